This design comes from an exercise in tuning for small area, a short achievable clock period and few clock cycles per item on the open sky130 flow, not from production work. In this exercise RTL edits were held to simulation tests only and were not proved equivalent to the original. The runs stand in the order in which they began. Some may have run side by side, so a run need not build on the results above it, and the first need not be the original design. The series may have gaps, and a smaller design here may also do less where the tests do not look. Power and IR drop assume default switching activity.

==> flow/run.sh <==
#!/bin/bash
# synth_recipe.tcl (not shown) runs the flow's synth.tcl, then flattens the netlist and writes it again
# the make line also repeats each setting of config.mk as NAME=value (left out here)
make -C /OpenROAD-flow-scripts/flow DESIGN_CONFIG=/design/flow/config.mk WORK_HOME=/design/flow/orfs CLKGATE_MAP_FILE= SYNTH_SCRIPT=/design/flow/synth_recipe.tcl finish
==> flow/config.mk <==
export PLATFORM = sky130hd
export DESIGN_NAME = dotoptact
export DESIGN_NICKNAME = dotoptact
export VERILOG_FILES = /design/flow/design.v
export SDC_FILE = /design/flow/constraint.sdc
export NUM_CORES = 4
export LEC_CHECK = 0
export CAP_MARGIN = 20
export CORE_MARGIN = 2
export CORE_UTILIZATION = 40
export SLEW_MARGIN = 20
==> flow/constraint.sdc <==
create_clock -name core_clock -period 15.0 [get_ports {clk}]
set_input_delay 3.0000 -clock core_clock [delete_from_list [all_inputs] [get_ports {clk}]]
set_output_delay 3.0000 -clock core_clock [all_outputs]
set_load 0.01 [all_outputs]
==> flow/design.v <==
module dotoptact(input logic clk, input logic rst_n,
           output logic slave_waitrequest,
           input logic [3:0] slave_address,
           input logic slave_read, output logic [31:0] slave_readdata,
           input logic slave_write, input logic [31:0] slave_writedata,
           input logic master_waitrequest,
           output logic [31:0] master_address,
           output logic master_read, input logic [31:0] master_readdata, input logic master_readdatavalid,
           output logic master_write, output logic [31:0] master_writedata,
           input logic master2_waitrequest,
           output logic [31:0] master2_address,
           output logic master2_read, input logic [31:0] master2_readdata, input logic master2_readdatavalid,
           output logic master2_write, output logic [31:0] master2_writedata);
    logic [31:2] r1, r2, r3, r4;
    logic [8:0] r5;
    logic r7;
    logic wr_q;
    logic ok;
    wire wxfer = slave_write & ~wr_q;
    wire start = wxfer & (slave_address == 4'd0);
    logic ibusy, ibias;
    logic [31:2] waddr;
    logic [8:0] icnt;
    wire itx = ibusy & ~master_waitrequest;
    logic v1;
    logic [31:0] w1, w2, w3, a3;
    logic ractive;
    logic [8:0] rcnt;
    logic [31:2] saddr;
    wire isb1 = v1 & ~ractive;
    wire isw1 = v1 & ractive;
    logic v2, b2, l2, v3, b3, l3, v4, b4, l4;
    logic [47:16] s4, c4;
    logic k4;
    logic [47:16] sm, cm;
    logic km;
    logic [31:0] sum, wdata;
    logic bpend;             
    logic uvalid;            
    logic opend;             
    logic [31:2] oaddr;
    logic oact;
    logic sdone, wpend;
    wire wrdo = wpend & ~isw1;
    assign slave_waitrequest = wr_q;
    assign slave_readdata = 32'd0;
    assign master_write = 1'b0;
    assign master_writedata = 32'd0;
    assign master_read = ibusy;
    assign master_address = {waddr, 2'b00};
    assign master2_read = isw1;
    assign master2_write = wrdo;
    assign master2_address = {wrdo ? oaddr : saddr, 2'b00};
    assign master2_writedata = wdata;
    wire [11:0] hd = oaddr[13:2] - r3[13:2];
    wire hazard = uvalid & (hd < {3'b000, r5});
    always_comb begin
        case (slave_address)
            4'd0: ok = ~ibusy & ~bpend & ~opend & ~hazard;
            4'd1, 4'd2: ok = ~ibias;
            4'd3, 4'd5: ok = ~bpend;
            4'd4, 4'd7: ok = ~opend;
            default: ok = 1'b1;
        endcase
        if (slave_read) ok = ~uvalid;
    end
    wire uvalid_n = start | (uvalid & ~(wrdo & ~opend));
    dot_multree mt(.a(a3), .w(w3), .s(sm), .c(cm), .k(km));
    always_ff @(posedge clk) begin
        if (wxfer) begin
            case (slave_address)
                4'd1: r1 <= slave_writedata[31:2];
                4'd2: r2 <= slave_writedata[31:2];
                4'd3: r3 <= slave_writedata[31:2];
                4'd4: r4 <= slave_writedata[31:2];
                4'd5: r5 <= slave_writedata[8:0];
                4'd7: r7 <= |slave_writedata;
                default: ;
            endcase
        end
        if (start) begin
            waddr <= r1;
            icnt <= r5;
        end else if (itx) begin
            if (ibias) begin
                waddr <= r2;
            end else begin
                waddr <= waddr + 30'd1;
                icnt <= icnt - 9'd1;
            end
        end
        w1 <= master_readdata;
        w2 <= w1;
        w3 <= w2;
        if (isb1) begin
            rcnt <= r5;
            saddr <= r3;
        end else if (isw1) begin
            rcnt <= rcnt - 9'd1;
            saddr <= saddr + 30'd1;
        end
        a3 <= b2 ? 32'h0001_0000 : master2_readdata;
        b2 <= isb1;
        l2 <= isw1 & (rcnt == 9'd1);
        b3 <= b2;
        l3 <= l2;
        s4 <= sm;
        c4 <= cm;
        k4 <= km;
        b4 <= b3;
        l4 <= l3;
        if (v4) sum <= (b4 ? 32'd0 : sum) + s4 + c4 + {31'd0, k4};
        if (sdone & ~wpend) wdata <= (oact & sum[31]) ? 32'd0 : sum;
        if (start & (~uvalid | (wrdo & ~opend))) begin
            oaddr <= r4;
            oact <= r7;
        end else if (wrdo & opend) begin
            oaddr <= r4;
            oact <= r7;
        end
        if (!rst_n) begin
            wr_q <= 1'b0;
            ibusy <= 1'b0;
            ibias <= 1'b0;
            v1 <= 1'b0;
            v2 <= 1'b0;
            v3 <= 1'b0;
            v4 <= 1'b0;
            ractive <= 1'b0;
            bpend <= 1'b0;
            uvalid <= 1'b0;
            opend <= 1'b0;
            sdone <= 1'b0;
            wpend <= 1'b0;
        end else begin
            wr_q <= ~(~uvalid_n | ((slave_write | slave_read) & wr_q & ok));
            if (start) begin
                ibusy <= 1'b1;
                ibias <= 1'b1;
            end else if (itx) begin
                ibias <= 1'b0;
                if (~ibias & (icnt == 9'd1)) ibusy <= 1'b0;
            end
            v1 <= master_readdatavalid;
            if (isb1) ractive <= 1'b1;
            else if (isw1 & (rcnt == 9'd1)) ractive <= 1'b0;
            v2 <= v1;
            v3 <= v2;
            v4 <= v3;
            if (start) bpend <= 1'b1;
            else if (isb1) bpend <= 1'b0;
            uvalid <= uvalid_n;
            if (start & uvalid & ~(wrdo & ~opend)) opend <= 1'b1;
            else if (wrdo) opend <= 1'b0;
            if (v4 & l4) sdone <= 1'b1;
            else if (~wpend) sdone <= 1'b0;
            if (sdone & ~wpend) wpend <= 1'b1;
            else if (wrdo) wpend <= 1'b0;
        end
    end
endmodule
module dot_multree(input logic [31:0] a, input logic [31:0] w,
                  output logic [47:16] s, output logic [47:16] c, output logic k);
    wire one0 = w[0] ^ 1'b0;
    wire two0 = (w[1] & ~w[0] & ~1'b0) | (~w[1] & w[0] & 1'b0);
    wire neg0 = w[1];
    wire one1 = w[2] ^ w[1];
    wire two1 = (w[3] & ~w[2] & ~w[1]) | (~w[3] & w[2] & w[1]);
    wire neg1 = w[3];
    wire one2 = w[4] ^ w[3];
    wire two2 = (w[5] & ~w[4] & ~w[3]) | (~w[5] & w[4] & w[3]);
    wire neg2 = w[5];
    wire one3 = w[6] ^ w[5];
    wire two3 = (w[7] & ~w[6] & ~w[5]) | (~w[7] & w[6] & w[5]);
    wire neg3 = w[7];
    wire one4 = w[8] ^ w[7];
    wire two4 = (w[9] & ~w[8] & ~w[7]) | (~w[9] & w[8] & w[7]);
    wire neg4 = w[9];
    wire one5 = w[10] ^ w[9];
    wire two5 = (w[11] & ~w[10] & ~w[9]) | (~w[11] & w[10] & w[9]);
    wire neg5 = w[11];
    wire one6 = w[12] ^ w[11];
    wire two6 = (w[13] & ~w[12] & ~w[11]) | (~w[13] & w[12] & w[11]);
    wire neg6 = w[13];
    wire one7 = w[14] ^ w[13];
    wire two7 = (w[15] & ~w[14] & ~w[13]) | (~w[15] & w[14] & w[13]);
    wire neg7 = w[15];
    wire one8 = w[16] ^ w[15];
    wire two8 = (w[17] & ~w[16] & ~w[15]) | (~w[17] & w[16] & w[15]);
    wire neg8 = w[17];
    wire one9 = w[18] ^ w[17];
    wire two9 = (w[19] & ~w[18] & ~w[17]) | (~w[19] & w[18] & w[17]);
    wire neg9 = w[19];
    wire one10 = w[20] ^ w[19];
    wire two10 = (w[21] & ~w[20] & ~w[19]) | (~w[21] & w[20] & w[19]);
    wire neg10 = w[21];
    wire one11 = w[22] ^ w[21];
    wire two11 = (w[23] & ~w[22] & ~w[21]) | (~w[23] & w[22] & w[21]);
    wire neg11 = w[23];
    wire one12 = w[24] ^ w[23];
    wire two12 = (w[25] & ~w[24] & ~w[23]) | (~w[25] & w[24] & w[23]);
    wire neg12 = w[25];
    wire one13 = w[26] ^ w[25];
    wire two13 = (w[27] & ~w[26] & ~w[25]) | (~w[27] & w[26] & w[25]);
    wire neg13 = w[27];
    wire one14 = w[28] ^ w[27];
    wire two14 = (w[29] & ~w[28] & ~w[27]) | (~w[29] & w[28] & w[27]);
    wire neg14 = w[29];
    wire one15 = w[30] ^ w[29];
    wire two15 = (w[31] & ~w[30] & ~w[29]) | (~w[31] & w[30] & w[29]);
    wire neg15 = w[31];
    wire t1 = (one0 & a[0]) ^ neg0;
    wire t2 = ((one0 & a[1]) | (two0 & a[0])) ^ neg0;
    wire t3 = ((one0 & a[2]) | (two0 & a[1])) ^ neg0;
    wire t4 = ((one0 & a[3]) | (two0 & a[2])) ^ neg0;
    wire t5 = ((one0 & a[4]) | (two0 & a[3])) ^ neg0;
    wire t6 = ((one0 & a[5]) | (two0 & a[4])) ^ neg0;
    wire t7 = ((one0 & a[6]) | (two0 & a[5])) ^ neg0;
    wire t8 = ((one0 & a[7]) | (two0 & a[6])) ^ neg0;
    wire t9 = ((one0 & a[8]) | (two0 & a[7])) ^ neg0;
    wire t10 = ((one0 & a[9]) | (two0 & a[8])) ^ neg0;
    wire t11 = ((one0 & a[10]) | (two0 & a[9])) ^ neg0;
    wire t12 = ((one0 & a[11]) | (two0 & a[10])) ^ neg0;
    wire t13 = ((one0 & a[12]) | (two0 & a[11])) ^ neg0;
    wire t14 = ((one0 & a[13]) | (two0 & a[12])) ^ neg0;
    wire t15 = ((one0 & a[14]) | (two0 & a[13])) ^ neg0;
    wire t16 = ((one0 & a[15]) | (two0 & a[14])) ^ neg0;
    wire t17 = ((one0 & a[16]) | (two0 & a[15])) ^ neg0;
    wire t18 = ((one0 & a[17]) | (two0 & a[16])) ^ neg0;
    wire t19 = ((one0 & a[18]) | (two0 & a[17])) ^ neg0;
    wire t20 = ((one0 & a[19]) | (two0 & a[18])) ^ neg0;
    wire t21 = ((one0 & a[20]) | (two0 & a[19])) ^ neg0;
    wire t22 = ((one0 & a[21]) | (two0 & a[20])) ^ neg0;
    wire t23 = ((one0 & a[22]) | (two0 & a[21])) ^ neg0;
    wire t24 = ((one0 & a[23]) | (two0 & a[22])) ^ neg0;
    wire t25 = ((one0 & a[24]) | (two0 & a[23])) ^ neg0;
    wire t26 = ((one0 & a[25]) | (two0 & a[24])) ^ neg0;
    wire t27 = ((one0 & a[26]) | (two0 & a[25])) ^ neg0;
    wire t28 = ((one0 & a[27]) | (two0 & a[26])) ^ neg0;
    wire t29 = ((one0 & a[28]) | (two0 & a[27])) ^ neg0;
    wire t30 = ((one0 & a[29]) | (two0 & a[28])) ^ neg0;
    wire t31 = ((one0 & a[30]) | (two0 & a[29])) ^ neg0;
    wire t32 = ((one0 & a[31]) | (two0 & a[30])) ^ neg0;
    wire t33 = ~(((one0 & a[31]) | (two0 & a[31])) ^ neg0);
    wire t34 = (one1 & a[0]) ^ neg1;
    wire t35 = ((one1 & a[1]) | (two1 & a[0])) ^ neg1;
    wire t36 = ((one1 & a[2]) | (two1 & a[1])) ^ neg1;
    wire t37 = ((one1 & a[3]) | (two1 & a[2])) ^ neg1;
    wire t38 = ((one1 & a[4]) | (two1 & a[3])) ^ neg1;
    wire t39 = ((one1 & a[5]) | (two1 & a[4])) ^ neg1;
    wire t40 = ((one1 & a[6]) | (two1 & a[5])) ^ neg1;
    wire t41 = ((one1 & a[7]) | (two1 & a[6])) ^ neg1;
    wire t42 = ((one1 & a[8]) | (two1 & a[7])) ^ neg1;
    wire t43 = ((one1 & a[9]) | (two1 & a[8])) ^ neg1;
    wire t44 = ((one1 & a[10]) | (two1 & a[9])) ^ neg1;
    wire t45 = ((one1 & a[11]) | (two1 & a[10])) ^ neg1;
    wire t46 = ((one1 & a[12]) | (two1 & a[11])) ^ neg1;
    wire t47 = ((one1 & a[13]) | (two1 & a[12])) ^ neg1;
    wire t48 = ((one1 & a[14]) | (two1 & a[13])) ^ neg1;
    wire t49 = ((one1 & a[15]) | (two1 & a[14])) ^ neg1;
    wire t50 = ((one1 & a[16]) | (two1 & a[15])) ^ neg1;
    wire t51 = ((one1 & a[17]) | (two1 & a[16])) ^ neg1;
    wire t52 = ((one1 & a[18]) | (two1 & a[17])) ^ neg1;
    wire t53 = ((one1 & a[19]) | (two1 & a[18])) ^ neg1;
    wire t54 = ((one1 & a[20]) | (two1 & a[19])) ^ neg1;
    wire t55 = ((one1 & a[21]) | (two1 & a[20])) ^ neg1;
    wire t56 = ((one1 & a[22]) | (two1 & a[21])) ^ neg1;
    wire t57 = ((one1 & a[23]) | (two1 & a[22])) ^ neg1;
    wire t58 = ((one1 & a[24]) | (two1 & a[23])) ^ neg1;
    wire t59 = ((one1 & a[25]) | (two1 & a[24])) ^ neg1;
    wire t60 = ((one1 & a[26]) | (two1 & a[25])) ^ neg1;
    wire t61 = ((one1 & a[27]) | (two1 & a[26])) ^ neg1;
    wire t62 = ((one1 & a[28]) | (two1 & a[27])) ^ neg1;
    wire t63 = ((one1 & a[29]) | (two1 & a[28])) ^ neg1;
    wire t64 = ((one1 & a[30]) | (two1 & a[29])) ^ neg1;
    wire t65 = ((one1 & a[31]) | (two1 & a[30])) ^ neg1;
    wire t66 = ~(((one1 & a[31]) | (two1 & a[31])) ^ neg1);
    wire t67 = (one2 & a[0]) ^ neg2;
    wire t68 = ((one2 & a[1]) | (two2 & a[0])) ^ neg2;
    wire t69 = ((one2 & a[2]) | (two2 & a[1])) ^ neg2;
    wire t70 = ((one2 & a[3]) | (two2 & a[2])) ^ neg2;
    wire t71 = ((one2 & a[4]) | (two2 & a[3])) ^ neg2;
    wire t72 = ((one2 & a[5]) | (two2 & a[4])) ^ neg2;
    wire t73 = ((one2 & a[6]) | (two2 & a[5])) ^ neg2;
    wire t74 = ((one2 & a[7]) | (two2 & a[6])) ^ neg2;
    wire t75 = ((one2 & a[8]) | (two2 & a[7])) ^ neg2;
    wire t76 = ((one2 & a[9]) | (two2 & a[8])) ^ neg2;
    wire t77 = ((one2 & a[10]) | (two2 & a[9])) ^ neg2;
    wire t78 = ((one2 & a[11]) | (two2 & a[10])) ^ neg2;
    wire t79 = ((one2 & a[12]) | (two2 & a[11])) ^ neg2;
    wire t80 = ((one2 & a[13]) | (two2 & a[12])) ^ neg2;
    wire t81 = ((one2 & a[14]) | (two2 & a[13])) ^ neg2;
    wire t82 = ((one2 & a[15]) | (two2 & a[14])) ^ neg2;
    wire t83 = ((one2 & a[16]) | (two2 & a[15])) ^ neg2;
    wire t84 = ((one2 & a[17]) | (two2 & a[16])) ^ neg2;
    wire t85 = ((one2 & a[18]) | (two2 & a[17])) ^ neg2;
    wire t86 = ((one2 & a[19]) | (two2 & a[18])) ^ neg2;
    wire t87 = ((one2 & a[20]) | (two2 & a[19])) ^ neg2;
    wire t88 = ((one2 & a[21]) | (two2 & a[20])) ^ neg2;
    wire t89 = ((one2 & a[22]) | (two2 & a[21])) ^ neg2;
    wire t90 = ((one2 & a[23]) | (two2 & a[22])) ^ neg2;
    wire t91 = ((one2 & a[24]) | (two2 & a[23])) ^ neg2;
    wire t92 = ((one2 & a[25]) | (two2 & a[24])) ^ neg2;
    wire t93 = ((one2 & a[26]) | (two2 & a[25])) ^ neg2;
    wire t94 = ((one2 & a[27]) | (two2 & a[26])) ^ neg2;
    wire t95 = ((one2 & a[28]) | (two2 & a[27])) ^ neg2;
    wire t96 = ((one2 & a[29]) | (two2 & a[28])) ^ neg2;
    wire t97 = ((one2 & a[30]) | (two2 & a[29])) ^ neg2;
    wire t98 = ((one2 & a[31]) | (two2 & a[30])) ^ neg2;
    wire t99 = ~(((one2 & a[31]) | (two2 & a[31])) ^ neg2);
    wire t100 = (one3 & a[0]) ^ neg3;
    wire t101 = ((one3 & a[1]) | (two3 & a[0])) ^ neg3;
    wire t102 = ((one3 & a[2]) | (two3 & a[1])) ^ neg3;
    wire t103 = ((one3 & a[3]) | (two3 & a[2])) ^ neg3;
    wire t104 = ((one3 & a[4]) | (two3 & a[3])) ^ neg3;
    wire t105 = ((one3 & a[5]) | (two3 & a[4])) ^ neg3;
    wire t106 = ((one3 & a[6]) | (two3 & a[5])) ^ neg3;
    wire t107 = ((one3 & a[7]) | (two3 & a[6])) ^ neg3;
    wire t108 = ((one3 & a[8]) | (two3 & a[7])) ^ neg3;
    wire t109 = ((one3 & a[9]) | (two3 & a[8])) ^ neg3;
    wire t110 = ((one3 & a[10]) | (two3 & a[9])) ^ neg3;
    wire t111 = ((one3 & a[11]) | (two3 & a[10])) ^ neg3;
    wire t112 = ((one3 & a[12]) | (two3 & a[11])) ^ neg3;
    wire t113 = ((one3 & a[13]) | (two3 & a[12])) ^ neg3;
    wire t114 = ((one3 & a[14]) | (two3 & a[13])) ^ neg3;
    wire t115 = ((one3 & a[15]) | (two3 & a[14])) ^ neg3;
    wire t116 = ((one3 & a[16]) | (two3 & a[15])) ^ neg3;
    wire t117 = ((one3 & a[17]) | (two3 & a[16])) ^ neg3;
    wire t118 = ((one3 & a[18]) | (two3 & a[17])) ^ neg3;
    wire t119 = ((one3 & a[19]) | (two3 & a[18])) ^ neg3;
    wire t120 = ((one3 & a[20]) | (two3 & a[19])) ^ neg3;
    wire t121 = ((one3 & a[21]) | (two3 & a[20])) ^ neg3;
    wire t122 = ((one3 & a[22]) | (two3 & a[21])) ^ neg3;
    wire t123 = ((one3 & a[23]) | (two3 & a[22])) ^ neg3;
    wire t124 = ((one3 & a[24]) | (two3 & a[23])) ^ neg3;
    wire t125 = ((one3 & a[25]) | (two3 & a[24])) ^ neg3;
    wire t126 = ((one3 & a[26]) | (two3 & a[25])) ^ neg3;
    wire t127 = ((one3 & a[27]) | (two3 & a[26])) ^ neg3;
    wire t128 = ((one3 & a[28]) | (two3 & a[27])) ^ neg3;
    wire t129 = ((one3 & a[29]) | (two3 & a[28])) ^ neg3;
    wire t130 = ((one3 & a[30]) | (two3 & a[29])) ^ neg3;
    wire t131 = ((one3 & a[31]) | (two3 & a[30])) ^ neg3;
    wire t132 = ~(((one3 & a[31]) | (two3 & a[31])) ^ neg3);
    wire t133 = (one4 & a[0]) ^ neg4;
    wire t134 = ((one4 & a[1]) | (two4 & a[0])) ^ neg4;
    wire t135 = ((one4 & a[2]) | (two4 & a[1])) ^ neg4;
    wire t136 = ((one4 & a[3]) | (two4 & a[2])) ^ neg4;
    wire t137 = ((one4 & a[4]) | (two4 & a[3])) ^ neg4;
    wire t138 = ((one4 & a[5]) | (two4 & a[4])) ^ neg4;
    wire t139 = ((one4 & a[6]) | (two4 & a[5])) ^ neg4;
    wire t140 = ((one4 & a[7]) | (two4 & a[6])) ^ neg4;
    wire t141 = ((one4 & a[8]) | (two4 & a[7])) ^ neg4;
    wire t142 = ((one4 & a[9]) | (two4 & a[8])) ^ neg4;
    wire t143 = ((one4 & a[10]) | (two4 & a[9])) ^ neg4;
    wire t144 = ((one4 & a[11]) | (two4 & a[10])) ^ neg4;
    wire t145 = ((one4 & a[12]) | (two4 & a[11])) ^ neg4;
    wire t146 = ((one4 & a[13]) | (two4 & a[12])) ^ neg4;
    wire t147 = ((one4 & a[14]) | (two4 & a[13])) ^ neg4;
    wire t148 = ((one4 & a[15]) | (two4 & a[14])) ^ neg4;
    wire t149 = ((one4 & a[16]) | (two4 & a[15])) ^ neg4;
    wire t150 = ((one4 & a[17]) | (two4 & a[16])) ^ neg4;
    wire t151 = ((one4 & a[18]) | (two4 & a[17])) ^ neg4;
    wire t152 = ((one4 & a[19]) | (two4 & a[18])) ^ neg4;
    wire t153 = ((one4 & a[20]) | (two4 & a[19])) ^ neg4;
    wire t154 = ((one4 & a[21]) | (two4 & a[20])) ^ neg4;
    wire t155 = ((one4 & a[22]) | (two4 & a[21])) ^ neg4;
    wire t156 = ((one4 & a[23]) | (two4 & a[22])) ^ neg4;
    wire t157 = ((one4 & a[24]) | (two4 & a[23])) ^ neg4;
    wire t158 = ((one4 & a[25]) | (two4 & a[24])) ^ neg4;
    wire t159 = ((one4 & a[26]) | (two4 & a[25])) ^ neg4;
    wire t160 = ((one4 & a[27]) | (two4 & a[26])) ^ neg4;
    wire t161 = ((one4 & a[28]) | (two4 & a[27])) ^ neg4;
    wire t162 = ((one4 & a[29]) | (two4 & a[28])) ^ neg4;
    wire t163 = ((one4 & a[30]) | (two4 & a[29])) ^ neg4;
    wire t164 = ((one4 & a[31]) | (two4 & a[30])) ^ neg4;
    wire t165 = ~(((one4 & a[31]) | (two4 & a[31])) ^ neg4);
    wire t166 = (one5 & a[0]) ^ neg5;
    wire t167 = ((one5 & a[1]) | (two5 & a[0])) ^ neg5;
    wire t168 = ((one5 & a[2]) | (two5 & a[1])) ^ neg5;
    wire t169 = ((one5 & a[3]) | (two5 & a[2])) ^ neg5;
    wire t170 = ((one5 & a[4]) | (two5 & a[3])) ^ neg5;
    wire t171 = ((one5 & a[5]) | (two5 & a[4])) ^ neg5;
    wire t172 = ((one5 & a[6]) | (two5 & a[5])) ^ neg5;
    wire t173 = ((one5 & a[7]) | (two5 & a[6])) ^ neg5;
    wire t174 = ((one5 & a[8]) | (two5 & a[7])) ^ neg5;
    wire t175 = ((one5 & a[9]) | (two5 & a[8])) ^ neg5;
    wire t176 = ((one5 & a[10]) | (two5 & a[9])) ^ neg5;
    wire t177 = ((one5 & a[11]) | (two5 & a[10])) ^ neg5;
    wire t178 = ((one5 & a[12]) | (two5 & a[11])) ^ neg5;
    wire t179 = ((one5 & a[13]) | (two5 & a[12])) ^ neg5;
    wire t180 = ((one5 & a[14]) | (two5 & a[13])) ^ neg5;
    wire t181 = ((one5 & a[15]) | (two5 & a[14])) ^ neg5;
    wire t182 = ((one5 & a[16]) | (two5 & a[15])) ^ neg5;
    wire t183 = ((one5 & a[17]) | (two5 & a[16])) ^ neg5;
    wire t184 = ((one5 & a[18]) | (two5 & a[17])) ^ neg5;
    wire t185 = ((one5 & a[19]) | (two5 & a[18])) ^ neg5;
    wire t186 = ((one5 & a[20]) | (two5 & a[19])) ^ neg5;
    wire t187 = ((one5 & a[21]) | (two5 & a[20])) ^ neg5;
    wire t188 = ((one5 & a[22]) | (two5 & a[21])) ^ neg5;
    wire t189 = ((one5 & a[23]) | (two5 & a[22])) ^ neg5;
    wire t190 = ((one5 & a[24]) | (two5 & a[23])) ^ neg5;
    wire t191 = ((one5 & a[25]) | (two5 & a[24])) ^ neg5;
    wire t192 = ((one5 & a[26]) | (two5 & a[25])) ^ neg5;
    wire t193 = ((one5 & a[27]) | (two5 & a[26])) ^ neg5;
    wire t194 = ((one5 & a[28]) | (two5 & a[27])) ^ neg5;
    wire t195 = ((one5 & a[29]) | (two5 & a[28])) ^ neg5;
    wire t196 = ((one5 & a[30]) | (two5 & a[29])) ^ neg5;
    wire t197 = ((one5 & a[31]) | (two5 & a[30])) ^ neg5;
    wire t198 = ~(((one5 & a[31]) | (two5 & a[31])) ^ neg5);
    wire t199 = (one6 & a[0]) ^ neg6;
    wire t200 = ((one6 & a[1]) | (two6 & a[0])) ^ neg6;
    wire t201 = ((one6 & a[2]) | (two6 & a[1])) ^ neg6;
    wire t202 = ((one6 & a[3]) | (two6 & a[2])) ^ neg6;
    wire t203 = ((one6 & a[4]) | (two6 & a[3])) ^ neg6;
    wire t204 = ((one6 & a[5]) | (two6 & a[4])) ^ neg6;
    wire t205 = ((one6 & a[6]) | (two6 & a[5])) ^ neg6;
    wire t206 = ((one6 & a[7]) | (two6 & a[6])) ^ neg6;
    wire t207 = ((one6 & a[8]) | (two6 & a[7])) ^ neg6;
    wire t208 = ((one6 & a[9]) | (two6 & a[8])) ^ neg6;
    wire t209 = ((one6 & a[10]) | (two6 & a[9])) ^ neg6;
    wire t210 = ((one6 & a[11]) | (two6 & a[10])) ^ neg6;
    wire t211 = ((one6 & a[12]) | (two6 & a[11])) ^ neg6;
    wire t212 = ((one6 & a[13]) | (two6 & a[12])) ^ neg6;
    wire t213 = ((one6 & a[14]) | (two6 & a[13])) ^ neg6;
    wire t214 = ((one6 & a[15]) | (two6 & a[14])) ^ neg6;
    wire t215 = ((one6 & a[16]) | (two6 & a[15])) ^ neg6;
    wire t216 = ((one6 & a[17]) | (two6 & a[16])) ^ neg6;
    wire t217 = ((one6 & a[18]) | (two6 & a[17])) ^ neg6;
    wire t218 = ((one6 & a[19]) | (two6 & a[18])) ^ neg6;
    wire t219 = ((one6 & a[20]) | (two6 & a[19])) ^ neg6;
    wire t220 = ((one6 & a[21]) | (two6 & a[20])) ^ neg6;
    wire t221 = ((one6 & a[22]) | (two6 & a[21])) ^ neg6;
    wire t222 = ((one6 & a[23]) | (two6 & a[22])) ^ neg6;
    wire t223 = ((one6 & a[24]) | (two6 & a[23])) ^ neg6;
    wire t224 = ((one6 & a[25]) | (two6 & a[24])) ^ neg6;
    wire t225 = ((one6 & a[26]) | (two6 & a[25])) ^ neg6;
    wire t226 = ((one6 & a[27]) | (two6 & a[26])) ^ neg6;
    wire t227 = ((one6 & a[28]) | (two6 & a[27])) ^ neg6;
    wire t228 = ((one6 & a[29]) | (two6 & a[28])) ^ neg6;
    wire t229 = ((one6 & a[30]) | (two6 & a[29])) ^ neg6;
    wire t230 = ((one6 & a[31]) | (two6 & a[30])) ^ neg6;
    wire t231 = ~(((one6 & a[31]) | (two6 & a[31])) ^ neg6);
    wire t232 = (one7 & a[0]) ^ neg7;
    wire t233 = ((one7 & a[1]) | (two7 & a[0])) ^ neg7;
    wire t234 = ((one7 & a[2]) | (two7 & a[1])) ^ neg7;
    wire t235 = ((one7 & a[3]) | (two7 & a[2])) ^ neg7;
    wire t236 = ((one7 & a[4]) | (two7 & a[3])) ^ neg7;
    wire t237 = ((one7 & a[5]) | (two7 & a[4])) ^ neg7;
    wire t238 = ((one7 & a[6]) | (two7 & a[5])) ^ neg7;
    wire t239 = ((one7 & a[7]) | (two7 & a[6])) ^ neg7;
    wire t240 = ((one7 & a[8]) | (two7 & a[7])) ^ neg7;
    wire t241 = ((one7 & a[9]) | (two7 & a[8])) ^ neg7;
    wire t242 = ((one7 & a[10]) | (two7 & a[9])) ^ neg7;
    wire t243 = ((one7 & a[11]) | (two7 & a[10])) ^ neg7;
    wire t244 = ((one7 & a[12]) | (two7 & a[11])) ^ neg7;
    wire t245 = ((one7 & a[13]) | (two7 & a[12])) ^ neg7;
    wire t246 = ((one7 & a[14]) | (two7 & a[13])) ^ neg7;
    wire t247 = ((one7 & a[15]) | (two7 & a[14])) ^ neg7;
    wire t248 = ((one7 & a[16]) | (two7 & a[15])) ^ neg7;
    wire t249 = ((one7 & a[17]) | (two7 & a[16])) ^ neg7;
    wire t250 = ((one7 & a[18]) | (two7 & a[17])) ^ neg7;
    wire t251 = ((one7 & a[19]) | (two7 & a[18])) ^ neg7;
    wire t252 = ((one7 & a[20]) | (two7 & a[19])) ^ neg7;
    wire t253 = ((one7 & a[21]) | (two7 & a[20])) ^ neg7;
    wire t254 = ((one7 & a[22]) | (two7 & a[21])) ^ neg7;
    wire t255 = ((one7 & a[23]) | (two7 & a[22])) ^ neg7;
    wire t256 = ((one7 & a[24]) | (two7 & a[23])) ^ neg7;
    wire t257 = ((one7 & a[25]) | (two7 & a[24])) ^ neg7;
    wire t258 = ((one7 & a[26]) | (two7 & a[25])) ^ neg7;
    wire t259 = ((one7 & a[27]) | (two7 & a[26])) ^ neg7;
    wire t260 = ((one7 & a[28]) | (two7 & a[27])) ^ neg7;
    wire t261 = ((one7 & a[29]) | (two7 & a[28])) ^ neg7;
    wire t262 = ((one7 & a[30]) | (two7 & a[29])) ^ neg7;
    wire t263 = ((one7 & a[31]) | (two7 & a[30])) ^ neg7;
    wire t264 = ~(((one7 & a[31]) | (two7 & a[31])) ^ neg7);
    wire t265 = (one8 & a[0]) ^ neg8;
    wire t266 = ((one8 & a[1]) | (two8 & a[0])) ^ neg8;
    wire t267 = ((one8 & a[2]) | (two8 & a[1])) ^ neg8;
    wire t268 = ((one8 & a[3]) | (two8 & a[2])) ^ neg8;
    wire t269 = ((one8 & a[4]) | (two8 & a[3])) ^ neg8;
    wire t270 = ((one8 & a[5]) | (two8 & a[4])) ^ neg8;
    wire t271 = ((one8 & a[6]) | (two8 & a[5])) ^ neg8;
    wire t272 = ((one8 & a[7]) | (two8 & a[6])) ^ neg8;
    wire t273 = ((one8 & a[8]) | (two8 & a[7])) ^ neg8;
    wire t274 = ((one8 & a[9]) | (two8 & a[8])) ^ neg8;
    wire t275 = ((one8 & a[10]) | (two8 & a[9])) ^ neg8;
    wire t276 = ((one8 & a[11]) | (two8 & a[10])) ^ neg8;
    wire t277 = ((one8 & a[12]) | (two8 & a[11])) ^ neg8;
    wire t278 = ((one8 & a[13]) | (two8 & a[12])) ^ neg8;
    wire t279 = ((one8 & a[14]) | (two8 & a[13])) ^ neg8;
    wire t280 = ((one8 & a[15]) | (two8 & a[14])) ^ neg8;
    wire t281 = ((one8 & a[16]) | (two8 & a[15])) ^ neg8;
    wire t282 = ((one8 & a[17]) | (two8 & a[16])) ^ neg8;
    wire t283 = ((one8 & a[18]) | (two8 & a[17])) ^ neg8;
    wire t284 = ((one8 & a[19]) | (two8 & a[18])) ^ neg8;
    wire t285 = ((one8 & a[20]) | (two8 & a[19])) ^ neg8;
    wire t286 = ((one8 & a[21]) | (two8 & a[20])) ^ neg8;
    wire t287 = ((one8 & a[22]) | (two8 & a[21])) ^ neg8;
    wire t288 = ((one8 & a[23]) | (two8 & a[22])) ^ neg8;
    wire t289 = ((one8 & a[24]) | (two8 & a[23])) ^ neg8;
    wire t290 = ((one8 & a[25]) | (two8 & a[24])) ^ neg8;
    wire t291 = ((one8 & a[26]) | (two8 & a[25])) ^ neg8;
    wire t292 = ((one8 & a[27]) | (two8 & a[26])) ^ neg8;
    wire t293 = ((one8 & a[28]) | (two8 & a[27])) ^ neg8;
    wire t294 = ((one8 & a[29]) | (two8 & a[28])) ^ neg8;
    wire t295 = ((one8 & a[30]) | (two8 & a[29])) ^ neg8;
    wire t296 = ((one8 & a[31]) | (two8 & a[30])) ^ neg8;
    wire t297 = (one9 & a[0]) ^ neg9;
    wire t298 = ((one9 & a[1]) | (two9 & a[0])) ^ neg9;
    wire t299 = ((one9 & a[2]) | (two9 & a[1])) ^ neg9;
    wire t300 = ((one9 & a[3]) | (two9 & a[2])) ^ neg9;
    wire t301 = ((one9 & a[4]) | (two9 & a[3])) ^ neg9;
    wire t302 = ((one9 & a[5]) | (two9 & a[4])) ^ neg9;
    wire t303 = ((one9 & a[6]) | (two9 & a[5])) ^ neg9;
    wire t304 = ((one9 & a[7]) | (two9 & a[6])) ^ neg9;
    wire t305 = ((one9 & a[8]) | (two9 & a[7])) ^ neg9;
    wire t306 = ((one9 & a[9]) | (two9 & a[8])) ^ neg9;
    wire t307 = ((one9 & a[10]) | (two9 & a[9])) ^ neg9;
    wire t308 = ((one9 & a[11]) | (two9 & a[10])) ^ neg9;
    wire t309 = ((one9 & a[12]) | (two9 & a[11])) ^ neg9;
    wire t310 = ((one9 & a[13]) | (two9 & a[12])) ^ neg9;
    wire t311 = ((one9 & a[14]) | (two9 & a[13])) ^ neg9;
    wire t312 = ((one9 & a[15]) | (two9 & a[14])) ^ neg9;
    wire t313 = ((one9 & a[16]) | (two9 & a[15])) ^ neg9;
    wire t314 = ((one9 & a[17]) | (two9 & a[16])) ^ neg9;
    wire t315 = ((one9 & a[18]) | (two9 & a[17])) ^ neg9;
    wire t316 = ((one9 & a[19]) | (two9 & a[18])) ^ neg9;
    wire t317 = ((one9 & a[20]) | (two9 & a[19])) ^ neg9;
    wire t318 = ((one9 & a[21]) | (two9 & a[20])) ^ neg9;
    wire t319 = ((one9 & a[22]) | (two9 & a[21])) ^ neg9;
    wire t320 = ((one9 & a[23]) | (two9 & a[22])) ^ neg9;
    wire t321 = ((one9 & a[24]) | (two9 & a[23])) ^ neg9;
    wire t322 = ((one9 & a[25]) | (two9 & a[24])) ^ neg9;
    wire t323 = ((one9 & a[26]) | (two9 & a[25])) ^ neg9;
    wire t324 = ((one9 & a[27]) | (two9 & a[26])) ^ neg9;
    wire t325 = ((one9 & a[28]) | (two9 & a[27])) ^ neg9;
    wire t326 = ((one9 & a[29]) | (two9 & a[28])) ^ neg9;
    wire t327 = (one10 & a[0]) ^ neg10;
    wire t328 = ((one10 & a[1]) | (two10 & a[0])) ^ neg10;
    wire t329 = ((one10 & a[2]) | (two10 & a[1])) ^ neg10;
    wire t330 = ((one10 & a[3]) | (two10 & a[2])) ^ neg10;
    wire t331 = ((one10 & a[4]) | (two10 & a[3])) ^ neg10;
    wire t332 = ((one10 & a[5]) | (two10 & a[4])) ^ neg10;
    wire t333 = ((one10 & a[6]) | (two10 & a[5])) ^ neg10;
    wire t334 = ((one10 & a[7]) | (two10 & a[6])) ^ neg10;
    wire t335 = ((one10 & a[8]) | (two10 & a[7])) ^ neg10;
    wire t336 = ((one10 & a[9]) | (two10 & a[8])) ^ neg10;
    wire t337 = ((one10 & a[10]) | (two10 & a[9])) ^ neg10;
    wire t338 = ((one10 & a[11]) | (two10 & a[10])) ^ neg10;
    wire t339 = ((one10 & a[12]) | (two10 & a[11])) ^ neg10;
    wire t340 = ((one10 & a[13]) | (two10 & a[12])) ^ neg10;
    wire t341 = ((one10 & a[14]) | (two10 & a[13])) ^ neg10;
    wire t342 = ((one10 & a[15]) | (two10 & a[14])) ^ neg10;
    wire t343 = ((one10 & a[16]) | (two10 & a[15])) ^ neg10;
    wire t344 = ((one10 & a[17]) | (two10 & a[16])) ^ neg10;
    wire t345 = ((one10 & a[18]) | (two10 & a[17])) ^ neg10;
    wire t346 = ((one10 & a[19]) | (two10 & a[18])) ^ neg10;
    wire t347 = ((one10 & a[20]) | (two10 & a[19])) ^ neg10;
    wire t348 = ((one10 & a[21]) | (two10 & a[20])) ^ neg10;
    wire t349 = ((one10 & a[22]) | (two10 & a[21])) ^ neg10;
    wire t350 = ((one10 & a[23]) | (two10 & a[22])) ^ neg10;
    wire t351 = ((one10 & a[24]) | (two10 & a[23])) ^ neg10;
    wire t352 = ((one10 & a[25]) | (two10 & a[24])) ^ neg10;
    wire t353 = ((one10 & a[26]) | (two10 & a[25])) ^ neg10;
    wire t354 = ((one10 & a[27]) | (two10 & a[26])) ^ neg10;
    wire t355 = (one11 & a[0]) ^ neg11;
    wire t356 = ((one11 & a[1]) | (two11 & a[0])) ^ neg11;
    wire t357 = ((one11 & a[2]) | (two11 & a[1])) ^ neg11;
    wire t358 = ((one11 & a[3]) | (two11 & a[2])) ^ neg11;
    wire t359 = ((one11 & a[4]) | (two11 & a[3])) ^ neg11;
    wire t360 = ((one11 & a[5]) | (two11 & a[4])) ^ neg11;
    wire t361 = ((one11 & a[6]) | (two11 & a[5])) ^ neg11;
    wire t362 = ((one11 & a[7]) | (two11 & a[6])) ^ neg11;
    wire t363 = ((one11 & a[8]) | (two11 & a[7])) ^ neg11;
    wire t364 = ((one11 & a[9]) | (two11 & a[8])) ^ neg11;
    wire t365 = ((one11 & a[10]) | (two11 & a[9])) ^ neg11;
    wire t366 = ((one11 & a[11]) | (two11 & a[10])) ^ neg11;
    wire t367 = ((one11 & a[12]) | (two11 & a[11])) ^ neg11;
    wire t368 = ((one11 & a[13]) | (two11 & a[12])) ^ neg11;
    wire t369 = ((one11 & a[14]) | (two11 & a[13])) ^ neg11;
    wire t370 = ((one11 & a[15]) | (two11 & a[14])) ^ neg11;
    wire t371 = ((one11 & a[16]) | (two11 & a[15])) ^ neg11;
    wire t372 = ((one11 & a[17]) | (two11 & a[16])) ^ neg11;
    wire t373 = ((one11 & a[18]) | (two11 & a[17])) ^ neg11;
    wire t374 = ((one11 & a[19]) | (two11 & a[18])) ^ neg11;
    wire t375 = ((one11 & a[20]) | (two11 & a[19])) ^ neg11;
    wire t376 = ((one11 & a[21]) | (two11 & a[20])) ^ neg11;
    wire t377 = ((one11 & a[22]) | (two11 & a[21])) ^ neg11;
    wire t378 = ((one11 & a[23]) | (two11 & a[22])) ^ neg11;
    wire t379 = ((one11 & a[24]) | (two11 & a[23])) ^ neg11;
    wire t380 = ((one11 & a[25]) | (two11 & a[24])) ^ neg11;
    wire t381 = (one12 & a[0]) ^ neg12;
    wire t382 = ((one12 & a[1]) | (two12 & a[0])) ^ neg12;
    wire t383 = ((one12 & a[2]) | (two12 & a[1])) ^ neg12;
    wire t384 = ((one12 & a[3]) | (two12 & a[2])) ^ neg12;
    wire t385 = ((one12 & a[4]) | (two12 & a[3])) ^ neg12;
    wire t386 = ((one12 & a[5]) | (two12 & a[4])) ^ neg12;
    wire t387 = ((one12 & a[6]) | (two12 & a[5])) ^ neg12;
    wire t388 = ((one12 & a[7]) | (two12 & a[6])) ^ neg12;
    wire t389 = ((one12 & a[8]) | (two12 & a[7])) ^ neg12;
    wire t390 = ((one12 & a[9]) | (two12 & a[8])) ^ neg12;
    wire t391 = ((one12 & a[10]) | (two12 & a[9])) ^ neg12;
    wire t392 = ((one12 & a[11]) | (two12 & a[10])) ^ neg12;
    wire t393 = ((one12 & a[12]) | (two12 & a[11])) ^ neg12;
    wire t394 = ((one12 & a[13]) | (two12 & a[12])) ^ neg12;
    wire t395 = ((one12 & a[14]) | (two12 & a[13])) ^ neg12;
    wire t396 = ((one12 & a[15]) | (two12 & a[14])) ^ neg12;
    wire t397 = ((one12 & a[16]) | (two12 & a[15])) ^ neg12;
    wire t398 = ((one12 & a[17]) | (two12 & a[16])) ^ neg12;
    wire t399 = ((one12 & a[18]) | (two12 & a[17])) ^ neg12;
    wire t400 = ((one12 & a[19]) | (two12 & a[18])) ^ neg12;
    wire t401 = ((one12 & a[20]) | (two12 & a[19])) ^ neg12;
    wire t402 = ((one12 & a[21]) | (two12 & a[20])) ^ neg12;
    wire t403 = ((one12 & a[22]) | (two12 & a[21])) ^ neg12;
    wire t404 = ((one12 & a[23]) | (two12 & a[22])) ^ neg12;
    wire t405 = (one13 & a[0]) ^ neg13;
    wire t406 = ((one13 & a[1]) | (two13 & a[0])) ^ neg13;
    wire t407 = ((one13 & a[2]) | (two13 & a[1])) ^ neg13;
    wire t408 = ((one13 & a[3]) | (two13 & a[2])) ^ neg13;
    wire t409 = ((one13 & a[4]) | (two13 & a[3])) ^ neg13;
    wire t410 = ((one13 & a[5]) | (two13 & a[4])) ^ neg13;
    wire t411 = ((one13 & a[6]) | (two13 & a[5])) ^ neg13;
    wire t412 = ((one13 & a[7]) | (two13 & a[6])) ^ neg13;
    wire t413 = ((one13 & a[8]) | (two13 & a[7])) ^ neg13;
    wire t414 = ((one13 & a[9]) | (two13 & a[8])) ^ neg13;
    wire t415 = ((one13 & a[10]) | (two13 & a[9])) ^ neg13;
    wire t416 = ((one13 & a[11]) | (two13 & a[10])) ^ neg13;
    wire t417 = ((one13 & a[12]) | (two13 & a[11])) ^ neg13;
    wire t418 = ((one13 & a[13]) | (two13 & a[12])) ^ neg13;
    wire t419 = ((one13 & a[14]) | (two13 & a[13])) ^ neg13;
    wire t420 = ((one13 & a[15]) | (two13 & a[14])) ^ neg13;
    wire t421 = ((one13 & a[16]) | (two13 & a[15])) ^ neg13;
    wire t422 = ((one13 & a[17]) | (two13 & a[16])) ^ neg13;
    wire t423 = ((one13 & a[18]) | (two13 & a[17])) ^ neg13;
    wire t424 = ((one13 & a[19]) | (two13 & a[18])) ^ neg13;
    wire t425 = ((one13 & a[20]) | (two13 & a[19])) ^ neg13;
    wire t426 = ((one13 & a[21]) | (two13 & a[20])) ^ neg13;
    wire t427 = (one14 & a[0]) ^ neg14;
    wire t428 = ((one14 & a[1]) | (two14 & a[0])) ^ neg14;
    wire t429 = ((one14 & a[2]) | (two14 & a[1])) ^ neg14;
    wire t430 = ((one14 & a[3]) | (two14 & a[2])) ^ neg14;
    wire t431 = ((one14 & a[4]) | (two14 & a[3])) ^ neg14;
    wire t432 = ((one14 & a[5]) | (two14 & a[4])) ^ neg14;
    wire t433 = ((one14 & a[6]) | (two14 & a[5])) ^ neg14;
    wire t434 = ((one14 & a[7]) | (two14 & a[6])) ^ neg14;
    wire t435 = ((one14 & a[8]) | (two14 & a[7])) ^ neg14;
    wire t436 = ((one14 & a[9]) | (two14 & a[8])) ^ neg14;
    wire t437 = ((one14 & a[10]) | (two14 & a[9])) ^ neg14;
    wire t438 = ((one14 & a[11]) | (two14 & a[10])) ^ neg14;
    wire t439 = ((one14 & a[12]) | (two14 & a[11])) ^ neg14;
    wire t440 = ((one14 & a[13]) | (two14 & a[12])) ^ neg14;
    wire t441 = ((one14 & a[14]) | (two14 & a[13])) ^ neg14;
    wire t442 = ((one14 & a[15]) | (two14 & a[14])) ^ neg14;
    wire t443 = ((one14 & a[16]) | (two14 & a[15])) ^ neg14;
    wire t444 = ((one14 & a[17]) | (two14 & a[16])) ^ neg14;
    wire t445 = ((one14 & a[18]) | (two14 & a[17])) ^ neg14;
    wire t446 = ((one14 & a[19]) | (two14 & a[18])) ^ neg14;
    wire t447 = (one15 & a[0]) ^ neg15;
    wire t448 = ((one15 & a[1]) | (two15 & a[0])) ^ neg15;
    wire t449 = ((one15 & a[2]) | (two15 & a[1])) ^ neg15;
    wire t450 = ((one15 & a[3]) | (two15 & a[2])) ^ neg15;
    wire t451 = ((one15 & a[4]) | (two15 & a[3])) ^ neg15;
    wire t452 = ((one15 & a[5]) | (two15 & a[4])) ^ neg15;
    wire t453 = ((one15 & a[6]) | (two15 & a[5])) ^ neg15;
    wire t454 = ((one15 & a[7]) | (two15 & a[6])) ^ neg15;
    wire t455 = ((one15 & a[8]) | (two15 & a[7])) ^ neg15;
    wire t456 = ((one15 & a[9]) | (two15 & a[8])) ^ neg15;
    wire t457 = ((one15 & a[10]) | (two15 & a[9])) ^ neg15;
    wire t458 = ((one15 & a[11]) | (two15 & a[10])) ^ neg15;
    wire t459 = ((one15 & a[12]) | (two15 & a[11])) ^ neg15;
    wire t460 = ((one15 & a[13]) | (two15 & a[12])) ^ neg15;
    wire t461 = ((one15 & a[14]) | (two15 & a[13])) ^ neg15;
    wire t462 = ((one15 & a[15]) | (two15 & a[14])) ^ neg15;
    wire t463 = ((one15 & a[16]) | (two15 & a[15])) ^ neg15;
    wire t464 = ((one15 & a[17]) | (two15 & a[16])) ^ neg15;
    wire t465 = t25 ^ t56;
    wire t466 = t25 & t56;
    wire t467 = t26 ^ t57;
    wire t468 = t26 & t57;
    wire t469 = t27 ^ t58 ^ t89;
    wire t470 = (t27 & t58) | (t27 & t89) | (t58 & t89);
    wire t471 = t120 ^ t151;
    wire t472 = t120 & t151;
    wire t473 = t28 ^ t59 ^ t90;
    wire t474 = (t28 & t59) | (t28 & t90) | (t59 & t90);
    wire t475 = t121 ^ t152;
    wire t476 = t121 & t152;
    wire t477 = t29 ^ t60 ^ t91;
    wire t478 = (t29 & t60) | (t29 & t91) | (t60 & t91);
    wire t479 = t122 ^ t153 ^ t184;
    wire t480 = (t122 & t153) | (t122 & t184) | (t153 & t184);
    wire t481 = t215 ^ t246;
    wire t482 = t215 & t246;
    wire t483 = t30 ^ t61 ^ t92;
    wire t484 = (t30 & t61) | (t30 & t92) | (t61 & t92);
    wire t485 = t123 ^ t154 ^ t185;
    wire t486 = (t123 & t154) | (t123 & t185) | (t154 & t185);
    wire t487 = t216 ^ t247;
    wire t488 = t216 & t247;
    wire t489 = t31 ^ t62 ^ t93;
    wire t490 = (t31 & t62) | (t31 & t93) | (t62 & t93);
    wire t491 = t124 ^ t155 ^ t186;
    wire t492 = (t124 & t155) | (t124 & t186) | (t155 & t186);
    wire t493 = t217 ^ t248 ^ t279;
    wire t494 = (t217 & t248) | (t217 & t279) | (t248 & t279);
    wire t495 = t309 ^ t337;
    wire t496 = t309 & t337;
    wire t497 = t32 ^ t63 ^ t94;
    wire t498 = (t32 & t63) | (t32 & t94) | (t63 & t94);
    wire t499 = t125 ^ t156 ^ t187;
    wire t500 = (t125 & t156) | (t125 & t187) | (t156 & t187);
    wire t501 = t218 ^ t249 ^ t280;
    wire t502 = (t218 & t249) | (t218 & t280) | (t249 & t280);
    wire t503 = t310 ^ t338;
    wire t504 = t310 & t338;
    wire t505 = t33 ^ t64 ^ t95;
    wire t506 = (t33 & t64) | (t33 & t95) | (t64 & t95);
    wire t507 = t126 ^ t157 ^ t188;
    wire t508 = (t126 & t157) | (t126 & t188) | (t157 & t188);
    wire t509 = t219 ^ t250 ^ t281;
    wire t510 = (t219 & t250) | (t219 & t281) | (t250 & t281);
    wire t511 = t311 ^ t339 ^ t365;
    wire t512 = (t311 & t339) | (t311 & t365) | (t339 & t365);
    wire t513 = t65 ^ t96 ^ t127;
    wire t514 = (t65 & t96) | (t65 & t127) | (t96 & t127);
    wire t515 = t158 ^ t189 ^ t220;
    wire t516 = (t158 & t189) | (t158 & t220) | (t189 & t220);
    wire t517 = t251 ^ t282 ^ t312;
    wire t518 = (t251 & t282) | (t251 & t312) | (t282 & t312);
    wire t519 = t340 ^ t366;
    wire t520 = t340 & t366;
    wire t521 = t66 ^ t97 ^ t128;
    wire t522 = (t66 & t97) | (t66 & t128) | (t97 & t128);
    wire t523 = t159 ^ t190 ^ t221;
    wire t524 = (t159 & t190) | (t159 & t221) | (t190 & t221);
    wire t525 = t252 ^ t283 ^ t313;
    wire t526 = (t252 & t283) | (t252 & t313) | (t283 & t313);
    wire t527 = t98 ^ t129 ^ t160;
    wire t528 = (t98 & t129) | (t98 & t160) | (t129 & t160);
    wire t529 = t191 ^ t222 ^ t253;
    wire t530 = (t191 & t222) | (t191 & t253) | (t222 & t253);
    wire t531 = t284 ^ t314;
    wire t532 = t284 & t314;
    wire t533 = t99 ^ t130 ^ t161;
    wire t534 = (t99 & t130) | (t99 & t161) | (t130 & t161);
    wire t535 = t192 ^ t223 ^ t254;
    wire t536 = (t192 & t223) | (t192 & t254) | (t223 & t254);
    wire t537 = t131 ^ t162 ^ t193;
    wire t538 = (t131 & t162) | (t131 & t193) | (t162 & t193);
    wire t539 = t224 ^ t255;
    wire t540 = t224 & t255;
    wire t541 = t132 ^ t163 ^ t194;
    wire t542 = (t132 & t163) | (t132 & t194) | (t163 & t194);
    wire t543 = t164 ^ t195;
    wire t544 = t164 & t195;
    wire t545 = t17 ^ t48;
    wire t546 = t17 & t48;
    wire t547 = t18 ^ t49;
    wire t548 = t18 & t49;
    wire t549 = t19 ^ t50 ^ t81;
    wire t550 = (t19 & t50) | (t19 & t81) | (t50 & t81);
    wire t551 = t112 ^ t143;
    wire t552 = t112 & t143;
    wire t553 = t20 ^ t51 ^ t82;
    wire t554 = (t20 & t51) | (t20 & t82) | (t51 & t82);
    wire t555 = t113 ^ t144;
    wire t556 = t113 & t144;
    wire t557 = t21 ^ t52 ^ t83;
    wire t558 = (t21 & t52) | (t21 & t83) | (t52 & t83);
    wire t559 = t114 ^ t145 ^ t176;
    wire t560 = (t114 & t145) | (t114 & t176) | (t145 & t176);
    wire t561 = t207 ^ t238;
    wire t562 = t207 & t238;
    wire t563 = t22 ^ t53 ^ t84;
    wire t564 = (t22 & t53) | (t22 & t84) | (t53 & t84);
    wire t565 = t115 ^ t146 ^ t177;
    wire t566 = (t115 & t146) | (t115 & t177) | (t146 & t177);
    wire t567 = t208 ^ t239;
    wire t568 = t208 & t239;
    wire t569 = t23 ^ t54 ^ t85;
    wire t570 = (t23 & t54) | (t23 & t85) | (t54 & t85);
    wire t571 = t116 ^ t147 ^ t178;
    wire t572 = (t116 & t147) | (t116 & t178) | (t147 & t178);
    wire t573 = t209 ^ t240 ^ t271;
    wire t574 = (t209 & t240) | (t209 & t271) | (t240 & t271);
    wire t575 = t301 ^ t329;
    wire t576 = t301 & t329;
    wire t577 = t24 ^ t55 ^ t86;
    wire t578 = (t24 & t55) | (t24 & t86) | (t55 & t86);
    wire t579 = t117 ^ t148 ^ t179;
    wire t580 = (t117 & t148) | (t117 & t179) | (t148 & t179);
    wire t581 = t210 ^ t241 ^ t272;
    wire t582 = (t210 & t241) | (t210 & t272) | (t241 & t272);
    wire t583 = t302 ^ t330;
    wire t584 = t302 & t330;
    wire t585 = t87 ^ t118 ^ t149;
    wire t586 = (t87 & t118) | (t87 & t149) | (t118 & t149);
    wire t587 = t180 ^ t211 ^ t242;
    wire t588 = (t180 & t211) | (t180 & t242) | (t211 & t242);
    wire t589 = t273 ^ t303 ^ t331;
    wire t590 = (t273 & t303) | (t273 & t331) | (t303 & t331);
    wire t591 = t357 ^ t381 ^ neg12;
    wire t592 = (t357 & t381) | (t357 & neg12) | (t381 & neg12);
    wire t593 = t88 ^ t119 ^ t150;
    wire t594 = (t88 & t119) | (t88 & t150) | (t119 & t150);
    wire t595 = t181 ^ t212 ^ t243;
    wire t596 = (t181 & t212) | (t181 & t243) | (t212 & t243);
    wire t597 = t274 ^ t304 ^ t332;
    wire t598 = (t274 & t304) | (t274 & t332) | (t304 & t332);
    wire t599 = t358 ^ t382 ^ t466;
    wire t600 = (t358 & t382) | (t358 & t466) | (t382 & t466);
    wire t601 = t182 ^ t213 ^ t244;
    wire t602 = (t182 & t213) | (t182 & t244) | (t213 & t244);
    wire t603 = t275 ^ t305 ^ t333;
    wire t604 = (t275 & t305) | (t275 & t333) | (t305 & t333);
    wire t605 = t359 ^ t383 ^ t405;
    wire t606 = (t359 & t383) | (t359 & t405) | (t383 & t405);
    wire t607 = neg13 ^ t468 ^ t469;
    wire t608 = (neg13 & t468) | (neg13 & t469) | (t468 & t469);
    wire t609 = t183 ^ t214 ^ t245;
    wire t610 = (t183 & t214) | (t183 & t245) | (t214 & t245);
    wire t611 = t276 ^ t306 ^ t334;
    wire t612 = (t276 & t306) | (t276 & t334) | (t306 & t334);
    wire t613 = t360 ^ t384 ^ t406;
    wire t614 = (t360 & t384) | (t360 & t406) | (t384 & t406);
    wire t615 = t470 ^ t472 ^ t473;
    wire t616 = (t470 & t472) | (t470 & t473) | (t472 & t473);
    wire t617 = t277 ^ t307 ^ t335;
    wire t618 = (t277 & t307) | (t277 & t335) | (t307 & t335);
    wire t619 = t361 ^ t385 ^ t407;
    wire t620 = (t361 & t385) | (t361 & t407) | (t385 & t407);
    wire t621 = t427 ^ neg14 ^ t474;
    wire t622 = (t427 & neg14) | (t427 & t474) | (neg14 & t474);
    wire t623 = t476 ^ t477 ^ t479;
    wire t624 = (t476 & t477) | (t476 & t479) | (t477 & t479);
    wire t625 = t278 ^ t308 ^ t336;
    wire t626 = (t278 & t308) | (t278 & t336) | (t308 & t336);
    wire t627 = t362 ^ t386 ^ t408;
    wire t628 = (t362 & t386) | (t362 & t408) | (t386 & t408);
    wire t629 = t428 ^ t478 ^ t480;
    wire t630 = (t428 & t478) | (t428 & t480) | (t478 & t480);
    wire t631 = t482 ^ t483 ^ t485;
    wire t632 = (t482 & t483) | (t482 & t485) | (t483 & t485);
    wire t633 = t363 ^ t387 ^ t409;
    wire t634 = (t363 & t387) | (t363 & t409) | (t387 & t409);
    wire t635 = t429 ^ t447 ^ neg15;
    wire t636 = (t429 & t447) | (t429 & neg15) | (t447 & neg15);
    wire t637 = t484 ^ t486 ^ t488;
    wire t638 = (t484 & t486) | (t484 & t488) | (t486 & t488);
    wire t639 = t489 ^ t491 ^ t493;
    wire t640 = (t489 & t491) | (t489 & t493) | (t491 & t493);
    wire t641 = t364 ^ t388 ^ t410;
    wire t642 = (t364 & t388) | (t364 & t410) | (t388 & t410);
    wire t643 = t430 ^ t448 ^ t490;
    wire t644 = (t430 & t448) | (t430 & t490) | (t448 & t490);
    wire t645 = t492 ^ t494 ^ t496;
    wire t646 = (t492 & t494) | (t492 & t496) | (t494 & t496);
    wire t647 = t497 ^ t499 ^ t501;
    wire t648 = (t497 & t499) | (t497 & t501) | (t499 & t501);
    wire t649 = t389 ^ t411 ^ t431;
    wire t650 = (t389 & t411) | (t389 & t431) | (t411 & t431);
    wire t651 = t449 ^ 1'b1 ^ t498;
    wire t652 = (t449 & 1'b1) | (t449 & t498) | (1'b1 & t498);
    wire t653 = t500 ^ t502 ^ t504;
    wire t654 = (t500 & t502) | (t500 & t504) | (t502 & t504);
    wire t655 = t505 ^ t507 ^ t509;
    wire t656 = (t505 & t507) | (t505 & t509) | (t507 & t509);
    wire t657 = t390 ^ t412 ^ t432;
    wire t658 = (t390 & t412) | (t390 & t432) | (t412 & t432);
    wire t659 = t450 ^ 1'b1 ^ t506;
    wire t660 = (t450 & 1'b1) | (t450 & t506) | (1'b1 & t506);
    wire t661 = t508 ^ t510 ^ t512;
    wire t662 = (t508 & t510) | (t508 & t512) | (t510 & t512);
    wire t663 = t513 ^ t515 ^ t517;
    wire t664 = (t513 & t515) | (t513 & t517) | (t515 & t517);
    wire t665 = t341 ^ t367 ^ t391;
    wire t666 = (t341 & t367) | (t341 & t391) | (t367 & t391);
    wire t667 = t413 ^ t433 ^ t451;
    wire t668 = (t413 & t433) | (t413 & t451) | (t433 & t451);
    wire t669 = t514 ^ t516 ^ t518;
    wire t670 = (t514 & t516) | (t514 & t518) | (t516 & t518);
    wire t671 = t520 ^ t521 ^ t523;
    wire t672 = (t520 & t521) | (t520 & t523) | (t521 & t523);
    wire t673 = t342 ^ t368 ^ t392;
    wire t674 = (t342 & t368) | (t342 & t392) | (t368 & t392);
    wire t675 = t414 ^ t434 ^ t452;
    wire t676 = (t414 & t434) | (t414 & t452) | (t434 & t452);
    wire t677 = 1'b1 ^ t522 ^ t524;
    wire t678 = (1'b1 & t522) | (1'b1 & t524) | (t522 & t524);
    wire t679 = t526 ^ t527 ^ t529;
    wire t680 = (t526 & t527) | (t526 & t529) | (t527 & t529);
    wire t681 = t285 ^ t315 ^ t343;
    wire t682 = (t285 & t315) | (t285 & t343) | (t315 & t343);
    wire t683 = t369 ^ t393 ^ t415;
    wire t684 = (t369 & t393) | (t369 & t415) | (t393 & t415);
    wire t685 = t435 ^ t453 ^ t528;
    wire t686 = (t435 & t453) | (t435 & t528) | (t453 & t528);
    wire t687 = t530 ^ t532 ^ t533;
    wire t688 = (t530 & t532) | (t530 & t533) | (t532 & t533);
    wire t689 = t286 ^ t316 ^ t344;
    wire t690 = (t286 & t316) | (t286 & t344) | (t316 & t344);
    wire t691 = t370 ^ t394 ^ t416;
    wire t692 = (t370 & t394) | (t370 & t416) | (t394 & t416);
    wire t693 = t436 ^ t454 ^ 1'b1;
    wire t694 = (t436 & t454) | (t436 & 1'b1) | (t454 & 1'b1);
    wire t695 = t534 ^ t536 ^ t537;
    wire t696 = (t534 & t536) | (t534 & t537) | (t536 & t537);
    wire t697 = t225 ^ t256 ^ t287;
    wire t698 = (t225 & t256) | (t225 & t287) | (t256 & t287);
    wire t699 = t317 ^ t345 ^ t371;
    wire t700 = (t317 & t345) | (t317 & t371) | (t345 & t371);
    wire t701 = t395 ^ t417 ^ t437;
    wire t702 = (t395 & t417) | (t395 & t437) | (t417 & t437);
    wire t703 = t455 ^ t538 ^ t540;
    wire t704 = (t455 & t538) | (t455 & t540) | (t538 & t540);
    wire t705 = t226 ^ t257 ^ t288;
    wire t706 = (t226 & t257) | (t226 & t288) | (t257 & t288);
    wire t707 = t318 ^ t346 ^ t372;
    wire t708 = (t318 & t346) | (t318 & t372) | (t346 & t372);
    wire t709 = t396 ^ t418 ^ t438;
    wire t710 = (t396 & t418) | (t396 & t438) | (t418 & t438);
    wire t711 = t456 ^ 1'b1 ^ t542;
    wire t712 = (t456 & 1'b1) | (t456 & t542) | (1'b1 & t542);
    wire t713 = t165 ^ t196 ^ t227;
    wire t714 = (t165 & t196) | (t165 & t227) | (t196 & t227);
    wire t715 = t258 ^ t289 ^ t319;
    wire t716 = (t258 & t289) | (t258 & t319) | (t289 & t319);
    wire t717 = t347 ^ t373 ^ t397;
    wire t718 = (t347 & t373) | (t347 & t397) | (t373 & t397);
    wire t719 = t419 ^ t439 ^ t457;
    wire t720 = (t419 & t439) | (t419 & t457) | (t439 & t457);
    wire t721 = t197 ^ t228 ^ t259;
    wire t722 = (t197 & t228) | (t197 & t259) | (t228 & t259);
    wire t723 = t290 ^ t320 ^ t348;
    wire t724 = (t290 & t320) | (t290 & t348) | (t320 & t348);
    wire t725 = t374 ^ t398 ^ t420;
    wire t726 = (t374 & t398) | (t374 & t420) | (t398 & t420);
    wire t727 = t440 ^ t458;
    wire t728 = t440 & t458;
    wire t729 = t198 ^ t229 ^ t260;
    wire t730 = (t198 & t229) | (t198 & t260) | (t229 & t260);
    wire t731 = t291 ^ t321 ^ t349;
    wire t732 = (t291 & t321) | (t291 & t349) | (t321 & t349);
    wire t733 = t375 ^ t399 ^ t421;
    wire t734 = (t375 & t399) | (t375 & t421) | (t399 & t421);
    wire t735 = t230 ^ t261 ^ t292;
    wire t736 = (t230 & t261) | (t230 & t292) | (t261 & t292);
    wire t737 = t322 ^ t350 ^ t376;
    wire t738 = (t322 & t350) | (t322 & t376) | (t350 & t376);
    wire t739 = t400 ^ t422;
    wire t740 = t400 & t422;
    wire t741 = t231 ^ t262 ^ t293;
    wire t742 = (t231 & t262) | (t231 & t293) | (t262 & t293);
    wire t743 = t323 ^ t351 ^ t377;
    wire t744 = (t323 & t351) | (t323 & t377) | (t351 & t377);
    wire t745 = t263 ^ t294 ^ t324;
    wire t746 = (t263 & t294) | (t263 & t324) | (t294 & t324);
    wire t747 = t352 ^ t378;
    wire t748 = t352 & t378;
    wire t749 = t264 ^ t295 ^ t325;
    wire t750 = (t264 & t295) | (t264 & t325) | (t295 & t325);
    wire t751 = t296 ^ t326;
    wire t752 = t296 & t326;
    wire t753 = t11 ^ t42;
    wire t754 = t11 & t42;
    wire t755 = t12 ^ t43;
    wire t756 = t12 & t43;
    wire t757 = t13 ^ t44 ^ t75;
    wire t758 = (t13 & t44) | (t13 & t75) | (t44 & t75);
    wire t759 = t106 ^ t137;
    wire t760 = t106 & t137;
    wire t761 = t14 ^ t45 ^ t76;
    wire t762 = (t14 & t45) | (t14 & t76) | (t45 & t76);
    wire t763 = t107 ^ t138;
    wire t764 = t107 & t138;
    wire t765 = t15 ^ t46 ^ t77;
    wire t766 = (t15 & t46) | (t15 & t77) | (t46 & t77);
    wire t767 = t108 ^ t139 ^ t170;
    wire t768 = (t108 & t139) | (t108 & t170) | (t139 & t170);
    wire t769 = t201 ^ t232;
    wire t770 = t201 & t232;
    wire t771 = t16 ^ t47 ^ t78;
    wire t772 = (t16 & t47) | (t16 & t78) | (t47 & t78);
    wire t773 = t109 ^ t140 ^ t171;
    wire t774 = (t109 & t140) | (t109 & t171) | (t140 & t171);
    wire t775 = t202 ^ t233;
    wire t776 = t202 & t233;
    wire t777 = t79 ^ t110 ^ t141;
    wire t778 = (t79 & t110) | (t79 & t141) | (t110 & t141);
    wire t779 = t172 ^ t203 ^ t234;
    wire t780 = (t172 & t203) | (t172 & t234) | (t203 & t234);
    wire t781 = t265 ^ neg8 ^ t545;
    wire t782 = (t265 & neg8) | (t265 & t545) | (neg8 & t545);
    wire t783 = t80 ^ t111 ^ t142;
    wire t784 = (t80 & t111) | (t80 & t142) | (t111 & t142);
    wire t785 = t173 ^ t204 ^ t235;
    wire t786 = (t173 & t204) | (t173 & t235) | (t204 & t235);
    wire t787 = t266 ^ t546 ^ t547;
    wire t788 = (t266 & t546) | (t266 & t547) | (t546 & t547);
    wire t789 = t174 ^ t205 ^ t236;
    wire t790 = (t174 & t205) | (t174 & t236) | (t205 & t236);
    wire t791 = t267 ^ t297 ^ neg9;
    wire t792 = (t267 & t297) | (t267 & neg9) | (t297 & neg9);
    wire t793 = t548 ^ t549 ^ t551;
    wire t794 = (t548 & t549) | (t548 & t551) | (t549 & t551);
    wire t795 = t175 ^ t206 ^ t237;
    wire t796 = (t175 & t206) | (t175 & t237) | (t206 & t237);
    wire t797 = t268 ^ t298 ^ t550;
    wire t798 = (t268 & t298) | (t268 & t550) | (t298 & t550);
    wire t799 = t552 ^ t553 ^ t555;
    wire t800 = (t552 & t553) | (t552 & t555) | (t553 & t555);
    wire t801 = t269 ^ t299 ^ t327;
    wire t802 = (t269 & t299) | (t269 & t327) | (t299 & t327);
    wire t803 = neg10 ^ t554 ^ t556;
    wire t804 = (neg10 & t554) | (neg10 & t556) | (t554 & t556);
    wire t805 = t557 ^ t559 ^ t561;
    wire t806 = (t557 & t559) | (t557 & t561) | (t559 & t561);
    wire t807 = t270 ^ t300 ^ t328;
    wire t808 = (t270 & t300) | (t270 & t328) | (t300 & t328);
    wire t809 = t558 ^ t560 ^ t562;
    wire t810 = (t558 & t560) | (t558 & t562) | (t560 & t562);
    wire t811 = t563 ^ t565 ^ t567;
    wire t812 = (t563 & t565) | (t563 & t567) | (t565 & t567);
    wire t813 = t355 ^ neg11 ^ t564;
    wire t814 = (t355 & neg11) | (t355 & t564) | (neg11 & t564);
    wire t815 = t566 ^ t568 ^ t569;
    wire t816 = (t566 & t568) | (t566 & t569) | (t568 & t569);
    wire t817 = t571 ^ t573 ^ t575;
    wire t818 = (t571 & t573) | (t571 & t575) | (t573 & t575);
    wire t819 = t356 ^ t570 ^ t572;
    wire t820 = (t356 & t570) | (t356 & t572) | (t570 & t572);
    wire t821 = t574 ^ t576 ^ t577;
    wire t822 = (t574 & t576) | (t574 & t577) | (t576 & t577);
    wire t823 = t579 ^ t581 ^ t583;
    wire t824 = (t579 & t581) | (t579 & t583) | (t581 & t583);
    wire t825 = t578 ^ t580 ^ t582;
    wire t826 = (t578 & t580) | (t578 & t582) | (t580 & t582);
    wire t827 = t584 ^ t585 ^ t587;
    wire t828 = (t584 & t585) | (t584 & t587) | (t585 & t587);
    wire t829 = t589 ^ t591 ^ t465;
    wire t830 = (t589 & t591) | (t589 & t465) | (t591 & t465);
    wire t831 = t586 ^ t588 ^ t590;
    wire t832 = (t586 & t588) | (t586 & t590) | (t588 & t590);
    wire t833 = t592 ^ t593 ^ t595;
    wire t834 = (t592 & t593) | (t592 & t595) | (t593 & t595);
    wire t835 = t597 ^ t467 ^ t599;
    wire t836 = (t597 & t467) | (t597 & t599) | (t467 & t599);
    wire t837 = t594 ^ t596 ^ t598;
    wire t838 = (t594 & t596) | (t594 & t598) | (t596 & t598);
    wire t839 = t601 ^ t603 ^ t605;
    wire t840 = (t601 & t603) | (t601 & t605) | (t603 & t605);
    wire t841 = t471 ^ t600 ^ t607;
    wire t842 = (t471 & t600) | (t471 & t607) | (t600 & t607);
    wire t843 = t602 ^ t604 ^ t606;
    wire t844 = (t602 & t604) | (t602 & t606) | (t604 & t606);
    wire t845 = t609 ^ t611 ^ t613;
    wire t846 = (t609 & t611) | (t609 & t613) | (t611 & t613);
    wire t847 = t475 ^ t608 ^ t615;
    wire t848 = (t475 & t608) | (t475 & t615) | (t608 & t615);
    wire t849 = t610 ^ t612 ^ t614;
    wire t850 = (t610 & t612) | (t610 & t614) | (t612 & t614);
    wire t851 = t617 ^ t619 ^ t481;
    wire t852 = (t617 & t619) | (t617 & t481) | (t619 & t481);
    wire t853 = t616 ^ t621 ^ t623;
    wire t854 = (t616 & t621) | (t616 & t623) | (t621 & t623);
    wire t855 = t618 ^ t620 ^ t625;
    wire t856 = (t618 & t620) | (t618 & t625) | (t620 & t625);
    wire t857 = t627 ^ t487 ^ t622;
    wire t858 = (t627 & t487) | (t627 & t622) | (t487 & t622);
    wire t859 = t624 ^ t629 ^ t631;
    wire t860 = (t624 & t629) | (t624 & t631) | (t629 & t631);
    wire t861 = t626 ^ t628 ^ t633;
    wire t862 = (t626 & t628) | (t626 & t633) | (t628 & t633);
    wire t863 = t635 ^ t495 ^ t630;
    wire t864 = (t635 & t495) | (t635 & t630) | (t495 & t630);
    wire t865 = t632 ^ t637 ^ t639;
    wire t866 = (t632 & t637) | (t632 & t639) | (t637 & t639);
    wire t867 = t634 ^ t636 ^ t641;
    wire t868 = (t634 & t636) | (t634 & t641) | (t636 & t641);
    wire t869 = t503 ^ t638 ^ t640;
    wire t870 = (t503 & t638) | (t503 & t640) | (t638 & t640);
    wire t871 = t643 ^ t645 ^ t647;
    wire t872 = (t643 & t645) | (t643 & t647) | (t645 & t647);
    wire t873 = t642 ^ t649 ^ t511;
    wire t874 = (t642 & t649) | (t642 & t511) | (t649 & t511);
    wire t875 = t644 ^ t646 ^ t648;
    wire t876 = (t644 & t646) | (t644 & t648) | (t646 & t648);
    wire t877 = t651 ^ t653 ^ t655;
    wire t878 = (t651 & t653) | (t651 & t655) | (t653 & t655);
    wire t879 = t650 ^ t657 ^ t519;
    wire t880 = (t650 & t657) | (t650 & t519) | (t657 & t519);
    wire t881 = t652 ^ t654 ^ t656;
    wire t882 = (t652 & t654) | (t652 & t656) | (t654 & t656);
    wire t883 = t659 ^ t661 ^ t663;
    wire t884 = (t659 & t661) | (t659 & t663) | (t661 & t663);
    wire t885 = t658 ^ t665 ^ t667;
    wire t886 = (t658 & t665) | (t658 & t667) | (t665 & t667);
    wire t887 = t525 ^ t660 ^ t662;
    wire t888 = (t525 & t660) | (t525 & t662) | (t660 & t662);
    wire t889 = t664 ^ t669 ^ t671;
    wire t890 = (t664 & t669) | (t664 & t671) | (t669 & t671);
    wire t891 = t666 ^ t668 ^ t673;
    wire t892 = (t666 & t668) | (t666 & t673) | (t668 & t673);
    wire t893 = t675 ^ t531 ^ t670;
    wire t894 = (t675 & t531) | (t675 & t670) | (t531 & t670);
    wire t895 = t672 ^ t677 ^ t679;
    wire t896 = (t672 & t677) | (t672 & t679) | (t677 & t679);
    wire t897 = t674 ^ t676 ^ t681;
    wire t898 = (t674 & t676) | (t674 & t681) | (t676 & t681);
    wire t899 = t683 ^ t535 ^ t678;
    wire t900 = (t683 & t535) | (t683 & t678) | (t535 & t678);
    wire t901 = t680 ^ t685 ^ t687;
    wire t902 = (t680 & t685) | (t680 & t687) | (t685 & t687);
    wire t903 = t682 ^ t684 ^ t689;
    wire t904 = (t682 & t684) | (t682 & t689) | (t684 & t689);
    wire t905 = t691 ^ t693 ^ t539;
    wire t906 = (t691 & t693) | (t691 & t539) | (t693 & t539);
    wire t907 = t686 ^ t688 ^ t695;
    wire t908 = (t686 & t688) | (t686 & t695) | (t688 & t695);
    wire t909 = t690 ^ t692 ^ t694;
    wire t910 = (t690 & t692) | (t690 & t694) | (t692 & t694);
    wire t911 = t697 ^ t699 ^ t701;
    wire t912 = (t697 & t699) | (t697 & t701) | (t699 & t701);
    wire t913 = t541 ^ t696 ^ t703;
    wire t914 = (t541 & t696) | (t541 & t703) | (t696 & t703);
    wire t915 = t698 ^ t700 ^ t702;
    wire t916 = (t698 & t700) | (t698 & t702) | (t700 & t702);
    wire t917 = t705 ^ t707 ^ t709;
    wire t918 = (t705 & t707) | (t705 & t709) | (t707 & t709);
    wire t919 = t543 ^ t704 ^ t711;
    wire t920 = (t543 & t704) | (t543 & t711) | (t704 & t711);
    wire t921 = t706 ^ t708 ^ t710;
    wire t922 = (t706 & t708) | (t706 & t710) | (t708 & t710);
    wire t923 = t713 ^ t715 ^ t717;
    wire t924 = (t713 & t715) | (t713 & t717) | (t715 & t717);
    wire t925 = t719 ^ t544 ^ t712;
    wire t926 = (t719 & t544) | (t719 & t712) | (t544 & t712);
    wire t927 = 1'b1 ^ t714 ^ t716;
    wire t928 = (1'b1 & t714) | (1'b1 & t716) | (t714 & t716);
    wire t929 = t718 ^ t720 ^ t721;
    wire t930 = (t718 & t720) | (t718 & t721) | (t720 & t721);
    wire t931 = t723 ^ t725 ^ t727;
    wire t932 = (t723 & t725) | (t723 & t727) | (t725 & t727);
    wire t933 = t441 ^ t459 ^ t722;
    wire t934 = (t441 & t459) | (t441 & t722) | (t459 & t722);
    wire t935 = t724 ^ t726 ^ t728;
    wire t936 = (t724 & t726) | (t724 & t728) | (t726 & t728);
    wire t937 = t729 ^ t731 ^ t733;
    wire t938 = (t729 & t731) | (t729 & t733) | (t731 & t733);
    wire t939 = t442 ^ t460 ^ 1'b1;
    wire t940 = (t442 & t460) | (t442 & 1'b1) | (t460 & 1'b1);
    wire t941 = t730 ^ t732 ^ t734;
    wire t942 = (t730 & t732) | (t730 & t734) | (t732 & t734);
    wire t943 = t735 ^ t737 ^ t739;
    wire t944 = (t735 & t737) | (t735 & t739) | (t737 & t739);
    wire t945 = t401 ^ t423 ^ t443;
    wire t946 = (t401 & t423) | (t401 & t443) | (t423 & t443);
    wire t947 = t461 ^ t736 ^ t738;
    wire t948 = (t461 & t736) | (t461 & t738) | (t736 & t738);
    wire t949 = t740 ^ t741 ^ t743;
    wire t950 = (t740 & t741) | (t740 & t743) | (t741 & t743);
    wire t951 = t402 ^ t424 ^ t444;
    wire t952 = (t402 & t424) | (t402 & t444) | (t424 & t444);
    wire t953 = t462 ^ 1'b1 ^ t742;
    wire t954 = (t462 & 1'b1) | (t462 & t742) | (1'b1 & t742);
    wire t955 = t744 ^ t745 ^ t747;
    wire t956 = (t744 & t745) | (t744 & t747) | (t745 & t747);
    wire t957 = t353 ^ t379 ^ t403;
    wire t958 = (t353 & t379) | (t353 & t403) | (t379 & t403);
    wire t959 = t425 ^ t445 ^ t463;
    wire t960 = (t425 & t445) | (t425 & t463) | (t445 & t463);
    wire t961 = t746 ^ t748 ^ t749;
    wire t962 = (t746 & t748) | (t746 & t749) | (t748 & t749);
    wire t963 = t354 ^ t380 ^ t404;
    wire t964 = (t354 & t380) | (t354 & t404) | (t380 & t404);
    wire t965 = t426 ^ t446 ^ t464;
    wire t966 = (t426 & t446) | (t426 & t464) | (t446 & t464);
    wire t967 = 1'b1 ^ t750 ^ t751;
    wire t968 = (1'b1 & t750) | (1'b1 & t751) | (t750 & t751);
    wire t969 = t7 ^ t38;
    wire t970 = t7 & t38;
    wire t971 = t8 ^ t39;
    wire t972 = t8 & t39;
    wire t973 = t9 ^ t40 ^ t71;
    wire t974 = (t9 & t40) | (t9 & t71) | (t40 & t71);
    wire t975 = t102 ^ t133;
    wire t976 = t102 & t133;
    wire t977 = t10 ^ t41 ^ t72;
    wire t978 = (t10 & t41) | (t10 & t72) | (t41 & t72);
    wire t979 = t103 ^ t134;
    wire t980 = t103 & t134;
    wire t981 = t73 ^ t104 ^ t135;
    wire t982 = (t73 & t104) | (t73 & t135) | (t104 & t135);
    wire t983 = t166 ^ neg5 ^ t753;
    wire t984 = (t166 & neg5) | (t166 & t753) | (neg5 & t753);
    wire t985 = t74 ^ t105 ^ t136;
    wire t986 = (t74 & t105) | (t74 & t136) | (t105 & t136);
    wire t987 = t167 ^ t754 ^ t755;
    wire t988 = (t167 & t754) | (t167 & t755) | (t754 & t755);
    wire t989 = t168 ^ t199 ^ neg6;
    wire t990 = (t168 & t199) | (t168 & neg6) | (t199 & neg6);
    wire t991 = t756 ^ t757 ^ t759;
    wire t992 = (t756 & t757) | (t756 & t759) | (t757 & t759);
    wire t993 = t169 ^ t200 ^ t758;
    wire t994 = (t169 & t200) | (t169 & t758) | (t200 & t758);
    wire t995 = t760 ^ t761 ^ t763;
    wire t996 = (t760 & t761) | (t760 & t763) | (t761 & t763);
    wire t997 = neg7 ^ t762 ^ t764;
    wire t998 = (neg7 & t762) | (neg7 & t764) | (t762 & t764);
    wire t999 = t765 ^ t767 ^ t769;
    wire t1000 = (t765 & t767) | (t765 & t769) | (t767 & t769);
    wire t1001 = t766 ^ t768 ^ t770;
    wire t1002 = (t766 & t768) | (t766 & t770) | (t768 & t770);
    wire t1003 = t771 ^ t773 ^ t775;
    wire t1004 = (t771 & t773) | (t771 & t775) | (t773 & t775);
    wire t1005 = t772 ^ t774 ^ t776;
    wire t1006 = (t772 & t774) | (t772 & t776) | (t774 & t776);
    wire t1007 = t777 ^ t779 ^ t781;
    wire t1008 = (t777 & t779) | (t777 & t781) | (t779 & t781);
    wire t1009 = t778 ^ t780 ^ t783;
    wire t1010 = (t778 & t780) | (t778 & t783) | (t780 & t783);
    wire t1011 = t785 ^ t782 ^ t787;
    wire t1012 = (t785 & t782) | (t785 & t787) | (t782 & t787);
    wire t1013 = t784 ^ t786 ^ t789;
    wire t1014 = (t784 & t786) | (t784 & t789) | (t786 & t789);
    wire t1015 = t791 ^ t788 ^ t793;
    wire t1016 = (t791 & t788) | (t791 & t793) | (t788 & t793);
    wire t1017 = t790 ^ t792 ^ t795;
    wire t1018 = (t790 & t792) | (t790 & t795) | (t792 & t795);
    wire t1019 = t794 ^ t797 ^ t799;
    wire t1020 = (t794 & t797) | (t794 & t799) | (t797 & t799);
    wire t1021 = t796 ^ t801 ^ t798;
    wire t1022 = (t796 & t801) | (t796 & t798) | (t801 & t798);
    wire t1023 = t800 ^ t803 ^ t805;
    wire t1024 = (t800 & t803) | (t800 & t805) | (t803 & t805);
    wire t1025 = t802 ^ t807 ^ t804;
    wire t1026 = (t802 & t807) | (t802 & t804) | (t807 & t804);
    wire t1027 = t806 ^ t809 ^ t811;
    wire t1028 = (t806 & t809) | (t806 & t811) | (t809 & t811);
    wire t1029 = t808 ^ t810 ^ t812;
    wire t1030 = (t808 & t810) | (t808 & t812) | (t810 & t812);
    wire t1031 = t813 ^ t815 ^ t817;
    wire t1032 = (t813 & t815) | (t813 & t817) | (t815 & t817);
    wire t1033 = t814 ^ t816 ^ t818;
    wire t1034 = (t814 & t816) | (t814 & t818) | (t816 & t818);
    wire t1035 = t819 ^ t821 ^ t823;
    wire t1036 = (t819 & t821) | (t819 & t823) | (t821 & t823);
    wire t1037 = t820 ^ t822 ^ t824;
    wire t1038 = (t820 & t822) | (t820 & t824) | (t822 & t824);
    wire t1039 = t825 ^ t827 ^ t829;
    wire t1040 = (t825 & t827) | (t825 & t829) | (t827 & t829);
    wire t1041 = t826 ^ t828 ^ t830;
    wire t1042 = (t826 & t828) | (t826 & t830) | (t828 & t830);
    wire t1043 = t831 ^ t833 ^ t835;
    wire t1044 = (t831 & t833) | (t831 & t835) | (t833 & t835);
    wire t1045 = t832 ^ t834 ^ t837;
    wire t1046 = (t832 & t834) | (t832 & t837) | (t834 & t837);
    wire t1047 = t839 ^ t836 ^ t841;
    wire t1048 = (t839 & t836) | (t839 & t841) | (t836 & t841);
    wire t1049 = t838 ^ t840 ^ t843;
    wire t1050 = (t838 & t840) | (t838 & t843) | (t840 & t843);
    wire t1051 = t845 ^ t842 ^ t847;
    wire t1052 = (t845 & t842) | (t845 & t847) | (t842 & t847);
    wire t1053 = t844 ^ t846 ^ t849;
    wire t1054 = (t844 & t846) | (t844 & t849) | (t846 & t849);
    wire t1055 = t851 ^ t848 ^ t853;
    wire t1056 = (t851 & t848) | (t851 & t853) | (t848 & t853);
    wire t1057 = t850 ^ t852 ^ t855;
    wire t1058 = (t850 & t852) | (t850 & t855) | (t852 & t855);
    wire t1059 = t854 ^ t857 ^ t859;
    wire t1060 = (t854 & t857) | (t854 & t859) | (t857 & t859);
    wire t1061 = t856 ^ t861 ^ t858;
    wire t1062 = (t856 & t861) | (t856 & t858) | (t861 & t858);
    wire t1063 = t860 ^ t863 ^ t865;
    wire t1064 = (t860 & t863) | (t860 & t865) | (t863 & t865);
    wire t1065 = t862 ^ t867 ^ t864;
    wire t1066 = (t862 & t867) | (t862 & t864) | (t867 & t864);
    wire t1067 = t866 ^ t869 ^ t871;
    wire t1068 = (t866 & t869) | (t866 & t871) | (t869 & t871);
    wire t1069 = t868 ^ t873 ^ t870;
    wire t1070 = (t868 & t873) | (t868 & t870) | (t873 & t870);
    wire t1071 = t872 ^ t875 ^ t877;
    wire t1072 = (t872 & t875) | (t872 & t877) | (t875 & t877);
    wire t1073 = t874 ^ t879 ^ t876;
    wire t1074 = (t874 & t879) | (t874 & t876) | (t879 & t876);
    wire t1075 = t878 ^ t881 ^ t883;
    wire t1076 = (t878 & t881) | (t878 & t883) | (t881 & t883);
    wire t1077 = t880 ^ t885 ^ t882;
    wire t1078 = (t880 & t885) | (t880 & t882) | (t885 & t882);
    wire t1079 = t884 ^ t887 ^ t889;
    wire t1080 = (t884 & t887) | (t884 & t889) | (t887 & t889);
    wire t1081 = t886 ^ t891 ^ t888;
    wire t1082 = (t886 & t891) | (t886 & t888) | (t891 & t888);
    wire t1083 = t890 ^ t893 ^ t895;
    wire t1084 = (t890 & t893) | (t890 & t895) | (t893 & t895);
    wire t1085 = t892 ^ t897 ^ t894;
    wire t1086 = (t892 & t897) | (t892 & t894) | (t897 & t894);
    wire t1087 = t896 ^ t899 ^ t901;
    wire t1088 = (t896 & t899) | (t896 & t901) | (t899 & t901);
    wire t1089 = t898 ^ t903 ^ t905;
    wire t1090 = (t898 & t903) | (t898 & t905) | (t903 & t905);
    wire t1091 = t900 ^ t902 ^ t907;
    wire t1092 = (t900 & t902) | (t900 & t907) | (t902 & t907);
    wire t1093 = t904 ^ t906 ^ t909;
    wire t1094 = (t904 & t906) | (t904 & t909) | (t906 & t909);
    wire t1095 = t911 ^ t908 ^ t913;
    wire t1096 = (t911 & t908) | (t911 & t913) | (t908 & t913);
    wire t1097 = t910 ^ t912 ^ t915;
    wire t1098 = (t910 & t912) | (t910 & t915) | (t912 & t915);
    wire t1099 = t917 ^ t914 ^ t919;
    wire t1100 = (t917 & t914) | (t917 & t919) | (t914 & t919);
    wire t1101 = t916 ^ t918 ^ t921;
    wire t1102 = (t916 & t918) | (t916 & t921) | (t918 & t921);
    wire t1103 = t923 ^ t920 ^ t925;
    wire t1104 = (t923 & t920) | (t923 & t925) | (t920 & t925);
    wire t1105 = t922 ^ t924 ^ t927;
    wire t1106 = (t922 & t924) | (t922 & t927) | (t924 & t927);
    wire t1107 = t929 ^ t931 ^ t926;
    wire t1108 = (t929 & t931) | (t929 & t926) | (t931 & t926);
    wire t1109 = t928 ^ t930 ^ t932;
    wire t1110 = (t928 & t930) | (t928 & t932) | (t930 & t932);
    wire t1111 = t933 ^ t935 ^ t937;
    wire t1112 = (t933 & t935) | (t933 & t937) | (t935 & t937);
    wire t1113 = t939 ^ t934 ^ t936;
    wire t1114 = (t939 & t934) | (t939 & t936) | (t934 & t936);
    wire t1115 = t938 ^ t941 ^ t943;
    wire t1116 = (t938 & t941) | (t938 & t943) | (t941 & t943);
    wire t1117 = t940 ^ t945 ^ t942;
    wire t1118 = (t940 & t945) | (t940 & t942) | (t945 & t942);
    wire t1119 = t944 ^ t947 ^ t949;
    wire t1120 = (t944 & t947) | (t944 & t949) | (t947 & t949);
    wire t1121 = t946 ^ t951 ^ t948;
    wire t1122 = (t946 & t951) | (t946 & t948) | (t951 & t948);
    wire t1123 = t950 ^ t953 ^ t955;
    wire t1124 = (t950 & t953) | (t950 & t955) | (t953 & t955);
    wire t1125 = t952 ^ t957 ^ t959;
    wire t1126 = (t952 & t957) | (t952 & t959) | (t957 & t959);
    wire t1127 = t954 ^ t956 ^ t961;
    wire t1128 = (t954 & t956) | (t954 & t961) | (t956 & t961);
    wire t1129 = t958 ^ t960 ^ t963;
    wire t1130 = (t958 & t960) | (t958 & t963) | (t960 & t963);
    wire t1131 = t965 ^ t962 ^ t967;
    wire t1132 = (t965 & t962) | (t965 & t967) | (t962 & t967);
    wire t1133 = t5 ^ t36;
    wire t1134 = t5 & t36;
    wire t1135 = t6 ^ t37;
    wire t1136 = t6 & t37;
    wire t1137 = t69 ^ t100 ^ neg3;
    wire t1138 = (t69 & t100) | (t69 & neg3) | (t100 & neg3);
    wire t1139 = t70 ^ t101 ^ t970;
    wire t1140 = (t70 & t101) | (t70 & t970) | (t101 & t970);
    wire t1141 = neg4 ^ t972 ^ t973;
    wire t1142 = (neg4 & t972) | (neg4 & t973) | (t972 & t973);
    wire t1143 = t974 ^ t976 ^ t977;
    wire t1144 = (t974 & t976) | (t974 & t977) | (t976 & t977);
    wire t1145 = t978 ^ t980 ^ t981;
    wire t1146 = (t978 & t980) | (t978 & t981) | (t980 & t981);
    wire t1147 = t982 ^ t985 ^ t984;
    wire t1148 = (t982 & t985) | (t982 & t984) | (t985 & t984);
    wire t1149 = t986 ^ t989 ^ t988;
    wire t1150 = (t986 & t989) | (t986 & t988) | (t989 & t988);
    wire t1151 = t990 ^ t992 ^ t993;
    wire t1152 = (t990 & t992) | (t990 & t993) | (t992 & t993);
    wire t1153 = t994 ^ t996 ^ t997;
    wire t1154 = (t994 & t996) | (t994 & t997) | (t996 & t997);
    wire t1155 = t998 ^ t1000 ^ t1001;
    wire t1156 = (t998 & t1000) | (t998 & t1001) | (t1000 & t1001);
    wire t1157 = t1002 ^ t1004 ^ t1005;
    wire t1158 = (t1002 & t1004) | (t1002 & t1005) | (t1004 & t1005);
    wire t1159 = t1006 ^ t1009 ^ t1008;
    wire t1160 = (t1006 & t1009) | (t1006 & t1008) | (t1009 & t1008);
    wire t1161 = t1010 ^ t1013 ^ t1012;
    wire t1162 = (t1010 & t1013) | (t1010 & t1012) | (t1013 & t1012);
    wire t1163 = t1014 ^ t1017 ^ t1016;
    wire t1164 = (t1014 & t1017) | (t1014 & t1016) | (t1017 & t1016);
    wire t1165 = t1018 ^ t1020 ^ t1021;
    wire t1166 = (t1018 & t1020) | (t1018 & t1021) | (t1020 & t1021);
    wire t1167 = t1022 ^ t1024 ^ t1025;
    wire t1168 = (t1022 & t1024) | (t1022 & t1025) | (t1024 & t1025);
    wire t1169 = t1026 ^ t1028 ^ t1029;
    wire t1170 = (t1026 & t1028) | (t1026 & t1029) | (t1028 & t1029);
    wire t1171 = t1030 ^ t1032 ^ t1033;
    wire t1172 = (t1030 & t1032) | (t1030 & t1033) | (t1032 & t1033);
    wire t1173 = t1034 ^ t1036 ^ t1037;
    wire t1174 = (t1034 & t1036) | (t1034 & t1037) | (t1036 & t1037);
    wire t1175 = t1038 ^ t1040 ^ t1041;
    wire t1176 = (t1038 & t1040) | (t1038 & t1041) | (t1040 & t1041);
    wire t1177 = t1042 ^ t1045 ^ t1044;
    wire t1178 = (t1042 & t1045) | (t1042 & t1044) | (t1045 & t1044);
    wire t1179 = t1046 ^ t1049 ^ t1048;
    wire t1180 = (t1046 & t1049) | (t1046 & t1048) | (t1049 & t1048);
    wire t1181 = t1050 ^ t1053 ^ t1052;
    wire t1182 = (t1050 & t1053) | (t1050 & t1052) | (t1053 & t1052);
    wire t1183 = t1054 ^ t1057 ^ t1056;
    wire t1184 = (t1054 & t1057) | (t1054 & t1056) | (t1057 & t1056);
    wire t1185 = t1058 ^ t1060 ^ t1061;
    wire t1186 = (t1058 & t1060) | (t1058 & t1061) | (t1060 & t1061);
    wire t1187 = t1062 ^ t1064 ^ t1065;
    wire t1188 = (t1062 & t1064) | (t1062 & t1065) | (t1064 & t1065);
    wire t1189 = t1066 ^ t1068 ^ t1069;
    wire t1190 = (t1066 & t1068) | (t1066 & t1069) | (t1068 & t1069);
    wire t1191 = t1070 ^ t1072 ^ t1073;
    wire t1192 = (t1070 & t1072) | (t1070 & t1073) | (t1072 & t1073);
    wire t1193 = t1074 ^ t1076 ^ t1077;
    wire t1194 = (t1074 & t1076) | (t1074 & t1077) | (t1076 & t1077);
    wire t1195 = t1078 ^ t1080 ^ t1081;
    wire t1196 = (t1078 & t1080) | (t1078 & t1081) | (t1080 & t1081);
    wire t1197 = t1082 ^ t1084 ^ t1085;
    wire t1198 = (t1082 & t1084) | (t1082 & t1085) | (t1084 & t1085);
    wire t1199 = t1089 ^ t1086 ^ t1088;
    wire t1200 = (t1089 & t1086) | (t1089 & t1088) | (t1086 & t1088);
    wire t1201 = t1090 ^ t1093 ^ t1092;
    wire t1202 = (t1090 & t1093) | (t1090 & t1092) | (t1093 & t1092);
    wire t1203 = t1094 ^ t1097 ^ t1096;
    wire t1204 = (t1094 & t1097) | (t1094 & t1096) | (t1097 & t1096);
    wire t1205 = t1098 ^ t1101 ^ t1100;
    wire t1206 = (t1098 & t1101) | (t1098 & t1100) | (t1101 & t1100);
    wire t1207 = t1102 ^ t1105 ^ t1104;
    wire t1208 = (t1102 & t1105) | (t1102 & t1104) | (t1105 & t1104);
    wire t1209 = t1106 ^ t1109 ^ t1111;
    wire t1210 = (t1106 & t1109) | (t1106 & t1111) | (t1109 & t1111);
    wire t1211 = t1110 ^ t1112 ^ t1113;
    wire t1212 = (t1110 & t1112) | (t1110 & t1113) | (t1112 & t1113);
    wire t1213 = t1114 ^ t1116 ^ t1117;
    wire t1214 = (t1114 & t1116) | (t1114 & t1117) | (t1116 & t1117);
    wire t1215 = t1118 ^ t1120 ^ t1121;
    wire t1216 = (t1118 & t1120) | (t1118 & t1121) | (t1120 & t1121);
    wire t1217 = t1125 ^ t1122 ^ t1124;
    wire t1218 = (t1125 & t1122) | (t1125 & t1124) | (t1122 & t1124);
    wire t1219 = t1126 ^ t1129 ^ t1128;
    wire t1220 = (t1126 & t1129) | (t1126 & t1128) | (t1129 & t1128);
    wire t1221 = t3 ^ t34;
    wire t1222 = t3 & t34;
    wire t1223 = t4 ^ t35;
    wire t1224 = t4 & t35;
    wire t1225 = t67 ^ neg2 ^ t1133;
    wire t1226 = (t67 & neg2) | (t67 & t1133) | (neg2 & t1133);
    wire t1227 = t68 ^ t1134 ^ t1135;
    wire t1228 = (t68 & t1134) | (t68 & t1135) | (t1134 & t1135);
    wire t1229 = t1136 ^ t1137 ^ t969;
    wire t1230 = (t1136 & t1137) | (t1136 & t969) | (t1137 & t969);
    wire t1231 = t1138 ^ t971 ^ t1139;
    wire t1232 = (t1138 & t971) | (t1138 & t1139) | (t971 & t1139);
    wire t1233 = t975 ^ t1140 ^ t1141;
    wire t1234 = (t975 & t1140) | (t975 & t1141) | (t1140 & t1141);
    wire t1235 = t979 ^ t1142 ^ t1143;
    wire t1236 = (t979 & t1142) | (t979 & t1143) | (t1142 & t1143);
    wire t1237 = t1144 ^ t1145 ^ t983;
    wire t1238 = (t1144 & t1145) | (t1144 & t983) | (t1145 & t983);
    wire t1239 = t1146 ^ t987 ^ t1147;
    wire t1240 = (t1146 & t987) | (t1146 & t1147) | (t987 & t1147);
    wire t1241 = t991 ^ t1148 ^ t1149;
    wire t1242 = (t991 & t1148) | (t991 & t1149) | (t1148 & t1149);
    wire t1243 = t995 ^ t1150 ^ t1151;
    wire t1244 = (t995 & t1150) | (t995 & t1151) | (t1150 & t1151);
    wire t1245 = t999 ^ t1152 ^ t1153;
    wire t1246 = (t999 & t1152) | (t999 & t1153) | (t1152 & t1153);
    wire t1247 = t1003 ^ t1154 ^ t1155;
    wire t1248 = (t1003 & t1154) | (t1003 & t1155) | (t1154 & t1155);
    wire t1249 = t1156 ^ t1157 ^ t1007;
    wire t1250 = (t1156 & t1157) | (t1156 & t1007) | (t1157 & t1007);
    wire t1251 = t1158 ^ t1011 ^ t1159;
    wire t1252 = (t1158 & t1011) | (t1158 & t1159) | (t1011 & t1159);
    wire t1253 = t1015 ^ t1160 ^ t1161;
    wire t1254 = (t1015 & t1160) | (t1015 & t1161) | (t1160 & t1161);
    wire t1255 = t1019 ^ t1162 ^ t1163;
    wire t1256 = (t1019 & t1162) | (t1019 & t1163) | (t1162 & t1163);
    wire t1257 = t1023 ^ t1164 ^ t1165;
    wire t1258 = (t1023 & t1164) | (t1023 & t1165) | (t1164 & t1165);
    wire t1259 = t1027 ^ t1166 ^ t1167;
    wire t1260 = (t1027 & t1166) | (t1027 & t1167) | (t1166 & t1167);
    wire t1261 = t1031 ^ t1168 ^ t1169;
    wire t1262 = (t1031 & t1168) | (t1031 & t1169) | (t1168 & t1169);
    wire t1263 = t1035 ^ t1170 ^ t1171;
    wire t1264 = (t1035 & t1170) | (t1035 & t1171) | (t1170 & t1171);
    wire t1265 = t1039 ^ t1172 ^ t1173;
    wire t1266 = (t1039 & t1172) | (t1039 & t1173) | (t1172 & t1173);
    wire t1267 = t1174 ^ t1175 ^ t1043;
    wire t1268 = (t1174 & t1175) | (t1174 & t1043) | (t1175 & t1043);
    wire t1269 = t1176 ^ t1047 ^ t1177;
    wire t1270 = (t1176 & t1047) | (t1176 & t1177) | (t1047 & t1177);
    wire t1271 = t1051 ^ t1178 ^ t1179;
    wire t1272 = (t1051 & t1178) | (t1051 & t1179) | (t1178 & t1179);
    wire t1273 = t1055 ^ t1180 ^ t1181;
    wire t1274 = (t1055 & t1180) | (t1055 & t1181) | (t1180 & t1181);
    wire t1275 = t1059 ^ t1182 ^ t1183;
    wire t1276 = (t1059 & t1182) | (t1059 & t1183) | (t1182 & t1183);
    wire t1277 = t1063 ^ t1184 ^ t1185;
    wire t1278 = (t1063 & t1184) | (t1063 & t1185) | (t1184 & t1185);
    wire t1279 = t1067 ^ t1186 ^ t1187;
    wire t1280 = (t1067 & t1186) | (t1067 & t1187) | (t1186 & t1187);
    wire t1281 = t1071 ^ t1188 ^ t1189;
    wire t1282 = (t1071 & t1188) | (t1071 & t1189) | (t1188 & t1189);
    wire t1283 = t1075 ^ t1190 ^ t1191;
    wire t1284 = (t1075 & t1190) | (t1075 & t1191) | (t1190 & t1191);
    wire t1285 = t1079 ^ t1192 ^ t1193;
    wire t1286 = (t1079 & t1192) | (t1079 & t1193) | (t1192 & t1193);
    wire t1287 = t1083 ^ t1194 ^ t1195;
    wire t1288 = (t1083 & t1194) | (t1083 & t1195) | (t1194 & t1195);
    wire t1289 = t1087 ^ t1196 ^ t1197;
    wire t1290 = (t1087 & t1196) | (t1087 & t1197) | (t1196 & t1197);
    wire t1291 = t1091 ^ t1198 ^ t1199;
    wire t1292 = (t1091 & t1198) | (t1091 & t1199) | (t1198 & t1199);
    wire t1293 = t1095 ^ t1200 ^ t1201;
    wire t1294 = (t1095 & t1200) | (t1095 & t1201) | (t1200 & t1201);
    wire t1295 = t1099 ^ t1202 ^ t1203;
    wire t1296 = (t1099 & t1202) | (t1099 & t1203) | (t1202 & t1203);
    wire t1297 = t1103 ^ t1204 ^ t1205;
    wire t1298 = (t1103 & t1204) | (t1103 & t1205) | (t1204 & t1205);
    wire t1299 = t1107 ^ t1206 ^ t1207;
    wire t1300 = (t1107 & t1206) | (t1107 & t1207) | (t1206 & t1207);
    wire t1301 = t1209 ^ t1108 ^ t1208;
    wire t1302 = (t1209 & t1108) | (t1209 & t1208) | (t1108 & t1208);
    wire t1303 = t1115 ^ t1210 ^ t1211;
    wire t1304 = (t1115 & t1210) | (t1115 & t1211) | (t1210 & t1211);
    wire t1305 = t1119 ^ t1212 ^ t1213;
    wire t1306 = (t1119 & t1212) | (t1119 & t1213) | (t1212 & t1213);
    wire t1307 = t1123 ^ t1214 ^ t1215;
    wire t1308 = (t1123 & t1214) | (t1123 & t1215) | (t1214 & t1215);
    wire t1309 = t1127 ^ t1216 ^ t1217;
    wire t1310 = (t1127 & t1216) | (t1127 & t1217) | (t1216 & t1217);
    wire t1311 = t1131 ^ t1218 ^ t1219;
    wire t1312 = (t1131 & t1218) | (t1131 & t1219) | (t1218 & t1219);
    wire [15:0] lo_s = {t1246, t1244, t1242, t1240, t1238, t1236, t1234, t1232, t1230, t1228, t1226, t1224, t1222, t1221, t2, t1};
    wire [15:0] lo_c = {t1247, t1245, t1243, t1241, t1239, t1237, t1235, t1233, t1231, t1229, t1227, t1225, t1223, neg1, 1'b0, neg0};
    wire [16:0] lo_sum = {1'b0, lo_s} + {1'b0, lo_c};
    assign k = lo_sum[16];
    assign s = {t1310, t1308, t1306, t1304, t1302, t1300, t1298, t1296, t1294, t1292, t1290, t1288, t1286, t1284, t1282, t1280, t1278, t1276, t1274, t1272, t1270, t1268, t1266, t1264, t1262, t1260, t1258, t1256, t1254, t1252, t1250, t1248};
    assign c = {t1311, t1309, t1307, t1305, t1303, t1301, t1299, t1297, t1295, t1293, t1291, t1289, t1287, t1285, t1283, t1281, t1279, t1277, t1275, t1273, t1271, t1269, t1267, t1265, t1263, t1261, t1259, t1257, t1255, t1253, t1251, t1249};
endmodule
==> results of run 1 <==
flip-flops by register name, indices dropped and copies added (netlist names), 9 cells and up:
register	flops
w3	32
r1	30
wdata	32
r2	30
saddr	30
r3	30
w1	32
sum	32
r5	9
r4	30
c4	32
waddr	30
rcnt	9
a3	32
w2	32
icnt	9
s4	32
oaddr	30
final cells by class:
class	instances	share of cell area, %
Antenna cell	4	0.01918
Clock buffer	67	2.824
Clock inverter	41	0.8653
Inverter	479	3.445
Multi-Input combinational cell	4131	58.04
Sequential cell	515	25.72
Tap cell	1600	3.835
Timing Repair Buffer	298	5.250
report_power, final:
group | switching (mW) | internal, mW
clock | 0.612 | 0.816
sequential | 0.114 | 1.82
combinational | 2.96 | 2.01
path summary, 6_finish.rpt:
path / startpoint / endpoint / slack, ns / cells past startpoint
min: w2[30]$_DFF_P_ / w3[30]$_DFF_P_ / 0.31 / 0
min reg2reg: w2[30]$_DFF_P_ / w3[30]$_DFF_P_ / 0.31 / 0
max reg2reg: w3[15]$_DFF_P_ / c4[36]$_DFF_P_ / 9.11 / 16
max: v1$_SDFF_PN0_ / master2_address[16] / 8.31 / 9
metal layers:
layer	track usage [%]	wire, um	vias up	part of all wire, %
met2	33.87	62440	1953	42
met4	5.102	2799	0	1.9
li1	-	-	19050	-
met3	5.031	16050	149	11
met5	0	0	-	0
met1	35.78	66640	19950	45
cells by family after synthesis:
kind of cell,after synthesis
buffers and inverters,1154
and+or+nand+nor,1579
AOI/OAI and AO/OA,1627
adders and majority gates,686
DFF,515
other,1
muxes,18
xor gates and xnor gates,152
critical path: stages (launching register included):
cell	delay [ns]
dfxtp_2	0.31
buf_4	0.48
nand2_1	0.18
nand2_1	0.11
buf_4	0.41
inv_1	0.43
buf_4	0.35
nand2_1	0.09
nand2_1	0.12
clkdlybuf4s50_1	0.53
through the flow:
stage	util (%)	worst slack (ns)	cell area, um2	hold slack [ns]
floorplan	-	9.201	48180	0.3096
global placement	42.45	8.947	50260	0.3098
detailed placement	42.45	8.943	50260	0.3118
CTS	44.08	8.220	52190	0.3191
global route	44.09	8.084	52200	0.3289
finish	44.09	8.306	52200	0.3146
layout by cell type (no fill, tap or decap), types with 93 or more instances in the layout:
cell,instances
ha_1,115
dfxtp_1,165
a22oi_1,163
buf_4,97
o22ai_1,195
o21ai_0,338
a21oi_1,490
clkdlybuf4s50_1,201
fa_1,394
maj3_1,177
nor2_1,256
edfxtp_1,303
a211oi_1,93
inv_1,469
nor2b_1,211
nand2_1,832
==> summary.txt, run 1 <==
post-route antenna net violation count: 0
TritonCTS clock tree: built
pin count of the biggest net entering global routing: 101
highest attainable clock frequency: 149.4 MHz
RSZ-0062 raised after global routing: no
synthesized netlist cell count: 5732
standby leakage power: 19.80 nW
WL final: 147900 um
# placed instances: 7023
min-delay worst type: flip-flop to flip-flop
clock-pin transition on the worst setup and hold timing paths: 0.07 ns
mean instance size in the synthesized netlist: 8.362 um2
via count: 41100
total negative slack: 0 ns
kind of start point of the critical path: flip-flop
number of placement rows: 126
number of max-slew violations in the final report: 0
First DRT Iteration DRCs: 5162
Global Route Usage Sum: 23.52%
overflow left after global routing: 0
Post-CTS Repair Setup Buffers: 0
peak supply drop: 106.5 uV
DRC violations left: 0
critical path fanouts, max: 43
maximum number of buffers from clock root to sink: 3
IO Pins: 273
sequential area share after synthesis: 27.84%
vias in the first global route: 36660
data arrival at the endpoint of the critical path: 3.69 ns
count of maximum capacitance violations: 0
part of the cycle the worst path needs: 44.63%
compound-cell area share of the yosys netlist: 21.45%
Final Non-Filler Cells: 7135
multi-input gate area in the final layout: 30300 um2
main combinational cell family by area after synthesis: adder cells
number of enable flip-flop cells after synthesis: 303
fraction of synthesized cell area in xor and xnor cells: 2.778%
leading area contributor after synthesis: edfxtp_1
hold buffers post-CTS: 0
multiplexer share of the synthesized area: 0.3838%
initial cell density of the core: 40.48%
antenna violations before repair: 5
IO buf count: 201
adder-cell share of the synthesized area: 23.16%
classification of the worst setup path: flip-flop to primary output
post-cts sizing count: 0
post-detailed-route wirelength per cell: 20.73 um
capturing element type of the critical path: primary output
count of endpoints failing hold in the final timing report: 0
cts bufs inserted: 57
number of iterations in the first detailed-routing pass: 8
layout cells sized above 1: 4.882%
final critical-path required period: 6.694 ns
Setup Skew: 0.03540 ns
flip-flop cell with the highest count after synthesis: edfxtp_1
Post-layout nets: 6099
clock latency at the later pin of the worst-skew pair: 0.69 ns
final weighted congestion of routability-driven global placement: 0.9104
Commonest cells post-synth: nand2_1 (833), clkbuf_1 (495), a21oi_1 (491), inv_1 (469), fa_1 (394)
CTS sink cnt: 515
Pwr per Cell Area: 159.7 nW/um2
outcome: finished clean
area fraction in and, or, nand and nor cells after synthesis: 14.79%
register area: 13420 um2
post-DP HPWL: 102000 um
cell types occupying the most area after synthesis: edfxtp_1 (19%), fa_1 (16%), dfxtp_1 (8.9%)
Die Height: 350.2 um
Die Area: 122600 um2
fill cell count: 11530
CTS H-tree lvls: 2
Area Overhead vs Synth: 8.907%
wire length of the first global-routing pass: 225600 um
#FFs+latches synth: 515
Distinct cells, synth: 73
final setup violation count: 0
cell at the root of the clock tree: clkbuf_16
total core area: 118400 um2
headroom to the max-slew limit: 30.40%
most frequent cell after synthesis: nand2_1
sum of internal, switching and leakage power: 8.335 mW
Avg Vias per Cell: 5.760
worst-margin pin slew: 1.044 ns
share of flip-flops with an asynchronous set or reset: 0%
post-synthesis instance area: 47930 um2
Horiz. Die Dim: 350.2 um
YS warnings: 1
proportion of netlist area held by the largest area contributor: 18.98%
data required time of the worst path: 12.00 ns
Testbench counts, summed over its fixed seeds: cycles 26,462, items 723.
==> run 2, diff against run 1 <==
==> flow/design.v (replaced) <==
module dotoptact(input logic clk, input logic rst_n,
           output logic slave_waitrequest,
           input logic [3:0] slave_address,
           input logic slave_read, output logic [31:0] slave_readdata,
           input logic slave_write, input logic [31:0] slave_writedata,
           input logic master_waitrequest,
           output logic [31:0] master_address,
           output logic master_read, input logic [31:0] master_readdata, input logic master_readdatavalid,
           output logic master_write, output logic [31:0] master_writedata,
           input logic master2_waitrequest,
           output logic [31:0] master2_address,
           output logic master2_read, input logic [31:0] master2_readdata, input logic master2_readdatavalid,
           output logic master2_write, output logic [31:0] master2_writedata);
    logic [31:2] r1, r2, r3, r4;
    logic [8:0] r5;
    logic r7;
    logic wr_q;
    logic ok;
    wire wxfer = slave_write & ~wr_q;
    wire start = wxfer & (slave_address == 4'd0);
    logic ibusy, ibias;
    logic [31:2] waddr;
    logic [8:0] icnt;
    wire itx = ibusy & ~master_waitrequest;
    logic v1;
    logic [31:0] w1, w2, a3;
    logic [15:0] one2, two2, neg2, one3, two3, neg3;
    logic ractive;
    logic [8:0] rcnt;
    logic [31:2] saddr;
    wire isb1 = v1 & ~ractive;
    wire isw1 = m2rd;        
    logic q2, b2, l2, b3, l3, b4, l4;
    logic m2rd, m2wr;
    logic [31:2] m2addr;
    logic [47:16] s4, c4;
    logic k4;
    logic [47:16] sm, cm;
    logic km;
    logic [31:0] sum, wdata;
    logic bpend;             
    logic uvalid;            
    logic opend;             
    logic [31:2] oaddr;
    logic oact;
    logic sdone, wpend;
    wire wrdo = m2wr;        
    assign slave_waitrequest = wr_q;
    assign slave_readdata = 32'd0;
    assign master_write = 1'b0;
    assign master_writedata = 32'd0;
    assign master_read = ibusy;
    assign master_address = {waddr, 2'b00};
    assign master2_read = m2rd;
    assign master2_write = m2wr;
    assign master2_address = {m2addr, 2'b00};
    assign master2_writedata = wdata;
    wire [11:0] hd = oaddr[13:2] - r3[13:2];
    wire hazard = uvalid & (hd < {3'b000, r5});
    always_comb begin
        case (slave_address)
            4'd0: ok = ~ibusy & ~bpend & ~opend & ~hazard;
            4'd1, 4'd2: ok = ~ibias;
            4'd3, 4'd5: ok = ~bpend;
            4'd4, 4'd7: ok = ~opend;
            default: ok = 1'b1;
        endcase
        if (slave_read) ok = ~uvalid;
    end
    wire uvalid_n = start | (uvalid & ~(wrdo & ~opend));
    logic ractive_n, wpend_n;
    logic [31:2] saddr_n, oaddr_n;
    always_comb begin
        ractive_n = ractive;
        if (isb1) ractive_n = 1'b1;
        else if (isw1 & (rcnt == 9'd1)) ractive_n = 1'b0;
        saddr_n = saddr;
        if (isb1) saddr_n = r3;
        else if (isw1) saddr_n = saddr + 30'd1;
        wpend_n = wpend;
        if (sdone & ~wpend) wpend_n = 1'b1;
        else if (wrdo) wpend_n = 1'b0;
        oaddr_n = oaddr;
        if ((start & (~uvalid | (wrdo & ~opend))) | (wrdo & opend)) oaddr_n = r4;
    end
    wire m2rd_n = master_readdatavalid & ractive_n;
    dot_booth be(.w(w2), .one(one2), .two(two2), .neg(neg2));
    dot_multree mt(.a(a3), .one(one3), .two(two3), .neg(neg3), .s(sm), .c(cm), .k(km));
    always_ff @(posedge clk) begin
        if (wxfer) begin
            case (slave_address)
                4'd1: r1 <= slave_writedata[31:2];
                4'd2: r2 <= slave_writedata[31:2];
                4'd3: r3 <= slave_writedata[31:2];
                4'd4: r4 <= slave_writedata[31:2];
                4'd5: r5 <= slave_writedata[8:0];
                4'd7: r7 <= |slave_writedata;
                default: ;
            endcase
        end
        if (start) begin
            waddr <= r1;
            icnt <= r5;
        end else if (itx) begin
            if (ibias) begin
                waddr <= r2;
            end else begin
                waddr <= waddr + 30'd1;
                icnt <= icnt - 9'd1;
            end
        end
        w1 <= master_readdata;
        w2 <= w1;
        one3 <= one2;
        two3 <= two2;
        neg3 <= neg2;
        if (isb1) rcnt <= r5;
        else if (isw1) rcnt <= rcnt - 9'd1;
        saddr <= saddr_n;
        m2addr <= m2rd_n ? saddr_n : oaddr_n;
        a3 <= b2 ? 32'h0001_0000 : (q2 ? master2_readdata : 32'd0);
        s4 <= sm;
        c4 <= cm;
        k4 <= km;
        sum <= (b4 ? 32'd0 : sum) + s4 + c4 + {31'd0, k4};
        if (sdone & ~wpend) wdata <= (oact & sum[31]) ? 32'd0 : sum;
        oaddr <= oaddr_n;
        if ((start & (~uvalid | (wrdo & ~opend))) | (wrdo & opend)) oact <= r7;
        if (!rst_n) begin
            wr_q <= 1'b0;
            ibusy <= 1'b0;
            ibias <= 1'b0;
            v1 <= 1'b0;
            q2 <= 1'b0;
            b2 <= 1'b0;
            l2 <= 1'b0;
            b3 <= 1'b0;
            l3 <= 1'b0;
            b4 <= 1'b0;
            l4 <= 1'b0;
            m2rd <= 1'b0;
            m2wr <= 1'b0;
            ractive <= 1'b0;
            bpend <= 1'b0;
            uvalid <= 1'b0;
            opend <= 1'b0;
            sdone <= 1'b0;
            wpend <= 1'b0;
        end else begin
            wr_q <= ~(~uvalid_n | ((slave_write | slave_read) & wr_q & ok));
            if (start) begin
                ibusy <= 1'b1;
                ibias <= 1'b1;
            end else if (itx) begin
                ibias <= 1'b0;
                if (~ibias & (icnt == 9'd1)) ibusy <= 1'b0;
            end
            v1 <= master_readdatavalid;
            ractive <= ractive_n;
            m2rd <= m2rd_n;
            m2wr <= wpend_n & ~m2rd_n;
            q2 <= isw1;
            b2 <= isb1;
            l2 <= isw1 & (rcnt == 9'd1);
            b3 <= b2;
            l3 <= l2;
            b4 <= b3;
            l4 <= l3;
            if (start) bpend <= 1'b1;
            else if (isb1) bpend <= 1'b0;
            uvalid <= uvalid_n;
            if (start & uvalid & ~(wrdo & ~opend)) opend <= 1'b1;
            else if (wrdo) opend <= 1'b0;
            if (l4) sdone <= 1'b1;
            else if (~wpend) sdone <= 1'b0;
            wpend <= wpend_n;
        end
    end
endmodule
module dot_booth(input logic [31:0] w, output logic [15:0] one, output logic [15:0] two,
                 output logic [15:0] neg);
    wire [32:0] wx = {w, 1'b0};
    for (genvar j = 0; j < 16; j++) begin : g
        assign one[j] = wx[2*j+1] ^ wx[2*j];
        assign two[j] = (wx[2*j+2] & ~wx[2*j+1] & ~wx[2*j]) | (~wx[2*j+2] & wx[2*j+1] & wx[2*j]);
        assign neg[j] = wx[2*j+2];
    end
endmodule
module dot_multree(input logic [31:0] a, input logic [15:0] one, input logic [15:0] two,
                   input logic [15:0] neg,
                   output logic [47:16] s, output logic [47:16] c, output logic k);
    wire t1 = (one[0] & a[0]) ^ neg[0];
    wire t2 = ((one[0] & a[1]) | (two[0] & a[0])) ^ neg[0];
    wire t3 = ((one[0] & a[2]) | (two[0] & a[1])) ^ neg[0];
    wire t4 = ((one[0] & a[3]) | (two[0] & a[2])) ^ neg[0];
    wire t5 = ((one[0] & a[4]) | (two[0] & a[3])) ^ neg[0];
    wire t6 = ((one[0] & a[5]) | (two[0] & a[4])) ^ neg[0];
    wire t7 = ((one[0] & a[6]) | (two[0] & a[5])) ^ neg[0];
    wire t8 = ((one[0] & a[7]) | (two[0] & a[6])) ^ neg[0];
    wire t9 = ((one[0] & a[8]) | (two[0] & a[7])) ^ neg[0];
    wire t10 = ((one[0] & a[9]) | (two[0] & a[8])) ^ neg[0];
    wire t11 = ((one[0] & a[10]) | (two[0] & a[9])) ^ neg[0];
    wire t12 = ((one[0] & a[11]) | (two[0] & a[10])) ^ neg[0];
    wire t13 = ((one[0] & a[12]) | (two[0] & a[11])) ^ neg[0];
    wire t14 = ((one[0] & a[13]) | (two[0] & a[12])) ^ neg[0];
    wire t15 = ((one[0] & a[14]) | (two[0] & a[13])) ^ neg[0];
    wire t16 = ((one[0] & a[15]) | (two[0] & a[14])) ^ neg[0];
    wire t17 = ((one[0] & a[16]) | (two[0] & a[15])) ^ neg[0];
    wire t18 = ((one[0] & a[17]) | (two[0] & a[16])) ^ neg[0];
    wire t19 = ((one[0] & a[18]) | (two[0] & a[17])) ^ neg[0];
    wire t20 = ((one[0] & a[19]) | (two[0] & a[18])) ^ neg[0];
    wire t21 = ((one[0] & a[20]) | (two[0] & a[19])) ^ neg[0];
    wire t22 = ((one[0] & a[21]) | (two[0] & a[20])) ^ neg[0];
    wire t23 = ((one[0] & a[22]) | (two[0] & a[21])) ^ neg[0];
    wire t24 = ((one[0] & a[23]) | (two[0] & a[22])) ^ neg[0];
    wire t25 = ((one[0] & a[24]) | (two[0] & a[23])) ^ neg[0];
    wire t26 = ((one[0] & a[25]) | (two[0] & a[24])) ^ neg[0];
    wire t27 = ((one[0] & a[26]) | (two[0] & a[25])) ^ neg[0];
    wire t28 = ((one[0] & a[27]) | (two[0] & a[26])) ^ neg[0];
    wire t29 = ((one[0] & a[28]) | (two[0] & a[27])) ^ neg[0];
    wire t30 = ((one[0] & a[29]) | (two[0] & a[28])) ^ neg[0];
    wire t31 = ((one[0] & a[30]) | (two[0] & a[29])) ^ neg[0];
    wire t32 = ((one[0] & a[31]) | (two[0] & a[30])) ^ neg[0];
    wire t33 = ~(((one[0] & a[31]) | (two[0] & a[31])) ^ neg[0]);
    wire t34 = (one[1] & a[0]) ^ neg[1];
    wire t35 = ((one[1] & a[1]) | (two[1] & a[0])) ^ neg[1];
    wire t36 = ((one[1] & a[2]) | (two[1] & a[1])) ^ neg[1];
    wire t37 = ((one[1] & a[3]) | (two[1] & a[2])) ^ neg[1];
    wire t38 = ((one[1] & a[4]) | (two[1] & a[3])) ^ neg[1];
    wire t39 = ((one[1] & a[5]) | (two[1] & a[4])) ^ neg[1];
    wire t40 = ((one[1] & a[6]) | (two[1] & a[5])) ^ neg[1];
    wire t41 = ((one[1] & a[7]) | (two[1] & a[6])) ^ neg[1];
    wire t42 = ((one[1] & a[8]) | (two[1] & a[7])) ^ neg[1];
    wire t43 = ((one[1] & a[9]) | (two[1] & a[8])) ^ neg[1];
    wire t44 = ((one[1] & a[10]) | (two[1] & a[9])) ^ neg[1];
    wire t45 = ((one[1] & a[11]) | (two[1] & a[10])) ^ neg[1];
    wire t46 = ((one[1] & a[12]) | (two[1] & a[11])) ^ neg[1];
    wire t47 = ((one[1] & a[13]) | (two[1] & a[12])) ^ neg[1];
    wire t48 = ((one[1] & a[14]) | (two[1] & a[13])) ^ neg[1];
    wire t49 = ((one[1] & a[15]) | (two[1] & a[14])) ^ neg[1];
    wire t50 = ((one[1] & a[16]) | (two[1] & a[15])) ^ neg[1];
    wire t51 = ((one[1] & a[17]) | (two[1] & a[16])) ^ neg[1];
    wire t52 = ((one[1] & a[18]) | (two[1] & a[17])) ^ neg[1];
    wire t53 = ((one[1] & a[19]) | (two[1] & a[18])) ^ neg[1];
    wire t54 = ((one[1] & a[20]) | (two[1] & a[19])) ^ neg[1];
    wire t55 = ((one[1] & a[21]) | (two[1] & a[20])) ^ neg[1];
    wire t56 = ((one[1] & a[22]) | (two[1] & a[21])) ^ neg[1];
    wire t57 = ((one[1] & a[23]) | (two[1] & a[22])) ^ neg[1];
    wire t58 = ((one[1] & a[24]) | (two[1] & a[23])) ^ neg[1];
    wire t59 = ((one[1] & a[25]) | (two[1] & a[24])) ^ neg[1];
    wire t60 = ((one[1] & a[26]) | (two[1] & a[25])) ^ neg[1];
    wire t61 = ((one[1] & a[27]) | (two[1] & a[26])) ^ neg[1];
    wire t62 = ((one[1] & a[28]) | (two[1] & a[27])) ^ neg[1];
    wire t63 = ((one[1] & a[29]) | (two[1] & a[28])) ^ neg[1];
    wire t64 = ((one[1] & a[30]) | (two[1] & a[29])) ^ neg[1];
    wire t65 = ((one[1] & a[31]) | (two[1] & a[30])) ^ neg[1];
    wire t66 = ~(((one[1] & a[31]) | (two[1] & a[31])) ^ neg[1]);
    wire t67 = (one[2] & a[0]) ^ neg[2];
    wire t68 = ((one[2] & a[1]) | (two[2] & a[0])) ^ neg[2];
    wire t69 = ((one[2] & a[2]) | (two[2] & a[1])) ^ neg[2];
    wire t70 = ((one[2] & a[3]) | (two[2] & a[2])) ^ neg[2];
    wire t71 = ((one[2] & a[4]) | (two[2] & a[3])) ^ neg[2];
    wire t72 = ((one[2] & a[5]) | (two[2] & a[4])) ^ neg[2];
    wire t73 = ((one[2] & a[6]) | (two[2] & a[5])) ^ neg[2];
    wire t74 = ((one[2] & a[7]) | (two[2] & a[6])) ^ neg[2];
    wire t75 = ((one[2] & a[8]) | (two[2] & a[7])) ^ neg[2];
    wire t76 = ((one[2] & a[9]) | (two[2] & a[8])) ^ neg[2];
    wire t77 = ((one[2] & a[10]) | (two[2] & a[9])) ^ neg[2];
    wire t78 = ((one[2] & a[11]) | (two[2] & a[10])) ^ neg[2];
    wire t79 = ((one[2] & a[12]) | (two[2] & a[11])) ^ neg[2];
    wire t80 = ((one[2] & a[13]) | (two[2] & a[12])) ^ neg[2];
    wire t81 = ((one[2] & a[14]) | (two[2] & a[13])) ^ neg[2];
    wire t82 = ((one[2] & a[15]) | (two[2] & a[14])) ^ neg[2];
    wire t83 = ((one[2] & a[16]) | (two[2] & a[15])) ^ neg[2];
    wire t84 = ((one[2] & a[17]) | (two[2] & a[16])) ^ neg[2];
    wire t85 = ((one[2] & a[18]) | (two[2] & a[17])) ^ neg[2];
    wire t86 = ((one[2] & a[19]) | (two[2] & a[18])) ^ neg[2];
    wire t87 = ((one[2] & a[20]) | (two[2] & a[19])) ^ neg[2];
    wire t88 = ((one[2] & a[21]) | (two[2] & a[20])) ^ neg[2];
    wire t89 = ((one[2] & a[22]) | (two[2] & a[21])) ^ neg[2];
    wire t90 = ((one[2] & a[23]) | (two[2] & a[22])) ^ neg[2];
    wire t91 = ((one[2] & a[24]) | (two[2] & a[23])) ^ neg[2];
    wire t92 = ((one[2] & a[25]) | (two[2] & a[24])) ^ neg[2];
    wire t93 = ((one[2] & a[26]) | (two[2] & a[25])) ^ neg[2];
    wire t94 = ((one[2] & a[27]) | (two[2] & a[26])) ^ neg[2];
    wire t95 = ((one[2] & a[28]) | (two[2] & a[27])) ^ neg[2];
    wire t96 = ((one[2] & a[29]) | (two[2] & a[28])) ^ neg[2];
    wire t97 = ((one[2] & a[30]) | (two[2] & a[29])) ^ neg[2];
    wire t98 = ((one[2] & a[31]) | (two[2] & a[30])) ^ neg[2];
    wire t99 = ~(((one[2] & a[31]) | (two[2] & a[31])) ^ neg[2]);
    wire t100 = (one[3] & a[0]) ^ neg[3];
    wire t101 = ((one[3] & a[1]) | (two[3] & a[0])) ^ neg[3];
    wire t102 = ((one[3] & a[2]) | (two[3] & a[1])) ^ neg[3];
    wire t103 = ((one[3] & a[3]) | (two[3] & a[2])) ^ neg[3];
    wire t104 = ((one[3] & a[4]) | (two[3] & a[3])) ^ neg[3];
    wire t105 = ((one[3] & a[5]) | (two[3] & a[4])) ^ neg[3];
    wire t106 = ((one[3] & a[6]) | (two[3] & a[5])) ^ neg[3];
    wire t107 = ((one[3] & a[7]) | (two[3] & a[6])) ^ neg[3];
    wire t108 = ((one[3] & a[8]) | (two[3] & a[7])) ^ neg[3];
    wire t109 = ((one[3] & a[9]) | (two[3] & a[8])) ^ neg[3];
    wire t110 = ((one[3] & a[10]) | (two[3] & a[9])) ^ neg[3];
    wire t111 = ((one[3] & a[11]) | (two[3] & a[10])) ^ neg[3];
    wire t112 = ((one[3] & a[12]) | (two[3] & a[11])) ^ neg[3];
    wire t113 = ((one[3] & a[13]) | (two[3] & a[12])) ^ neg[3];
    wire t114 = ((one[3] & a[14]) | (two[3] & a[13])) ^ neg[3];
    wire t115 = ((one[3] & a[15]) | (two[3] & a[14])) ^ neg[3];
    wire t116 = ((one[3] & a[16]) | (two[3] & a[15])) ^ neg[3];
    wire t117 = ((one[3] & a[17]) | (two[3] & a[16])) ^ neg[3];
    wire t118 = ((one[3] & a[18]) | (two[3] & a[17])) ^ neg[3];
    wire t119 = ((one[3] & a[19]) | (two[3] & a[18])) ^ neg[3];
    wire t120 = ((one[3] & a[20]) | (two[3] & a[19])) ^ neg[3];
    wire t121 = ((one[3] & a[21]) | (two[3] & a[20])) ^ neg[3];
    wire t122 = ((one[3] & a[22]) | (two[3] & a[21])) ^ neg[3];
    wire t123 = ((one[3] & a[23]) | (two[3] & a[22])) ^ neg[3];
    wire t124 = ((one[3] & a[24]) | (two[3] & a[23])) ^ neg[3];
    wire t125 = ((one[3] & a[25]) | (two[3] & a[24])) ^ neg[3];
    wire t126 = ((one[3] & a[26]) | (two[3] & a[25])) ^ neg[3];
    wire t127 = ((one[3] & a[27]) | (two[3] & a[26])) ^ neg[3];
    wire t128 = ((one[3] & a[28]) | (two[3] & a[27])) ^ neg[3];
    wire t129 = ((one[3] & a[29]) | (two[3] & a[28])) ^ neg[3];
    wire t130 = ((one[3] & a[30]) | (two[3] & a[29])) ^ neg[3];
    wire t131 = ((one[3] & a[31]) | (two[3] & a[30])) ^ neg[3];
    wire t132 = ~(((one[3] & a[31]) | (two[3] & a[31])) ^ neg[3]);
    wire t133 = (one[4] & a[0]) ^ neg[4];
    wire t134 = ((one[4] & a[1]) | (two[4] & a[0])) ^ neg[4];
    wire t135 = ((one[4] & a[2]) | (two[4] & a[1])) ^ neg[4];
    wire t136 = ((one[4] & a[3]) | (two[4] & a[2])) ^ neg[4];
    wire t137 = ((one[4] & a[4]) | (two[4] & a[3])) ^ neg[4];
    wire t138 = ((one[4] & a[5]) | (two[4] & a[4])) ^ neg[4];
    wire t139 = ((one[4] & a[6]) | (two[4] & a[5])) ^ neg[4];
    wire t140 = ((one[4] & a[7]) | (two[4] & a[6])) ^ neg[4];
    wire t141 = ((one[4] & a[8]) | (two[4] & a[7])) ^ neg[4];
    wire t142 = ((one[4] & a[9]) | (two[4] & a[8])) ^ neg[4];
    wire t143 = ((one[4] & a[10]) | (two[4] & a[9])) ^ neg[4];
    wire t144 = ((one[4] & a[11]) | (two[4] & a[10])) ^ neg[4];
    wire t145 = ((one[4] & a[12]) | (two[4] & a[11])) ^ neg[4];
    wire t146 = ((one[4] & a[13]) | (two[4] & a[12])) ^ neg[4];
    wire t147 = ((one[4] & a[14]) | (two[4] & a[13])) ^ neg[4];
    wire t148 = ((one[4] & a[15]) | (two[4] & a[14])) ^ neg[4];
    wire t149 = ((one[4] & a[16]) | (two[4] & a[15])) ^ neg[4];
    wire t150 = ((one[4] & a[17]) | (two[4] & a[16])) ^ neg[4];
    wire t151 = ((one[4] & a[18]) | (two[4] & a[17])) ^ neg[4];
    wire t152 = ((one[4] & a[19]) | (two[4] & a[18])) ^ neg[4];
    wire t153 = ((one[4] & a[20]) | (two[4] & a[19])) ^ neg[4];
    wire t154 = ((one[4] & a[21]) | (two[4] & a[20])) ^ neg[4];
    wire t155 = ((one[4] & a[22]) | (two[4] & a[21])) ^ neg[4];
    wire t156 = ((one[4] & a[23]) | (two[4] & a[22])) ^ neg[4];
    wire t157 = ((one[4] & a[24]) | (two[4] & a[23])) ^ neg[4];
    wire t158 = ((one[4] & a[25]) | (two[4] & a[24])) ^ neg[4];
    wire t159 = ((one[4] & a[26]) | (two[4] & a[25])) ^ neg[4];
    wire t160 = ((one[4] & a[27]) | (two[4] & a[26])) ^ neg[4];
    wire t161 = ((one[4] & a[28]) | (two[4] & a[27])) ^ neg[4];
    wire t162 = ((one[4] & a[29]) | (two[4] & a[28])) ^ neg[4];
    wire t163 = ((one[4] & a[30]) | (two[4] & a[29])) ^ neg[4];
    wire t164 = ((one[4] & a[31]) | (two[4] & a[30])) ^ neg[4];
    wire t165 = ~(((one[4] & a[31]) | (two[4] & a[31])) ^ neg[4]);
    wire t166 = (one[5] & a[0]) ^ neg[5];
    wire t167 = ((one[5] & a[1]) | (two[5] & a[0])) ^ neg[5];
    wire t168 = ((one[5] & a[2]) | (two[5] & a[1])) ^ neg[5];
    wire t169 = ((one[5] & a[3]) | (two[5] & a[2])) ^ neg[5];
    wire t170 = ((one[5] & a[4]) | (two[5] & a[3])) ^ neg[5];
    wire t171 = ((one[5] & a[5]) | (two[5] & a[4])) ^ neg[5];
    wire t172 = ((one[5] & a[6]) | (two[5] & a[5])) ^ neg[5];
    wire t173 = ((one[5] & a[7]) | (two[5] & a[6])) ^ neg[5];
    wire t174 = ((one[5] & a[8]) | (two[5] & a[7])) ^ neg[5];
    wire t175 = ((one[5] & a[9]) | (two[5] & a[8])) ^ neg[5];
    wire t176 = ((one[5] & a[10]) | (two[5] & a[9])) ^ neg[5];
    wire t177 = ((one[5] & a[11]) | (two[5] & a[10])) ^ neg[5];
    wire t178 = ((one[5] & a[12]) | (two[5] & a[11])) ^ neg[5];
    wire t179 = ((one[5] & a[13]) | (two[5] & a[12])) ^ neg[5];
    wire t180 = ((one[5] & a[14]) | (two[5] & a[13])) ^ neg[5];
    wire t181 = ((one[5] & a[15]) | (two[5] & a[14])) ^ neg[5];
    wire t182 = ((one[5] & a[16]) | (two[5] & a[15])) ^ neg[5];
    wire t183 = ((one[5] & a[17]) | (two[5] & a[16])) ^ neg[5];
    wire t184 = ((one[5] & a[18]) | (two[5] & a[17])) ^ neg[5];
    wire t185 = ((one[5] & a[19]) | (two[5] & a[18])) ^ neg[5];
    wire t186 = ((one[5] & a[20]) | (two[5] & a[19])) ^ neg[5];
    wire t187 = ((one[5] & a[21]) | (two[5] & a[20])) ^ neg[5];
    wire t188 = ((one[5] & a[22]) | (two[5] & a[21])) ^ neg[5];
    wire t189 = ((one[5] & a[23]) | (two[5] & a[22])) ^ neg[5];
    wire t190 = ((one[5] & a[24]) | (two[5] & a[23])) ^ neg[5];
    wire t191 = ((one[5] & a[25]) | (two[5] & a[24])) ^ neg[5];
    wire t192 = ((one[5] & a[26]) | (two[5] & a[25])) ^ neg[5];
    wire t193 = ((one[5] & a[27]) | (two[5] & a[26])) ^ neg[5];
    wire t194 = ((one[5] & a[28]) | (two[5] & a[27])) ^ neg[5];
    wire t195 = ((one[5] & a[29]) | (two[5] & a[28])) ^ neg[5];
    wire t196 = ((one[5] & a[30]) | (two[5] & a[29])) ^ neg[5];
    wire t197 = ((one[5] & a[31]) | (two[5] & a[30])) ^ neg[5];
    wire t198 = ~(((one[5] & a[31]) | (two[5] & a[31])) ^ neg[5]);
    wire t199 = (one[6] & a[0]) ^ neg[6];
    wire t200 = ((one[6] & a[1]) | (two[6] & a[0])) ^ neg[6];
    wire t201 = ((one[6] & a[2]) | (two[6] & a[1])) ^ neg[6];
    wire t202 = ((one[6] & a[3]) | (two[6] & a[2])) ^ neg[6];
    wire t203 = ((one[6] & a[4]) | (two[6] & a[3])) ^ neg[6];
    wire t204 = ((one[6] & a[5]) | (two[6] & a[4])) ^ neg[6];
    wire t205 = ((one[6] & a[6]) | (two[6] & a[5])) ^ neg[6];
    wire t206 = ((one[6] & a[7]) | (two[6] & a[6])) ^ neg[6];
    wire t207 = ((one[6] & a[8]) | (two[6] & a[7])) ^ neg[6];
    wire t208 = ((one[6] & a[9]) | (two[6] & a[8])) ^ neg[6];
    wire t209 = ((one[6] & a[10]) | (two[6] & a[9])) ^ neg[6];
    wire t210 = ((one[6] & a[11]) | (two[6] & a[10])) ^ neg[6];
    wire t211 = ((one[6] & a[12]) | (two[6] & a[11])) ^ neg[6];
    wire t212 = ((one[6] & a[13]) | (two[6] & a[12])) ^ neg[6];
    wire t213 = ((one[6] & a[14]) | (two[6] & a[13])) ^ neg[6];
    wire t214 = ((one[6] & a[15]) | (two[6] & a[14])) ^ neg[6];
    wire t215 = ((one[6] & a[16]) | (two[6] & a[15])) ^ neg[6];
    wire t216 = ((one[6] & a[17]) | (two[6] & a[16])) ^ neg[6];
    wire t217 = ((one[6] & a[18]) | (two[6] & a[17])) ^ neg[6];
    wire t218 = ((one[6] & a[19]) | (two[6] & a[18])) ^ neg[6];
    wire t219 = ((one[6] & a[20]) | (two[6] & a[19])) ^ neg[6];
    wire t220 = ((one[6] & a[21]) | (two[6] & a[20])) ^ neg[6];
    wire t221 = ((one[6] & a[22]) | (two[6] & a[21])) ^ neg[6];
    wire t222 = ((one[6] & a[23]) | (two[6] & a[22])) ^ neg[6];
    wire t223 = ((one[6] & a[24]) | (two[6] & a[23])) ^ neg[6];
    wire t224 = ((one[6] & a[25]) | (two[6] & a[24])) ^ neg[6];
    wire t225 = ((one[6] & a[26]) | (two[6] & a[25])) ^ neg[6];
    wire t226 = ((one[6] & a[27]) | (two[6] & a[26])) ^ neg[6];
    wire t227 = ((one[6] & a[28]) | (two[6] & a[27])) ^ neg[6];
    wire t228 = ((one[6] & a[29]) | (two[6] & a[28])) ^ neg[6];
    wire t229 = ((one[6] & a[30]) | (two[6] & a[29])) ^ neg[6];
    wire t230 = ((one[6] & a[31]) | (two[6] & a[30])) ^ neg[6];
    wire t231 = ~(((one[6] & a[31]) | (two[6] & a[31])) ^ neg[6]);
    wire t232 = (one[7] & a[0]) ^ neg[7];
    wire t233 = ((one[7] & a[1]) | (two[7] & a[0])) ^ neg[7];
    wire t234 = ((one[7] & a[2]) | (two[7] & a[1])) ^ neg[7];
    wire t235 = ((one[7] & a[3]) | (two[7] & a[2])) ^ neg[7];
    wire t236 = ((one[7] & a[4]) | (two[7] & a[3])) ^ neg[7];
    wire t237 = ((one[7] & a[5]) | (two[7] & a[4])) ^ neg[7];
    wire t238 = ((one[7] & a[6]) | (two[7] & a[5])) ^ neg[7];
    wire t239 = ((one[7] & a[7]) | (two[7] & a[6])) ^ neg[7];
    wire t240 = ((one[7] & a[8]) | (two[7] & a[7])) ^ neg[7];
    wire t241 = ((one[7] & a[9]) | (two[7] & a[8])) ^ neg[7];
    wire t242 = ((one[7] & a[10]) | (two[7] & a[9])) ^ neg[7];
    wire t243 = ((one[7] & a[11]) | (two[7] & a[10])) ^ neg[7];
    wire t244 = ((one[7] & a[12]) | (two[7] & a[11])) ^ neg[7];
    wire t245 = ((one[7] & a[13]) | (two[7] & a[12])) ^ neg[7];
    wire t246 = ((one[7] & a[14]) | (two[7] & a[13])) ^ neg[7];
    wire t247 = ((one[7] & a[15]) | (two[7] & a[14])) ^ neg[7];
    wire t248 = ((one[7] & a[16]) | (two[7] & a[15])) ^ neg[7];
    wire t249 = ((one[7] & a[17]) | (two[7] & a[16])) ^ neg[7];
    wire t250 = ((one[7] & a[18]) | (two[7] & a[17])) ^ neg[7];
    wire t251 = ((one[7] & a[19]) | (two[7] & a[18])) ^ neg[7];
    wire t252 = ((one[7] & a[20]) | (two[7] & a[19])) ^ neg[7];
    wire t253 = ((one[7] & a[21]) | (two[7] & a[20])) ^ neg[7];
    wire t254 = ((one[7] & a[22]) | (two[7] & a[21])) ^ neg[7];
    wire t255 = ((one[7] & a[23]) | (two[7] & a[22])) ^ neg[7];
    wire t256 = ((one[7] & a[24]) | (two[7] & a[23])) ^ neg[7];
    wire t257 = ((one[7] & a[25]) | (two[7] & a[24])) ^ neg[7];
    wire t258 = ((one[7] & a[26]) | (two[7] & a[25])) ^ neg[7];
    wire t259 = ((one[7] & a[27]) | (two[7] & a[26])) ^ neg[7];
    wire t260 = ((one[7] & a[28]) | (two[7] & a[27])) ^ neg[7];
    wire t261 = ((one[7] & a[29]) | (two[7] & a[28])) ^ neg[7];
    wire t262 = ((one[7] & a[30]) | (two[7] & a[29])) ^ neg[7];
    wire t263 = ((one[7] & a[31]) | (two[7] & a[30])) ^ neg[7];
    wire t264 = ~(((one[7] & a[31]) | (two[7] & a[31])) ^ neg[7]);
    wire t265 = (one[8] & a[0]) ^ neg[8];
    wire t266 = ((one[8] & a[1]) | (two[8] & a[0])) ^ neg[8];
    wire t267 = ((one[8] & a[2]) | (two[8] & a[1])) ^ neg[8];
    wire t268 = ((one[8] & a[3]) | (two[8] & a[2])) ^ neg[8];
    wire t269 = ((one[8] & a[4]) | (two[8] & a[3])) ^ neg[8];
    wire t270 = ((one[8] & a[5]) | (two[8] & a[4])) ^ neg[8];
    wire t271 = ((one[8] & a[6]) | (two[8] & a[5])) ^ neg[8];
    wire t272 = ((one[8] & a[7]) | (two[8] & a[6])) ^ neg[8];
    wire t273 = ((one[8] & a[8]) | (two[8] & a[7])) ^ neg[8];
    wire t274 = ((one[8] & a[9]) | (two[8] & a[8])) ^ neg[8];
    wire t275 = ((one[8] & a[10]) | (two[8] & a[9])) ^ neg[8];
    wire t276 = ((one[8] & a[11]) | (two[8] & a[10])) ^ neg[8];
    wire t277 = ((one[8] & a[12]) | (two[8] & a[11])) ^ neg[8];
    wire t278 = ((one[8] & a[13]) | (two[8] & a[12])) ^ neg[8];
    wire t279 = ((one[8] & a[14]) | (two[8] & a[13])) ^ neg[8];
    wire t280 = ((one[8] & a[15]) | (two[8] & a[14])) ^ neg[8];
    wire t281 = ((one[8] & a[16]) | (two[8] & a[15])) ^ neg[8];
    wire t282 = ((one[8] & a[17]) | (two[8] & a[16])) ^ neg[8];
    wire t283 = ((one[8] & a[18]) | (two[8] & a[17])) ^ neg[8];
    wire t284 = ((one[8] & a[19]) | (two[8] & a[18])) ^ neg[8];
    wire t285 = ((one[8] & a[20]) | (two[8] & a[19])) ^ neg[8];
    wire t286 = ((one[8] & a[21]) | (two[8] & a[20])) ^ neg[8];
    wire t287 = ((one[8] & a[22]) | (two[8] & a[21])) ^ neg[8];
    wire t288 = ((one[8] & a[23]) | (two[8] & a[22])) ^ neg[8];
    wire t289 = ((one[8] & a[24]) | (two[8] & a[23])) ^ neg[8];
    wire t290 = ((one[8] & a[25]) | (two[8] & a[24])) ^ neg[8];
    wire t291 = ((one[8] & a[26]) | (two[8] & a[25])) ^ neg[8];
    wire t292 = ((one[8] & a[27]) | (two[8] & a[26])) ^ neg[8];
    wire t293 = ((one[8] & a[28]) | (two[8] & a[27])) ^ neg[8];
    wire t294 = ((one[8] & a[29]) | (two[8] & a[28])) ^ neg[8];
    wire t295 = ((one[8] & a[30]) | (two[8] & a[29])) ^ neg[8];
    wire t296 = ((one[8] & a[31]) | (two[8] & a[30])) ^ neg[8];
    wire t297 = (one[9] & a[0]) ^ neg[9];
    wire t298 = ((one[9] & a[1]) | (two[9] & a[0])) ^ neg[9];
    wire t299 = ((one[9] & a[2]) | (two[9] & a[1])) ^ neg[9];
    wire t300 = ((one[9] & a[3]) | (two[9] & a[2])) ^ neg[9];
    wire t301 = ((one[9] & a[4]) | (two[9] & a[3])) ^ neg[9];
    wire t302 = ((one[9] & a[5]) | (two[9] & a[4])) ^ neg[9];
    wire t303 = ((one[9] & a[6]) | (two[9] & a[5])) ^ neg[9];
    wire t304 = ((one[9] & a[7]) | (two[9] & a[6])) ^ neg[9];
    wire t305 = ((one[9] & a[8]) | (two[9] & a[7])) ^ neg[9];
    wire t306 = ((one[9] & a[9]) | (two[9] & a[8])) ^ neg[9];
    wire t307 = ((one[9] & a[10]) | (two[9] & a[9])) ^ neg[9];
    wire t308 = ((one[9] & a[11]) | (two[9] & a[10])) ^ neg[9];
    wire t309 = ((one[9] & a[12]) | (two[9] & a[11])) ^ neg[9];
    wire t310 = ((one[9] & a[13]) | (two[9] & a[12])) ^ neg[9];
    wire t311 = ((one[9] & a[14]) | (two[9] & a[13])) ^ neg[9];
    wire t312 = ((one[9] & a[15]) | (two[9] & a[14])) ^ neg[9];
    wire t313 = ((one[9] & a[16]) | (two[9] & a[15])) ^ neg[9];
    wire t314 = ((one[9] & a[17]) | (two[9] & a[16])) ^ neg[9];
    wire t315 = ((one[9] & a[18]) | (two[9] & a[17])) ^ neg[9];
    wire t316 = ((one[9] & a[19]) | (two[9] & a[18])) ^ neg[9];
    wire t317 = ((one[9] & a[20]) | (two[9] & a[19])) ^ neg[9];
    wire t318 = ((one[9] & a[21]) | (two[9] & a[20])) ^ neg[9];
    wire t319 = ((one[9] & a[22]) | (two[9] & a[21])) ^ neg[9];
    wire t320 = ((one[9] & a[23]) | (two[9] & a[22])) ^ neg[9];
    wire t321 = ((one[9] & a[24]) | (two[9] & a[23])) ^ neg[9];
    wire t322 = ((one[9] & a[25]) | (two[9] & a[24])) ^ neg[9];
    wire t323 = ((one[9] & a[26]) | (two[9] & a[25])) ^ neg[9];
    wire t324 = ((one[9] & a[27]) | (two[9] & a[26])) ^ neg[9];
    wire t325 = ((one[9] & a[28]) | (two[9] & a[27])) ^ neg[9];
    wire t326 = ((one[9] & a[29]) | (two[9] & a[28])) ^ neg[9];
    wire t327 = (one[10] & a[0]) ^ neg[10];
    wire t328 = ((one[10] & a[1]) | (two[10] & a[0])) ^ neg[10];
    wire t329 = ((one[10] & a[2]) | (two[10] & a[1])) ^ neg[10];
    wire t330 = ((one[10] & a[3]) | (two[10] & a[2])) ^ neg[10];
    wire t331 = ((one[10] & a[4]) | (two[10] & a[3])) ^ neg[10];
    wire t332 = ((one[10] & a[5]) | (two[10] & a[4])) ^ neg[10];
    wire t333 = ((one[10] & a[6]) | (two[10] & a[5])) ^ neg[10];
    wire t334 = ((one[10] & a[7]) | (two[10] & a[6])) ^ neg[10];
    wire t335 = ((one[10] & a[8]) | (two[10] & a[7])) ^ neg[10];
    wire t336 = ((one[10] & a[9]) | (two[10] & a[8])) ^ neg[10];
    wire t337 = ((one[10] & a[10]) | (two[10] & a[9])) ^ neg[10];
    wire t338 = ((one[10] & a[11]) | (two[10] & a[10])) ^ neg[10];
    wire t339 = ((one[10] & a[12]) | (two[10] & a[11])) ^ neg[10];
    wire t340 = ((one[10] & a[13]) | (two[10] & a[12])) ^ neg[10];
    wire t341 = ((one[10] & a[14]) | (two[10] & a[13])) ^ neg[10];
    wire t342 = ((one[10] & a[15]) | (two[10] & a[14])) ^ neg[10];
    wire t343 = ((one[10] & a[16]) | (two[10] & a[15])) ^ neg[10];
    wire t344 = ((one[10] & a[17]) | (two[10] & a[16])) ^ neg[10];
    wire t345 = ((one[10] & a[18]) | (two[10] & a[17])) ^ neg[10];
    wire t346 = ((one[10] & a[19]) | (two[10] & a[18])) ^ neg[10];
    wire t347 = ((one[10] & a[20]) | (two[10] & a[19])) ^ neg[10];
    wire t348 = ((one[10] & a[21]) | (two[10] & a[20])) ^ neg[10];
    wire t349 = ((one[10] & a[22]) | (two[10] & a[21])) ^ neg[10];
    wire t350 = ((one[10] & a[23]) | (two[10] & a[22])) ^ neg[10];
    wire t351 = ((one[10] & a[24]) | (two[10] & a[23])) ^ neg[10];
    wire t352 = ((one[10] & a[25]) | (two[10] & a[24])) ^ neg[10];
    wire t353 = ((one[10] & a[26]) | (two[10] & a[25])) ^ neg[10];
    wire t354 = ((one[10] & a[27]) | (two[10] & a[26])) ^ neg[10];
    wire t355 = (one[11] & a[0]) ^ neg[11];
    wire t356 = ((one[11] & a[1]) | (two[11] & a[0])) ^ neg[11];
    wire t357 = ((one[11] & a[2]) | (two[11] & a[1])) ^ neg[11];
    wire t358 = ((one[11] & a[3]) | (two[11] & a[2])) ^ neg[11];
    wire t359 = ((one[11] & a[4]) | (two[11] & a[3])) ^ neg[11];
    wire t360 = ((one[11] & a[5]) | (two[11] & a[4])) ^ neg[11];
    wire t361 = ((one[11] & a[6]) | (two[11] & a[5])) ^ neg[11];
    wire t362 = ((one[11] & a[7]) | (two[11] & a[6])) ^ neg[11];
    wire t363 = ((one[11] & a[8]) | (two[11] & a[7])) ^ neg[11];
    wire t364 = ((one[11] & a[9]) | (two[11] & a[8])) ^ neg[11];
    wire t365 = ((one[11] & a[10]) | (two[11] & a[9])) ^ neg[11];
    wire t366 = ((one[11] & a[11]) | (two[11] & a[10])) ^ neg[11];
    wire t367 = ((one[11] & a[12]) | (two[11] & a[11])) ^ neg[11];
    wire t368 = ((one[11] & a[13]) | (two[11] & a[12])) ^ neg[11];
    wire t369 = ((one[11] & a[14]) | (two[11] & a[13])) ^ neg[11];
    wire t370 = ((one[11] & a[15]) | (two[11] & a[14])) ^ neg[11];
    wire t371 = ((one[11] & a[16]) | (two[11] & a[15])) ^ neg[11];
    wire t372 = ((one[11] & a[17]) | (two[11] & a[16])) ^ neg[11];
    wire t373 = ((one[11] & a[18]) | (two[11] & a[17])) ^ neg[11];
    wire t374 = ((one[11] & a[19]) | (two[11] & a[18])) ^ neg[11];
    wire t375 = ((one[11] & a[20]) | (two[11] & a[19])) ^ neg[11];
    wire t376 = ((one[11] & a[21]) | (two[11] & a[20])) ^ neg[11];
    wire t377 = ((one[11] & a[22]) | (two[11] & a[21])) ^ neg[11];
    wire t378 = ((one[11] & a[23]) | (two[11] & a[22])) ^ neg[11];
    wire t379 = ((one[11] & a[24]) | (two[11] & a[23])) ^ neg[11];
    wire t380 = ((one[11] & a[25]) | (two[11] & a[24])) ^ neg[11];
    wire t381 = (one[12] & a[0]) ^ neg[12];
    wire t382 = ((one[12] & a[1]) | (two[12] & a[0])) ^ neg[12];
    wire t383 = ((one[12] & a[2]) | (two[12] & a[1])) ^ neg[12];
    wire t384 = ((one[12] & a[3]) | (two[12] & a[2])) ^ neg[12];
    wire t385 = ((one[12] & a[4]) | (two[12] & a[3])) ^ neg[12];
    wire t386 = ((one[12] & a[5]) | (two[12] & a[4])) ^ neg[12];
    wire t387 = ((one[12] & a[6]) | (two[12] & a[5])) ^ neg[12];
    wire t388 = ((one[12] & a[7]) | (two[12] & a[6])) ^ neg[12];
    wire t389 = ((one[12] & a[8]) | (two[12] & a[7])) ^ neg[12];
    wire t390 = ((one[12] & a[9]) | (two[12] & a[8])) ^ neg[12];
    wire t391 = ((one[12] & a[10]) | (two[12] & a[9])) ^ neg[12];
    wire t392 = ((one[12] & a[11]) | (two[12] & a[10])) ^ neg[12];
    wire t393 = ((one[12] & a[12]) | (two[12] & a[11])) ^ neg[12];
    wire t394 = ((one[12] & a[13]) | (two[12] & a[12])) ^ neg[12];
    wire t395 = ((one[12] & a[14]) | (two[12] & a[13])) ^ neg[12];
    wire t396 = ((one[12] & a[15]) | (two[12] & a[14])) ^ neg[12];
    wire t397 = ((one[12] & a[16]) | (two[12] & a[15])) ^ neg[12];
    wire t398 = ((one[12] & a[17]) | (two[12] & a[16])) ^ neg[12];
    wire t399 = ((one[12] & a[18]) | (two[12] & a[17])) ^ neg[12];
    wire t400 = ((one[12] & a[19]) | (two[12] & a[18])) ^ neg[12];
    wire t401 = ((one[12] & a[20]) | (two[12] & a[19])) ^ neg[12];
    wire t402 = ((one[12] & a[21]) | (two[12] & a[20])) ^ neg[12];
    wire t403 = ((one[12] & a[22]) | (two[12] & a[21])) ^ neg[12];
    wire t404 = ((one[12] & a[23]) | (two[12] & a[22])) ^ neg[12];
    wire t405 = (one[13] & a[0]) ^ neg[13];
    wire t406 = ((one[13] & a[1]) | (two[13] & a[0])) ^ neg[13];
    wire t407 = ((one[13] & a[2]) | (two[13] & a[1])) ^ neg[13];
    wire t408 = ((one[13] & a[3]) | (two[13] & a[2])) ^ neg[13];
    wire t409 = ((one[13] & a[4]) | (two[13] & a[3])) ^ neg[13];
    wire t410 = ((one[13] & a[5]) | (two[13] & a[4])) ^ neg[13];
    wire t411 = ((one[13] & a[6]) | (two[13] & a[5])) ^ neg[13];
    wire t412 = ((one[13] & a[7]) | (two[13] & a[6])) ^ neg[13];
    wire t413 = ((one[13] & a[8]) | (two[13] & a[7])) ^ neg[13];
    wire t414 = ((one[13] & a[9]) | (two[13] & a[8])) ^ neg[13];
    wire t415 = ((one[13] & a[10]) | (two[13] & a[9])) ^ neg[13];
    wire t416 = ((one[13] & a[11]) | (two[13] & a[10])) ^ neg[13];
    wire t417 = ((one[13] & a[12]) | (two[13] & a[11])) ^ neg[13];
    wire t418 = ((one[13] & a[13]) | (two[13] & a[12])) ^ neg[13];
    wire t419 = ((one[13] & a[14]) | (two[13] & a[13])) ^ neg[13];
    wire t420 = ((one[13] & a[15]) | (two[13] & a[14])) ^ neg[13];
    wire t421 = ((one[13] & a[16]) | (two[13] & a[15])) ^ neg[13];
    wire t422 = ((one[13] & a[17]) | (two[13] & a[16])) ^ neg[13];
    wire t423 = ((one[13] & a[18]) | (two[13] & a[17])) ^ neg[13];
    wire t424 = ((one[13] & a[19]) | (two[13] & a[18])) ^ neg[13];
    wire t425 = ((one[13] & a[20]) | (two[13] & a[19])) ^ neg[13];
    wire t426 = ((one[13] & a[21]) | (two[13] & a[20])) ^ neg[13];
    wire t427 = (one[14] & a[0]) ^ neg[14];
    wire t428 = ((one[14] & a[1]) | (two[14] & a[0])) ^ neg[14];
    wire t429 = ((one[14] & a[2]) | (two[14] & a[1])) ^ neg[14];
    wire t430 = ((one[14] & a[3]) | (two[14] & a[2])) ^ neg[14];
    wire t431 = ((one[14] & a[4]) | (two[14] & a[3])) ^ neg[14];
    wire t432 = ((one[14] & a[5]) | (two[14] & a[4])) ^ neg[14];
    wire t433 = ((one[14] & a[6]) | (two[14] & a[5])) ^ neg[14];
    wire t434 = ((one[14] & a[7]) | (two[14] & a[6])) ^ neg[14];
    wire t435 = ((one[14] & a[8]) | (two[14] & a[7])) ^ neg[14];
    wire t436 = ((one[14] & a[9]) | (two[14] & a[8])) ^ neg[14];
    wire t437 = ((one[14] & a[10]) | (two[14] & a[9])) ^ neg[14];
    wire t438 = ((one[14] & a[11]) | (two[14] & a[10])) ^ neg[14];
    wire t439 = ((one[14] & a[12]) | (two[14] & a[11])) ^ neg[14];
    wire t440 = ((one[14] & a[13]) | (two[14] & a[12])) ^ neg[14];
    wire t441 = ((one[14] & a[14]) | (two[14] & a[13])) ^ neg[14];
    wire t442 = ((one[14] & a[15]) | (two[14] & a[14])) ^ neg[14];
    wire t443 = ((one[14] & a[16]) | (two[14] & a[15])) ^ neg[14];
    wire t444 = ((one[14] & a[17]) | (two[14] & a[16])) ^ neg[14];
    wire t445 = ((one[14] & a[18]) | (two[14] & a[17])) ^ neg[14];
    wire t446 = ((one[14] & a[19]) | (two[14] & a[18])) ^ neg[14];
    wire t447 = (one[15] & a[0]) ^ neg[15];
    wire t448 = ((one[15] & a[1]) | (two[15] & a[0])) ^ neg[15];
    wire t449 = ((one[15] & a[2]) | (two[15] & a[1])) ^ neg[15];
    wire t450 = ((one[15] & a[3]) | (two[15] & a[2])) ^ neg[15];
    wire t451 = ((one[15] & a[4]) | (two[15] & a[3])) ^ neg[15];
    wire t452 = ((one[15] & a[5]) | (two[15] & a[4])) ^ neg[15];
    wire t453 = ((one[15] & a[6]) | (two[15] & a[5])) ^ neg[15];
    wire t454 = ((one[15] & a[7]) | (two[15] & a[6])) ^ neg[15];
    wire t455 = ((one[15] & a[8]) | (two[15] & a[7])) ^ neg[15];
    wire t456 = ((one[15] & a[9]) | (two[15] & a[8])) ^ neg[15];
    wire t457 = ((one[15] & a[10]) | (two[15] & a[9])) ^ neg[15];
    wire t458 = ((one[15] & a[11]) | (two[15] & a[10])) ^ neg[15];
    wire t459 = ((one[15] & a[12]) | (two[15] & a[11])) ^ neg[15];
    wire t460 = ((one[15] & a[13]) | (two[15] & a[12])) ^ neg[15];
    wire t461 = ((one[15] & a[14]) | (two[15] & a[13])) ^ neg[15];
    wire t462 = ((one[15] & a[15]) | (two[15] & a[14])) ^ neg[15];
    wire t463 = ((one[15] & a[16]) | (two[15] & a[15])) ^ neg[15];
    wire t464 = ((one[15] & a[17]) | (two[15] & a[16])) ^ neg[15];
    wire t465, t466;
    assign {t466, t465} = {1'b0, t25} + {1'b0, t56};
    wire t467, t468;
    assign {t468, t467} = {1'b0, t26} + {1'b0, t57};
    wire t469, t470;
    assign {t470, t469} = {1'b0, t27} + {1'b0, t58} + {1'b0, t89};
    wire t471, t472;
    assign {t472, t471} = {1'b0, t120} + {1'b0, t151};
    wire t473, t474;
    assign {t474, t473} = {1'b0, t28} + {1'b0, t59} + {1'b0, t90};
    wire t475, t476;
    assign {t476, t475} = {1'b0, t121} + {1'b0, t152};
    wire t477, t478;
    assign {t478, t477} = {1'b0, t29} + {1'b0, t60} + {1'b0, t91};
    wire t479, t480;
    assign {t480, t479} = {1'b0, t122} + {1'b0, t153} + {1'b0, t184};
    wire t481, t482;
    assign {t482, t481} = {1'b0, t215} + {1'b0, t246};
    wire t483, t484;
    assign {t484, t483} = {1'b0, t30} + {1'b0, t61} + {1'b0, t92};
    wire t485, t486;
    assign {t486, t485} = {1'b0, t123} + {1'b0, t154} + {1'b0, t185};
    wire t487, t488;
    assign {t488, t487} = {1'b0, t216} + {1'b0, t247};
    wire t489, t490;
    assign {t490, t489} = {1'b0, t31} + {1'b0, t62} + {1'b0, t93};
    wire t491, t492;
    assign {t492, t491} = {1'b0, t124} + {1'b0, t155} + {1'b0, t186};
    wire t493, t494;
    assign {t494, t493} = {1'b0, t217} + {1'b0, t248} + {1'b0, t279};
    wire t495, t496;
    assign {t496, t495} = {1'b0, t309} + {1'b0, t337};
    wire t497, t498;
    assign {t498, t497} = {1'b0, t32} + {1'b0, t63} + {1'b0, t94};
    wire t499, t500;
    assign {t500, t499} = {1'b0, t125} + {1'b0, t156} + {1'b0, t187};
    wire t501, t502;
    assign {t502, t501} = {1'b0, t218} + {1'b0, t249} + {1'b0, t280};
    wire t503, t504;
    assign {t504, t503} = {1'b0, t310} + {1'b0, t338};
    wire t505, t506;
    assign {t506, t505} = {1'b0, t33} + {1'b0, t64} + {1'b0, t95};
    wire t507, t508;
    assign {t508, t507} = {1'b0, t126} + {1'b0, t157} + {1'b0, t188};
    wire t509, t510;
    assign {t510, t509} = {1'b0, t219} + {1'b0, t250} + {1'b0, t281};
    wire t511, t512;
    assign {t512, t511} = {1'b0, t311} + {1'b0, t339} + {1'b0, t365};
    wire t513, t514;
    assign {t514, t513} = {1'b0, t65} + {1'b0, t96} + {1'b0, t127};
    wire t515, t516;
    assign {t516, t515} = {1'b0, t158} + {1'b0, t189} + {1'b0, t220};
    wire t517, t518;
    assign {t518, t517} = {1'b0, t251} + {1'b0, t282} + {1'b0, t312};
    wire t519, t520;
    assign {t520, t519} = {1'b0, t340} + {1'b0, t366};
    wire t521, t522;
    assign {t522, t521} = {1'b0, t66} + {1'b0, t97} + {1'b0, t128};
    wire t523, t524;
    assign {t524, t523} = {1'b0, t159} + {1'b0, t190} + {1'b0, t221};
    wire t525, t526;
    assign {t526, t525} = {1'b0, t252} + {1'b0, t283} + {1'b0, t313};
    wire t527, t528;
    assign {t528, t527} = {1'b0, t98} + {1'b0, t129} + {1'b0, t160};
    wire t529, t530;
    assign {t530, t529} = {1'b0, t191} + {1'b0, t222} + {1'b0, t253};
    wire t531, t532;
    assign {t532, t531} = {1'b0, t284} + {1'b0, t314};
    wire t533, t534;
    assign {t534, t533} = {1'b0, t99} + {1'b0, t130} + {1'b0, t161};
    wire t535, t536;
    assign {t536, t535} = {1'b0, t192} + {1'b0, t223} + {1'b0, t254};
    wire t537, t538;
    assign {t538, t537} = {1'b0, t131} + {1'b0, t162} + {1'b0, t193};
    wire t539, t540;
    assign {t540, t539} = {1'b0, t224} + {1'b0, t255};
    wire t541, t542;
    assign {t542, t541} = {1'b0, t132} + {1'b0, t163} + {1'b0, t194};
    wire t543, t544;
    assign {t544, t543} = {1'b0, t164} + {1'b0, t195};
    wire t545, t546;
    assign {t546, t545} = {1'b0, t17} + {1'b0, t48};
    wire t547, t548;
    assign {t548, t547} = {1'b0, t18} + {1'b0, t49};
    wire t549, t550;
    assign {t550, t549} = {1'b0, t19} + {1'b0, t50} + {1'b0, t81};
    wire t551, t552;
    assign {t552, t551} = {1'b0, t112} + {1'b0, t143};
    wire t553, t554;
    assign {t554, t553} = {1'b0, t20} + {1'b0, t51} + {1'b0, t82};
    wire t555, t556;
    assign {t556, t555} = {1'b0, t113} + {1'b0, t144};
    wire t557, t558;
    assign {t558, t557} = {1'b0, t21} + {1'b0, t52} + {1'b0, t83};
    wire t559, t560;
    assign {t560, t559} = {1'b0, t114} + {1'b0, t145} + {1'b0, t176};
    wire t561, t562;
    assign {t562, t561} = {1'b0, t207} + {1'b0, t238};
    wire t563, t564;
    assign {t564, t563} = {1'b0, t22} + {1'b0, t53} + {1'b0, t84};
    wire t565, t566;
    assign {t566, t565} = {1'b0, t115} + {1'b0, t146} + {1'b0, t177};
    wire t567, t568;
    assign {t568, t567} = {1'b0, t208} + {1'b0, t239};
    wire t569, t570;
    assign {t570, t569} = {1'b0, t23} + {1'b0, t54} + {1'b0, t85};
    wire t571, t572;
    assign {t572, t571} = {1'b0, t116} + {1'b0, t147} + {1'b0, t178};
    wire t573, t574;
    assign {t574, t573} = {1'b0, t209} + {1'b0, t240} + {1'b0, t271};
    wire t575, t576;
    assign {t576, t575} = {1'b0, t301} + {1'b0, t329};
    wire t577, t578;
    assign {t578, t577} = {1'b0, t24} + {1'b0, t55} + {1'b0, t86};
    wire t579, t580;
    assign {t580, t579} = {1'b0, t117} + {1'b0, t148} + {1'b0, t179};
    wire t581, t582;
    assign {t582, t581} = {1'b0, t210} + {1'b0, t241} + {1'b0, t272};
    wire t583, t584;
    assign {t584, t583} = {1'b0, t302} + {1'b0, t330};
    wire t585, t586;
    assign {t586, t585} = {1'b0, t87} + {1'b0, t118} + {1'b0, t149};
    wire t587, t588;
    assign {t588, t587} = {1'b0, t180} + {1'b0, t211} + {1'b0, t242};
    wire t589, t590;
    assign {t590, t589} = {1'b0, t273} + {1'b0, t303} + {1'b0, t331};
    wire t591, t592;
    assign {t592, t591} = {1'b0, t357} + {1'b0, t381} + {1'b0, neg[12]};
    wire t593, t594;
    assign {t594, t593} = {1'b0, t88} + {1'b0, t119} + {1'b0, t150};
    wire t595, t596;
    assign {t596, t595} = {1'b0, t181} + {1'b0, t212} + {1'b0, t243};
    wire t597, t598;
    assign {t598, t597} = {1'b0, t274} + {1'b0, t304} + {1'b0, t332};
    wire t599, t600;
    assign {t600, t599} = {1'b0, t358} + {1'b0, t382} + {1'b0, t466};
    wire t601, t602;
    assign {t602, t601} = {1'b0, t182} + {1'b0, t213} + {1'b0, t244};
    wire t603, t604;
    assign {t604, t603} = {1'b0, t275} + {1'b0, t305} + {1'b0, t333};
    wire t605, t606;
    assign {t606, t605} = {1'b0, t359} + {1'b0, t383} + {1'b0, t405};
    wire t607, t608;
    assign {t608, t607} = {1'b0, neg[13]} + {1'b0, t468} + {1'b0, t469};
    wire t609, t610;
    assign {t610, t609} = {1'b0, t183} + {1'b0, t214} + {1'b0, t245};
    wire t611, t612;
    assign {t612, t611} = {1'b0, t276} + {1'b0, t306} + {1'b0, t334};
    wire t613, t614;
    assign {t614, t613} = {1'b0, t360} + {1'b0, t384} + {1'b0, t406};
    wire t615, t616;
    assign {t616, t615} = {1'b0, t470} + {1'b0, t472} + {1'b0, t473};
    wire t617, t618;
    assign {t618, t617} = {1'b0, t277} + {1'b0, t307} + {1'b0, t335};
    wire t619, t620;
    assign {t620, t619} = {1'b0, t361} + {1'b0, t385} + {1'b0, t407};
    wire t621, t622;
    assign {t622, t621} = {1'b0, t427} + {1'b0, neg[14]} + {1'b0, t474};
    wire t623, t624;
    assign {t624, t623} = {1'b0, t476} + {1'b0, t477} + {1'b0, t479};
    wire t625, t626;
    assign {t626, t625} = {1'b0, t278} + {1'b0, t308} + {1'b0, t336};
    wire t627, t628;
    assign {t628, t627} = {1'b0, t362} + {1'b0, t386} + {1'b0, t408};
    wire t629, t630;
    assign {t630, t629} = {1'b0, t428} + {1'b0, t478} + {1'b0, t480};
    wire t631, t632;
    assign {t632, t631} = {1'b0, t482} + {1'b0, t483} + {1'b0, t485};
    wire t633, t634;
    assign {t634, t633} = {1'b0, t363} + {1'b0, t387} + {1'b0, t409};
    wire t635, t636;
    assign {t636, t635} = {1'b0, t429} + {1'b0, t447} + {1'b0, neg[15]};
    wire t637, t638;
    assign {t638, t637} = {1'b0, t484} + {1'b0, t486} + {1'b0, t488};
    wire t639, t640;
    assign {t640, t639} = {1'b0, t489} + {1'b0, t491} + {1'b0, t493};
    wire t641, t642;
    assign {t642, t641} = {1'b0, t364} + {1'b0, t388} + {1'b0, t410};
    wire t643, t644;
    assign {t644, t643} = {1'b0, t430} + {1'b0, t448} + {1'b0, t490};
    wire t645, t646;
    assign {t646, t645} = {1'b0, t492} + {1'b0, t494} + {1'b0, t496};
    wire t647, t648;
    assign {t648, t647} = {1'b0, t497} + {1'b0, t499} + {1'b0, t501};
    wire t649, t650;
    assign {t650, t649} = {1'b0, t389} + {1'b0, t411} + {1'b0, t431};
    wire t651, t652;
    assign {t652, t651} = {1'b0, t449} + {1'b0, 1'b1} + {1'b0, t498};
    wire t653, t654;
    assign {t654, t653} = {1'b0, t500} + {1'b0, t502} + {1'b0, t504};
    wire t655, t656;
    assign {t656, t655} = {1'b0, t505} + {1'b0, t507} + {1'b0, t509};
    wire t657, t658;
    assign {t658, t657} = {1'b0, t390} + {1'b0, t412} + {1'b0, t432};
    wire t659, t660;
    assign {t660, t659} = {1'b0, t450} + {1'b0, 1'b1} + {1'b0, t506};
    wire t661, t662;
    assign {t662, t661} = {1'b0, t508} + {1'b0, t510} + {1'b0, t512};
    wire t663, t664;
    assign {t664, t663} = {1'b0, t513} + {1'b0, t515} + {1'b0, t517};
    wire t665, t666;
    assign {t666, t665} = {1'b0, t341} + {1'b0, t367} + {1'b0, t391};
    wire t667, t668;
    assign {t668, t667} = {1'b0, t413} + {1'b0, t433} + {1'b0, t451};
    wire t669, t670;
    assign {t670, t669} = {1'b0, t514} + {1'b0, t516} + {1'b0, t518};
    wire t671, t672;
    assign {t672, t671} = {1'b0, t520} + {1'b0, t521} + {1'b0, t523};
    wire t673, t674;
    assign {t674, t673} = {1'b0, t342} + {1'b0, t368} + {1'b0, t392};
    wire t675, t676;
    assign {t676, t675} = {1'b0, t414} + {1'b0, t434} + {1'b0, t452};
    wire t677, t678;
    assign {t678, t677} = {1'b0, 1'b1} + {1'b0, t522} + {1'b0, t524};
    wire t679, t680;
    assign {t680, t679} = {1'b0, t526} + {1'b0, t527} + {1'b0, t529};
    wire t681, t682;
    assign {t682, t681} = {1'b0, t285} + {1'b0, t315} + {1'b0, t343};
    wire t683, t684;
    assign {t684, t683} = {1'b0, t369} + {1'b0, t393} + {1'b0, t415};
    wire t685, t686;
    assign {t686, t685} = {1'b0, t435} + {1'b0, t453} + {1'b0, t528};
    wire t687, t688;
    assign {t688, t687} = {1'b0, t530} + {1'b0, t532} + {1'b0, t533};
    wire t689, t690;
    assign {t690, t689} = {1'b0, t286} + {1'b0, t316} + {1'b0, t344};
    wire t691, t692;
    assign {t692, t691} = {1'b0, t370} + {1'b0, t394} + {1'b0, t416};
    wire t693, t694;
    assign {t694, t693} = {1'b0, t436} + {1'b0, t454} + {1'b0, 1'b1};
    wire t695, t696;
    assign {t696, t695} = {1'b0, t534} + {1'b0, t536} + {1'b0, t537};
    wire t697, t698;
    assign {t698, t697} = {1'b0, t225} + {1'b0, t256} + {1'b0, t287};
    wire t699, t700;
    assign {t700, t699} = {1'b0, t317} + {1'b0, t345} + {1'b0, t371};
    wire t701, t702;
    assign {t702, t701} = {1'b0, t395} + {1'b0, t417} + {1'b0, t437};
    wire t703, t704;
    assign {t704, t703} = {1'b0, t455} + {1'b0, t538} + {1'b0, t540};
    wire t705, t706;
    assign {t706, t705} = {1'b0, t226} + {1'b0, t257} + {1'b0, t288};
    wire t707, t708;
    assign {t708, t707} = {1'b0, t318} + {1'b0, t346} + {1'b0, t372};
    wire t709, t710;
    assign {t710, t709} = {1'b0, t396} + {1'b0, t418} + {1'b0, t438};
    wire t711, t712;
    assign {t712, t711} = {1'b0, t456} + {1'b0, 1'b1} + {1'b0, t542};
    wire t713, t714;
    assign {t714, t713} = {1'b0, t165} + {1'b0, t196} + {1'b0, t227};
    wire t715, t716;
    assign {t716, t715} = {1'b0, t258} + {1'b0, t289} + {1'b0, t319};
    wire t717, t718;
    assign {t718, t717} = {1'b0, t347} + {1'b0, t373} + {1'b0, t397};
    wire t719, t720;
    assign {t720, t719} = {1'b0, t419} + {1'b0, t439} + {1'b0, t457};
    wire t721, t722;
    assign {t722, t721} = {1'b0, t197} + {1'b0, t228} + {1'b0, t259};
    wire t723, t724;
    assign {t724, t723} = {1'b0, t290} + {1'b0, t320} + {1'b0, t348};
    wire t725, t726;
    assign {t726, t725} = {1'b0, t374} + {1'b0, t398} + {1'b0, t420};
    wire t727, t728;
    assign {t728, t727} = {1'b0, t440} + {1'b0, t458};
    wire t729, t730;
    assign {t730, t729} = {1'b0, t198} + {1'b0, t229} + {1'b0, t260};
    wire t731, t732;
    assign {t732, t731} = {1'b0, t291} + {1'b0, t321} + {1'b0, t349};
    wire t733, t734;
    assign {t734, t733} = {1'b0, t375} + {1'b0, t399} + {1'b0, t421};
    wire t735, t736;
    assign {t736, t735} = {1'b0, t230} + {1'b0, t261} + {1'b0, t292};
    wire t737, t738;
    assign {t738, t737} = {1'b0, t322} + {1'b0, t350} + {1'b0, t376};
    wire t739, t740;
    assign {t740, t739} = {1'b0, t400} + {1'b0, t422};
    wire t741, t742;
    assign {t742, t741} = {1'b0, t231} + {1'b0, t262} + {1'b0, t293};
    wire t743, t744;
    assign {t744, t743} = {1'b0, t323} + {1'b0, t351} + {1'b0, t377};
    wire t745, t746;
    assign {t746, t745} = {1'b0, t263} + {1'b0, t294} + {1'b0, t324};
    wire t747, t748;
    assign {t748, t747} = {1'b0, t352} + {1'b0, t378};
    wire t749, t750;
    assign {t750, t749} = {1'b0, t264} + {1'b0, t295} + {1'b0, t325};
    wire t751, t752;
    assign {t752, t751} = {1'b0, t296} + {1'b0, t326};
    wire t753, t754;
    assign {t754, t753} = {1'b0, t11} + {1'b0, t42};
    wire t755, t756;
    assign {t756, t755} = {1'b0, t12} + {1'b0, t43};
    wire t757, t758;
    assign {t758, t757} = {1'b0, t13} + {1'b0, t44} + {1'b0, t75};
    wire t759, t760;
    assign {t760, t759} = {1'b0, t106} + {1'b0, t137};
    wire t761, t762;
    assign {t762, t761} = {1'b0, t14} + {1'b0, t45} + {1'b0, t76};
    wire t763, t764;
    assign {t764, t763} = {1'b0, t107} + {1'b0, t138};
    wire t765, t766;
    assign {t766, t765} = {1'b0, t15} + {1'b0, t46} + {1'b0, t77};
    wire t767, t768;
    assign {t768, t767} = {1'b0, t108} + {1'b0, t139} + {1'b0, t170};
    wire t769, t770;
    assign {t770, t769} = {1'b0, t201} + {1'b0, t232};
    wire t771, t772;
    assign {t772, t771} = {1'b0, t16} + {1'b0, t47} + {1'b0, t78};
    wire t773, t774;
    assign {t774, t773} = {1'b0, t109} + {1'b0, t140} + {1'b0, t171};
    wire t775, t776;
    assign {t776, t775} = {1'b0, t202} + {1'b0, t233};
    wire t777, t778;
    assign {t778, t777} = {1'b0, t79} + {1'b0, t110} + {1'b0, t141};
    wire t779, t780;
    assign {t780, t779} = {1'b0, t172} + {1'b0, t203} + {1'b0, t234};
    wire t781, t782;
    assign {t782, t781} = {1'b0, t265} + {1'b0, neg[8]} + {1'b0, t545};
    wire t783, t784;
    assign {t784, t783} = {1'b0, t80} + {1'b0, t111} + {1'b0, t142};
    wire t785, t786;
    assign {t786, t785} = {1'b0, t173} + {1'b0, t204} + {1'b0, t235};
    wire t787, t788;
    assign {t788, t787} = {1'b0, t266} + {1'b0, t546} + {1'b0, t547};
    wire t789, t790;
    assign {t790, t789} = {1'b0, t174} + {1'b0, t205} + {1'b0, t236};
    wire t791, t792;
    assign {t792, t791} = {1'b0, t267} + {1'b0, t297} + {1'b0, neg[9]};
    wire t793, t794;
    assign {t794, t793} = {1'b0, t548} + {1'b0, t549} + {1'b0, t551};
    wire t795, t796;
    assign {t796, t795} = {1'b0, t175} + {1'b0, t206} + {1'b0, t237};
    wire t797, t798;
    assign {t798, t797} = {1'b0, t268} + {1'b0, t298} + {1'b0, t550};
    wire t799, t800;
    assign {t800, t799} = {1'b0, t552} + {1'b0, t553} + {1'b0, t555};
    wire t801, t802;
    assign {t802, t801} = {1'b0, t269} + {1'b0, t299} + {1'b0, t327};
    wire t803, t804;
    assign {t804, t803} = {1'b0, neg[10]} + {1'b0, t554} + {1'b0, t556};
    wire t805, t806;
    assign {t806, t805} = {1'b0, t557} + {1'b0, t559} + {1'b0, t561};
    wire t807, t808;
    assign {t808, t807} = {1'b0, t270} + {1'b0, t300} + {1'b0, t328};
    wire t809, t810;
    assign {t810, t809} = {1'b0, t558} + {1'b0, t560} + {1'b0, t562};
    wire t811, t812;
    assign {t812, t811} = {1'b0, t563} + {1'b0, t565} + {1'b0, t567};
    wire t813, t814;
    assign {t814, t813} = {1'b0, t355} + {1'b0, neg[11]} + {1'b0, t564};
    wire t815, t816;
    assign {t816, t815} = {1'b0, t566} + {1'b0, t568} + {1'b0, t569};
    wire t817, t818;
    assign {t818, t817} = {1'b0, t571} + {1'b0, t573} + {1'b0, t575};
    wire t819, t820;
    assign {t820, t819} = {1'b0, t356} + {1'b0, t570} + {1'b0, t572};
    wire t821, t822;
    assign {t822, t821} = {1'b0, t574} + {1'b0, t576} + {1'b0, t577};
    wire t823, t824;
    assign {t824, t823} = {1'b0, t579} + {1'b0, t581} + {1'b0, t583};
    wire t825, t826;
    assign {t826, t825} = {1'b0, t578} + {1'b0, t580} + {1'b0, t582};
    wire t827, t828;
    assign {t828, t827} = {1'b0, t584} + {1'b0, t585} + {1'b0, t587};
    wire t829, t830;
    assign {t830, t829} = {1'b0, t589} + {1'b0, t591} + {1'b0, t465};
    wire t831, t832;
    assign {t832, t831} = {1'b0, t586} + {1'b0, t588} + {1'b0, t590};
    wire t833, t834;
    assign {t834, t833} = {1'b0, t592} + {1'b0, t593} + {1'b0, t595};
    wire t835, t836;
    assign {t836, t835} = {1'b0, t597} + {1'b0, t467} + {1'b0, t599};
    wire t837, t838;
    assign {t838, t837} = {1'b0, t594} + {1'b0, t596} + {1'b0, t598};
    wire t839, t840;
    assign {t840, t839} = {1'b0, t601} + {1'b0, t603} + {1'b0, t605};
    wire t841, t842;
    assign {t842, t841} = {1'b0, t471} + {1'b0, t600} + {1'b0, t607};
    wire t843, t844;
    assign {t844, t843} = {1'b0, t602} + {1'b0, t604} + {1'b0, t606};
    wire t845, t846;
    assign {t846, t845} = {1'b0, t609} + {1'b0, t611} + {1'b0, t613};
    wire t847, t848;
    assign {t848, t847} = {1'b0, t475} + {1'b0, t608} + {1'b0, t615};
    wire t849, t850;
    assign {t850, t849} = {1'b0, t610} + {1'b0, t612} + {1'b0, t614};
    wire t851, t852;
    assign {t852, t851} = {1'b0, t617} + {1'b0, t619} + {1'b0, t481};
    wire t853, t854;
    assign {t854, t853} = {1'b0, t616} + {1'b0, t621} + {1'b0, t623};
    wire t855, t856;
    assign {t856, t855} = {1'b0, t618} + {1'b0, t620} + {1'b0, t625};
    wire t857, t858;
    assign {t858, t857} = {1'b0, t627} + {1'b0, t487} + {1'b0, t622};
    wire t859, t860;
    assign {t860, t859} = {1'b0, t624} + {1'b0, t629} + {1'b0, t631};
    wire t861, t862;
    assign {t862, t861} = {1'b0, t626} + {1'b0, t628} + {1'b0, t633};
    wire t863, t864;
    assign {t864, t863} = {1'b0, t635} + {1'b0, t495} + {1'b0, t630};
    wire t865, t866;
    assign {t866, t865} = {1'b0, t632} + {1'b0, t637} + {1'b0, t639};
    wire t867, t868;
    assign {t868, t867} = {1'b0, t634} + {1'b0, t636} + {1'b0, t641};
    wire t869, t870;
    assign {t870, t869} = {1'b0, t503} + {1'b0, t638} + {1'b0, t640};
    wire t871, t872;
    assign {t872, t871} = {1'b0, t643} + {1'b0, t645} + {1'b0, t647};
    wire t873, t874;
    assign {t874, t873} = {1'b0, t642} + {1'b0, t649} + {1'b0, t511};
    wire t875, t876;
    assign {t876, t875} = {1'b0, t644} + {1'b0, t646} + {1'b0, t648};
    wire t877, t878;
    assign {t878, t877} = {1'b0, t651} + {1'b0, t653} + {1'b0, t655};
    wire t879, t880;
    assign {t880, t879} = {1'b0, t650} + {1'b0, t657} + {1'b0, t519};
    wire t881, t882;
    assign {t882, t881} = {1'b0, t652} + {1'b0, t654} + {1'b0, t656};
    wire t883, t884;
    assign {t884, t883} = {1'b0, t659} + {1'b0, t661} + {1'b0, t663};
    wire t885, t886;
    assign {t886, t885} = {1'b0, t658} + {1'b0, t665} + {1'b0, t667};
    wire t887, t888;
    assign {t888, t887} = {1'b0, t525} + {1'b0, t660} + {1'b0, t662};
    wire t889, t890;
    assign {t890, t889} = {1'b0, t664} + {1'b0, t669} + {1'b0, t671};
    wire t891, t892;
    assign {t892, t891} = {1'b0, t666} + {1'b0, t668} + {1'b0, t673};
    wire t893, t894;
    assign {t894, t893} = {1'b0, t675} + {1'b0, t531} + {1'b0, t670};
    wire t895, t896;
    assign {t896, t895} = {1'b0, t672} + {1'b0, t677} + {1'b0, t679};
    wire t897, t898;
    assign {t898, t897} = {1'b0, t674} + {1'b0, t676} + {1'b0, t681};
    wire t899, t900;
    assign {t900, t899} = {1'b0, t683} + {1'b0, t535} + {1'b0, t678};
    wire t901, t902;
    assign {t902, t901} = {1'b0, t680} + {1'b0, t685} + {1'b0, t687};
    wire t903, t904;
    assign {t904, t903} = {1'b0, t682} + {1'b0, t684} + {1'b0, t689};
    wire t905, t906;
    assign {t906, t905} = {1'b0, t691} + {1'b0, t693} + {1'b0, t539};
    wire t907, t908;
    assign {t908, t907} = {1'b0, t686} + {1'b0, t688} + {1'b0, t695};
    wire t909, t910;
    assign {t910, t909} = {1'b0, t690} + {1'b0, t692} + {1'b0, t694};
    wire t911, t912;
    assign {t912, t911} = {1'b0, t697} + {1'b0, t699} + {1'b0, t701};
    wire t913, t914;
    assign {t914, t913} = {1'b0, t541} + {1'b0, t696} + {1'b0, t703};
    wire t915, t916;
    assign {t916, t915} = {1'b0, t698} + {1'b0, t700} + {1'b0, t702};
    wire t917, t918;
    assign {t918, t917} = {1'b0, t705} + {1'b0, t707} + {1'b0, t709};
    wire t919, t920;
    assign {t920, t919} = {1'b0, t543} + {1'b0, t704} + {1'b0, t711};
    wire t921, t922;
    assign {t922, t921} = {1'b0, t706} + {1'b0, t708} + {1'b0, t710};
    wire t923, t924;
    assign {t924, t923} = {1'b0, t713} + {1'b0, t715} + {1'b0, t717};
    wire t925, t926;
    assign {t926, t925} = {1'b0, t719} + {1'b0, t544} + {1'b0, t712};
    wire t927, t928;
    assign {t928, t927} = {1'b0, 1'b1} + {1'b0, t714} + {1'b0, t716};
    wire t929, t930;
    assign {t930, t929} = {1'b0, t718} + {1'b0, t720} + {1'b0, t721};
    wire t931, t932;
    assign {t932, t931} = {1'b0, t723} + {1'b0, t725} + {1'b0, t727};
    wire t933, t934;
    assign {t934, t933} = {1'b0, t441} + {1'b0, t459} + {1'b0, t722};
    wire t935, t936;
    assign {t936, t935} = {1'b0, t724} + {1'b0, t726} + {1'b0, t728};
    wire t937, t938;
    assign {t938, t937} = {1'b0, t729} + {1'b0, t731} + {1'b0, t733};
    wire t939, t940;
    assign {t940, t939} = {1'b0, t442} + {1'b0, t460} + {1'b0, 1'b1};
    wire t941, t942;
    assign {t942, t941} = {1'b0, t730} + {1'b0, t732} + {1'b0, t734};
    wire t943, t944;
    assign {t944, t943} = {1'b0, t735} + {1'b0, t737} + {1'b0, t739};
    wire t945, t946;
    assign {t946, t945} = {1'b0, t401} + {1'b0, t423} + {1'b0, t443};
    wire t947, t948;
    assign {t948, t947} = {1'b0, t461} + {1'b0, t736} + {1'b0, t738};
    wire t949, t950;
    assign {t950, t949} = {1'b0, t740} + {1'b0, t741} + {1'b0, t743};
    wire t951, t952;
    assign {t952, t951} = {1'b0, t402} + {1'b0, t424} + {1'b0, t444};
    wire t953, t954;
    assign {t954, t953} = {1'b0, t462} + {1'b0, 1'b1} + {1'b0, t742};
    wire t955, t956;
    assign {t956, t955} = {1'b0, t744} + {1'b0, t745} + {1'b0, t747};
    wire t957, t958;
    assign {t958, t957} = {1'b0, t353} + {1'b0, t379} + {1'b0, t403};
    wire t959, t960;
    assign {t960, t959} = {1'b0, t425} + {1'b0, t445} + {1'b0, t463};
    wire t961, t962;
    assign {t962, t961} = {1'b0, t746} + {1'b0, t748} + {1'b0, t749};
    wire t963, t964;
    assign {t964, t963} = {1'b0, t354} + {1'b0, t380} + {1'b0, t404};
    wire t965, t966;
    assign {t966, t965} = {1'b0, t426} + {1'b0, t446} + {1'b0, t464};
    wire t967, t968;
    assign {t968, t967} = {1'b0, 1'b1} + {1'b0, t750} + {1'b0, t751};
    wire t969, t970;
    assign {t970, t969} = {1'b0, t7} + {1'b0, t38};
    wire t971, t972;
    assign {t972, t971} = {1'b0, t8} + {1'b0, t39};
    wire t973, t974;
    assign {t974, t973} = {1'b0, t9} + {1'b0, t40} + {1'b0, t71};
    wire t975, t976;
    assign {t976, t975} = {1'b0, t102} + {1'b0, t133};
    wire t977, t978;
    assign {t978, t977} = {1'b0, t10} + {1'b0, t41} + {1'b0, t72};
    wire t979, t980;
    assign {t980, t979} = {1'b0, t103} + {1'b0, t134};
    wire t981, t982;
    assign {t982, t981} = {1'b0, t73} + {1'b0, t104} + {1'b0, t135};
    wire t983, t984;
    assign {t984, t983} = {1'b0, t166} + {1'b0, neg[5]} + {1'b0, t753};
    wire t985, t986;
    assign {t986, t985} = {1'b0, t74} + {1'b0, t105} + {1'b0, t136};
    wire t987, t988;
    assign {t988, t987} = {1'b0, t167} + {1'b0, t754} + {1'b0, t755};
    wire t989, t990;
    assign {t990, t989} = {1'b0, t168} + {1'b0, t199} + {1'b0, neg[6]};
    wire t991, t992;
    assign {t992, t991} = {1'b0, t756} + {1'b0, t757} + {1'b0, t759};
    wire t993, t994;
    assign {t994, t993} = {1'b0, t169} + {1'b0, t200} + {1'b0, t758};
    wire t995, t996;
    assign {t996, t995} = {1'b0, t760} + {1'b0, t761} + {1'b0, t763};
    wire t997, t998;
    assign {t998, t997} = {1'b0, neg[7]} + {1'b0, t762} + {1'b0, t764};
    wire t999, t1000;
    assign {t1000, t999} = {1'b0, t765} + {1'b0, t767} + {1'b0, t769};
    wire t1001, t1002;
    assign {t1002, t1001} = {1'b0, t766} + {1'b0, t768} + {1'b0, t770};
    wire t1003, t1004;
    assign {t1004, t1003} = {1'b0, t771} + {1'b0, t773} + {1'b0, t775};
    wire t1005, t1006;
    assign {t1006, t1005} = {1'b0, t772} + {1'b0, t774} + {1'b0, t776};
    wire t1007, t1008;
    assign {t1008, t1007} = {1'b0, t777} + {1'b0, t779} + {1'b0, t781};
    wire t1009, t1010;
    assign {t1010, t1009} = {1'b0, t778} + {1'b0, t780} + {1'b0, t783};
    wire t1011, t1012;
    assign {t1012, t1011} = {1'b0, t785} + {1'b0, t782} + {1'b0, t787};
    wire t1013, t1014;
    assign {t1014, t1013} = {1'b0, t784} + {1'b0, t786} + {1'b0, t789};
    wire t1015, t1016;
    assign {t1016, t1015} = {1'b0, t791} + {1'b0, t788} + {1'b0, t793};
    wire t1017, t1018;
    assign {t1018, t1017} = {1'b0, t790} + {1'b0, t792} + {1'b0, t795};
    wire t1019, t1020;
    assign {t1020, t1019} = {1'b0, t794} + {1'b0, t797} + {1'b0, t799};
    wire t1021, t1022;
    assign {t1022, t1021} = {1'b0, t796} + {1'b0, t801} + {1'b0, t798};
    wire t1023, t1024;
    assign {t1024, t1023} = {1'b0, t800} + {1'b0, t803} + {1'b0, t805};
    wire t1025, t1026;
    assign {t1026, t1025} = {1'b0, t802} + {1'b0, t807} + {1'b0, t804};
    wire t1027, t1028;
    assign {t1028, t1027} = {1'b0, t806} + {1'b0, t809} + {1'b0, t811};
    wire t1029, t1030;
    assign {t1030, t1029} = {1'b0, t808} + {1'b0, t810} + {1'b0, t812};
    wire t1031, t1032;
    assign {t1032, t1031} = {1'b0, t813} + {1'b0, t815} + {1'b0, t817};
    wire t1033, t1034;
    assign {t1034, t1033} = {1'b0, t814} + {1'b0, t816} + {1'b0, t818};
    wire t1035, t1036;
    assign {t1036, t1035} = {1'b0, t819} + {1'b0, t821} + {1'b0, t823};
    wire t1037, t1038;
    assign {t1038, t1037} = {1'b0, t820} + {1'b0, t822} + {1'b0, t824};
    wire t1039, t1040;
    assign {t1040, t1039} = {1'b0, t825} + {1'b0, t827} + {1'b0, t829};
    wire t1041, t1042;
    assign {t1042, t1041} = {1'b0, t826} + {1'b0, t828} + {1'b0, t830};
    wire t1043, t1044;
    assign {t1044, t1043} = {1'b0, t831} + {1'b0, t833} + {1'b0, t835};
    wire t1045, t1046;
    assign {t1046, t1045} = {1'b0, t832} + {1'b0, t834} + {1'b0, t837};
    wire t1047, t1048;
    assign {t1048, t1047} = {1'b0, t839} + {1'b0, t836} + {1'b0, t841};
    wire t1049, t1050;
    assign {t1050, t1049} = {1'b0, t838} + {1'b0, t840} + {1'b0, t843};
    wire t1051, t1052;
    assign {t1052, t1051} = {1'b0, t845} + {1'b0, t842} + {1'b0, t847};
    wire t1053, t1054;
    assign {t1054, t1053} = {1'b0, t844} + {1'b0, t846} + {1'b0, t849};
    wire t1055, t1056;
    assign {t1056, t1055} = {1'b0, t851} + {1'b0, t848} + {1'b0, t853};
    wire t1057, t1058;
    assign {t1058, t1057} = {1'b0, t850} + {1'b0, t852} + {1'b0, t855};
    wire t1059, t1060;
    assign {t1060, t1059} = {1'b0, t854} + {1'b0, t857} + {1'b0, t859};
    wire t1061, t1062;
    assign {t1062, t1061} = {1'b0, t856} + {1'b0, t861} + {1'b0, t858};
    wire t1063, t1064;
    assign {t1064, t1063} = {1'b0, t860} + {1'b0, t863} + {1'b0, t865};
    wire t1065, t1066;
    assign {t1066, t1065} = {1'b0, t862} + {1'b0, t867} + {1'b0, t864};
    wire t1067, t1068;
    assign {t1068, t1067} = {1'b0, t866} + {1'b0, t869} + {1'b0, t871};
    wire t1069, t1070;
    assign {t1070, t1069} = {1'b0, t868} + {1'b0, t873} + {1'b0, t870};
    wire t1071, t1072;
    assign {t1072, t1071} = {1'b0, t872} + {1'b0, t875} + {1'b0, t877};
    wire t1073, t1074;
    assign {t1074, t1073} = {1'b0, t874} + {1'b0, t879} + {1'b0, t876};
    wire t1075, t1076;
    assign {t1076, t1075} = {1'b0, t878} + {1'b0, t881} + {1'b0, t883};
    wire t1077, t1078;
    assign {t1078, t1077} = {1'b0, t880} + {1'b0, t885} + {1'b0, t882};
    wire t1079, t1080;
    assign {t1080, t1079} = {1'b0, t884} + {1'b0, t887} + {1'b0, t889};
    wire t1081, t1082;
    assign {t1082, t1081} = {1'b0, t886} + {1'b0, t891} + {1'b0, t888};
    wire t1083, t1084;
    assign {t1084, t1083} = {1'b0, t890} + {1'b0, t893} + {1'b0, t895};
    wire t1085, t1086;
    assign {t1086, t1085} = {1'b0, t892} + {1'b0, t897} + {1'b0, t894};
    wire t1087, t1088;
    assign {t1088, t1087} = {1'b0, t896} + {1'b0, t899} + {1'b0, t901};
    wire t1089, t1090;
    assign {t1090, t1089} = {1'b0, t898} + {1'b0, t903} + {1'b0, t905};
    wire t1091, t1092;
    assign {t1092, t1091} = {1'b0, t900} + {1'b0, t902} + {1'b0, t907};
    wire t1093, t1094;
    assign {t1094, t1093} = {1'b0, t904} + {1'b0, t906} + {1'b0, t909};
    wire t1095, t1096;
    assign {t1096, t1095} = {1'b0, t911} + {1'b0, t908} + {1'b0, t913};
    wire t1097, t1098;
    assign {t1098, t1097} = {1'b0, t910} + {1'b0, t912} + {1'b0, t915};
    wire t1099, t1100;
    assign {t1100, t1099} = {1'b0, t917} + {1'b0, t914} + {1'b0, t919};
    wire t1101, t1102;
    assign {t1102, t1101} = {1'b0, t916} + {1'b0, t918} + {1'b0, t921};
    wire t1103, t1104;
    assign {t1104, t1103} = {1'b0, t923} + {1'b0, t920} + {1'b0, t925};
    wire t1105, t1106;
    assign {t1106, t1105} = {1'b0, t922} + {1'b0, t924} + {1'b0, t927};
    wire t1107, t1108;
    assign {t1108, t1107} = {1'b0, t929} + {1'b0, t931} + {1'b0, t926};
    wire t1109, t1110;
    assign {t1110, t1109} = {1'b0, t928} + {1'b0, t930} + {1'b0, t932};
    wire t1111, t1112;
    assign {t1112, t1111} = {1'b0, t933} + {1'b0, t935} + {1'b0, t937};
    wire t1113, t1114;
    assign {t1114, t1113} = {1'b0, t939} + {1'b0, t934} + {1'b0, t936};
    wire t1115, t1116;
    assign {t1116, t1115} = {1'b0, t938} + {1'b0, t941} + {1'b0, t943};
    wire t1117, t1118;
    assign {t1118, t1117} = {1'b0, t940} + {1'b0, t945} + {1'b0, t942};
    wire t1119, t1120;
    assign {t1120, t1119} = {1'b0, t944} + {1'b0, t947} + {1'b0, t949};
    wire t1121, t1122;
    assign {t1122, t1121} = {1'b0, t946} + {1'b0, t951} + {1'b0, t948};
    wire t1123, t1124;
    assign {t1124, t1123} = {1'b0, t950} + {1'b0, t953} + {1'b0, t955};
    wire t1125, t1126;
    assign {t1126, t1125} = {1'b0, t952} + {1'b0, t957} + {1'b0, t959};
    wire t1127, t1128;
    assign {t1128, t1127} = {1'b0, t954} + {1'b0, t956} + {1'b0, t961};
    wire t1129, t1130;
    assign {t1130, t1129} = {1'b0, t958} + {1'b0, t960} + {1'b0, t963};
    wire t1131, t1132;
    assign {t1132, t1131} = {1'b0, t965} + {1'b0, t962} + {1'b0, t967};
    wire t1133, t1134;
    assign {t1134, t1133} = {1'b0, t5} + {1'b0, t36};
    wire t1135, t1136;
    assign {t1136, t1135} = {1'b0, t6} + {1'b0, t37};
    wire t1137, t1138;
    assign {t1138, t1137} = {1'b0, t69} + {1'b0, t100} + {1'b0, neg[3]};
    wire t1139, t1140;
    assign {t1140, t1139} = {1'b0, t70} + {1'b0, t101} + {1'b0, t970};
    wire t1141, t1142;
    assign {t1142, t1141} = {1'b0, neg[4]} + {1'b0, t972} + {1'b0, t973};
    wire t1143, t1144;
    assign {t1144, t1143} = {1'b0, t974} + {1'b0, t976} + {1'b0, t977};
    wire t1145, t1146;
    assign {t1146, t1145} = {1'b0, t978} + {1'b0, t980} + {1'b0, t981};
    wire t1147, t1148;
    assign {t1148, t1147} = {1'b0, t982} + {1'b0, t985} + {1'b0, t984};
    wire t1149, t1150;
    assign {t1150, t1149} = {1'b0, t986} + {1'b0, t989} + {1'b0, t988};
    wire t1151, t1152;
    assign {t1152, t1151} = {1'b0, t990} + {1'b0, t992} + {1'b0, t993};
    wire t1153, t1154;
    assign {t1154, t1153} = {1'b0, t994} + {1'b0, t996} + {1'b0, t997};
    wire t1155, t1156;
    assign {t1156, t1155} = {1'b0, t998} + {1'b0, t1000} + {1'b0, t1001};
    wire t1157, t1158;
    assign {t1158, t1157} = {1'b0, t1002} + {1'b0, t1004} + {1'b0, t1005};
    wire t1159, t1160;
    assign {t1160, t1159} = {1'b0, t1006} + {1'b0, t1009} + {1'b0, t1008};
    wire t1161, t1162;
    assign {t1162, t1161} = {1'b0, t1010} + {1'b0, t1013} + {1'b0, t1012};
    wire t1163, t1164;
    assign {t1164, t1163} = {1'b0, t1014} + {1'b0, t1017} + {1'b0, t1016};
    wire t1165, t1166;
    assign {t1166, t1165} = {1'b0, t1018} + {1'b0, t1020} + {1'b0, t1021};
    wire t1167, t1168;
    assign {t1168, t1167} = {1'b0, t1022} + {1'b0, t1024} + {1'b0, t1025};
    wire t1169, t1170;
    assign {t1170, t1169} = {1'b0, t1026} + {1'b0, t1028} + {1'b0, t1029};
    wire t1171, t1172;
    assign {t1172, t1171} = {1'b0, t1030} + {1'b0, t1032} + {1'b0, t1033};
    wire t1173, t1174;
    assign {t1174, t1173} = {1'b0, t1034} + {1'b0, t1036} + {1'b0, t1037};
    wire t1175, t1176;
    assign {t1176, t1175} = {1'b0, t1038} + {1'b0, t1040} + {1'b0, t1041};
    wire t1177, t1178;
    assign {t1178, t1177} = {1'b0, t1042} + {1'b0, t1045} + {1'b0, t1044};
    wire t1179, t1180;
    assign {t1180, t1179} = {1'b0, t1046} + {1'b0, t1049} + {1'b0, t1048};
    wire t1181, t1182;
    assign {t1182, t1181} = {1'b0, t1050} + {1'b0, t1053} + {1'b0, t1052};
    wire t1183, t1184;
    assign {t1184, t1183} = {1'b0, t1054} + {1'b0, t1057} + {1'b0, t1056};
    wire t1185, t1186;
    assign {t1186, t1185} = {1'b0, t1058} + {1'b0, t1060} + {1'b0, t1061};
    wire t1187, t1188;
    assign {t1188, t1187} = {1'b0, t1062} + {1'b0, t1064} + {1'b0, t1065};
    wire t1189, t1190;
    assign {t1190, t1189} = {1'b0, t1066} + {1'b0, t1068} + {1'b0, t1069};
    wire t1191, t1192;
    assign {t1192, t1191} = {1'b0, t1070} + {1'b0, t1072} + {1'b0, t1073};
    wire t1193, t1194;
    assign {t1194, t1193} = {1'b0, t1074} + {1'b0, t1076} + {1'b0, t1077};
    wire t1195, t1196;
    assign {t1196, t1195} = {1'b0, t1078} + {1'b0, t1080} + {1'b0, t1081};
    wire t1197, t1198;
    assign {t1198, t1197} = {1'b0, t1082} + {1'b0, t1084} + {1'b0, t1085};
    wire t1199, t1200;
    assign {t1200, t1199} = {1'b0, t1089} + {1'b0, t1086} + {1'b0, t1088};
    wire t1201, t1202;
    assign {t1202, t1201} = {1'b0, t1090} + {1'b0, t1093} + {1'b0, t1092};
    wire t1203, t1204;
    assign {t1204, t1203} = {1'b0, t1094} + {1'b0, t1097} + {1'b0, t1096};
    wire t1205, t1206;
    assign {t1206, t1205} = {1'b0, t1098} + {1'b0, t1101} + {1'b0, t1100};
    wire t1207, t1208;
    assign {t1208, t1207} = {1'b0, t1102} + {1'b0, t1105} + {1'b0, t1104};
    wire t1209, t1210;
    assign {t1210, t1209} = {1'b0, t1106} + {1'b0, t1109} + {1'b0, t1111};
    wire t1211, t1212;
    assign {t1212, t1211} = {1'b0, t1110} + {1'b0, t1112} + {1'b0, t1113};
    wire t1213, t1214;
    assign {t1214, t1213} = {1'b0, t1114} + {1'b0, t1116} + {1'b0, t1117};
    wire t1215, t1216;
    assign {t1216, t1215} = {1'b0, t1118} + {1'b0, t1120} + {1'b0, t1121};
    wire t1217, t1218;
    assign {t1218, t1217} = {1'b0, t1125} + {1'b0, t1122} + {1'b0, t1124};
    wire t1219, t1220;
    assign {t1220, t1219} = {1'b0, t1126} + {1'b0, t1129} + {1'b0, t1128};
    wire t1221, t1222;
    assign {t1222, t1221} = {1'b0, t3} + {1'b0, t34};
    wire t1223, t1224;
    assign {t1224, t1223} = {1'b0, t4} + {1'b0, t35};
    wire t1225, t1226;
    assign {t1226, t1225} = {1'b0, t67} + {1'b0, neg[2]} + {1'b0, t1133};
    wire t1227, t1228;
    assign {t1228, t1227} = {1'b0, t68} + {1'b0, t1134} + {1'b0, t1135};
    wire t1229, t1230;
    assign {t1230, t1229} = {1'b0, t1136} + {1'b0, t1137} + {1'b0, t969};
    wire t1231, t1232;
    assign {t1232, t1231} = {1'b0, t1138} + {1'b0, t971} + {1'b0, t1139};
    wire t1233, t1234;
    assign {t1234, t1233} = {1'b0, t975} + {1'b0, t1140} + {1'b0, t1141};
    wire t1235, t1236;
    assign {t1236, t1235} = {1'b0, t979} + {1'b0, t1142} + {1'b0, t1143};
    wire t1237, t1238;
    assign {t1238, t1237} = {1'b0, t1144} + {1'b0, t1145} + {1'b0, t983};
    wire t1239, t1240;
    assign {t1240, t1239} = {1'b0, t1146} + {1'b0, t987} + {1'b0, t1147};
    wire t1241, t1242;
    assign {t1242, t1241} = {1'b0, t991} + {1'b0, t1148} + {1'b0, t1149};
    wire t1243, t1244;
    assign {t1244, t1243} = {1'b0, t995} + {1'b0, t1150} + {1'b0, t1151};
    wire t1245, t1246;
    assign {t1246, t1245} = {1'b0, t999} + {1'b0, t1152} + {1'b0, t1153};
    wire t1247, t1248;
    assign {t1248, t1247} = {1'b0, t1003} + {1'b0, t1154} + {1'b0, t1155};
    wire t1249, t1250;
    assign {t1250, t1249} = {1'b0, t1156} + {1'b0, t1157} + {1'b0, t1007};
    wire t1251, t1252;
    assign {t1252, t1251} = {1'b0, t1158} + {1'b0, t1011} + {1'b0, t1159};
    wire t1253, t1254;
    assign {t1254, t1253} = {1'b0, t1015} + {1'b0, t1160} + {1'b0, t1161};
    wire t1255, t1256;
    assign {t1256, t1255} = {1'b0, t1019} + {1'b0, t1162} + {1'b0, t1163};
    wire t1257, t1258;
    assign {t1258, t1257} = {1'b0, t1023} + {1'b0, t1164} + {1'b0, t1165};
    wire t1259, t1260;
    assign {t1260, t1259} = {1'b0, t1027} + {1'b0, t1166} + {1'b0, t1167};
    wire t1261, t1262;
    assign {t1262, t1261} = {1'b0, t1031} + {1'b0, t1168} + {1'b0, t1169};
    wire t1263, t1264;
    assign {t1264, t1263} = {1'b0, t1035} + {1'b0, t1170} + {1'b0, t1171};
    wire t1265, t1266;
    assign {t1266, t1265} = {1'b0, t1039} + {1'b0, t1172} + {1'b0, t1173};
    wire t1267, t1268;
    assign {t1268, t1267} = {1'b0, t1174} + {1'b0, t1175} + {1'b0, t1043};
    wire t1269, t1270;
    assign {t1270, t1269} = {1'b0, t1176} + {1'b0, t1047} + {1'b0, t1177};
    wire t1271, t1272;
    assign {t1272, t1271} = {1'b0, t1051} + {1'b0, t1178} + {1'b0, t1179};
    wire t1273, t1274;
    assign {t1274, t1273} = {1'b0, t1055} + {1'b0, t1180} + {1'b0, t1181};
    wire t1275, t1276;
    assign {t1276, t1275} = {1'b0, t1059} + {1'b0, t1182} + {1'b0, t1183};
    wire t1277, t1278;
    assign {t1278, t1277} = {1'b0, t1063} + {1'b0, t1184} + {1'b0, t1185};
    wire t1279, t1280;
    assign {t1280, t1279} = {1'b0, t1067} + {1'b0, t1186} + {1'b0, t1187};
    wire t1281, t1282;
    assign {t1282, t1281} = {1'b0, t1071} + {1'b0, t1188} + {1'b0, t1189};
    wire t1283, t1284;
    assign {t1284, t1283} = {1'b0, t1075} + {1'b0, t1190} + {1'b0, t1191};
    wire t1285, t1286;
    assign {t1286, t1285} = {1'b0, t1079} + {1'b0, t1192} + {1'b0, t1193};
    wire t1287, t1288;
    assign {t1288, t1287} = {1'b0, t1083} + {1'b0, t1194} + {1'b0, t1195};
    wire t1289, t1290;
    assign {t1290, t1289} = {1'b0, t1087} + {1'b0, t1196} + {1'b0, t1197};
    wire t1291, t1292;
    assign {t1292, t1291} = {1'b0, t1091} + {1'b0, t1198} + {1'b0, t1199};
    wire t1293, t1294;
    assign {t1294, t1293} = {1'b0, t1095} + {1'b0, t1200} + {1'b0, t1201};
    wire t1295, t1296;
    assign {t1296, t1295} = {1'b0, t1099} + {1'b0, t1202} + {1'b0, t1203};
    wire t1297, t1298;
    assign {t1298, t1297} = {1'b0, t1103} + {1'b0, t1204} + {1'b0, t1205};
    wire t1299, t1300;
    assign {t1300, t1299} = {1'b0, t1107} + {1'b0, t1206} + {1'b0, t1207};
    wire t1301, t1302;
    assign {t1302, t1301} = {1'b0, t1209} + {1'b0, t1108} + {1'b0, t1208};
    wire t1303, t1304;
    assign {t1304, t1303} = {1'b0, t1115} + {1'b0, t1210} + {1'b0, t1211};
    wire t1305, t1306;
    assign {t1306, t1305} = {1'b0, t1119} + {1'b0, t1212} + {1'b0, t1213};
    wire t1307, t1308;
    assign {t1308, t1307} = {1'b0, t1123} + {1'b0, t1214} + {1'b0, t1215};
    wire t1309, t1310;
    assign {t1310, t1309} = {1'b0, t1127} + {1'b0, t1216} + {1'b0, t1217};
    wire t1311, t1312;
    assign {t1312, t1311} = {1'b0, t1131} + {1'b0, t1218} + {1'b0, t1219};
    wire [15:0] lo_s = {t1246, t1244, t1242, t1240, t1238, t1236, t1234, t1232, t1230, t1228, t1226, t1224, t1222, t1221, t2, t1};
    wire [15:0] lo_c = {t1247, t1245, t1243, t1241, t1239, t1237, t1235, t1233, t1231, t1229, t1227, t1225, t1223, neg[1], 1'b0, neg[0]};
    wire [16:0] lo_sum = {1'b0, lo_s} + {1'b0, lo_c};
    assign k = lo_sum[16];
    assign s = {t1310, t1308, t1306, t1304, t1302, t1300, t1298, t1296, t1294, t1292, t1290, t1288, t1286, t1284, t1282, t1280, t1278, t1276, t1274, t1272, t1270, t1268, t1266, t1264, t1262, t1260, t1258, t1256, t1254, t1252, t1250, t1248};
    assign c = {t1311, t1309, t1307, t1305, t1303, t1301, t1299, t1297, t1295, t1293, t1291, t1289, t1287, t1285, t1283, t1281, t1279, t1277, t1275, t1273, t1271, t1269, t1267, t1265, t1263, t1261, t1259, t1257, t1255, t1253, t1251, t1249};
endmodule
--- a/flow/config.mk
+++ b/flow/config.mk
@@ -5,6 +5,7 @@
 export SDC_FILE = /design/flow/constraint.sdc
 export NUM_CORES = 4
 export LEC_CHECK = 0
+export ABC_AREA = 1
 export CAP_MARGIN = 20
 export CORE_MARGIN = 2
 export CORE_UTILIZATION = 40
==> summary.txt, run 2 <==
headroom to the max-slew limit: 27.55%
WL final: 116200 um
data required time of the worst path: 15.57 ns
Die Area: 101700 um2
Post-CTS Repair Setup Buffers: 0
count of maximum capacitance violations: 0
Area Overhead vs Synth: 12.70%
Post-layout nets: 4870
DRC violations left: 0
CTS H-tree lvls: 2
YS warnings: 1
outcome: finished clean
layout cells sized above 1: 6.131%
#FFs+latches synth: 561
post-synthesis instance area: 39670 um2
proportion of netlist area held by the largest area contributor: 19.88%
antenna violations before repair: 0
wire length of the first global-routing pass: 177800 um
Pwr per Cell Area: 173.2 nW/um2
TritonCTS clock tree: built
leading area contributor after synthesis: fa_1
Die Height: 318.9 um
number of iterations in the first detailed-routing pass: 6
Top delay family on crit path: adder cells
number of placement rows: 115
total core area: 98280 um2
Setup Skew: 0.03800 ns
Commonest cells post-synth: inv_1 (542), xor2_1 (510), nand2_1 (457), o22ai_1 (442), fa_1 (394)
slowest cell delay on critical path: 0.96 ns
most used routing layer: met2
standby leakage power: 19.31 nW
classification of the worst setup path: flip-flop to flip-flop
sum of internal, switching and leakage power: 7.743 mW
peak supply drop: 130.6 uV
worst-margin pin slew: 1.080 ns
pin count of the biggest net entering global routing: 55
min-delay worst type: flip-flop to flip-flop
Avg Vias per Cell: 5.307
RSZ-0062 raised after global routing: no
vias in the first global route: 29420
critical path fanouts, max: 14
number of max-slew violations in the final report: 0
First DRT Iteration DRCs: 3327
highest attainable clock frequency: 172.2 MHz
met2 routing resource usage after global routing: 36.01%
Worst Path Buf+Inv: 3
initial cell density of the core: 40.36%
total negative slack: 0 ns
IO Pins: 273
sequential area share after synthesis: 33.64%
data arrival at the endpoint of the critical path: 6.37 ns
cell at the root of the clock tree: clkbuf_16
maximum number of buffers from clock root to sink: 3
met1 Use GR: 30.04%
cts bufs inserted: 61
final core area utilization: 45.49%
hold buffers post-CTS: 0
post-route antenna net violation count: 0
most frequent cell after synthesis: inv_1
Distinct cells, synth: 62
capturing element type of the critical path: flip-flop
Horiz. Die Dim: 318.9 um
count of endpoints failing hold in the final timing report: 0
worst-case register-to-register setup slack: 9.19 ns
final setup violation count: 0
standard cell with the maximum stage delay on the critical path: clkinv_1
Global Route Usage Sum: 22.56%
crit-path cells: clkinv_1, buf_4, xor2_1, fa_1, fa_1, fa_1, fa_1, fa_1, fa_1, inv_1
synthesized netlist cell count: 4163
fill cell count: 9419
IO buf count: 201
clock latency at the later pin of the worst-skew pair: 0.71 ns
CTS sink cnt: 561
clock-pin transition on the worst setup and hold timing paths: 0.06 ns
via count: 29690
post-DP HPWL: 82350 um
part of the cycle the worst path needs: 38.72%
final critical-path required period: 5.808 ns
final weighted congestion of routability-driven global placement: 0.9207
met3 Track Usage GR: 5.030%
kind of start point of the critical path: flip-flop
commonest cells after routing, fill and taps aside: inv_1 (538), xor2_1 (510), nand2_1 (457)
flip-flop cell with the highest count after synthesis: dfxtp_1
mean instance size in the synthesized netlist: 9.528 um2
post-detailed-route wirelength per cell: 20.77 um
commonest non-fill, non-tap cell in the layout: inv_1
cell types occupying the most area after synthesis: fa_1 (20%), dfxtp_1 (18%), edfxtp_1 (16%)
overflow left after global routing: 0
share of flip-flops with an asynchronous set or reset: 0%
post-cts sizing count: 0
most frequent cell on the critical path: fa_1
number of enable flip-flop cells after synthesis: 211
==> run 2: cell types whose count changed after synthesis, sizes merged, moves of 92 or more <==
cell	delta
xor2	+437
a21oi	-420
nand2	-373
clkbuf	-306
o22ai	+248
nor2b	-212
o21ai	-206
maj3	-177
a22oi	-162
dfxtp	+138
edfxtp	-92
==> run 2: final timing paths <==
| path | start | end | cells past startpoint |
|---|---|---|---|
| setup / recovery | neg3[3]$_DFF_P_ | c4[34]$_DFF_P_ | 10 |
| hold / removal | w1[10]$_DFF_P_ | w2[10]$_DFF_P_ | 0 |
| setup reg to reg | neg3[3]$_DFF_P_ | c4[34]$_DFF_P_ | 10 |
| hold reg to reg | w1[10]$_DFF_P_ | w2[10]$_DFF_P_ | 0 |
==> run 2: area by class of cell <==
cell class	instances	area, um2	share of cell area [%]
multi-input cells	2785	22950	51.35
well taps	1287	1610	3.602
flip-flops and latches	561	13340	29.85
clock inverters	38	432.9	0.9684
diodes	1	2.502	0.005598
repair buffers	274	2560	5.727
clock buffers	78	1662	3.717
inverters	570	2140	4.786
==> run 2: layer usage <==
| layer | wire [um] | part of all wire [%] |
|---|---|---|
| met1 | 47820 | 41 |
| met2 | 53690 | 46 |
| met3 | 10250 | 8.8 |
| met4 | 4455 | 3.8 |
| met5 | 0 | 0 |
==> run 2: cells by family (layout without fill, tap and decap cells) <==
| group | Yosys count | in the layout | share of synthesized area [%] |
|---|---|---|---|
| AO/OA/AOI/OAI | 696 | 696 | 10.53 |
| XOR/XNOR | 543 | 543 | 11.99 |
| adder cells (fa/ha/maj) | 509 | 509 | 23.51 |
| buffers and inverters | 885 | 960 | 9.173 |
| flip-flops | 561 | 561 | 33.64 |
| multiplexers | 39 | 39 | 1.199 |
| other | 1 | 70 | 0.009454 |
| AND/OR/NAND/NOR | 929 | 929 | 9.952 |
==> run 2: through the flow <==
stage | instance area (um2) | setup WS (ns) | instances | hold WS (ns)
final | 44700 | 9.192 | 5594 | 0.3235
after global routing | 44700 | 9.058 | 5593 | 0.3247
after CTS | 44700 | 9.244 | 5593 | 0.3259
after detailed placement | 42610 | 9.033 | 5477 | 0.3121
after global placement | 42610 | 9.055 | 5477 | 0.3115
after floorplan | 39920 | 10.07 | 4231 | 0.3096
==> run 2: report_power, final <==
group	switching, mW	internal, mW	total [mW]	leakage, nW
Sequential	0.139	1.90	2.04	4.85
Combinational	2.53	1.62	4.15	13.5
Clock	0.659	0.893	1.55	1.02
Testbench counts for the RTL of run 2, summed over its fixed seeds: cycles 26,462, items 723.
==> run 3, diff against run 2 <==
--- a/flow/design.v
+++ b/flow/design.v
@@ -19,9 +19,12 @@
     wire wxfer = slave_write & ~wr_q;
     wire start = wxfer & (slave_address == 4'd0);
     logic ibusy, ibias;
+    logic pstart;            
     logic [31:2] waddr;
     logic [8:0] icnt;
     wire itx = ibusy & ~master_waitrequest;
+    wire ilast = itx & ~ibias & (icnt == 9'd1);           
+    wire inew = (start & (~ibusy | ilast)) | (pstart & ilast);
     logic v1;
     logic [31:0] w1, w2, a3;
     logic [15:0] one2, two2, neg2, one3, two3, neg3;
@@ -59,8 +62,8 @@
     wire hazard = uvalid & (hd < {3'b000, r5});
     always_comb begin
         case (slave_address)
-            4'd0: ok = ~ibusy & ~bpend & ~opend & ~hazard;
-            4'd1, 4'd2: ok = ~ibias;
+            4'd0: ok = ~pstart & ~bpend & ~opend & ~hazard;
+            4'd1, 4'd2: ok = ~ibias & ~pstart;
             4'd3, 4'd5: ok = ~bpend;
             4'd4, 4'd7: ok = ~opend;
             default: ok = 1'b1;
@@ -98,7 +101,7 @@
                 default: ;
             endcase
         end
-        if (start) begin
+        if (inew) begin
             waddr <= r1;
             icnt <= r5;
         end else if (itx) begin
@@ -130,6 +133,7 @@
             wr_q <= 1'b0;
             ibusy <= 1'b0;
             ibias <= 1'b0;
+            pstart <= 1'b0;
             v1 <= 1'b0;
             q2 <= 1'b0;
             b2 <= 1'b0;
@@ -148,13 +152,15 @@
             wpend <= 1'b0;
         end else begin
             wr_q <= ~(~uvalid_n | ((slave_write | slave_read) & wr_q & ok));
-            if (start) begin
+            if (inew) begin
                 ibusy <= 1'b1;
                 ibias <= 1'b1;
             end else if (itx) begin
                 ibias <= 1'b0;
-                if (~ibias & (icnt == 9'd1)) ibusy <= 1'b0;
+                if (ilast) ibusy <= 1'b0;
             end
+            if (start & ibusy & ~ilast) pstart <= 1'b1;
+            else if (ilast) pstart <= 1'b0;
             v1 <= master_readdatavalid;
             ractive <= ractive_n;
             m2rd <= m2rd_n;
==> flow/flow/run.sh (new file) <==
#!/bin/bash
# Layout flow: the standard flow (standard.sh) unchanged, except that ORFS's
# timing repair aims at a setup slack of SETUP_SLACK_MARGIN ns below the 15 ns
# constraint, i.e. at a shorter clock period. The constraints are not changed.
# make's output goes to flow_make.log; each ORFS step keeps its own log under orfs/logs.
set -euo pipefail
cd "$(dirname "$0")/.."
bash standard.sh SETUP_SLACK_MARGIN=10.5 finish > flow_make.log 2>&1
==> flow/standard.sh (new file) <==
#!/bin/bash
# synth_recipe.tcl (not shown) runs the flow's synth.tcl, then flattens the netlist and writes it again
# the make line also repeats each setting of config.mk as NAME=value (left out here)
make -C /OpenROAD-flow-scripts/flow DESIGN_CONFIG=/design/flow/config.mk WORK_HOME=/design/flow/orfs CLKGATE_MAP_FILE= SYNTH_SCRIPT=/design/flow/synth_recipe.tcl "${@:-finish}"
removed: flow/run.sh
==> summary.txt, run 3 <==
outcome: finished clean
Avg Vias per Cell: 5.293
post-DP HPWL: 81410 um
Worst Path Buf+Inv: 1
Post-layout nets: 4921
clock latency at the later pin of the worst-skew pair: 0.71 ns
total negative slack: 0 ns
register area: 13410 um2
critical register-to-register path endpoint: c4[34]$_DFF_P_
share of flip-flops with an asynchronous set or reset: 0%
fill cell count: 9395
part of the cycle the worst path needs: 29.66%
pin count of the biggest net entering global routing: 53
Die Height: 319.3 um
sequential area share after synthesis: 33.60%
number of instances on the worst hold path: 0
cell at the root of the clock tree: clkbuf_16
cell-internal power: 4.423 mW
synthesized netlist cell count: 4162
peak supply drop: 117.9 uV
Worst Setup Slack post-DPL: 9.570 ns
Die Area: 101900 um2
antenna violations before repair: 1
IO buf count: 201
initial cell density of the core: 40.40%
proportion of netlist area held by the largest area contributor: 19.84%
Area Overhead vs Synth: 14.33%
final critical-path required period: 4.449 ns
highest attainable clock frequency: 224.8 MHz
data arrival at the endpoint of the critical path: 1.45 ns
Top delay family on crit path: flip-flops
hold buffers post-CTS: 0
post-synthesis instance area: 39760 um2
count of maximum capacitance violations: 0
slowest cell delay on critical path: 0.46 ns
commonest cells after routing, fill and taps aside: inv_1 (540), xor2_1 (514), nand2_1 (454)
Distinct cells, synth: 63
critical path fanouts, max: 3
vias in the first global route: 29620
Global Route Usage Sum: 22.68%
classification of the worst setup path: flip-flop to primary output
standard cell with the maximum stage delay on the critical path: edfxtp_1
leading area contributor after synthesis: fa_1
worst-margin pin slew: 1.049 ns
IO Pins: 273
multi-input gate area in the final layout: 23000 um2
number of placement rows: 115
First DRT Iteration DRCs: 2720
total stage count of the critical path: 1
clock share of power: 19.5%
#FFs+latches synth: 562
number of enable flip-flop cells after synthesis: 211
overflow left after global routing: 0
worst-case register-to-register setup slack: 10.59 ns
worst-case reg-to-reg path depth: 12
data required time of the worst path: 12.00 ns
Horiz. Die Dim: 319.3 um
kind of start point of the critical path: flip-flop
min-delay worst type: flip-flop to flip-flop
crit-path cells: clkdlybuf4s15_1
CTS H-tree lvls: 2
capturing element type of the critical path: primary output
layout cells sized above 1: 8.337%
sum of internal, switching and leakage power: 7.786 mW
DRC violations left: 0
total core area: 98420 um2
mean instance size in the synthesized netlist: 9.554 um2
post-route antenna net violation count: 0
CTS sink cnt: 562
maximum number of buffers from clock root to sink: 3
TritonCTS clock tree: built
number of iterations in the first detailed-routing pass: 7
Pwr per Cell Area: 171.3 nW/um2
startpoint of the worst setup timing path: waddr[11]$_DFFE_PP_
via count: 29860
standby leakage power: 19.97 nW
RSZ-0062 raised after global routing: yes
cts bufs inserted: 60
final weighted congestion of routability-driven global placement: 0.9042
diodes inserted: 0
Worst Setup EP: master_address[11]
YS warnings: 1
Final Worst Setup Slack: 10.55 ns
Commonest cells post-synth: inv_1 (549), xor2_1 (514), nand2_1 (456), o22ai_1 (441), fa_1 (394)
switching share of total power: 43.19%
number of max-slew violations in the final report: 0
P_sw: 3.363 mW
final setup violation count: 0
wire length of the first global-routing pass: 177600 um
WL final: 117500 um
register share of total power: 26.3%
most frequent cell after synthesis: inv_1
clock-pin transition on the worst setup and hold timing paths: 0.06 ns
post-detailed-route wirelength per cell: 20.84 um
Comb pwr share: 54.2%
headroom to the max-slew limit: 29.99%
flip-flop cell with the highest count after synthesis: dfxtp_1
commonest non-fill, non-tap cell in the layout: inv_1
count of endpoints failing hold in the final timing report: 0
Setup Skew: 0.05009 ns
cell types occupying the most area after synthesis: fa_1 (20%), dfxtp_1 (18%), edfxtp_1 (16%)
startpoint of the most critical register-to-register path: neg3[7]$_DFF_P_
run 3: cell count changes in the layout (fill, tap and decap cells not counted), sizes merged, moves of 20 or more:
cell	before	now
clkinv	47	25
buf	73	120
dlygate4sd2	0	67
nand3	89	69
clkdlybuf4s50	201	105
clkdlybuf4s15	0	28
run 3: logic make-up (layout without fill, tap and decap cells):
logic type | Yosys count | after routing | synth area share (%)
buf+inv | 901 | 1025 | 9.396
simple gates | 882 | 882 | 9.559
xor+xnor | 549 | 549 | 12.09
mux | 36 | 36 | 1.016
compound gates | 722 | 722 | 10.87
fa+ha+maj | 509 | 509 | 23.45
other cells | 1 | 69 | 0.009431
flops | 562 | 562 | 33.60
run 3: layer usage:
layer	vias up	wire, um	GRT usage, %
li1	13700	-	-
met1	14380	48580	30.18
met2	1450	53380	35.63
met3	330	10330	5.182
met4	0	5245	9.287
met5	-	0	0
run 3: power groups by stage:
stage	Sequential [mW]	Combinational (mW)	Clock (mW)
after floorplan	2.03	3.01	0
after global placement	2.08	4.15	0
after detailed placement	2.08	4.21	0
after CTS	2.05	4.23	1.57
after global routing	2.07	4.80	1.63
final	2.05	4.22	1.52
run 3: what timing repair did:
item                       4_1_cts  5_1_grt
resized for setup              171       83
gates cloned                     5        0
setup endpoints to repair      179       91
pin swaps                        0        1
setup buffers                   35       17
run 3: area by class of cell:
cell class	instances	area share, %
Multi-Input combinational cell	2767	50.58
Sequential cell	562	29.49
Timing Repair Buffer	323	6.762
Inverter	585	5.081
Clock buffer	88	3.735
Tap cell	1287	3.542
Clock inverter	24	0.7321
Timing Repair inverter	5	0.07156
run 3: worst min-delay path by stage:
stage	from	end	slack [ns]
CTS	w1[8]$_DFF_P_	w2[8]$_DFF_P_	0.33
finish	w1[5]$_DFF_P_	w2[5]$_DFF_P_	0.32
global placement	w1[0]$_DFF_P_	w2[0]$_DFF_P_	0.31
global route	w1[15]$_DFF_P_	w2[15]$_DFF_P_	0.33
floorplan	w1[0]$_DFF_P_	w2[0]$_DFF_P_	0.31
detailed placement	w1[8]$_DFF_P_	w2[8]$_DFF_P_	0.31
run 3: through the flow:
stage	hold WS, ns	cell area, um2	std cells	utilization, %
after floorplan	0.3096	40030	4230	-
after CTS	0.3255	45030	5623	45.75
after global placement	0.3101	42660	5471	43.34
final	0.3245	45460	5641	46.19
after global routing	0.3293	45460	5641	46.19
after detailed placement	0.3121	42660	5471	43.34
Testbench counts for the RTL of run 3, summed over its fixed seeds: cycles 25,402, items 723.
==> run 4, diff against run 3 <==
--- a/flow/design.v
+++ b/flow/design.v
@@ -13,7 +13,8 @@
            output logic master2_write, output logic [31:0] master2_writedata);
     logic [31:2] r1, r2, r3, r4;
     logic [8:0] r5;
-    logic r7;
+    logic [3:0] r7q;         
+    wire r7 = |r7q;
     logic wr_q;
     logic ok;
     wire wxfer = slave_write & ~wr_q;
@@ -22,9 +23,15 @@
     logic pstart;            
     logic [31:2] waddr;
     logic [8:0] icnt;
+    logic icnt1;             
     wire itx = ibusy & ~master_waitrequest;
-    wire ilast = itx & ~ibias & (icnt == 9'd1);           
-    wire inew = (start & (~ibusy | ilast)) | (pstart & ilast);
+    wire atlast = ibusy & ~ibias & icnt1;                   
+    wire ilast = atlast & ~master_waitrequest;
+    wire inew = (start & ~ibusy) | (ilast & (pstart | start));
+    wire iload = ~ibusy | atlast;
+    wire [31:2] waddr_d = iload ? r1 : ibias ? r2 : waddr + 30'd1;
+    wire [8:0] icnt_d = iload ? r5 : ibias ? icnt : icnt - 9'd1;
+    wire ien = (start & ~ibusy) | itx;
     logic v1;
     logic [31:0] w1, w2, a3;
     logic [15:0] one2, two2, neg2, one3, two3, neg3;
@@ -97,20 +104,15 @@
                 4'd3: r3 <= slave_writedata[31:2];
                 4'd4: r4 <= slave_writedata[31:2];
                 4'd5: r5 <= slave_writedata[8:0];
-                4'd7: r7 <= |slave_writedata;
+                4'd7: r7q <= {|slave_writedata[31:24], |slave_writedata[23:16],
+                               |slave_writedata[15:8], |slave_writedata[7:0]};
                 default: ;
             endcase
         end
-        if (inew) begin
-            waddr <= r1;
-            icnt <= r5;
-        end else if (itx) begin
-            if (ibias) begin
-                waddr <= r2;
-            end else begin
-                waddr <= waddr + 30'd1;
-                icnt <= icnt - 9'd1;
-            end
+        if (ien) begin
+            waddr <= waddr_d;
+            icnt <= icnt_d;
+            icnt1 <= icnt_d == 9'd1;
         end
         w1 <= master_readdata;
         w2 <= w1;
==> flow/flow/run.sh (replaced) <==
#!/bin/bash
# Layout flow: the standard flow (standard.sh) unchanged, except that ORFS's
# timing repair aims at a setup slack of SETUP_SLACK_MARGIN ns below the 15 ns
# constraint, i.e. at a shorter clock period, working on the worst path only
# (TNS_END_PERCENT=0), and the port buffers start out as buf_2. The constraints
# are not changed. make's output goes to flow_make.log; each ORFS step keeps its
# own log under orfs/logs.
set -euo pipefail
cd "$(dirname "$0")/.."
bash standard.sh SETUP_SLACK_MARGIN=10.8 TNS_END_PERCENT=0 \
    "BUFFER_PORTS_ARGS=-buffer_cell sky130_fd_sc_hd__buf_2" finish > flow_make.log 2>&1
==> summary.txt, run 4 <==
peak supply drop: 124.2 uV
slowest cell delay on critical path: 0.49 ns
mean instance size in the synthesized netlist: 9.594 um2
part of the cycle the worst path needs: 28.96%
overflow left after global routing: 0
data required time of the worst path: 12.00 ns
worst-margin pin slew: 1.017 ns
TritonCTS clock tree: built
vias in the first global route: 29720
post-detailed-route wirelength per cell: 21.12 um
data arrival at the endpoint of the critical path: 1.34 ns
#FFs+latches synth: 566
DRC violations left: 0
min-delay worst type: flip-flop to flip-flop
Setup Skew: 0.04065 ns
final setup violation count: 0
headroom to the max-slew limit: 32.12%
commonest non-fill, non-tap cell in the layout: inv_1
outcome: finished clean
count of maximum capacitance violations: 0
Final Non-Filler Cells: 5637
standby leakage power: 19.85 nW
sum of internal, switching and leakage power: 7.889 mW
hold buffers post-CTS: 0
capturing element type of the critical path: primary output
IO buf count: 201
final critical-path required period: 4.344 ns
final weighted congestion of routability-driven global placement: 0.9003
classification of the worst setup path: flip-flop to primary output
YS warnings: 1
startpoint of the worst setup timing path: waddr[12]$_DFFE_PP_
Global Route Usage Sum: 22.75%
highest attainable clock frequency: 230.2 MHz
critical register-to-register path endpoint: c4[34]$_DFF_P_
CTS sink cnt: 566
post-synthesis instance area: 39820 um2
cts bufs inserted: 67
post-route antenna net violation count: 0
Die Area: 102100 um2
flip-flop cell with the highest count after synthesis: dfxtp_1
proportion of netlist area held by the largest area contributor: 19.81%
via count: 30340
total core area: 98560 um2
number of max-slew violations in the final report: 0
Final Worst Setup Slack: 10.66 ns
kind of start point of the critical path: flip-flop
crit-path cells: buf_2
worst-case reg-to-reg path depth: 12
clock latency at the later pin of the worst-skew pair: 0.67 ns
Horiz. Die Dim: 319.5 um
synthesized netlist cell count: 4151
RSZ-0062 raised after global routing: yes
number of enable flip-flop cells after synthesis: 215
startpoint of the most critical register-to-register path: one3[5]$_DFF_P_
Commonest cells post-synth: inv_1 (537), xor2_1 (509), o22ai_1 (441), nand2_1 (404), fa_1 (394)
Avg Vias per Cell: 5.383
WL final: 119000 um
share of flip-flops with an asynchronous set or reset: 0%
First DRT Iteration DRCs: 2791
pin count of the biggest net entering global routing: 51
layout cells sized above 1: 13.68%
Pwr per Cell Area: 175.3 nW/um2
Post-layout nets: 4912
sequential area share after synthesis: 33.86%
clock-pin transition on the worst setup and hold timing paths: 0.07 ns
total negative slack: 0 ns
critical path fanouts, max: 5
HP Start: w1[18]$_DFF_P_
fill cell count: 9374
count of endpoints failing hold in the final timing report: 0
antenna violations before repair: 0
cell at the root of the clock tree: clkbuf_16
Die Height: 319.5 um
Top delay family on crit path: flip-flops
endpoint of the worst hold path: w2[18]$_DFF_P_
number of iterations in the first detailed-routing pass: 8
leading area contributor after synthesis: fa_1
maximum number of buffers from clock root to sink: 3
Worst Setup Slack post-DPL: 9.614 ns
Distinct cells, synth: 61
initial cell density of the core: 40.40%
number of instances on the worst hold path: 0
Worst Path Buf+Inv: 1
# placed instances: 5462
most frequent cell after synthesis: inv_1
number of placement rows: 115
post-DP HPWL: 80770 um
cell types occupying the most area after synthesis: fa_1 (20%), dfxtp_1 (18%), edfxtp_1 (16%)
Area Overhead vs Synth: 12.99%
commonest cells after routing, fill and taps aside: inv_1 (522), xor2_1 (508), o22ai_1 (436)
IO Pins: 273
diodes inserted: 0
standard cell with the maximum stage delay on the critical path: edfxtp_1
wire length of the first global-routing pass: 179600 um
worst-case register-to-register setup slack: 10.69 ns
CTS H-tree lvls: 3
==> run 4: changes by cell type after synthesis, moves of 6 or more <==
cell | before | now
mux2_2 | 31 | 22
nand3_1 | 66 | 74
o21ai_1 | 52 | 30
inv_1 | 549 | 537
o21ai_2 | 7 | 1
o21ai_0 | 89 | 107
nor3_1 | 25 | 31
or2_2 | 8 | 16
a21oi_1 | 78 | 102
nand2_1 | 456 | 404
nor2_1 | 238 | 256
mux2_4 | 0 | 7
==> run 4: logic make-up (layout without fill, tap and decap cells) <==
kind of cell | count (synthesis) | in the layout | share of synthesized area [%]
buf+inv | 889 | 1020 | 9.256
mux | 33 | 33 | 0.9991
simple gates | 860 | 860 | 9.250
xor+xnor | 543 | 543 | 11.94
compound gates | 751 | 751 | 11.30
fa+ha+maj | 508 | 508 | 23.39
flops | 566 | 566 | 33.86
other cells | 1 | 69 | 0.009417
==> run 4: area by class of cell <==
cell class | count | area [um2] | share of cell area (%)
Multi-Input combinational cell | 2764 | 23010 | 51.15
Sequential cell | 566 | 13540 | 30.09
Inverter | 572 | 2237 | 4.972
Timing Repair Buffer | 314 | 2188 | 4.864
Clock buffer | 88 | 1866 | 4.146
Tap cell | 1287 | 1610 | 3.579
Clock inverter | 35 | 464.2 | 1.032
Timing Repair inverter | 11 | 77.57 | 0.1724
==> run 4: how the worst max path moves through the flow <==
stage                                    end  slack (ns)  cells past startpoint
after floorplan             r1[10]$_DFFE_PP_       10.56                      4
after global placement        c4[36]$_DFF_P_        9.62                     10
after detailed placement      c4[36]$_DFF_P_        9.61                     10
after CTS                 master_address[12]       10.61                      1
after global routing      master_address[12]       10.59                      1
final                     master_address[12]       10.66                      1
==> run 4: timing repair <==
item	CTS	global route
resized for setup	85	80
setup buffers	27	12
pin swaps	0	13
setup endpoints to repair	122	154
endpoints found under the hold margin	0	0
cloned	11	2
==> run 4: metal layers <==
metal	track usage (%)	part of all wire (%)	wire, um
met1	30.25	41	48310
met2	35.45	46	54200
met3	5.762	10	11950
met4	9.151	3.9	4584
met5	0	0	0
==> run 4: through the flow <==
stage               hold WS [ns]  area, um2  utilization (%)
global route              0.3308      44990            45.65
floorplan                 0.3096      40100                -
CTS                       0.3243      44580            45.23
finish                    0.3261      44990            45.65
detailed placement        0.3121      41720            42.33
global placement          0.3136      41720            42.33
==> run 4: power by group <==
group	internal [mW]	total, mW	switching [mW]
sequential	1.91	2.05	0.133
combinational	1.64	4.15	2.51
clock	0.971	1.69	0.717
Testbench counts for the RTL of run 4, summed over its fixed seeds: cycles 25,402, items 723.
==> run 5, diff against run 4 <==
--- a/flow/flow/run.sh
+++ b/flow/flow/run.sh
@@ -7,5 +7,5 @@
 # own log under orfs/logs.
 set -euo pipefail
 cd "$(dirname "$0")/.."
-bash standard.sh SETUP_SLACK_MARGIN=10.8 TNS_END_PERCENT=0 \
+bash standard.sh SETUP_SLACK_MARGIN=11.0 TNS_END_PERCENT=0 \
     "BUFFER_PORTS_ARGS=-buffer_cell sky130_fd_sc_hd__buf_2" finish > flow_make.log 2>&1
--- a/flow/config.mk
+++ b/flow/config.mk
@@ -8,5 +8,5 @@
 export ABC_AREA = 1
 export CAP_MARGIN = 20
 export CORE_MARGIN = 2
-export CORE_UTILIZATION = 40
+export CORE_UTILIZATION = 65
 export SLEW_MARGIN = 20
==> summary.txt, run 5 <==
outcome: finished clean
layout cells sized above 1: 14.84%
most frequent cell on the critical path: fa_2
cell types occupying the most area after synthesis: fa_1 (20%), dfxtp_1 (18%), edfxtp_1 (16%)
share of flip-flops with an asynchronous set or reset: 0%
Final Non-Filler Cells: 5138
post-detailed-route wirelength per cell: 22.19 um
Die Area: 63260 um2
Post-layout nets: 4923
met2 routing resource usage after global routing: 52.46%
startpoint of the worst setup timing path: a3[28]$_SDFF_PP0_
CTS sink cnt: 566
Distinct cells, synth: 61
main combinational cell family by area after synthesis: adder cells
# placed instances: 4953
count of endpoints failing hold in the final timing report: 0
number of iterations in the first detailed-routing pass: 8
number of max-slew violations in the final report: 0
critical path fanouts, max: 5
data arrival at the endpoint of the critical path: 4.88 ns
RSZ-0062 raised after global routing: yes
proportion of netlist area held by the largest area contributor: 19.81%
DRC violations left: 0
headroom to the max-slew limit: 26.60%
clock latency at the later pin of the worst-skew pair: 0.63 ns
mean instance size in the synthesized netlist: 9.594 um2
Horiz. Die Dim: 251.5 um
total core area: 60470 um2
IO Pins: 273
standby leakage power: 19.97 nW
sum of internal, switching and leakage power: 7.953 mW
via count: 30970
IO buf count: 201
clock-pin transition on the worst setup and hold timing paths: 0.07 ns
kind of start point of the critical path: flip-flop
crit-path cells: clkinvlp_4, buf_6, o22ai_2, xor2_1, fa_1, fa_2, fa_2, fa_2, fa_1, fa_2, inv_1
commonest non-fill, non-tap cell in the layout: inv_1
Commonest cells post-synth: inv_1 (537), xor2_1 (509), o22ai_1 (441), nand2_1 (404), fa_1 (394)
number of enable flip-flop cells after synthesis: 215
TritonCTS clock tree: built
#FFs+latches synth: 566
worst-case reg-to-reg path depth: 11
WL final: 114000 um
maximum number of buffers from clock root to sink: 3
leading area contributor after synthesis: fa_1
highest attainable clock frequency: 229.9 MHz
number of placement rows: 90
wire length of the first global-routing pass: 173500 um
compound-cell area share of the yosys netlist: 11.30%
Global Route Usage Sum: 35.70%
min-delay worst type: flip-flop to flip-flop
most used routing layer: met2
cts bufs inserted: 56
Worst Setup EP: c4[37]$_DFF_P_
Pwr per Cell Area: 177.7 nW/um2
post-route antenna net violation count: 0
fraction of synthesized cell area in xor and xnor cells: 11.94%
area fraction in and, or, nand and nor cells after synthesis: 9.250%
classification of the worst setup path: flip-flop to flip-flop
post-DP HPWL: 75510 um
sequential area share after synthesis: 33.86%
slowest cell delay on critical path: 0.62 ns
startpoint of the most critical register-to-register path: a3[28]$_SDFF_PP0_
worst-margin pin slew: 1.098 ns
commonest cells after routing, fill and taps aside: inv_1 (514), xor2_1 (502), o22ai_1 (410)
CTS H-tree lvls: 2
final weighted congestion of routability-driven global placement: 0.9204
multiplexer share of the synthesized area: 0.9991%
adder-cell share of the synthesized area: 23.39%
met3 Track Usage GR: 11.49%
synthesized netlist cell count: 4151
Die Height: 251.5 um
antenna violations before repair: 2
post-synthesis instance area: 39820 um2
Setup Skew: 0.04902 ns
pin count of the biggest net entering global routing: 51
worst-case register-to-register setup slack: 10.65 ns
cell at the root of the clock tree: clkbuf_16
flip-flop cell with the highest count after synthesis: dfxtp_1
most frequent cell after synthesis: inv_1
Avg Vias per Cell: 6.028
total negative slack: 0 ns
vias in the first global route: 30490
critical register-to-register path endpoint: c4[37]$_DFF_P_
First DRT Iteration DRCs: 3448
Area Overhead vs Synth: 12.40%
peak supply drop: 129.4 uV
YS warnings: 1
data required time of the worst path: 15.53 ns
fill cell count: 4412
met1 Use GR: 49.16%
count of maximum capacitance violations: 0
capturing element type of the critical path: flip-flop
part of the cycle the worst path needs: 29.00%
overflow left after global routing: 0
final setup violation count: 0
final critical-path required period: 4.350 ns
standard cell with the maximum stage delay on the critical path: fa_2
initial cell density of the core: 65.86%
run 5: cell counts after synthesis:
Identical to the previous run, type by type.
run 5: worst min path at each step:
stage                         startpoint        endpoint  slack, ns  cells past startpoint
after floorplan            w1[0]$_DFF_P_   w2[0]$_DFF_P_       0.31                      0
final                      w1[1]$_DFF_P_   w2[1]$_DFF_P_       0.32                      0
after detailed placement  w1[11]$_DFF_P_  w2[11]$_DFF_P_       0.31                      0
after global placement    w1[10]$_DFF_P_  w2[10]$_DFF_P_       0.31                      0
after CTS                 w1[24]$_DFF_P_  w2[24]$_DFF_P_       0.33                      0
after global routing      w1[24]$_DFF_P_  w2[24]$_DFF_P_       0.33                      0
run 5: worst max-delay path, delay by kind of cell, from the launching register on:
kind	cells	cell delay, ns
compound gates	1	0.16
xor+xnor	1	0.23
fa+ha+maj	6	2.89
buf+inv	3	0.52
flops	1	0.43
run 5: logic make-up after synthesis:
family / count (synthesis)
AO/OA/AOI/OAI: 751
flip-flops: 566
multiplexers: 33
adder cells (fa/ha/maj): 508
AND/OR/NAND/NOR: 860
other: 1
buffers and inverters: 889
XOR/XNOR: 543
run 5: area by class of cell:
| type | count | area, um2 | share of cell area, % |
|---|---|---|---|
| well taps | 782 | 978.4 | 2.186 |
| diodes | 2 | 5.005 | 0.01118 |
| inverters | 572 | 2273 | 5.079 |
| clock inverters | 18 | 222.7 | 0.4975 |
| multi-input cells | 2764 | 23310 | 52.09 |
| repair buffers | 340 | 2673 | 5.970 |
| repair inverters | 7 | 52.55 | 0.1174 |
| clock buffers | 87 | 1704 | 3.807 |
| flip-flops and latches | 566 | 13540 | 30.25 |
run 5: through the flow:
| stage | hold slack, ns | worst slack (ns) | cell area, um2 | utilization [%] |
|---|---|---|---|---|
| final | 0.3243 | 10.65 | 44760 | 74.02 |
| after global placement | 0.3104 | 9.340 | 41110 | 67.98 |
| after floorplan | 0.3096 | 10.69 | 40160 | - |
| after CTS | 0.3264 | 10.71 | 44050 | 72.85 |
| after detailed placement | 0.3121 | 9.294 | 41110 | 67.98 |
| after global routing | 0.3271 | 10.62 | 44760 | 74.02 |
run 5: layer usage:
layer,share of wire [%],routed length (um)
met2,43,48450
met3,13,15160
met5,0,0
met4,4.6,5190
met1,40,45180
run 5: timing repair:
action / CTS / global route
setup buffers: 40 / 23
hold endpoints to repair: 0 / 0
hold buffers: 0 / 0
endpoints found under the setup margin: 282 / 347
pin swaps: 23 / 58
gates cloned: 10 / 4
gates resized for setup: 156 / 103
run 5: report_power, final:
group | switching [mW] | internal, mW | leakage [nW] | total [mW]
Clock | 0.600 | 0.840 | 0.943 | 1.44
Combinational | 2.70 | 1.78 | 14.1 | 4.48
Sequential | 0.119 | 1.91 | 4.90 | 2.03
==> run 6, diff against run 5 <==
--- a/flow/design.v
+++ b/flow/design.v
@@ -78,7 +78,7 @@
         if (slave_read) ok = ~uvalid;
     end
     wire uvalid_n = start | (uvalid & ~(wrdo & ~opend));
-    logic ractive_n, wpend_n;
+    logic ractive_n, wpend_n, oact_n;
     logic [31:2] saddr_n, oaddr_n;
     always_comb begin
         ractive_n = ractive;
@@ -91,7 +91,11 @@
         if (sdone & ~wpend) wpend_n = 1'b1;
         else if (wrdo) wpend_n = 1'b0;
         oaddr_n = oaddr;
-        if ((start & (~uvalid | (wrdo & ~opend))) | (wrdo & opend)) oaddr_n = r4;
+        oact_n = oact;
+        if ((start & (~uvalid | (wrdo & ~opend))) | (wrdo & opend)) begin
+            oaddr_n = r4;
+            oact_n = r7;
+        end
     end
     wire m2rd_n = master_readdatavalid & ractive_n;
     dot_booth be(.w(w2), .one(one2), .two(two2), .neg(neg2));
@@ -130,7 +134,7 @@
         sum <= (b4 ? 32'd0 : sum) + s4 + c4 + {31'd0, k4};
         if (sdone & ~wpend) wdata <= (oact & sum[31]) ? 32'd0 : sum;
         oaddr <= oaddr_n;
-        if ((start & (~uvalid | (wrdo & ~opend))) | (wrdo & opend)) oact <= r7;
+        oact <= oact_n;
         if (!rst_n) begin
             wr_q <= 1'b0;
             ibusy <= 1'b0;
==> flow/flow/run.sh (replaced) <==
#!/bin/bash
# Layout flow: the standard flow (standard.sh) with these changes:
#  - synthesis runs the standard flow's own synth_recipe.tcl with -noabc added to its synth
#    calls. That skips only the quick "abc -fast" inside Yosys's synth command
#    (ORFS's full ABC mapping still runs afterwards), so that extract_fa finds the
#    multiplier tree's full adders without inverters between them. The registers
#    and their names are those of the standard synthesis.
#  - ORFS's timing repair aims at a setup slack of SETUP_SLACK_MARGIN ns below
#    the 15 ns constraint (a shorter period), on the worst path only
#    (TNS_END_PERCENT=0), and the port buffers start out as buf_2.
# The constraints are not changed. make's output goes to flow_make.log; each ORFS
# step keeps its own log under orfs/logs.
set -euo pipefail
cd "$(dirname "$0")/.."
sed 's/yosys synth -nofsm -noshare /yosys synth -nofsm -noshare -noabc /' synth_recipe.tcl > synth_recipe_noabc.tcl
grep -q -- '-noabc' synth_recipe_noabc.tcl
bash standard.sh SYNTH_SCRIPT="$PWD/synth_recipe_noabc.tcl" SETUP_SLACK_MARGIN=10.8 \
    TNS_END_PERCENT=0 "BUFFER_PORTS_ARGS=-buffer_cell sky130_fd_sc_hd__buf_2" finish > flow_make.log 2>&1
--- a/flow/config.mk
+++ b/flow/config.mk
@@ -8,5 +8,5 @@
 export ABC_AREA = 1
 export CAP_MARGIN = 20
 export CORE_MARGIN = 2
-export CORE_UTILIZATION = 65
+export CORE_UTILIZATION = 40
 export SLEW_MARGIN = 20
==> summary.txt, run 6 <==
outcome: finished clean
Hold WS: 0.3124 ns
CTS sink cnt: 566
Post-layout nets: 4824
classification of the worst setup path: flip-flop to primary output
count of maximum capacitance violations: 0
count of endpoints failing hold in the final timing report: 0
Global Route Usage Sum: 23.36%
Setup Skew: 0.04848 ns
IO Pins: 273
crit-path cells: buf_2
standby leakage power: 19.37 nW
number of enable flip-flop cells after synthesis: 215
startpoint of the worst setup timing path: waddr[28]$_DFFE_PP_
number of max-slew violations in the final report: 0
RSZ-0062 raised after global routing: yes
TritonCTS clock tree: built
maximum number of buffers from clock root to sink: 3
number of placement rows: 115
HP Start: w1[12]$_DFF_P_
cts bufs inserted: 67
Commonest cells post-synth: xor2_1 (502), nand2_1 (474), o22ai_1 (440), fa_1 (404), inv_1 (399)
final weighted congestion of routability-driven global placement: 0.9487
leading area contributor after synthesis: fa_1
WL final: 120000 um
Final Non-Filler Cells: 5538
clock-pin transition on the worst setup and hold timing paths: 0.07 ns
commonest non-fill, non-tap cell in the layout: xor2_1
Final Worst Setup Slack: 10.67 ns
adder-cell share of the synthesized area: 24.15%
total core area: 98130 um2
number of instances on the worst hold path: 0
vias in the first global route: 30230
Worst Path Buf+Inv: 1
initial cell density of the core: 40.30%
IO buf count: 201
kind of start point of the critical path: flip-flop
hold buffers post-CTS: 0
Area Overhead vs Synth: 13.12%
post-detailed-route wirelength per cell: 21.66 um
Top delay family on crit path: flip-flops
commonest cells after routing, fill and taps aside: xor2_1 (497), nand2_1 (474), o22ai_1 (429)
number of iterations in the first detailed-routing pass: 9
proportion of netlist area held by the largest area contributor: 20.45%
mean instance size in the synthesized netlist: 9.715 um2
share of flip-flops with an asynchronous set or reset: 0%
worst-case reg-to-reg path depth: 10
overflow left after global routing: 0
multiplexer share of the synthesized area: 0.9870%
pin count of the biggest net entering global routing: 53
standard cell with the maximum stage delay on the critical path: edfxtp_1
highest attainable clock frequency: 231.0 MHz
Die Area: 101400 um2
sequential area share after synthesis: 34.09%
layout cells sized above 1: 13.76%
capturing element type of the critical path: primary output
data required time of the worst path: 12.00 ns
min-delay worst type: flip-flop to flip-flop
fraction of synthesized cell area in xor and xnor cells: 11.76%
DRC violations left: 0
compound-cell area share of the yosys netlist: 10.97%
post-route antenna net violation count: 0
synthesized netlist cell count: 4071
final standard cell area without fillers: 44740 um2
total cell area at the placement stage: 41510 um2
#FFs+latches synth: 566
cell types occupying the most area after synthesis: fa_1 (20%), dfxtp_1 (18%), edfxtp_1 (16%)
worst-margin pin slew: 1.045 ns
slowest cell delay on critical path: 0.47 ns
wire length of the first global-routing pass: 182600 um
area fraction in and, or, nand and nor cells after synthesis: 10.18%
Worst Setup Slack post-DPL: 9.827 ns
data arrival at the endpoint of the critical path: 1.33 ns
post-synthesis instance area: 39550 um2
main combinational cell family by area after synthesis: adder cells
total stage count of the critical path: 1
clock latency at the later pin of the worst-skew pair: 0.67 ns
cell at the root of the clock tree: clkbuf_16
part of the cycle the worst path needs: 28.86%
via count: 30070
post-DP HPWL: 80720 um
Distinct cells, synth: 54
Avg Vias per Cell: 5.429
worst-case register-to-register setup slack: 10.74 ns
Die Height: 318.5 um
critical path fanouts, max: 4
final critical-path required period: 4.329 ns
flip-flop cell with the highest count after synthesis: dfxtp_1
most frequent cell after synthesis: xor2_1
# placed instances: 5377
CTS H-tree lvls: 3
First DRT Iteration DRCs: 2829
startpoint of the most critical register-to-register path: a3[24]$_SDFF_PP0_
YS warnings: 1
final setup violation count: 0
peak supply drop: 108.9 uV
Pwr per Cell Area: 177.5 nW/um2
antenna violations before repair: 8
Horiz. Die Dim: 318.5 um
headroom to the max-slew limit: 30.26%
total negative slack: 0 ns
[run 6: worst paths after layout]
| path | to |
|---|---|
| worst max-delay path | master_address[28] |
| worst min-delay path | w2[12]$_DFF_P_ |
| worst max register to register | c4[28]$_DFF_P_ |
| worst min register to register | w2[12]$_DFF_P_ |
[run 6: kinds of logic (layout without fill, tap and decap cells)]
| kind of cell | count (synthesis) | count (layout) |
|---|---|---|
| simple gates | 956 | 956 |
| flops | 566 | 566 |
| compound gates | 722 | 722 |
| buf+inv | 743 | 854 |
| mux | 31 | 31 |
| fa+ha+maj | 521 | 521 |
| xor+xnor | 531 | 531 |
| other cells | 1 | 70 |
[run 6: metrics by stage]
stage | util (%) | total power, mW
3_5_place_dp | 42.30 | 6.213
4_1_cts | 45.17 | 7.951
3_3_place_gp | 42.28 | 6.159
5_1_grt | 45.59 | 8.618
6_report | 45.59 | 7.942
2_1_floorplan | - | 4.910
[run 6: area by class of cell]
type / count / area [um2]
Multi-Input combinational cell: 2830 / 23400
Clock buffer: 90 / 1927
Tap cell: 1287 / 1610
Clock inverter: 34 / 441.7
Antenna cell: 1 / 2.502
Timing Repair inverter: 5 / 35.03
Inverter: 417 / 1629
Sequential cell: 566 / 13520
Fill cell: 9182 / 53390
Timing Repair Buffer: 308 / 2173
[run 6: timing repair]
item	CTS	global route
gates cloned	5	0
buffers inserted	21	10
gates resized for setup	64	96
pin swaps	0	11
setup endpoints to repair	121	133
[run 6: routing by layer]
| metal | up-vias | global-route usage (%) | part of all wire, % |
|---|---|---|---|
| met2 | 1605 | 35.05 | 43 |
| li1 | 13580 | - | - |
| met5 | - | 0 | 0.026 |
| met1 | 14570 | 31.49 | 42 |
| met3 | 310 | 6.525 | 11 |
| met4 | 6 | 10.26 | 4.0 |
[run 6: report_power, final]
| group | internal, mW | switching (mW) | leakage [nW] | total [mW] |
|---|---|---|---|---|
| registers | 1.91 | 0.111 | 4.90 | 2.02 |
| clock network | 0.983 | 0.715 | 1.15 | 1.70 |
| logic | 1.66 | 2.56 | 13.3 | 4.22 |
| total | 4.55 | 3.39 | 19.4 | 7.94 |
Testbench counts for the RTL of run 6, summed over its fixed seeds: cycles 25,402, items 723.
==> run 7, diff against run 6 <==
--- a/flow/design.v
+++ b/flow/design.v
@@ -65,8 +65,8 @@
     assign master2_write = m2wr;
     assign master2_address = {m2addr, 2'b00};
     assign master2_writedata = wdata;
-    wire [11:0] hd = oaddr[13:2] - r3[13:2];
-    wire hazard = uvalid & (hd < {3'b000, r5});
+    wire [9:0] hd = oaddr[11:2] - r3[11:2];
+    wire hazard = uvalid & (hd < {1'b0, r5});
     always_comb begin
         case (slave_address)
             4'd0: ok = ~pstart & ~bpend & ~opend & ~hazard;
@@ -98,6 +98,8 @@
         end
     end
     wire m2rd_n = master_readdatavalid & ractive_n;
+    logic [31:0] acc_y;
+    dot_acc ac(.a(b4 ? 32'd0 : sum), .s(s4), .c(c4), .k(k4), .y(acc_y));
     dot_booth be(.w(w2), .one(one2), .two(two2), .neg(neg2));
     dot_multree mt(.a(a3), .one(one3), .two(two3), .neg(neg3), .s(sm), .c(cm), .k(km));
     always_ff @(posedge clk) begin
@@ -131,7 +133,7 @@
         s4 <= sm;
         c4 <= cm;
         k4 <= km;
-        sum <= (b4 ? 32'd0 : sum) + s4 + c4 + {31'd0, k4};
+        sum <= acc_y;
         if (sdone & ~wpend) wdata <= (oact & sum[31]) ? 32'd0 : sum;
         oaddr <= oaddr_n;
         oact <= oact_n;
@@ -1520,3 +1522,250 @@
     assign s = {t1310, t1308, t1306, t1304, t1302, t1300, t1298, t1296, t1294, t1292, t1290, t1288, t1286, t1284, t1282, t1280, t1278, t1276, t1274, t1272, t1270, t1268, t1266, t1264, t1262, t1260, t1258, t1256, t1254, t1252, t1250, t1248};
     assign c = {t1311, t1309, t1307, t1305, t1303, t1301, t1299, t1297, t1295, t1293, t1291, t1289, t1287, t1285, t1283, t1281, t1279, t1277, t1275, t1273, t1271, t1269, t1267, t1265, t1263, t1261, t1259, t1257, t1255, t1253, t1251, t1249};
 endmodule
+module dot_acc(input logic [31:0] a, input logic [31:0] s, input logic [31:0] c,
+               input logic k, output logic [31:0] y);
+    logic [31:0] x, z, g, p;
+    wire cy0;
+    assign {cy0, x[0]} = {1'b0, a[0]} + {1'b0, s[0]} + {1'b0, c[0]};
+    wire cy1;
+    assign {cy1, x[1]} = {1'b0, a[1]} + {1'b0, s[1]} + {1'b0, c[1]};
+    wire cy2;
+    assign {cy2, x[2]} = {1'b0, a[2]} + {1'b0, s[2]} + {1'b0, c[2]};
+    wire cy3;
+    assign {cy3, x[3]} = {1'b0, a[3]} + {1'b0, s[3]} + {1'b0, c[3]};
+    wire cy4;
+    assign {cy4, x[4]} = {1'b0, a[4]} + {1'b0, s[4]} + {1'b0, c[4]};
+    wire cy5;
+    assign {cy5, x[5]} = {1'b0, a[5]} + {1'b0, s[5]} + {1'b0, c[5]};
+    wire cy6;
+    assign {cy6, x[6]} = {1'b0, a[6]} + {1'b0, s[6]} + {1'b0, c[6]};
+    wire cy7;
+    assign {cy7, x[7]} = {1'b0, a[7]} + {1'b0, s[7]} + {1'b0, c[7]};
+    wire cy8;
+    assign {cy8, x[8]} = {1'b0, a[8]} + {1'b0, s[8]} + {1'b0, c[8]};
+    wire cy9;
+    assign {cy9, x[9]} = {1'b0, a[9]} + {1'b0, s[9]} + {1'b0, c[9]};
+    wire cy10;
+    assign {cy10, x[10]} = {1'b0, a[10]} + {1'b0, s[10]} + {1'b0, c[10]};
+    wire cy11;
+    assign {cy11, x[11]} = {1'b0, a[11]} + {1'b0, s[11]} + {1'b0, c[11]};
+    wire cy12;
+    assign {cy12, x[12]} = {1'b0, a[12]} + {1'b0, s[12]} + {1'b0, c[12]};
+    wire cy13;
+    assign {cy13, x[13]} = {1'b0, a[13]} + {1'b0, s[13]} + {1'b0, c[13]};
+    wire cy14;
+    assign {cy14, x[14]} = {1'b0, a[14]} + {1'b0, s[14]} + {1'b0, c[14]};
+    wire cy15;
+    assign {cy15, x[15]} = {1'b0, a[15]} + {1'b0, s[15]} + {1'b0, c[15]};
+    wire cy16;
+    assign {cy16, x[16]} = {1'b0, a[16]} + {1'b0, s[16]} + {1'b0, c[16]};
+    wire cy17;
+    assign {cy17, x[17]} = {1'b0, a[17]} + {1'b0, s[17]} + {1'b0, c[17]};
+    wire cy18;
+    assign {cy18, x[18]} = {1'b0, a[18]} + {1'b0, s[18]} + {1'b0, c[18]};
+    wire cy19;
+    assign {cy19, x[19]} = {1'b0, a[19]} + {1'b0, s[19]} + {1'b0, c[19]};
+    wire cy20;
+    assign {cy20, x[20]} = {1'b0, a[20]} + {1'b0, s[20]} + {1'b0, c[20]};
+    wire cy21;
+    assign {cy21, x[21]} = {1'b0, a[21]} + {1'b0, s[21]} + {1'b0, c[21]};
+    wire cy22;
+    assign {cy22, x[22]} = {1'b0, a[22]} + {1'b0, s[22]} + {1'b0, c[22]};
+    wire cy23;
+    assign {cy23, x[23]} = {1'b0, a[23]} + {1'b0, s[23]} + {1'b0, c[23]};
+    wire cy24;
+    assign {cy24, x[24]} = {1'b0, a[24]} + {1'b0, s[24]} + {1'b0, c[24]};
+    wire cy25;
+    assign {cy25, x[25]} = {1'b0, a[25]} + {1'b0, s[25]} + {1'b0, c[25]};
+    wire cy26;
+    assign {cy26, x[26]} = {1'b0, a[26]} + {1'b0, s[26]} + {1'b0, c[26]};
+    wire cy27;
+    assign {cy27, x[27]} = {1'b0, a[27]} + {1'b0, s[27]} + {1'b0, c[27]};
+    wire cy28;
+    assign {cy28, x[28]} = {1'b0, a[28]} + {1'b0, s[28]} + {1'b0, c[28]};
+    wire cy29;
+    assign {cy29, x[29]} = {1'b0, a[29]} + {1'b0, s[29]} + {1'b0, c[29]};
+    wire cy30;
+    assign {cy30, x[30]} = {1'b0, a[30]} + {1'b0, s[30]} + {1'b0, c[30]};
+    wire cy31;
+    assign {cy31, x[31]} = {1'b0, a[31]} + {1'b0, s[31]} + {1'b0, c[31]};
+    assign z = {cy30, cy29, cy28, cy27, cy26, cy25, cy24, cy23, cy22, cy21, cy20, cy19, cy18, cy17, cy16, cy15, cy14, cy13, cy12, cy11, cy10, cy9, cy8, cy7, cy6, cy5, cy4, cy3, cy2, cy1, cy0, k};
+    assign {g[0], p[0]} = {1'b0, x[0]} + {1'b0, z[0]};
+    assign {g[1], p[1]} = {1'b0, x[1]} + {1'b0, z[1]};
+    assign {g[2], p[2]} = {1'b0, x[2]} + {1'b0, z[2]};
+    assign {g[3], p[3]} = {1'b0, x[3]} + {1'b0, z[3]};
+    assign {g[4], p[4]} = {1'b0, x[4]} + {1'b0, z[4]};
+    assign {g[5], p[5]} = {1'b0, x[5]} + {1'b0, z[5]};
+    assign {g[6], p[6]} = {1'b0, x[6]} + {1'b0, z[6]};
+    assign {g[7], p[7]} = {1'b0, x[7]} + {1'b0, z[7]};
+    assign {g[8], p[8]} = {1'b0, x[8]} + {1'b0, z[8]};
+    assign {g[9], p[9]} = {1'b0, x[9]} + {1'b0, z[9]};
+    assign {g[10], p[10]} = {1'b0, x[10]} + {1'b0, z[10]};
+    assign {g[11], p[11]} = {1'b0, x[11]} + {1'b0, z[11]};
+    assign {g[12], p[12]} = {1'b0, x[12]} + {1'b0, z[12]};
+    assign {g[13], p[13]} = {1'b0, x[13]} + {1'b0, z[13]};
+    assign {g[14], p[14]} = {1'b0, x[14]} + {1'b0, z[14]};
+    assign {g[15], p[15]} = {1'b0, x[15]} + {1'b0, z[15]};
+    assign {g[16], p[16]} = {1'b0, x[16]} + {1'b0, z[16]};
+    assign {g[17], p[17]} = {1'b0, x[17]} + {1'b0, z[17]};
+    assign {g[18], p[18]} = {1'b0, x[18]} + {1'b0, z[18]};
+    assign {g[19], p[19]} = {1'b0, x[19]} + {1'b0, z[19]};
+    assign {g[20], p[20]} = {1'b0, x[20]} + {1'b0, z[20]};
+    assign {g[21], p[21]} = {1'b0, x[21]} + {1'b0, z[21]};
+    assign {g[22], p[22]} = {1'b0, x[22]} + {1'b0, z[22]};
+    assign {g[23], p[23]} = {1'b0, x[23]} + {1'b0, z[23]};
+    assign {g[24], p[24]} = {1'b0, x[24]} + {1'b0, z[24]};
+    assign {g[25], p[25]} = {1'b0, x[25]} + {1'b0, z[25]};
+    assign {g[26], p[26]} = {1'b0, x[26]} + {1'b0, z[26]};
+    assign {g[27], p[27]} = {1'b0, x[27]} + {1'b0, z[27]};
+    assign {g[28], p[28]} = {1'b0, x[28]} + {1'b0, z[28]};
+    assign {g[29], p[29]} = {1'b0, x[29]} + {1'b0, z[29]};
+    assign {g[30], p[30]} = {1'b0, x[30]} + {1'b0, z[30]};
+    assign {g[31], p[31]} = {1'b0, x[31]} + {1'b0, z[31]};
+    wire G1_1 = g[1] | (p[1] & g[0]);
+    wire P1_1 = p[1] & p[0];
+    wire G3_2 = g[3] | (p[3] & g[2]);
+    wire P3_2 = p[3] & p[2];
+    wire G5_3 = g[5] | (p[5] & g[4]);
+    wire P5_3 = p[5] & p[4];
+    wire G7_4 = g[7] | (p[7] & g[6]);
+    wire P7_4 = p[7] & p[6];
+    wire G9_5 = g[9] | (p[9] & g[8]);
+    wire P9_5 = p[9] & p[8];
+    wire G11_6 = g[11] | (p[11] & g[10]);
+    wire P11_6 = p[11] & p[10];
+    wire G13_7 = g[13] | (p[13] & g[12]);
+    wire P13_7 = p[13] & p[12];
+    wire G15_8 = g[15] | (p[15] & g[14]);
+    wire P15_8 = p[15] & p[14];
+    wire G17_9 = g[17] | (p[17] & g[16]);
+    wire P17_9 = p[17] & p[16];
+    wire G19_10 = g[19] | (p[19] & g[18]);
+    wire P19_10 = p[19] & p[18];
+    wire G21_11 = g[21] | (p[21] & g[20]);
+    wire P21_11 = p[21] & p[20];
+    wire G23_12 = g[23] | (p[23] & g[22]);
+    wire P23_12 = p[23] & p[22];
+    wire G25_13 = g[25] | (p[25] & g[24]);
+    wire P25_13 = p[25] & p[24];
+    wire G27_14 = g[27] | (p[27] & g[26]);
+    wire P27_14 = p[27] & p[26];
+    wire G29_15 = g[29] | (p[29] & g[28]);
+    wire P29_15 = p[29] & p[28];
+    wire G31_16 = g[31] | (p[31] & g[30]);
+    wire P31_16 = p[31] & p[30];
+    wire G3_17 = G3_2 | (P3_2 & G1_1);
+    wire P3_17 = P3_2 & P1_1;
+    wire G7_18 = G7_4 | (P7_4 & G5_3);
+    wire P7_18 = P7_4 & P5_3;
+    wire G11_19 = G11_6 | (P11_6 & G9_5);
+    wire P11_19 = P11_6 & P9_5;
+    wire G15_20 = G15_8 | (P15_8 & G13_7);
+    wire P15_20 = P15_8 & P13_7;
+    wire G19_21 = G19_10 | (P19_10 & G17_9);
+    wire P19_21 = P19_10 & P17_9;
+    wire G23_22 = G23_12 | (P23_12 & G21_11);
+    wire P23_22 = P23_12 & P21_11;
+    wire G27_23 = G27_14 | (P27_14 & G25_13);
+    wire P27_23 = P27_14 & P25_13;
+    wire G31_24 = G31_16 | (P31_16 & G29_15);
+    wire P31_24 = P31_16 & P29_15;
+    wire G7_25 = G7_18 | (P7_18 & G3_17);
+    wire P7_25 = P7_18 & P3_17;
+    wire G15_26 = G15_20 | (P15_20 & G11_19);
+    wire P15_26 = P15_20 & P11_19;
+    wire G23_27 = G23_22 | (P23_22 & G19_21);
+    wire P23_27 = P23_22 & P19_21;
+    wire G31_28 = G31_24 | (P31_24 & G27_23);
+    wire P31_28 = P31_24 & P27_23;
+    wire G15_29 = G15_26 | (P15_26 & G7_25);
+    wire P15_29 = P15_26 & P7_25;
+    wire G31_30 = G31_28 | (P31_28 & G23_27);
+    wire P31_30 = P31_28 & P23_27;
+    wire G31_31 = G31_30 | (P31_30 & G15_29);
+    wire P31_31 = P31_30 & P15_29;
+    wire G23_32 = G23_27 | (P23_27 & G15_29);
+    wire P23_32 = P23_27 & P15_29;
+    wire G11_33 = G11_19 | (P11_19 & G7_25);
+    wire P11_33 = P11_19 & P7_25;
+    wire G19_34 = G19_21 | (P19_21 & G15_29);
+    wire P19_34 = P19_21 & P15_29;
+    wire G27_35 = G27_23 | (P27_23 & G23_32);
+    wire P27_35 = P27_23 & P23_32;
+    wire G5_36 = G5_3 | (P5_3 & G3_17);
+    wire P5_36 = P5_3 & P3_17;
+    wire G9_37 = G9_5 | (P9_5 & G7_25);
+    wire P9_37 = P9_5 & P7_25;
+    wire G13_38 = G13_7 | (P13_7 & G11_33);
+    wire P13_38 = P13_7 & P11_33;
+    wire G17_39 = G17_9 | (P17_9 & G15_29);
+    wire P17_39 = P17_9 & P15_29;
+    wire G21_40 = G21_11 | (P21_11 & G19_34);
+    wire P21_40 = P21_11 & P19_34;
+    wire G25_41 = G25_13 | (P25_13 & G23_32);
+    wire P25_41 = P25_13 & P23_32;
+    wire G29_42 = G29_15 | (P29_15 & G27_35);
+    wire P29_42 = P29_15 & P27_35;
+    wire G2_43 = g[2] | (p[2] & G1_1);
+    wire P2_43 = p[2] & P1_1;
+    wire G4_44 = g[4] | (p[4] & G3_17);
+    wire P4_44 = p[4] & P3_17;
+    wire G6_45 = g[6] | (p[6] & G5_36);
+    wire P6_45 = p[6] & P5_36;
+    wire G8_46 = g[8] | (p[8] & G7_25);
+    wire P8_46 = p[8] & P7_25;
+    wire G10_47 = g[10] | (p[10] & G9_37);
+    wire P10_47 = p[10] & P9_37;
+    wire G12_48 = g[12] | (p[12] & G11_33);
+    wire P12_48 = p[12] & P11_33;
+    wire G14_49 = g[14] | (p[14] & G13_38);
+    wire P14_49 = p[14] & P13_38;
+    wire G16_50 = g[16] | (p[16] & G15_29);
+    wire P16_50 = p[16] & P15_29;
+    wire G18_51 = g[18] | (p[18] & G17_39);
+    wire P18_51 = p[18] & P17_39;
+    wire G20_52 = g[20] | (p[20] & G19_34);
+    wire P20_52 = p[20] & P19_34;
+    wire G22_53 = g[22] | (p[22] & G21_40);
+    wire P22_53 = p[22] & P21_40;
+    wire G24_54 = g[24] | (p[24] & G23_32);
+    wire P24_54 = p[24] & P23_32;
+    wire G26_55 = g[26] | (p[26] & G25_41);
+    wire P26_55 = p[26] & P25_41;
+    wire G28_56 = g[28] | (p[28] & G27_35);
+    wire P28_56 = p[28] & P27_35;
+    wire G30_57 = g[30] | (p[30] & G29_42);
+    wire P30_57 = p[30] & P29_42;
+    assign y[0] = p[0];
+    assign y[1] = p[1] ^ g[0];
+    assign y[2] = p[2] ^ G1_1;
+    assign y[3] = p[3] ^ G2_43;
+    assign y[4] = p[4] ^ G3_17;
+    assign y[5] = p[5] ^ G4_44;
+    assign y[6] = p[6] ^ G5_36;
+    assign y[7] = p[7] ^ G6_45;
+    assign y[8] = p[8] ^ G7_25;
+    assign y[9] = p[9] ^ G8_46;
+    assign y[10] = p[10] ^ G9_37;
+    assign y[11] = p[11] ^ G10_47;
+    assign y[12] = p[12] ^ G11_33;
+    assign y[13] = p[13] ^ G12_48;
+    assign y[14] = p[14] ^ G13_38;
+    assign y[15] = p[15] ^ G14_49;
+    assign y[16] = p[16] ^ G15_29;
+    assign y[17] = p[17] ^ G16_50;
+    assign y[18] = p[18] ^ G17_39;
+    assign y[19] = p[19] ^ G18_51;
+    assign y[20] = p[20] ^ G19_34;
+    assign y[21] = p[21] ^ G20_52;
+    assign y[22] = p[22] ^ G21_40;
+    assign y[23] = p[23] ^ G22_53;
+    assign y[24] = p[24] ^ G23_32;
+    assign y[25] = p[25] ^ G24_54;
+    assign y[26] = p[26] ^ G25_41;
+    assign y[27] = p[27] ^ G26_55;
+    assign y[28] = p[28] ^ G27_35;
+    assign y[29] = p[29] ^ G28_56;
+    assign y[30] = p[30] ^ G29_42;
+    assign y[31] = p[31] ^ G30_57;
+endmodule
--- a/flow/flow/run.sh
+++ b/flow/flow/run.sh
@@ -8,6 +8,8 @@
 #  - ORFS's timing repair aims at a setup slack of SETUP_SLACK_MARGIN ns below
 #    the 15 ns constraint (a shorter period), on the worst path only
 #    (TNS_END_PERCENT=0), and the port buffers start out as buf_2.
+#  - clock tree synthesis runs with ORFS's default arguments plus
+#    -dont_use_dummy_load.
 # The constraints are not changed. make's output goes to flow_make.log; each ORFS
 # step keeps its own log under orfs/logs.
 set -euo pipefail
@@ -15,4 +17,6 @@
 sed 's/yosys synth -nofsm -noshare /yosys synth -nofsm -noshare -noabc /' synth_recipe.tcl > synth_recipe_noabc.tcl
 grep -q -- '-noabc' synth_recipe_noabc.tcl
 bash standard.sh SYNTH_SCRIPT="$PWD/synth_recipe_noabc.tcl" SETUP_SLACK_MARGIN=10.8 \
-    TNS_END_PERCENT=0 "BUFFER_PORTS_ARGS=-buffer_cell sky130_fd_sc_hd__buf_2" finish > flow_make.log 2>&1
+    TNS_END_PERCENT=0 "BUFFER_PORTS_ARGS=-buffer_cell sky130_fd_sc_hd__buf_2" \
+    "CTS_ARGS=-sink_clustering_enable -repair_clock_nets -dont_use_dummy_load" \
+    finish > flow_make.log 2>&1
==> summary.txt, run 7 <==
First DRT Iteration DRCs: 2567
number of placement rows: 113
final core area utilization: 44.83%
DRC violations left: 0
data arrival at the endpoint of the critical path: 1.35 ns
headroom to the max-slew limit: 32.64%
post-detailed-route wirelength per cell: 20.51 um
multi-input gate area in the final layout: 22530 um2
CTS H-tree lvls: 2
proportion of netlist area held by the largest area contributor: 21.74%
most frequent cell after synthesis: xor2_1
data required time of the worst path: 12.00 ns
total cell area at the placement stage: 40540 um2
number of enable flip-flop cells after synthesis: 215
highest attainable clock frequency: 229.8 MHz
pin count of the biggest net entering global routing: 46
count of endpoints failing hold in the final timing report: 0
fill cell count: 9133
final critical-path required period: 4.351 ns
number of max-slew violations in the final report: 0
standard cell with the maximum stage delay on the critical path: edfxtp_1
commonest cells after routing, fill and taps aside: xor2_1 (492), o22ai_1 (427), nand2_1 (409), fa_1 (409), inv_1 (368)
register area: 13520 um2
via count: 27920
post-route antenna net violation count: 0
standby leakage power: 18.50 nW
WL final: 107200 um
clock latency at the later pin of the worst-skew pair: 0.70 ns
Horiz. Die Dim: 314.6 um
final weighted congestion of routability-driven global placement: 0.9052
#FFs+latches synth: 566
total core area: 95290 um2
initial cell density of the core: 40.49%
Setup Skew: 0.1230 ns
Hold WS: 0.2600 ns
post-DP HPWL: 73670 um
IO buf count: 201
Distinct cells, synth: 50
flip-flop cell with the highest count after synthesis: dfxtp_1
slowest cell delay on critical path: 0.47 ns
number of iterations in the first detailed-routing pass: 5
count of maximum capacitance violations: 0
final standard cell area without fillers: 42720 um2
peak supply drop: 114.5 uV
post-synthesis instance area: 38580 um2
vias in the first global route: 28390
antenna violations before repair: 10
capturing element type of the critical path: primary output
Worst Path Buf+Inv: 1
commonest non-fill, non-tap cell in the layout: xor2_1
min-delay worst type: flip-flop to flip-flop
mean instance size in the synthesized netlist: 10.02 um2
wire length of the first global-routing pass: 165500 um
classification of the worst setup path: flip-flop to primary output
cell at the root of the clock tree: clkbuf_16
overflow left after global routing: 0
cell types occupying the most area after synthesis: fa_1 (22%), dfxtp_1 (18%), edfxtp_1 (17%)
synthesized netlist cell count: 3849
cts bufs inserted: 60
Top delay family on crit path: flip-flops
sum of internal, switching and leakage power: 6.337 mW
part of the cycle the worst path needs: 29.01%
Commonest cells post-synth: xor2_1 (494), o22ai_1 (438), fa_1 (419), nand2_1 (411), inv_1 (376)
CTS sink cnt: 566
TritonCTS clock tree: built
Area Overhead vs Synth: 10.71%
kind of start point of the critical path: flip-flop
RSZ-0062 raised after global routing: yes
clock-pin transition on the worst setup and hold timing paths: 0.06 ns
layout cells sized above 1: 12.20%
Die Area: 98960 um2
worst-case register-to-register setup slack: 10.72 ns
final setup violation count: 0
worst-margin pin slew: 1.009 ns
YS warnings: 1
maximum number of buffers from clock root to sink: 3
Post-layout nets: 4601
share of flip-flops with an asynchronous set or reset: 0%
Global Route Usage Sum: 21.64%
Die Height: 314.6 um
Avg Vias per Cell: 5.343
critical path fanouts, max: 4
IO Pins: 273
outcome: finished clean
Pwr per Cell Area: 148.3 nW/um2
total negative slack: 0 ns
crit-path cells: buf_2
leading area contributor after synthesis: fa_1
sequential area share after synthesis: 34.94%
## run 7: cell count changes in the layout (fill, tap and decap cells not counted), moves of 12 or more
| cell | previous run | this run |
|---|---|---|
| inv_1 | 390 | 368 |
| fa_1 | 388 | 409 |
| nand2_1 | 474 | 409 |
| clkinv_2 | 12 | 0 |
| nor2_1 | 270 | 235 |
| a21oi_1 | 91 | 67 |
## run 7: cells by family (layout without fill, tap and decap cells)
group	count (synthesis)	in the layout	share of synthesized area (%)
XOR/XNOR	515	515	11.69
adder cells (fa/ha/maj)	532	532	25.40
buffers and inverters	718	760	7.747
multiplexers	31	31	0.9047
flip-flops	566	566	34.94
AND/OR/NAND/NOR	817	817	8.850
AO/OA/AOI/OAI	669	669	10.45
other	1	70	0.009719
## run 7: worst paths after layout
kind	end	start	cells after the start
max	master_address[30]	waddr[30]$_DFFE_PP_	1
min	w2[19]$_DFF_P_	w1[19]$_DFF_P_	0
max reg2reg	c4[34]$_DFF_P_	a3[15]$_SDFF_PP0_	12
min reg2reg	w2[19]$_DFF_P_	w1[19]$_DFF_P_	0
## run 7: final cells by class
type	instances	area share (%)
antenna	1	0.005858
multi-input combinational	2633	52.75
inverter	396	3.567
sequential	566	31.65
tap	1265	3.705
timing repair inverter	5	0.08201
clock buffer	60	3.515
timing repair buffer	299	4.724
## run 7: metrics by stage
stage          std cells  setup WS (ns)
5_1_grt             5224          10.60
3_3_place_gp        5137          10.04
3_5_place_dp        5137          10.04
4_1_cts             5215          10.60
6_report            5225          10.65
2_1_floorplan       3917          10.55
## run 7: repair_timing
item | CTS | global route
buffers inserted | 13 | 7
cloned | 5 | 1
gates resized for setup | 46 | 71
hold buffers | 0 | 0
pin swaps | 0 | 12
setup endpoints to repair | 92 | 154
## run 7: layer usage
| metal | track usage (%) | part of all wire [%] |
|---|---|---|
| met1 | 30.08 | 43 |
| met2 | 32.88 | 44 |
| met3 | 4.842 | 8.8 |
| met4 | 8.355 | 4.3 |
| met5 | 0 | 0.077 |
## run 7: report_power, final
part / switching, mW / internal (mW) / leakage, nW
clock: 0.556 / 0.692 / 0.739
sequential: 0.108 / 1.91 / 4.90
combinational: 1.73 / 1.33 / 12.9
Testbench counts for the RTL of run 7, summed over its fixed seeds: cycles 25,402, items 723.
==> run 8, diff against run 7 <==
--- a/flow/flow/run.sh
+++ b/flow/flow/run.sh
@@ -16,7 +16,7 @@
 cd "$(dirname "$0")/.."
 sed 's/yosys synth -nofsm -noshare /yosys synth -nofsm -noshare -noabc /' synth_recipe.tcl > synth_recipe_noabc.tcl
 grep -q -- '-noabc' synth_recipe_noabc.tcl
-bash standard.sh SYNTH_SCRIPT="$PWD/synth_recipe_noabc.tcl" SETUP_SLACK_MARGIN=10.8 \
+bash standard.sh SYNTH_SCRIPT="$PWD/synth_recipe_noabc.tcl" SETUP_SLACK_MARGIN=11.0 \
     TNS_END_PERCENT=0 "BUFFER_PORTS_ARGS=-buffer_cell sky130_fd_sc_hd__buf_2" \
     "CTS_ARGS=-sink_clustering_enable -repair_clock_nets -dont_use_dummy_load" \
     finish > flow_make.log 2>&1
--- a/flow/config.mk
+++ b/flow/config.mk
@@ -8,5 +8,5 @@
 export ABC_AREA = 1
 export CAP_MARGIN = 20
 export CORE_MARGIN = 2
-export CORE_UTILIZATION = 40
+export CORE_UTILIZATION = 65
 export SLEW_MARGIN = 20
==> summary.txt, run 8 <==
outcome: finished clean
area fraction in and, or, nand and nor cells after synthesis: 8.849%
clock-pin transition on the worst setup and hold timing paths: 0.06 ns
proportion of netlist area held by the largest area contributor: 21.74%
post-route antenna net violation count: 0
cts bufs inserted: 56
number of instances on the worst hold path: 0
cell types occupying the most area after synthesis: fa_1 (22%), dfxtp_1 (18%), edfxtp_1 (17%)
Worst Setup Slack post-DPL: 10.09 ns
most frequent cell on the critical path: fa_1
Final Worst Setup Slack: 10.68 ns
total negative slack: 0 ns
Post-layout nets: 4615
standard cell with the maximum stage delay on the critical path: fa_1
commonest non-fill, non-tap cell in the layout: xor2_1
YS warnings: 1
Distinct cells, synth: 50
antenna violations before repair: 3
Worst Path Buf+Inv: 1
number of enable flip-flop cells after synthesis: 215
main combinational cell family by area after synthesis: adder cells
fraction of synthesized cell area in xor and xnor cells: 11.69%
multiplexer share of the synthesized area: 0.9047%
share of flip-flops with an asynchronous set or reset: 0%
final critical-path required period: 4.315 ns
routed metal-1 wire length: 41480 um
hold buffers post-CTS: 0
most frequent cell after synthesis: xor2_1
wire length of the first global-routing pass: 172900 um
layout cells sized above 1: 13.34%
final weighted congestion of routability-driven global placement: 0.9601
Setup Skew: 0.07784 ns
Die Height: 247.6 um
compound-cell area share of the yosys netlist: 10.45%
clock latency at the later pin of the worst-skew pair: 0.66 ns
final standard cell area without fillers: 42580 um2
routed wl met3: 12660 um
WL final: 114200 um
Pwr per Cell Area: 151.4 nW/um2
maximum number of buffers from clock root to sink: 3
headroom to the max-slew limit: 27.59%
CTS H-tree lvls: 2
overflow left after global routing: 0
total cell area at the placement stage: 39920 um2
post-detailed-route wirelength per cell: 24.06 um
Die Area: 61330 um2
peak supply drop: 227.6 uV
count of maximum capacitance violations: 0
First DRT Iteration DRCs: 3238
highest attainable clock frequency: 231.7 MHz
mean instance size in the synthesized netlist: 10.02 um2
Commonest cells post-synth: xor2_1 (494), o22ai_1 (438), fa_1 (419), nand2_1 (411), inv_1 (376)
Top delay family on crit path: adder cells
kind of start point of the critical path: flip-flop
fill cell count: 4327
number of max-slew violations in the final report: 0
min-delay worst type: flip-flop to flip-flop
final setup violation count: 0
adder-cell share of the synthesized area: 25.40%
number of iterations in the first detailed-routing pass: 7
leading area contributor after synthesis: fa_1
total stage count of the critical path: 8
data required time of the worst path: 15.46 ns
via count: 29620
part of the cycle the worst path needs: 28.77%
TritonCTS clock tree: built
cell at the root of the clock tree: clkbuf_16
commonest cells after routing, fill and taps aside: xor2_1 (485), nand2_1 (409), o22ai_1 (409)
worst-case reg-to-reg path depth: 8
IO Pins: 273
post-synthesis instance area: 38580 um2
number of placement rows: 89
sum of internal, switching and leakage power: 6.446 mW
classification of the worst setup path: flip-flop to flip-flop
sequential area share after synthesis: 34.94%
Horiz. Die Dim: 247.6 um
CTS sink cnt: 566
slowest cell delay on critical path: 0.54 ns
DRC violations left: 0
#FFs+latches synth: 566
DR top layer: met5
count of endpoints failing hold in the final timing report: 0
synthesized netlist cell count: 3849
standby leakage power: 18.61 nW
IO buf count: 201
total core area: 58910 um2
Area Overhead vs Synth: 10.35%
Avg Vias per Cell: 6.239
RSZ-0062 raised after global routing: yes
met2 wire length: 53070 um
flip-flop cell with the highest count after synthesis: dfxtp_1
Global Route Usage Sum: 37.27%
capturing element type of the critical path: flip-flop
critical path fanouts, max: 12
worst-margin pin slew: 1.084 ns
pin count of the biggest net entering global routing: 46
vias in the first global route: 30250
data arrival at the endpoint of the critical path: 4.77 ns
initial cell density of the core: 65.50%
post-DP HPWL: 76460 um
crit-path cells: clkinvlp_4, o22ai_1, xor2_1, fa_1, fa_1, fa_1, fa_1, fa_1
run 8: cell counts after synthesis:
No cell type changed its count.
run 8: logic make-up after synthesis:
kind of cell    Yosys count
mux                      31
other cells               1
fa+ha+maj               532
xor+xnor                515
simple gates            817
flops                   566
compound gates          669
buf+inv                 718
run 8: layout make-up:
class                   instances  area, um2  share of cell area, %
repair inverters                9      67.56                 0.1587
clock buffers                  56       1401                  3.291
well taps                     773      967.2                  2.272
repair buffers                313       2333                  5.480
diodes                          2      5.005                0.01175
inverters                     396       1543                  3.623
flip-flops and latches        566      13520                  31.76
multi-input cells            2633      22740                  53.40
run 8: power breakdown:
part	internal, mW	switching, mW
combinational	1.39	1.84
clock	0.649	0.544
sequential	1.91	0.111
run 8: repair_timing:
action / CTS / global route
buffers inserted: 14 / 18
endpoints found under the setup margin: 262 / 332
gates cloned: 11 / 2
pin swaps: 3 / 28
resized for setup: 96 / 109
run 8: path summary, 6_finish.rpt:
kind / start / slack (ns) / to
worst min-delay path: w1[9]$_DFF_P_ / 0.33 / w2[9]$_DFF_P_
worst max register to register: two3[12]$_DFF_P_ / 10.68 / c4[42]$_DFF_P_
worst min register to register: w1[9]$_DFF_P_ / 0.33 / w2[9]$_DFF_P_
worst max-delay path: two3[12]$_DFF_P_ / 10.68 / c4[42]$_DFF_P_
run 8: metal layers:
metal | global-route usage (%) | up-vias
met2 | 60.77 | 1970
met5 | 0 | -
met1 | 46.46 | 14300
met3 | 9.624 | 589
met4 | 17.95 | 2
li1 | - | 12770
run 8: through the flow:
stage                     cells  util, %  hold slack, ns
after floorplan            3917        -          0.3096
after global placement     4643    67.77          0.3112
after detailed placement   4643    67.77          0.3121
after CTS                  4724    71.15          0.3262
after global routing       4746    72.27          0.3296
final                      4748    72.28          0.3260
==> run 9, diff against run 8 <==
--- a/flow/design.v
+++ b/flow/design.v
@@ -65,8 +65,8 @@
     assign master2_write = m2wr;
     assign master2_address = {m2addr, 2'b00};
     assign master2_writedata = wdata;
-    wire [9:0] hd = oaddr[11:2] - r3[11:2];
-    wire hazard = uvalid & (hd < {1'b0, r5});
+    wire [3:0] hb = oaddr[11:8] - r3[11:8];
+    wire hazard = uvalid & (hb <= {1'b0, r5[8:6]} + 4'd1);
     always_comb begin
         case (slave_address)
             4'd0: ok = ~pstart & ~bpend & ~opend & ~hazard;
--- a/flow/flow/run.sh
+++ b/flow/flow/run.sh
@@ -16,7 +16,7 @@
 cd "$(dirname "$0")/.."
 sed 's/yosys synth -nofsm -noshare /yosys synth -nofsm -noshare -noabc /' synth_recipe.tcl > synth_recipe_noabc.tcl
 grep -q -- '-noabc' synth_recipe_noabc.tcl
-bash standard.sh SYNTH_SCRIPT="$PWD/synth_recipe_noabc.tcl" SETUP_SLACK_MARGIN=11.0 \
+bash standard.sh SYNTH_SCRIPT="$PWD/synth_recipe_noabc.tcl" SETUP_SLACK_MARGIN=10.8 \
     TNS_END_PERCENT=0 "BUFFER_PORTS_ARGS=-buffer_cell sky130_fd_sc_hd__buf_2" \
     "CTS_ARGS=-sink_clustering_enable -repair_clock_nets -dont_use_dummy_load" \
     finish > flow_make.log 2>&1
--- a/flow/config.mk
+++ b/flow/config.mk
@@ -8,5 +8,5 @@
 export ABC_AREA = 1
 export CAP_MARGIN = 20
 export CORE_MARGIN = 2
-export CORE_UTILIZATION = 65
+export CORE_UTILIZATION = 40
 export SLEW_MARGIN = 20
==> summary.txt, run 9 <==
outcome: finished clean
layout cells sized above 1: 13.61%
post-DP HPWL: 75940 um
wire length of the first global-routing pass: 169100 um
number of iterations in the first detailed-routing pass: 6
worst-margin pin slew: 1.008 ns
synthesized netlist cell count: 3918
peak supply drop: 112.7 uV
Horiz. Die Dim: 314.6 um
TritonCTS clock tree: built
Setup Skew: 0.08517 ns
final critical-path required period: 4.359 ns
Pwr per Cell Area: 148.3 nW/um2
Final Non-Filler Cells: 5316
# placed instances: 5195
Area Overhead vs Synth: 11.56%
number of enable flip-flop cells after synthesis: 215
pin count of the biggest net entering global routing: 47
clock-pin transition on the worst setup and hold timing paths: 0.06 ns
adder-cell share of the synthesized area: 25.08%
#FFs+latches synth: 566
proportion of netlist area held by the largest area contributor: 21.74%
post-route antenna net violation count: 0
Hold WS: 0.3135 ns
headroom to the max-slew limit: 32.32%
startpoint of the most critical register-to-register path: one3[12]$_DFF_P_
HP Start: w1[14]$_DFF_P_
commonest cells after routing, fill and taps aside: nand2_1 (557), xor2_1 (479), o22ai_1 (418)
standard cell with the maximum stage delay on the critical path: edfxtp_1
IO buf count: 201
CTS H-tree lvls: 2
part of the cycle the worst path needs: 29.06%
capturing element type of the critical path: primary output
startpoint of the worst setup timing path: waddr[11]$_DFFE_PP_
via count: 28610
antenna violations before repair: 1
count of maximum capacitance violations: 0
DRC violations left: 0
min-delay worst type: flip-flop to flip-flop
number of max-slew violations in the final report: 0
overflow left after global routing: 0
data arrival at the endpoint of the critical path: 1.36 ns
Die Area: 98960 um2
leading area contributor after synthesis: fa_1
cell at the root of the clock tree: clkbuf_16
classification of the worst setup path: flip-flop to primary output
CTS sink cnt: 566
sequential area share after synthesis: 34.94%
standby leakage power: 18.59 nW
cell types occupying the most area after synthesis: fa_1 (22%), dfxtp_1 (18%), edfxtp_1 (17%)
final setup violation count: 0
maximum number of buffers from clock root to sink: 3
mean instance size in the synthesized netlist: 9.848 um2
IO Pins: 273
flip-flop cell with the highest count after synthesis: dfxtp_1
vias in the first global route: 29130
fraction of synthesized cell area in xor and xnor cells: 11.35%
critical path fanouts, max: 4
kind of start point of the critical path: flip-flop
Distinct cells, synth: 53
cts bufs inserted: 61
initial cell density of the core: 40.49%
number of placement rows: 113
highest attainable clock frequency: 229.4 MHz
crit-path cells: buf_2
share of flip-flops with an asynchronous set or reset: 0%
sum of internal, switching and leakage power: 6.382 mW
total negative slack: 0 ns
final weighted congestion of routability-driven global placement: 0.9018
count of endpoints failing hold in the final timing report: 0
total core area: 95290 um2
main combinational cell family by area after synthesis: adder cells
Post-layout nets: 4681
Avg Vias per Cell: 5.381
commonest non-fill, non-tap cell in the layout: nand2_1
WL final: 110500 um
slowest cell delay on critical path: 0.49 ns
area fraction in and, or, nand and nor cells after synthesis: 11.20%
Worst Path Buf+Inv: 1
most frequent cell after synthesis: nand2_1
First DRT Iteration DRCs: 2566
data required time of the worst path: 12.00 ns
post-synthesis instance area: 38590 um2
Die Height: 314.6 um
YS warnings: 1
multiplexer share of the synthesized area: 0.4378%
Top delay family on crit path: flip-flops
clock latency at the later pin of the worst-skew pair: 0.65 ns
Global Route Usage Sum: 22.08%
RSZ-0062 raised after global routing: yes
Commonest cells post-synth: nand2_1 (560), xor2_1 (483), o22ai_1 (435), fa_1 (419), dfxtp_1 (351)
compound-cell area share of the yosys netlist: 9.527%
post-detailed-route wirelength per cell: 20.79 um
## run 9: cell count changes in the layout (fill, tap and decap cells not counted), sizes merged, moves of 10 or more
cell   change
buf       +14
mux2      -16
nand3     +57
xor2      -11
nand4     -13
ha        -10
o21a      -11
nor2      +19
o21ai     -44
nand2    +150
a21oi     -11
inv       -62
## run 9: worst paths after layout
kind | slack (ns) | to | depth (start not counted)
worst max-delay path | 10.64 | master_address[11] | 1
worst min-delay path | 0.31 | w2[14]$_DFF_P_ | 0
worst max register to register | 10.70 | c4[39]$_DFF_P_ | 8
worst min register to register | 0.31 | w2[14]$_DFF_P_ | 0
## run 9: logic make-up (layout without fill, tap and decap cells)
family	count (synthesis)	after routing
AO/OA/AOI/OAI	603	603
XOR/XNOR	500	500
adder cells (fa/ha/maj)	522	522
buffers and inverters	668	731
flip-flops	566	566
multiplexers	15	15
other	1	71
AND/OR/NAND/NOR	1043	1043
## run 9: stage by stage
step | cell area [um2] | setup slack [ns] | util (%)
floorplan | 38900 | 10.57 | -
global placement | 40460 | 9.902 | 42.45
detailed placement | 40460 | 9.909 | 42.45
CTS | 42530 | 10.61 | 44.63
global route | 43040 | 10.59 | 45.17
finish | 43050 | 10.64 | 45.17
## run 9: layer usage
metal	GRT usage, %	vias up	part of all wire, %
met5	0	-	0
met4	9.123	0	4.2
met3	4.005	277	7.8
met2	35.06	1242	46
met1	29.75	14090	42
li1	-	13000	-
## run 9: report_power, final
group / leakage, nW / internal [mW] / switching (mW) / total [mW]
combinational: 12.9 / 1.35 / 1.74 / 3.09
clock: 0.752 / 0.704 / 0.561 / 1.26
sequential: 4.90 / 1.91 / 0.120 / 2.03
total: 18.6 / 3.96 / 2.42 / 6.38
## run 9: repair_timing
| action | 4_1_cts | 5_1_grt |
|---|---|---|
| pin swaps | 0 | 20 |
| setup buffers | 36 | 12 |
| hold endpoints to repair | 0 | 0 |
| resized for setup | 64 | 96 |
| cloned | 5 | 5 |
| setup endpoints to repair | 175 | 202 |
| hold buffers | 0 | 0 |
## run 9: cell type report
class | count | area (um2)
clock buffers | 61 | 1526
flip-flops and latches | 566 | 13550
fillers | 9089 | 52250
well taps | 1265 | 1583
repair buffers | 325 | 2258
diodes | 2 | 5.005
inverters | 337 | 1350
repair inverters | 8 | 52.55
multi-input cells | 2752 | 22720
Testbench counts for the RTL of run 9, summed over its fixed seeds: cycles 25,402, items 723.
==> run 10, diff against run 9 <==
--- a/flow/design.v
+++ b/flow/design.v
@@ -65,8 +65,8 @@
     assign master2_write = m2wr;
     assign master2_address = {m2addr, 2'b00};
     assign master2_writedata = wdata;
-    wire [3:0] hb = oaddr[11:8] - r3[11:8];
-    wire hazard = uvalid & (hb <= {1'b0, r5[8:6]} + 4'd1);
+    wire [9:0] hd = oaddr[11:2] - r3[11:2];
+    wire hazard = uvalid & (hd < {1'b0, r5});
     always_comb begin
         case (slave_address)
             4'd0: ok = ~pstart & ~bpend & ~opend & ~hazard;
@@ -88,7 +88,7 @@
         if (isb1) saddr_n = r3;
         else if (isw1) saddr_n = saddr + 30'd1;
         wpend_n = wpend;
-        if (sdone & ~wpend) wpend_n = 1'b1;
+        if ((l4 | sdone) & ~wpend) wpend_n = 1'b1;
         else if (wrdo) wpend_n = 1'b0;
         oaddr_n = oaddr;
         oact_n = oact;
@@ -99,6 +99,7 @@
     end
     wire m2rd_n = master_readdatavalid & ractive_n;
     logic [31:0] acc_y;
+    wire [31:0] res = sdone ? sum : acc_y;
     dot_acc ac(.a(b4 ? 32'd0 : sum), .s(s4), .c(c4), .k(k4), .y(acc_y));
     dot_booth be(.w(w2), .one(one2), .two(two2), .neg(neg2));
     dot_multree mt(.a(a3), .one(one3), .two(two3), .neg(neg3), .s(sm), .c(cm), .k(km));
@@ -134,7 +135,7 @@
         c4 <= cm;
         k4 <= km;
         sum <= acc_y;
-        if (sdone & ~wpend) wdata <= (oact & sum[31]) ? 32'd0 : sum;
+        if ((l4 | sdone) & ~wpend) wdata <= (oact & res[31]) ? 32'd0 : res;
         oaddr <= oaddr_n;
         oact <= oact_n;
         if (!rst_n) begin
@@ -185,8 +186,7 @@
             uvalid <= uvalid_n;
             if (start & uvalid & ~(wrdo & ~opend)) opend <= 1'b1;
             else if (wrdo) opend <= 1'b0;
-            if (l4) sdone <= 1'b1;
-            else if (~wpend) sdone <= 1'b0;
+            sdone <= (l4 | sdone) & wpend;
             wpend <= wpend_n;
         end
     end
==> summary.txt, run 10 <==
diodes inserted: 0
standard cell with the maximum stage delay on the critical path: inv_1
Post-layout nets: 4778
hold buffers post-CTS: 0
multi-input gate area in the final layout: 23260 um2
final critical-path required period: 4.400 ns
vias in the first global route: 28890
total cell area at the placement stage: 41150 um2
flip-flop cell with the highest count after synthesis: dfxtp_1
classification of the worst setup path: flip-flop to flip-flop
Die Area: 100700 um2
Die Height: 317.3 um
Pwr per Cell Area: 186.1 nW/um2
WL final: 116400 um
adder-cell share of the synthesized area: 24.96%
DRC violations left: 0
IO Pins: 273
post-DP HPWL: 76730 um
maximum number of buffers from clock root to sink: 3
Hold WS: 0.3156 ns
post-detailed-route wirelength per cell: 21.50 um
outcome: finished clean
part of the cycle the worst path needs: 29.33%
worst-margin pin slew: 1.024 ns
total negative slack: 0 ns
multiplexer share of the synthesized area: 0.7170%
count of maximum capacitance violations: 0
leading area contributor after synthesis: fa_1
IO buf count: 201
layout cells sized above 1: 13.88%
share of flip-flops with an asynchronous set or reset: 0%
synthesized netlist cell count: 4001
sum of internal, switching and leakage power: 8.199 mW
most frequent cell on the critical path: fa_1
number of max-slew violations in the final report: 0
critical path fanouts, max: 17
TritonCTS clock tree: built
standby leakage power: 19.23 nW
RSZ-0062 raised after global routing: yes
number of enable flip-flop cells after synthesis: 215
YS warnings: 1
headroom to the max-slew limit: 31.66%
via count: 29300
kind of start point of the critical path: flip-flop
First DRT Iteration DRCs: 2938
compound-cell area share of the yosys netlist: 10.75%
area fraction in and, or, nand and nor cells after synthesis: 9.649%
final standard cell area without fillers: 44050 um2
commonest cells after routing, fill and taps aside: xor2_1 (492), nand2_1 (487), o22ai_1 (436)
final weighted congestion of routability-driven global placement: 0.8936
data required time of the worst path: 15.48 ns
Area Overhead vs Synth: 12.19%
proportion of netlist area held by the largest area contributor: 21.36%
register area: 13520 um2
antenna violations before repair: 1
min-delay worst type: flip-flop to flip-flop
sequential area share after synthesis: 34.34%
data arrival at the endpoint of the critical path: 4.88 ns
Setup Skew: 0.1179 ns
post-route antenna net violation count: 0
fill cell count: 9210
most frequent cell after synthesis: nand2_1
startpoint of the worst setup timing path: a3[0]$_SDFF_PP0_
Global Route Usage Sum: 22.83%
peak supply drop: 153.2 uV
highest attainable clock frequency: 227.3 MHz
total core area: 96990 um2
number of placement rows: 114
Top delay family on crit path: adder cells
#FFs+latches synth: 566
CTS H-tree lvls: 2
overflow left after global routing: 0
number of iterations in the first detailed-routing pass: 6
startpoint of the most critical register-to-register path: a3[0]$_SDFF_PP0_
capturing element type of the critical path: flip-flop
cell types occupying the most area after synthesis: fa_1 (21%), dfxtp_1 (18%), edfxtp_1 (16%)
Horiz. Die Dim: 317.3 um
clock latency at the later pin of the worst-skew pair: 0.72 ns
cts bufs inserted: 61
final core area utilization: 45.41%
slowest cell delay on critical path: 0.74 ns
crit-path cells: buf_4, inv_1, o22ai_1, xor2_1, fa_1, fa_1, fa_1, fa_1, fa_1
pin count of the biggest net entering global routing: 66
wire length of the first global-routing pass: 175100 um
cell at the root of the clock tree: clkbuf_16
Worst Path Buf+Inv: 2
Distinct cells, synth: 52
Commonest cells post-synth: nand2_1 (502), xor2_1 (492), o22ai_1 (438), fa_1 (419), inv_1 (402)
mean instance size in the synthesized netlist: 9.814 um2
initial cell density of the core: 40.48%
final setup violation count: 0
commonest non-fill, non-tap cell in the layout: xor2_1
count of endpoints failing hold in the final timing report: 0
clock-pin transition on the worst setup and hold timing paths: 0.06 ns
HP Start: w1[31]$_DFF_P_
CTS sink cnt: 566
main combinational cell family by area after synthesis: adder cells
Avg Vias per Cell: 5.415
fraction of synthesized cell area in xor and xnor cells: 11.51%
post-synthesis instance area: 39260 um2
[run 10: cell types whose count changed in the layout (fill, tap and decap cells not counted), sizes merged, moves of 10 or more]
cell,before,now
ha,103,113
inv,313,403
mux2,15,25
nand2,562,502
nand3,128,87
nor2,268,221
o21a,3,19
o21ai,70,134
[run 10: cell type report]
type	count	area share, %
inverters	424	3.761
repair buffers	328	5.488
multi-input cells	2747	52.81
well taps	1276	3.624
clock buffers	61	3.465
flip-flops and latches	566	30.69
repair inverters	10	0.1647
[run 10: cell families after synthesis]
kind of cell / Yosys count
other: 1
buffers and inverters: 756
xor gates and xnor gates: 516
muxes: 25
DFF: 566
adders and majority gates: 532
and+or+nand+nor: 907
AOI/OAI and AO/OA: 698
[run 10: per-layer routing]
layer,wire length (um),up-vias,track usage (%),part of all wire [%]
li1,-,13270,-,-
met5,16,-,0,0.014
met4,4230,2,8.291,3.6
met1,48740,14190,31.50,42
met3,12130,274,5.804,10
met2,51260,1568,34.67,44
[run 10: repair_timing]
action,CTS,global route
gates cloned,14,2
resized for setup,122,61
pin swaps,11,21
setup buffers,37,11
setup endpoints to repair,165,206
[run 10: worst reg2reg max path, cell delays in order (launching register included)]
cell	delay (ns)
dfxtp_1	0.29
buf_4	0.22
inv_1	0.75
o22ai_1	0.25
xor2_1	0.20
fa_1	0.58
fa_1	0.50
fa_1	0.48
fa_1	0.50
fa_1	0.47
[run 10: stage by stage]
| stage | std cells | setup slack, ns |
|---|---|---|
| finish | 5412 | 10.60 |
| detailed placement | 5286 | 9.697 |
| global route | 5412 | 10.47 |
| floorplan | 4069 | 10.52 |
| CTS | 5398 | 10.62 |
| global placement | 5286 | 9.755 |
[run 10: path summary, 6_finish.rpt]
kind | slack (ns) | cells past startpoint | to
max reg2reg | 10.60 | 9 | c4[30]$_DFF_P_
min reg2reg | 0.32 | 0 | w2[31]$_DFF_P_
max | 10.60 | 9 | c4[30]$_DFF_P_
min | 0.32 | 0 | w2[31]$_DFF_P_
[run 10: where the power goes]
part           switching (mW)  internal (mW)  leakage [nW]
Clock                   0.576          0.704         0.752
Combinational            2.67           2.10          13.6
Sequential              0.115           2.03          4.90
Total                    3.36           4.84          19.2
Testbench counts for the RTL of run 10, summed over its fixed seeds: cycles 25,310, items 723.

re-timing with driven ports:
The flow's constraints put no driver on any port. The routed layouts listed below were extracted and timed again, unchanged, in two steps. Step 1, drivers: a clkbuf_16 drives clk and a buf_2 each remaining input, both assumed. Step 2 times the ports against the registers' clock, not the clock port: input delays grow and output delays shrink by t, the midpoint of the rising clock arrivals with the driver on. Three values: ideal, step 1, step 2; two values: the first two.
| run | t, ns | slack for setup (ns) | worst setup path after step 2 |
|---|---|---|---|
| run 1 | 0.734 | 8.306 / 8.237 / 8.971 | register to output |
| run 2 | 0.758 | 9.192 / 9.192 / 8.978 | input to register |
| run 3 | 0.760 | 10.551 / 10.479 / 9.887 | input to register |
| run 4 | 0.715 | 10.656 / 10.585 / 10.161 | input to register |
| run 5 | 0.679 | 10.650 / 10.649 / 10.154 | input to register |
| run 6 | 0.712 | 10.671 / 10.605 / 10.117 | input to register |
| run 7 | 0.706 | 10.649 / 10.580 / 10.069 | input to register |
| run 8 | 0.689 | 10.685 / 10.634 / 10.236 | input to register |
| run 9 | 0.694 | 10.641 / 10.572 / 10.145 | input to register |
| run 10 | 0.717 | 10.600 / 10.589 / 9.989 | input to register |
After both steps every run listed still meets setup and hold. For run 3, which loses most, drivers alone change the setup slack by -0.072 ns; drivers and shift together by -0.664 ns.
